This is an optimization exercise on Yosys and OpenROAD, whose aim is small area, not a production implementation. RTL that was checked went through simulation tests only; none was proved equivalent to the original. Order is by start time. A run may have started before the one above it ended, and the first run may already hold edits. Some runs may be left out. An edit can pass the tests and still lose a function that they never use. No functional check of the RTL was part of runs 1, 2, 7, 9, 10, 12 to 17, 21 and 24. Power figures rest on the tool's default switching activity, not on a simulated workload.

<file path="design/flow/run.sh">
#!/bin/bash
# synth_recipe.tcl (not shown) runs the flow's synth.tcl, then flattens the netlist and writes it again
# the make line also repeats each setting of config.mk as NAME=value (left out here)
make -C /OpenROAD-flow-scripts/flow DESIGN_CONFIG=/design/flow/config.mk WORK_HOME=/design/flow/orfs CLKGATE_MAP_FILE= SYNTH_SCRIPT=/design/flow/synth_recipe.tcl finish
</file>
<file path="design/flow/constraint.sdc">
create_clock -name core_clock -period 10.0 [get_ports {i_clk}]
set_input_delay 2.0000 -clock core_clock [delete_from_list [all_inputs] [get_ports {i_clk}]]
set_output_delay 2.0000 -clock core_clock [all_outputs]
set_load 0.01 [all_outputs]
</file>
<file path="design/flow/design.v">
module mult_signed_nuc (
    input                clk    ,
    input                rstn   ,
    input         [15:0] mul_a  ,
    input         [15:0] mul_b  ,
    output        [31:0] product
);
reg  signed [15:0] a_r  ;
reg  signed [15:0] b_r  ;
reg         [31:0] p_r0 ;
reg         [31:0] p_r1 ;
reg         [31:0] p_r2 ;
reg         [31:0] p_r3 ;
always @(posedge clk) begin
    a_r  <= mul_a;
    b_r  <= mul_b;
    p_r0 <= a_r * b_r;
    p_r1 <= p_r0;
    p_r2 <= p_r1;
    p_r3 <= p_r2;
end
assign product = p_r3;
endmodule
module unsigned_divider #(
    parameter NUMER_DW   =  16                                      ,
    parameter DENOM_DW   =  16                                     
) (
    input                                       i_clk               ,
    input                                       i_rst_n             ,
    input                                       i_div_en            ,
    input           [NUMER_DW-1:0]              i_numer             ,
    input           [DENOM_DW-1:0]              i_denom             ,
    output reg      [NUMER_DW-1:0]              o_quotient          ,
    output reg                                  o_quotient_vld           
);  
function integer depth2width;
input [31:0] depth;
begin : fnDepth2Width
    if (depth > 1) begin
        for (depth2width=0; depth>0; depth2width = depth2width + 1)
            depth = depth>>1;
        end
    else
    depth2width = 0;
end
endfunction 
localparam IDLE   = 3'b000;
localparam STATE1 = 3'b001;
localparam STATE2 = 3'b010;
localparam STATE3 = 3'b100;
reg         [2:0]                               state_c     ;
reg         [NUMER_DW-1:0]                      numer_buff  ;
reg         [DENOM_DW-1:0]                      denom_buff  ;
reg         [depth2width(NUMER_DW)-1:0]         cnt         ;
reg         [DENOM_DW:0]                        numer_high  ;
always @(posedge i_clk ) begin
    if(!i_rst_n)begin
        state_c <= IDLE;
    end
    else begin
        case (state_c)
    IDLE   : begin
        if(i_div_en == 1'b1)begin
            state_c <= STATE1;
        end
        else begin
            state_c <= IDLE;
        end
    end
    STATE1 :state_c <= STATE2;
    STATE2 :begin
        if(|cnt ==1'b0)begin
            state_c <= STATE3;
        end
        else begin
            state_c <= STATE1;
        end
    end
    STATE3 : state_c <= IDLE;
            default: state_c <= IDLE;
        endcase
    end
end
always @(posedge i_clk ) begin
    if((state_c == IDLE) && i_div_en == 1'b1)begin
        numer_buff <= i_numer;
        denom_buff <= i_denom;
    end
    else begin
        numer_buff <= numer_buff;
        denom_buff <= denom_buff;
    end
end
always @(posedge i_clk ) begin
    if((i_div_en == 1'b1) && (state_c ==IDLE))begin
       numer_high <= {(DENOM_DW+1){1'b0}}; 
    end
    else if(state_c == STATE1)begin
        numer_high <= {numer_high[DENOM_DW-1:0],numer_buff[cnt]};
    end
    else if(state_c == STATE2 && numer_high >= {1'b0,denom_buff})begin
        numer_high <= numer_high - {1'b0,denom_buff};
    end
    else begin
        numer_high <= numer_high;
    end
end
always @(posedge i_clk ) begin
    if((i_div_en == 1'b1) && (state_c ==IDLE))begin
        cnt <= NUMER_DW-1;
    end
    else if(state_c ==STATE2)begin
        cnt <= cnt-1'b1;
    end
    else begin
        cnt <= cnt;
    end
end
always @(posedge i_clk ) begin
    if((state_c == STATE2) && {1'b0,denom_buff}  <= numer_high)begin
        o_quotient <= {o_quotient[NUMER_DW-2:0],1'b1};
    end
    else if(state_c == STATE2)begin
        o_quotient <= {o_quotient[NUMER_DW-2:0],1'b0};
    end
    else begin
        o_quotient <= o_quotient;
    end
end
always @(posedge i_clk ) begin
    if(state_c == STATE3)begin
        o_quotient_vld <= 1'b1;        
    end
    else begin
        o_quotient_vld <= 1'b0;
    end
end
endmodule
module calc_b_v10 #(
    parameter IMAGE_WIDE_LENGTH = 256    ,
    parameter IMAGE_HIGH_LENGTH = 192    ,
    parameter ADDRS_DW          = 21     ,
    parameter DW                = 14       
) (
    input                           i_rst_n             ,
    input                           i_clk               ,
    input                           i_calc_en           ,
    input       [3:0]               i_base_mean_num     ,
    input       [ADDRS_DW - 1 : 0]  i_addrs             ,
    input       [DW - 1 : 0]        i_data              ,
    input                           i_data_vld          ,
    input                           i_data_vs           ,
    output  reg                     o_mem_rd_start      , 
    output      [ADDRS_DW - 1 : 0]  o_mem_rd_addrs      ,
    output      [ADDRS_DW - 1 : 0]  o_mem_rd_lengths    ,
    input       [DW - 1 : 0]        i_mem_rd_data       ,
    output                          o_mem_rd_data_req   ,      
    output  reg                     o_mem_wr_start      ,
    output      [ADDRS_DW - 1 : 0]  o_mem_wr_addrs      ,
    output      [ADDRS_DW - 1 : 0]  o_mem_wr_lengths    ,
    output  reg [DW - 1 : 0]        o_mem_wr_data       ,
    output  reg                     o_mem_wr_data_vld   ,
    output  reg [DW - 1 : 0]        o_b_mean_data       ,
    output                          o_calc_busy         ,
    output  reg                     o_calc_done               
);
function integer depth2width;
input [31:0] depth;
begin : fnDepth2Width
    if (depth > 1) begin
        for (depth2width=0; depth>0; depth2width = depth2width + 1)
            depth = depth>>1;
        end
    else
    depth2width = 0;
end
endfunction 
localparam IMAGE_LENGTH      = IMAGE_WIDE_LENGTH*IMAGE_HIGH_LENGTH          ;
localparam SUM_DW            =  depth2width(IMAGE_LENGTH)                   ;
reg                 [1:0]           calc_en_dly                             ;
reg                                 calc_sync                               ;
reg                 [1:0]           vs_dly                                  ;
reg                 [1:0]           hs_dly                                  ;
reg                                 calc_en                                 ;
reg                 [5:0]           fcnt                                    ;
reg                 [7:0]           start_cnt                               ;
reg                 [DW : 0]        data_add                                ;
reg                                 mean_en                                 ;
reg                 [SUM_DW + DW -1:0]                      data_sum        ;
wire                [SUM_DW + DW -1:0]                      data_div        ;
wire                                                        data_div_vld    ;
assign o_mem_rd_addrs   = i_addrs       ;
assign o_mem_rd_lengths = IMAGE_LENGTH  ;
assign o_mem_wr_addrs   = i_addrs       ;
assign o_mem_wr_lengths = IMAGE_LENGTH  ;
assign o_calc_busy      = calc_en       ;
always @(posedge i_clk or negedge i_rst_n) begin
    if(!i_rst_n)begin
        calc_en_dly <= 2'b00;
    end
    else begin
        calc_en_dly <= {calc_en_dly[0],i_calc_en};
    end
end
always @(posedge i_clk or negedge i_rst_n) begin
    if(!i_rst_n)begin
        calc_sync <= 1'b0;
    end
    else if((vs_dly ==2'b10) && (calc_sync == 1'b1))begin
        calc_sync <= 1'b0;
    end
    else if((calc_en_dly == 2'b01) && (calc_sync == 1'b0))begin
        calc_sync <= 1'b1;
    end
    else begin
        calc_sync <= calc_sync;
    end
end
always @(posedge i_clk ) begin
    vs_dly <= {vs_dly[0],i_data_vs};
    hs_dly <= {hs_dly[0],i_data_vld};
end
always @(posedge i_clk or negedge i_rst_n) begin
    if(!i_rst_n)begin
        calc_en <= 1'b0;
    end
    else if((calc_en == 1'b1) && (o_calc_done == 1'b1))begin
        calc_en <= 1'b0;
    end
    else if((vs_dly ==2'b10) && (calc_sync == 1'b1))begin
        calc_en <= 1'b1;
    end
    else begin
        calc_en <= calc_en;
    end
end
always @(posedge i_clk ) begin
    if({calc_en,i_data_vs,i_data_vld} == 3'b111)begin
        case (i_base_mean_num)
        4'b0001: data_add <= i_data + 2'd2 ;
        4'b0010: data_add <= i_data + 3'd4 ;
        4'b0100: data_add <= i_data + 4'd8 ;
        4'b1000: data_add <= i_data + 5'd16;
            default: data_add <= i_data + 4'd8 ;
        endcase
    end
    else begin
        data_add <= {(DW+1){1'b0}};
    end
end
always @(posedge i_clk ) begin
    case (i_base_mean_num)
    4'b0001: if(fcnt == 6'd0)begin
                o_mem_wr_data <= {1'd0,data_add[DW:2]};
            end
            else begin
                o_mem_wr_data <= {1'd0,data_add[DW:2]} + i_mem_rd_data;
            end
    4'b0010: if(fcnt == 6'd0)begin
                o_mem_wr_data <= {2'd0,data_add[DW:3]};
            end
            else begin
                o_mem_wr_data <= {2'd0,data_add[DW:3]} + i_mem_rd_data;
            end
    4'b0100: if(fcnt == 6'd0)begin
                o_mem_wr_data <= {3'd0,data_add[DW:4]};
            end
            else begin
                o_mem_wr_data <= {3'd0,data_add[DW:4]} + i_mem_rd_data;
            end
    4'b1000:if(fcnt == 6'd0)begin
                o_mem_wr_data <= {4'd0,data_add[DW:5]};
            end
            else begin
                o_mem_wr_data <= {4'd0,data_add[DW:5]} + i_mem_rd_data;
            end 
        default: if(fcnt == 6'd0)begin
                o_mem_wr_data <= {3'd0,data_add[DW:4]};
            end
            else begin
                o_mem_wr_data <= {3'd0,data_add[DW:4]} + i_mem_rd_data;
            end
    endcase
end
always @(posedge i_clk ) begin
    if(calc_en == 1'b0)begin
        start_cnt <= 8'h0f;
    end
    else if(i_data_vs == 1'b1)begin
        start_cnt <= 8'h00;
    end
    else if(start_cnt == 8'hFF)begin
        start_cnt <= start_cnt;
    end
    else begin
        start_cnt <= start_cnt + 8'h01;
    end
end
always @(posedge i_clk ) begin
    if(start_cnt == 8'hF0)begin
        o_mem_rd_start <= 1'b1;
        o_mem_wr_start <= 1'b1;
    end
    else begin
        o_mem_rd_start <= 1'b0;
        o_mem_wr_start <= 1'b0;
    end
end
always @(posedge i_clk ) begin
    if(calc_en == 1'b0)begin
        fcnt <= 6'd0;
    end
    else if(start_cnt  == 8'h0A)begin
        fcnt <= fcnt + 8'd1;
    end
    else begin
        fcnt <= fcnt;
    end
end
always @(posedge i_clk ) begin
    case (i_base_mean_num)
    4'b0001: if((start_cnt == 8'h0A) && (fcnt > 6'd2 ))begin
        o_calc_done <= 1'b1;
    end
    else begin
        o_calc_done <= 1'b0;
    end
    4'b0010: if((start_cnt == 8'h0A) && (fcnt > 6'd6 ))begin
        o_calc_done <= 1'b1;
    end
    else begin
        o_calc_done <= 1'b0;
    end
    4'b0100: if((start_cnt == 8'h0A) && (fcnt > 6'd14))begin
        o_calc_done <= 1'b1;
    end
    else begin
        o_calc_done <= 1'b0;
    end
    4'b1000: if((start_cnt == 8'h0A) && (fcnt > 6'd30))begin
        o_calc_done <= 1'b1;
    end
    else begin
        o_calc_done <= 1'b0;
    end
        default: if((start_cnt == 8'h0A) && (fcnt > 6'd14))begin
            o_calc_done <= 1'b1;            
        end
        else begin
            o_calc_done <= 1'b0;
        end
    endcase
end
assign o_mem_rd_data_req = ({calc_en,i_data_vs,i_data_vld} == 3'b111)? 1'b1 : 1'b0;
always @(posedge i_clk ) begin
    if(fcnt == 6'd0)begin
        mean_en <= 1'b0;
    end
    else begin
        case (i_base_mean_num)
        4'b0001: if((fcnt == 6'd3) && (o_mem_rd_start == 1'b1))begin
            mean_en <= 1'b1 ;
        end
        else begin
            mean_en <= mean_en;
        end
        4'b0010: if((fcnt == 6'd7) && (o_mem_rd_start == 1'b1))begin
            mean_en <= 1'b1 ;
        end
        else begin
            mean_en <= mean_en;
        end
        4'b0100: if((fcnt == 6'd15) && (o_mem_rd_start == 1'b1))begin
            mean_en <= 1'b1 ;
        end
        else begin
            mean_en <= mean_en;
        end
        4'b1000:if((fcnt == 6'd3) && (o_mem_rd_start == 1'b1))begin
            mean_en <= 1'b1 ;
        end
        else begin
            mean_en <= mean_en;
        end
            default:if((fcnt == 6'd15) && (o_mem_rd_start == 1'b1))begin
                mean_en <= 1'b1 ;
            end
            else begin
                mean_en <= mean_en;
            end
        endcase 
    end
end
always @(posedge i_clk ) begin
    if({vs_dly,calc_en} ==3'b011 )begin
        data_sum <= {(SUM_DW + DW ){1'b0}}; 
    end
    else if({mean_en,o_mem_wr_data_vld} == 2'b11)begin
        data_sum <= data_sum + o_mem_wr_data;
    end
    else begin
        data_sum <= data_sum;
    end
end
always @(posedge i_clk ) begin
    if({hs_dly[0],vs_dly[0]} == 2'b11)begin
        o_mem_wr_data_vld <= 1'b1;
    end
    else begin
        o_mem_wr_data_vld <= 1'b0;        
    end
end
unsigned_divider #(
    .NUMER_DW   (SUM_DW + DW                            )     ,
    .DENOM_DW   (depth2width(IMAGE_LENGTH       )       )                                     
)unsigned_divider_inst (
    .i_clk               (i_clk         ),         
    .i_rst_n             (i_rst_n       ),         
    .i_div_en            (o_calc_done   ),         
    .i_numer             (data_sum      ),         
    .i_denom             (IMAGE_LENGTH  ),         
    .o_quotient          (data_div      ),         
    .o_quotient_vld      (data_div_vld  )          
);  
always @(posedge i_clk ) begin
    if(data_div_vld == 1'b1)begin
        o_b_mean_data <= data_div[0 +:DW];
    end
    else begin
        o_b_mean_data <= o_b_mean_data;
    end
end
endmodule
`timescale 1ns / 1ps
module revise_v10 #(
    parameter SINED_SEL         = "YES"  ,    
    parameter MULT_DELAY        = 1      ,
    parameter IMAGE_WIDE_LENGTH = 256    ,
    parameter IMAGE_HIGH_LENGTH = 192    ,
    parameter ADDRS_DW          = 21     ,
    parameter DW                = 16    
) (
    input                           i_rst_n             ,
    input                           i_clk               ,
    input           [DW-1:0]        i_data              ,
    input                           i_hs                ,
    input                           i_vs                ,
    input           [3:0]           i_sel               ,
    input           [DW-1:0]        i_b_mean_data       ,
    input           [ADDRS_DW-1:0]  i_b_addrs           ,
    input           [ADDRS_DW-1:0]  i_k_addrs           ,
    input                           i_init_k_load       ,
    output reg                      o_rd_b_start        ,
    output          [ADDRS_DW-1:0]  o_rd_b_addrs        ,
    output          [ADDRS_DW-1:0]  o_rd_b_lengths      , 
    output                          o_rd_b_req          ,
    input           [DW-1:0]        i_rd_b_data         ,
    output reg                      o_rd_k_start        ,
    output          [ADDRS_DW-1:0]  o_rd_k_addrs        ,
    output          [ADDRS_DW-1:0]  o_rd_k_lengths      , 
    output                          o_rd_k_req          ,
    input           [DW-1:0]        i_rd_k_data         ,
    output reg                      o_bp_type           ,
    output reg      [DW-1:0]        o_data              ,
    output reg      [DW-1:0]        o_center_y16_data   ,
    output reg                      o_hs               ,
    output reg                      o_vs                    
);
function integer depth2width;
input [31:0] depth;
begin : fnDepth2Width
    if (depth > 1) begin
        for (depth2width=0; depth>0; depth2width = depth2width + 1)
            depth = depth>>1;
        end
    else
    depth2width = 0;
end
endfunction
reg             [DW-1 : 0]                              data_dly                ;
reg             [DW-1 : 0]                              sub_b_data              ;
reg             [1:0]                                   vs_out_dly              ;
reg                                                     init_k_load             ;
reg             [DW-1:0]                                data_k                  ;
wire            [31:0]                                  multi_y16               ;
reg             [18:0]                                  multi_y16_div           ;
reg             [18:0]                                  y16_pipe                ;
reg                                                     bp_type                 ;
reg             [(MULT_DELAY+4)*DW-1:0]                 data_b_dly              ;
reg             [(MULT_DELAY+3)*DW-1:0]                 data_k_dly              ;
reg             [(MULT_DELAY+5)*DW-1:0]                 data_x16_dly            ;
reg             [MULT_DELAY+4 : 0]                      vs_dly                  ;   
reg             [MULT_DELAY+4 : 0]                      hs_dly                  ;   
reg             [DW-1:0]                                data_y16                ;   
reg             [3:0]                                   sel                     ;          
always @(posedge i_clk ) begin
    if(vs_out_dly == 2'b10)begin
        o_rd_b_start <= 1'b1;
    end
    else begin
        o_rd_b_start <= 1'b0;
    end
end
always @(posedge i_clk ) begin
    if(vs_out_dly == 2'b10)begin
        o_rd_k_start <= 1'b1;
    end
    else begin
        o_rd_k_start <= 1'b0;
    end
end
assign o_rd_k_req       = ({i_hs,i_vs} == 2'b11)? 1'b1 : 1'b0  ;
assign o_rd_b_req       = ({i_hs,i_vs} == 2'b11)? 1'b1 : 1'b0  ;
assign o_rd_b_lengths   = IMAGE_WIDE_LENGTH * IMAGE_HIGH_LENGTH;
assign o_rd_k_lengths   = IMAGE_WIDE_LENGTH * IMAGE_HIGH_LENGTH;
assign o_rd_b_addrs     = i_b_addrs ;
assign o_rd_k_addrs     = i_k_addrs ;
always @(posedge i_clk ) begin
    vs_out_dly <= {vs_out_dly[0],o_vs};
end
always @(posedge i_clk ) begin
    if(vs_out_dly == 2'b10)begin
        init_k_load <= i_init_k_load;
    end
    else begin
        init_k_load <= init_k_load;
    end
end
always @(posedge i_clk ) begin
    if({i_hs,i_vs} == 2'b11)begin
        data_dly <= i_data;
    end
    else begin
        data_dly <= {DW{1'b0}};
    end
end
always @(posedge i_clk ) begin
    if({hs_dly[0],vs_dly[0]} == 2'b11)begin
        sub_b_data <= data_dly - i_rd_b_data;
    end
    else begin
        sub_b_data <= {DW{1'b0}};
    end
end
always @(posedge i_clk ) begin
    if(({hs_dly[0],vs_dly[0]} == 2'b11) && (init_k_load == 1'b0))begin
        data_k <= {1'b0,i_rd_k_data[DW-2:0]};
    end
    else begin
        data_k <= 'd8192;
    end
end
always @(posedge i_clk ) begin
    if({hs_dly[0],vs_dly[0]} == 2'b11)begin
        bp_type <= i_rd_k_data[DW-1]; 
    end
    else begin
        bp_type <= 1'b0;
    end
end
mult_signed_nuc mult_signed_nuc_inst(
	.clk        (i_clk          ),  
	.rstn       (i_rst_n        ),  
	.mul_a      (data_k         ),  
	.mul_b      (sub_b_data     ),  
	.product    (multi_y16      )  
);
always @(posedge i_clk ) begin   
    if({hs_dly[1+MULT_DELAY],vs_dly[1+MULT_DELAY]} == 2'b11)begin
        multi_y16_div <= multi_y16[31:13]; 
    end
    else begin
        multi_y16_div <= 19'd0; 
    end
end
always @(posedge i_clk ) begin   
    y16_pipe <= multi_y16_div + i_b_mean_data;
end
generate
    if(SINED_SEL == "YES")begin
        always @(posedge i_clk ) begin  
            if((y16_pipe[18] == 1'b0) && (|y16_pipe[18:15] == 1'b1))begin
                data_y16 <= 16'h7FFF;
            end
            else if((y16_pipe[18] == 1'b1) && (y16_pipe[18:0] < 19'h78000) )begin
                data_y16 <= 16'h8000;
            end
            else begin
                data_y16 <= y16_pipe[15:0];
            end
        end 
    end
    else begin
        always @(posedge i_clk ) begin  
            if(y16_pipe[18] == 1'b1)begin
                data_y16 <= {DW{1'b0}};
            end
            else if(|y16_pipe[18:14] == 1'b1)begin
                data_y16 <= {{(DW-14){1'b0}},{14{1'b1}}};
            end
            else begin
                data_y16 <= {{(DW-14){1'b0}},y16_pipe[13:0]};
            end
        end       
    end
endgenerate
always @(posedge i_clk ) begin
    if(vs_out_dly == 2'b10 )begin
        sel <= i_sel;
    end
    else begin
        sel <= sel;
    end
end
always @(posedge i_clk ) begin
    data_x16_dly <= {data_x16_dly[(MULT_DELAY+4)*DW-1:0],i_data};
end
always @(posedge i_clk ) begin
    data_b_dly <= {data_b_dly[(MULT_DELAY+3)*DW-1:0],i_rd_b_data};
end
always @(posedge i_clk ) begin
    data_k_dly <= {data_k_dly[(MULT_DELAY+2)*DW-1:0],{bp_type,data_k[DW-2:0]}};
end
always @(posedge i_clk ) begin
    case (sel)
    4'b0001:o_data <= data_y16;                                              
    4'b0010:o_data <= data_x16_dly[(MULT_DELAY+5)*DW-1 -: DW];               
    4'b0100:o_data <= data_b_dly[(MULT_DELAY+4)*DW-1 -: DW];                 
    4'b1000:o_data <= {1'b0,{data_k_dly[(MULT_DELAY+3)*DW-2 -: DW-1]}};      
        default: o_data <= data_y16;
    endcase
end
always @(posedge i_clk ) begin
    o_bp_type <= data_k_dly[(MULT_DELAY+3)*DW-1];
end
always @(posedge i_clk ) begin
    vs_dly[MULT_DELAY+4 : 0] <= {vs_dly[MULT_DELAY+3:0],i_vs};
    hs_dly[MULT_DELAY+4 : 0] <= {hs_dly[MULT_DELAY+3:0],i_hs};
end
always @(posedge i_clk ) begin
    o_vs <= vs_dly[MULT_DELAY+4];
    o_hs <= hs_dly[MULT_DELAY+4];
end
reg             [depth2width(IMAGE_WIDE_LENGTH)-1:0]                         hcnt                                    ;
reg             [depth2width(IMAGE_HIGH_LENGTH)-1:0]                         vcnt                                    ;
always @(posedge i_clk ) begin
    if(vs_dly[MULT_DELAY+4] == 1'b0)begin
        hcnt <= {depth2width(IMAGE_WIDE_LENGTH){1'b0}};
    end
    else if((hs_dly[MULT_DELAY+4] == 1'b1) && (hcnt == IMAGE_WIDE_LENGTH-1))begin
        hcnt <= {depth2width(IMAGE_WIDE_LENGTH){1'b0}};
    end
    else if(hs_dly[MULT_DELAY+4] == 1'b1)begin
        hcnt <= hcnt + 1'b1;
    end
    else begin
        hcnt <= hcnt;
    end
end
always @(posedge i_clk ) begin
    if(vs_dly[MULT_DELAY+4] == 1'b0)begin
        vcnt <= {depth2width(IMAGE_HIGH_LENGTH){1'b0}};
    end
    else if((hs_dly[MULT_DELAY+4] == 1'b1) && (hcnt == IMAGE_WIDE_LENGTH-1) && (vcnt == IMAGE_HIGH_LENGTH-1))begin
        vcnt <= vcnt;
    end
    else if((hs_dly[MULT_DELAY+4] == 1'b1) && (hcnt == IMAGE_WIDE_LENGTH-1))begin
        vcnt <= vcnt + 1'b1;
    end
    else begin
        vcnt <= vcnt;
    end
end
always @(posedge i_clk ) begin
    if((vs_dly[MULT_DELAY+4])&& (hs_dly[MULT_DELAY+4]) && (hcnt == (IMAGE_WIDE_LENGTH >> 1) -1) && (vcnt == (IMAGE_HIGH_LENGTH >> 1)-1))begin
        o_center_y16_data <= data_y16;
    end
    else begin
        o_center_y16_data <= o_center_y16_data;        
    end
end
endmodule
`timescale 1ns / 1ps
module nonuniform_top_v0 #(
    parameter IMAGE_WIDE_LENGTH = 256    ,
    parameter IMAGE_HIGH_LENGTH = 192    ,
    parameter ADDRS_DW          = 21     ,
    parameter DW                = 16       
) (
    input                               i_rst_n                 ,
    input                               i_clk                   ,
    input   [DW-1:0]                    i_data                  ,
    input                               i_hs                    ,
    input                               i_vs                    ,
    input   [3:0]                       i_clac_b_mean_num       ,
    input                               i_clac_b_en             ,
    input   [ADDRS_DW-1:0]              i_b_addrs               ,
    output                              o_clac_b_done           ,
    input   [3:0]                       i_data_sel              ,
    input   [ADDRS_DW-1:0]              i_k_addrs               ,
    input                               i_init_k_load           ,
    output                              o_bp_type               ,
    output  [DW-1:0]                    o_data                  ,
    output  [DW-1:0]                    o_calc_b_mean_data      ,
    output  [DW-1:0]                    o_center_y16_data       ,
    output  [DW-1:0]                    o_sub_aver_y16          ,
    output                              o_hs                    ,
    output                              o_vs                    ,
    output                              o_mem_wr_start          ,
    output   [ADDRS_DW-1:0]             o_mem_wr_addrs          ,
    output   [ADDRS_DW-1:0]             o_mem_wr_lengths        ,
    output   [DW-1:0]                   o_mem_wr_data           ,
    output                              o_mem_wr_data_vld       ,
    output                              o_mem_rd0_start         ,
    output   [ADDRS_DW-1:0]             o_mem_rd0_addrs         ,
    output   [ADDRS_DW-1:0]             o_mem_rd0_lengths       ,
    input    [DW-1:0]                   i_mem_rd0_data          ,
    output                              o_mem_rd0_data_req      ,
    output                              o_mem_rd1_start         ,
    output   [ADDRS_DW-1:0]             o_mem_rd1_addrs         ,
    output   [ADDRS_DW-1:0]             o_mem_rd1_lengths       ,
    input    [DW-1:0]                   i_mem_rd1_data          ,
    output                              o_mem_rd1_data_req       
);
wire                                    mem_rd_calc_b_start     ;
wire         [ADDRS_DW-1:0]             mem_rd_calc_b_addrs     ;
wire         [ADDRS_DW-1:0]             mem_rd_calc_b_lengths   ;
wire         [DW-1:0]                   mem_rd_calc_b_data      ;
wire                                    mem_rd_calc_b_data_req  ;
wire                                   mem_rd_revise_b_start    ;
wire         [ADDRS_DW-1:0]            mem_rd_revise_b_addrs    ;
wire         [ADDRS_DW-1:0]            mem_rd_revise_b_lengths  ;
wire                                   mem_rd_revise_b_data_req ;
wire         [DW-1:0]                  mem_rd_revise_b_data     ;
wire         [DW-1:0]                  calc_b_mean_data         ;
wire                                   calc_b_busy              ;
assign o_mem_rd0_start      = (calc_b_busy == 1'b1)? mem_rd_calc_b_start      : mem_rd_revise_b_start     ;
assign o_mem_rd0_addrs      = (calc_b_busy == 1'b1)? mem_rd_calc_b_addrs      : mem_rd_revise_b_addrs     ;
assign o_mem_rd0_lengths    = (calc_b_busy == 1'b1)? mem_rd_calc_b_lengths    : mem_rd_revise_b_lengths   ;
assign mem_rd_calc_b_data   = (calc_b_busy == 1'b1)? i_mem_rd0_data           : 16'd1                     ;
assign mem_rd_revise_b_data = (calc_b_busy == 1'b1)? 16'd1                    : i_mem_rd0_data            ;
assign o_mem_rd0_data_req   = (calc_b_busy == 1'b1)? mem_rd_calc_b_data_req   : mem_rd_revise_b_data_req  ;
calc_b_v10 #(
    .IMAGE_WIDE_LENGTH  (IMAGE_WIDE_LENGTH             )  ,
    .IMAGE_HIGH_LENGTH  (IMAGE_HIGH_LENGTH             )  ,
    .ADDRS_DW           (ADDRS_DW                      )  ,
    .DW                 (DW                            )    
)calc_b_v10_inst(
    .i_rst_n             (i_rst_n                       ),     
    .i_clk               (i_clk                         ),     
    .i_calc_en           (i_clac_b_en                   ),     
    .i_base_mean_num     (i_clac_b_mean_num             ),     
    .i_addrs             (i_b_addrs                     ),     
    .i_data              (i_data                        ),     
    .i_data_vld          (i_hs                          ),     
    .i_data_vs           (i_vs                          ),     
    .o_mem_rd_start      (mem_rd_calc_b_start           ),     
    .o_mem_rd_addrs      (mem_rd_calc_b_addrs           ),     
    .o_mem_rd_lengths    (mem_rd_calc_b_lengths         ),     
    .i_mem_rd_data       (mem_rd_calc_b_data            ),     
    .o_mem_rd_data_req   (mem_rd_calc_b_data_req        ),     
    .o_mem_wr_start      (o_mem_wr_start                ),     
    .o_mem_wr_addrs      (o_mem_wr_addrs                ),     
    .o_mem_wr_lengths    (o_mem_wr_lengths              ),     
    .o_mem_wr_data       (o_mem_wr_data                 ),     
    .o_mem_wr_data_vld   (o_mem_wr_data_vld             ),     
    .o_b_mean_data       (calc_b_mean_data          ),     
    .o_calc_busy         (calc_b_busy                   ),     
    .o_calc_done         (o_clac_b_done                 )      
);
assign  o_calc_b_mean_data  = calc_b_mean_data;
assign  o_sub_aver_y16      = o_center_y16_data - calc_b_mean_data;
revise_v10 #(
    .SINED_SEL         ("YES"  ),    
    .MULT_DELAY        (5      ),
    .IMAGE_WIDE_LENGTH (IMAGE_WIDE_LENGTH           ),
    .IMAGE_HIGH_LENGTH (IMAGE_HIGH_LENGTH           ),
    .ADDRS_DW          (ADDRS_DW                    ),
    .DW                (DW                          )
)revise_v10_inst (
    .i_rst_n             (i_rst_n                   ),     
    .i_clk               (i_clk                     ),     
    .i_data              (i_data                    ),     
    .i_hs                (i_hs                      ),     
    .i_vs                (i_vs                      ),     
    .i_sel               (i_data_sel                ),     
    .i_b_mean_data       (0                         ),     
    .i_b_addrs           (i_b_addrs                 ),     
    .i_k_addrs           (i_k_addrs                 ),     
    .i_init_k_load       (i_init_k_load             ),     
    .o_rd_b_start        (mem_rd_revise_b_start     ),     
    .o_rd_b_addrs        (mem_rd_revise_b_addrs     ),     
    .o_rd_b_lengths      (mem_rd_revise_b_lengths   ),     
    .o_rd_b_req          (mem_rd_revise_b_data_req  ),     
    .i_rd_b_data         (mem_rd_revise_b_data      ),     
    .o_rd_k_start        (o_mem_rd1_start           ),     
    .o_rd_k_addrs        (o_mem_rd1_addrs           ),     
    .o_rd_k_lengths      (o_mem_rd1_lengths         ),     
    .o_rd_k_req          (o_mem_rd1_data_req        ),     
    .i_rd_k_data         (i_mem_rd1_data            ),     
    .o_bp_type           (o_bp_type                 ),     
    .o_data              (o_data                    ),     
    .o_center_y16_data   (o_center_y16_data         ),       
    .o_hs                (o_hs                      ),     
    .o_vs                (o_vs                      )      
);
reg             [15:0]          cnt11;
always @(posedge i_clk ) begin
    if(o_mem_rd1_start == 1'b1)begin
        cnt11 <= 16'd0;
    end
    else if(o_mem_rd1_data_req == 1'b1)begin
      cnt11 <= cnt11 +1'b1;
    end
    else begin
      cnt11 <= cnt11;
    end
end
endmodule
</file>
<file path="design/flow/config.mk">
export PLATFORM = sky130hd
export DESIGN_NAME = nonuniform_top_v0
export DESIGN_NICKNAME = nonuniform_top_v0
export VERILOG_FILES = /design/flow/design.v
export SDC_FILE = /design/flow/constraint.sdc
export NUM_CORES = 4
export LEC_CHECK = 0
export CAP_MARGIN = 20
export CORE_MARGIN = 2
export CORE_UTILIZATION = 40
export PLACE_DENSITY = 0.6
export SLEW_MARGIN = 20
</file>
==> flow_summary.ini, run 1 <==
[logic_synthesis]
synth_top_cell_area_share_pct = 43.0
synth_enable_flop_cells = 84
syn_inst = 3427
ys_async_sr_fraction_pct = 0.454
synth_seq_cells = 882
synth.cell_area_um2 = 37000
synth_ff_type = dfxtp_1
ys.warnings.count = 88
synth_area_leader_cell = dfxtp_1
ys_types = 82
seq_area_frac_synth_pct = 50.1
yosys-top-cells-area = dfxtp_1, fa_1, ha_1
syn_area_per_cell_um2 = 10.8

[clocking]
clock-sinks = 882
cts_setup_buffers = 0
clockBufferDepth = 3
cts_repair_resize_count = 0
clk_pin_slew_ps = 60
cts_tree = built
ctsRootBufferMaster = clkbuf_16
clkLatencyLatePin_ps = 650
cts-hold-fix-buffers = 0
cts_buffers = 86
h-tree-depth = 3

[setup_path]
crit_type = reg2reg
startpoint_type = register
crit_arrival_ps = 7190
cp_data_required_time_ps = 10510
cp-end-kind = register
cp_max_fo = 17

[global_routing]
antenna_found_initial = 7
grt_usage_pct = 16.5
grt_max_degree = 51
grt_remaining_overflow = 0
grt_pass1_vias = 22581
grt_pass1_wl_um = 124000

[sta]
fmax_mhz = 150
relSlewSlack_pct = 25.5
final.setup.tns_ps = 0
worst_pin_slew_ps = 1110
rsz0062_at_grt = false
finalCriticalPeriod_ps = 6670
fin_worst_skew_ps = 42.3
period_share_pct = 66.7
drv_slew = 0
hold_violations = 0
finalSetupViolCount = 0

[detailed_routing]
drtIter0Drc = 1320
wl_per_cell_um = 16.3
antenna_left = 0
viasPerCell = 4.77
dr.pass1.iters = 5
post-route-drc-count = 0
vias = 22764
drt_wl_total_um = 77800

[cells_and_area]
diodes = 0
area_delta_synth_final_pct = 13.4
final_nets = 4041
final_cell_mix = dfxtp_1, nand2_1, inv_1
layout-drive-gt1-share_pct = 5.44
final_common_cell = dfxtp_1
design_area_um2 = 41900

[power_and_ir_drop]
power_density_nw_per_um2 = 206
p_leak_nw = 18.3
ir_drop_mv = 0.131

[floorplan]
pin_count = 320
initial_core_util_pct = 40.3
fp.dieH_um = 308
rows = 111
core_um2 = 91700
die_area_um2 = 94800
die_x_um = 308

[placed_design]
gp_congestion = 0.867
dpl-instance-area_um2 = 39000
port_buffers = 151
hpwl_um = 58800

[min_path]
hold_class = reg2reg

[run_status]
status = no timing/DRC/antenna violations

[run]
drv_cap = 0
## where the power goes
part	total (mW)	internal, mW	switching (mW)
clock	3.19	1.83	1.35
combinational	1.29	0.543	0.744
sequential	4.17	3.97	0.206
## area by class of cell
type / instances / area [µm²]
Timing Repair Buffer: 167 / 1630
Clock buffer: 119 / 2470
Clock inverter: 36 / 425
Fill cell: 8492 / 49800
Multi-Input combinational cell: 2070 / 16200
Inverter: 310 / 1160
Tap cell: 1186 / 1480
Sequential cell: 882 / 18500
## final timing paths
| check | start | to | slack (ps) | cells past startpoint |
|---|---|---|---|---|
| worst max-delay path | revise_v10_inst.data_k_dly[5] | revise_v10_inst.mult_signed_nuc_inst.p_r0[28] | 3330 | 22 |
| worst min-delay path | revise_v10_inst.mult_signed_nuc_inst.p_r2[29] | revise_v10_inst.mult_signed_nuc_inst.p_r3[29] | 300 | 0 |
| worst min register to register | revise_v10_inst.mult_signed_nuc_inst.p_r2[29] | revise_v10_inst.mult_signed_nuc_inst.p_r3[29] | 300 | 0 |
| max in group asynchronous | i_rst_n | calc_b_v10_inst.calc_en_dly[0] | 8110 | 1 |
| min in group asynchronous | i_rst_n | calc_b_v10_inst.calc_en_dly[1] | 1640 | 1 |
| worst max register to register | revise_v10_inst.data_k_dly[5] | revise_v10_inst.mult_signed_nuc_inst.p_r0[28] | 3330 | 22 |
## worst max-delay path, cell delays in order (launching register included)
cell and delay [ps]:
dfxtp_1 710, nand2_1 160, fa_1 560, inv_1 50
fa_1 510, inv_1 50, fa_1 470, inv_1 50
fa_1 500, fa_1 540, inv_1 50, fa_1 520
inv_1 40, ha_1 330, a211oi_1 260, o221ai_1 170
a21o_1 210, a21oi_2 200, a31oi_4 140, a311o_2 430
a31o_2 250, a211oi_1 240, nor2_1 70
## sequential cells by signal, indices dropped and copies added, names as in the netlist, 17 cells and up
| signal | cells |
|---|---|
| calc_b_v10_inst.unsigned_divider_inst.numer_buff | 32 |
| revise_v10_inst.data_x16_dly | 160 |
| revise_v10_inst.mult_signed_nuc_inst.p_r2 | 19 |
| revise_v10_inst.mult_signed_nuc_inst.p_r1 | 19 |
| revise_v10_inst.data_b_dly | 144 |
| revise_v10_inst.mult_signed_nuc_inst.p_r3 | 19 |
| revise_v10_inst.mult_signed_nuc_inst.p_r0 | 19 |
| revise_v10_inst.y16_pipe | 19 |
| revise_v10_inst.data_k_dly | 128 |
| calc_b_v10_inst.data_sum | 32 |
| revise_v10_inst.multi_y16_div | 19 |
| calc_b_v10_inst.unsigned_divider_inst.numer_high | 17 |
## cell usage after synthesis, types with 5 or more instances
master     instances
nor4_1            14
clkbuf_1          88
o31ai_1            9
xor2_1            56
xnor2_1           96
nand3b_1           7
nor3_1            43
mux4_2            10
o2111ai_1          5
buf_1              9
ha_1             234
nand2_1          340
o21bai_1          10
a31oi_1           15
a22oi_1           10
o211ai_1          13
o21ai_0           89
nand2b_1          19
fa_1             186
nor2b_1           28
and3_1            73
a21boi_0          11
a222oi_1          20
inv_1            309
a211oi_1          20
or2_2              6
and2_1           143
nand3_1           54
edfxtp_1          84
nand4_1           15
a221oi_1           7
mux2i_1            7
nor4b_1            6
a21oi_1          150
dfxtp_1          794
or3_1             18
o21a_1            32
a21o_1            17
nor2_1           176
buf_4            127
## metrics by stage
step	total power [mW]	instances	hold slack, ps	worst slack (ps)	utilization [%]
3_5_place_dp	5.54	4615	312	3330	42.6
6_report	8.64	4770	301	3330	45.7
4_1_cts	8.74	4770	298	3310	45.7
5_1_grt	9.09	4770	304	2930	45.7
3_3_place_gp	5.52	4615	310	3420	42.6
2_1_floorplan	5.12	3488	310	3770	-
## kinds of logic (layout without fill, tap and decap cells)
logic type	Yosys count	after routing	share of synthesized area, %
compound gates	456	456	8.06
xor+xnor	152	152	3.60
fa+ha+maj	421	421	18.0
buf+inv	536	632	6.74
flops	882	882	50.1
mux	18	18	0.830
other cells	2	63	0.0203
simple gates	960	960	12.6
## layer usage
layer,global-route usage [%],vias up,routed length [µm]
li1,-,11351,-
met1,22.4,10735,36300
met2,26.4,559,35100
met3,3.57,113,4440
met4,4.78,6,1920
met5,0,-,44
==> run 2: changes to the inputs <==
==> design/flow/design.v (replaced) <==
`timescale 1ns / 1ps
module nonuniform_top_v0 #(
    parameter IMAGE_WIDE_LENGTH = 256    ,
    parameter IMAGE_HIGH_LENGTH = 192    ,
    parameter ADDRS_DW          = 21     ,
    parameter DW                = 16
) (
    input                               i_rst_n                 ,
    input                               i_clk                   ,
    input   [DW-1:0]                    i_data                  ,
    input                               i_hs                    ,
    input                               i_vs                    ,
    input   [3:0]                       i_clac_b_mean_num       ,
    input                               i_clac_b_en             ,
    input   [ADDRS_DW-1:0]              i_b_addrs               ,
    output                              o_clac_b_done           ,
    input   [3:0]                       i_data_sel              ,
    input   [ADDRS_DW-1:0]              i_k_addrs               ,
    input                               i_init_k_load           ,
    output                              o_bp_type               ,
    output  [DW-1:0]                    o_data                  ,
    output  [DW-1:0]                    o_calc_b_mean_data      ,
    output  [DW-1:0]                    o_center_y16_data       ,
    output  [DW-1:0]                    o_sub_aver_y16          ,
    output                              o_hs                    ,
    output                              o_vs                    ,
    output                              o_mem_wr_start          ,
    output   [ADDRS_DW-1:0]             o_mem_wr_addrs          ,
    output   [ADDRS_DW-1:0]             o_mem_wr_lengths        ,
    output   [DW-1:0]                   o_mem_wr_data           ,
    output                              o_mem_wr_data_vld       ,
    output                              o_mem_rd0_start         ,
    output   [ADDRS_DW-1:0]             o_mem_rd0_addrs         ,
    output   [ADDRS_DW-1:0]             o_mem_rd0_lengths       ,
    input    [DW-1:0]                   i_mem_rd0_data          ,
    output                              o_mem_rd0_data_req      ,
    output                              o_mem_rd1_start         ,
    output   [ADDRS_DW-1:0]             o_mem_rd1_addrs         ,
    output   [ADDRS_DW-1:0]             o_mem_rd1_lengths       ,
    input    [DW-1:0]                   i_mem_rd1_data          ,
    output                              o_mem_rd1_data_req
);
localparam IMAGE_LENGTH = IMAGE_WIDE_LENGTH * IMAGE_HIGH_LENGTH;
reg     [12:0]  vsd;
reg     [10:0]  hsd;
always @(posedge i_clk) begin
    vsd <= {vsd[11:0], i_vs};
    hsd <= {hsd[9:0], i_hs};
end
assign o_vs = vsd[10];
assign o_hs = hsd[10];
wire    pix_vld   = i_hs & i_vs;
wire    frame_end = vsd[12] & ~vsd[11];
assign o_mem_rd0_data_req = pix_vld;
assign o_mem_rd1_data_req = pix_vld;
assign o_mem_rd0_addrs    = i_b_addrs;
assign o_mem_wr_addrs     = i_b_addrs;
assign o_mem_rd1_addrs    = i_k_addrs;
assign o_mem_rd0_lengths  = IMAGE_LENGTH;
assign o_mem_rd1_lengths  = IMAGE_LENGTH;
assign o_mem_wr_lengths   = IMAGE_LENGTH;
reg             rd_start;
reg     [1:0]   sel;             
reg             init_k_load;
always @(posedge i_clk) begin
    rd_start <= frame_end;
    if (frame_end) begin
        case (i_data_sel)
        4'b0010: sel <= 2'd1;
        4'b0100: sel <= 2'd2;
        4'b1000: sel <= 2'd3;
        default: sel <= 2'd0;
        endcase
        init_k_load <= i_init_k_load;
    end
end
assign o_mem_rd1_start = rd_start;
reg             calc_en;         
reg     [DW-1:0] data_dly;
always @(posedge i_clk) begin
    data_dly <= i_data;
end
wire    [DW-1:0]    b_word  = calc_en ? 16'd1 : i_mem_rd0_data;
wire    [14:0]      k_word  = init_k_load ? 15'd8192 : i_mem_rd1_data[14:0];
wire    [DW-1:0]    x_sub_b = data_dly - b_word;
wire signed [31:0]  prod    = $signed({1'b0, k_word}) * $signed(x_sub_b);
wire    [18:0]      y19     = prod[31:13];
reg     [DW-1:0]    y16;
always @(*) begin
    if ((y19[18] == 1'b0) && (|y19[17:15]))
        y16 = 16'h7FFF;
    else if ((y19[18] == 1'b1) && (y19[17:15] != 3'b111))
        y16 = 16'h8000;
    else
        y16 = y19[15:0];
end
reg     [DW-1:0]    out_word;
always @(*) begin
    case (sel)
    2'd1:    out_word = data_dly;
    2'd2:    out_word = b_word;
    2'd3:    out_word = {1'b0, k_word};
    default: out_word = y16;
    endcase
end
reg     [DW-1:0]    pipe [0:9];
reg     [9:0]       bp_pipe;
integer i;
always @(posedge i_clk) begin
    pipe[0] <= out_word;
    for (i = 1; i < 10; i = i + 1)
        pipe[i] <= pipe[i-1];
    bp_pipe <= {bp_pipe[8:0], i_mem_rd1_data[DW-1]};
end
assign o_data    = pipe[9];
assign o_bp_type = bp_pipe[9];
reg     [7:0]   hcnt;
reg     [7:0]   vcnt;
wire            line_end = i_hs & (hcnt == 8'd255);
always @(posedge i_clk) begin
    if (!i_vs)
        hcnt <= 8'd0;
    else if (i_hs)
        hcnt <= hcnt + 1'b1;
    if (!i_vs)
        vcnt <= 8'd0;
    else if (line_end && (vcnt != IMAGE_HIGH_LENGTH - 1))
        vcnt <= vcnt + 1'b1;
end
wire    center_in = pix_vld && (hcnt == (IMAGE_WIDE_LENGTH >> 1) - 1)
                            && (vcnt == (IMAGE_HIGH_LENGTH >> 1) - 1);
reg     [3:0]       ccnt;        
reg     [DW-1:0]    center_y16;
reg     [DW-1:0]    center_out;
always @(posedge i_clk) begin
    if (center_in)
        ccnt <= 4'd10;
    else if (ccnt != 4'd0)
        ccnt <= ccnt - 1'b1;
    if (ccnt == 4'd10)
        center_y16 <= y16;
    if (ccnt == 4'd1)
        center_out <= center_y16;
end
assign o_center_y16_data = center_out;
reg     [1:0]   calc_en_dly;
reg             calc_sync;
reg             calc_done;
wire            vs_fall = vsd[1] & ~vsd[0];
wire            vs_rise = ~vsd[1] & vsd[0];
always @(posedge i_clk or negedge i_rst_n) begin
    if (!i_rst_n) begin
        calc_en_dly <= 2'b00;
        calc_sync   <= 1'b0;
        calc_en     <= 1'b0;
    end
    else begin
        calc_en_dly <= {calc_en_dly[0], i_clac_b_en};
        if (vs_fall && calc_sync)
            calc_sync <= 1'b0;
        else if ((calc_en_dly == 2'b01) && !calc_sync)
            calc_sync <= 1'b1;
        if (calc_en && calc_done)
            calc_en <= 1'b0;
        else if (vs_fall && calc_sync)
            calc_en <= 1'b1;
    end
end
reg     [7:0]   start_cnt;
reg     [5:0]   fcnt;
reg             wr_start;
reg             mean_en;
reg             calc_en_d;       
reg     [1:0]   round_d;         
always @(posedge i_clk) begin
    if (!calc_en)
        start_cnt <= 8'h0f;
    else if (i_vs)
        start_cnt <= 8'h00;
    else if (start_cnt != 8'hFF)
        start_cnt <= start_cnt + 8'h01;
    wr_start <= (start_cnt == 8'hF0);
    if (!calc_en)
        fcnt <= 6'd0;
    else if (start_cnt == 8'h0A)
        fcnt <= fcnt + 6'd1;
    case (i_clac_b_mean_num)
    4'b0001: calc_done <= (start_cnt == 8'h0A) && (fcnt > 6'd2 );
    4'b0010: calc_done <= (start_cnt == 8'h0A) && (fcnt > 6'd6 );
    4'b1000: calc_done <= (start_cnt == 8'h0A) && (fcnt > 6'd30);
    default: calc_done <= (start_cnt == 8'h0A) && (fcnt > 6'd14);
    endcase
    if (fcnt == 6'd0)
        mean_en <= 1'b0;
    else if (wr_start) begin
        case (i_clac_b_mean_num)
        4'b0001: if (fcnt == 6'd3 ) mean_en <= 1'b1;
        4'b0010: if (fcnt == 6'd7 ) mean_en <= 1'b1;
        4'b1000: if (fcnt == 6'd3 ) mean_en <= 1'b1;
        default: if (fcnt == 6'd15) mean_en <= 1'b1;
        endcase
    end
    calc_en_d <= calc_en;
    case (i_clac_b_mean_num)
    4'b0001: round_d <= 2'd0;
    4'b0010: round_d <= 2'd1;
    4'b1000: round_d <= 2'd3;
    default: round_d <= 2'd2;
    endcase
end
assign o_clac_b_done   = calc_done;
assign o_mem_wr_start  = wr_start;
assign o_mem_rd0_start = calc_en ? wr_start : rd_start;
wire    [16:0]  add_full = {1'b0, data_dly} + ({15'd0, 2'b10} << round_d);
wire    [14:0]  add_q    = calc_en_d ? add_full[16:2] : 15'd0;
wire    [DW-1:0] rd_word = calc_en ? i_mem_rd0_data : 16'd1;
reg     [DW-1:0] add_sh;
always @(*) begin
    case (i_clac_b_mean_num)
    4'b0001: add_sh = {1'b0, add_q};
    4'b0010: add_sh = {2'b0, add_q[14:1]};
    4'b1000: add_sh = {4'b0, add_q[14:3]};
    default: add_sh = {3'b0, add_q[14:2]};
    endcase
end
reg     [DW-1:0]    wr_data;
always @(posedge i_clk) begin
    wr_data <= add_sh + ((fcnt == 6'd0) ? 16'd0 : rd_word);
end
assign o_mem_wr_data     = wr_data;
assign o_mem_wr_data_vld = hsd[1] & vsd[1];
reg     [31:0]  data_sum;
always @(posedge i_clk) begin
    if (vs_rise && calc_en)
        data_sum <= 32'd0;
    else if (mean_en && o_mem_wr_data_vld)
        data_sum <= data_sum + wr_data;
end
localparam D_IDLE = 2'd0, D_S1 = 2'd1, D_S2 = 2'd2, D_S3 = 2'd3;
reg     [1:0]   dstate;
reg     [4:0]   dcnt;
reg     [1:0]   drem;
reg     [16:0]  dsh;
reg             dvld;
reg     [DW-1:0] mean;
wire    [2:0]   dtrial = {drem, dsh[16]};
wire            dq     = (dtrial >= 3'd3);
wire            dstart = (dstate == D_IDLE) && calc_done;
always @(posedge i_clk) begin
    if (!i_rst_n)
        dstate <= D_IDLE;
    else begin
        case (dstate)
        D_IDLE: if (calc_done) dstate <= D_S1;
        D_S1:   dstate <= D_S2;
        D_S2:   dstate <= (dcnt == 5'd0) ? D_S3 : D_S1;
        default: dstate <= D_IDLE;
        endcase
    end
end
always @(posedge i_clk) begin
    if (dstart)
        dcnt <= 5'd31;
    else if (dstate == D_S2)
        dcnt <= dcnt - 1'b1;
    if (dstart) begin
        drem <= {1'b0, data_sum[31]};
        dsh  <= data_sum[30:14];
    end
    else if ((dstate == D_S2) && (dcnt[4] | (dcnt[3:0] == 4'hF))) begin
        drem <= dq ? (dtrial - 3'd3) : dtrial[1:0];
        dsh  <= {dsh[15:0], dq};
    end
    dvld <= (dstate == D_S3);
    if (dvld)
        mean <= dsh[15:0];
end
assign o_calc_b_mean_data = mean;
assign o_sub_aver_y16     = o_center_y16_data - mean;
endmodule
==> run 2 against run 1 <==
Cell count down 27%. First-iteration DRC count decreased by 17%. Setup slack worse by 3100 ps. Critical path type is now in2reg. Critical endpoint is now pipe[0][14].
==> flow_summary.ini, run 2 <==
[min_path]
hold_class = reg2reg
hold_depth = 0
hold_path_startpoint = pipe[0][7]
hold_path_end = pipe[1][7]

[logic_synthesis]
ys.warnings.count = 2
synth_ff_type = dfxtp_1
syn_area_per_cell_um2 = 9.67
seq_area_frac_synth_pct = 35.0
ys_async_sr_fraction_pct = 1.05
synth_area_leader_cell = dfxtp_1
synth_enable_flop_cells = 69
synth_top_cell_area_share_pct = 25.9
syn_inst = 2460
yosys-top-cells-area = dfxtp_1, fa_1, ha_1
synth.cell_area_um2 = 23800
yosysMostFrequentCell = dfxtp_1
synth_seq_cells = 381
ys_types = 83
yosys-top-cells-count = dfxtp_1, nand2_1, inv_1, ha_1, nor2_1

[detailed_routing]
drt-met1-wl_um = 26400
post-route-drc-count = 0
routed-wl-met3_um = 4200
viasPerCell = 4.93
drtIter0Drc = 1101
dr.pass1.iters = 5
vias = 17128
wl_per_cell_um = 17.0
drt_wl_total_um = 59100
antenna_left = 0
dr_wl_met2_um = 26800
top_layer_used = met4

[setup_path]
cp-end-kind = register
crit_arrival_ps = 10220
startpoint_type = input port
crit_top_cell = fa_1
cp_data_required_time_ps = 10410
crit_type = in2reg
slowest_delay_ps = 540
rr_worst_depth = 35
slowest_stage = fa_1
cp_max_fo = 9
r2r_slack_ps = 1180
r2r_start = calc_en
regToRegEndpoint = pipe[0][14]

[global_routing]
grt_pass1_vias = 17750
grt_max_degree = 33
grt_pass1_wl_um = 94100
antenna_found_initial = 3
grt_usage_pct = 19.5
grt_remaining_overflow = 0

[cells_and_area]
fillers = 5514
final_nets = 3159
reg.largest.list = pipe x160, data_sum x32, dsh x17
design_area_um2 = 28000
multiInputGateArea_um2 = 13600
largest_reg_flops = 160
area_delta_synth_final_pct = 17.5
seqCellArea_um2 = 8340
layout-drive-gt1-share_pct = 10.5
final_cell_mix = dfxtp_1, nand2_1, inv_1
top_register = pipe
finalNonFillerCells = 3472
final_common_cell = dfxtp_1

[placed_design]
dpl-instance-area_um2 = 26400
hpwl_um = 47400
dp.cells = 3386
port_buffers = 151
gp_congestion = 0.891

[sta]
finalSetupViolCount = 0
finalCriticalPeriod_ps = 9810
fin_worst_skew_ps = 15.2
hold_violations = 0
worst_pin_slew_ps = 970
drv_slew = 0
fmax_mhz = 102
period_share_pct = 98.1
relSlewSlack_pct = 35.2

[clocking]
cts_tree = built
clk_pin_slew_ps = 70
clkLatencyLatePin_ps = 540
cts-hold-fix-buffers = 0
cts_buffers = 36
clockBufferDepth = 3
h-tree-depth = 2
ctsRootBufferMaster = clkbuf_16
clock-sinks = 381

[floorplan]
fp.dieH_um = 248
initial_core_util_pct = 40.4
rows = 89
pin_count = 320
die_x_um = 248
die_area_um2 = 61500
core_um2 = 58900

[run]
drv_cap = 0

[run_status]
status = no timing/DRC/antenna violations
## run 2: final cells by class
class | instances | share of cell area (%)
Multi-Input combinational cell | 1665 | 48.6
Sequential cell | 381 | 29.8
Timing Repair Buffer | 307 | 9.92
Inverter | 280 | 3.76
Clock buffer | 50 | 3.74
Tap cell | 773 | 3.46
Clock inverter | 15 | 0.707
Antenna cell | 1 | 0.00895
## run 2: how the worst max path moves through the flow
stage                          endpoint              start  cells after the start  slack, ps
after floorplan           center_y16[4]  i_mem_rd0_data[0]                     34        0.7
after detailed placement  center_y16[2]  i_mem_rd0_data[0]                     37       -790
after global routing        pipe[0][14]  i_mem_rd0_data[6]                     35        -90
after CTS                   pipe[0][14]  i_mem_rd0_data[0]                     40          4
after global placement    center_y16[5]  i_mem_rd0_data[0]                     37       -640
final                       pipe[0][14]  i_mem_rd0_data[6]                     34        190
## run 2: repair_timing
| action | CTS | global route |
|---|---|---|
| pin swaps | 18 | 27 |
| setup endpoints to repair | 30 | 32 |
| buffers inserted | 10 | 8 |
| cloned | 1 | 0 |
| resized for setup | 13 | 37 |
## run 2: cells by family after synthesis
kind of cell	count (synthesis)	synth area share, %
buf+inv	475	9.55
other cells	2	0.0316
compound gates	310	8.67
fa+ha+maj	384	26.0
flops	381	35.0
mux	21	0.889
xor+xnor	129	4.78
simple gates	758	15.0
## run 2: worst max-delay path, delay by kind of cell
| kind | cells | cell delay, ps |
|---|---|---|
| muxes | 1 | 320 |
| xor gates and xnor gates | 1 | 170 |
| AOI/OAI and AO/OA | 8 | 1540 |
| and+or+nand+nor | 9 | 1320 |
| buffers and inverters | 7 | 1240 |
| adders and majority gates | 8 | 3580 |
## run 2: layer usage
layer	vias to the layer above	global-route usage (%)
met5	-	0
met4	0	6.04
met3	135	4.01
met2	566	31.5
met1	8201	26.2
li1	8226	-
## run 2: stage by stage
| stage | setup TNS [ps] | hold slack (ps) | utilization [%] | worst slack [ps] |
|---|---|---|---|---|
| after CTS | 0 | 313 | 47.1 | 3.69 |
| after floorplan | 0 | 310 | - | 0.717 |
| after detailed placement | -22810 | 312 | 44.8 | -792 |
| final | 0 | 321 | 47.5 | 191 |
| after global placement | -18510 | 310 | 44.7 | -642 |
| after global routing | -832 | 328 | 47.5 | -92.0 |
Power of run 2 is not shown: default switching activity piles up to over one toggle a cycle in this logic, so the estimate is an artifact.
==> run 3: changes to the inputs <==
--- a/design/flow/design.v
+++ b/design/flow/design.v
@@ -1,3 +1,1084 @@
+module nuc_mul (input [14:0] k, input [15:0] d, output [30:0] p);
+wire pp1;
+wire pp2;
+wire pp3;
+wire pp4;
+wire pp5;
+wire pp6;
+wire pp7;
+wire pp8;
+wire pp9;
+wire pp10;
+wire pp11;
+wire pp12;
+wire pp13;
+wire pp14;
+wire pp15;
+wire pp16;
+wire pp17;
+wire pp18;
+wire pp19;
+wire pp20;
+wire pp21;
+wire pp22;
+wire pp23;
+wire pp24;
+wire pp25;
+wire pp26;
+wire pp27;
+wire pp28;
+wire pp29;
+wire pp30;
+wire pp31;
+wire pp32;
+wire pp33;
+wire pp34;
+wire pp35;
+wire pp36;
+wire pp37;
+wire pp38;
+wire pp39;
+wire pp40;
+wire pp41;
+wire pp42;
+wire pp43;
+wire pp44;
+wire pp45;
+wire pp46;
+wire pp47;
+wire pp48;
+wire pp49;
+wire pp50;
+wire pp51;
+wire pp52;
+wire pp53;
+wire pp54;
+wire pp55;
+wire pp56;
+wire pp57;
+wire pp58;
+wire pp59;
+wire pp60;
+wire pp61;
+wire pp62;
+wire pp63;
+wire pp64;
+wire pp65;
+wire pp66;
+wire pp67;
+wire pp68;
+wire pp69;
+wire pp70;
+wire pp71;
+wire pp72;
+wire pp73;
+wire pp74;
+wire pp75;
+wire pp76;
+wire pp77;
+wire pp78;
+wire pp79;
+wire pp80;
+wire pp81;
+wire pp82;
+wire pp83;
+wire pp84;
+wire pp85;
+wire pp86;
+wire pp87;
+wire pp88;
+wire pp89;
+wire pp90;
+wire pp91;
+wire pp92;
+wire pp93;
+wire pp94;
+wire pp95;
+wire pp96;
+wire pp97;
+wire pp98;
+wire pp99;
+wire pp100;
+wire pp101;
+wire pp102;
+wire pp103;
+wire pp104;
+wire pp105;
+wire pp106;
+wire pp107;
+wire pp108;
+wire pp109;
+wire pp110;
+wire pp111;
+wire pp112;
+wire pp113;
+wire pp114;
+wire pp115;
+wire pp116;
+wire pp117;
+wire pp118;
+wire pp119;
+wire pp120;
+wire pp121;
+wire pp122;
+wire pp123;
+wire pp124;
+wire pp125;
+wire pp126;
+wire pp127;
+wire pp128;
+wire pp129;
+wire pp130;
+wire pp131;
+wire pp132;
+wire pp133;
+wire pp134;
+wire pp135;
+wire pp136;
+wire pp137;
+wire pp138;
+wire pp139;
+wire pp140;
+wire pp141;
+wire pp142;
+wire pp143;
+wire pp144;
+wire pp145;
+wire pp146;
+wire pp147;
+wire pp148;
+wire pp149;
+wire pp150;
+wire pp151;
+wire pp152;
+wire pp153;
+wire pp154;
+wire pp155;
+wire pp156;
+wire pp157;
+wire pp158;
+wire pp159;
+wire pp160;
+wire pp161;
+wire pp162;
+wire pp163;
+wire pp164;
+wire pp165;
+wire pp166;
+wire pp167;
+wire pp168;
+wire pp169;
+wire pp170;
+wire pp171;
+wire pp172;
+wire pp173;
+wire pp174;
+wire pp175;
+wire pp176;
+wire pp177;
+wire pp178;
+wire pp179;
+wire pp180;
+wire pp181;
+wire pp182;
+wire pp183;
+wire pp184;
+wire pp185;
+wire pp186;
+wire pp187;
+wire pp188;
+wire pp189;
+wire pp190;
+wire pp191;
+wire pp192;
+wire pp193;
+wire pp194;
+wire pp195;
+wire pp196;
+wire pp197;
+wire pp198;
+wire pp199;
+wire pp200;
+wire pp201;
+wire pp202;
+wire pp203;
+wire pp204;
+wire pp205;
+wire pp206;
+wire pp207;
+wire pp208;
+wire pp209;
+wire pp210;
+wire pp211;
+wire pp212;
+wire pp213;
+wire pp214;
+wire pp215;
+wire pp216;
+wire pp217;
+wire pp218;
+wire pp219;
+wire pp220;
+wire pp221;
+wire pp222;
+wire pp223;
+wire pp224;
+wire pp225;
+wire pp226;
+wire pp227;
+wire pp228;
+wire pp229;
+wire pp230;
+wire pp231;
+wire pp232;
+wire pp233;
+wire pp234;
+wire pp235;
+wire pp236;
+wire pp237;
+wire pp238;
+wire pp239;
+wire pp240;
+wire s241;
+wire c242;
+wire s243;
+wire c244;
+wire s245;
+wire c246;
+wire s247;
+wire c248;
+wire s249;
+wire c250;
+wire s251;
+wire c252;
+wire s253;
+wire c254;
+wire s255;
+wire c256;
+wire s257;
+wire c258;
+wire s259;
+wire c260;
+wire s261;
+wire c262;
+wire s263;
+wire c264;
+wire s265;
+wire c266;
+wire s267;
+wire c268;
+wire s269;
+wire c270;
+wire s271;
+wire c272;
+wire s273;
+wire c274;
+wire s275;
+wire c276;
+wire s277;
+wire c278;
+wire s279;
+wire c280;
+wire s281;
+wire c282;
+wire s283;
+wire c284;
+wire s285;
+wire c286;
+wire s287;
+wire c288;
+wire s289;
+wire c290;
+wire s291;
+wire c292;
+wire s293;
+wire c294;
+wire s295;
+wire c296;
+wire s297;
+wire c298;
+wire s299;
+wire c300;
+wire s301;
+wire c302;
+wire s303;
+wire c304;
+wire s305;
+wire c306;
+wire s307;
+wire c308;
+wire s309;
+wire c310;
+wire s311;
+wire c312;
+wire s313;
+wire c314;
+wire s315;
+wire c316;
+wire s317;
+wire c318;
+wire s319;
+wire c320;
+wire s321;
+wire c322;
+wire s323;
+wire c324;
+wire s325;
+wire c326;
+wire s327;
+wire c328;
+wire s329;
+wire c330;
+wire s331;
+wire c332;
+wire s333;
+wire c334;
+wire s335;
+wire c336;
+wire s337;
+wire c338;
+wire s339;
+wire c340;
+wire s341;
+wire c342;
+wire s343;
+wire c344;
+wire s345;
+wire c346;
+wire s347;
+wire c348;
+wire s349;
+wire c350;
+wire s351;
+wire c352;
+wire s353;
+wire c354;
+wire s355;
+wire c356;
+wire s357;
+wire c358;
+wire s359;
+wire c360;
+wire s361;
+wire c362;
+wire s363;
+wire c364;
+wire s365;
+wire c366;
+wire s367;
+wire c368;
+wire s369;
+wire c370;
+wire s371;
+wire c372;
+wire s373;
+wire c374;
+wire s375;
+wire c376;
+wire s377;
+wire c378;
+wire s379;
+wire c380;
+wire s381;
+wire c382;
+wire s383;
+wire c384;
+wire s385;
+wire c386;
+wire s387;
+wire c388;
+wire s389;
+wire c390;
+wire s391;
+wire c392;
+wire s393;
+wire c394;
+wire s395;
+wire c396;
+wire s397;
+wire c398;
+wire s399;
+wire c400;
+wire s401;
+wire c402;
+wire s403;
+wire c404;
+wire s405;
+wire c406;
+wire s407;
+wire c408;
+wire s409;
+wire c410;
+wire s411;
+wire c412;
+wire s413;
+wire c414;
+wire s415;
+wire c416;
+wire s417;
+wire c418;
+wire s419;
+wire c420;
+wire s421;
+wire c422;
+wire s423;
+wire c424;
+wire s425;
+wire c426;
+wire s427;
+wire c428;
+wire s429;
+wire c430;
+wire s431;
+wire c432;
+wire s433;
+wire c434;
+wire s435;
+wire c436;
+wire s437;
+wire c438;
+wire s439;
+wire c440;
+wire s441;
+wire c442;
+wire s443;
+wire c444;
+wire s445;
+wire c446;
+wire s447;
+wire c448;
+wire s449;
+wire c450;
+wire s451;
+wire c452;
+wire s453;
+wire c454;
+wire s455;
+wire c456;
+wire s457;
+wire c458;
+wire s459;
+wire c460;
+wire s461;
+wire c462;
+wire s463;
+wire c464;
+wire s465;
+wire c466;
+wire s467;
+wire c468;
+wire s469;
+wire c470;
+wire s471;
+wire c472;
+wire s473;
+wire c474;
+wire s475;
+wire c476;
+wire s477;
+wire c478;
+wire s479;
+wire c480;
+wire s481;
+wire c482;
+wire s483;
+wire c484;
+wire s485;
+wire c486;
+wire s487;
+wire c488;
+wire s489;
+wire c490;
+wire s491;
+wire c492;
+wire s493;
+wire c494;
+wire s495;
+wire c496;
+wire s497;
+wire c498;
+wire s499;
+wire c500;
+wire s501;
+wire c502;
+wire s503;
+wire c504;
+wire s505;
+wire c506;
+wire s507;
+wire c508;
+wire s509;
+wire c510;
+wire s511;
+wire c512;
+wire s513;
+wire c514;
+wire s515;
+wire c516;
+wire s517;
+wire c518;
+wire s519;
+wire c520;
+wire s521;
+wire c522;
+wire s523;
+wire c524;
+wire s525;
+wire c526;
+wire s527;
+wire c528;
+wire s529;
+wire c530;
+wire s531;
+wire c532;
+wire s533;
+wire c534;
+wire s535;
+wire c536;
+wire s537;
+wire c538;
+wire s539;
+wire c540;
+wire s541;
+wire c542;
+wire s543;
+wire c544;
+wire s545;
+wire c546;
+wire s547;
+wire c548;
+wire s549;
+wire c550;
+wire s551;
+wire c552;
+wire s553;
+wire c554;
+wire s555;
+wire c556;
+wire s557;
+wire c558;
+wire s559;
+wire c560;
+wire s561;
+wire c562;
+wire s563;
+wire c564;
+wire s565;
+wire c566;
+wire s567;
+wire c568;
+wire s569;
+wire c570;
+wire s571;
+wire c572;
+wire s573;
+wire c574;
+wire s575;
+wire c576;
+wire s577;
+wire c578;
+wire s579;
+wire c580;
+wire s581;
+wire c582;
+wire s583;
+wire c584;
+wire s585;
+wire c586;
+wire s587;
+wire c588;
+wire s589;
+wire c590;
+wire s591;
+wire c592;
+wire s593;
+wire c594;
+wire s595;
+wire c596;
+wire s597;
+wire c598;
+wire s599;
+wire c600;
+wire s601;
+wire c602;
+wire s603;
+wire c604;
+wire s605;
+wire c606;
+wire s607;
+wire c608;
+wire s609;
+wire c610;
+wire s611;
+wire c612;
+wire s613;
+wire c614;
+wire s615;
+wire c616;
+wire s617;
+wire c618;
+wire s619;
+wire c620;
+wire s621;
+wire c622;
+wire s623;
+wire c624;
+wire s625;
+wire c626;
+wire s627;
+wire c628;
+wire s629;
+wire c630;
+wire s631;
+wire c632;
+assign pp1 = ~(k[0] & d[0]);
+assign pp2 = ~(k[0] & d[1]);
+assign pp3 = ~(k[0] & d[2]);
+assign pp4 = ~(k[0] & d[3]);
+assign pp5 = ~(k[0] & d[4]);
+assign pp6 = ~(k[0] & d[5]);
+assign pp7 = ~(k[0] & d[6]);
+assign pp8 = ~(k[0] & d[7]);
+assign pp9 = ~(k[0] & d[8]);
+assign pp10 = ~(k[0] & d[9]);
+assign pp11 = ~(k[0] & d[10]);
+assign pp12 = ~(k[0] & d[11]);
+assign pp13 = ~(k[0] & d[12]);
+assign pp14 = ~(k[0] & d[13]);
+assign pp15 = ~(k[0] & d[14]);
+assign pp16 = k[0] & d[15];
+assign pp17 = ~(k[1] & d[0]);
+assign pp18 = ~(k[1] & d[1]);
+assign pp19 = ~(k[1] & d[2]);
+assign pp20 = ~(k[1] & d[3]);
+assign pp21 = ~(k[1] & d[4]);
+assign pp22 = ~(k[1] & d[5]);
+assign pp23 = ~(k[1] & d[6]);
+assign pp24 = ~(k[1] & d[7]);
+assign pp25 = ~(k[1] & d[8]);
+assign pp26 = ~(k[1] & d[9]);
+assign pp27 = ~(k[1] & d[10]);
+assign pp28 = ~(k[1] & d[11]);
+assign pp29 = ~(k[1] & d[12]);
+assign pp30 = ~(k[1] & d[13]);
+assign pp31 = ~(k[1] & d[14]);
+assign pp32 = k[1] & d[15];
+assign pp33 = ~(k[2] & d[0]);
+assign pp34 = ~(k[2] & d[1]);
+assign pp35 = ~(k[2] & d[2]);
+assign pp36 = ~(k[2] & d[3]);
+assign pp37 = ~(k[2] & d[4]);
+assign pp38 = ~(k[2] & d[5]);
+assign pp39 = ~(k[2] & d[6]);
+assign pp40 = ~(k[2] & d[7]);
+assign pp41 = ~(k[2] & d[8]);
+assign pp42 = ~(k[2] & d[9]);
+assign pp43 = ~(k[2] & d[10]);
+assign pp44 = ~(k[2] & d[11]);
+assign pp45 = ~(k[2] & d[12]);
+assign pp46 = ~(k[2] & d[13]);
+assign pp47 = ~(k[2] & d[14]);
+assign pp48 = k[2] & d[15];
+assign pp49 = ~(k[3] & d[0]);
+assign pp50 = ~(k[3] & d[1]);
+assign pp51 = ~(k[3] & d[2]);
+assign pp52 = ~(k[3] & d[3]);
+assign pp53 = ~(k[3] & d[4]);
+assign pp54 = ~(k[3] & d[5]);
+assign pp55 = ~(k[3] & d[6]);
+assign pp56 = ~(k[3] & d[7]);
+assign pp57 = ~(k[3] & d[8]);
+assign pp58 = ~(k[3] & d[9]);
+assign pp59 = ~(k[3] & d[10]);
+assign pp60 = ~(k[3] & d[11]);
+assign pp61 = ~(k[3] & d[12]);
+assign pp62 = ~(k[3] & d[13]);
+assign pp63 = ~(k[3] & d[14]);
+assign pp64 = k[3] & d[15];
+assign pp65 = ~(k[4] & d[0]);
+assign pp66 = ~(k[4] & d[1]);
+assign pp67 = ~(k[4] & d[2]);
+assign pp68 = ~(k[4] & d[3]);
+assign pp69 = ~(k[4] & d[4]);
+assign pp70 = ~(k[4] & d[5]);
+assign pp71 = ~(k[4] & d[6]);
+assign pp72 = ~(k[4] & d[7]);
+assign pp73 = ~(k[4] & d[8]);
+assign pp74 = ~(k[4] & d[9]);
+assign pp75 = ~(k[4] & d[10]);
+assign pp76 = ~(k[4] & d[11]);
+assign pp77 = ~(k[4] & d[12]);
+assign pp78 = ~(k[4] & d[13]);
+assign pp79 = ~(k[4] & d[14]);
+assign pp80 = k[4] & d[15];
+assign pp81 = ~(k[5] & d[0]);
+assign pp82 = ~(k[5] & d[1]);
+assign pp83 = ~(k[5] & d[2]);
+assign pp84 = ~(k[5] & d[3]);
+assign pp85 = ~(k[5] & d[4]);
+assign pp86 = ~(k[5] & d[5]);
+assign pp87 = ~(k[5] & d[6]);
+assign pp88 = ~(k[5] & d[7]);
+assign pp89 = ~(k[5] & d[8]);
+assign pp90 = ~(k[5] & d[9]);
+assign pp91 = ~(k[5] & d[10]);
+assign pp92 = ~(k[5] & d[11]);
+assign pp93 = ~(k[5] & d[12]);
+assign pp94 = ~(k[5] & d[13]);
+assign pp95 = ~(k[5] & d[14]);
+assign pp96 = k[5] & d[15];
+assign pp97 = ~(k[6] & d[0]);
+assign pp98 = ~(k[6] & d[1]);
+assign pp99 = ~(k[6] & d[2]);
+assign pp100 = ~(k[6] & d[3]);
+assign pp101 = ~(k[6] & d[4]);
+assign pp102 = ~(k[6] & d[5]);
+assign pp103 = ~(k[6] & d[6]);
+assign pp104 = ~(k[6] & d[7]);
+assign pp105 = ~(k[6] & d[8]);
+assign pp106 = ~(k[6] & d[9]);
+assign pp107 = ~(k[6] & d[10]);
+assign pp108 = ~(k[6] & d[11]);
+assign pp109 = ~(k[6] & d[12]);
+assign pp110 = ~(k[6] & d[13]);
+assign pp111 = ~(k[6] & d[14]);
+assign pp112 = k[6] & d[15];
+assign pp113 = ~(k[7] & d[0]);
+assign pp114 = ~(k[7] & d[1]);
+assign pp115 = ~(k[7] & d[2]);
+assign pp116 = ~(k[7] & d[3]);
+assign pp117 = ~(k[7] & d[4]);
+assign pp118 = ~(k[7] & d[5]);
+assign pp119 = ~(k[7] & d[6]);
+assign pp120 = ~(k[7] & d[7]);
+assign pp121 = ~(k[7] & d[8]);
+assign pp122 = ~(k[7] & d[9]);
+assign pp123 = ~(k[7] & d[10]);
+assign pp124 = ~(k[7] & d[11]);
+assign pp125 = ~(k[7] & d[12]);
+assign pp126 = ~(k[7] & d[13]);
+assign pp127 = ~(k[7] & d[14]);
+assign pp128 = k[7] & d[15];
+assign pp129 = ~(k[8] & d[0]);
+assign pp130 = ~(k[8] & d[1]);
+assign pp131 = ~(k[8] & d[2]);
+assign pp132 = ~(k[8] & d[3]);
+assign pp133 = ~(k[8] & d[4]);
+assign pp134 = ~(k[8] & d[5]);
+assign pp135 = ~(k[8] & d[6]);
+assign pp136 = ~(k[8] & d[7]);
+assign pp137 = ~(k[8] & d[8]);
+assign pp138 = ~(k[8] & d[9]);
+assign pp139 = ~(k[8] & d[10]);
+assign pp140 = ~(k[8] & d[11]);
+assign pp141 = ~(k[8] & d[12]);
+assign pp142 = ~(k[8] & d[13]);
+assign pp143 = ~(k[8] & d[14]);
+assign pp144 = k[8] & d[15];
+assign pp145 = ~(k[9] & d[0]);
+assign pp146 = ~(k[9] & d[1]);
+assign pp147 = ~(k[9] & d[2]);
+assign pp148 = ~(k[9] & d[3]);
+assign pp149 = ~(k[9] & d[4]);
+assign pp150 = ~(k[9] & d[5]);
+assign pp151 = ~(k[9] & d[6]);
+assign pp152 = ~(k[9] & d[7]);
+assign pp153 = ~(k[9] & d[8]);
+assign pp154 = ~(k[9] & d[9]);
+assign pp155 = ~(k[9] & d[10]);
+assign pp156 = ~(k[9] & d[11]);
+assign pp157 = ~(k[9] & d[12]);
+assign pp158 = ~(k[9] & d[13]);
+assign pp159 = ~(k[9] & d[14]);
+assign pp160 = k[9] & d[15];
+assign pp161 = ~(k[10] & d[0]);
+assign pp162 = ~(k[10] & d[1]);
+assign pp163 = ~(k[10] & d[2]);
+assign pp164 = ~(k[10] & d[3]);
+assign pp165 = ~(k[10] & d[4]);
+assign pp166 = ~(k[10] & d[5]);
+assign pp167 = ~(k[10] & d[6]);
+assign pp168 = ~(k[10] & d[7]);
+assign pp169 = ~(k[10] & d[8]);
+assign pp170 = ~(k[10] & d[9]);
+assign pp171 = ~(k[10] & d[10]);
+assign pp172 = ~(k[10] & d[11]);
+assign pp173 = ~(k[10] & d[12]);
+assign pp174 = ~(k[10] & d[13]);
+assign pp175 = ~(k[10] & d[14]);
+assign pp176 = k[10] & d[15];
+assign pp177 = ~(k[11] & d[0]);
+assign pp178 = ~(k[11] & d[1]);
+assign pp179 = ~(k[11] & d[2]);
+assign pp180 = ~(k[11] & d[3]);
+assign pp181 = ~(k[11] & d[4]);
+assign pp182 = ~(k[11] & d[5]);
+assign pp183 = ~(k[11] & d[6]);
+assign pp184 = ~(k[11] & d[7]);
+assign pp185 = ~(k[11] & d[8]);
+assign pp186 = ~(k[11] & d[9]);
+assign pp187 = ~(k[11] & d[10]);
+assign pp188 = ~(k[11] & d[11]);
+assign pp189 = ~(k[11] & d[12]);
+assign pp190 = ~(k[11] & d[13]);
+assign pp191 = ~(k[11] & d[14]);
+assign pp192 = k[11] & d[15];
+assign pp193 = ~(k[12] & d[0]);
+assign pp194 = ~(k[12] & d[1]);
+assign pp195 = ~(k[12] & d[2]);
+assign pp196 = ~(k[12] & d[3]);
+assign pp197 = ~(k[12] & d[4]);
+assign pp198 = ~(k[12] & d[5]);
+assign pp199 = ~(k[12] & d[6]);
+assign pp200 = ~(k[12] & d[7]);
+assign pp201 = ~(k[12] & d[8]);
+assign pp202 = ~(k[12] & d[9]);
+assign pp203 = ~(k[12] & d[10]);
+assign pp204 = ~(k[12] & d[11]);
+assign pp205 = ~(k[12] & d[12]);
+assign pp206 = ~(k[12] & d[13]);
+assign pp207 = ~(k[12] & d[14]);
+assign pp208 = k[12] & d[15];
+assign pp209 = ~(k[13] & d[0]);
+assign pp210 = ~(k[13] & d[1]);
+assign pp211 = ~(k[13] & d[2]);
+assign pp212 = ~(k[13] & d[3]);
+assign pp213 = ~(k[13] & d[4]);
+assign pp214 = ~(k[13] & d[5]);
+assign pp215 = ~(k[13] & d[6]);
+assign pp216 = ~(k[13] & d[7]);
+assign pp217 = ~(k[13] & d[8]);
+assign pp218 = ~(k[13] & d[9]);
+assign pp219 = ~(k[13] & d[10]);
+assign pp220 = ~(k[13] & d[11]);
+assign pp221 = ~(k[13] & d[12]);
+assign pp222 = ~(k[13] & d[13]);
+assign pp223 = ~(k[13] & d[14]);
+assign pp224 = k[13] & d[15];
+assign pp225 = ~(k[14] & d[0]);
+assign pp226 = ~(k[14] & d[1]);
+assign pp227 = ~(k[14] & d[2]);
+assign pp228 = ~(k[14] & d[3]);
+assign pp229 = ~(k[14] & d[4]);
+assign pp230 = ~(k[14] & d[5]);
+assign pp231 = ~(k[14] & d[6]);
+assign pp232 = ~(k[14] & d[7]);
+assign pp233 = ~(k[14] & d[8]);
+assign pp234 = ~(k[14] & d[9]);
+assign pp235 = ~(k[14] & d[10]);
+assign pp236 = ~(k[14] & d[11]);
+assign pp237 = ~(k[14] & d[12]);
+assign pp238 = ~(k[14] & d[13]);
+assign pp239 = ~(k[14] & d[14]);
+assign pp240 = k[14] & d[15];
+nuc_han u242 (pp14, pp29, s241, c242);
+nuc_fa u244 (pp15, pp30, pp45, s243, c244);
+nuc_han u246 (pp60, pp75, s245, c246);
+nuc_fa u248 (pp16, pp31, pp46, s247, c248);
+nuc_fa u250 (pp61, pp76, pp91, s249, c250);
+nuc_han u252 (pp106, pp121, s251, c252);
+nuc_fa u254 (pp32, pp47, pp62, s253, c254);
+nuc_fa u256 (pp77, pp92, pp107, s255, c256);
+nuc_fa u258 (pp48, pp63, pp78, s257, c258);
+nuc_han u260 (pp10, pp25, s259, c260);
+nuc_fa u262 (pp11, pp26, pp41, s261, c262);
+nuc_han u264 (pp56, pp71, s263, c264);
+nuc_fa u266 (pp12, pp27, pp42, s265, c266);
+nuc_fa u268 (pp57, pp72, pp87, s267, c268);
+nuc_han u270 (pp102, pp117, s269, c270);
+nuc_fa u272 (pp13, pp28, pp43, s271, c272);
+nuc_fa u274 (pp58, pp73, pp88, s273, c274);
+nuc_fa u276 (pp103, pp118, pp133, s275, c276);
+nuc_han u278 (pp148, pp163, s277, c278);
+nuc_fa u280 (s241, pp44, pp59, s279, c280);
+nuc_fa u282 (pp74, pp89, pp104, s281, c282);
+nuc_fa u284 (pp119, pp134, pp149, s283, c284);
+nuc_fa u286 (pp164, pp179, pp194, s285, c286);
+nuc_fa u288 (s243, s245, pp90, s287, c288);
+nuc_fa u290 (pp105, pp120, pp135, s289, c290);
+nuc_fa u292 (pp150, pp165, pp180, s291, c292);
+nuc_fa u294 (pp195, pp210, pp225, s293, c294);
+nuc_fa u296 (s247, s249, s251, s295, c296);
+nuc_fa u298 (pp136, pp151, pp166, s297, c298);
+nuc_fa u300 (pp181, pp196, pp211, s299, c300);
+nuc_fa u302 (pp226, 1'b0, c244, s301, c302);
+nuc_fa u304 (s253, s255, pp122, s303, c304);
+nuc_fa u306 (pp137, pp152, pp167, s305, c306);
+nuc_fa u308 (pp182, pp197, pp212, s307, c308);
+nuc_fa u310 (pp227, c248, c250, s309, c310);
+nuc_fa u312 (s257, pp93, pp108, s311, c312);
+nuc_fa u314 (pp123, pp138, pp153, s313, c314);
+nuc_fa u316 (pp168, pp183, pp198, s315, c316);
+nuc_fa u318 (pp213, pp228, c254, s317, c318);
+nuc_fa u320 (pp64, pp79, pp94, s319, c320);
+nuc_fa u322 (pp109, pp124, pp139, s321, c322);
+nuc_fa u324 (pp154, pp169, pp184, s323, c324);
+nuc_fa u326 (pp199, pp214, pp229, s325, c326);
+nuc_fa u328 (pp80, pp95, pp110, s327, c328);
+nuc_fa u330 (pp125, pp140, pp155, s329, c330);
+nuc_fa u332 (pp170, pp185, pp200, s331, c332);
+nuc_fa u334 (pp96, pp111, pp126, s333, c334);
+nuc_fa u336 (pp141, pp156, pp171, s335, c336);
+nuc_fa u338 (pp112, pp127, pp142, s337, c338);
+nuc_han u340 (pp7, pp22, s339, c340);
+nuc_fa u342 (pp8, pp23, pp38, s341, c342);
+nuc_han u344 (pp53, pp68, s343, c344);
+nuc_fa u346 (pp9, pp24, pp39, s345, c346);
+nuc_fa u348 (pp54, pp69, pp84, s347, c348);
+nuc_han u350 (pp99, pp114, s349, c350);
+nuc_fa u352 (s259, pp40, pp55, s351, c352);
+nuc_fa u354 (pp70, pp85, pp100, s353, c354);
+nuc_fa u356 (pp115, pp130, pp145, s355, c356);
+nuc_fa u358 (s261, s263, pp86, s357, c358);
+nuc_fa u360 (pp101, pp116, pp131, s359, c360);
+nuc_fa u362 (pp146, pp161, c260, s361, c362);
+nuc_fa u364 (s265, s267, s269, s363, c364);
+nuc_fa u366 (pp132, pp147, pp162, s365, c366);
+nuc_fa u368 (pp177, c262, c264, s367, c368);
+nuc_fa u370 (s271, s273, s275, s369, c370);
+nuc_fa u372 (s277, pp178, pp193, s371, c372);
+nuc_fa u374 (c266, c268, c270, s373, c374);
+nuc_fa u376 (s279, s281, s283, s375, c376);
+nuc_fa u378 (s285, pp209, c272, s377, c378);
+nuc_fa u380 (c274, c276, c278, s379, c380);
+nuc_fa u382 (s287, s289, s291, s381, c382);
+nuc_fa u384 (s293, c242, c280, s383, c384);
+nuc_fa u386 (c282, c284, c286, s385, c386);
+nuc_fa u388 (s295, s297, s299, s387, c388);
+nuc_fa u390 (s301, c246, c288, s389, c390);
+nuc_fa u392 (c290, c292, c294, s391, c392);
+nuc_fa u394 (s303, s305, s307, s393, c394);
+nuc_fa u396 (s309, c252, c296, s395, c396);
+nuc_fa u398 (c298, c300, c302, s397, c398);
+nuc_fa u400 (s311, s313, s315, s399, c400);
+nuc_fa u402 (s317, c256, c304, s401, c402);
+nuc_fa u404 (c306, c308, c310, s403, c404);
+nuc_fa u406 (s319, s321, s323, s405, c406);
+nuc_fa u408 (s325, c258, c312, s407, c408);
+nuc_fa u410 (c314, c316, c318, s409, c410);
+nuc_fa u412 (s327, s329, s331, s411, c412);
+nuc_fa u414 (pp215, pp230, c320, s413, c414);
+nuc_fa u416 (c322, c324, c326, s415, c416);
+nuc_fa u418 (s333, s335, pp186, s417, c418);
+nuc_fa u420 (pp201, pp216, pp231, s419, c420);
+nuc_fa u422 (c328, c330, c332, s421, c422);
+nuc_fa u424 (s337, pp157, pp172, s423, c424);
+nuc_fa u426 (pp187, pp202, pp217, s425, c426);
+nuc_fa u428 (pp232, c334, c336, s427, c428);
+nuc_fa u430 (pp128, pp143, pp158, s429, c430);
+nuc_fa u432 (pp173, pp188, pp203, s431, c432);
+nuc_fa u434 (pp218, pp233, c338, s433, c434);
+nuc_fa u436 (pp144, pp159, pp174, s435, c436);
+nuc_fa u438 (pp189, pp204, pp219, s437, c438);
+nuc_fa u440 (pp160, pp175, pp190, s439, c440);
+nuc_han u442 (pp5, pp20, s441, c442);
+nuc_fa u444 (pp6, pp21, pp36, s443, c444);
+nuc_han u446 (pp51, pp66, s445, c446);
+nuc_fa u448 (s339, pp37, pp52, s447, c448);
+nuc_fa u450 (pp67, pp82, pp97, s449, c450);
+nuc_fa u452 (s341, s343, pp83, s451, c452);
+nuc_fa u454 (pp98, pp113, c340, s453, c454);
+nuc_fa u456 (s345, s347, s349, s455, c456);
+nuc_fa u458 (pp129, c342, c344, s457, c458);
+nuc_fa u460 (s351, s353, s355, s459, c460);
+nuc_fa u462 (c346, c348, c350, s461, c462);
+nuc_fa u464 (s357, s359, s361, s463, c464);
+nuc_fa u466 (c352, c354, c356, s465, c466);
+nuc_fa u468 (s363, s365, s367, s467, c468);
+nuc_fa u470 (c358, c360, c362, s469, c470);
+nuc_fa u472 (s369, s371, s373, s471, c472);
+nuc_fa u474 (c364, c366, c368, s473, c474);
+nuc_fa u476 (s375, s377, s379, s475, c476);
+nuc_fa u478 (c370, c372, c374, s477, c478);
+nuc_fa u480 (s381, s383, s385, s479, c480);
+nuc_fa u482 (c376, c378, c380, s481, c482);
+nuc_fa u484 (s387, s389, s391, s483, c484);
+nuc_fa u486 (c382, c384, c386, s485, c486);
+nuc_fa u488 (s393, s395, s397, s487, c488);
+nuc_fa u490 (c388, c390, c392, s489, c490);
+nuc_fa u492 (s399, s401, s403, s491, c492);
+nuc_fa u494 (c394, c396, c398, s493, c494);
+nuc_fa u496 (s405, s407, s409, s495, c496);
+nuc_fa u498 (c400, c402, c404, s497, c498);
+nuc_fa u500 (s411, s413, s415, s499, c500);
+nuc_fa u502 (c406, c408, c410, s501, c502);
+nuc_fa u504 (s417, s419, s421, s503, c504);
+nuc_fa u506 (c412, c414, c416, s505, c506);
+nuc_fa u508 (s423, s425, s427, s507, c508);
+nuc_fa u510 (c418, c420, c422, s509, c510);
+nuc_fa u512 (s429, s431, s433, s511, c512);
+nuc_fa u514 (c424, c426, c428, s513, c514);
+nuc_fa u516 (s435, s437, pp234, s515, c516);
+nuc_fa u518 (c430, c432, c434, s517, c518);
+nuc_fa u520 (s439, pp205, pp220, s519, c520);
+nuc_fa u522 (pp235, c436, c438, s521, c522);
+nuc_fa u524 (pp176, pp191, pp206, s523, c524);
+nuc_fa u526 (pp221, pp236, c440, s525, c526);
+nuc_fa u528 (pp192, pp207, pp222, s527, c528);
+nuc_han u530 (pp4, pp19, s529, c530);
+nuc_fa u532 (s441, pp35, pp50, s531, c532);
+nuc_fa u534 (s443, s445, pp81, s533, c534);
+nuc_fa u536 (s447, s449, c444, s535, c536);
+nuc_fa u538 (s451, s453, c448, s537, c538);
+nuc_fa u540 (s455, s457, c452, s539, c540);
+nuc_fa u542 (s459, s461, c456, s541, c542);
+nuc_fa u544 (s463, s465, c460, s543, c544);
+nuc_fa u546 (s467, s469, c464, s545, c546);
+nuc_fa u548 (s471, s473, c468, s547, c548);
+nuc_fa u550 (s475, s477, c472, s549, c550);
+nuc_fa u552 (s479, s481, c476, s551, c552);
+nuc_fa u554 (s483, s485, c480, s553, c554);
+nuc_fa u556 (s487, s489, c484, s555, c556);
+nuc_fa u558 (s491, s493, c488, s557, c558);
+nuc_fa u560 (s495, s497, c492, s559, c560);
+nuc_fa u562 (s499, s501, c496, s561, c562);
+nuc_fa u564 (s503, s505, c500, s563, c564);
+nuc_fa u566 (s507, s509, c504, s565, c566);
+nuc_fa u568 (s511, s513, c508, s567, c568);
+nuc_fa u570 (s515, s517, c512, s569, c570);
+nuc_fa u572 (s519, s521, c516, s571, c572);
+nuc_fa u574 (s523, s525, c520, s573, c574);
+nuc_fa u576 (s527, pp237, c524, s575, c576);
+nuc_fa u578 (pp208, pp223, pp238, s577, c578);
+nuc_han u580 (pp3, pp18, s579, c580);
+nuc_fa u582 (s529, pp34, pp49, s581, c582);
+nuc_fa u584 (s531, pp65, c530, s583, c584);
+nuc_fa u586 (s533, c442, c532, s585, c586);
+nuc_fa u588 (s535, c446, c534, s587, c588);
+nuc_fa u590 (s537, c450, c536, s589, c590);
+nuc_fa u592 (s539, c454, c538, s591, c592);
+nuc_fa u594 (s541, c458, c540, s593, c594);
+nuc_fa u596 (s543, c462, c542, s595, c596);
+nuc_fa u598 (s545, c466, c544, s597, c598);
+nuc_fa u600 (s547, c470, c546, s599, c600);
+nuc_fa u602 (s549, c474, c548, s601, c602);
+nuc_fa u604 (s551, c478, c550, s603, c604);
+nuc_fa u606 (s553, c482, c552, s605, c606);
+nuc_fa u608 (s555, c486, c554, s607, c608);
+nuc_fa u610 (s557, c490, c556, s609, c610);
+nuc_fa u612 (s559, c494, c558, s611, c612);
+nuc_fa u614 (s561, c498, c560, s613, c614);
+nuc_fa u616 (s563, c502, c562, s615, c616);
+nuc_fa u618 (s565, c506, c564, s617, c618);
+nuc_fa u620 (s567, c510, c566, s619, c620);
+nuc_fa u622 (s569, c514, c568, s621, c622);
+nuc_fa u624 (s571, c518, c570, s623, c624);
+nuc_fa u626 (s573, c522, c572, s625, c626);
+nuc_fa u628 (s575, c526, c574, s627, c628);
+nuc_fa u630 (s577, c528, c576, s629, c630);
+nuc_fa u632 (pp224, pp239, c578, s631, c632);
+wire [30:0] ra = {1'b0, pp240, s631, s629, s627, s625, s623, s621, s619, s617, s615, s613, s611, s609, s607, s605, s603, s601, s599, s597, s595, s593, s591, s589, s587, s585, s583, s581, s579, pp2, pp1};
+wire [30:0] rb = {1'b1, c632, c630, c628, c626, c624, c622, c620, c618, c616, c614, c612, c610, c608, c606, c604, c602, c600, c598, c596, c594, c592, c590, c588, c586, c584, c582, c580, pp33, pp17, 1'b1};
+assign p = ~(ra + rb + 1'b1);
+endmodule
+module nuc_fa (input a, input b, input c, output s, output co);
+assign s = a ^ b ^ c;
+assign co = (a & b) | (a & c) | (b & c);
+endmodule
+module nuc_han (input a, input b, output s, output co);
+assign s = ~(a ^ b);
+assign co = a | b;
+endmodule
 `timescale 1ns / 1ps
 module nonuniform_top_v0 #(
     parameter IMAGE_WIDE_LENGTH = 256    ,
@@ -83,16 +1164,16 @@
 wire    [DW-1:0]    b_word  = calc_en ? 16'd1 : i_mem_rd0_data;
 wire    [14:0]      k_word  = init_k_load ? 15'd8192 : i_mem_rd1_data[14:0];
 wire    [DW-1:0]    x_sub_b = data_dly - b_word;
-wire signed [31:0]  prod    = $signed({1'b0, k_word}) * $signed(x_sub_b);
-wire    [18:0]      y19     = prod[31:13];
+wire    [30:0]      prod;        
 reg     [DW-1:0]    y16;
+nuc_mul mul_inst (.k(k_word), .d(x_sub_b), .p(prod));
 always @(*) begin
-    if ((y19[18] == 1'b0) && (|y19[17:15]))
+    if (!prod[30] && (prod[29] | prod[28]))
         y16 = 16'h7FFF;
-    else if ((y19[18] == 1'b1) && (y19[17:15] != 3'b111))
+    else if (prod[30] && !(prod[29] & prod[28]))
         y16 = 16'h8000;
     else
-        y16 = y19[15:0];
+        y16 = prod[28:13];
 end
 reg     [DW-1:0]    out_word;
 always @(*) begin
@@ -230,11 +1311,25 @@
 assign o_mem_wr_data     = wr_data;
 assign o_mem_wr_data_vld = hsd[1] & vsd[1];
 reg     [31:0]  data_sum;
+wire    [31:0]  data_sum_nx;
+wire    [32:0]  sum_c;
+assign sum_c[0] = 1'b0;
+genvar gi;
+generate
+    for (gi = 0; gi < 32; gi = gi + 1) begin : g_sum
+        if (gi < DW) begin : g_fa
+            nuc_fa u_fa (.a(data_sum[gi]), .b(wr_data[gi]), .c(sum_c[gi]), .s(data_sum_nx[gi]), .co(sum_c[gi+1]));
+        end
+        else begin : g_ha
+            nuc_ha u_ha (.a(data_sum[gi]), .b(sum_c[gi]), .s(data_sum_nx[gi]), .co(sum_c[gi+1]));
+        end
+    end
+endgenerate
 always @(posedge i_clk) begin
     if (vs_rise && calc_en)
         data_sum <= 32'd0;
     else if (mean_en && o_mem_wr_data_vld)
-        data_sum <= data_sum + wr_data;
+        data_sum <= data_sum_nx;
 end
 localparam D_IDLE = 2'd0, D_S1 = 2'd1, D_S2 = 2'd2, D_S3 = 2'd3;
 reg     [1:0]   dstate;
@@ -276,5 +1371,15 @@
         mean <= dsh[15:0];
 end
 assign o_calc_b_mean_data = mean;
-assign o_sub_aver_y16     = o_center_y16_data - mean;
+wire    [DW:0]  sub_c;
+assign sub_c[0] = 1'b1;
+generate
+    for (gi = 0; gi < DW; gi = gi + 1) begin : g_sub
+        nuc_fa u_fa (.a(center_out[gi]), .b(~mean[gi]), .c(sub_c[gi]), .s(o_sub_aver_y16[gi]), .co(sub_c[gi+1]));
+    end
+endgenerate
+endmodule
+module nuc_ha (input a, input b, output s, output co);
+assign s  = a ^ b;
+assign co = a & b;
 endmodule
--- a/design/flow/config.mk
+++ b/design/flow/config.mk
@@ -10,3 +10,5 @@
 export CORE_UTILIZATION = 40
 export PLACE_DENSITY = 0.6
 export SLEW_MARGIN = 20
+export SYNTH_HIERARCHICAL = 1
+export SYNTH_MINIMUM_KEEP_SIZE = 0
==> run 3 against run 2 <==
Worst hold slack improved by 2.9 ps. Area after synthesis fell by 7.6%. Core utilization rose by 1.2 points. Register-to-register slack got worse by 780 ps. Global-route usage barely moved. Routed wire length fell by 5.8%. Clock skew rose by 3.6 ps. Via count fell by 8.6%. Non-clock buffer count rose by 26. Critical path depth fell by 3. First-iteration DRC count fell by 15%. Sequential share of layout area rose by 1.9 points.
==> flow_summary.ini, run 3 <==
[cells_and_area]
reg.largest.list = pipe x160, data_sum x32, dsh x17
layout-drive-gt1-share_pct = 13.6
final_cell_mix = nand2_1, dfxtp_1, fa_1
final_nets = 2798
top_register = pipe
design_area_um2 = 26300
final_common_cell = nand2_1
largest_reg_flops = 160
area_delta_synth_final_pct = 19.7
finalNonFillerCells = 3094

[placed_design]
hpwl_um = 43100
dpl-instance-area_um2 = 24800
dp.cells = 3016
gp_congestion = 0.932
post-place-ws_ps = -533
port_buffers = 151

[sta]
period_share_pct = 97.7
fmax_mhz = 102
fin_worst_skew_ps = 18.7
drv_slew = 0
finalCriticalPeriod_ps = 9770
hold_violations = 0
worst_pin_slew_ps = 1060
finalSetupViolCount = 0
relSlewSlack_pct = 29.4
setup_ws_ps = 229
holdWs_ps = 323

[detailed_routing]
wl_per_cell_um = 18.0
viasPerCell = 5.06
dr.pass1.iters = 5
vias = 15652
drt_wl_total_um = 55700
antenna_left = 0
post-route-drc-count = 0
drtIter0Drc = 940

[min_path]
hold_class = reg2reg

[setup_path]
cp_data_required_time_ps = 10470
crit_arrival_ps = 10240
crit_top_cell = fa_1
cp-end-kind = register
slowest_stage = fa_2
startpoint_type = input port
slowest_delay_ps = 610
crit_type = in2reg
cpLargestDelayFamily = adder cells
cp_max_fo = 7
path_buf_inv = 4

[clocking]
ctsRootBufferMaster = clkbuf_16
clock-sinks = 381
clkLatencyLatePin_ps = 540
cts_buffers = 37
cts_tree = built
h-tree-depth = 2
clockBufferDepth = 3
cts-hold-fix-buffers = 0
clk_pin_slew_ps = 60

[global_routing]
grt_pass1_wl_um = 87100
grt_remaining_overflow = 0
antenna_found_initial = 2
grt_pass1_vias = 16053
grt_max_degree = 33
grt_usage_pct = 19.5

[floorplan]
die_area_um2 = 56900
die_x_um = 238
initial_core_util_pct = 40.6
rows = 85
fp.dieH_um = 238
pin_count = 320
core_um2 = 54100

[run_status]
status = no timing/DRC/antenna violations

[logic_synthesis]
ys.warnings.count = 8
syn_inst = 2134
syn_area_per_cell_um2 = 10.3
synth.cell_area_um2 = 22000

[run]
drv_cap = 0
[run 3: cell count changes in the layout (fill, tap and decap cells not counted), sizes merged, moves of 15 or more]
cell,before,now
nand2,282,396
a22o,17,0
xor2,49,29
xnor2,80,48
ha,200,108
mux4,0,15
o21ai,75,42
fa,184,218
nor2,191,100
buf,155,181
inv,284,122
nand2b,49,15
[run 3: area by class of cell]
class / count / area, µm²
Antenna cell: 2 / 5.00
Clock buffer: 47 / 1000
Clock inverter: 20 / 241
Fill cell: 4916 / 27800
Inverter: 120 / 450
Multi-Input combinational cell: 1495 / 12500
Sequential cell: 381 / 8340
Tap cell: 696 / 871
Timing Repair Buffer: 333 / 2970
[run 3: repair_timing]
action                     4_1_cts  5_1_grt
resized for setup                5       50
pin swaps                        0       30
setup endpoints to repair        2       33
buffers inserted                 1        5
gates cloned                     0        2
[run 3: worst paths after layout]
kind,startpoint,end,slack [ps],cells past startpoint
setup / recovery,i_mem_rd0_data[8],pipe[0][11],230,31
hold / removal,hsd[9],hsd[10],320,0
setup reg to reg,data_sum[0],data_sum[31],400,34
hold reg to reg,hsd[9],hsd[10],320,0
max in group asynchronous,i_rst_n,calc_en,7950,1
min in group asynchronous,i_rst_n,calc_en_dly[0],1760,1
[run 3: per-stage QoR]
step | TNS, ps | utilization, %
2_1_floorplan | 0 | -
3_3_place_gp | -10380 | 45.8
3_5_place_dp | -13660 | 45.8
4_1_cts | 0 | 48.1
5_1_grt | -71.1 | 48.6
6_report | 0 | 48.6
[run 3: routing by layer]
metal / up-vias / routed length [µm] / global-route usage (%)
met3: 122 / 4580 / 4.41
li1: 7324 / - / -
met2: 671 / 25100 / 30.7
met5: - / 0 / 0
met4: 0 / 1470 / 5.66
met1: 7535 / 24600 / 27.0
Power of run 3 is left out for the same reason.
==> run 4: changes to the inputs <==
--- a/design/flow/config.mk
+++ b/design/flow/config.mk
@@ -5,10 +5,11 @@
 export SDC_FILE = /design/flow/constraint.sdc
 export NUM_CORES = 4
 export LEC_CHECK = 0
-export CAP_MARGIN = 20
+export CAP_MARGIN = 0
 export CORE_MARGIN = 2
 export CORE_UTILIZATION = 40
+export GPL_TIMING_DRIVEN = 0
 export PLACE_DENSITY = 0.6
-export SLEW_MARGIN = 20
+export SLEW_MARGIN = 0
 export SYNTH_HIERARCHICAL = 1
 export SYNTH_MINIMUM_KEEP_SIZE = 0
==> run 4 against run 3 <==
Cell area increased by 5.8%. First-iteration DRC count increased by 12%. Register-to-register slack got worse by 40 ps. Still clean. Non-clock buffer count increased by 144. Via count increased by 3.5%. Cell count increased by 4.7%. Sequential share of layout area decreased by 1.7 points.
==> flow_summary.ini, run 4 <==
[run_status]
status = no timing/DRC/antenna violations

[logic_synthesis]
ys.warnings.count = 8
synth.cell_area_um2 = 22000
syn_area_per_cell_um2 = 10.3
syn_inst = 2134

[sta]
finalCriticalPeriod_ps = 9870
fmax_mhz = 101
period_share_pct = 98.7
hold_violations = 0
finalSetupViolCount = 0
drv_slew = 0
relSlewSlack_pct = 7.97
worst_pin_slew_ps = 1380
fin_worst_skew_ps = 13.9
rsz0062_at_grt = true

[detailed_routing]
viasPerCell = 5.00
post-route-drc-count = 0
drt_wl_total_um = 57000
antenna_left = 0
vias = 16199
drtIter0Drc = 1054
wl_per_cell_um = 17.6
dr.pass1.iters = 7

[setup_path]
startpoint_type = input port
cp-end-kind = register
cp_max_fo = 5
cp_data_required_time_ps = 10460
slowest_delay_ps = 590
slowest_stage = fa_1
crit_arrival_ps = 10330
cpLargestDelayFamily = adder cells
path_buf_inv = 4
crit_top_cell = fa_1
crit_type = in2reg

[clocking]
clkLatencyLatePin_ps = 540
cts-hold-fix-buffers = 0
clock-sinks = 381
cts_buffers = 38
clockBufferDepth = 3
clk_pin_slew_ps = 60
h-tree-depth = 2
ctsRootBufferMaster = clkbuf_16
cts_tree = built

[run]
drv_cap = 0

[cells_and_area]
reg.largest.list = pipe x160, data_sum x32, dsh x17
final_nets = 2943
design_area_um2 = 27900
final_common_cell = nand2_1
top_register = pipe
area_delta_synth_final_pct = 26.7
layout-drive-gt1-share_pct = 16.4
fin_util_pct = 51.5
diodes = 0
final_cell_mix = nand2_1, dfxtp_1, clkdlybuf4s50_1
largest_reg_flops = 160

[placed_design]
hpwl_um = 44400
port_buffers = 214
dpl-instance-area_um2 = 25300
gp_congestion = 0.908

[floorplan]
core_um2 = 54100
pin_count = 320
initial_core_util_pct = 40.6
die_x_um = 238
fp.dieH_um = 238
rows = 85
die_area_um2 = 56900

[global_routing]
grt_usage_pct = 19.5
antenna_found_initial = 1
grt_pass1_wl_um = 87000
grt_remaining_overflow = 0
grt_max_degree = 19
grt_pass1_vias = 16026

[min_path]
hold_class = reg2reg
run 4: final cells by class:
class | instances | area, µm²
Fill cell | 4800 | 26300
Multi-Input combinational cell | 1495 | 12900
Sequential cell | 381 | 8340
Timing Repair Buffer | 280 | 2690
Buffer | 197 | 1290
Clock buffer | 53 | 1090
Tap cell | 696 | 871
Inverter | 120 | 450
Clock inverter | 17 | 244
run 4: metrics by stage:
step	instances	setup TNS, ps	setup slack (ps)	hold slack, ps
3_3_place_gp	3107	-60580	-2190	312
5_1_grt	3239	-300	-45.6	323
3_5_place_dp	3108	-63610	-2290	312
6_report	3239	0	128	320
4_1_cts	3211	0	0.648	320
2_1_floorplan	2197	0	24.4	310
run 4: path summary, 6_finish.rpt:
path / from / endpoint / slack (ps) / depth (start not counted)
worst max-delay path: i_mem_rd0_data[0] / pipe[0][3] / 130 / 33
worst min-delay path: hsd[0] / hsd[1] / 320 / 0
worst max register to register: data_sum[0] / data_sum[31] / 360 / 34
worst min register to register: hsd[0] / hsd[1] / 320 / 0
max in group asynchronous: i_rst_n / calc_en_dly[0] / 7960 / 1
min in group asynchronous: i_rst_n / calc_en / 1750 / 1
run 4: layer usage:
metal | GRT usage, % | up-vias | wire (µm)
met1 | 26.1 | 7811 | 24900
met2 | 31.3 | 665 | 25600
met4 | 6.00 | 2 | 1630
li1 | - | 7612 | -
met3 | 4.71 | 109 | 4860
met5 | 0.433 | - | 18
run 4: repair_timing:
item	4_1_cts	5_1_grt
hold endpoints to repair	0	0
gates resized for setup	100	91
buffers inserted	34	27
endpoints found under the setup margin	34	33
pin swaps	40	58
cloned	0	4
Power of run 4 is left out for the same reason.
==> run 5: changes to the inputs <==
==> design/flow/config.mk (replaced) <==
export PLATFORM = sky130hd
export DESIGN_NAME = nonuniform_top_v0
export DESIGN_NICKNAME = nonuniform_top_v0
export VERILOG_FILES = /design/flow/design.v
export SDC_FILE = /design/flow/constraint.sdc
export NUM_CORES = 4
export LEC_CHECK = 0
export CAP_MARGIN = 20
export CORE_MARGIN = 2
export CORE_UTILIZATION = 65
export PLACE_DENSITY = 0.8
export SLEW_MARGIN = 20
export SYNTH_HIERARCHICAL = 1
export SYNTH_MINIMUM_KEEP_SIZE = 0
==> run 5 against run 4 <==
First-iteration DRC count increased by 40%. Global-route usage increased by 12 points. Sequential share of layout area increased by 2.4 points. Register-to-register slack got worse by 120 ps. Via count increased by 0.41%. Flip-flop and latch count unchanged. Fmax increased by 0.78%. Routed wire length decreased by 0.91%. Cell count decreased by 13%. Critical path depth decreased by 16.
==> flow_summary.ini, run 5 <==
[run_status]
status = no timing/DRC/antenna violations

[placed_design]
dpl-instance-area_um2 = 24300
dp.cells = 2744
hpwl_um = 41500
gp_congestion = 0.972
port_buffers = 151

[setup_path]
slowest_delay_ps = 530
rr_worst_depth = 34
worstPathCellList = fa_2 > fa_1 > fa_2 > fa_2 > fa_1 > fa_1 > fa_1 > fa_2 > fa_2 > fa_2 > fa_1 > fa_1 > fa_1 > fa_1 > fa_1 > fa_1 > clkdlybuf4s50_1
crit_type = reg2out
r2r_slack_ps = 240
cp-end-kind = output pin
crit_arrival_ps = 7800
regToRegEndpoint = data_sum[31]
slowest_stage = clkdlybuf4s50_1
startpoint_type = register
cpLargestDelayFamily = adder cells
cp_max_fo = 2
path_buf_inv = 1
r2r_start = data_sum[0]
crit_top_cell = fa_1
cp_data_required_time_ps = 8000

[run]
drv_cap = 0

[cells_and_area]
final_nets = 2774
largest_reg_flops = 160
reg.largest.list = pipe x160, data_sum x32, dsh x17
finalNonFillerCells = 2823
layout-drive-gt1-share_pct = 12.6
fin_util_pct = 77.2
area_delta_synth_final_pct = 17.5
final_cell_mix = nand2_1, dfxtp_1, fa_1
final_common_cell = nand2_1
top_register = pipe
design_area_um2 = 25800

[global_routing]
grt_pass1_vias = 16387
grt_usage_pct = 31.8
grt_pass1_wl_um = 87000
grt_remaining_overflow = 0
antenna_found_initial = 2
grt_max_degree = 33

[sta]
hold_violations = 0
relSlewSlack_pct = 39.3
rsz0062_at_grt = true
fin_worst_skew_ps = 14.1
drv_slew = 0
worst_pin_slew_ps = 909
finalSetupViolCount = 0
holdWs_ps = 313
fmax_mhz = 102
period_share_pct = 98.0
finalCriticalPeriod_ps = 9800

[detailed_routing]
drtIter0Drc = 1478
antenna_left = 0
dr.pass1.iters = 5
vias = 16265
wl_per_cell_um = 20.0
viasPerCell = 5.76
drt_wl_total_um = 56500
post-route-drc-count = 0

[min_path]
hold_class = reg2reg
hold_path_end = vsd[5]
hold_depth = 0
hold_path_startpoint = vsd[4]

[clocking]
clockBufferDepth = 3
clock-sinks = 381
clkLatencyLatePin_ps = 540
cts_buffers = 38
ctsRootBufferMaster = clkbuf_16
cts_tree = built
h-tree-depth = 2
clk_pin_slew_ps = 60

[floorplan]
die_area_um2 = 35300
core_um2 = 33400
die_x_um = 188
pin_count = 320
fp.dieH_um = 188
rows = 67
initial_core_util_pct = 65.7

[logic_synthesis]
ys.warnings.count = 8
syn_area_per_cell_um2 = 10.3
syn_inst = 2134
synth.cell_area_um2 = 22000
run 5: cell type report:
type	instances	area, µm²
Multi-Input combinational cell	1495	12400
Sequential cell	381	8340
Fill cell	2192	7620
Timing Repair Buffer	308	2740
Clock buffer	48	1050
Tap cell	448	561
Inverter	120	450
Clock inverter	22	313
Antenna cell	1	2.50
run 5: stage by stage:
| step | TNS (ps) | worst slack [ps] |
|---|---|---|
| 3_5_place_dp | -13550 | -553 |
| 2_1_floorplan | 0 | 24.4 |
| 6_report | 0 | 204 |
| 4_1_cts | 0 | 21.6 |
| 5_1_grt | -118 | -53.8 |
| 3_3_place_gp | -7910 | -338 |
run 5: per-layer routing:
layer / share of wire (%) / routed length (µm) / GRT usage [%] / up-vias
met3: 9.9 / 5590 / 7.45 / 199
met4: 4.7 / 2670 / 14.4 / 0
met5: 0 / 0 / 0 / -
met1: 38 / 21400 / 40.2 / 7863
li1: - / - / - / 7291
met2: 47 / 26800 / 52.2 / 912
run 5: what timing repair did:
action	4_1_cts	5_1_grt
gates cloned	0	1
endpoints found under the setup margin	5	33
gates resized for setup	8	29
pin swaps	1	14
buffers inserted	1	5
hold buffers	0	0
run 5: worst max-delay path by stage:
stage                            startpoint                 end  slack (ps)  cells past startpoint
after floorplan           i_mem_rd0_data[0]         pipe[0][11]          20                     31
after global placement    i_mem_rd0_data[0]          pipe[0][0]        -340                     32
after detailed placement  i_mem_rd0_data[0]          pipe[0][5]        -550                     32
after CTS                 i_mem_rd0_data[0]          pipe[0][0]          20                     32
after global routing      i_mem_rd0_data[0]          pipe[0][0]         -50                     32
final                         center_out[0]  o_sub_aver_y16[15]         200                     17
run 5: worst reg2reg max path, delay by kind of cell, from the launching register on:
kind / cells / cell delay (ps)
fa+ha+maj: 32 / 9190
flops: 1 / 330
simple gates: 1 / 60
compound gates: 1 / 50
Power of run 5 is left out for the same reason.
==> run 6: changes to the inputs <==
==> design/flow/flow/run.sh (new file) <==
#!/bin/bash
# Standard ORFS layout, with the port buffers made from the smallest buffer cell.
set -euo pipefail
export BUFFER_PORTS_ARGS="-buffer_cell sky130_fd_sc_hd__buf_1"
bash standard.sh > standard.log 2>&1
==> design/flow/standard.sh (new file) <==
#!/bin/bash
# synth_recipe.tcl (not shown) runs the flow's synth.tcl, then flattens the netlist and writes it again
# the make line also repeats each setting of config.mk as NAME=value (left out here)
make -C /OpenROAD-flow-scripts/flow DESIGN_CONFIG=/design/flow/config.mk WORK_HOME=/design/flow/orfs CLKGATE_MAP_FILE= SYNTH_SCRIPT=/design/flow/synth_recipe.tcl "${@:-finish}"
--- a/design/flow/config.mk
+++ b/design/flow/config.mk
@@ -7,8 +7,8 @@
 export LEC_CHECK = 0
 export CAP_MARGIN = 20
 export CORE_MARGIN = 2
-export CORE_UTILIZATION = 65
-export PLACE_DENSITY = 0.8
+export CORE_UTILIZATION = 40
+export PLACE_DENSITY = 0.6
 export SLEW_MARGIN = 20
 export SYNTH_HIERARCHICAL = 1
 export SYNTH_MINIMUM_KEEP_SIZE = 0
removed: design/flow/run.sh
==> run 6 against run 5 <==
Synthesized cell count stayed put. Fmax is 0.81% higher. Die area is 61% higher. Clock skew is 7.6 ps higher. Sequential share of layout area is 1.3 points higher. Cell area is 3.9% lower. Global-route usage is 13 points lower. Critical path depth stayed put. Register-to-register slack better by 130 ps. Non-clock buffer count is 31 lower. Via count is 5.6% lower. Still clean on timing, DRC and antenna. Setup slack better by 78 ps.
==> flow_summary.ini, run 6 <==
[cells_and_area]
design_area_um2 = 24800
top_register = pipe
final_cell_mix = nand2_1, dfxtp_1, fa_1
reg.largest.list = pipe x160, data_sum x32, dsh x17
fillers = 5105
layout-drive-gt1-share_pct = 10.9
multiInputGateArea_um2 = 12300
fin_util_pct = 45.8
final_common_cell = nand2_1
seqCellArea_um2 = 8340
final_nets = 2742
area_delta_synth_final_pct = 12.9
largest_reg_flops = 160

[floorplan]
fp.dieH_um = 238
core_um2 = 54100
die_x_um = 238
initial_core_util_pct = 40.6
pin_count = 320
rows = 85
die_area_um2 = 56900

[setup_path]
regToRegEndpoint = data_sum[31]
crit_type = reg2out
r2r_slack_ps = 370
startpoint_type = register
cp-endpoint = o_sub_aver_y16[15]
critPathLaunch = center_out[0]
crit_top_cell = fa_1
worstPathCellList = fa_1 > fa_1 > fa_1 > fa_1 > fa_1 > fa_1 > fa_1 > fa_1 > fa_1 > fa_1 > fa_1 > fa_1 > fa_1 > fa_1 > fa_1 > fa_1 > buf_1
r2r_start = data_sum[0]
slowest_delay_ps = 490
rr_worst_depth = 34
cp-end-kind = output pin
crit_arrival_ps = 7720
cp_max_fo = 2
slowest_stage = fa_1
cp_data_required_time_ps = 8000

[detailed_routing]
antenna_left = 0
wl_per_cell_um = 17.8
viasPerCell = 5.05
post-route-drc-count = 0
drt_wl_total_um = 54000
drtIter0Drc = 1042
dr.pass1.iters = 6
vias = 15362

[min_path]
hold_depth = 0
hold_class = reg2reg

[logic_synthesis]
syn_inst = 2134
ys.warnings.count = 8
synth.cell_area_um2 = 22000
syn_area_per_cell_um2 = 10.3

[clocking]
cts_tree = built
cts_buffers = 37
clkLatencyLatePin_ps = 550
clockBufferDepth = 3
h-tree-depth = 2
clock-sinks = 381
ctsRootBufferMaster = clkbuf_16
clk_pin_slew_ps = 60

[global_routing]
grt_pass1_vias = 15679
antenna_found_initial = 2
grt_max_degree = 33
grt_pass1_wl_um = 85300
grt_usage_pct = 19.2
grt_remaining_overflow = 0

[sta]
finalCriticalPeriod_ps = 9720
worst_pin_slew_ps = 1080
drv_slew = 0
fin_worst_skew_ps = 21.7
finalSetupViolCount = 0
final.setup.tns_ps = 0
hold_violations = 0
period_share_pct = 97.2
relSlewSlack_pct = 27.4
holdWs_ps = 323
fmax_mhz = 103

[placed_design]
hpwl_um = 42100
gp_congestion = 0.919
dpl-instance-area_um2 = 23400
port_buffers = 151

[run_status]
status = no timing/DRC/antenna violations

[run]
drv_cap = 0
-- run 6: worst min path at each step --
stage | slack [ps] | startpoint | endpoint
finish | 320 | pipe[1][1] | pipe[2][1]
CTS | 320 | vsd[6] | vsd[7]
floorplan | 310 | bp_pipe[0] | bp_pipe[1]
detailed placement | 310 | hsd[0] | hsd[1]
global placement | 310 | pipe[3][2] | pipe[4][2]
global route | 330 | pipe[3][11] | pipe[4][11]
-- run 6: worst max-delay path: cells and delay by family, from the launching register on --
| family | cells | cell delay (ps) |
|---|---|---|
| adders and majority gates | 16 | 6570 |
| DFF | 1 | 450 |
| buffers and inverters | 1 | 150 |
-- run 6: per-stage QoR --
stage | setup slack [ps] | cells
4_1_cts | 20.8 | 3034
3_5_place_dp | -328 | 2966
3_3_place_gp | -97.4 | 2966
2_1_floorplan | 24.4 | 2197
5_1_grt | -5.76 | 3037
6_report | 283 | 3039
-- run 6: repair_timing --
action,4_1_cts,5_1_grt
resized for setup,4,18
hold buffers,0,0
buffers inserted,0,2
pin swaps,1,2
endpoints found under the setup margin,1,33
-- run 6: per-layer routing --
metal  GRT usage (%)  wire [µm]  vias up
li1                -          -     7215
met2            29.6      23800      638
met1            26.2      24200     7390
met3            4.88       4340      119
met4            6.57       1610        0
met5               0          0        -
-- run 6: area by class of cell --
class	count	area share, %
clock buffer	55	4.41
inverter	120	1.82
timing repair buffer	277	6.23
sequential	381	33.6
clock inverter	13	0.671
antenna	2	0.0202
tap	696	3.51
multi-input combinational	1495	49.7
Power of run 6 is left out for the same reason.
==> run 7: changes to the inputs <==
--- a/design/flow/design.v
+++ b/design/flow/design.v
@@ -871,25 +871,25 @@
 assign pp238 = ~(k[14] & d[13]);
 assign pp239 = ~(k[14] & d[14]);
 assign pp240 = k[14] & d[15];
-nuc_han u242 (pp14, pp29, s241, c242);
+nuc_fa u242 (pp14, pp29, 1'b1, s241, c242);
 nuc_fa u244 (pp15, pp30, pp45, s243, c244);
-nuc_han u246 (pp60, pp75, s245, c246);
+nuc_fa u246 (pp60, pp75, 1'b1, s245, c246);
 nuc_fa u248 (pp16, pp31, pp46, s247, c248);
 nuc_fa u250 (pp61, pp76, pp91, s249, c250);
-nuc_han u252 (pp106, pp121, s251, c252);
+nuc_fa u252 (pp106, pp121, 1'b1, s251, c252);
 nuc_fa u254 (pp32, pp47, pp62, s253, c254);
 nuc_fa u256 (pp77, pp92, pp107, s255, c256);
 nuc_fa u258 (pp48, pp63, pp78, s257, c258);
-nuc_han u260 (pp10, pp25, s259, c260);
+nuc_fa u260 (pp10, pp25, 1'b1, s259, c260);
 nuc_fa u262 (pp11, pp26, pp41, s261, c262);
-nuc_han u264 (pp56, pp71, s263, c264);
+nuc_fa u264 (pp56, pp71, 1'b1, s263, c264);
 nuc_fa u266 (pp12, pp27, pp42, s265, c266);
 nuc_fa u268 (pp57, pp72, pp87, s267, c268);
-nuc_han u270 (pp102, pp117, s269, c270);
+nuc_fa u270 (pp102, pp117, 1'b1, s269, c270);
 nuc_fa u272 (pp13, pp28, pp43, s271, c272);
 nuc_fa u274 (pp58, pp73, pp88, s273, c274);
 nuc_fa u276 (pp103, pp118, pp133, s275, c276);
-nuc_han u278 (pp148, pp163, s277, c278);
+nuc_fa u278 (pp148, pp163, 1'b1, s277, c278);
 nuc_fa u280 (s241, pp44, pp59, s279, c280);
 nuc_fa u282 (pp74, pp89, pp104, s281, c282);
 nuc_fa u284 (pp119, pp134, pp149, s283, c284);
@@ -920,12 +920,12 @@
 nuc_fa u334 (pp96, pp111, pp126, s333, c334);
 nuc_fa u336 (pp141, pp156, pp171, s335, c336);
 nuc_fa u338 (pp112, pp127, pp142, s337, c338);
-nuc_han u340 (pp7, pp22, s339, c340);
+nuc_fa u340 (pp7, pp22, 1'b1, s339, c340);
 nuc_fa u342 (pp8, pp23, pp38, s341, c342);
-nuc_han u344 (pp53, pp68, s343, c344);
+nuc_fa u344 (pp53, pp68, 1'b1, s343, c344);
 nuc_fa u346 (pp9, pp24, pp39, s345, c346);
 nuc_fa u348 (pp54, pp69, pp84, s347, c348);
-nuc_han u350 (pp99, pp114, s349, c350);
+nuc_fa u350 (pp99, pp114, 1'b1, s349, c350);
 nuc_fa u352 (s259, pp40, pp55, s351, c352);
 nuc_fa u354 (pp70, pp85, pp100, s353, c354);
 nuc_fa u356 (pp115, pp130, pp145, s355, c356);
@@ -971,9 +971,9 @@
 nuc_fa u436 (pp144, pp159, pp174, s435, c436);
 nuc_fa u438 (pp189, pp204, pp219, s437, c438);
 nuc_fa u440 (pp160, pp175, pp190, s439, c440);
-nuc_han u442 (pp5, pp20, s441, c442);
+nuc_fa u442 (pp5, pp20, 1'b1, s441, c442);
 nuc_fa u444 (pp6, pp21, pp36, s443, c444);
-nuc_han u446 (pp51, pp66, s445, c446);
+nuc_fa u446 (pp51, pp66, 1'b1, s445, c446);
 nuc_fa u448 (s339, pp37, pp52, s447, c448);
 nuc_fa u450 (pp67, pp82, pp97, s449, c450);
 nuc_fa u452 (s341, s343, pp83, s451, c452);
@@ -1015,7 +1015,7 @@
 nuc_fa u524 (pp176, pp191, pp206, s523, c524);
 nuc_fa u526 (pp221, pp236, c440, s525, c526);
 nuc_fa u528 (pp192, pp207, pp222, s527, c528);
-nuc_han u530 (pp4, pp19, s529, c530);
+nuc_fa u530 (pp4, pp19, 1'b1, s529, c530);
 nuc_fa u532 (s441, pp35, pp50, s531, c532);
 nuc_fa u534 (s443, s445, pp81, s533, c534);
 nuc_fa u536 (s447, s449, c444, s535, c536);
@@ -1040,7 +1040,7 @@
 nuc_fa u574 (s523, s525, c520, s573, c574);
 nuc_fa u576 (s527, pp237, c524, s575, c576);
 nuc_fa u578 (pp208, pp223, pp238, s577, c578);
-nuc_han u580 (pp3, pp18, s579, c580);
+nuc_fa u580 (pp3, pp18, 1'b1, s579, c580);
 nuc_fa u582 (s529, pp34, pp49, s581, c582);
 nuc_fa u584 (s531, pp65, c530, s583, c584);
 nuc_fa u586 (s533, c442, c532, s585, c586);
@@ -1075,10 +1075,6 @@
 assign s = a ^ b ^ c;
 assign co = (a & b) | (a & c) | (b & c);
 endmodule
-module nuc_han (input a, input b, output s, output co);
-assign s = ~(a ^ b);
-assign co = a | b;
-endmodule
 `timescale 1ns / 1ps
 module nonuniform_top_v0 #(
     parameter IMAGE_WIDE_LENGTH = 256    ,
@@ -1313,12 +1309,13 @@
 reg     [31:0]  data_sum;
 wire    [31:0]  data_sum_nx;
 wire    [32:0]  sum_c;
+wire            sum_en = mean_en & o_mem_wr_data_vld;
 assign sum_c[0] = 1'b0;
 genvar gi;
 generate
     for (gi = 0; gi < 32; gi = gi + 1) begin : g_sum
         if (gi < DW) begin : g_fa
-            nuc_fa u_fa (.a(data_sum[gi]), .b(wr_data[gi]), .c(sum_c[gi]), .s(data_sum_nx[gi]), .co(sum_c[gi+1]));
+            nuc_fa u_fa (.a(data_sum[gi]), .b(wr_data[gi] & sum_en), .c(sum_c[gi]), .s(data_sum_nx[gi]), .co(sum_c[gi+1]));
         end
         else begin : g_ha
             nuc_ha u_ha (.a(data_sum[gi]), .b(sum_c[gi]), .s(data_sum_nx[gi]), .co(sum_c[gi+1]));
@@ -1328,8 +1325,8 @@
 always @(posedge i_clk) begin
     if (vs_rise && calc_en)
         data_sum <= 32'd0;
-    else if (mean_en && o_mem_wr_data_vld)
-        data_sum <= data_sum_nx;
+    else
+        data_sum <= data_sum_nx;     
 end
 localparam D_IDLE = 2'd0, D_S1 = 2'd1, D_S2 = 2'd2, D_S3 = 2'd3;
 reg     [1:0]   dstate;
==> design/flow/flow/run.sh (replaced) <==
#!/bin/bash
# Standard ORFS layout, with the port buffers made from the smallest buffer
# cell and no dummy loads in the clock tree.
set -euo pipefail
export BUFFER_PORTS_ARGS="-buffer_cell sky130_fd_sc_hd__buf_1"
export CTS_ARGS="-sink_clustering_enable -repair_clock_nets -dont_use_dummy_load"
bash standard.sh > standard.log 2>&1
--- a/design/flow/config.mk
+++ b/design/flow/config.mk
@@ -7,8 +7,8 @@
 export LEC_CHECK = 0
 export CAP_MARGIN = 20
 export CORE_MARGIN = 2
-export CORE_UTILIZATION = 40
-export PLACE_DENSITY = 0.6
+export CORE_UTILIZATION = 65
+export PLACE_DENSITY = 0.8
 export SLEW_MARGIN = 20
 export SYNTH_HIERARCHICAL = 1
 export SYNTH_MINIMUM_KEEP_SIZE = 0
==> run 7 against run 6 <==
Via count shrank 2.4%. Cell area down 3.9%. Critical path depth grew 13. Synthesized cell count fell by 6.3%. Core utilization is 27 points higher. Non-clock buffer count down 10. Largest cell class unchanged.
==> flow_summary.ini, run 7 <==
[detailed_routing]
wl_per_cell_um = 19.4
antenna_left = 0
dr.pass1.iters = 6
post-route-drc-count = 0
viasPerCell = 5.70
drt_wl_total_um = 51000
drtIter0Drc = 1043
vias = 14987

[floorplan]
initial_core_util_pct = 66.4
fp.dieH_um = 187
die_area_um2 = 34900
pin_count = 320
core_um2 = 32700
die_x_um = 187
rows = 66

[global_routing]
grt_pass1_vias = 15607
grt_usage_pct = 29.4
grt_remaining_overflow = 0
grt_max_degree = 33
antenna_found_initial = 1
grt_pass1_wl_um = 80900

[setup_path]
slowest_stage = fa_1
crit_type = in2reg
cp_data_required_time_ps = 10350
startpoint_type = input port
cpLargestDelayFamily = adder cells
r2r_slack_ps = 370
cp_max_fo = 14
slowest_delay_ps = 580
cp-end-kind = register
crit_arrival_ps = 10150
path_buf_inv = 4
crit_top_cell = fa_1

[clocking]
ctsRootBufferMaster = clkbuf_16
h-tree-depth = 2
clk_pin_slew_ps = 60
cts_buffers = 36
cts-hold-fix-buffers = 0
clock-sinks = 381
clkLatencyLatePin_ps = 520
clockBufferDepth = 3
cts_tree = built

[cells_and_area]
area_delta_synth_final_pct = 9.73
final_common_cell = nand2_1
largest_reg_flops = 160
top_register = pipe
final_cell_mix = nand2_1, dfxtp_1, fa_1
seqCellArea_um2 = 8340
final_nets = 2618
reg.largest.list = pipe x160, data_sum x32, dsh x17
fillers = 2235
multiInputGateArea_um2 = 12300
fin_util_pct = 72.9
layout-drive-gt1-share_pct = 10.1

[sta]
fin_worst_skew_ps = 63.6
fmax_mhz = 102
finalCriticalPeriod_ps = 9800
finalSetupViolCount = 0
relSlewSlack_pct = 20.6
period_share_pct = 98.0
hold_violations = 0
final.setup.tns_ps = 0
worst_pin_slew_ps = 1190
drv_slew = 0

[logic_synthesis]
synth.cell_area_um2 = 21700
ys.warnings.count = 8
syn_area_per_cell_um2 = 10.9
syn_inst = 1999

[placed_design]
hpwl_um = 38500
port_buffers = 151
gp_congestion = 0.972

[run_status]
status = no timing/DRC/antenna violations

[run]
drv_cap = 0

[min_path]
hold_class = reg2reg
run 7: path summary, 6_finish.rpt:
kind                                    from  depth (start not counted)           end
max reg2reg                           vsd[1]                         35  data_sum[31]
min reg2reg                      pipe[6][10]                          0   pipe[7][10]
max                        i_mem_rd0_data[0]                         30   pipe[0][12]
max in group asynchronous            i_rst_n                          1       calc_en
min in group asynchronous            i_rst_n                          1     calc_sync
min                              pipe[6][10]                          0   pipe[7][10]
run 7: metal layers:
| layer | routed length [µm] | GRT usage (%) | up-vias |
|---|---|---|---|
| li1 | - | - | 6812 |
| met1 | 20100 | 38.6 | 7212 |
| met2 | 24300 | 48.3 | 798 |
| met3 | 4970 | 6.87 | 163 |
| met4 | 1620 | 10.2 | 2 |
| met5 | 32 | 0.962 | - |
run 7: metrics by stage:
stage               cells  hold slack, ps  setup slack, ps  area (µm²)
finish               2629             297              201       23800
global route         2628             306            -59.4       23800
CTS                  2626             294             32.1       23800
detailed placement   2590             312             -245       22900
global placement     2590             309             -151       22800
floorplan            2075             310             14.6       22000
run 7: worst reg2reg max path, delay by kind of cell, from the launching register on:
kind / cells / cell delay, ps
and+or+nand+nor: 3 / 500
DFF: 1 / 310
adders and majority gates: 32 / 8700
run 7: what timing repair did:
action / CTS / global route
setup buffers: 0 / 1
pin swaps: 0 / 6
setup endpoints to repair: 2 / 31
resized for setup: 6 / 17
run 7: final cells by class:
| cell class | count | share of cell area [%] |
|---|---|---|
| multi-input combinational | 1439 | 51.7 |
| inverter | 63 | 0.992 |
| clock buffer | 36 | 3.78 |
| timing repair buffer | 267 | 6.22 |
| sequential | 381 | 35.0 |
| antenna | 1 | 0.0105 |
| tap | 442 | 2.32 |
Power of run 7 is left out for the same reason.
==> run 8: changes to the inputs <==
--- a/design/flow/design.v
+++ b/design/flow/design.v
@@ -1,4 +1,4 @@
-module nuc_mul (input [14:0] k, input [15:0] d, output [30:0] p);
+module nuc_mul (input [14:0] k, input [15:0] d, output [30:13] p);
 wire pp1;
 wire pp2;
 wire pp3;
@@ -1069,7 +1069,8 @@
 nuc_fa u632 (pp224, pp239, c578, s631, c632);
 wire [30:0] ra = {1'b0, pp240, s631, s629, s627, s625, s623, s621, s619, s617, s615, s613, s611, s609, s607, s605, s603, s601, s599, s597, s595, s593, s591, s589, s587, s585, s583, s581, s579, pp2, pp1};
 wire [30:0] rb = {1'b1, c632, c630, c628, c626, c624, c622, c620, c618, c616, c614, c612, c610, c608, c606, c604, c602, c600, c598, c596, c594, c592, c590, c588, c586, c584, c582, c580, pp33, pp17, 1'b1};
-assign p = ~(ra + rb + 1'b1);
+wire [30:0] sum = ~(ra + rb + 1'b1);
+assign p = sum[30:13];
 endmodule
 module nuc_fa (input a, input b, input c, output s, output co);
 assign s = a ^ b ^ c;
@@ -1160,7 +1161,7 @@
 wire    [DW-1:0]    b_word  = calc_en ? 16'd1 : i_mem_rd0_data;
 wire    [14:0]      k_word  = init_k_load ? 15'd8192 : i_mem_rd1_data[14:0];
 wire    [DW-1:0]    x_sub_b = data_dly - b_word;
-wire    [30:0]      prod;        
+wire    [30:13]     prod;        
 reg     [DW-1:0]    y16;
 nuc_mul mul_inst (.k(k_word), .d(x_sub_b), .p(prod));
 always @(*) begin
==> design/flow/flow/run.sh (replaced) <==
#!/bin/bash
# Standard ORFS layout (standard.sh), with the port buffers made from
# the smallest buffer cell and the clock tree built as below.
set -euo pipefail
export BUFFER_PORTS_ARGS="-buffer_cell sky130_fd_sc_hd__buf_1"
export CTS_ARGS="-sink_clustering_enable -repair_clock_nets -dont_use_dummy_load -buf_list {sky130_fd_sc_hd__clkbuf_8}"
bash standard.sh > standard.log 2>&1
==> run 8 against run 7 <==
Cell count increased by 3.0%. Routed wire length up 0.23%. Die area rose by 0.21%. Setup slack improved by 37 ps. Via count rose by 4.6%. Area after synthesis rose by 0.21%. Sequential share of layout area increased by 0.37 points. First-iteration DRC count increased by 19%.
==> flow_summary.ini, run 8 <==
[run_status]
status = no timing/DRC/antenna violations

[floorplan]
fp.dieH_um = 187
core_um2 = 33300
rows = 67
initial_core_util_pct = 65.4
pin_count = 320
die_x_um = 187
die_area_um2 = 35000

[detailed_routing]
antenna_left = 0
post-route-drc-count = 0
viasPerCell = 5.79
drtIter0Drc = 1245
dr.pass1.iters = 6
vias = 15683
wl_per_cell_um = 18.9
drt_wl_total_um = 51100

[logic_synthesis]
yosys-top-cells-area = dfxtp_1, fa_1, edfxtp_1
ys_async_sr_fraction_pct = 1.05
seq_area_frac_synth_pct = 38.3
synth_top_cell_area_share_pct = 28.3
synth.cell_area_um2 = 21800
synth_enable_flop_cells = 69
synth_seq_cells = 381
ys.warnings.count = 8
yosys-top-cells-count = nand2_1, dfxtp_1, fa_1, buf_4, nor2_1
synth_ff_type = dfxtp_1
synth_area_leader_cell = dfxtp_1
syn_area_per_cell_um2 = 10.5
syn_inst = 2073
ys_types = 76
yosysMostFrequentCell = nand2_1

[global_routing]
grt_usage_pct = 29.5
grt_remaining_overflow = 0
grt_max_degree = 40
antenna_found_initial = 0
grt_pass1_wl_um = 81700
grt_pass1_vias = 15673

[sta]
drv_slew = 0
rsz0062_at_grt = false
relSlewSlack_pct = 31.6
period_share_pct = 97.6
hold_violations = 0
fmax_mhz = 102
setup_ws_ps = 238
finalSetupViolCount = 0
worst_pin_slew_ps = 1020
finalCriticalPeriod_ps = 9760
fin_worst_skew_ps = 78.9

[clocking]
clk_pin_slew_ps = 60
clock-sinks = 381
cts_buffers = 55
h-tree-depth = 2
clockBufferDepth = 3
clkLatencyLatePin_ps = 590
cts_tree = built
ctsRootBufferMaster = clkbuf_8

[placed_design]
hpwl_um = 39500
port_buffers = 151
post-place-ws_ps = -246
gp_congestion = 0.949

[cells_and_area]
layout-drive-gt1-share_pct = 9.43
final_nets = 2689
final_common_cell = nand2_1
reg.largest.list = pipe x160, data_sum x32, dsh x17
seqCellArea_um2 = 8340
multiInputGateArea_um2 = 12400
largest_reg_flops = 160
diodes = 0
area_delta_synth_final_pct = 8.34
final_cell_mix = nand2_1, dfxtp_1, fa_1
fillers = 2433
top_register = pipe

[setup_path]
cp_data_required_time_ps = 8000
cp-end-kind = output pin
slowest_delay_ps = 500
path_buf_inv = 2
cpLargestDelayFamily = adder cells
crit_type = reg2out
crit_arrival_ps = 7760
crit_top_cell = fa_1
slowest_stage = fa_1
startpoint_type = register
cp_max_fo = 2
worstPathCellList = inv_1 > fa_1 > fa_1 > fa_2 > fa_1 > fa_1 > fa_1 > fa_1 > fa_1 > fa_1 > fa_1 > fa_2 > fa_1 > fa_1 > fa_1 > fa_1 > fa_1 > buf_1

[min_path]
hold_class = reg2reg

[run]
drv_cap = 0
==> run 8: cell families (layout without fill, tap and decap cells) <==
logic type,after synthesis,count (layout),share of synthesized area [%]
buffers and inverters,258,368,6.69
AO/OA/AOI/OAI,261,261,8.04
multiplexers,22,22,1.25
AND/OR/NAND/NOR,753,753,16.3
adder cells (fa/ha/maj),324,324,26.6
other,4,80,0.0689
XOR/XNOR,70,70,2.82
flip-flops,381,381,38.3
==> run 8: worst paths after layout <==
kind | start | slack [ps] | cells after the start | to
max | mean[0] | 240 | 18 | o_sub_aver_y16[15]
min | pipe[0][8] | 300 | 0 | pipe[1][8]
max reg2reg | vsd[1] | 330 | 35 | data_sum[31]
min reg2reg | pipe[0][8] | 300 | 0 | pipe[1][8]
max in group asynchronous | i_rst_n | 8330 | 1 | calc_en_dly[1]
min in group asynchronous | i_rst_n | 1370 | 1 | calc_sync
==> run 8: area by class of cell <==
class	count	share of cell area [%]
inverter	53	0.843
clock buffer	55	3.21
timing repair buffer	260	5.87
sequential	381	35.3
multi-input combinational	1510	52.4
tap	448	2.38
==> run 8: what timing repair did <==
action,in CTS,in global routing
endpoints found under the setup margin,2,16
gates resized for setup,6,15
hold buffers,0,0
cloned,0,0
pin swaps,0,0
setup buffers,0,1
endpoints found under the hold margin,0,0
==> run 8: per-stage QoR <==
stage               cell area (µm²)  std cells  setup TNS (ps)  hold WS [ps]  utilization [%]
global route                  23600       2707               0           292             70.9
global placement              22800       2651            -139           310             68.4
CTS                           23500       2706               0           285             70.7
floorplan                     22100       2149               0           310                -
finish                        23600       2707               0           301             70.9
detailed placement            22800       2651           -1920           312             68.4
==> run 8: Yosys stat by module (local to each module, per instance) <==
module	cells inside	area (µm²)
nuc_mul	466	2420
nuc_fa	1	20.0
nuc_ha	1	12.5
nonuniform_top_v0	1363	14600
==> run 8: routing by layer <==
| metal | global-route usage, % | vias to the layer above | wire length [µm] |
|---|---|---|---|
| met1 | 37.8 | 7549 | 19700 |
| met5 | 0.824 | - | 0 |
| met2 | 48.9 | 903 | 24200 |
| met3 | 7.69 | 172 | 5340 |
| met4 | 10.3 | 0 | 1920 |
| li1 | - | 7059 | - |
Power of run 8 is left out for the same reason.
==> run 9: changes to the inputs <==
--- a/design/flow/design.v
+++ b/design/flow/design.v
@@ -1162,31 +1162,25 @@
 wire    [14:0]      k_word  = init_k_load ? 15'd8192 : i_mem_rd1_data[14:0];
 wire    [DW-1:0]    x_sub_b = data_dly - b_word;
 wire    [30:13]     prod;        
-reg     [DW-1:0]    y16;
 nuc_mul mul_inst (.k(k_word), .d(x_sub_b), .p(prod));
-always @(*) begin
-    if (!prod[30] && (prod[29] | prod[28]))
-        y16 = 16'h7FFF;
-    else if (prod[30] && !(prod[29] & prod[28]))
-        y16 = 16'h8000;
-    else
-        y16 = prod[28:13];
-end
-reg     [DW-1:0]    out_word;
+reg     [DW-1:0]    raw_word;
 always @(*) begin
     case (sel)
-    2'd1:    out_word = data_dly;
-    2'd2:    out_word = b_word;
-    2'd3:    out_word = {1'b0, k_word};
-    default: out_word = y16;
+    2'd1:    raw_word = data_dly;
+    2'd2:    raw_word = b_word;
+    default: raw_word = {1'b0, k_word};
     endcase
 end
-reg     [DW-1:0]    pipe [0:9];
+reg     [17:0]      pipe0;
+wire    [DW-1:0]    pipe0_sat;
+reg     [DW-1:0]    pipe [1:9];
 reg     [9:0]       bp_pipe;
 integer i;
+nuc_sat sat_pipe (.p(pipe0), .y(pipe0_sat));
 always @(posedge i_clk) begin
-    pipe[0] <= out_word;
-    for (i = 1; i < 10; i = i + 1)
+    pipe0 <= (sel == 2'd0) ? prod : {{2{raw_word[DW-1]}}, raw_word};
+    pipe[1] <= pipe0_sat;
+    for (i = 2; i < 10; i = i + 1)
         pipe[i] <= pipe[i-1];
     bp_pipe <= {bp_pipe[8:0], i_mem_rd1_data[DW-1]};
 end
@@ -1208,17 +1202,19 @@
 wire    center_in = pix_vld && (hcnt == (IMAGE_WIDE_LENGTH >> 1) - 1)
                             && (vcnt == (IMAGE_HIGH_LENGTH >> 1) - 1);
 reg     [3:0]       ccnt;        
-reg     [DW-1:0]    center_y16;
+reg     [17:0]      center_prod;
+wire    [DW-1:0]    center_sat;
 reg     [DW-1:0]    center_out;
+nuc_sat sat_center (.p(center_prod), .y(center_sat));
 always @(posedge i_clk) begin
     if (center_in)
         ccnt <= 4'd10;
     else if (ccnt != 4'd0)
         ccnt <= ccnt - 1'b1;
     if (ccnt == 4'd10)
-        center_y16 <= y16;
+        center_prod <= prod;
     if (ccnt == 4'd1)
-        center_out <= center_y16;
+        center_out <= center_sat;
 end
 assign o_center_y16_data = center_out;
 reg     [1:0]   calc_en_dly;
@@ -1381,3 +1377,7 @@
 assign s  = a ^ b;
 assign co = a & b;
 endmodule
+module nuc_sat (input [17:0] p, output [15:0] y);
+assign y = (!p[17] && (p[16] | p[15])) ? 16'h7FFF :
+           ( p[17] && !(p[16] & p[15])) ? 16'h8000 : p[15:0];
+endmodule
==> design/flow/flow/run.sh (replaced) <==
#!/bin/bash
# Standard ORFS layout (standard.sh), with the port buffers made from
# the smallest buffer cell and the clock tree built as below.
set -euo pipefail
export BUFFER_PORTS_ARGS="-buffer_cell sky130_fd_sc_hd__buf_1"
export CTS_ARGS="-sink_clustering_enable -repair_clock_nets -dont_use_dummy_load -buf_list {sky130_fd_sc_hd__clkbuf_8} -sink_clustering_size 16 -sink_clustering_max_diameter 50"
bash standard.sh > standard.log 2>&1
==> run 9 against run 8 <==
Fmax increased by 0.26%. Die area rose by 3.5%. Setup slack gained 25 ps. Largest cell class unchanged.
==> flow_summary.ini, run 9 <==
[sta]
period_share_pct = 97.4
relSlewSlack_pct = 17.0
worst_pin_slew_ps = 1240
rsz0062_at_grt = false
finalSetupViolCount = 0
fmax_mhz = 103
finalCriticalPeriod_ps = 9740
fin_worst_skew_ps = 65.7
drv_slew = 0
setup_ws_ps = 263
hold_violations = 0

[global_routing]
grt_pass1_vias = 15705
grtUsageMet1_pct = 38.1
grt_pass1_wl_um = 82500
grt_max_degree = 35
grt_usage_pct = 29.1
antenna_found_initial = 1
grt_remaining_overflow = 0
met3_usage_pct = 7.89
grt_busiest_layer = met2
met2_usage_pct = 47.0

[setup_path]
cp_max_fo = 3
startpoint_type = register
critPathLaunch = hsd[1]
crit_top_cell = ha_1
crit_type = reg2reg
rr_worst_depth = 35
regToRegEndpoint = data_sum[31]
cp-end-kind = register
slowest_stage = fa_1
cp_data_required_time_ps = 10490
r2r_start = hsd[1]
crit_arrival_ps = 10230
r2r_slack_ps = 260
slowest_delay_ps = 400

[logic_synthesis]
synth_seq_cells = 385
ys_async_sr_fraction_pct = 1.04
seq_area_frac_synth_pct = 37.4
ys.warnings.count = 8
synth.cell_area_um2 = 22600
yosysMostFrequentCell = nand2_1
synth_ff_type = dfxtp_1
yosys-top-cells-area = dfxtp_1, fa_1, edfxtp_1
syn_inst = 2168
synth_area_leader_cell = dfxtp_1
synth_top_cell_area_share_pct = 27.5
syn_area_per_cell_um2 = 10.4
synth_enable_flop_cells = 71
yosys-top-cells-count = nand2_1, dfxtp_1, fa_1, buf_4, and2_1
ys_types = 88

[placed_design]
hpwl_um = 39600
gp_congestion = 0.948
post-place-ws_ps = -214
port_buffers = 151

[floorplan]
core_um2 = 34400
die_x_um = 190
initial_core_util_pct = 65.6
fp.dieH_um = 190
rows = 68
die_area_um2 = 36200
pin_count = 320

[detailed_routing]
wl_per_cell_um = 19.3
antenna_left = 0
viasPerCell = 5.88
drtIter0Drc = 1443
drt_wl_total_um = 52000
dr.pass1.iters = 6
post-route-drc-count = 0
vias = 15829

[cells_and_area]
diodes = 0
final_nets = 2671
top_register = pipe
final_common_cell = nand2_1
reg.largest.list = pipe x144, data_sum x32
final_cell_mix = nand2_1, dfxtp_1, fa_1
area_delta_synth_final_pct = 3.64
largest_reg_flops = 144
layout-drive-gt1-share_pct = 5.18

[clocking]
clock-sinks = 385
cts_repair_resize_count = 7
cts_setup_buffers = 0
h-tree-depth = 1
cts_buffers = 31
clk_pin_slew_ps = 100
cts_tree = built
clkLatencyLatePin_ps = 620
cts-hold-fix-buffers = 0
ctsRootBufferMaster = clkbuf_8
clockBufferDepth = 3

[min_path]
hold_class = reg2reg
hold_path_startpoint = bp_pipe[7]
hold_path_end = bp_pipe[8]
hold_depth = 0

[run_status]
status = no timing/DRC/antenna violations

[run]
drv_cap = 0
==> run 9: changes by cell type in the layout (fill, tap and decap cells not counted), moves of 9 or more <==
cell,previous run,this run
clkbuf_8,55,31
nor2_1,121,97
nor3_1,40,28
a22oi_1,1,17
mux2i_1,17,6
nand2_1,346,373
o21ai_0,45,70
o22ai_1,11,37
a21boi_1,0,30
and2_1,94,103
a311oi_1,10,1
buf_4,109,31
==> run 9: modules after synthesis (local to each module, per instance) <==
module	area (µm²)	cells inside	times used
nonuniform_top_v0	14600	1329	1
nuc_mul	2590	487	1
nuc_sat	320	54	2
nuc_fa	20.0	1	228
nuc_ha	12.5	1	16
==> run 9: final cells by class <==
type	count	area, µm²
multi-input cells	1594	13000
fillers	2630	11000
flip-flops and latches	385	8440
repair buffers	182	800
well taps	455	569
clock buffers	31	427
inverters	46	173
==> run 9: cells by family after synthesis <==
kind of cell,count (synthesis),share of synthesized area [%]
multiplexers,7,0.316
other,4,0.0665
buffers and inverters,265,6.76
AND/OR/NAND/NOR,758,16.0
XOR/XNOR,78,3.09
AO/OA/AOI/OAI,343,10.5
flip-flops,385,37.4
adder cells (fa/ha/maj),328,25.9
==> run 9: critical path: cells and delay by family (launching register included) <==
family / cells / cell delay, ps
and+or+nand+nor: 3 / 470
adders and majority gates: 32 / 8800
DFF: 1 / 330
==> run 9: routing by layer <==
metal,routed length [µm],share of wire (%)
met5,0,0
met1,20400,39
met2,24300,47
met4,1880,3.6
met3,5520,11
==> run 9: worst max-delay path by stage <==
stage	depth (start not counted)	endpoint
after floorplan	35	data_sum[31]
after global placement	35	data_sum[31]
after detailed placement	35	data_sum[31]
after CTS	35	data_sum[31]
after global routing	35	data_sum[31]
final	35	data_sum[31]
==> run 9: through the flow <==
stage | hold WS [ps] | utilization, % | std cells | TNS, ps | instance area, µm²
detailed placement | 312 | 66.6 | 2662 | -232 | 22900
floorplan | 310 | - | 2244 | 0 | 22800
global route | 331 | 68.0 | 2693 | 0 | 23400
finish | 328 | 68.0 | 2693 | 0 | 23400
CTS | 330 | 67.9 | 2693 | 0 | 23400
global placement | 310 | 66.6 | 2662 | -103 | 22900
Power of run 9 is not shown: the default activity estimate is doubtful for this run.
==> run 10: changes to the inputs <==
==> design/flow/flow/run.sh (replaced) <==
#!/bin/bash
# Standard ORFS layout (standard.sh), with the port buffers made from
# the smallest buffer cell and the clock tree built as below.
set -euo pipefail
export BUFFER_PORTS_ARGS="-buffer_cell sky130_fd_sc_hd__buf_1"
export GPL_KEEP_OVERFLOW=0
export CTS_ARGS="-sink_clustering_enable -repair_clock_nets -dont_use_dummy_load -buf_list {sky130_fd_sc_hd__clkbuf_8} -sink_clustering_size 16 -sink_clustering_max_diameter 50"
bash standard.sh > standard.log 2>&1
==> run 10 against run 9 <==
Via count is 0.10% lower. Synthesized cell count stayed put. Count of clock-buffer cells in the layout is 4 higher. Still clean on timing, DRC and antenna. Flip-flop and latch count stayed put. Cell area is 1.0% higher. Non-clock buffer count is 2 lower. Die area stayed put. Clock skew is 30 ps higher. Setup slack worse by 72 ps. Critical path depth is 18 lower.
==> flow_summary.ini, run 10 <==
[run_status]
status = no timing/DRC/antenna violations

[setup_path]
critPathLaunch = center_out[0]
rr_worst_depth = 35
cp-end-kind = output pin
r2r_start = hsd[1]
cp_max_fo = 2
startpoint_type = register
cp-endpoint = o_sub_aver_y16[15]
crit_type = reg2out
r2r_slack_ps = 280
crit_arrival_ps = 7810
regToRegEndpoint = data_sum[31]
cp_data_required_time_ps = 8000

[placed_design]
hpwl_um = 40300
port_buffers = 151
gp_congestion = 0.991

[cells_and_area]
layout-drive-gt1-share_pct = 5.98
reg.largest.list = pipe x144, data_sum x32
area_delta_synth_final_pct = 4.68
final_cell_mix = nand2_1, dfxtp_1, fa_1
final_common_cell = nand2_1
top_register = pipe
diodes = 0
fin_util_pct = 68.7
largest_reg_flops = 144
final_nets = 2673

[run]
drv_cap = 0

[logic_synthesis]
yosysMostFrequentCell = nand2_1
synth_enable_flop_cells = 71
syn_inst = 2168
synth_seq_cells = 385
syn_area_per_cell_um2 = 10.4
ys.warnings.count = 8
seq_area_frac_synth_pct = 37.4
synth_top_cell_area_share_pct = 27.5
ys_async_sr_fraction_pct = 1.04
synth_area_leader_cell = dfxtp_1
yosys-top-cells-area = dfxtp_1, fa_1, edfxtp_1
synth.cell_area_um2 = 22600
yosys-top-cells-count = nand2_1, dfxtp_1, fa_1, buf_4, and2_1
ys_types = 88
synth_ff_type = dfxtp_1

[global_routing]
grt_pass1_wl_um = 81400
antenna_found_initial = 0
grt_max_degree = 35
grt_pass1_vias = 15714
grt_usage_pct = 28.9
grt_remaining_overflow = 0

[floorplan]
fp.dieH_um = 190
die_x_um = 190
rows = 68
pin_count = 320
initial_core_util_pct = 65.6
die_area_um2 = 36200
core_um2 = 34400

[clocking]
ctsRootBufferMaster = clkbuf_8
cts_tree = built
clkLatencyLatePin_ps = 580
clk_pin_slew_ps = 90
clockBufferDepth = 3
h-tree-depth = 2
cts_buffers = 35
clock-sinks = 385

[sta]
hold_violations = 0
fmax_mhz = 102
drv_slew = 0
relSlewSlack_pct = 28.7
rsz0062_at_grt = false
finalCriticalPeriod_ps = 9810
fin_worst_skew_ps = 95.8
period_share_pct = 98.1
finalSetupViolCount = 0
worst_pin_slew_ps = 1070

[detailed_routing]
post-route-drc-count = 0
dr.pass1.iters = 6
vias = 15813
wl_per_cell_um = 19.5
drt_wl_total_um = 52400
drtIter0Drc = 1478
viasPerCell = 5.87
antenna_left = 0

[min_path]
hold_class = reg2reg
## run 10: modules after synthesis (local to each module, per instance)
module	cells	cell area, µm²	flip-flops and latches	times used
nuc_sat	54	320	0	2
nuc_ha	1	12.5	0	16
nonuniform_top_v0	1329	14600	385	1
nuc_mul	487	2590	0	1
nuc_fa	1	20.0	0	228
## run 10: timing repair
item                                    in CTS  in global routing
pin swaps                                    0                  1
setup buffers                                0                  4
hold endpoints to repair                     0                  0
resized for setup                           11                  8
endpoints found under the setup margin       4                  6
hold buffers                                 0                  0
## run 10: worst min path at each step
stage | startpoint | to | slack [ps] | cells after the start
6_report | pipe[2][13] | pipe[3][13] | 300 | 0
5_1_grt | pipe[2][13] | pipe[3][13] | 300 | 0
4_1_cts | pipe[2][13] | pipe[3][13] | 290 | 0
3_5_place_dp | pipe[1][13] | pipe[2][13] | 310 | 0
3_3_place_gp | pipe[3][7] | pipe[4][7] | 310 | 0
2_1_floorplan | bp_pipe[0] | bp_pipe[1] | 310 | 0
## run 10: area by class of cell
| cell class | count | area, µm² |
|---|---|---|
| clock buffers | 35 | 482 |
| fillers | 2546 | 10800 |
| inverters | 46 | 173 |
| multi-input cells | 1594 | 13100 |
| flip-flops and latches | 385 | 8440 |
| well taps | 455 | 569 |
| repair buffers | 180 | 893 |
## run 10: metal layers
metal	track usage, %	part of all wire, %
met4	12.4	4.3
met1	37.0	39
met5	0	0
met3	7.43	10
met2	46.9	47
## run 10: through the flow
stage                     hold slack (ps)  TNS, ps  cell area, µm²  setup WS, ps  std cells
after CTS                             293        0           23600          22.2       2690
final                                 301        0           23600           191       2695
after global routing                  299        0           23600          3.56       2695
after global placement                310    -5050           22600          -314       2631
after floorplan                       310        0           22800           154       2244
after detailed placement              312    -1380           23000          -425       2655
## run 10: critical path: stages (launching register included)
cell	delay [ps]
edfxtp_1	460
fa_1	460
fa_1	390
fa_1	420
fa_2	390
fa_2	390
fa_1	430
fa_1	410
fa_1	420
fa_1	430
fa_1	420
fa_1	400
fa_1	390
fa_1	390
fa_1	430
fa_1	400
fa_1	480
buf_1	150
## run 10: kinds of logic after synthesis
group	Yosys count	synth area share, %
DFF	385	37.4
xor gates and xnor gates	78	3.09
and+or+nand+nor	758	16.0
AOI/OAI and AO/OA	343	10.5
buffers and inverters	265	6.76
adders and majority gates	328	25.9
muxes	7	0.316
other	4	0.0665
Power of run 10 is not shown: the default activity estimate is doubtful for this run.
==> run 11: changes to the inputs <==
--- a/design/flow/design.v
+++ b/design/flow/design.v
@@ -1162,25 +1162,31 @@
 wire    [14:0]      k_word  = init_k_load ? 15'd8192 : i_mem_rd1_data[14:0];
 wire    [DW-1:0]    x_sub_b = data_dly - b_word;
 wire    [30:13]     prod;        
+reg     [DW-1:0]    y16;
 nuc_mul mul_inst (.k(k_word), .d(x_sub_b), .p(prod));
-reg     [DW-1:0]    raw_word;
+always @(*) begin
+    if (!prod[30] && (prod[29] | prod[28]))
+        y16 = 16'h7FFF;
+    else if (prod[30] && !(prod[29] & prod[28]))
+        y16 = 16'h8000;
+    else
+        y16 = prod[28:13];
+end
+reg     [DW-1:0]    out_word;
 always @(*) begin
     case (sel)
-    2'd1:    raw_word = data_dly;
-    2'd2:    raw_word = b_word;
-    default: raw_word = {1'b0, k_word};
+    2'd1:    out_word = data_dly;
+    2'd2:    out_word = b_word;
+    2'd3:    out_word = {1'b0, k_word};
+    default: out_word = y16;
     endcase
 end
-reg     [17:0]      pipe0;
-wire    [DW-1:0]    pipe0_sat;
-reg     [DW-1:0]    pipe [1:9];
+reg     [DW-1:0]    pipe [0:9];
 reg     [9:0]       bp_pipe;
 integer i;
-nuc_sat sat_pipe (.p(pipe0), .y(pipe0_sat));
 always @(posedge i_clk) begin
-    pipe0 <= (sel == 2'd0) ? prod : {{2{raw_word[DW-1]}}, raw_word};
-    pipe[1] <= pipe0_sat;
-    for (i = 2; i < 10; i = i + 1)
+    pipe[0] <= out_word;
+    for (i = 1; i < 10; i = i + 1)
         pipe[i] <= pipe[i-1];
     bp_pipe <= {bp_pipe[8:0], i_mem_rd1_data[DW-1]};
 end
@@ -1202,19 +1208,17 @@
 wire    center_in = pix_vld && (hcnt == (IMAGE_WIDE_LENGTH >> 1) - 1)
                             && (vcnt == (IMAGE_HIGH_LENGTH >> 1) - 1);
 reg     [3:0]       ccnt;        
-reg     [17:0]      center_prod;
-wire    [DW-1:0]    center_sat;
+reg     [DW-1:0]    center_y16;
 reg     [DW-1:0]    center_out;
-nuc_sat sat_center (.p(center_prod), .y(center_sat));
 always @(posedge i_clk) begin
     if (center_in)
         ccnt <= 4'd10;
     else if (ccnt != 4'd0)
         ccnt <= ccnt - 1'b1;
     if (ccnt == 4'd10)
-        center_prod <= prod;
+        center_y16 <= y16;
     if (ccnt == 4'd1)
-        center_out <= center_sat;
+        center_out <= center_y16;
 end
 assign o_center_y16_data = center_out;
 reg     [1:0]   calc_en_dly;
@@ -1377,7 +1381,3 @@
 assign s  = a ^ b;
 assign co = a & b;
 endmodule
-module nuc_sat (input [17:0] p, output [15:0] y);
-assign y = (!p[17] && (p[16] | p[15])) ? 16'h7FFF :
-           ( p[17] && !(p[16] & p[15])) ? 16'h8000 : p[15:0];
-endmodule
==> design/flow/flow/run.sh (replaced) <==
#!/bin/bash
# Standard ORFS layout (standard.sh), with the port buffers made from
# the smallest buffer cell and the clock tree built as below.
set -euo pipefail
export BUFFER_PORTS_ARGS="-buffer_cell sky130_fd_sc_hd__buf_1"
export CTS_ARGS="-sink_clustering_enable -repair_clock_nets -dont_use_dummy_load -buf_list {sky130_fd_sc_hd__clkbuf_8} -sink_clustering_size 16 -sink_clustering_max_diameter 50"
bash standard.sh > standard.log 2>&1
==> run 11 against run 10 <==
Highest routed layer unchanged. Cell area fell by 1.2%. Count of clock-buffer cells in the layout did not move. Largest cell class unchanged. Clock skew fell by 16 ps. Global-route usage rose by 0.46 points. Cell count fell by 0.19%. Non-clock buffer count rose by 83. Critical path depth rose by 1.
==> flow_summary.ini, run 11 <==
[run]
drv_cap = 0

[floorplan]
fp.dieH_um = 187
core_um2 = 33300
rows = 67
die_x_um = 187
pin_count = 320
initial_core_util_pct = 65.4
die_area_um2 = 35000

[sta]
worst_pin_slew_ps = 1030
final.setup.tns_ps = 0
period_share_pct = 97.8
fmax_mhz = 102
fin_worst_skew_ps = 80.2
relSlewSlack_pct = 31.3
holdWs_ps = 290
hold_violations = 0
drv_slew = 0
finalCriticalPeriod_ps = 9780
rsz0062_at_grt = false
finalSetupViolCount = 0

[setup_path]
worstPathCellList = inv_1 > fa_1 > fa_1 > fa_1 > fa_1 > fa_1 > fa_1 > fa_1 > fa_1 > fa_1 > fa_1 > fa_2 > fa_1 > fa_1 > fa_1 > fa_1 > fa_1 > buf_1
crit_type = reg2out
crit_arrival_ps = 7780
r2r_start = vsd[1]
slowest_stage = fa_1
critPathLaunch = mean[0]
startpoint_type = register
path_buf_inv = 2
cp_max_fo = 2
cpLargestDelayFamily = adder cells
crit_cells = 18
cp-end-kind = output pin
cp_data_required_time_ps = 8000
crit_top_cell = fa_1
slowest_delay_ps = 500
rr_worst_depth = 35
r2r_slack_ps = 340

[global_routing]
grt_remaining_overflow = 0
antenna_found_initial = 0
grt_pass1_wl_um = 81400
grt_max_degree = 40
grt_pass1_vias = 15628
grt_usage_pct = 29.4

[cells_and_area]
design_area_um2 = 23300
final_common_cell = nand2_1
top_register = pipe
layout-drive-gt1-share_pct = 8.74
reg.largest.list = pipe x160, data_sum x32, dsh x17
finalNonFillerCells = 2690
final_cell_mix = nand2_1, dfxtp_1, fa_1
largest_reg_flops = 160
diodes = 0
area_delta_synth_final_pct = 7.18
final_nets = 2672

[logic_synthesis]
synth_ff_type = dfxtp_1
ys_types = 76
synth_seq_cells = 381
ys_async_sr_fraction_pct = 1.05
synth_area_leader_cell = dfxtp_1
synth_top_cell_area_share_pct = 28.3
synth.cell_area_um2 = 21800
ys.warnings.count = 8
yosys-top-cells-count = nand2_1, dfxtp_1, fa_1, buf_4, nor2_1
syn_inst = 2073
yosys-top-cells-area = dfxtp_1, fa_1, edfxtp_1
syn_area_per_cell_um2 = 10.5
seq_area_frac_synth_pct = 38.3
yosysMostFrequentCell = nand2_1
synth_enable_flop_cells = 69

[placed_design]
dp.cells = 2651
hpwl_um = 39500
gp_congestion = 0.949
dpl-instance-area_um2 = 22800
port_buffers = 151

[detailed_routing]
drt_wl_total_um = 51100
dr.pass1.iters = 5
wl_per_cell_um = 19.0
antenna_left = 0
vias = 15538
drtIter0Drc = 1210
post-route-drc-count = 0
viasPerCell = 5.78

[run_status]
status = no timing/DRC/antenna violations

[min_path]
hold_depth = 0
hold_path_startpoint = pipe[0][15]
hold_class = reg2reg

[clocking]
clkLatencyLatePin_ps = 550
cts_tree = built
h-tree-depth = 2
clockBufferDepth = 3
cts_buffers = 35
ctsRootBufferMaster = clkbuf_8
cts-hold-fix-buffers = 0
clock-sinks = 381
clk_pin_slew_ps = 90
==> run 11: metal layers <==
layer	GRT usage [%]	up-vias	wire [µm]
li1	-	7028	-
met1	37.6	7465	19600
met2	48.5	881	24100
met3	7.77	164	5420
met4	10.3	0	1990
met5	0.824	-	0
==> run 11: kinds of logic (layout without fill, tap and decap cells) <==
group,Yosys count,after routing,synth area share [%]
AND/OR/NAND/NOR,753,753,16.3
flip-flops,381,381,38.3
adder cells (fa/ha/maj),324,324,26.6
AO/OA/AOI/OAI,261,261,8.04
buffers and inverters,258,351,6.69
XOR/XNOR,70,70,2.82
multiplexers,22,22,1.25
other,4,80,0.0689
==> run 11: repair_timing <==
action                                  in CTS  in global routing
gates cloned                                 0                  0
pin swaps                                    0                  2
setup buffers                                0                  4
resized for setup                            7                 16
endpoints found under the setup margin       2                 17
==> run 11: final timing paths <==
path	to
worst max register to register	data_sum[31]
max in group asynchronous	calc_en_dly[0]
worst min register to register	pipe[1][15]
worst max-delay path	o_sub_aver_y16[15]
worst min-delay path	pipe[1][15]
min in group asynchronous	calc_sync
==> run 11: per-module statistics from Yosys, one instance, submodules excluded <==
module             cell area [µm²]  cells inside  flops+latches  copies in the design
nuc_fa                        20.0             1              0                   228
nonuniform_top_v0            14600          1363            381                     1
nuc_mul                       2420           466              0                     1
nuc_ha                        12.5             1              0                    16
==> run 11: cell type report <==
type / count / area [µm²]
flip-flops and latches: 381 / 8340
inverters: 53 / 199
fillers: 2496 / 9940
well taps: 448 / 561
clock buffers: 35 / 482
repair buffers: 263 / 1410
multi-input cells: 1510 / 12300
==> run 11: stage by stage <==
step	util (%)	setup WS, ps
4_1_cts	69.9	29.0
5_1_grt	70.1	13.4
3_5_place_dp	68.4	-246
3_3_place_gp	68.4	-139
2_1_floorplan	-	11.1
6_report	70.1	221
Power of run 11 is not shown: default switching activity piles up to over one toggle a cycle in this logic, so the estimate is an artifact.
==> run 12: changes to the inputs <==
--- a/design/flow/design.v
+++ b/design/flow/design.v
@@ -1162,31 +1162,32 @@
 wire    [14:0]      k_word  = init_k_load ? 15'd8192 : i_mem_rd1_data[14:0];
 wire    [DW-1:0]    x_sub_b = data_dly - b_word;
 wire    [30:13]     prod;        
-reg     [DW-1:0]    y16;
 nuc_mul mul_inst (.k(k_word), .d(x_sub_b), .p(prod));
-always @(*) begin
-    if (!prod[30] && (prod[29] | prod[28]))
-        y16 = 16'h7FFF;
-    else if (prod[30] && !(prod[29] & prod[28]))
-        y16 = 16'h8000;
-    else
-        y16 = prod[28:13];
-end
-reg     [DW-1:0]    out_word;
+reg     [DW-1:0]    raw_word;
 always @(*) begin
     case (sel)
-    2'd1:    out_word = data_dly;
-    2'd2:    out_word = b_word;
-    2'd3:    out_word = {1'b0, k_word};
-    default: out_word = y16;
+    2'd1:    raw_word = data_dly;
+    2'd2:    raw_word = b_word;
+    default: raw_word = {1'b0, k_word};
     endcase
 end
-reg     [DW-1:0]    pipe [0:9];
+function [15:0] sat16;
+    input [17:0] p;
+    reg          pos, neg;
+    begin
+        pos   = !p[17] && (p[16] | p[15]);
+        neg   =  p[17] && !(p[16] & p[15]);
+        sat16 = {neg | (p[15] & !pos), {15{pos}} | (p[14:0] & {15{!neg}})};
+    end
+endfunction
+reg     [17:0]      pipe0;
+reg     [DW-1:0]    pipe [1:9];
 reg     [9:0]       bp_pipe;
 integer i;
 always @(posedge i_clk) begin
-    pipe[0] <= out_word;
-    for (i = 1; i < 10; i = i + 1)
+    pipe0 <= (sel == 2'd0) ? prod : {{2{raw_word[DW-1]}}, raw_word};
+    pipe[1] <= sat16(pipe0);
+    for (i = 2; i < 10; i = i + 1)
         pipe[i] <= pipe[i-1];
     bp_pipe <= {bp_pipe[8:0], i_mem_rd1_data[DW-1]};
 end
@@ -1208,7 +1209,7 @@
 wire    center_in = pix_vld && (hcnt == (IMAGE_WIDE_LENGTH >> 1) - 1)
                             && (vcnt == (IMAGE_HIGH_LENGTH >> 1) - 1);
 reg     [3:0]       ccnt;        
-reg     [DW-1:0]    center_y16;
+reg     [17:0]      center_prod;
 reg     [DW-1:0]    center_out;
 always @(posedge i_clk) begin
     if (center_in)
@@ -1216,9 +1217,9 @@
     else if (ccnt != 4'd0)
         ccnt <= ccnt - 1'b1;
     if (ccnt == 4'd10)
-        center_y16 <= y16;
+        center_prod <= prod;
     if (ccnt == 4'd1)
-        center_out <= center_y16;
+        center_out <= sat16(center_prod);
 end
 assign o_center_y16_data = center_out;
 reg     [1:0]   calc_en_dly;
==> design/flow/flow/run.sh (replaced) <==
#!/bin/bash
# Standard ORFS layout (standard.sh), with the port buffers made from
# the smallest buffer cell and the clock tree built as below.
set -euo pipefail
export BUFFER_PORTS_ARGS="-buffer_cell sky130_fd_sc_hd__buf_1"
export SKIP_REPAIR_TIE_FANOUT=1
export CTS_ARGS="-sink_clustering_enable -repair_clock_nets -dont_use_dummy_load -buf_list {sky130_fd_sc_hd__clkbuf_8} -sink_clustering_size 16 -sink_clustering_max_diameter 50"
bash standard.sh > standard.log 2>&1
==> run 12 against run 11 <==
Still clean on timing, DRC and antenna. Worst hold slack improved by 33 ps. First-iteration DRC count rose by 11%. Global-route usage fell by 0.80 points. Setup slack got worse by 13 ps. Core utilization fell by 2.1 points. Sequential share of layout area rose by 1.1 points. Area after synthesis rose by 2.4%. Clock skew fell by 26 ps. Largest cell class unchanged.
==> flow_summary.ini, run 12 <==
[run_status]
status = no timing/DRC/antenna violations

[detailed_routing]
dr.pass1.iters = 6
post-route-drc-count = 0
vias = 15646
drtIter0Drc = 1339
antenna_left = 0
wl_per_cell_um = 19.1
viasPerCell = 5.93
drt_wl_total_um = 50500

[logic_synthesis]
synth_top_cell_area_share_pct = 27.8
seq_area_frac_synth_pct = 37.8
ys.warnings.count = 8
ys_async_sr_fraction_pct = 1.04
synth_area_leader_cell = dfxtp_1
synth_enable_flop_cells = 71
synth.cell_area_um2 = 22300
syn_inst = 2186
ys_types = 81
syn_area_per_cell_um2 = 10.2
yosysMostFrequentCell = nand2_1
synth_ff_type = dfxtp_1
yosys-top-cells-area = dfxtp_1, fa_1, edfxtp_1
synth_seq_cells = 385
yosys-top-cells-count = nand2_1, dfxtp_1, fa_1, nor2_1, buf_4

[global_routing]
grt_pass1_vias = 15593
grt_max_degree = 59
grt_remaining_overflow = 0
grt_usage_pct = 28.6
antenna_found_initial = 3
grt_pass1_wl_um = 81000

[setup_path]
slowest_delay_ps = 390
cp-end-kind = register
cp_data_required_time_ps = 10490
crit_arrival_ps = 10280
r2r_start = vsd[1]
rr_worst_depth = 35
regToRegEndpoint = data_sum[31]
crit_type = reg2reg
startpoint_type = register
r2r_slack_ps = 210
cp_max_fo = 2
slowest_stage = fa_1
crit_top_cell = ha_1

[sta]
drv_slew = 0
finalSetupViolCount = 0
relSlewSlack_pct = 21.4
rsz0062_at_grt = true
hold_violations = 0
finalCriticalPeriod_ps = 9790
fin_worst_skew_ps = 53.9
final.setup.tns_ps = 0
worst_pin_slew_ps = 1160
period_share_pct = 97.9
fmax_mhz = 102

[min_path]
hold_path_end = hsd[4]
hold_path_startpoint = hsd[3]
hold_class = reg2reg
hold_depth = 0

[floorplan]
die_x_um = 189
pin_count = 320
core_um2 = 33700
initial_core_util_pct = 66.2
die_area_um2 = 35800
fp.dieH_um = 189
rows = 67

[placed_design]
hpwl_um = 38700
gp_congestion = 0.951
port_buffers = 151
dp.cells = 2606
dpl-instance-area_um2 = 22500

[cells_and_area]
final_nets = 2622
top_register = pipe
final_common_cell = nand2_1
area_delta_synth_final_pct = 2.80
finalNonFillerCells = 2639
design_area_um2 = 22900
layout-drive-gt1-share_pct = 5.34
reg.largest.list = pipe x144, data_sum x32
largest_reg_flops = 144
final_cell_mix = nand2_1, dfxtp_1, fa_1

[clocking]
clk_pin_slew_ps = 90
cts_repair_resize_count = 7
clkLatencyLatePin_ps = 610
cts_setup_buffers = 0
cts_buffers = 31
h-tree-depth = 1
clock-sinks = 385
clockBufferDepth = 3
ctsRootBufferMaster = clkbuf_8
cts_tree = built
cts-hold-fix-buffers = 0

[run]
drv_cap = 0
## run 12: cell types whose count changed after synthesis, moves of 9 or more
cell / delta
mux2i_1: -9
o31a_1: -10
nand2b_1: +9
a21oi_1: +24
nor3_1: -19
o22ai_1: -9
nand2_1: +50
o21ai_0: +31
clkbuf_1: +17
a311oi_1: -10
nor2_1: +22
a22oi_1: +16
and2_1: +12
## run 12: final cells by class
class / instances / area [µm²]
sequential: 385 / 8440
inverter: 47 / 176
antenna: 2 / 5.00
multi-input combinational: 1540 / 12500
clock buffer: 31 / 427
tap: 448 / 561
fill: 2530 / 10800
timing repair buffer: 186 / 830
## run 12: metrics by stage
step / hold slack [ps] / setup slack (ps) / utilization, %
finish: 323 / 208 / 68.0
global route: 327 / -43.0 / 68.0
CTS: 324 / 20.3 / 68.0
detailed placement: 312 / -233 / 66.7
global placement: 310 / -70.3 / 66.6
floorplan: 310 / 12.1 / -
## run 12: critical path: cells and delay by family, from the launching register on
| family | cells | cell delay, ps |
|---|---|---|
| adder cells (fa/ha/maj) | 32 | 8850 |
| flip-flops | 1 | 320 |
| AND/OR/NAND/NOR | 3 | 500 |
## run 12: per-layer routing
metal / vias up / global-route usage (%) / wire length (µm)
met4: 2 / 10.4 / 1910
li1: 7082 / - / -
met3: 215 / 6.64 / 5030
met1: 7512 / 37.3 / 20000
met5: - / 0 / 12
met2: 835 / 47.0 / 23500
## run 12: logic make-up after synthesis
| logic type | after synthesis | share of synthesized area [%] |
|---|---|---|
| DFF | 385 | 37.8 |
| other | 4 | 0.0673 |
| xor gates and xnor gates | 76 | 2.98 |
| buffers and inverters | 261 | 6.53 |
| and+or+nand+nor | 820 | 17.0 |
| muxes | 9 | 0.410 |
| AOI/OAI and AO/OA | 304 | 9.05 |
| adders and majority gates | 327 | 26.1 |
## run 12: Yosys stat by module (local to each module, per instance)
module	times used	cell area [µm²]	cells
nonuniform_top_v0	1	15100	1477
nuc_fa	228	20.0	1
nuc_ha	16	12.5	1
nuc_mul	1	2430	465
## run 12: how the worst max path moves through the flow
stage	from	end	cells after the start
after floorplan	vsd[1]	data_sum[31]	36
after global placement	vsd[1]	data_sum[31]	35
after detailed placement	vsd[1]	data_sum[31]	35
after CTS	mean[0]	o_sub_aver_y16[15]	18
after global routing	vsd[1]	data_sum[31]	35
final	vsd[1]	data_sum[31]	35
Power of run 12 is not shown: the default activity estimate is doubtful for this run.
==> run 13: changes to the inputs <==
--- a/design/flow/config.mk
+++ b/design/flow/config.mk
@@ -7,8 +7,8 @@
 export LEC_CHECK = 0
 export CAP_MARGIN = 20
 export CORE_MARGIN = 2
-export CORE_UTILIZATION = 65
-export PLACE_DENSITY = 0.8
+export CORE_UTILIZATION = 75
+export PLACE_DENSITY = 0.88
 export SLEW_MARGIN = 20
 export SYNTH_HIERARCHICAL = 1
 export SYNTH_MINIMUM_KEEP_SIZE = 0
==> run 13 against run 12 <==
Flip-flop and latch count did not move. Setup slack got worse by 58 ps. Register-to-register slack worse by 60 ps. Synthesized cell count unchanged. Clock skew up 30 ps. Area after synthesis is the same. Fmax is 0.59% lower. Core utilization is 10 points higher. Count of clock-buffer cells in the layout unchanged. Non-clock buffer count grew 3. Critical path type unchanged. Highest routed layer is now met4.
==> flow_summary.ini, run 13 <==
[cells_and_area]
top_register = pipe
final_nets = 2625
largest_reg_flops = 144
final_common_cell = nand2_1
final_cell_mix = nand2_1, dfxtp_1, fa_1
layout-drive-gt1-share_pct = 6.02
reg.largest.list = pipe x144, data_sum x32
area_delta_synth_final_pct = 3.14

[min_path]
hold_class = reg2reg

[setup_path]
startpoint_type = register
cp-end-kind = register
cp_data_required_time_ps = 10520
cp_max_fo = 2
crit_arrival_ps = 10370
crit_type = reg2reg
slowest_delay_ps = 420
crit_top_cell = fa_2
slowest_stage = fa_2

[logic_synthesis]
syn_inst = 2186
yosys-top-cells-count = nand2_1, dfxtp_1, fa_1, nor2_1, buf_4
synth_enable_flop_cells = 71
ys.warnings.count = 8
syn_area_per_cell_um2 = 10.2
synth-simple-area-share_pct = 17.0
synth_area_leader_cell = dfxtp_1
seq_area_frac_synth_pct = 37.8
ys_types = 81
synth_compound_area_share_pct = 9.05
synth_seq_cells = 385
synth_xor_area_share_pct = 2.98
yosysMostFrequentCell = nand2_1
synth_top_cell_area_share_pct = 27.8
synth.cell_area_um2 = 22300
yosys-top-cells-area = dfxtp_1, fa_1, edfxtp_1
synth_top_family_by_area = adder cells
ys_async_sr_fraction_pct = 1.04
muxShareOfSynthArea_pct = 0.410
synth_ff_type = dfxtp_1
synthAdderAreaFrac_pct = 26.1

[detailed_routing]
dr.pass1.iters = 5
wl_per_cell_um = 19.6
drtIter0Drc = 1548
viasPerCell = 6.16
antenna_left = 0
post-route-drc-count = 0
drt_wl_total_um = 50600
vias = 15917

[floorplan]
fp.dieH_um = 176
pin_count = 320
die_area_um2 = 31100
core_um2 = 29500
die_x_um = 176
initial_core_util_pct = 75.7
rows = 63

[global_routing]
grt_max_degree = 59
grt_pass1_vias = 15936
antenna_found_initial = 3
grt_pass1_wl_um = 79700
grt_remaining_overflow = 0
grt_usage_pct = 32.4

[clocking]
ctsRootBufferMaster = clkbuf_8
cts_buffers = 31
cts_tree = built
h-tree-depth = 1
clock-sinks = 385
cts-hold-fix-buffers = 0
clockBufferDepth = 3
clk_pin_slew_ps = 100
clkLatencyLatePin_ps = 630

[placed_design]
port_buffers = 151
gp_congestion = 0.993
hpwl_um = 37600

[sta]
finalCriticalPeriod_ps = 9850
fmax_mhz = 102
holdWs_ps = 296
drv_slew = 0
relSlewSlack_pct = 29.3
finalSetupViolCount = 0
worst_pin_slew_ps = 1060
period_share_pct = 98.5
fin_worst_skew_ps = 83.8
hold_violations = 0

[run_status]
status = no timing/DRC/antenna violations

[run]
drv_cap = 0
==> run 13: cell counts after synthesis <==
No cell type changed its count.
==> run 13: worst max-delay path: cells and delay by family (launching register included) <==
kind / cells / cell delay, ps
adder cells (fa/ha/maj): 32 / 8930
flip-flops: 1 / 330
AND/OR/NAND/NOR: 3 / 480
==> run 13: kinds of logic after synthesis <==
kind of cell	count (synthesis)
AND/OR/NAND/NOR	820
flip-flops	385
adder cells (fa/ha/maj)	327
AO/OA/AOI/OAI	304
buffers and inverters	261
XOR/XNOR	76
multiplexers	9
other	4
==> run 13: per-module statistics from Yosys (local to each module, per instance) <==
module / cell area [µm²] / cells
nonuniform_top_v0: 15100 / 1477
nuc_mul: 2430 / 465
nuc_fa: 20.0 / 1
nuc_ha: 12.5 / 1
==> run 13: final timing paths <==
| check | start | to | slack, ps | depth (start not counted) |
|---|---|---|---|---|
| min in group asynchronous | i_rst_n | calc_en | 1280 | 1 |
| max in group asynchronous | i_rst_n | calc_en_dly[0] | 8400 | 1 |
| hold / removal | pipe[1][14] | pipe[2][14] | 300 | 0 |
| setup / recovery | vsd[1] | data_sum[31] | 150 | 35 |
| setup reg to reg | vsd[1] | data_sum[31] | 150 | 35 |
| hold reg to reg | pipe[1][14] | pipe[2][14] | 300 | 0 |
==> run 13: metal layers <==
| metal | GRT usage, % | vias up | wire length [µm] |
|---|---|---|---|
| li1 | - | 7085 | - |
| met1 | 41.6 | 7665 | 19300 |
| met2 | 54.2 | 959 | 24000 |
| met3 | 7.90 | 208 | 5330 |
| met4 | 11.3 | 0 | 1950 |
| met5 | 0 | - | 0 |
==> run 13: layout make-up <==
| class | count | area (µm²) |
|---|---|---|
| Clock buffer | 31 | 427 |
| Multi-Input combinational cell | 1540 | 12600 |
| Antenna cell | 1 | 2.50 |
| Tap cell | 390 | 488 |
| Sequential cell | 385 | 8440 |
| Inverter | 47 | 176 |
| Fill cell | 1824 | 6480 |
| Timing Repair Buffer | 189 | 877 |
==> run 13: timing repair <==
item	CTS	global route
endpoints found under the setup margin	3	4
pin swaps	0	17
gates resized for setup	7	31
hold endpoints to repair	0	0
setup buffers	0	1
==> run 13: stage by stage <==
stage	util, %	instance area, µm²	setup slack [ps]	TNS (ps)	std cells
finish	78.0	23000	150	0	2583
global route	78.0	23000	-69.1	-69.1	2583
CTS	77.5	22900	3.22	0	2581
detailed placement	76.0	22400	-310	-424	2550
global placement	76.0	22400	-77.3	-77.3	2550
floorplan	-	22300	12.1	0	2186
Power of run 13 is not shown: the default activity estimate is doubtful for this run.
==> run 14: changes to the inputs <==
==> design/flow/flow/run.sh (replaced) <==
#!/bin/bash
# Standard ORFS layout (standard.sh), with the port buffers made from
# the smallest buffer cell and the clock tree built as below.
set -euo pipefail
export BUFFER_PORTS_ARGS="-buffer_cell sky130_fd_sc_hd__buf_1"
export SKIP_REPAIR_TIE_FANOUT=1
export CTS_ARGS="-sink_clustering_enable -repair_clock_nets -dont_use_dummy_load -buf_list {sky130_fd_sc_hd__clkbuf_4} -sink_clustering_size 10 -sink_clustering_max_diameter 40"
bash standard.sh > standard.log 2>&1
--- a/design/flow/config.mk
+++ b/design/flow/config.mk
@@ -7,8 +7,8 @@
 export LEC_CHECK = 0
 export CAP_MARGIN = 20
 export CORE_MARGIN = 2
-export CORE_UTILIZATION = 75
-export PLACE_DENSITY = 0.88
+export CORE_UTILIZATION = 65
+export PLACE_DENSITY = 0.8
 export SLEW_MARGIN = 20
 export SYNTH_HIERARCHICAL = 1
 export SYNTH_MINIMUM_KEEP_SIZE = 0
==> run 14 against run 13 <==
Still clean on timing, DRC and antenna. Cell area fell by 0.54%. Area after synthesis did not move. Count of clock-buffer cells in the layout rose by 17. Flip-flop and latch count did not move. First-iteration DRC count fell by 28%. Worst hold slack improved by 6.7 ps. Cell count rose by 2.9%. Synthesized cell count did not move. Sequential share of layout area rose by 0.20 points. Via count fell by 0.96%. Register-to-register slack improved by 160 ps. Largest cell class unchanged. Highest routed layer is now met5.
==> flow_summary.ini, run 14 <==
[clocking]
clock-sinks = 385
cts_setup_buffers = 0
cts_buffers = 48
h-tree-depth = 2
clk_pin_slew_ps = 100
cts_tree = built
ctsRootBufferMaster = clkbuf_4
clkLatencyLatePin_ps = 710
clockBufferDepth = 3

[setup_path]
startpoint_type = register
path_buf_inv = 2
slowest_stage = fa_1
crit_type = reg2out
worstPathCellList = inv_1 > fa_2 > fa_2 > fa_1 > fa_1 > fa_1 > fa_1 > fa_1 > fa_1 > fa_2 > fa_1 > fa_1 > fa_1 > fa_1 > fa_1 > fa_1 > fa_1 > clkbuf_2
cp_max_fo = 2
crit_arrival_ps = 7780
cp-end-kind = output pin
cp_data_required_time_ps = 8000
slowest_delay_ps = 520
crit_top_cell = fa_1
cpLargestDelayFamily = adder cells

[cells_and_area]
design_area_um2 = 22900
final_cell_mix = nand2_1, dfxtp_1, fa_1
layout-drive-gt1-share_pct = 6.30
top_register = pipe
final_common_cell = nand2_1
largest_reg_flops = 144
fin_util_pct = 67.9
final_nets = 2639
reg.largest.list = pipe x144, data_sum x32
area_delta_synth_final_pct = 2.58

[logic_synthesis]
synth_ff_type = dfxtp_1
ys.warnings.count = 8
synth_area_leader_cell = dfxtp_1
ys_types = 81
synth.cell_area_um2 = 22300
synth_enable_flop_cells = 71
syn_inst = 2186
yosys-top-cells-count = nand2_1, dfxtp_1, fa_1, nor2_1, buf_4
seq_area_frac_synth_pct = 37.8
synth_seq_cells = 385
yosys-top-cells-area = dfxtp_1, fa_1, edfxtp_1
syn_area_per_cell_um2 = 10.2
ys_async_sr_fraction_pct = 1.04
synth_top_cell_area_share_pct = 27.8
yosysMostFrequentCell = nand2_1

[sta]
period_share_pct = 97.8
finalCriticalPeriod_ps = 9780
finalSetupViolCount = 0
worst_pin_slew_ps = 1160
hold_violations = 0
drv_slew = 0
rsz0062_at_grt = false
holdWs_ps = 302
fin_worst_skew_ps = 77.2
relSlewSlack_pct = 21.7
fmax_mhz = 102

[placed_design]
gp_congestion = 0.951
hpwl_um = 38700
dpl-instance-area_um2 = 22500
port_buffers = 151

[detailed_routing]
antenna_left = 0
wl_per_cell_um = 19.1
viasPerCell = 5.93
post-route-drc-count = 0
drt-met1-wl_um = 20200
drt_wl_total_um = 50900
vias = 15764
top_layer_used = met5
routed-wl-met3_um = 5170
dr.pass1.iters = 6
drtIter0Drc = 1114
dr_wl_met2_um = 23700

[floorplan]
die_area_um2 = 35800
die_x_um = 189
pin_count = 320
initial_core_util_pct = 66.2
rows = 67
fp.dieH_um = 189
core_um2 = 33700

[min_path]
hold_class = reg2reg

[global_routing]
grt_max_degree = 59
antenna_found_initial = 4
grt_remaining_overflow = 0
grt_pass1_wl_um = 81000
grt_usage_pct = 28.7
grt_pass1_vias = 15689

[run_status]
status = no timing/DRC/antenna violations

[run]
drv_cap = 0
run 14: cell count changes in the layout (fill, tap and decap cells not counted), moves of 6 or more:
| cell | before | now |
|---|---|---|
| nor2b_2 | 0 | 6 |
| nor2b_1 | 28 | 22 |
| clkbuf_4 | 0 | 48 |
| clkbuf_8 | 31 | 0 |
| ha_1 | 86 | 96 |
| ha_4 | 7 | 0 |
run 14: through the flow:
| stage | std cells | setup WS [ps] | setup TNS [ps] |
|---|---|---|---|
| final | 2658 | 221 | 0 |
| after global routing | 2657 | 6.80 | 0 |
| after CTS | 2654 | 1.38 | 0 |
| after detailed placement | 2606 | -233 | -291 |
| after global placement | 2606 | -70.3 | -70.3 |
| after floorplan | 2186 | 12.1 | 0 |
run 14: Yosys stat by module, one instance, submodules excluded:
module             cells inside  cell area (µm²)  flip-flops and latches  times used
nuc_fa                        1             20.0                       0         228
nuc_ha                        1             12.5                       0          16
nuc_mul                     465             2430                       0           1
nonuniform_top_v0          1477            15100                     385           1
run 14: final timing paths:
check	from	to	slack, ps	depth (start not counted)
worst max register to register	vsd[1]	data_sum[31]	310	35
max in group asynchronous	i_rst_n	calc_en	8490	1
min in group asynchronous	i_rst_n	calc_en_dly[1]	1200	1
worst min-delay path	pipe[1][5]	pipe[2][5]	300	0
worst max-delay path	mean[0]	o_sub_aver_y16[15]	220	18
worst min register to register	pipe[1][5]	pipe[2][5]	300	0
run 14: area by class of cell:
| cell class | instances | area, µm² |
|---|---|---|
| Clock buffer | 48 | 360 |
| Fill cell | 2557 | 10800 |
| Tap cell | 448 | 561 |
| Inverter | 47 | 176 |
| Sequential cell | 385 | 8440 |
| Timing Repair Buffer | 186 | 831 |
| Multi-Input combinational cell | 1540 | 12500 |
| Antenna cell | 4 | 10.0 |
run 14: timing repair:
item                       4_1_cts  5_1_grt
hold buffers                     0        0
pin swaps                        0        1
setup endpoints to repair        3        3
resized for setup                8       11
run 14: layer usage:
layer / global-route usage (%) / up-vias
met5: 0 / -
met3: 7.08 / 197
met1: 37.2 / 7574
li1: - / 7138
met4: 11.7 / 2
met2: 46.6 / 853
run 14: cells by family (layout without fill, tap and decap cells):
group / count (synthesis) / count (layout) / synth area share [%]
mux: 9 / 9 / 0.410
buf+inv: 261 / 281 / 6.53
xor+xnor: 76 / 76 / 2.98
compound gates: 304 / 304 / 9.05
fa+ha+maj: 327 / 327 / 26.1
other cells: 4 / 8 / 0.0673
simple gates: 820 / 820 / 17.0
flops: 385 / 385 / 37.8
Power of run 14 is not shown: the default activity estimate is doubtful for this run.
==> run 15: changes to the inputs <==
--- a/design/flow/design.v
+++ b/design/flow/design.v
@@ -1119,6 +1119,7 @@
     output                              o_mem_rd1_data_req
 );
 localparam IMAGE_LENGTH = IMAGE_WIDE_LENGTH * IMAGE_HIGH_LENGTH;
+genvar gi;
 reg     [12:0]  vsd;
 reg     [10:0]  hsd;
 always @(posedge i_clk) begin
@@ -1193,21 +1194,23 @@
 end
 assign o_data    = pipe[9];
 assign o_bp_type = bp_pipe[9];
-reg     [7:0]   hcnt;
-reg     [7:0]   vcnt;
-wire            line_end = i_hs & (hcnt == 8'd255);
+localparam CENTER_NUM = (IMAGE_HIGH_LENGTH / 2 - 1) * IMAGE_WIDE_LENGTH + IMAGE_WIDE_LENGTH / 2 - 1;
+reg     [14:0]  pcnt;
+wire    [14:0]  pcnt_inc;
+wire    [15:0]  pcnt_c;
+assign pcnt_c[0] = 1'b1;
+generate
+    for (gi = 0; gi < 15; gi = gi + 1) begin : g_pcnt
+        nuc_ha u_ha (.a(pcnt[gi]), .b(pcnt_c[gi]), .s(pcnt_inc[gi]), .co(pcnt_c[gi+1]));
+    end
+endgenerate
 always @(posedge i_clk) begin
     if (!i_vs)
-        hcnt <= 8'd0;
-    else if (i_hs)
-        hcnt <= hcnt + 1'b1;
-    if (!i_vs)
-        vcnt <= 8'd0;
-    else if (line_end && (vcnt != IMAGE_HIGH_LENGTH - 1))
-        vcnt <= vcnt + 1'b1;
+        pcnt <= 15'd0;
+    else if (i_hs && !(pcnt[14] & pcnt[13]))
+        pcnt <= pcnt_inc;
 end
-wire    center_in = pix_vld && (hcnt == (IMAGE_WIDE_LENGTH >> 1) - 1)
-                            && (vcnt == (IMAGE_HIGH_LENGTH >> 1) - 1);
+wire    center_in = pix_vld && (pcnt == CENTER_NUM);
 reg     [3:0]       ccnt;        
 reg     [17:0]      center_prod;
 reg     [DW-1:0]    center_out;
@@ -1290,21 +1293,63 @@
 assign o_clac_b_done   = calc_done;
 assign o_mem_wr_start  = wr_start;
 assign o_mem_rd0_start = calc_en ? wr_start : rd_start;
-wire    [16:0]  add_full = {1'b0, data_dly} + ({15'd0, 2'b10} << round_d);
-wire    [14:0]  add_q    = calc_en_d ? add_full[16:2] : 15'd0;
-wire    [DW-1:0] rd_word = calc_en ? i_mem_rd0_data : 16'd1;
-reg     [DW-1:0] add_sh;
+reg     [1:0]   sh_c;            
 always @(*) begin
     case (i_clac_b_mean_num)
-    4'b0001: add_sh = {1'b0, add_q};
-    4'b0010: add_sh = {2'b0, add_q[14:1]};
-    4'b1000: add_sh = {4'b0, add_q[14:3]};
-    default: add_sh = {3'b0, add_q[14:2]};
+    4'b0001: sh_c = 2'd0;
+    4'b0010: sh_c = 2'd1;
+    4'b1000: sh_c = 2'd3;
+    default: sh_c = 2'd2;
+    endcase
+end
+reg     [13:0]  x_sh;
+always @(*) begin
+    case (sh_c)
+    2'd0:    x_sh = data_dly[15:2];
+    2'd1:    x_sh = {1'b0, data_dly[15:3]};
+    2'd2:    x_sh = {2'b0, data_dly[15:4]};
+    default: x_sh = {3'b0, data_dly[15:5]};
     endcase
 end
+reg             drop_c;
+integer         bi;
+always @(*) begin
+    drop_c = 1'b1;
+    for (bi = 1; bi <= 4; bi = bi + 1)
+        if ((bi >= round_d + 1) && (bi <= sh_c + 1) && !data_dly[bi])
+            drop_c = 1'b0;
+end
+wire    [2:0]   t_add;
+assign t_add[0] = calc_en_d & ((round_d <= sh_c) ? drop_c : ({1'b0, round_d} == {1'b0, sh_c} + 3'd1));
+assign t_add[1] = calc_en_d & ({1'b0, round_d} == {1'b0, sh_c} + 3'd2);
+assign t_add[2] = calc_en_d & ({1'b0, round_d} == {1'b0, sh_c} + 3'd3);
+wire    [13:0]  a_in = x_sh & {14{calc_en_d}};
+wire    [13:0]  a_sum;
+wire    [14:0]  a_c;
+assign a_c[0] = t_add[0];
+generate
+    for (gi = 0; gi < 14; gi = gi + 1) begin : g_inc
+        if (gi == 1 || gi == 2) begin : g_t
+            nuc_ha u_ha (.a(a_in[gi]), .b(a_c[gi] | t_add[gi]), .s(a_sum[gi]), .co(a_c[gi+1]));
+        end
+        else begin : g_n
+            nuc_ha u_ha (.a(a_in[gi]), .b(a_c[gi]), .s(a_sum[gi]), .co(a_c[gi+1]));
+        end
+    end
+endgenerate
+wire    [DW-1:0] rd_word = (fcnt == 6'd0) ? 16'd0 : calc_en ? i_mem_rd0_data : 16'd1;
+wire    [DW-1:0] add_a   = {1'b0, a_c[14], a_sum};
+wire    [DW-1:0] wr_nx;
+wire    [DW:0]   wr_c;
+assign wr_c[0] = 1'b0;
+generate
+    for (gi = 0; gi < DW; gi = gi + 1) begin : g_wr
+        nuc_fa u_fa (.a(add_a[gi]), .b(rd_word[gi]), .c(wr_c[gi]), .s(wr_nx[gi]), .co(wr_c[gi+1]));
+    end
+endgenerate
 reg     [DW-1:0]    wr_data;
 always @(posedge i_clk) begin
-    wr_data <= add_sh + ((fcnt == 6'd0) ? 16'd0 : rd_word);
+    wr_data <= wr_nx;
 end
 assign o_mem_wr_data     = wr_data;
 assign o_mem_wr_data_vld = hsd[1] & vsd[1];
@@ -1313,7 +1358,6 @@
 wire    [32:0]  sum_c;
 wire            sum_en = mean_en & o_mem_wr_data_vld;
 assign sum_c[0] = 1'b0;
-genvar gi;
 generate
     for (gi = 0; gi < 32; gi = gi + 1) begin : g_sum
         if (gi < DW) begin : g_fa
==> design/flow/flow/run.sh (replaced) <==
#!/bin/bash
# Standard ORFS layout (standard.sh), with the port buffers made from
# the smallest buffer cell and the clock tree built as below.
set -euo pipefail
export BUFFER_PORTS_ARGS="-buffer_cell sky130_fd_sc_hd__buf_1"
export SKIP_REPAIR_TIE_FANOUT=1
export CTS_ARGS="-sink_clustering_enable -repair_clock_nets -dont_use_dummy_load -buf_list {sky130_fd_sc_hd__clkbuf_8} -sink_clustering_size 16 -sink_clustering_max_diameter 50"
bash standard.sh > standard.log 2>&1
==> run 15 against run 14 <==
Routed wire length fell by 3.1%. Fmax rose by 0.35%. Core utilization rose by 0.39 points. Critical path depth fell by 1. Via count fell by 3.9%. Flip-flop and latch count fell by 1. Cell count fell by 2.1%. Sequential share of layout area fell by 0.20 points. Die area barely moved. Register-to-register slack got worse by 20 ps. Setup slack improved by 34 ps.
==> flow_summary.ini, run 15 <==
[min_path]
hold_class = reg2reg

[placed_design]
gp_congestion = 0.913
port_buffers = 151
hpwl_um = 37300

[floorplan]
die_area_um2 = 35800
rows = 67
core_um2 = 33600
initial_core_util_pct = 66.3
fp.dieH_um = 189
die_x_um = 189
pin_count = 320

[detailed_routing]
viasPerCell = 5.83
drtIter0Drc = 1306
wl_per_cell_um = 18.9
vias = 15152
post-route-drc-count = 0
drt_wl_total_um = 49300
antenna_left = 0
dr.pass1.iters = 8

[setup_path]
crit_arrival_ps = 7740
cp_max_fo = 2
crit_type = reg2out
cp_data_required_time_ps = 8000
worstPathCellList = fa_1 > fa_1 > fa_2 > fa_1 > fa_1 > fa_1 > fa_1 > fa_1 > fa_1 > fa_1 > fa_1 > fa_1 > fa_1 > fa_1 > fa_2 > fa_1 > clkbuf_2
r2r_slack_ps = 290
startpoint_type = register
cp-end-kind = output pin
slowest_delay_ps = 500
slowest_stage = fa_1
path_buf_inv = 1
crit_top_cell = fa_1
cpLargestDelayFamily = adder cells

[global_routing]
antenna_found_initial = 1
grt_remaining_overflow = 0
grt_max_degree = 61
grt_usage_pct = 28.2
grt_pass1_wl_um = 79300
grt_pass1_vias = 15266

[logic_synthesis]
yosys-top-cells-count = nand2_1, dfxtp_1, fa_1, nor2_1, buf_4
ys_async_sr_fraction_pct = 1.04
synth_enable_flop_cells = 71
seq_area_frac_synth_pct = 37.8
synth_seq_cells = 384
synth_top_cell_area_share_pct = 27.7
synth_ff_type = dfxtp_1
synth.cell_area_um2 = 22300
yosys-top-cells-area = dfxtp_1, fa_1, edfxtp_1
ys_types = 82
synth_area_leader_cell = dfxtp_1
syn_inst = 2146
yosysMostFrequentCell = nand2_1
ys.warnings.count = 8
syn_area_per_cell_um2 = 10.4

[sta]
drv_slew = 0
finalCriticalPeriod_ps = 9740
relSlewSlack_pct = 23.1
hold_violations = 0
rsz0062_at_grt = false
period_share_pct = 97.4
final.setup.tns_ps = 0
worst_pin_slew_ps = 1150
holdWs_ps = 309
finalSetupViolCount = 0
fin_worst_skew_ps = 101
fmax_mhz = 103

[clocking]
h-tree-depth = 2
clkLatencyLatePin_ps = 570
cts_tree = built
cts_buffers = 35
clock-sinks = 384
clockBufferDepth = 3
ctsRootBufferMaster = clkbuf_8
cts-hold-fix-buffers = 0
clk_pin_slew_ps = 90
cts_setup_buffers = 0

[cells_and_area]
seqCellArea_um2 = 8420
final_nets = 2607
final_common_cell = nand2_1
layout-drive-gt1-share_pct = 5.95
largest_reg_flops = 144
multiInputGateArea_um2 = 12500
reg.largest.list = pipe x144, data_sum x32
fillers = 2511
area_delta_synth_final_pct = 2.95
final_cell_mix = nand2_1, dfxtp_1, fa_1
top_register = pipe

[run_status]
status = no timing/DRC/antenna violations

[run]
drv_cap = 0
==> run 15: cell types whose count changed in the layout (fill, tap and decap cells not counted), moves of 13 or more <==
cell / before / now
clkbuf_4: 48 / 0
clkbuf_8: 0 / 35
xor2_1: 28 / 15
xnor2_1: 45 / 24
nand2_1: 396 / 426
o21ai_0: 77 / 59
fa_1: 213 / 227
and2_1: 106 / 88
==> run 15: path summary, 6_finish.rpt <==
| kind | startpoint | endpoint | cells past startpoint |
|---|---|---|---|
| max | center_out[0] | o_sub_aver_y16[15] | 17 |
| max reg2reg | hsd[1] | data_sum[31] | 35 |
| min reg2reg | pipe[1][5] | pipe[2][5] | 0 |
| min | pipe[1][5] | pipe[2][5] | 0 |
| min in group asynchronous | i_rst_n | calc_en_dly[1] | 1 |
| max in group asynchronous | i_rst_n | calc_sync | 1 |
==> run 15: cells by family (layout without fill, tap and decap cells) <==
logic type | Yosys count | after routing | share of synthesized area, %
multiplexers | 4 | 4 | 0.185
flip-flops | 384 | 384 | 37.8
adder cells (fa/ha/maj) | 350 | 350 | 27.9
AO/OA/AOI/OAI | 296 | 296 | 9.39
buffers and inverters | 264 | 269 | 6.73
XOR/XNOR | 39 | 39 | 1.53
AND/OR/NAND/NOR | 805 | 805 | 16.4
other | 4 | 6 | 0.0673
==> run 15: cell type report <==
| class | count | share of cell area, % |
|---|---|---|
| diodes | 2 | 0.0218 |
| clock buffers | 35 | 2.10 |
| inverters | 42 | 0.687 |
| flip-flops and latches | 384 | 36.7 |
| repair buffers | 192 | 3.82 |
| multi-input cells | 1498 | 54.3 |
| well taps | 448 | 2.44 |
==> run 15: repair_timing <==
item | CTS | global route
cloned | 0 | 0
pin swaps | 0 | 1
endpoints found under the setup margin | 2 | 3
resized for setup | 8 | 9
==> run 15: worst reg2reg max path, delay by kind of cell (launching register included) <==
family	cells	cell delay, ps
fa+ha+maj	32	8770
simple gates	3	520
flops	1	330
==> run 15: metrics by stage <==
step / worst slack (ps) / instance area [µm²] / util, % / cells
global route: 0.269 / 22900 / 68.3 / 2599
CTS: 31.3 / 22900 / 68.2 / 2599
finish: 255 / 23000 / 68.3 / 2601
detailed placement: -166 / 22400 / 66.7 / 2564
global placement: -95.7 / 22400 / 66.7 / 2564
floorplan: 4.72 / 22300 / - / 2146
==> run 15: per-layer routing <==
| metal | track usage [%] | wire (µm) |
|---|---|---|
| met1 | 36.9 | 19500 |
| met2 | 45.8 | 23000 |
| met3 | 6.28 | 4850 |
| met4 | 11.1 | 1960 |
| met5 | 0 | 0 |
==> run 15: per-module statistics from Yosys (local to each module, per instance) <==
module,flops+latches,copies in the design,area [µm²]
nonuniform_top_v0,384,1,14300
nuc_fa,0,244,20.0
nuc_ha,0,45,12.5
nuc_mul,0,1,2590
Power of run 15 is left out: the tool's default activity adds up to more than one toggle a clock period on the data nets, which glitch-free logic cannot reach.
==> run 16: changes to the inputs <==
--- a/design/flow/design.v
+++ b/design/flow/design.v
@@ -1358,13 +1358,18 @@
 wire    [32:0]  sum_c;
 wire            sum_en = mean_en & o_mem_wr_data_vld;
 assign sum_c[0] = 1'b0;
+wire    [15:0]  hi_ones;         
+assign hi_ones[0] = 1'b1;
 generate
     for (gi = 0; gi < 32; gi = gi + 1) begin : g_sum
         if (gi < DW) begin : g_fa
             nuc_fa u_fa (.a(data_sum[gi]), .b(wr_data[gi] & sum_en), .c(sum_c[gi]), .s(data_sum_nx[gi]), .co(sum_c[gi+1]));
         end
-        else begin : g_ha
-            nuc_ha u_ha (.a(data_sum[gi]), .b(sum_c[gi]), .s(data_sum_nx[gi]), .co(sum_c[gi+1]));
+        else begin : g_inc
+            if (gi > DW) begin : g_ones
+                assign hi_ones[gi-DW] = hi_ones[gi-DW-1] & data_sum[gi-1];
+            end
+            assign data_sum_nx[gi] = data_sum[gi] ^ (sum_c[DW] & hi_ones[gi-DW]);
         end
     end
 endgenerate
==> run 16 against run 15 <==
Still clean. Core utilization decreased by 0.19 points. Clock skew decreased by 3.8 ps. Via count increased by 2.4%. First-iteration DRC count increased by 8.1%. Cell area decreased by 0.27%. Fmax decreased by 0.44%. Largest cell class unchanged.
==> flow_summary.ini, run 16 <==
[sta]
drv_slew = 0
finalSetupViolCount = 0
relSlewSlack_pct = 23.9
final.setup.tns_ps = 0
worst_pin_slew_ps = 1120
finalCriticalPeriod_ps = 9790
fin_worst_skew_ps = 97.1
period_share_pct = 97.9
rsz0062_at_grt = false
hold_violations = 0
fmax_mhz = 102

[logic_synthesis]
yosysMostFrequentCell = nand2_1
seq_area_frac_synth_pct = 37.8
ys_types = 84
syn_inst = 2169
yosys-top-cells-count = nand2_1, dfxtp_1, fa_1, nor2_1, buf_4
synth_seq_cells = 384
yosys-top-cells-area = dfxtp_1, fa_1, edfxtp_1
synth_area_leader_cell = dfxtp_1
synth_top_cell_area_share_pct = 27.8
ys.warnings.count = 8
synth_enable_flop_cells = 71
synth_ff_type = dfxtp_1
ys_async_sr_fraction_pct = 1.04
syn_area_per_cell_um2 = 10.3
synth.cell_area_um2 = 22300

[clocking]
clockBufferDepth = 3
cts_tree = built
cts_setup_buffers = 0
clock-sinks = 384
ctsRootBufferMaster = clkbuf_8
cts_buffers = 31
clkLatencyLatePin_ps = 620
clk_pin_slew_ps = 90
h-tree-depth = 1

[placed_design]
hpwl_um = 37800
port_buffers = 151
gp_congestion = 0.972

[detailed_routing]
drt_wl_total_um = 50300
viasPerCell = 5.93
antenna_left = 0
vias = 15520
post-route-drc-count = 0
wl_per_cell_um = 19.2
dr.pass1.iters = 9
drtIter0Drc = 1412

[global_routing]
grt_pass1_wl_um = 81100
antenna_found_initial = 0
grt_pass1_vias = 15778
grt_remaining_overflow = 0
grt_usage_pct = 28.7
grt_max_degree = 61

[min_path]
hold_path_startpoint = pipe[1][3]
hold_class = reg2reg

[cells_and_area]
seqCellArea_um2 = 8420
area_delta_synth_final_pct = 2.83
fillers = 2531
reg.largest.list = pipe x144, data_sum x32
final_nets = 2613
top_register = pipe
final_cell_mix = nand2_1, dfxtp_1, fa_1
largest_reg_flops = 144
diodes = 0
multiInputGateArea_um2 = 12400
layout-drive-gt1-share_pct = 5.30
final_common_cell = nand2_1

[setup_path]
r2r_start = hsd[1]
cp_max_fo = 2
crit_top_cell = fa_1
r2r_slack_ps = 1630
cp_data_required_time_ps = 8000
slowest_delay_ps = 540
critPathLaunch = center_out[0]
cp-end-kind = output pin
crit_arrival_ps = 7790
worstPathCellList = fa_1 > fa_1 > fa_1 > fa_2 > fa_2 > fa_1 > fa_1 > fa_1 > fa_1 > fa_1 > fa_1 > fa_1 > fa_1 > fa_1 > fa_1 > fa_1 > buf_1
startpoint_type = register
slowest_stage = fa_1
crit_type = reg2out

[run]
drv_cap = 0

[floorplan]
initial_core_util_pct = 66.2
rows = 67
core_um2 = 33600
pin_count = 320
die_x_um = 189
die_area_um2 = 35700
fp.dieH_um = 189

[run_status]
status = no timing/DRC/antenna violations
[run 16: worst max-delay path: cells and delay by family, from the launching register on]
kind                     cells  cell delay [ps]
adder cells (fa/ha/maj)     16             6630
buffers and inverters        1              160
flip-flops                   1              450
[run 16: final timing paths]
kind,to,depth (start not counted)
worst max-delay path,o_sub_aver_y16[15],17
worst min-delay path,pipe[2][3],0
worst max register to register,data_sum[29],23
worst min register to register,pipe[2][3],0
max in group asynchronous,calc_en_dly[1],1
min in group asynchronous,calc_en_dly[0],1
[run 16: what timing repair did]
item	4_1_cts	5_1_grt
hold buffers	0	0
endpoints found under the setup margin	0	2
resized for setup	0	7
[run 16: per-layer routing]
| metal | track usage (%) | vias to the layer above | wire length, µm |
|---|---|---|---|
| met3 | 6.51 | 188 | 4820 |
| met2 | 46.3 | 791 | 23300 |
| met4 | 10.2 | 0 | 1930 |
| met5 | 0 | - | 0 |
| li1 | - | 7040 | - |
| met1 | 38.3 | 7501 | 20200 |
[run 16: layout make-up]
cell class | instances | share of cell area (%)
repair buffers | 191 | 3.79
clock buffers | 31 | 1.86
multi-input cells | 1514 | 54.2
inverters | 51 | 0.891
flip-flops and latches | 384 | 36.8
well taps | 448 | 2.45
[run 16: Yosys stat by module (local to each module, per instance)]
module | times used | cell area, µm² | cells
nonuniform_top_v0 | 1 | 14400 | 1409
nuc_ha | 29 | 12.5 | 1
nuc_fa | 244 | 20.0 | 1
nuc_mul | 1 | 2590 | 487
[run 16: cell families (layout without fill, tap and decap cells)]
family	count (synthesis)	after routing	share of synthesized area [%]
DFF	384	384	37.8
adders and majority gates	336	336	27.2
buffers and inverters	271	273	6.85
AOI/OAI and AO/OA	316	316	9.53
and+or+nand+nor	802	802	16.4
xor gates and xnor gates	52	52	2.05
muxes	4	4	0.185
other	4	4	0.0674
[run 16: through the flow]
step	util (%)	instance area, µm²	hold slack, ps	setup WS [ps]	cells
2_1_floorplan	-	22300	310	8.20	2169
3_3_place_gp	66.7	22400	310	-163	2588
3_5_place_dp	66.7	22400	312	-379	2588
4_1_cts	68.0	22900	285	14.2	2619
5_1_grt	68.1	22900	309	14.6	2619
6_report	68.1	22900	291	213	2619
Power of run 16 is left out for the same reason.
==> run 17: changes to the inputs <==
--- a/design/flow/config.mk
+++ b/design/flow/config.mk
@@ -8,6 +8,7 @@
 export CAP_MARGIN = 20
 export CORE_MARGIN = 2
 export CORE_UTILIZATION = 65
+export GPL_TIMING_DRIVEN = 0
 export PLACE_DENSITY = 0.8
 export SLEW_MARGIN = 20
 export SYNTH_HIERARCHICAL = 1
==> run 17 against run 16 <==
Still clean on timing, DRC and antenna. Via count rose by 6.6%. Global-route usage rose by 1.0 points. Sequential share of layout area fell by 2.0 points. Clock skew decreased by 9.4 ps. Cell area rose by 5.8%. Core utilization is 3.9 points higher. Die area unchanged. Setup slack got worse by 31 ps. Largest cell class unchanged.
==> flow_summary.ini, run 17 <==
[placed_design]
gp_congestion = 0.974
dpl-instance-area_um2 = 23700
hpwl_um = 41500
port_buffers = 213

[floorplan]
fp.dieH_um = 189
initial_core_util_pct = 66.2
die_x_um = 189
pin_count = 320
rows = 67
die_area_um2 = 35700
core_um2 = 33600

[setup_path]
critPathLaunch = center_out[0]
slowest_delay_ps = 530
path_buf_inv = 1
cpLargestDelayFamily = adder cells
crit_arrival_ps = 7820
r2r_slack_ps = 520
regToRegEndpoint = pipe0[10]
cp-end-kind = output pin
cp-endpoint = o_sub_aver_y16[15]
crit_cells = 17
r2r_start = calc_en
worstPathCellList = fa_1 > fa_1 > fa_1 > fa_2 > fa_2 > fa_1 > fa_1 > fa_1 > fa_1 > fa_1 > fa_1 > fa_1 > fa_1 > fa_1 > fa_1 > fa_1 > buf_1
rr_worst_depth = 28
crit_top_cell = fa_1
crit_type = reg2out
cp_max_fo = 2
startpoint_type = register
slowest_stage = fa_1
cp_data_required_time_ps = 8000

[min_path]
hold_class = reg2reg
hold_path_startpoint = vsd[5]

[detailed_routing]
dr.pass1.iters = 12
viasPerCell = 5.77
wl_per_cell_um = 18.5
drtIter0Drc = 1570
post-route-drc-count = 0
antenna_left = 0
drt_wl_total_um = 53200
vias = 16542

[logic_synthesis]
synth_enable_flop_cells = 71
synth_compound_area_share_pct = 9.53
synth_top_cell_area_share_pct = 27.8
ys.warnings.count = 8
syn_area_per_cell_um2 = 10.3
synth_seq_cells = 384
yosysMostFrequentCell = nand2_1
synth_area_leader_cell = dfxtp_1
seq_area_frac_synth_pct = 37.8
synth.cell_area_um2 = 22300
ys_async_sr_fraction_pct = 1.04
synthAdderAreaFrac_pct = 27.2
yosys-top-cells-count = nand2_1, dfxtp_1, fa_1, nor2_1, buf_4
yosys-top-cells-area = dfxtp_1, fa_1, edfxtp_1
synth-simple-area-share_pct = 16.4
synth_xor_area_share_pct = 2.05
synth_ff_type = dfxtp_1
muxShareOfSynthArea_pct = 0.185
synth_top_family_by_area = adder cells
syn_inst = 2169
ys_types = 84

[sta]
fin_worst_skew_ps = 87.7
hold_violations = 0
drv_slew = 0
worst_pin_slew_ps = 1250
relSlewSlack_pct = 16.7
fmax_mhz = 102
period_share_pct = 98.2
finalCriticalPeriod_ps = 9820
rsz0062_at_grt = false
finalSetupViolCount = 0

[cells_and_area]
final_nets = 2861
fin_util_pct = 72.0
layout-drive-gt1-share_pct = 8.85
final_common_cell = nand2_1
reg.largest.list = pipe x144, data_sum x32
largest_reg_flops = 144
area_delta_synth_final_pct = 8.75
final_cell_mix = nand2_1, dfxtp_1, fa_1
design_area_um2 = 24200
fillers = 2475
seqCellArea_um2 = 8420
top_register = pipe
multiInputGateArea_um2 = 12400

[clocking]
clock-sinks = 384
ctsRootBufferMaster = clkbuf_8
cts-hold-fix-buffers = 0
cts_buffers = 35
clk_pin_slew_ps = 100
clkLatencyLatePin_ps = 550
h-tree-depth = 2
clockBufferDepth = 3
cts_tree = built

[global_routing]
grt_pass1_wl_um = 83800
antenna_found_initial = 1
grt_max_degree = 61
grt_remaining_overflow = 0
grt_usage_pct = 29.7
grt_pass1_vias = 16308

[run]
drv_cap = 0

[run_status]
status = no timing/DRC/antenna violations
## run 17: cell counts after synthesis
Identical to the previous run, type by type.
## run 17: how the worst min path moves through the flow
stage | cells after the start | end
floorplan | 0 | bp_pipe[1]
global placement | 0 | pipe[7][5]
detailed placement | 0 | pipe[6][12]
CTS | 0 | vsd[6]
global route | 0 | pipe[2][7]
finish | 0 | vsd[6]
## run 17: kinds of logic after synthesis
| group | Yosys count |
|---|---|
| compound gates | 316 |
| xor+xnor | 52 |
| fa+ha+maj | 336 |
| buf+inv | 271 |
| flops | 384 |
| mux | 4 |
| other cells | 4 |
| simple gates | 802 |
## run 17: timing repair
action | 4_1_cts | 5_1_grt
setup endpoints to repair | 4 | 15
setup buffers | 1 | 0
gates resized for setup | 4 | 19
## run 17: per-module statistics from Yosys (local to each module, per instance)
module	cells	flops+latches
nonuniform_top_v0	1409	384
nuc_fa	1	0
nuc_ha	1	0
nuc_mul	487	0
## run 17: worst register-to-register path: cells and delay by family (launching register included)
family	cells	cell delay (ps)
adder cells (fa/ha/maj)	8	3590
XOR/XNOR	1	350
AO/OA/AOI/OAI	10	2300
flip-flops	1	550
AND/OR/NAND/NOR	4	690
buffers and inverters	5	1870
## run 17: metal layers
layer,GRT usage [%],wire [µm],vias up
li1,-,-,7533
met2,47.6,24500,961
met5,0,0,-
met1,39.3,20900,7856
met4,11.5,2160,0
met3,7.23,5540,192
## run 17: per-stage QoR
step | TNS, ps | setup WS, ps | std cells | hold WS (ps)
after floorplan | 0 | 8.20 | 2169 | 310
after detailed placement | -12150 | -739 | 2831 | 312
after global routing | 0 | 16.5 | 2867 | 322
after global placement | -7880 | -594 | 2830 | 309
final | 0 | 182 | 2868 | 321
after CTS | 0 | 46.1 | 2867 | 318
## run 17: layout make-up
class | count | area share, %
diodes | 1 | 0.0103
plain buffers | 220 | 5.54
clock buffers | 35 | 1.99
inverters | 51 | 0.843
multi-input cells | 1514 | 51.1
flip-flops and latches | 384 | 34.8
well taps | 448 | 2.32
repair buffers | 215 | 3.40
Power of run 17 is left out for the same reason.
==> run 18: changes to the inputs <==
--- a/design/flow/design.v
+++ b/design/flow/design.v
@@ -1069,8 +1069,100 @@
 nuc_fa u632 (pp224, pp239, c578, s631, c632);
 wire [30:0] ra = {1'b0, pp240, s631, s629, s627, s625, s623, s621, s619, s617, s615, s613, s611, s609, s607, s605, s603, s601, s599, s597, s595, s593, s591, s589, s587, s585, s583, s581, s579, pp2, pp1};
 wire [30:0] rb = {1'b1, c632, c630, c628, c626, c624, c622, c620, c618, c616, c614, c612, c610, c608, c606, c604, c602, c600, c598, c596, c594, c592, c590, c588, c586, c584, c582, c580, pp33, pp17, 1'b1};
-wire [30:0] sum = ~(ra + rb + 1'b1);
-assign p = sum[30:13];
+wire [13:0] lc;
+assign lc[0] = 1'b1;
+nuc_maj m0 (ra[0], rb[0], lc[0], lc[1]);
+nuc_maj m1 (ra[1], rb[1], lc[1], lc[2]);
+nuc_maj m2 (ra[2], rb[2], lc[2], lc[3]);
+nuc_maj m3 (ra[3], rb[3], lc[3], lc[4]);
+nuc_maj m4 (ra[4], rb[4], lc[4], lc[5]);
+nuc_maj m5 (ra[5], rb[5], lc[5], lc[6]);
+nuc_maj m6 (ra[6], rb[6], lc[6], lc[7]);
+nuc_maj m7 (ra[7], rb[7], lc[7], lc[8]);
+nuc_maj m8 (ra[8], rb[8], lc[8], lc[9]);
+nuc_maj m9 (ra[9], rb[9], lc[9], lc[10]);
+nuc_maj m10 (ra[10], rb[10], lc[10], lc[11]);
+nuc_maj m11 (ra[11], rb[11], lc[11], lc[12]);
+nuc_maj m12 (ra[12], rb[12], lc[12], lc[13]);
+wire [17:0] hg = ra[30:13] & rb[30:13];
+wire [17:0] hp = ra[30:13] ^ rb[30:13];
+wire bg1 = hg[1] | (hp[1] & hg[0]);
+wire bp1 = hp[1] & hp[0];
+wire bg2 = hg[3] | (hp[3] & hg[2]);
+wire bp2 = hp[3] & hp[2];
+wire bg3 = hg[5] | (hp[5] & hg[4]);
+wire bp3 = hp[5] & hp[4];
+wire bg4 = hg[7] | (hp[7] & hg[6]);
+wire bp4 = hp[7] & hp[6];
+wire bg5 = hg[9] | (hp[9] & hg[8]);
+wire bp5 = hp[9] & hp[8];
+wire bg6 = hg[11] | (hp[11] & hg[10]);
+wire bp6 = hp[11] & hp[10];
+wire bg7 = hg[13] | (hp[13] & hg[12]);
+wire bp7 = hp[13] & hp[12];
+wire bg8 = hg[15] | (hp[15] & hg[14]);
+wire bp8 = hp[15] & hp[14];
+wire bg9 = bg2 | (bp2 & bg1);
+wire bp9 = bp2 & bp1;
+wire bg10 = bg4 | (bp4 & bg3);
+wire bp10 = bp4 & bp3;
+wire bg11 = bg6 | (bp6 & bg5);
+wire bp11 = bp6 & bp5;
+wire bg12 = bg8 | (bp8 & bg7);
+wire bp12 = bp8 & bp7;
+wire bg13 = bg10 | (bp10 & bg9);
+wire bp13 = bp10 & bp9;
+wire bg14 = bg12 | (bp12 & bg11);
+wire bp14 = bp12 & bp11;
+wire bg15 = bg14 | (bp14 & bg13);
+wire bp15 = bp14 & bp13;
+wire bg16 = bg11 | (bp11 & bg13);
+wire bp16 = bp11 & bp13;
+wire bg17 = bg3 | (bp3 & bg9);
+wire bp17 = bp3 & bp9;
+wire bg18 = bg5 | (bp5 & bg13);
+wire bp18 = bp5 & bp13;
+wire bg19 = bg7 | (bp7 & bg16);
+wire bp19 = bp7 & bp16;
+wire bg20 = hg[2] | (hp[2] & bg1);
+wire bp20 = hp[2] & bp1;
+wire bg21 = hg[4] | (hp[4] & bg9);
+wire bp21 = hp[4] & bp9;
+wire bg22 = hg[6] | (hp[6] & bg17);
+wire bp22 = hp[6] & bp17;
+wire bg23 = hg[8] | (hp[8] & bg13);
+wire bp23 = hp[8] & bp13;
+wire bg24 = hg[10] | (hp[10] & bg18);
+wire bp24 = hp[10] & bp18;
+wire bg25 = hg[12] | (hp[12] & bg16);
+wire bp25 = hp[12] & bp16;
+wire bg26 = hg[14] | (hp[14] & bg19);
+wire bp26 = hp[14] & bp19;
+wire bg27 = hg[16] | (hp[16] & bg15);
+wire bp27 = hp[16] & bp15;
+wire [17:0] hc;
+assign hc[0] = lc[13];
+assign hc[1] = hg[0] | (hp[0] & lc[13]);
+assign hc[2] = bg1 | (bp1 & lc[13]);
+assign hc[3] = bg20 | (bp20 & lc[13]);
+assign hc[4] = bg9 | (bp9 & lc[13]);
+assign hc[5] = bg21 | (bp21 & lc[13]);
+assign hc[6] = bg17 | (bp17 & lc[13]);
+assign hc[7] = bg22 | (bp22 & lc[13]);
+assign hc[8] = bg13 | (bp13 & lc[13]);
+assign hc[9] = bg23 | (bp23 & lc[13]);
+assign hc[10] = bg18 | (bp18 & lc[13]);
+assign hc[11] = bg24 | (bp24 & lc[13]);
+assign hc[12] = bg16 | (bp16 & lc[13]);
+assign hc[13] = bg25 | (bp25 & lc[13]);
+assign hc[14] = bg19 | (bp19 & lc[13]);
+assign hc[15] = bg26 | (bp26 & lc[13]);
+assign hc[16] = bg15 | (bp15 & lc[13]);
+assign hc[17] = bg27 | (bp27 & lc[13]);
+assign p = ~(hp ^ hc);
+endmodule
+module nuc_maj (input a, input b, input c, output y);
+assign y = (a & b) | (a & c) | (b & c);
 endmodule
 module nuc_fa (input a, input b, input c, output s, output co);
 assign s = a ^ b ^ c;
--- a/design/flow/config.mk
+++ b/design/flow/config.mk
@@ -8,7 +8,6 @@
 export CAP_MARGIN = 20
 export CORE_MARGIN = 2
 export CORE_UTILIZATION = 65
-export GPL_TIMING_DRIVEN = 0
 export PLACE_DENSITY = 0.8
 export SLEW_MARGIN = 20
 export SYNTH_HIERARCHICAL = 1
==> run 18 against run 17 <==
Flip-flop and latch count unchanged. Count of clock-buffer cells in the layout down 1. Non-clock buffer count down 236. Sequential share of layout area up 3.2 points. Worst hold slack worse by 38 ps. Routed wire length down 16%. Cell count down 13%. Setup slack better by 97 ps. Area after synthesis down 3.5%.
==> flow_summary.ini, run 18 <==
[run_status]
status = no timing/DRC/antenna violations

[cells_and_area]
top_register = pipe
area_delta_synth_final_pct = 3.31
fin_util_pct = 68.2
reg.largest.list = pipe x144, data_sum x32
largest_reg_flops = 144
final_common_cell = nand2_1
final_cell_mix = nand2_1, dfxtp_1, fa_1
final_nets = 2495
fillers = 2438
layout-drive-gt1-share_pct = 6.16

[logic_synthesis]
yosys-top-cells-area = dfxtp_1, fa_1, edfxtp_1
synth_ff_type = dfxtp_1
ys.warnings.count = 8
synth_top_cell_area_share_pct = 28.8
syn_inst = 2042
syn_area_per_cell_um2 = 10.5
synth.cell_area_um2 = 21500
ys_async_sr_fraction_pct = 1.04
synth_seq_cells = 384
yosys-top-cells-count = nand2_1, dfxtp_1, fa_1, nor2_1, buf_4
synth_area_leader_cell = dfxtp_1
ys_types = 72
seq_area_frac_synth_pct = 39.2
synth_enable_flop_cells = 71
yosysMostFrequentCell = nand2_1

[setup_path]
crit_top_cell = fa_1
slowest_stage = fa_1
r2r_start = vsd[1]
r2r_slack_ps = 1430
cp_max_fo = 2
cp_data_required_time_ps = 8000
worstPathCellList = fa_1 > fa_1 > fa_1 > fa_1 > fa_1 > fa_1 > fa_1 > fa_1 > fa_1 > fa_1 > fa_1 > fa_1 > fa_1 > fa_1 > fa_1 > fa_1 > buf_1
slowest_delay_ps = 490
crit_arrival_ps = 7720
startpoint_type = register
rr_worst_depth = 23
cp-end-kind = output pin
regToRegEndpoint = data_sum[24]
crit_type = reg2out

[detailed_routing]
vias = 14195
antenna_left = 0
wl_per_cell_um = 17.9
drtIter0Drc = 1113
dr.pass1.iters = 9
viasPerCell = 5.66
post-route-drc-count = 0
drt_wl_total_um = 44900

[clocking]
cts_repair_resize_count = 0
clk_pin_slew_ps = 80
cts-hold-fix-buffers = 0
cts_tree = built
cts_setup_buffers = 0
clockBufferDepth = 3
clkLatencyLatePin_ps = 550
clock-sinks = 384
ctsRootBufferMaster = clkbuf_8
cts_buffers = 34
h-tree-depth = 2

[floorplan]
die_x_um = 186
rows = 66
die_area_um2 = 34500
pin_count = 320
core_um2 = 32500
fp.dieH_um = 186
initial_core_util_pct = 66.0

[sta]
finalCriticalPeriod_ps = 9720
drv_slew = 0
fin_worst_skew_ps = 56.2
period_share_pct = 97.2
rsz0062_at_grt = false
hold_violations = 0
relSlewSlack_pct = 27.4
worst_pin_slew_ps = 1090
setup_ws_ps = 279
finalSetupViolCount = 0
fmax_mhz = 103

[global_routing]
grt_max_degree = 61
grt_usage_pct = 26.6
grt_remaining_overflow = 0
grt_pass1_wl_um = 71600
antenna_found_initial = 2
grt_pass1_vias = 14194

[min_path]
hold_class = reg2reg
hold_depth = 0
hold_path_startpoint = pipe[5][12]
hold_path_end = pipe[6][12]

[placed_design]
gp_congestion = 0.907
port_buffers = 151
hpwl_um = 34300
post-place-ws_ps = -340

[run]
drv_cap = 0
## run 18: cell count changes after synthesis, sizes merged, moves of 10 or more
cell,change
a21o,-12
a21oi,-12
ha,-11
maj3,+13
nand2,-21
nand3,-10
nor2,-11
o211ai,-10
o21ai,-11
## run 18: worst max-delay path by stage
stage	from	end	slack, ps
after floorplan	i_clac_b_mean_num[3]	wr_data[15]	20
after global placement	i_clac_b_mean_num[1]	wr_data[15]	-210
after detailed placement	i_clac_b_mean_num[1]	wr_data[15]	-340
after CTS	i_clac_b_mean_num[1]	wr_data[15]	210
after global routing	i_clac_b_mean_num[1]	wr_data[15]	30
final	center_out[0]	o_sub_aver_y16[15]	280
## run 18: modules after synthesis (local to each module, per instance)
module	times used	cell area, µm²
nuc_ha	29	12.5
nonuniform_top_v0	1	14300
nuc_maj	13	11.3
nuc_mul	1	1750
nuc_fa	244	20.0
## run 18: metal layers
metal | GRT usage (%) | routed length (µm) | vias up
met5 | 0 | 7 | -
met2 | 44.0 | 21400 | 625
met4 | 8.57 | 1340 | 2
met3 | 6.08 | 4030 | 121
li1 | - | - | 6551
met1 | 34.9 | 18100 | 6896
## run 18: cells by family after synthesis
logic type | count (synthesis) | synth area share, %
multiplexers | 6 | 0.285
adder cells (fa/ha/maj) | 339 | 28.3
flip-flops | 384 | 39.2
AND/OR/NAND/NOR | 746 | 15.7
XOR/XNOR | 54 | 2.20
AO/OA/AOI/OAI | 248 | 7.40
buffers and inverters | 261 | 6.87
other | 4 | 0.0699
## run 18: per-stage QoR
step / instance area, µm² / setup TNS (ps) / hold WS, ps / cells
floorplan: 21500 / 0 / 310 / 2042
global placement: 21700 / -210 / 310 / 2471
detailed placement: 21700 / -340 / 312 / 2471
CTS: 22200 / 0 / 280 / 2505
global route: 22200 / 0 / 283 / 2505
finish: 22200 / 0 / 283 / 2506
## run 18: critical path: cells and delay by family, from the launching register on
| family | cells | cell delay, ps |
|---|---|---|
| flops | 1 | 450 |
| buf+inv | 1 | 150 |
| fa+ha+maj | 16 | 6560 |
## run 18: layout make-up
cell class	instances	area [µm²]	area share, %
multi-input cells	1397	11600	52.4
clock buffers	34	468	2.11
inverters	49	189	0.851
repair buffers	199	927	4.18
diodes	1	2.50	0.0113
flip-flops and latches	384	8420	37.9
well taps	442	553	2.49
Power of run 18 is not shown: the default activity estimate is doubtful for this run.
==> run 19: changes to the inputs <==
==> design/flow/flow/run.sh (replaced) <==
#!/bin/bash
# Standard ORFS layout (standard.sh), with the port buffers made from
# the smallest buffer cell and the clock tree built as below.
set -euo pipefail
export BUFFER_PORTS_ARGS="-buffer_cell sky130_fd_sc_hd__buf_1"
export SKIP_REPAIR_TIE_FANOUT=1
export CTS_ARGS="-sink_clustering_enable -repair_clock_nets -dont_use_dummy_load -buf_list {sky130_fd_sc_hd__clkbuf_4} -sink_clustering_size 10 -sink_clustering_max_diameter 40"
bash standard.sh > standard.log 2>&1
==> run 19 against run 18 <==
Cell count grew 0.80%. Critical path type unchanged. Still clean on timing, DRC and antenna. Die area is the same. Non-clock buffer count rose by 1. Largest cell class unchanged. Register-to-register slack got worse by 50 ps. Routed wire length grew 0.43%. Core utilization is 0.25 points lower.
==> flow_summary.ini, run 19 <==
[logic_synthesis]
synth-simple-area-share_pct = 15.7
synth.cell_area_um2 = 21500
synth_top_cell_area_share_pct = 28.8
syn_area_per_cell_um2 = 10.5
ys_types = 72
synth_top_family_by_area = adder cells
ys_async_sr_fraction_pct = 1.04
synth_ff_type = dfxtp_1
yosys-top-cells-count = nand2_1, dfxtp_1, fa_1, nor2_1, buf_4
yosysMostFrequentCell = nand2_1
synthAdderAreaFrac_pct = 28.3
yosys-top-cells-area = dfxtp_1, fa_1, edfxtp_1
syn_inst = 2042
muxShareOfSynthArea_pct = 0.285
synth_seq_cells = 384
ys.warnings.count = 8
seq_area_frac_synth_pct = 39.2
synth_compound_area_share_pct = 7.40
synth_xor_area_share_pct = 2.20
synth_enable_flop_cells = 71
synth_area_leader_cell = dfxtp_1

[min_path]
hold_depth = 0
hold_class = reg2reg
hold_path_end = pipe[2][6]
hold_path_startpoint = pipe[1][6]

[sta]
hold_violations = 0
period_share_pct = 97.1
worst_pin_slew_ps = 1090
finalSetupViolCount = 0
fin_worst_skew_ps = 67.8
finalCriticalPeriod_ps = 9710
relSlewSlack_pct = 27.4
drv_slew = 0
fmax_mhz = 103
rsz0062_at_grt = false

[cells_and_area]
final_common_cell = nand2_1
finalNonFillerCells = 2526
area_delta_synth_final_pct = 2.93
fillers = 2457
layout-drive-gt1-share_pct = 6.97
reg.largest.list = pipe x144, data_sum x32
final_cell_mix = nand2_1, dfxtp_1, fa_1
final_nets = 2511
largest_reg_flops = 144
top_register = pipe
fin_util_pct = 68.0

[detailed_routing]
dr.pass1.iters = 12
vias = 14291
wl_per_cell_um = 17.8
viasPerCell = 5.66
drt_wl_total_um = 45100
antenna_left = 0
post-route-drc-count = 0
drtIter0Drc = 1123

[setup_path]
r2r_slack_ps = 1380
r2r_start = vsd[1]
crit_arrival_ps = 7710
crit_type = reg2out
rr_worst_depth = 23
startpoint_type = register
cp-end-kind = output pin
regToRegEndpoint = data_sum[31]
cp_data_required_time_ps = 8000
cp_max_fo = 2

[floorplan]
rows = 66
die_x_um = 186
fp.dieH_um = 186
pin_count = 320
core_um2 = 32500
die_area_um2 = 34500
initial_core_util_pct = 66.0

[clocking]
clk_pin_slew_ps = 100
ctsRootBufferMaster = clkbuf_4
clkLatencyLatePin_ps = 760
cts-hold-fix-buffers = 0
cts_buffers = 49
h-tree-depth = 2
cts_tree = built
clockBufferDepth = 3
clock-sinks = 384

[placed_design]
hpwl_um = 34300
dp.cells = 2471
gp_congestion = 0.907
port_buffers = 151

[global_routing]
antenna_found_initial = 4
grt_usage_pct = 26.9
grt_max_degree = 61
grt_pass1_vias = 14291
grt_pass1_wl_um = 71700
grt_remaining_overflow = 0

[run]
drv_cap = 0

[run_status]
status = no timing/DRC/antenna violations
==> run 19: cells by family after synthesis <==
family / Yosys count
flip-flops: 384
AND/OR/NAND/NOR: 746
other: 4
AO/OA/AOI/OAI: 248
adder cells (fa/ha/maj): 339
XOR/XNOR: 54
multiplexers: 6
buffers and inverters: 261
==> run 19: layout make-up <==
| class | instances | area (µm²) | share of cell area, % |
|---|---|---|---|
| antenna | 5 | 12.5 | 0.0566 |
| clock buffer | 49 | 368 | 1.66 |
| inverter | 49 | 189 | 0.854 |
| multi-input combinational | 1397 | 11600 | 52.6 |
| sequential | 384 | 8420 | 38.1 |
| tap | 442 | 553 | 2.50 |
| timing repair buffer | 200 | 936 | 4.23 |
==> run 19: critical path: stages (launching register included) <==
cell and delay, ps:
edfxtp_1 450, fa_2 420, fa_1 380, fa_1 400, fa_2 370, fa_1 400
fa_2 370, fa_1 380, fa_1 390, fa_1 390, fa_1 390, fa_1 410
fa_1 400, fa_1 410, fa_1 400, fa_2 370, fa_1 490, clkbuf_2 130
==> run 19: how the worst max path moves through the flow <==
stage,start,endpoint,cells after the start
2_1_floorplan,i_clac_b_mean_num[3],wr_data[15],27
3_3_place_gp,i_clac_b_mean_num[1],wr_data[15],27
3_5_place_dp,i_clac_b_mean_num[1],wr_data[15],27
4_1_cts,center_out[0],o_sub_aver_y16[15],17
5_1_grt,center_out[0],o_sub_aver_y16[15],17
6_report,center_out[0],o_sub_aver_y16[15],17
==> run 19: metrics by stage <==
stage | hold WS, ps | cell area [µm²] | setup TNS (ps) | worst slack, ps
3_5_place_dp | 312 | 21700 | -340 | -340
6_report | 302 | 22100 | 0 | 289
3_3_place_gp | 310 | 21700 | -210 | -210
2_1_floorplan | 310 | 21500 | 0 | 21.7
5_1_grt | 307 | 22100 | 0 | 28.3
4_1_cts | 304 | 22100 | 0 | 0.0355
==> run 19: layer usage <==
metal / track usage [%] / wire (µm) / part of all wire [%]
met1: 34.4 / 18200 / 40
met2: 44.0 / 21300 / 47
met3: 7.26 / 4160 / 9.2
met4: 10.0 / 1380 / 3.1
met5: 0 / 7 / 0.016
==> run 19: what timing repair did <==
| item | CTS | global route |
|---|---|---|
| endpoints found under the setup margin | 0 | 1 |
| gates resized for setup | 0 | 5 |
| setup buffers | 0 | 1 |
==> run 19: modules after synthesis (local to each module, per instance) <==
module | flip-flops and latches | cells inside | times used | area (µm²)
nuc_ha | 0 | 1 | 29 | 12.5
nonuniform_top_v0 | 384 | 1397 | 1 | 14300
nuc_maj | 0 | 1 | 13 | 11.3
nuc_fa | 0 | 1 | 244 | 20.0
nuc_mul | 0 | 359 | 1 | 1750
Power of run 19 is not shown: the default activity estimate is doubtful for this run.
==> run 20: changes to the inputs <==
--- a/design/flow/config.mk
+++ b/design/flow/config.mk
@@ -5,6 +5,7 @@
 export SDC_FILE = /design/flow/constraint.sdc
 export NUM_CORES = 4
 export LEC_CHECK = 0
+export ABC_AREA = 1
 export CAP_MARGIN = 20
 export CORE_MARGIN = 2
 export CORE_UTILIZATION = 65
==> run 20 against run 19 <==
Non-clock buffer count down 3. First-iteration DRC count up 11%. Count of clock-buffer cells in the layout down 3. Clock skew up 6.7 ps. Setup slack worse by 32 ps. Cell area down 0.63%. Area after synthesis down 0.48%. Via count up 2.4%. Synthesized cell count up 7.2%. Fmax down 0.33%. Critical endpoint unchanged.
==> flow_summary.ini, run 20 <==
[setup_path]
crit_cells = 17
crit_top_cell = fa_1
r2r_start = calc_en
regToRegEndpoint = pipe0[11]
crit_type = reg2out
worstPathCellList = fa_1 > fa_2 > fa_1 > fa_1 > fa_1 > fa_1 > fa_1 > fa_1 > fa_1 > fa_1 > fa_2 > fa_1 > fa_1 > fa_1 > fa_1 > fa_1 > buf_1
cp_max_fo = 2
r2r_slack_ps = 1400
cp-end-kind = output pin
cp-endpoint = o_sub_aver_y16[15]
cp_data_required_time_ps = 8000
rr_worst_depth = 35
crit_arrival_ps = 7740
critPathLaunch = center_out[0]
startpoint_type = register
slowest_stage = fa_1
slowest_delay_ps = 480
path_buf_inv = 1
cpLargestDelayFamily = adder cells

[global_routing]
grt_pass1_vias = 14948
antenna_found_initial = 2
grt_max_degree = 61
grt_pass1_wl_um = 76200
grt_usage_pct = 28.7
grt_remaining_overflow = 0

[clocking]
cts_buffers = 46
clk_pin_slew_ps = 100
clkLatencyLatePin_ps = 660
clockBufferDepth = 3
h-tree-depth = 2
cts-hold-fix-buffers = 0
cts_tree = built
ctsRootBufferMaster = clkbuf_4
clock-sinks = 384

[floorplan]
initial_core_util_pct = 65.9
die_x_um = 185
pin_count = 320
rows = 66
die_area_um2 = 34400
core_um2 = 32500
fp.dieH_um = 185

[logic_synthesis]
yosys-top-cells-count = nand2_1, dfxtp_1, inv_1, fa_1, buf_4
synthAdderAreaFrac_pct = 27.7
synth_xor_area_share_pct = 1.27
synth_compound_area_share_pct = 6.84
ys.warnings.count = 8
synth-simple-area-share_pct = 14.2
synth_top_family_by_area = adder cells
synth_enable_flop_cells = 71
muxShareOfSynthArea_pct = 0
ys_types = 54
synth_ff_type = dfxtp_1
yosys-top-cells-area = dfxtp_1, fa_1, edfxtp_1
syn_inst = 2189
synth_seq_cells = 384
synth_area_leader_cell = dfxtp_1
yosysMostFrequentCell = nand2_1
synth_top_cell_area_share_pct = 28.9
synth.cell_area_um2 = 21400
ys_async_sr_fraction_pct = 1.04
syn_area_per_cell_um2 = 9.77
seq_area_frac_synth_pct = 39.4

[sta]
worst_pin_slew_ps = 1040
holdWs_ps = 292
finalCriticalPeriod_ps = 9740
relSlewSlack_pct = 30.5
fin_worst_skew_ps = 74.4
finalSetupViolCount = 0
rsz0062_at_grt = false
drv_slew = 0
fmax_mhz = 103
period_share_pct = 97.4
hold_violations = 0
setup_ws_ps = 257

[detailed_routing]
drtIter0Drc = 1247
vias = 14631
post-route-drc-count = 0
wl_per_cell_um = 17.8
antenna_left = 0
drt_wl_total_um = 47500
dr.pass1.iters = 6
viasPerCell = 5.49

[placed_design]
gp_congestion = 0.986
post-place-ws_ps = -397
dp.cells = 2615
port_buffers = 151
hpwl_um = 36500

[run]
drv_cap = 0

[cells_and_area]
layout-drive-gt1-share_pct = 6.80
final_common_cell = nand2_1
final_cell_mix = nand2_1, dfxtp_1, inv_1
top_register = pipe
final_nets = 2652
finalNonFillerCells = 2663
largest_reg_flops = 144
area_delta_synth_final_pct = 2.77
reg.largest.list = pipe x144, data_sum x32

[min_path]
hold_class = reg2reg
hold_path_startpoint = pipe[1][1]

[run_status]
status = no timing/DRC/antenna violations
[run 20: modules after synthesis, one instance, submodules excluded]
module | copies in the design | flip-flops and latches | cells | cell area, µm²
nuc_ha | 29 | 0 | 1 | 12.5
nuc_mul | 1 | 0 | 426 | 1940
nonuniform_top_v0 | 1 | 384 | 1438 | 13900
nuc_maj | 13 | 0 | 4 | 21.3
nuc_fa | 244 | 0 | 1 | 20.0
[run 20: worst min path at each step]
stage	endpoint	depth (start not counted)	slack [ps]
floorplan	bp_pipe[1]	0	310
global placement	hsd[5]	0	310
detailed placement	pipe[3][1]	0	310
CTS	pipe[5][4]	0	290
global route	vsd[8]	0	310
finish	pipe[2][1]	0	290
[run 20: cell type report]
class,instances,area (µm²)
clock buffers,46,345
multi-input cells,1332,10800
inverters,261,980
fillers,2469,10500
flip-flops and latches,384,8420
well taps,442,553
diodes,1,2.50
repair buffers,197,912
[run 20: logic make-up (layout without fill, tap and decap cells)]
group / count (synthesis) / after routing
buf+inv: 473 / 504
flops: 384 / 384
compound gates: 260 / 260
fa+ha+maj: 326 / 326
simple gates: 711 / 711
other cells: 4 / 5
xor+xnor: 31 / 31
[run 20: through the flow]
step	cell area [µm²]	TNS [ps]	util (%)
2_1_floorplan	21400	0	-
3_3_place_gp	21600	-174	66.6
3_5_place_dp	21600	-403	66.6
4_1_cts	21900	0	67.6
5_1_grt	22000	0	67.7
6_report	22000	0	67.7
[run 20: worst register-to-register path, delay by kind of cell, from the launching register on]
kind            cells  cell delay (ps)
compound gates      6             1030
fa+ha+maj           8             3750
simple gates       18             1470
xor+xnor            1              610
buf+inv             2              850
flops               1              690
[run 20: timing repair]
item | CTS | global route
endpoints found under the setup margin | 0 | 2
gates resized for setup | 0 | 4
setup buffers | 0 | 1
[run 20: metal layers]
layer	wire, µm	vias to the layer above	track usage (%)	share of wire [%]
met5	0	-	0	0
met4	1950	0	12.1	4.1
met3	4840	180	6.65	10
met2	22400	780	47.3	47
met1	18300	6901	36.4	38
li1	-	6770	-	-
Power of run 20 is not shown: default switching activity piles up to over one toggle a cycle in this logic, so the estimate is an artifact.
==> run 21: changes to the inputs <==
--- a/design/flow/design.v
+++ b/design/flow/design.v
@@ -1304,7 +1304,7 @@
 end
 wire    center_in = pix_vld && (pcnt == CENTER_NUM);
 reg     [3:0]       ccnt;        
-reg     [17:0]      center_prod;
+reg     [DW-1:0]    center_y16;
 reg     [DW-1:0]    center_out;
 always @(posedge i_clk) begin
     if (center_in)
@@ -1312,9 +1312,9 @@
     else if (ccnt != 4'd0)
         ccnt <= ccnt - 1'b1;
     if (ccnt == 4'd10)
-        center_prod <= prod;
+        center_y16 <= sat16(prod);
     if (ccnt == 4'd1)
-        center_out <= sat16(center_prod);
+        center_out <= center_y16;
 end
 assign o_center_y16_data = center_out;
 reg     [1:0]   calc_en_dly;
==> run 21 against run 20 <==
Still clean on timing, DRC and antenna. First-iteration DRC count fell by 23%. Setup slack worse by 36 ps. Area after synthesis is 0.35% lower. Count of clock-buffer cells in the layout is 2 higher. Via count hardly changed. Die area fell by 0.34%. Synthesized cell count is 0.87% lower. Clock skew fell by 12 ps. Cell area about the same. Critical path type unchanged. Highest routed layer is now met5.
==> flow_summary.ini, run 21 <==
[detailed_routing]
post-route-drc-count = 0
drt_wl_total_um = 48300
wl_per_cell_um = 18.2
drtIter0Drc = 960
dr.pass1.iters = 5
antenna_left = 0
vias = 14634
viasPerCell = 5.52

[floorplan]
core_um2 = 32400
pin_count = 320
fp.dieH_um = 185
initial_core_util_pct = 65.8
die_area_um2 = 34200
rows = 66
die_x_um = 185

[setup_path]
cp_max_fo = 2
rr_worst_depth = 36
crit_arrival_ps = 7780
crit_type = reg2out
slowest_stage = edfxtp_1
cpLargestDelayFamily = adder cells
path_buf_inv = 1
cp_data_required_time_ps = 8000
worstPathCellList = fa_2 > fa_2 > fa_1 > fa_1 > fa_1 > fa_1 > fa_1 > fa_1 > fa_1 > fa_2 > fa_1 > fa_1 > fa_1 > fa_1 > fa_1 > fa_1 > clkbuf_2
r2r_slack_ps = 1180
r2r_start = calc_en
slowest_delay_ps = 510
crit_top_cell = fa_1
regToRegEndpoint = center_y16[10]
startpoint_type = register
cp-end-kind = output pin

[clocking]
ctsRootBufferMaster = clkbuf_4
h-tree-depth = 2
clkLatencyLatePin_ps = 670
clk_pin_slew_ps = 100
cts-hold-fix-buffers = 0
cts_tree = built
clockBufferDepth = 3
cts_buffers = 48
clock-sinks = 382

[sta]
worst_pin_slew_ps = 1240
rsz0062_at_grt = false
fin_worst_skew_ps = 62.3
hold_violations = 0
period_share_pct = 97.8
finalCriticalPeriod_ps = 9780
finalSetupViolCount = 0
drv_slew = 0
fmax_mhz = 102
relSlewSlack_pct = 16.4

[logic_synthesis]
synth_top_cell_area_share_pct = 29.0
synth.cell_area_um2 = 21300
seq_area_frac_synth_pct = 39.2
ys.warnings.count = 8
synth_seq_cells = 382
synth_ff_type = dfxtp_1
synth_area_leader_cell = dfxtp_1
syn_area_per_cell_um2 = 9.82
yosys-top-cells-count = nand2_1, dfxtp_1, inv_1, fa_1, buf_4
ys_async_sr_fraction_pct = 1.05
synth_enable_flop_cells = 69
ys_types = 54
yosys-top-cells-area = dfxtp_1, fa_1, edfxtp_1
syn_inst = 2170
yosysMostFrequentCell = nand2_1

[run]
drv_cap = 0

[placed_design]
hpwl_um = 37100
gp_congestion = 0.948
port_buffers = 151

[run_status]
status = no timing/DRC/antenna violations

[cells_and_area]
reg.largest.list = pipe x144, data_sum x32, pipe0 x18
final_cell_mix = nand2_1, dfxtp_1, inv_1
top_register = pipe
layout-drive-gt1-share_pct = 7.66
final_nets = 2637
final_common_cell = nand2_1
fin_util_pct = 67.8
largest_reg_flops = 144
area_delta_synth_final_pct = 3.04

[global_routing]
antenna_found_initial = 3
grt_usage_pct = 29.4
grt_pass1_wl_um = 77500
grt_remaining_overflow = 0
grt_max_degree = 61
grt_pass1_vias = 15122

[min_path]
hold_path_startpoint = pipe[1][10]
hold_class = reg2reg
hold_depth = 0
hold_path_end = pipe[2][10]
## run 21: changes by cell type after synthesis, sizes merged, moves of 2 or more
cell | previous run | this run
nor2 | 122 | 124
a22oi | 2 | 0
o21ai | 105 | 91
nand2 | 486 | 470
nor3 | 21 | 19
o211ai | 3 | 18
a21oi | 102 | 104
inv | 260 | 258
edfxtp | 71 | 69
o22ai | 3 | 5
## run 21: modules after synthesis, one instance, submodules excluded
module / cells / copies in the design / flops+latches
nonuniform_top_v0: 1419 / 1 / 382
nuc_mul: 426 / 1 / 0
nuc_maj: 4 / 13 / 0
nuc_fa: 1 / 244 / 0
nuc_ha: 1 / 29 / 0
## run 21: per-stage QoR
step / setup TNS [ps] / hold slack (ps) / setup WS, ps / cell area [µm²] / instances
3_3_place_gp: -187 / 310 / -187 / 21600 / 2598
3_5_place_dp: -330 / 312 / -330 / 21600 / 2598
4_1_cts: 0 / 281 / 31.6 / 21900 / 2646
6_report: 0 / 291 / 221 / 22000 / 2649
2_1_floorplan: 0 / 310 / 47.2 / 21300 / 2170
5_1_grt: 0 / 293 / 15.4 / 22000 / 2648
## run 21: cell type report
cell class,instances,area [µm²]
Multi-Input combinational cell,1317,10800
Fill cell,2514,10400
Sequential cell,382,8360
Inverter,258,968
Timing Repair Buffer,200,937
Tap cell,442,553
Clock buffer,48,360
Antenna cell,2,5.00
## run 21: cell families after synthesis
family | after synthesis | share of synthesized area (%)
xor+xnor | 32 | 1.32
other cells | 4 | 0.0704
fa+ha+maj | 326 | 27.8
simple gates | 693 | 14.0
buf+inv | 471 | 10.6
compound gates | 262 | 7.07
flops | 382 | 39.2
## run 21: routing by layer
layer,GRT usage [%],wire (µm)
met1,37.3,18800
met2,50.1,23300
met3,6.94,4900
met4,8.95,1320
met5,0,27
## run 21: how the worst max path moves through the flow
stage                                     from                  to  slack (ps)  cells after the start
final                            center_out[0]  o_sub_aver_y16[15]         220                     17
after CTS                        center_out[0]  o_sub_aver_y16[15]          30                     17
after floorplan           i_clac_b_mean_num[1]         wr_data[15]          50                     28
after detailed placement  i_clac_b_mean_num[0]         wr_data[15]        -330                     29
after global placement    i_clac_b_mean_num[0]         wr_data[15]        -190                     29
after global routing      i_clac_b_mean_num[2]         wr_data[15]          20                     29
## run 21: what timing repair did
| action | 4_1_cts | 5_1_grt |
|---|---|---|
| pin swaps | 0 | 2 |
| setup endpoints to repair | 1 | 2 |
| buffers inserted | 0 | 1 |
| resized for setup | 1 | 7 |
Power of run 21 is left out for the same reason.
==> run 22: changes to the inputs <==
--- a/design/flow/design.v
+++ b/design/flow/design.v
@@ -1273,14 +1273,13 @@
         sat16 = {neg | (p[15] & !pos), {15{pos}} | (p[14:0] & {15{!neg}})};
     end
 endfunction
-reg     [17:0]      pipe0;
-reg     [DW-1:0]    pipe [1:9];
+wire    [DW-1:0]    y16 = sat16(prod);
+reg     [DW-1:0]    pipe [0:9];
 reg     [9:0]       bp_pipe;
 integer i;
 always @(posedge i_clk) begin
-    pipe0 <= (sel == 2'd0) ? prod : {{2{raw_word[DW-1]}}, raw_word};
-    pipe[1] <= sat16(pipe0);
-    for (i = 2; i < 10; i = i + 1)
+    pipe[0] <= (sel == 2'd0) ? y16 : raw_word;
+    for (i = 1; i < 10; i = i + 1)
         pipe[i] <= pipe[i-1];
     bp_pipe <= {bp_pipe[8:0], i_mem_rd1_data[DW-1]};
 end
@@ -1312,7 +1311,7 @@
     else if (ccnt != 4'd0)
         ccnt <= ccnt - 1'b1;
     if (ccnt == 4'd10)
-        center_y16 <= sat16(prod);
+        center_y16 <= y16;
     if (ccnt == 4'd1)
         center_out <= center_y16;
 end
==> run 22 against run 21 <==
Synthesized cell count down 2.4%. Sequential share of layout area up 0.35 points. Clock skew increased by 18 ps. Critical path type is now in2reg. Largest cell class unchanged.
==> flow_summary.ini, run 22 <==
[sta]
holdWs_ps = 284
fmax_mhz = 102
relSlewSlack_pct = 37.1
hold_violations = 0
worst_pin_slew_ps = 939
period_share_pct = 98.1
drv_slew = 0
finalCriticalPeriod_ps = 9810
finalSetupViolCount = 0
rsz0062_at_grt = true
fin_worst_skew_ps = 80.5

[clocking]
clk_pin_slew_ps = 100
ctsRootBufferMaster = clkbuf_4
cts-hold-fix-buffers = 0
cts_buffers = 47
clockBufferDepth = 3
clkLatencyLatePin_ps = 670
cts_setup_buffers = 0
clock-sinks = 380
h-tree-depth = 2
cts_tree = built

[setup_path]
cpLargestDelayFamily = adder cells
crit_cells = 29
crit_arrival_ps = 10330
slowest_stage = fa_1
rr_worst_depth = 30
cp_data_required_time_ps = 10520
path_buf_inv = 2
crit_top_cell = fa_1
slowest_delay_ps = 450
crit_type = in2reg
cp_max_fo = 2
cp-end-kind = register
startpoint_type = input port

[logic_synthesis]
synth_top_cell_area_share_pct = 29.2
synth_enable_flop_cells = 69
syn_area_per_cell_um2 = 9.93
synth_seq_cells = 380
ys_async_sr_fraction_pct = 1.05
synth_ff_type = dfxtp_1
yosys-top-cells-area = dfxtp_1, fa_1, edfxtp_1
ys.warnings.count = 8
yosys-top-cells-count = nand2_1, dfxtp_1, fa_1, inv_1, buf_4
yosysMostFrequentCell = nand2_1
ys_types = 51
seq_area_frac_synth_pct = 39.5
synth.cell_area_um2 = 21000
syn_inst = 2118
synth_area_leader_cell = dfxtp_1

[floorplan]
fp.dieH_um = 184
die_area_um2 = 33800
pin_count = 320
die_x_um = 184
core_um2 = 31700
rows = 65
initial_core_util_pct = 66.3

[placed_design]
hpwl_um = 35400
gp_congestion = 0.906
port_buffers = 151

[detailed_routing]
dr.pass1.iters = 6
wl_per_cell_um = 18.1
drtIter0Drc = 1157
viasPerCell = 5.62
vias = 14403
drt_wl_total_um = 46400
post-route-drc-count = 0
antenna_left = 0

[run_status]
status = no timing/DRC/antenna violations

[cells_and_area]
largest_reg_flops = 160
final_nets = 2594
area_delta_synth_final_pct = 2.93
top_register = pipe
final_common_cell = nand2_1
final_cell_mix = nand2_1, dfxtp_1, fa_1
layout-drive-gt1-share_pct = 7.31
reg.largest.list = pipe x160, data_sum x32, dsh x17

[min_path]
hold_class = reg2reg
hold_depth = 0

[global_routing]
grt_pass1_vias = 14623
grt_usage_pct = 28.1
grt_max_degree = 61
grt_remaining_overflow = 0
antenna_found_initial = 2
grt_pass1_wl_um = 74200

[run]
drv_cap = 0
==> run 22: cell types whose count changed in the layout (fill, tap and decap cells not counted), sizes merged, moves of 13 or more <==
cell | previous run | this run
inv | 258 | 234
a21oi | 104 | 56
nand2 | 470 | 496
o221ai | 0 | 13
o21ai | 91 | 104
o211ai | 18 | 5
nand3 | 57 | 44
==> run 22: final cells by class <==
| type | instances | area (µm²) |
|---|---|---|
| Antenna cell | 1 | 2.50 |
| Clock buffer | 47 | 353 |
| Fill cell | 2408 | 10100 |
| Inverter | 234 | 878 |
| Multi-Input combinational cell | 1297 | 10600 |
| Sequential cell | 380 | 8320 |
| Tap cell | 402 | 503 |
| Timing Repair Buffer | 203 | 971 |
==> run 22: worst paths after layout <==
path / from / end / slack [ps]
setup reg to reg: vsd[1] / data_sum[30] / 1570
hold reg to reg: pipe[0][5] / pipe[1][5] / 280
setup / recovery: i_clac_b_mean_num[1] / wr_data[15] / 190
min in group asynchronous: i_rst_n / calc_en_dly[0] / 1160
max in group asynchronous: i_rst_n / calc_en / 8600
hold / removal: pipe[0][5] / pipe[1][5] / 280
==> run 22: worst register-to-register path: cells and delay by family, from the launching register on <==
kind	cells	cell delay (ps)
fa+ha+maj	16	6620
buf+inv	2	280
flops	1	370
simple gates	12	1010
==> run 22: repair_timing <==
item                                    4_1_cts  5_1_grt
endpoints found under the hold margin         0        0
gates resized for setup                       0        9
endpoints found under the setup margin        0        2
==> run 22: logic make-up after synthesis <==
kind of cell               count (synthesis)  share of synthesized area (%)
other                                      4                         0.0713
and+or+nand+nor                          705                           14.2
buffers and inverters                    441                           10.2
xor gates and xnor gates                  33                           1.37
DFF                                      380                           39.5
adders and majority gates                327                           28.2
AOI/OAI and AO/OA                        228                           6.42
==> run 22: layer usage <==
layer,up-vias,part of all wire (%),GRT usage [%]
met1,6953,40,36.2
met2,720,48,46.3
met5,-,0.028,0
met4,2,3.4,10.9
li1,6579,-,-
met3,149,9.5,6.66
==> run 22: per-stage QoR <==
step	utilization, %	setup WS, ps	setup TNS, ps	std cells	instance area (µm²)
after detailed placement	67.1	-465	-533	2516	21300
after CTS	68.2	122	0	2563	21600
after global routing	68.3	-68.1	-68.1	2564	21700
after global placement	67.1	-204	-204	2516	21300
final	68.3	192	0	2564	21700
after floorplan	-	62.5	0	2118	21000
==> run 22: per-module statistics from Yosys (local to each module, per instance) <==
module | cells inside | cell area (µm²) | times used | flops+latches
nonuniform_top_v0 | 1367 | 13600 | 1 | 380
nuc_fa | 1 | 20.0 | 244 | 0
nuc_ha | 1 | 12.5 | 29 | 0
nuc_maj | 4 | 21.3 | 13 | 0
nuc_mul | 426 | 1940 | 1 | 0
Power of run 22 is left out for the same reason.
==> run 23: changes to the inputs <==
--- a/design/flow/config.mk
+++ b/design/flow/config.mk
@@ -8,8 +8,8 @@
 export ABC_AREA = 1
 export CAP_MARGIN = 20
 export CORE_MARGIN = 2
-export CORE_UTILIZATION = 65
-export PLACE_DENSITY = 0.8
+export CORE_UTILIZATION = 60
+export PLACE_DENSITY = 0.72
 export SLEW_MARGIN = 20
 export SYNTH_HIERARCHICAL = 1
 export SYNTH_MINIMUM_KEEP_SIZE = 0
==> run 23 against run 22 <==
Routed wire length up 3.0%. Die area is 8.1% higher. Worst hold slack worse by 9.7 ps. Cell area grew 0.31%. Non-clock buffer count is 4 lower. Cell count rose by 2.0%. Sequential share of layout area shrank 0.12 points. Synthesized cell count unchanged. Count of clock-buffer cells in the layout rose by 2. Flip-flop and latch count unchanged. Global-route usage down 1.0 points. Still clean. Register-to-register slack worse by 100 ps. Largest cell class unchanged.
==> flow_summary.ini, run 23 <==
[logic_synthesis]
yosys-top-cells-count = nand2_1, dfxtp_1, fa_1, inv_1, buf_4
synth_ff_type = dfxtp_1
synth_area_leader_cell = dfxtp_1
syn_area_per_cell_um2 = 9.93
yosys-top-cells-area = dfxtp_1, fa_1, edfxtp_1
syn_inst = 2118
synth_top_cell_area_share_pct = 29.2
yosysMostFrequentCell = nand2_1
synth.cell_area_um2 = 21000
synth_enable_flop_cells = 69
seq_area_frac_synth_pct = 39.5
ys.warnings.count = 8
ys_async_sr_fraction_pct = 1.05
synth_seq_cells = 380
ys_types = 51

[sta]
finalCriticalPeriod_ps = 9790
final.setup.tns_ps = 0
drv_slew = 0
fmax_mhz = 102
period_share_pct = 97.9
fin_worst_skew_ps = 79.9
worst_pin_slew_ps = 1000
hold_violations = 0
rsz0062_at_grt = false
relSlewSlack_pct = 33.2
finalSetupViolCount = 0

[floorplan]
rows = 68
fp.dieH_um = 191
pin_count = 320
initial_core_util_pct = 60.9
core_um2 = 34500
die_x_um = 191
die_area_um2 = 36600

[cells_and_area]
top_register = pipe
layout-drive-gt1-share_pct = 7.23
design_area_um2 = 21700
reg.largest.list = pipe x160, data_sum x32, dsh x17
largest_reg_flops = 160
final_nets = 2592
fillers = 2891
final_common_cell = nand2_1
area_delta_synth_final_pct = 3.24
final_cell_mix = nand2_1, dfxtp_1, fa_1

[clocking]
ctsRootBufferMaster = clkbuf_4
clock-sinks = 380
cts_buffers = 49
clk_pin_slew_ps = 90
clkLatencyLatePin_ps = 720
cts_setup_buffers = 0
clockBufferDepth = 3
cts_tree = built
h-tree-depth = 2

[detailed_routing]
antenna_left = 0
dr.pass1.iters = 7
wl_per_cell_um = 18.3
drt_wl_total_um = 47700
drtIter0Drc = 1419
vias = 14270
post-route-drc-count = 0
viasPerCell = 5.45

[global_routing]
met2_usage_pct = 43.9
grt_remaining_overflow = 0
met3_usage_pct = 4.72
grt_busiest_layer = met2
grt_pass1_wl_um = 76300
antenna_found_initial = 2
grtUsageMet1_pct = 36.5
grt_max_degree = 61
grt_usage_pct = 27.1
grt_pass1_vias = 14648

[setup_path]
crit_arrival_ps = 10380
cp_max_fo = 3
slowest_stage = fa_1
crit_type = in2reg
crit_top_cell = fa_1
startpoint_type = input port
slowest_delay_ps = 460
cp-end-kind = register
cp_data_required_time_ps = 10590

[min_path]
hold_class = reg2reg

[placed_design]
hpwl_um = 36800
dpl-instance-area_um2 = 21300
gp_congestion = 0.941
port_buffers = 151

[run]
drv_cap = 0

[run_status]
status = no timing/DRC/antenna violations
[run 23: cell counts after synthesis]
No cell type changed its count.
[run 23: worst paths after layout]
kind	start	cells after the start	slack, ps	to
min in group asynchronous	i_rst_n	1	1140	calc_en_dly[0]
max reg2reg	calc_en	39	1470	pipe[0][9]
max in group asynchronous	i_rst_n	1	8580	calc_sync
max	i_clac_b_mean_num[0]	29	210	wr_data[15]
min	pipe[8][6]	0	270	pipe[9][6]
min reg2reg	pipe[8][6]	0	270	pipe[9][6]
[run 23: final cells by class]
type	instances	area [µm²]	share of cell area (%)
Clock buffer	49	368	1.69
Timing Repair Buffer	199	953	4.39
Antenna cell	2	5.00	0.0230
Tap cell	455	569	2.62
Multi-Input combinational cell	1297	10600	48.9
Inverter	234	878	4.04
Sequential cell	380	8320	38.3
[run 23: repair_timing]
item / 4_1_cts / 5_1_grt
pin swaps: 0 / 0
hold buffers: 0 / 0
gates cloned: 0 / 0
resized for setup: 2 / 3
setup endpoints to repair: 1 / 1
[run 23: kinds of logic after synthesis]
logic type	synth area share [%]
adders and majority gates	28.2
buffers and inverters	10.2
DFF	39.5
xor gates and xnor gates	1.37
AOI/OAI and AO/OA	6.42
other	0.0713
and+or+nand+nor	14.2
[run 23: layer usage]
| metal | wire (µm) | vias to the layer above |
|---|---|---|
| met2 | 22400 | 690 |
| met1 | 19900 | 6860 |
| li1 | - | 6591 |
| met5 | 0 | - |
| met4 | 1630 | 0 |
| met3 | 3860 | 129 |
[run 23: critical path: cells and delay by family]
family,cells,cell delay [ps]
fa+ha+maj,18,7120
buf+inv,3,230
simple gates,5,510
compound gates,3,480
[run 23: through the flow]
step,utilization [%],setup slack [ps],std cells,hold WS (ps)
finish,62.9,209,2616,275
CTS,62.8,39.2,2614,259
global route,62.9,3.54,2615,292
detailed placement,61.8,-416,2565,312
global placement,61.8,-237,2565,310
floorplan,-,62.5,2118,310
[run 23: per-module statistics from Yosys, one instance, submodules excluded]
module             cells  area [µm²]  flops+latches  copies in the design
nonuniform_top_v0   1367       13600            380                     1
nuc_fa                 1        20.0              0                   244
nuc_ha                 1        12.5              0                    29
nuc_maj                4        21.3              0                    13
nuc_mul              426        1940              0                     1
Power of run 23 is left out for the same reason.
==> run 24: changes to the inputs <==
--- a/design/flow/design.v
+++ b/design/flow/design.v
@@ -1341,6 +1341,20 @@
 end
 reg     [7:0]   start_cnt;
 reg     [5:0]   fcnt;
+wire    [7:0]   start_inc;
+wire    [8:0]   start_c;
+wire    [5:0]   fcnt_inc;
+wire    [6:0]   fcnt_c;
+assign start_c[0] = 1'b1;
+assign fcnt_c[0]  = 1'b1;
+generate
+    for (gi = 0; gi < 8; gi = gi + 1) begin : g_start_inc
+        nuc_ha u_ha (.a(start_cnt[gi]), .b(start_c[gi]), .s(start_inc[gi]), .co(start_c[gi+1]));
+    end
+    for (gi = 0; gi < 6; gi = gi + 1) begin : g_fcnt_inc
+        nuc_ha u_ha (.a(fcnt[gi]), .b(fcnt_c[gi]), .s(fcnt_inc[gi]), .co(fcnt_c[gi+1]));
+    end
+endgenerate
 reg             wr_start;
 reg             mean_en;
 reg             calc_en_d;       
@@ -1351,12 +1365,12 @@
     else if (i_vs)
         start_cnt <= 8'h00;
     else if (start_cnt != 8'hFF)
-        start_cnt <= start_cnt + 8'h01;
+        start_cnt <= start_inc;
     wr_start <= (start_cnt == 8'hF0);
     if (!calc_en)
         fcnt <= 6'd0;
     else if (start_cnt == 8'h0A)
-        fcnt <= fcnt + 6'd1;
+        fcnt <= fcnt_inc;
     case (i_clac_b_mean_num)
     4'b0001: calc_done <= (start_cnt == 8'h0A) && (fcnt > 6'd2 );
     4'b0010: calc_done <= (start_cnt == 8'h0A) && (fcnt > 6'd6 );
--- a/design/flow/config.mk
+++ b/design/flow/config.mk
@@ -8,8 +8,8 @@
 export ABC_AREA = 1
 export CAP_MARGIN = 20
 export CORE_MARGIN = 2
-export CORE_UTILIZATION = 60
-export PLACE_DENSITY = 0.72
+export CORE_UTILIZATION = 65
+export PLACE_DENSITY = 0.8
 export SLEW_MARGIN = 20
 export SYNTH_HIERARCHICAL = 1
 export SYNTH_MINIMUM_KEEP_SIZE = 0
==> run 24 against run 23 <==
Still clean on timing, DRC and antenna. Global-route usage increased by 1.4 points. Fmax grew 0.14%. Non-clock buffer count is 9 higher. First-iteration DRC count fell by 6.8%. Register-to-register slack lost 160 ps. Synthesized cell count decreased by 0.71%. Setup slack improved by 14 ps. Core utilization rose by 5.4 points. Worst hold slack gained 30 ps. Via count increased by 0.29%. Flip-flop and latch count unchanged. Count of clock-buffer cells in the layout down 1. Critical path type is now reg2out. Largest cell class unchanged.
==> flow_summary.ini, run 24 <==
[run_status]
status = no timing/DRC/antenna violations

[placed_design]
gp_congestion = 0.911
dp.cells = 2507
hpwl_um = 35700
port_buffers = 151
post-place-ws_ps = -262

[cells_and_area]
finalNonFillerCells = 2556
reg.largest.list = pipe x160, data_sum x32, dsh x17
fin_util_pct = 68.3
largest_reg_flops = 160
final_cell_mix = nand2_1, dfxtp_1, fa_1
final_common_cell = nand2_1
top_register = pipe
final_nets = 2594
layout-drive-gt1-share_pct = 7.48
area_delta_synth_final_pct = 3.18
fillers = 2394

[floorplan]
die_x_um = 184
initial_core_util_pct = 66.2
rows = 65
core_um2 = 31700
fp.dieH_um = 184
die_area_um2 = 33800
pin_count = 320

[logic_synthesis]
syn_area_per_cell_um2 = 9.99
syn_inst = 2103
synth_seq_cells = 380
ys_async_sr_fraction_pct = 1.05
synth_enable_flop_cells = 69
ys.warnings.count = 8
seq_area_frac_synth_pct = 39.6
synth.cell_area_um2 = 21000
yosysMostFrequentCell = nand2_1
synth_area_leader_cell = dfxtp_1
synth_top_cell_area_share_pct = 29.3
synth_ff_type = dfxtp_1
yosys-top-cells-area = dfxtp_1, fa_1, edfxtp_1
ys_types = 50
yosys-top-cells-count = nand2_1, dfxtp_1, fa_1, inv_1, buf_4

[sta]
fin_worst_skew_ps = 69.9
finalSetupViolCount = 0
setup_ws_ps = 223
worst_pin_slew_ps = 979
finalCriticalPeriod_ps = 9780
fmax_mhz = 102
final.setup.tns_ps = 0
hold_violations = 0
drv_slew = 0
period_share_pct = 97.8
relSlewSlack_pct = 34.5

[detailed_routing]
antenna_left = 0
dr.pass1.iters = 6
wl_per_cell_um = 18.2
drtIter0Drc = 1323
viasPerCell = 5.60
drt_wl_total_um = 46400
post-route-drc-count = 0
vias = 14311

[run]
drv_cap = 0

[setup_path]
startpoint_type = register
crit_arrival_ps = 7780
rr_worst_depth = 41
cp-end-kind = output pin
crit_type = reg2out
cp_data_required_time_ps = 8000
cp_max_fo = 2

[clocking]
cts_tree = built
clockBufferDepth = 3
cts_setup_buffers = 0
ctsRootBufferMaster = clkbuf_4
cts-hold-fix-buffers = 0
cts_buffers = 48
clkLatencyLatePin_ps = 710
h-tree-depth = 2
clk_pin_slew_ps = 100
clock-sinks = 380
cts_repair_resize_count = 0

[global_routing]
grt_pass1_vias = 14578
antenna_found_initial = 2
grt_remaining_overflow = 0
grt_pass1_wl_um = 74300
grt_usage_pct = 28.5
grt_max_degree = 61

[min_path]
hold_depth = 0
hold_class = reg2reg
-- run 24: metrics by stage --
stage | area, µm² | hold slack, ps
2_1_floorplan | 21000 | 310
5_1_grt | 21700 | 303
3_3_place_gp | 21300 | 310
6_report | 21700 | 304
3_5_place_dp | 21300 | 312
4_1_cts | 21700 | 289
-- run 24: per-module statistics from Yosys (local to each module, per instance) --
module	flip-flops and latches	cells inside
nuc_mul	0	426
nuc_maj	0	4
nuc_ha	0	1
nuc_fa	0	1
nonuniform_top_v0	380	1338
-- run 24: logic make-up after synthesis --
| family | synth area share, % |
|---|---|
| XOR/XNOR | 1.29 |
| flip-flops | 39.6 |
| AND/OR/NAND/NOR | 14.4 |
| adder cells (fa/ha/maj) | 28.8 |
| AO/OA/AOI/OAI | 6.05 |
| buffers and inverters | 9.85 |
| other | 0.0715 |
-- run 24: worst max-delay path: stages (launching register included) --
cell and delay (ps):
edfxtp_1 450, fa_2 440, fa_2 370, fa_1 400, fa_1 400, fa_1 410
fa_1 410, fa_1 390, fa_1 410, fa_1 400, fa_1 390, fa_1 400
fa_1 400, fa_1 400, fa_1 390, fa_1 390, fa_1 500, clkbuf_2 140
-- run 24: final cells by class --
cell class	instances	area, µm²	area share, %
multi-input cells	1300	10700	49.2
inverters	217	815	3.76
flip-flops and latches	380	8320	38.4
clock buffers	48	360	1.66
repair buffers	208	1010	4.65
diodes	1	2.50	0.0115
well taps	402	503	2.32
-- run 24: final timing paths --
kind | start | end | slack, ps
worst max-delay path | center_out[0] | o_sub_aver_y16[15] | 220
worst min-delay path | pipe[1][4] | pipe[2][4] | 300
worst max register to register | calc_en | pipe[0][4] | 1310
worst min register to register | pipe[1][4] | pipe[2][4] | 300
max in group asynchronous | i_rst_n | calc_en | 8580
min in group asynchronous | i_rst_n | calc_sync | 1130
-- run 24: per-layer routing --
metal | GRT usage, % | up-vias | wire length (µm)
met4 | 12.7 | 2 | 1920
met1 | 37.0 | 6854 | 18400
met5 | 0 | - | 10
met3 | 5.61 | 169 | 4110
li1 | - | 6563 | -
met2 | 46.9 | 723 | 22000
Power of run 24 is left out for the same reason.
==> run 25: changes to the inputs <==
--- a/design/flow/design.v
+++ b/design/flow/design.v
@@ -1341,20 +1341,6 @@
 end
 reg     [7:0]   start_cnt;
 reg     [5:0]   fcnt;
-wire    [7:0]   start_inc;
-wire    [8:0]   start_c;
-wire    [5:0]   fcnt_inc;
-wire    [6:0]   fcnt_c;
-assign start_c[0] = 1'b1;
-assign fcnt_c[0]  = 1'b1;
-generate
-    for (gi = 0; gi < 8; gi = gi + 1) begin : g_start_inc
-        nuc_ha u_ha (.a(start_cnt[gi]), .b(start_c[gi]), .s(start_inc[gi]), .co(start_c[gi+1]));
-    end
-    for (gi = 0; gi < 6; gi = gi + 1) begin : g_fcnt_inc
-        nuc_ha u_ha (.a(fcnt[gi]), .b(fcnt_c[gi]), .s(fcnt_inc[gi]), .co(fcnt_c[gi+1]));
-    end
-endgenerate
 reg             wr_start;
 reg             mean_en;
 reg             calc_en_d;       
@@ -1365,12 +1351,12 @@
     else if (i_vs)
         start_cnt <= 8'h00;
     else if (start_cnt != 8'hFF)
-        start_cnt <= start_inc;
+        start_cnt <= start_cnt + 8'h01;
     wr_start <= (start_cnt == 8'hF0);
     if (!calc_en)
         fcnt <= 6'd0;
     else if (start_cnt == 8'h0A)
-        fcnt <= fcnt_inc;
+        fcnt <= fcnt + 6'd1;
     case (i_clac_b_mean_num)
     4'b0001: calc_done <= (start_cnt == 8'h0A) && (fcnt > 6'd2 );
     4'b0010: calc_done <= (start_cnt == 8'h0A) && (fcnt > 6'd6 );
--- a/design/flow/flow/run.sh
+++ b/design/flow/flow/run.sh
@@ -4,5 +4,6 @@
 set -euo pipefail
 export BUFFER_PORTS_ARGS="-buffer_cell sky130_fd_sc_hd__buf_1"
 export SKIP_REPAIR_TIE_FANOUT=1
+export GPL_KEEP_OVERFLOW=0
 export CTS_ARGS="-sink_clustering_enable -repair_clock_nets -dont_use_dummy_load -buf_list {sky130_fd_sc_hd__clkbuf_4} -sink_clustering_size 10 -sink_clustering_max_diameter 40"
 bash standard.sh > standard.log 2>&1
==> run 25 against run 24 <==
Still clean on timing, DRC and antenna. Non-clock buffer count shrank 28. Via count decreased by 0.68%. Flip-flop and latch count is the same. Register-to-register slack lost 610 ps. First-iteration DRC count down 16%. Setup slack gained 6.6 ps. Count of clock-buffer cells in the layout fell by 1. Die area rose by 0.17%. Synthesized cell count rose by 0.71%. Clock skew rose by 39 ps. Highest routed layer unchanged.
==> flow_summary.ini, run 25 <==
[detailed_routing]
top_layer_used = met5
drt_wl_total_um = 46700
wl_per_cell_um = 18.4
post-route-drc-count = 0
viasPerCell = 5.59
dr_wl_met2_um = 22200
drt-met1-wl_um = 18900
drtIter0Drc = 1115
antenna_left = 0
routed-wl-met3_um = 4060
vias = 14213
dr.pass1.iters = 5

[clocking]
clk_pin_slew_ps = 100
clock-sinks = 380
clockBufferDepth = 3
clkLatencyLatePin_ps = 680
cts_tree = built
h-tree-depth = 2
cts_buffers = 47
cts-hold-fix-buffers = 0
ctsRootBufferMaster = clkbuf_4

[cells_and_area]
final_cell_mix = nand2_1, dfxtp_1, fa_1
layout-drive-gt1-share_pct = 8.56
reg.largest.list = pipe x160, data_sum x32, dsh x17
fillers = 2444
final_common_cell = nand2_1
largest_reg_flops = 160
area_delta_synth_final_pct = 3.63
final_nets = 2572
top_register = pipe

[logic_synthesis]
syn_inst = 2118
synth_area_leader_cell = dfxtp_1
synth-simple-area-share_pct = 14.2
yosysMostFrequentCell = nand2_1
yosys-top-cells-area = dfxtp_1, fa_1, edfxtp_1
synth_compound_area_share_pct = 6.42
synth_xor_area_share_pct = 1.37
ys_async_sr_fraction_pct = 1.05
muxShareOfSynthArea_pct = 0
synth_top_family_by_area = adder cells
ys_types = 51
ys.warnings.count = 8
synth_seq_cells = 380
synth_top_cell_area_share_pct = 29.2
yosys-top-cells-count = nand2_1, dfxtp_1, fa_1, inv_1, buf_4
synth.cell_area_um2 = 21000
syn_area_per_cell_um2 = 9.93
seq_area_frac_synth_pct = 39.5
synth_ff_type = dfxtp_1
synthAdderAreaFrac_pct = 28.2
synth_enable_flop_cells = 69

[sta]
period_share_pct = 97.7
setup_ws_ps = 230
fmax_mhz = 102
drv_slew = 0
finalCriticalPeriod_ps = 9770
worst_pin_slew_ps = 1070
relSlewSlack_pct = 28.4
rsz0062_at_grt = true
fin_worst_skew_ps = 108
finalSetupViolCount = 0
hold_violations = 0

[floorplan]
pin_count = 320
fp.dieH_um = 184
rows = 65
die_x_um = 184
core_um2 = 31700
die_area_um2 = 33800
initial_core_util_pct = 66.3

[global_routing]
antenna_found_initial = 3
grt_remaining_overflow = 0
grt_usage_pct = 28.4
grt_max_degree = 61
grt_pass1_wl_um = 75100
grt_pass1_vias = 14671

[run_status]
status = no timing/DRC/antenna violations

[run]
drv_cap = 0

[placed_design]
gp_congestion = 0.902
post-place-ws_ps = -1400
port_buffers = 151
hpwl_um = 35400

[setup_path]
cp_max_fo = 2
crit_arrival_ps = 7770
cp-end-kind = output pin
crit_type = reg2out
startpoint_type = register
cp_data_required_time_ps = 8000

[min_path]
hold_class = reg2reg
==> run 25: changes by cell type after synthesis, moves of 4 or more <==
cell / previous run / this run
inv_1: 215 / 233
ha_1: 89 / 81
o21ai_0: 94 / 100
nand2_1: 492 / 482
nor2_1: 126 / 115
nor3_1: 12 / 21
a21oi_1: 50 / 54
==> run 25: metrics by stage <==
stage                     setup TNS [ps]  hold slack [ps]  util, %  std cells  instance area, µm²
after floorplan                        0              310        -       2118               21000
after global placement            -31200              310     65.7       2464               20800
after detailed placement          -35870              312     66.6       2474               21100
after CTS                              0              289     68.0       2525               21600
after global routing               -6.60              288     68.7       2542               21800
final                                  0              292     68.7       2542               21800
==> run 25: final timing paths <==
kind / startpoint / end / slack (ps) / depth (start not counted)
max: center_out[0] / o_sub_aver_y16[15] / 230 / 17
min: pipe[3][14] / pipe[4][14] / 290 / 0
max reg2reg: calc_en / pipe[0][3] / 700 / 36
min reg2reg: pipe[3][14] / pipe[4][14] / 290 / 0
max in group asynchronous: i_rst_n / calc_en / 8570 / 1
min in group asynchronous: i_rst_n / calc_en_dly[1] / 1200 / 1
==> run 25: per-layer routing <==
| metal | vias up | GRT usage [%] |
|---|---|---|
| met5 | - | 0 |
| met4 | 4 | 10.2 |
| met3 | 144 | 6.68 |
| met2 | 735 | 46.4 |
| met1 | 6787 | 37.4 |
| li1 | 6543 | - |
==> run 25: repair_timing <==
action / CTS / global route
endpoints found under the hold margin: 0 / 0
pin swaps: 2 / 7
buffers inserted: 4 / 15
gates cloned: 0 / 1
resized for setup: 15 / 22
endpoints found under the setup margin: 32 / 33
==> run 25: logic make-up after synthesis <==
family                   after synthesis
XOR/XNOR                              33
AO/OA/AOI/OAI                        228
buffers and inverters                441
other                                  4
AND/OR/NAND/NOR                      705
flip-flops                           380
adder cells (fa/ha/maj)              327
==> run 25: worst max-delay path: stages (launching register included) <==
cell,delay (ps)
edfxtp_1,460
fa_1,490
fa_2,370
fa_1,400
fa_1,400
fa_1,400
fa_1,400
fa_1,410
fa_1,400
fa_1,400
fa_1,390
fa_1,390
fa_1,380
fa_1,410
fa_1,400
fa_1,400
fa_1,490
clkbuf_2,130
==> run 25: per-module statistics from Yosys, one instance, submodules excluded <==
module | copies in the design | cells | flip-flops and latches
nuc_maj | 13 | 4 | 0
nuc_mul | 1 | 426 | 0
nuc_fa | 244 | 1 | 0
nuc_ha | 29 | 1 | 0
nonuniform_top_v0 | 1 | 1367 | 380
==> run 25: final cells by class <==
type	count	area (µm²)	share of cell area [%]
Multi-Input combinational cell	1297	10900	49.9
Sequential cell	380	8320	38.2
Clock buffer	47	353	1.62
Antenna cell	1	2.50	0.0115
Timing Repair inverter	1	5.00	0.0230
Timing Repair Buffer	180	853	3.91
Tap cell	402	503	2.31
Inverter	234	886	4.06
Power of run 25 is left out for the same reason.
==> run 26: changes to the inputs <==
==> design/flow/flow/run.sh (replaced) <==
#!/bin/bash
# Standard ORFS layout (standard.sh), with the port buffers made from
# the smallest buffer cell and the clock tree built as below.
set -euo pipefail
export BUFFER_PORTS_ARGS="-buffer_cell sky130_fd_sc_hd__buf_1"
export SKIP_REPAIR_TIE_FANOUT=1
export CTS_ARGS="-sink_clustering_enable -repair_clock_nets -dont_use_dummy_load -buf_list {sky130_fd_sc_hd__clkbuf_2 sky130_fd_sc_hd__clkbuf_4} -sink_clustering_size 10 -sink_clustering_max_diameter 40"
bash standard.sh > standard.log 2>&1
==> run 26 against run 25 <==
Clock skew decreased by 28 ps. Setup slack got worse by 38 ps. Critical path type is now in2reg. Global-route usage decreased by 0.33 points. Area after synthesis unchanged. Non-clock buffer count increased by 23. Routed wire length decreased by 0.63%. Cell count increased by 0.87%. Die area unchanged. Flip-flop and latch count unchanged. Core utilization decreased by 0.47 points.
==> flow_summary.ini, run 26 <==
[run_status]
status = no timing/DRC/antenna violations

[detailed_routing]
antenna_left = 0
drtIter0Drc = 1157
drt_wl_total_um = 46400
viasPerCell = 5.62
post-route-drc-count = 0
vias = 14403
dr.pass1.iters = 6
wl_per_cell_um = 18.1

[sta]
hold_violations = 0
finalSetupViolCount = 0
fmax_mhz = 102
drv_slew = 0
fin_worst_skew_ps = 80.5
rsz0062_at_grt = true
relSlewSlack_pct = 37.1
period_share_pct = 98.1
holdWs_ps = 284
worst_pin_slew_ps = 939
finalCriticalPeriod_ps = 9810

[logic_synthesis]
synth_area_leader_cell = dfxtp_1
syn_inst = 2118
yosysMostFrequentCell = nand2_1
syn_area_per_cell_um2 = 9.93
synth_compound_area_share_pct = 6.42
ys_types = 51
synthAdderAreaFrac_pct = 28.2
synth.cell_area_um2 = 21000
synth_top_cell_area_share_pct = 29.2
yosys-top-cells-area = dfxtp_1, fa_1, edfxtp_1
synth_top_family_by_area = adder cells
synth_ff_type = dfxtp_1
yosys-top-cells-count = nand2_1, dfxtp_1, fa_1, inv_1, buf_4
ys.warnings.count = 8
synth_xor_area_share_pct = 1.37
muxShareOfSynthArea_pct = 0
ys_async_sr_fraction_pct = 1.05
seq_area_frac_synth_pct = 39.5
synth-simple-area-share_pct = 14.2
synth_seq_cells = 380
synth_enable_flop_cells = 69

[clocking]
ctsRootBufferMaster = clkbuf_4
clk_pin_slew_ps = 100
h-tree-depth = 2
cts_setup_buffers = 0
clock-sinks = 380
clkLatencyLatePin_ps = 670
clockBufferDepth = 3
cts_buffers = 47
cts-hold-fix-buffers = 0
cts_tree = built

[setup_path]
cp_max_fo = 2
crit_type = in2reg
startpoint_type = input port
crit_top_cell = fa_1
cp-end-kind = register
path_buf_inv = 2
slowest_stage = fa_1
cpLargestDelayFamily = adder cells
slowest_delay_ps = 450
cp_data_required_time_ps = 10520
crit_arrival_ps = 10330
r2r_slack_ps = 1570

[placed_design]
port_buffers = 151
hpwl_um = 35400
gp_congestion = 0.906

[floorplan]
die_area_um2 = 33800
fp.dieH_um = 184
die_x_um = 184
core_um2 = 31700
pin_count = 320
initial_core_util_pct = 66.3
rows = 65

[min_path]
hold_class = reg2reg

[cells_and_area]
top_register = pipe
layout-drive-gt1-share_pct = 7.31
final_nets = 2594
final_cell_mix = nand2_1, dfxtp_1, fa_1
reg.largest.list = pipe x160, data_sum x32, dsh x17
final_common_cell = nand2_1
area_delta_synth_final_pct = 2.93
fillers = 2408
largest_reg_flops = 160

[global_routing]
antenna_found_initial = 2
grt_usage_pct = 28.1
grt_pass1_wl_um = 74200
grt_max_degree = 61
grt_remaining_overflow = 0
grt_pass1_vias = 14623

[run]
drv_cap = 0
==> run 26: cell counts after synthesis <==
Identical to the previous run, type by type.
==> run 26: area by class of cell <==
type                            instances  area, µm²  area share [%]
Antenna cell                            1       2.50          0.0116
Clock buffer                           47        353            1.63
Multi-Input combinational cell       1297      10600            49.1
Timing Repair Buffer                  203        971            4.48
Sequential cell                       380       8320            38.4
Tap cell                              402        503            2.32
Inverter                              234        878            4.06
==> run 26: final timing paths <==
kind,endpoint,from,cells after the start
min in group asynchronous,calc_en_dly[0],i_rst_n,1
min,pipe[1][5],pipe[0][5],0
max in group asynchronous,calc_en,i_rst_n,1
max reg2reg,data_sum[30],vsd[1],30
min reg2reg,pipe[1][5],pipe[0][5],0
max,wr_data[15],i_clac_b_mean_num[1],29
==> run 26: cells by family after synthesis <==
family,after synthesis
other,4
buffers and inverters,441
adders and majority gates,327
AOI/OAI and AO/OA,228
xor gates and xnor gates,33
DFF,380
and+or+nand+nor,705
==> run 26: Yosys stat by module, one instance, submodules excluded <==
module             copies in the design  cells
nonuniform_top_v0                     1   1367
nuc_mul                               1    426
nuc_maj                              13      4
nuc_fa                              244      1
nuc_ha                               29      1
==> run 26: routing by layer <==
metal  up-vias  share of wire (%)  global-route usage (%)
met1      6953                 40                    36.2
met4         2                3.4                    10.9
met3       149                9.5                    6.66
met2       720                 48                    46.3
li1       6579                  -                       -
met5         -              0.028                       0
==> run 26: repair_timing <==
item                       CTS  global route
hold endpoints to repair     0             0
setup endpoints to repair    0             2
gates resized for setup      0             9
==> run 26: per-stage QoR <==
stage / setup WS [ps] / utilization [%] / instance area [µm²] / instances / setup TNS (ps)
floorplan: 62.5 / - / 21000 / 2118 / 0
global placement: -204 / 67.1 / 21300 / 2516 / -204
detailed placement: -465 / 67.1 / 21300 / 2516 / -533
CTS: 122 / 68.2 / 21600 / 2563 / 0
global route: -68.1 / 68.3 / 21700 / 2564 / -68.1
finish: 192 / 68.3 / 21700 / 2564 / 0
Power of run 26 is left out for the same reason.
==> run 27: changes to the inputs <==
==> design/flow/flow/run.sh (replaced) <==
#!/bin/bash
# Standard ORFS layout (standard.sh), with the port buffers made from
# the smallest buffer cell and the clock tree built as below.
set -euo pipefail
export BUFFER_PORTS_ARGS="-buffer_cell sky130_fd_sc_hd__buf_1"
export SKIP_REPAIR_TIE_FANOUT=1
export CTS_ARGS="-sink_clustering_enable -repair_clock_nets -dont_use_dummy_load -buf_list {sky130_fd_sc_hd__clkbuf_4} -sink_clustering_size 10 -sink_clustering_max_diameter 40"
bash standard.sh > standard.log 2>&1
--- a/design/flow/config.mk
+++ b/design/flow/config.mk
@@ -9,7 +9,7 @@
 export CAP_MARGIN = 20
 export CORE_MARGIN = 2
 export CORE_UTILIZATION = 65
-export PLACE_DENSITY = 0.8
+export PLACE_DENSITY = 0.88
 export SLEW_MARGIN = 20
 export SYNTH_HIERARCHICAL = 1
 export SYNTH_MINIMUM_KEEP_SIZE = 0
==> run 27 against run 26 <==
Still clean on timing, DRC and antenna. Die area is the same. Setup slack gained 57 ps. Cell area is the same. Routed wire length grew 3.0%. Fmax grew 0.59%. Highest routed layer is now met4.
==> flow_summary.ini, run 27 <==
[run_status]
status = no timing/DRC/antenna violations

[min_path]
hold_class = reg2reg
hold_depth = 0
hold_path_end = pipe[1][13]
hold_path_startpoint = pipe[0][13]

[floorplan]
rows = 65
fp.dieH_um = 184
die_x_um = 184
core_um2 = 31700
initial_core_util_pct = 66.3
pin_count = 320
die_area_um2 = 33800

[clocking]
cts_tree = built
clkLatencyLatePin_ps = 690
ctsRootBufferMaster = clkbuf_4
clockBufferDepth = 3
cts_buffers = 47
cts-hold-fix-buffers = 0
clock-sinks = 380
h-tree-depth = 2
clk_pin_slew_ps = 110

[detailed_routing]
wl_per_cell_um = 18.6
dr.pass1.iters = 5
viasPerCell = 5.69
drt_wl_total_um = 47800
vias = 14591
post-route-drc-count = 0
drtIter0Drc = 1285
antenna_left = 0

[sta]
rsz0062_at_grt = true
worst_pin_slew_ps = 1010
period_share_pct = 97.5
finalCriticalPeriod_ps = 9750
drv_slew = 0
fmax_mhz = 103
finalSetupViolCount = 0
relSlewSlack_pct = 32.0
hold_violations = 0
setup_ws_ps = 249
fin_worst_skew_ps = 88.1

[cells_and_area]
final_common_cell = nand2_1
top_register = pipe
layout-drive-gt1-share_pct = 7.26
final_nets = 2595
design_area_um2 = 21700
reg.largest.list = pipe x160, data_sum x32, dsh x17
final_cell_mix = nand2_1, dfxtp_1, fa_1
fin_util_pct = 68.3
largest_reg_flops = 160
area_delta_synth_final_pct = 2.93

[logic_synthesis]
yosys-top-cells-area = dfxtp_1, fa_1, edfxtp_1
synth.cell_area_um2 = 21000
synth_enable_flop_cells = 69
syn_area_per_cell_um2 = 9.93
synth_top_cell_area_share_pct = 29.2
syn_inst = 2118
yosysMostFrequentCell = nand2_1
ys_types = 51
seq_area_frac_synth_pct = 39.5
ys.warnings.count = 8
synth_ff_type = dfxtp_1
synth_area_leader_cell = dfxtp_1
ys_async_sr_fraction_pct = 1.05
synth_seq_cells = 380
yosys-top-cells-count = nand2_1, dfxtp_1, fa_1, inv_1, buf_4

[global_routing]
grt_remaining_overflow = 0
grt_pass1_wl_um = 76600
grt_max_degree = 61
grt_pass1_vias = 15110
antenna_found_initial = 2
grt_usage_pct = 29.0

[setup_path]
crit_top_cell = fa_1
rr_worst_depth = 40
cp_data_required_time_ps = 10550
cp-end-kind = register
cp_max_fo = 3
r2r_slack_ps = 1290
slowest_stage = fa_1
crit_arrival_ps = 10300
r2r_start = calc_en
slowest_delay_ps = 440
startpoint_type = input port
regToRegEndpoint = pipe[0][13]
crit_type = in2reg

[run]
drv_cap = 0

[placed_design]
port_buffers = 151
post-place-ws_ps = -393
gp_congestion = 0.919
dpl-instance-area_um2 = 21300
hpwl_um = 36700
==> run 27: cell counts after synthesis <==
Identical to the previous run, type by type.
==> run 27: critical path, delay by kind of cell <==
family / cells / cell delay, ps
AO/OA/AOI/OAI: 3 / 470
adder cells (fa/ha/maj): 18 / 7020
buffers and inverters: 3 / 300
AND/OR/NAND/NOR: 5 / 510
==> run 27: repair_timing <==
action	CTS	global route
setup buffers	0	1
endpoints found under the setup margin	0	2
gates resized for setup	0	4
==> run 27: metrics by stage <==
step                      setup TNS, ps  instances  hold WS [ps]
final                                 0       2565           275
after global routing              -44.5       2565           266
after CTS                             0       2563           275
after detailed placement           -416       2516           312
after global placement             -188       2516           310
after floorplan                       0       2118           310
==> run 27: worst max path at each step <==
stage	start	to	slack (ps)	cells after the start
after global placement	i_clac_b_mean_num[0]	wr_data[15]	-190	29
after CTS	mean[0]	o_sub_aver_y16[15]	160	18
after detailed placement	i_clac_b_mean_num[0]	wr_data[15]	-390	29
final	i_clac_b_mean_num[0]	wr_data[15]	250	29
after floorplan	i_clac_b_mean_num[1]	wr_data[15]	60	28
after global routing	i_clac_b_mean_num[0]	wr_data[15]	-40	29
==> run 27: layer usage <==
metal,up-vias,track usage (%),part of all wire [%]
met5,-,0,0
met4,0,14.3,4.8
met3,193,4.91,8.9
met2,812,47.7,48
met1,6992,37.5,39
li1,6594,-,-
==> run 27: final cells by class <==
type / instances / area, µm²
Antenna cell: 1 / 2.50
Sequential cell: 380 / 8320
Tap cell: 402 / 503
Fill cell: 2338 / 10100
Inverter: 234 / 878
Clock buffer: 47 / 353
Multi-Input combinational cell: 1297 / 10600
Timing Repair Buffer: 204 / 965
==> run 27: cells by family after synthesis <==
group / count (synthesis) / share of synthesized area, %
AOI/OAI and AO/OA: 228 / 6.42
xor gates and xnor gates: 33 / 1.37
adders and majority gates: 327 / 28.2
buffers and inverters: 441 / 10.2
DFF: 380 / 39.5
other: 4 / 0.0713
and+or+nand+nor: 705 / 14.2
==> run 27: per-module statistics from Yosys, one instance, submodules excluded <==
module | cell area (µm²) | times used | flip-flops and latches
nuc_maj | 21.3 | 13 | 0
nuc_ha | 12.5 | 29 | 0
nuc_fa | 20.0 | 244 | 0
nuc_mul | 1940 | 1 | 0
nonuniform_top_v0 | 13600 | 1 | 380
Power of run 27 is left out for the same reason.

[re-timing with driven ports]
How much do the figures lean on ideal ports? The routed layouts below were timed once more, with nothing changed but the port constraints. Step 1: set_driving_cell puts a clkbuf_16 on i_clk and a buf_2 on each other input, an assumption about the parent block. Step 2 moves the port delays by t, midway between the first and last clock arrival at a register: inputs arrive t later, outputs are due t later. That takes back most of the time a late clock gives input paths. Slacks: no drivers / after step 1 / after step 2; pairs: no drivers / after step 1.
run | t, ns | slack for setup (ns) | pins driven straight from the clock port
run 1 | 0.695 | 3.325 / 3.325 / 3.325 | 1
run 2 | 0.587 | 0.191 / 0.190 / -0.397 | 1
run 3 | 0.581 | 0.229 / 0.204 / -0.344 | 1
run 4 | 0.583 | 0.128 / 0.150 / -0.433 | 1
run 5 | 0.584 | 0.204 / 0.151 / -0.314 | 1
run 6 | 0.589 | 0.283 / 0.232 / -0.211 | 1
run 7 | 0.542 | 0.201 / 0.214 / -0.318 | 1
run 8 | 0.603 | 0.238 / 0.190 / -0.094 | 1
run 9 | 0.631 | 0.263 / 0.240 / 0.086 | 1
run 10 | 0.577 | 0.191 / 0.142 / -0.104 | 1
run 11 | 0.553 | 0.221 / 0.176 / -0.159 | 1
run 12 | 0.630 | 0.208 / 0.170 / 0.208 | 1
run 13 | 0.633 | 0.150 / 0.150 / 0.150 | 1
run 14 | 0.715 | 0.221 / 0.175 / 0.235 | 1
run 15 | 0.564 | 0.255 / 0.211 / -0.139 | 1
run 16 | 0.615 | 0.213 / 0.166 / -0.354 | 1
run 17 | 0.553 | 0.182 / 0.134 / -0.312 | 1
run 18 | 0.575 | 0.279 / 0.229 / -0.242 | 1
run 19 | 0.776 | 0.289 / 0.241 / -0.413 | 1
run 20 | 0.680 | 0.257 / 0.209 / -0.358 | 1
run 21 | 0.690 | 0.221 / 0.174 / -0.322 | 1
run 22 | 0.668 | 0.192 / 0.174 / -0.459 | 1
run 23 | 0.727 | 0.209 / 0.177 / -0.499 | 1
run 24 | 0.716 | 0.223 / 0.180 / -0.251 | 1
run 25 | 0.668 | 0.230 / 0.187 / -0.405 | 1
run 26 | 0.668 | 0.192 / 0.174 / -0.459 | 1
run 27 | 0.689 | 0.249 / 0.229 / -0.423 | 1
Met with ideal ports but missed after step 2: setup timing in 22 of these runs. The setup slack of run 23, which loses most, moves by -0.032 ns with the drivers and by -0.708 ns with both steps.
